This is an optimization exercise on Yosys and OpenROAD, whose aim is small area, a short achievable clock period and few clock cycles per item, not a production implementation.
RTL that was checked went through simulation tests only; none was proved equivalent to the original.
Order is by start time. A run may have started before the one above it ended, and the first run may already hold edits.
Not every run is shown, and edits may drop behaviour that the tests do not exercise.
Function not checked in runs 7, 8, 10, 16 to 23, 28 and 29: the RTL went through the layout flow alone.
Power is estimated from default activity; no workload was simulated.

--- flow/run.sh ---
#!/bin/bash
# synth_recipe.tcl (not shown) runs the flow's synth.tcl, then flattens the netlist and writes it again
# the make line also repeats each setting of config.mk as NAME=value (left out here)
make -C /OpenROAD-flow-scripts/flow DESIGN_CONFIG=/design/flow/config.mk WORK_HOME=/design/flow/orfs CLKGATE_MAP_FILE= SYNTH_SCRIPT=/design/flow/synth_recipe.tcl finish
--- flow/config.mk ---
export PLATFORM = sky130hd
export DESIGN_NAME = mult32x32
export DESIGN_NICKNAME = mult32x32
export VERILOG_FILES = /design/flow/design.v
export SDC_FILE = /design/flow/constraint.sdc
export NUM_CORES = 4
export LEC_CHECK = 0
export CAP_MARGIN = 20
export CORE_MARGIN = 2
export CORE_UTILIZATION = 40
export SLEW_MARGIN = 20
--- flow/constraint.sdc ---
create_clock -name core_clock -period 12.0 [get_ports {clk}]
set_input_delay 2.4000 -clock core_clock [delete_from_list [all_inputs] [get_ports {clk}]]
set_output_delay 2.4000 -clock core_clock [all_outputs]
set_load 0.01 [all_outputs]
--- flow/design.v ---
module mult32x32_arith (
    input logic clk,              
    input logic reset,            
    input logic [31:0] a,         
    input logic [31:0] b,         
    input logic upd_prod,         
    output logic [63:0] product   
);
always_ff @(posedge clk, posedge reset) begin
	if (reset == 1'b1)
		product <= 64'b0;
	else if (upd_prod == 1'b1)
		product <= a * b;
end
endmodule
module mult32x32_fsm (
    input logic start,      
    output logic busy,      
    output logic upd_prod   
);
assign busy = 1'b0;
assign upd_prod = start;
endmodule
module mult32x32 (
    input logic clk,             
    input logic reset,           
    input logic start,           
    input logic [31:0] a,        
    input logic [31:0] b,        
    output logic busy,           
    output logic [63:0] product  
);
logic upd_prod;
mult32x32_arith arith(.clk(clk),
                      .reset(reset),
                      .a(a),
                      .b(b),
                      .upd_prod(upd_prod),
                      .product(product));
mult32x32_fsm fsm(.start(start),
                  .busy(busy),
                  .upd_prod(upd_prod));
endmodule
==> impl_results.md, run 1 <==
* Vias in the first global route at 28100
* Count of cell types in the netlist at 69
* Number of flip-flops in the largest register at 64
* Dpl ws at about 1.0 ns
* Hold_sp: arith.product[6]$_DFFE_PP0P_
* Most common cell after layout, fill and taps aside: fa_1
* Tcrit/Tclk final at around nine tenths
* Biggest regs: arith.product (64)
* Final hold violations at 0
* CP delay by family, top: adder cells
* Least-Margin Pin Slew at 1.02 ns
* Root Driver: clkbuf_16
* Mapped cell area at ~36000 sq um
* Post-route ant nets at 0
* Post-CTS Setup Bufs at 0
* DRC Markers at 0
* GRT overflow at 0
* Minimum clock period at 10.65 ns
* Pins Over Slew Limit at 0
* Top reg by flops: arith.product
* R2R cell count at 2
* Initial core utilization at 40.5%
* 1st-iter DRT viols at approximately 1600
* Synth top area share at between 40% and 50%
* WP buf/inv at 7
* Site Rows at ~110
* I/O pin total at between 100 and 150
* Worst setup EP type: flip-flop
* First-pass GRT wire length at between 150000 and 200000 um
* Register area share after synthesis at between 4 and 5%
* Layout Utilization at 43.6%
* Number of antenna violations at the first check in global routing at 3
* HPWL Detailed at between 80000 and 90000 um
* Largest cells by area after synthesis: fa_1 (50%), and2_1 (10%), ha_1 (9.2%), inv_1 (9.1%), nand2_1 (5.2%)
* Total global-route track usage at about 23%
* Most frequent CP cell: fa_1
* WP data required at between 10 and 15 ns
* H-tree depth at 3
* Pin count of the biggest net entering global routing at 65
* Final worst slack at ~1.4 ns
* CP Max Fanout at 19
* Area delta synth->final at 7.63%
* Post-synth ARST share at 100%
* Die Footprint at between 90000 and 100000 sq um
* Crit path DAT at roughly 11 ns
* Commonest cells after routing, fill and taps aside: fa_1 (896), inv_1 (870), and2_1 (603)
* NumNets Final at approximately 5100
* Hold path endpoint: arith.product[6]$_DFFE_PP0P_
* Crit-path cells: clkdlybuf4s50_1 -> buf_4 -> nand2_1 -> fa_1 -> inv_1 -> fa_1 -> inv_1 -> fa_1 -> inv_1 -> fa_1 -> fa_1 -> fa_1 -> fa_1 -> inv_1 -> fa_1 -> inv_1 -> ha_1 -> and3_1 -> nand4_1 -> a311oi_1 -> o311ai_4 -> a211oi_2 -> nor2_1 -> o311ai_1
* Startpoint Class: input port
* WL/cell at around 20 um
* Achievable frequency at between 0.09 and 0.1 GHz
* Rel. slew slack at a little under a third
* Seq cells post-synth at between 60 and 70
* Hold WS at a little under 0.5 ns
* CTS tree: built
* Layout cell share with drive strength beyond 1 at between 3 and 4%
* Hold Path Class: flip-flop to flip-flop
* Synth area leader: fa_1
* Worst setup path class: input port to flip-flop
* Drt pass-1 iters at 5
* CTS Buf Count at 9
* Top_reg_cell synth: dfrtp_1
* Setup violators final at 0
* DRT Wirelength at 99200 um
* N_diodes at 0
* YS warnings at 1
* Clock skew at 0 ns
* MaxCap Viol Count at 0
* Flop2flop setup slack at 11.14 ns
* Clock Sinks at 64
* Hold path depth at 1
* Maximum root-to-sink buffer count at 2
* Reg clk slew, reported paths at around 0.060 ns
* DR vias/cell at about 5.1
* Reg2reg end: arith.product[60]$_DFFE_PP0P_
* Post-synth EDFFs at 0
* Worst-Skew Late Latency at ~0.34 ns
* Routed vias at ~26000
* Crit path max-delay cell type: clkdlybuf4s50_1
* Die width at between 300 and 400 um
* Port Buf Inserts at 130
* Run status: finished clean
* CP max stage delay at around 1.1 ns
* Worst R2R Start: arith.product[60]$_DFFE_PP0P_
* RSZ-0062 raised after global routing: no
* RD Place Congestion at approximately 0.87
* Core box area at roughly 89000 sq um
* Resize count post-CTS at 0
* CTS Hold Bufs at 0
* Die Y at roughly 300 um
* Synth Area per Inst at between 9 and 10 sq um
* Post-synthesis instance total at slightly below 4000
* Final-layout fill cell count at ~8700
* Setup tns final at 0 ns
==> how the worst max path moves through the flow <==
stage | from | end | slack [ns] | cells past startpoint
5_1_grt | b[9] | arith.product[54]$_DFFE_PP0P_ | 0.99 | 24
4_1_cts | b[9] | arith.product[62]$_DFFE_PP0P_ | 1.38 | 24
2_1_floorplan | a[25] | arith.product[62]$_DFFE_PP0P_ | 2.84 | 25
6_report | b[9] | arith.product[62]$_DFFE_PP0P_ | 1.35 | 24
3_3_place_gp | b[8] | arith.product[61]$_DFFE_PP0P_ | 1.15 | 25
3_5_place_dp | b[9] | arith.product[62]$_DFFE_PP0P_ | 1.05 | 24
==> stage by stage <==
| stage | cells | instance area, sq um |
|---|---|---|
| 5_1_grt | 5063 | 38700 |
| 3_3_place_gp | 5047 | 38400 |
| 2_1_floorplan | 3906 | 35900 |
| 6_report | 5063 | 38700 |
| 4_1_cts | 5063 | 38700 |
| 3_5_place_dp | 5047 | 38400 |
==> synth_stat cells (3+ instances only) <==
library cell	count
a21o_1	19
nand2_1	500
nor3_1	22
nand2b_1	4
inv_1	871
clkbuf_2	3
buf_2	10
or2_2	4
and3_1	12
o31ai_1	16
a31oi_1	7
nand4_1	17
fa_1	896
xnor2_1	26
or3_1	4
clkbuf_1	209
xor2_1	18
o21ai_1	3
a41oi_1	3
nand3_1	18
a311oi_1	3
and2_1	603
a21oi_1	76
mux2_2	39
nor2_1	36
dfrtp_1	64
a211oi_1	11
o31a_1	4
o21ai_0	49
o21a_1	24
o21bai_1	16
o211ai_1	5
ha_1	263
==> routing by layer <==
| metal | GRT usage [%] | vias to the layer above | routed length [um] |
|---|---|---|---|
| li1 | - | 11400 | - |
| met1 | 34.4 | 13600 | 47300 |
| met2 | 34.7 | 770 | 44100 |
| met3 | 3.23 | 73 | 6400 |
| met4 | 3.32 | 4 | 1350 |
| met5 | 0 | - | 26 |
==> cells by family (layout without fill, tap and decap cells) <==
logic type | count (synthesis) | count (layout) | share of synthesized area, %
AND/OR/NAND/NOR | 1232 | 1232 | 17.6
adder cells (fa/ha/maj) | 1159 | 1159 | 59.1
buffers and inverters | 1097 | 1089 | 11.5
AO/OA/AOI/OAI | 268 | 268 | 4.97
flip-flops | 64 | 64 | 4.46
XOR/XNOR | 44 | 44 | 1.07
multiplexers | 41 | 41 | 1.28
other | 1 | 1 | 0.0104
==> layout make-up <==
cell class / instances / area (sq um) / area share [%]
Multi-Input combinational cell: 2745 / 30200 / 78.1
Inverter: 871 / 3270 / 8.45
Timing Repair Buffer: 202 / 1830 / 4.72
Sequential cell: 64 / 1600 / 4.14
Tap cell: 1165 / 1460 / 3.77
Clock buffer: 11 / 253 / 0.653
Clock inverter: 5 / 78.8 / 0.204
Testbench counts, summed over its fixed seeds: cycles 3,200, items 3,200.
Power of run 1 is not shown: default switching activity piles up to over one toggle a cycle in this logic, so the estimate is an artifact.
## Run 2: large edit since run 1, in outline
flow/design.v: 43 -> 1903 lines; modules unchanged: 2
  mult32x32_arith: edited, 15 -> 1861 lines, shown in part
  mult32x32_fa: new, 7 lines
  mult32x32_ha: new, 7 lines
==> module mult32x32_arith, changes in run 2, first 92 of 1859 lines <==
@@ -6,10 +6,1856 @@
     input logic upd_prod,         
     output logic [63:0] product   
 );
+logic one0, two0, neg0;
+logic [32:0] x0;
+logic [32:0] pp0;
+logic one1, two1, neg1;
+logic [32:0] x1;
+logic [32:0] pp1;
+logic one2, two2, neg2;
+logic [32:0] x2;
+logic [32:0] pp2;
+logic one3, two3, neg3;
+logic [32:0] x3;
+logic [32:0] pp3;
+logic one4, two4, neg4;
+logic [32:0] x4;
+logic [32:0] pp4;
+logic one5, two5, neg5;
+logic [32:0] x5;
+logic [32:0] pp5;
+logic one6, two6, neg6;
+logic [32:0] x6;
+logic [32:0] pp6;
+logic one7, two7, neg7;
+logic [32:0] x7;
+logic [32:0] pp7;
+logic one8, two8, neg8;
+logic [32:0] x8;
+logic [32:0] pp8;
+logic one9, two9, neg9;
+logic [32:0] x9;
+logic [32:0] pp9;
+logic one10, two10, neg10;
+logic [32:0] x10;
+logic [32:0] pp10;
+logic one11, two11, neg11;
+logic [32:0] x11;
+logic [32:0] pp11;
+logic one12, two12, neg12;
+logic [32:0] x12;
+logic [32:0] pp12;
+logic one13, two13, neg13;
+logic [32:0] x13;
+logic [32:0] pp13;
+logic one14, two14, neg14;
+logic [32:0] x14;
+logic [32:0] pp14;
+logic one15, two15, neg15;
+logic [32:0] x15;
+logic [32:0] pp15;
+logic s1, c2;
+logic s3, c4;
+logic s5, c6;
+logic s7, c8;
+logic s9, c10;
+logic s11, c12;
+logic s13, c14;
+logic s15, c16;
+logic s17, c18;
+logic s19, c20;
+logic s21, c22;
+logic s23, c24;
+logic s25, c26;
+logic s27, c28;
+logic s29, c30;
+logic s31, c32;
+logic s33, c34;
+logic s35, c36;
+logic s37, c38;
+logic s39, c40;
+logic s41, c42;
+logic s43, c44;
+logic s45, c46;
+logic s47, c48;
+logic s49, c50;
+logic s51, c52;
+logic s53, c54;
+logic s55, c56;
+logic s57, c58;
+logic s59, c60;
+logic s61, c62;
+logic s63, c64;
+logic s65, c66;
+logic s67, c68;
+logic s69, c70;
+logic s71, c72;
+logic s73, c74;
+logic s75, c76;
+logic s77, c78;
+logic s79, c80;
==> module mult32x32_fa as of run 2 <==
module mult32x32_fa (
    input logic x, y, z,
    output logic s, c
);
assign s = x ^ y ^ z;
assign c = (x & y) | (x & z) | (y & z);
endmodule
==> module mult32x32_ha as of run 2 <==
module mult32x32_ha (
    input logic x, y,
    output logic s, c
);
assign s = x ^ y;
assign c = x & y;
endmodule
--- a/flow/config.mk
+++ b/flow/config.mk
@@ -9,3 +9,5 @@
 export CORE_MARGIN = 2
 export CORE_UTILIZATION = 40
 export SLEW_MARGIN = 20
+export SYNTH_HIERARCHICAL = 1
+export SYNTH_MINIMUM_KEEP_SIZE = 0
==> run 2 against run 1 <==
  * Sequential cell count is 64 higher
  * Setup slack better by 3.2 ns
  * Sequential share of layout area increased by 8.4 points
  * Core utilization increased by 0.90 points
==> impl_results.md, run 2 <==
* Layout cell share with drive strength beyond 1 at 6.70%
* Reg clk slew, reported paths at 0.07 ns
* Synth Area per Inst at around 10 sq um
* Uppermost routed layer: met5
* Crit path max-delay cell type: inv_2
* DR vias/cell at about 6.3
* CTS Hold Bufs at 0
* Synth area leader: fa_1
* Minimum clock period at about 7.5 ns
* Vias in the first global route at about 24000
* Synth top area share at between 30% and 40%
* Tcrit/Tclk final at roughly 62%
* Seq cells post-synth at 128
* Port Buf Inserts at 130
* CTS Buf Count at 17
* N_diodes at 0
* Crit-path cells: clkdlybuf4s50_1 -> ha_1 -> nand2b_1 -> inv_2 -> xnor2_1 -> o22ai_1 -> fa_1 -> fa_1 -> fa_1 -> fa_1 -> fa_1 -> fa_1
* Pin count of the biggest net entering global routing at between 70 and 80
* Rel. slew slack at between 20% and 30%
* Biggest regs: arith.sum_q (64), arith.carry_q (63), arith.valid (1)
* Design area at between 30000 and 40000 sq um
* Final hold violations at 0
* Post-synth EDFFs at between 100 and 150
* Routed vias at 23300
* Site Rows at 96
* Critical Path Source: b[15]
* Mapped cell area at roughly 28000 sq um
* Worst setup EP type: flip-flop
* Clock skew at 0 ns
* CTS tree: built
* Count of cell types in the netlist at 75
* Resize count post-CTS at 0
* Most common cell after layout, fill and taps aside: xnor2_1
* WP data required at between 10 and 15 ns
* HPWL Detailed at 74900 um
* Met2 WL post-DR at roughly 45000 um
* CP Max Fanout at 34
* Setup violators final at 0
* H-tree depth at 4
* I/O pin total at approximately 130
* Drt pass-1 iters at 8
* Achievable frequency at 0.134 GHz
* Hold_sp: arith.valid$_DFFE_PP0P_
* Top reg by flops: arith.sum_q
* Post-route ant nets at 0
* Crit path DAT at between 7 and 8 ns
* Post-synth ARST share at 0.781%
* Count leader, synth: xnor2_1
* Final-layout fill cell count at approximately 6400
* Pins Over Slew Limit at 0
* Die Y at between 200 and 300 um
* Worst setup path class: input port to flip-flop
* Run status: finished clean
* RSZ-0062 raised after global routing: no
* Met3 wire len at between 10000 and 15000 um
* WL/cell at ~27 um
* Clock Sinks at 128
* Total global-route track usage at 28.3%
* DRT Wirelength at 101000 um
* Initial core utilization at 40.6%
* Post-synthesis instance total at 2772
* Register area share after synthesis at 13.7%
* Post-CTS Setup Bufs at 0
* Least-Margin Pin Slew at ~1.1 ns
* Worst R2R Start: arith.valid$_DFFE_PP0P_
* Setup tns final at 0 ns
* Die width at 268 um
* Hold WS at 1.30 ns
* GRT overflow at 0
* Commonest cells after routing, fill and taps aside: xnor2_1 (503), o22ai_1 (481), fa_1 (469)
* 1st-iter DRT viols at about 2700
* DRC Markers at 0
* Maximum root-to-sink buffer count at 2
* Root Driver: clkbuf_16
* Hold Path Class: flip-flop to flip-flop
* CP max stage delay at a little over 0.8 ns
* Number of antenna violations at the first check in global routing at 3
* Synth cell count leaders: xnor2_1 (503), o22ai_1 (481), fa_1 (469)
* Number of flip-flops in the largest register at 64
* Worst-Skew Late Latency at 0.44 ns
* MaxCap Viol Count at 0
* YS warnings at 7
* Die Footprint at 71900 sq um
* RD Place Congestion at between 1 and 1.5
* Core box area at between 60000 and 70000 sq um
* Most frequent CP cell: fa_1
* CP delay by family, top: adder cells
* Top_reg_cell synth: edfxtp_1
* NumNets Final at approximately 3400
* Met1 WL at 39700 um
* Startpoint Class: input port
* Area after DPL at 30000 sq um
* First-pass GRT wire length at roughly 150000 um
* WP buf/inv at 2
* Area delta synth->final at 9.63%
* Largest cells by area after synthesis: fa_1 (34%), xnor2_1 (16%), edfxtp_1 (14%), o22ai_1 (11%), ha_1 (5.8%)
## run 2: changes by cell type in the layout (fill, tap and decap cells not counted), sizes merged, moves of 60 or more
cell,change
inv,-795
and2,-575
o22ai,+479
xnor2,+477
fa,-427
nand2,-378
ha,-133
edfxtp,+127
dfrtp,-63
nor2,+60
## run 2: cell families (layout without fill, tap and decap cells)
logic type | count (synthesis) | in the layout | synth area share [%]
compound gates | 792 | 792 | 18.2
fa+ha+maj | 599 | 599 | 39.4
xor+xnor | 529 | 529 | 16.6
simple gates | 379 | 379 | 6.66
buf+inv | 315 | 303 | 4.31
flops | 128 | 128 | 13.7
mux | 29 | 29 | 1.04
other cells | 1 | 1 | 0.0134
## run 2: stage by stage
| stage | std cells | utilization [%] | worst slack [ns] |
|---|---|---|---|
| CTS | 3691 | 44.5 | 4.55 |
| global route | 3691 | 44.5 | 4.34 |
| floorplan | 2772 | - | 5.18 |
| detailed placement | 3659 | 43.6 | 4.08 |
| global placement | 3659 | 43.6 | 4.09 |
| finish | 3691 | 44.5 | 4.53 |
## run 2: worst paths after layout
| check | end | slack (ns) | cells after the start |
|---|---|---|---|
| min in group asynchronous | arith.valid$_DFFE_PP0P_ | 2.08 | 2 |
| setup reg to reg | arith.valid$_DFFE_PP0P_ | 10.63 | 1 |
| hold / removal | arith.valid$_DFFE_PP0P_ | 1.30 | 1 |
| setup / recovery | arith.carry_q[36]$_DFFE_PP_ | 4.53 | 12 |
| hold reg to reg | arith.valid$_DFFE_PP0P_ | 1.30 | 1 |
| max in group asynchronous | arith.valid$_DFFE_PP0P_ | 9.83 | 2 |
## run 2: Yosys stat by module, one instance, submodules excluded, a selection
module / flops+latches / times used / area (sq um) / cells
mult32x32_ha: 0 / 41 / 12.5 / 1
mult32x32_fa: 0 / 469 / 20.0 / 1
mult32x32_arith: 128 / 1 / 18000 / 2259
mult32x32_fsm: 0 / 1 / 18.8 / 3
## run 2: metal layers
| layer | vias to the layer above | track usage, % |
|---|---|---|
| met5 | - | 0.270 |
| met1 | 11600 | 37.6 |
| met3 | 278 | 8.18 |
| li1 | 9854 | - |
| met2 | 1559 | 43.7 |
| met4 | 6 | 11.3 |
## run 2: final cells by class
| class | instances | area [sq um] | area share [%] |
|---|---|---|---|
| multi-input cells | 2329 | 22900 | 74.9 |
| clock buffers | 17 | 425 | 1.39 |
| clock inverters | 15 | 196 | 0.642 |
| well taps | 931 | 1160 | 3.81 |
| flip-flops and latches | 128 | 3840 | 12.5 |
| inverters | 69 | 259 | 0.846 |
| repair buffers | 202 | 1790 | 5.84 |
Testbench counts for the RTL of run 2, summed over its fixed seeds: cycles 3,200, items 3,200.
Power of run 2 is not shown: the default activity estimate is doubtful for this run.
==> run 3, diff against run 2 <==
--- a/flow/config.mk
+++ b/flow/config.mk
@@ -8,6 +8,7 @@
 export CAP_MARGIN = 20
 export CORE_MARGIN = 2
 export CORE_UTILIZATION = 40
+export SETUP_SLACK_MARGIN = 5
 export SLEW_MARGIN = 20
 export SYNTH_HIERARCHICAL = 1
 export SYNTH_MINIMUM_KEEP_SIZE = 0
==> run 3 against run 2 <==
  * Still clean
  * Clock skew unchanged
  * Setup slack improved by 0.54 ns
  * Die area stayed put
  * Largest cell class unchanged
  * Highest routed layer unchanged
==> impl_results.md, run 3 <==
* Synth Area per Inst at around 10 sq um
* Worst-Skew Late Latency at ~0.44 ns
* Minimum clock period at 6.93 ns
* Tcrit/Tclk final at between 50% and 60%
* Number of antenna violations at the first check in global routing at 2
* DRC Markers at 0
* RD Place Congestion at just over 1
* Port Buf Inserts at 130
* HPWL Detailed at about 75000 um
* Achievable frequency at 0.144 GHz
* NumNets Final at between 3000 and 4000
* Vias in the first global route at approximately 24000
* Core box area at 68800 sq um
* Count of cell types in the netlist at 75
* Least-Margin Pin Slew at 1.02 ns
* CP max stage delay at 0.56 ns
* Number of flip-flops in the largest register at 64
* Biggest regs: arith.sum_q (64), arith.carry_q (63), arith.valid (1)
* Largest cells by area after synthesis: fa_1 (34%), xnor2_1 (16%), edfxtp_1 (14%), o22ai_1 (11%), ha_1 (5.8%)
* Maximum root-to-sink buffer count at 2
* Clock skew at 0 ns
* Dpl ws at around 4.1 ns
* Clock Sinks at 128
* Register area share after synthesis at between 10 and 15%
* N_diodes at 0
* Post-synthesis instance total at roughly 2800
* Register area at around 3800 sq um
* Crit path max-delay cell type: fa_1
* Total global-route track usage at between 20% and 30%
* Pins Over Slew Limit at 0
* Seq cells post-synth at 128
* Area delta synth->final at 11.6%
* H-tree depth at 4
* Multi-input gate area at 23000 sq um
* CP delay by family, top: adder cells
* WP buf/inv at 4
* Setup violators final at 0
* WL/cell at about 28 um
* Commonest cells after routing, fill and taps aside: xnor2_1 (501), o22ai_1 (478), fa_1 (469)
* Count leader, synth: xnor2_1
* Final worst slack at slightly above 5 ns
* Top reg by flops: arith.sum_q
* Root Driver: clkbuf_16
* Die Y at between 200 and 300 um
* MaxCap Viol Count at 0
* Final-layout fill cell count at ~6300
* I/O pin total at 132
* CP Max Fanout at 35
* Post-route ant nets at 0
* Synth top area share at between 30 and 40%
* Most common cell after layout, fill and taps aside: xnor2_1
* Rel. slew slack at a little under a third
* DR vias/cell at 6.37
* First-pass GRT wire length at 154000 um
* Setup tns final at 0 ns
* Reg clk slew, reported paths at 0.06 ns
* Run status: finished clean
* CTS Buf Count at 17
* CTS tree: built
* Final hold violations at 0
* Worst setup path class: input port to flip-flop
* Top_reg_cell synth: edfxtp_1
* Crit-path cells: clkdlybuf4s50_1 -> buf_6 -> nand2b_1 -> inv_2 -> clkbuf_8 -> xnor2_1 -> o22ai_1 -> fa_1 -> fa_1 -> fa_1 -> fa_1 -> fa_1
* Pin count of the biggest net entering global routing at between 70 and 80
* 1st-iter DRT viols at roughly 2700
* Die Footprint at between 70000 and 80000 sq um
* Initial core utilization at between 40% and 50%
* Most frequent CP cell: fa_1
* Drt pass-1 iters at 8
* Worst setup EP type: flip-flop
* RSZ-0062 raised after global routing: no
* Crit path DAT at a little over 7 ns
* Post-synth ARST share at less than 1%
* Startpoint Class: input port
* Synth area leader: fa_1
* Mapped cell area at 27900 sq um
* GRT overflow at 0
* Die width at roughly 270 um
* Synth cell count leaders: xnor2_1 (503), o22ai_1 (481), fa_1 (469)
* Site Rows at 96
* Routed vias at 23600
* Layout cell share with drive strength beyond 1 at under 10%
* Post-synth EDFFs at 127
* WP data required at about 12 ns
* DRT Wirelength at about 100000 um
* YS warnings at 7
* Hold Path Class: flip-flop to flip-flop
* CTS Hold Bufs at 0
==> run 3: cell counts after synthesis <==
Identical to the previous run, type by type.
==> run 3: per-module statistics from Yosys (local to each module, per instance), a selection <==
module	flops+latches	times used	cell area (sq um)	cells inside
mult32x32_fsm	0	1	18.8	3
mult32x32_ha	0	41	12.5	1
mult32x32_arith	128	1	18000	2259
mult32x32_fa	0	469	20.0	1
==> run 3: per-stage QoR <==
step | cells | hold slack, ns | utilization (%) | area [sq um]
after floorplan | 2772 | 0.800 | - | 27900
after global placement | 3659 | 1.30 | 43.6 | 30000
after detailed placement | 3659 | 1.29 | 43.6 | 30000
after CTS | 3697 | 1.31 | 45.0 | 31000
after global routing | 3702 | 1.35 | 45.3 | 31200
final | 3702 | 1.29 | 45.3 | 31200
==> run 3: cell type report <==
type | instances | share of cell area, %
clock inverter | 15 | 0.630
sequential | 128 | 12.3
multi-input combinational | 2329 | 73.9
clock buffer | 17 | 1.36
tap | 931 | 3.74
timing repair inverter | 4 | 0.112
timing repair buffer | 209 | 6.65
inverter | 69 | 1.34
==> run 3: final timing paths <==
kind / end / slack (ns) / startpoint / cells after the start
setup / recovery: arith.sum_q[44]$_DFFE_PP_ / 5.07 / b[31] / 12
hold / removal: arith.valid$_DFFE_PP0P_ / 1.29 / arith.valid$_DFFE_PP0P_ / 1
setup reg to reg: arith.valid$_DFFE_PP0P_ / 10.64 / arith.valid$_DFFE_PP0P_ / 1
hold reg to reg: arith.valid$_DFFE_PP0P_ / 1.29 / arith.valid$_DFFE_PP0P_ / 1
max in group asynchronous: arith.valid$_DFFE_PP0P_ / 9.82 / reset / 2
min in group asynchronous: arith.valid$_DFFE_PP0P_ / 2.09 / reset / 2
==> run 3: logic make-up (layout without fill, tap and decap cells) <==
family	count (synthesis)	count (layout)	synth area share, %
AOI/OAI and AO/OA	792	792	18.2
adders and majority gates	599	599	39.4
xor gates and xnor gates	529	529	16.6
and+or+nand+nor	379	379	6.66
buffers and inverters	315	314	4.31
DFF	128	128	13.7
muxes	29	29	1.04
other	1	1	0.0134
==> run 3: what timing repair did <==
item	4_1_cts	5_1_grt
buffers inserted	0	2
endpoints found under the setup margin	63	38
gates cloned	6	3
hold endpoints to repair	0	0
gates resized for setup	56	34
==> run 3: metal layers <==
| layer | routed length [um] | global-route usage (%) | vias to the layer above |
|---|---|---|---|
| met4 | 4780 | 11.9 | 4 |
| met1 | 40000 | 37.4 | 11800 |
| met5 | 32 | 0.338 | - |
| li1 | - | - | 9889 |
| met3 | 13000 | 9.15 | 301 |
| met2 | 45400 | 43.9 | 1583 |
Power of run 3 is not shown: the default activity estimate is doubtful for this run.
==> run 4, diff against run 3 <==
--- a/flow/config.mk
+++ b/flow/config.mk
@@ -5,6 +5,7 @@
 export SDC_FILE = /design/flow/constraint.sdc
 export NUM_CORES = 4
 export LEC_CHECK = 0
+export ABC_AREA = 1
 export CAP_MARGIN = 20
 export CORE_MARGIN = 2
 export CORE_UTILIZATION = 40
==> run 4 against run 3 <==
  * Maximum frequency rose by 0.41%
  * Routed wire length rose by 5.8%
  * Die area up 7.9%
  * Setup slack better by 0.029 ns
  * Hold slack worse by 0.63 ns
  * Clock-buffer cell count increased by 1
  * First-iteration DRC count is 0.29% higher
  * Critical path type unchanged
==> impl_results.md, run 4 <==
* Startpoint Class: input port
* Tcrit/Tclk final at a little under three fifths
* NumNets Final at 4157
* Mapped cell area at between 30000 and 40000 sq um
* Port Buf Inserts at 130
* Routed vias at 25500
* Largest cells by area after synthesis: fa_1 (31%), xnor2_1 (14%), edfxtp_1 (13%), o22ai_1 (11%), nand2_1 (7.4%)
* Site Rows at 100
* RD Place Congestion at between 0.9 and 1
* Rel. slew slack at approximately a third
* Most common cell after layout, fill and taps aside: nand2_1
* WP buf/inv at 3
* DR vias/cell at 5.69
* Register area share after synthesis at roughly 13%
* Crit path max-delay cell type: fa_1
* Synth top area share at 31.1%
* Layout cell share with drive strength beyond 1 at 7.25%
* Post-synth ARST share at 0.781%
* R2R cell count at 1
* Reg clk slew, reported paths at around 0.070 ns
* Hold Path Class: flip-flop to flip-flop
* Count leader, synth: nand2_1
* CTS Buf Count at 17
* Count of cell types in the netlist at 40
* 1st-iter DRT viols at about 2700
* Setup tns final at 0 ns
* CP delay by family, top: adder cells
* Flop2flop setup slack at between 10 and 15 ns
* Setup violators final at 0
* Pin count of the biggest net entering global routing at 74
* H-tree depth at 4
* Synth cell count leaders: nand2_1 (591), o22ai_1 (516), xnor2_1 (483)
* Synth area leader: fa_1
* Post-route ant nets at 0
* WL/cell at 24.4 um
* Top reg by flops: arith.sum_q
* Crit path depth at 11
* DRT Wirelength at 109000 um
* Clock skew at 0 ns
* Number of flip-flops in the largest register at between 60 and 70
* Worst setup EP type: flip-flop
* Reg2reg end: arith.valid$_DFFE_PP0P_
* I/O pin total at 132
* Die Footprint at around 78000 sq um
* Die Y at approximately 280 um
* WP data required at between 10 and 15 ns
* First-pass GRT wire length at approximately 160000 um
* Clock Sinks at around 130
* Post-synthesis instance total at about 3500
* Post-synth EDFFs at between 100 and 150
* HPWL Detailed at between 80000 and 90000 um
* Total global-route track usage at ~28%
* RSZ-0062 raised after global routing: yes
* Achievable frequency at approximately 0.14 GHz
* Top_reg_cell synth: edfxtp_1
* CTS tree: built
* Minimum clock period at ~7 ns
* Worst-Skew Late Latency at ~0.46 ns
* Maximum root-to-sink buffer count at 2
* Least-Margin Pin Slew at around 1 ns
* CP max stage delay at roughly 0.57 ns
* Crit path DAT at around 7.1 ns
* Number of antenna violations at the first check in global routing at 4
* Crit-path cells: clkdlybuf4s50_1 -> ha_1 -> inv_1 -> buf_6 -> o22ai_1 -> fa_1 -> fa_1 -> fa_1 -> fa_1 -> fa_1 -> fa_1
* Pins Over Slew Limit at 0
* Most frequent CP cell: fa_1
* Run status: finished clean
* Worst setup path class: input port to flip-flop
* Vias in the first global route at between 20000 and 30000
* Biggest regs: arith.sum_q (64), arith.carry_q (63), arith.valid (1)
* Commonest cells after routing, fill and taps aside: nand2_1 (591), o22ai_1 (516), xnor2_1 (483)
* Initial core utilization at 40.4%
* Die width at 279 um
* CTS Hold Bufs at 0
* DRC Markers at 0
* Critical Path Source: b[15]
* YS warnings at 7
* Worst R2R Start: arith.valid$_DFFE_PP0P_
* MaxCap Viol Count at 0
* Core box area at approximately 75000 sq um
* Drt pass-1 iters at 8
* Seq cells post-synth at between 100 and 150
* Critical Path End: arith.carry_q[36]$_DFFE_PP_
* CP Max Fanout at 25
* Synth Area per Inst at about 8.7 sq um
* GRT overflow at 0
* Root Driver: clkbuf_16
* Area delta synth->final at 8.87%
* Final hold violations at 0
-- run 4: cell types whose count changed after synthesis, moves of 33 or more --
cell / delta
buf_4: +38
buf_1: -35
inv_1: +366
a21o_1: -33
buf_2: +69
nor2_1: +38
o21ai_0: -42
nand2_2: +47
nand3_1: +36
o22ai_1: +35
nand2_1: +471
clkbuf_1: -102
-- run 4: per-module statistics from Yosys, one instance, submodules excluded, a selection --
module	copies in the design	area, sq um
mult32x32_arith	1	20200
mult32x32_fa	469	20.0
mult32x32_fsm	1	18.8
mult32x32_ha	41	12.5
-- run 4: metrics by stage --
step	hold WS (ns)	util, %	area, sq um	setup WS, ns	instances
6_report	0.654	44.0	32800	5.10	4475
3_5_place_dp	0.630	43.1	32100	4.20	4433
3_3_place_gp	0.642	43.1	32100	4.22	4433
2_1_floorplan	0.640	-	30200	5.53	3475
5_1_grt	0.691	44.0	32800	4.99	4473
4_1_cts	0.646	43.9	32700	5.04	4467
-- run 4: worst min-delay path by stage --
stage	to	depth (start not counted)	start
global placement	arith.valid$_DFFE_PP0P_	1	arith.valid$_DFFE_PP0P_
finish	arith.valid$_DFFE_PP0P_	1	arith.valid$_DFFE_PP0P_
global route	arith.valid$_DFFE_PP0P_	1	arith.valid$_DFFE_PP0P_
detailed placement	arith.valid$_DFFE_PP0P_	1	arith.valid$_DFFE_PP0P_
CTS	arith.valid$_DFFE_PP0P_	1	arith.valid$_DFFE_PP0P_
floorplan	arith.valid$_DFFE_PP0P_	2	arith.valid$_DFFE_PP0P_
-- run 4: cell type report --
class	instances	area (sq um)
well taps	969	1210
repair buffers	214	1960
fillers	7365	41700
diodes	2	5.00
clock buffers	18	429
flip-flops and latches	128	3840
multi-input cells	2698	23600
clock inverters	14	134
inverters	432	1630
-- run 4: cells by family after synthesis --
logic type	count (synthesis)	share of synthesized area, %
buffers and inverters	649	8.94
adder cells (fa/ha/maj)	599	36.5
AO/OA/AOI/OAI	640	12.8
XOR/XNOR	525	15.2
flip-flops	128	12.7
other	1	0.0124
AND/OR/NAND/NOR	933	13.7
-- run 4: repair_timing --
item	CTS	global route
resized for setup	6	14
setup buffers	2	6
setup endpoints to repair	31	32
pin swaps	0	1
-- run 4: routing by layer --
metal  routed length, um  track usage (%)  vias up
met5                  35                0        -
met4                4980             11.5        4
met3               13600             9.39      242
met2               46300             42.6     1517
met1               44200             37.7    12200
li1                    -                -    11500
Power of run 4 is not shown: the default activity estimate is doubtful for this run.
==> run 5, diff against run 4 <==
==> flow/flow/run.sh (new file) <==
#!/bin/bash
# Standard ORFS layout, with a plain buffer on each port and a tighter
# setup target for repair_timing.
set -euo pipefail
export BUFFER_PORTS_ARGS="-buffer_cell sky130_fd_sc_hd__buf_2"
export SETUP_SLACK_MARGIN=5
bash standard.sh > standard.log 2>&1
==> flow/standard.sh (new file) <==
#!/bin/bash
# synth_recipe.tcl (not shown) runs the flow's synth.tcl, then flattens the netlist and writes it again
# the make line also repeats each setting of config.mk as NAME=value (left out here)
make -C /OpenROAD-flow-scripts/flow DESIGN_CONFIG=/design/flow/config.mk WORK_HOME=/design/flow/orfs CLKGATE_MAP_FILE= SYNTH_SCRIPT=/design/flow/synth_recipe.tcl "${@:-finish}"
--- a/flow/config.mk
+++ b/flow/config.mk
@@ -5,11 +5,9 @@
 export SDC_FILE = /design/flow/constraint.sdc
 export NUM_CORES = 4
 export LEC_CHECK = 0
-export ABC_AREA = 1
 export CAP_MARGIN = 20
 export CORE_MARGIN = 2
 export CORE_UTILIZATION = 40
-export SETUP_SLACK_MARGIN = 5
 export SLEW_MARGIN = 20
 export SYNTH_HIERARCHICAL = 1
 export SYNTH_MINIMUM_KEEP_SIZE = 0
removed: flow/run.sh
==> run 5 against run 4 <==
  * Core utilization decreased by 0.56 points
  * Final cell count decreased by 18%
  * Hold slack improved by 0.16 ns
  * Clock-buffer cell count increased by 4
  * Sequential cell count unchanged
  * Critical path depth increased by 2
  * Synthesized area decreased by 7.4%
  * Global-route usage decreased by 0.29 points
  * Highest routed layer is now met4
  * Via count decreased by 9.0%
  * Routed wire length decreased by 7.3%
  * Non-clock buffer count decreased by 27
  * Die area decreased by 7.3%
==> impl_results.md, run 5 <==
* Run status: finished clean
* Setup tns final at 0 ns
* DR vias/cell at about 6.3
* Achievable frequency at around 0.15 GHz
* H-tree depth at 4
* CTS Hold Bufs at 0
* Layout cell share with drive strength beyond 1 at 10.5%
* Most common cell after layout, fill and taps aside: xnor2_1
* Setup violators final at 0
* Minimum clock period at between 6 and 7 ns
* Rel. slew slack at 33.9%
* Synth top area share at roughly a third
* Largest cells by area after synthesis: fa_1 (34%), xnor2_1 (16%), edfxtp_1 (14%), o22ai_1 (11%), ha_1 (5.8%)
* Mapped cell area at about 28000 sq um
* Synth area leader: fa_1
* Post-synthesis instance total at about 2800
* Initial core utilization at 40.6%
* Worst-Skew Late Latency at between 0.4 and 0.5 ns
* 1st-iter DRT viols at about 2900
* Top_reg_cell synth: edfxtp_1
* Area after DPL at about 30000 sq um
* RD Place Congestion at a little over 1
* Core box area at 68800 sq um
* I/O pin total at ~130
* RSZ-0062 raised after global routing: no
* Post-synth ARST share at less than 1%
* Pin count of the biggest net entering global routing at between 70 and 80
* Vias in the first global route at 23200
* Crit path DAT at 7.08 ns
* DRT Wirelength at about 100000 um
* Post-route ant nets at 0
* Final hold violations at 0
* Hold path depth at 2
* CTS tree: built
* Pins Over Slew Limit at 0
* Die Footprint at between 70000 and 80000 sq um
* Top reg by flops: arith.sum_q
* Number of flip-flops in the largest register at 64
* DRC Markers at 0
* MaxCap Viol Count at 0
* Count leader, synth: xnor2_1
* YS warnings at 7
* Final worst slack at between 5 and 6 ns
* Worst setup EP type: flip-flop
* Startpoint Class: input port
* Multi-input gate area at roughly 23000 sq um
* Post-synth EDFFs at around 130
* Synth Area per Inst at 10.1 sq um
* Clock Sinks at roughly 130
* Design area at 29900 sq um
* Register area share after synthesis at between 10% and 20%
* Final-layout fill cell count at roughly 6500
* Port Buf Inserts at 130
* Area delta synth->final at 7.15%
* Maximum root-to-sink buffer count at 2
* CP Max Fanout at 34
* GRT overflow at 0
* Clock skew at 0 ns
* Reg clk slew, reported paths at about 0.060 ns
* First-pass GRT wire length at 149000 um
* Number of antenna violations at the first check in global routing at 3
* HPWL Detailed at 76900 um
* WP data required at about 12 ns
* Seq cells post-synth at about 130
* R2R cell count at 2
* NumNets Final at roughly 3400
* WL/cell at ~27 um
* Least-Margin Pin Slew at 0.991 ns
* Layout Cells excl Fill at between 3000 and 4000
* CTS Buf Count at 17
* Placed insts at approximately 3600
* Dpl ws at roughly 4.3 ns
* Register area at ~3800 sq um
* Tcrit/Tclk final at between 50 and 60%
* Die width at ~270 um
* Hold Path Class: flip-flop to flip-flop
* Worst setup path class: input port to flip-flop
* Count of cell types in the netlist at 75
* Site Rows at 96
* Total global-route track usage at 28.1%
* Commonest cells after routing, fill and taps aside: xnor2_1 (503), o22ai_1 (481), fa_1 (469)
* Synth cell count leaders: xnor2_1 (503), o22ai_1 (481), fa_1 (469)
* Root Driver: clkbuf_16
* Biggest regs: arith.sum_q (64), arith.carry_q (63), arith.valid (1)
* Routed vias at between 20000 and 25000
* Die Y at approximately 270 um
* Drt pass-1 iters at 9
[run 5: kinds of logic (layout without fill, tap and decap cells)]
kind of cell | count (synthesis) | in the layout | share of synthesized area (%)
buf+inv | 315 | 288 | 4.31
simple gates | 379 | 379 | 6.66
compound gates | 792 | 792 | 18.2
fa+ha+maj | 599 | 599 | 39.4
flops | 128 | 128 | 13.7
other cells | 1 | 2 | 0.0134
xor+xnor | 529 | 529 | 16.6
mux | 29 | 29 | 1.04
[run 5: final cells by class]
type                            count  area share (%)
Sequential cell                   128            12.8
Antenna cell                        1         0.00836
Inverter                           69           0.912
Clock inverter                     10           0.335
Multi-Input combinational cell   2329            76.7
Tap cell                          931            3.89
Clock buffer                       22            1.62
Timing Repair Buffer              187            3.73
[run 5: path summary, 6_finish.rpt]
| kind | start | endpoint | slack, ns |
|---|---|---|---|
| setup / recovery | b[3] | arith.carry_q[36]$_DFFE_PP_ | 5.11 |
| max in group asynchronous | reset | arith.valid$_DFFE_PP0P_ | 10.14 |
| hold / removal | arith.valid$_DFFE_PP0P_ | arith.valid$_DFFE_PP0P_ | 0.82 |
| setup reg to reg | arith.valid$_DFFE_PP0P_ | arith.valid$_DFFE_PP0P_ | 10.98 |
| min in group asynchronous | reset | arith.valid$_DFFE_PP0P_ | 1.78 |
| hold reg to reg | arith.valid$_DFFE_PP0P_ | arith.valid$_DFFE_PP0P_ | 0.82 |
[run 5: per-module statistics from Yosys (local to each module, per instance), excerpt]
module / area, sq um / copies in the design
mult32x32_arith: 18000 / 1
mult32x32_fa: 20.0 / 469
mult32x32_fsm: 18.8 / 1
mult32x32_ha: 12.5 / 41
[run 5: stage by stage]
step | utilization, % | hold slack [ns]
2_1_floorplan | - | 0.800
4_1_cts | 43.4 | 0.834
6_report | 43.5 | 0.819
5_1_grt | 43.5 | 0.874
3_3_place_gp | 42.5 | 0.816
3_5_place_dp | 42.5 | 0.821
[run 5: worst max-delay path, cell delays in order]
cell and delay, ns:
buf_2 0.17, ha_1 0.21, nand2b_1 0.40, inv_2 0.13
clkbuf_8 0.38, xnor2_1 0.21, o22ai_1 0.16, fa_1 0.51
fa_1 0.48, fa_1 0.45, fa_1 0.54, fa_1 0.59
fa_1 0.42
[run 5: what timing repair did]
action / 4_1_cts / 5_1_grt
cloned: 0 / 0
pin swaps: 0 / 0
gates resized for setup: 3 / 15
endpoints found under the setup margin: 21 / 27
setup buffers: 0 / 0
[run 5: routing by layer]
metal	share of wire [%]	GRT usage, %	up-vias
li1	-	-	9814
met1	41	38.9	11600
met2	43	42.9	1519
met3	11	6.68	255
met4	4.2	9.98	0
met5	0	0	-
Power of run 5 is not shown: the default activity estimate is doubtful for this run.
==> run 6, diff against run 5 <==
==> flow/flow/run.sh (replaced) <==
#!/bin/bash
# Standard ORFS layout, with a plain buffer on each port and a tighter
# setup target for repair_timing.
set -euo pipefail
export BUFFER_PORTS_ARGS="-buffer_cell sky130_fd_sc_hd__buf_2"
export SETUP_SLACK_MARGIN=6.5
bash standard.sh > standard.log 2>&1
==> run 6 against run 5 <==
  * Cell area increased by 26%
  * Die area unchanged
  * Synthesized cell count is the same
  * Clock skew unchanged
  * Non-clock buffer count grew 209
  * Sequential cell count stayed put
  * Register-to-register slack is essentially flat
  * Synthesized area unchanged
  * Global-route usage up 3.9 points
  * Via count is 9.2% higher
  * First-iteration DRC count rose by 2.8%
  * Critical path depth shrank 4
  * Critical path type unchanged
==> impl_results.md, run 6 <==
* GRT overflow at 0
* CTS tree: built
* Achievable frequency at 0.163 GHz
* Post-route ant nets at 0
* Top_reg_cell synth: edfxtp_1
* Worst setup EP type: flip-flop
* CP max stage delay at about 0.56 ns
* Multi-input gate area at about 27000 sq um
* Core box area at between 60000 and 70000 sq um
* 1st-iter DRT viols at ~3000
* First-pass GRT wire length at roughly 170000 um
* Least-Margin Pin Slew at ~0.94 ns
* HPWL Detailed at 76200 um
* Flop2flop setup slack at between 10 and 15 ns
* Final hold violations at 0
* Most common cell after layout, fill and taps aside: o22ai_1
* Worst-Skew Late Latency at 0.44 ns
* CP delay by family, top: adder cells
* Port Buf Inserts at 130
* Post-synthesis instance total at 2772
* Number of antenna violations at the first check in global routing at 2
* Synth cell count leaders: xnor2_1 (503), o22ai_1 (481), fa_1 (469)
* Die width at about 270 um
* Setup tns final at 0 ns
* CTS Buf Count at 17
* Pins Over Slew Limit at 0
* Minimum clock period at just over 6 ns
* Run status: finished clean
* Startpoint Class: input port
* Commonest cells after routing, fill and taps aside: o22ai_1 (372), xnor2_1 (349), fa_1 (278)
* Maximum root-to-sink buffer count at 2
* Die Y at roughly 270 um
* DRT Wirelength at between 100000 and 150000 um
* Drt pass-1 iters at 5
* Count of cell types in the netlist at between 70 and 80
* Hold Path Class: flip-flop to flip-flop
* Largest cells by area after synthesis: fa_1 (34%), xnor2_1 (16%), edfxtp_1 (14%), o22ai_1 (11%), ha_1 (5.8%)
* Mapped cell area at about 28000 sq um
* Top reg by flops: arith.sum_q
* Layout cell share with drive strength beyond 1 at approximately 39%
* Most frequent CP cell: fa_2
* Synth top area share at approximately 34%
* Seq cells post-synth at about 130
* I/O pin total at approximately 130
* CTS Hold Bufs at 0
* Hold_sp: arith.valid$_DFFE_PP0P_
* Worst R2R Start: arith.valid$_DFFE_PP0P_
* Area delta synth->final at 35.5%
* YS warnings at 7
* Final-layout fill cell count at ~5700
* RSZ-0062 raised after global routing: yes
* Setup violators final at 0
* Hold path endpoint: arith.valid$_DFFE_PP0P_
* NumNets Final at about 3600
* Crit path DAT at roughly 6.3 ns
* R2R cell count at 2
* Clock skew at 0 ns
* WP data required at between 10 and 15 ns
* Rel. slew slack at between 30 and 40%
* Worst setup path class: input port to flip-flop
* Pin count of the biggest net entering global routing at 73
* Biggest regs: arith.sum_q (64), arith.carry_q (63), arith.valid (1)
* Site Rows at 96
* Register area share after synthesis at ~14%
* Crit-path cells: buf_4 -> xnor2_1 -> o22ai_1 -> fa_1 -> fa_1 -> fa_2 -> fa_2 -> fa_2 -> fa_2
* Reg clk slew, reported paths at approximately 0.06 ns
* Synth Area per Inst at 10.1 sq um
* Register area at about 3800 sq um
* Post-synth EDFFs at 127
* MaxCap Viol Count at 0
* Root Driver: clkbuf_16
* Tcrit/Tclk final at roughly half
* DR vias/cell at approximately 6.5
* Hold path depth at 2
* CP Max Fanout at 19
* WP buf/inv at 1
* H-tree depth at 4
* DRC Markers at 0
* Vias in the first global route at around 26000
* Crit path max-delay cell type: fa_2
* Die Footprint at between 70000 and 80000 sq um
* Count leader, synth: xnor2_1
* Routed vias at roughly 25000
* Clock Sinks at around 130
* Reg2reg end: arith.valid$_DFFE_PP0P_
* Synth area leader: fa_1
* Post-synth ARST share at less than 1%
* Initial core utilization at 40.6%
* N_diodes at 0
* WL/cell at 29.7 um
* Total global-route track usage at between 30% and 40%
* Number of flip-flops in the largest register at 64
* RD Place Congestion at between 0.9 and 1
-- run 6: cell types whose count changed in the layout (fill, tap and decap cells not counted), moves of 51 or more --
cell,change
xnor2_2,+103
fa_2,+191
xnor2_1,-154
ha_1,-53
buf_12,+51
buf_4,+132
o22ai_2,+103
o22ai_1,-109
xnor2_4,+51
fa_1,-191
-- run 6: per-module statistics from Yosys (local to each module, per instance), a selection --
module           copies in the design  cell area (sq um)  cells inside
mult32x32_fa                      469               20.0             1
mult32x32_arith                     1              18000          2259
mult32x32_ha                       41               12.5             1
mult32x32_fsm                       1               18.8             3
-- run 6: cells by family (layout without fill, tap and decap cells) --
group / after synthesis / in the layout / synth area share [%]
xor gates and xnor gates: 529 / 529 / 16.6
buffers and inverters: 315 / 524 / 4.31
adders and majority gates: 599 / 599 / 39.4
muxes: 29 / 29 / 1.04
and+or+nand+nor: 379 / 379 / 6.66
DFF: 128 / 128 / 13.7
other: 1 / 1 / 0.0134
AOI/OAI and AO/OA: 792 / 792 / 18.2
-- run 6: timing repair --
action	4_1_cts	5_1_grt
endpoints found under the setup margin	124	118
resized for setup	671	208
gates cloned	35	2
pin swaps	227	110
buffers inserted	148	69
-- run 6: final cells by class --
class / instances / share of cell area [%]
Sequential cell: 128 / 10.1
Multi-Input combinational cell: 2329 / 72.3
Clock buffer: 18 / 1.13
Clock inverter: 14 / 0.480
Inverter: 69 / 1.35
Timing Repair Buffer: 396 / 10.4
Tap cell: 931 / 3.08
Timing Repair inverter: 27 / 1.10
-- run 6: tightest hold or removal path, stage by stage (launching register included) --
cell and delay [ns]:
dfrtp_1 0.32, buf_4 0.30, or2_2 0.17
-- run 6: stage by stage --
stage	cell area, sq um	cells	hold WS [ns]	worst slack [ns]	util (%)
2_1_floorplan	29900	2772	0.800	5.84	-
3_3_place_gp	30400	3626	0.812	4.63	44.2
3_5_place_dp	30400	3626	0.827	4.44	44.2
4_1_cts	36200	3841	0.844	5.90	52.6
5_1_grt	37800	3912	0.878	5.82	55.0
6_report	37800	3912	0.825	5.85	55.0
-- run 6: per-layer routing --
metal | track usage (%) | vias to the layer above | part of all wire (%)
met3 | 7.47 | 421 | 11
met1 | 42.7 | 12700 | 39
met5 | 0 | - | 0.0086
met2 | 49.8 | 1878 | 45
li1 | - | 10300 | -
met4 | 14.2 | 2 | 5.6
-- run 6: worst max-delay path by stage --
stage          slack [ns]   from  depth (start not counted)                           to
2_1_floorplan        5.84   b[1]                         12  arith.carry_q[30]$_DFFE_PP_
5_1_grt              5.82   b[7]                         13  arith.carry_q[32]$_DFFE_PP_
3_3_place_gp         4.63   b[0]                         12  arith.carry_q[32]$_DFFE_PP_
6_report             5.85  a[28]                          9  arith.carry_q[35]$_DFFE_PP_
3_5_place_dp         4.44   b[0]                         12  arith.carry_q[32]$_DFFE_PP_
4_1_cts              5.90   b[1]                         13  arith.carry_q[31]$_DFFE_PP_
Power of run 6 is not shown: the default activity estimate is doubtful for this run.
==> run 7, diff against run 6 <==
--- a/flow/design.v
+++ b/flow/design.v
@@ -582,6 +582,7 @@
 logic s1051, c1052;
 logic [63:0] sum_d, carry_d;
 logic [63:0] sum_q, carry_q;
+logic [63:0] third_d, third_q;
 logic valid;
 assign one0 = b[0] ^ 1'b0;
 assign two0 = (b[1] & ~b[0] & ~1'b0) | (~b[1] & b[0] & 1'b0);
@@ -1679,26 +1680,26 @@
 mult32x32_fa s971_i (.x(s665), .y(c848), .z(s849), .s(s971), .c(c972));
 mult32x32_fa s973_i (.x(s669), .y(c850), .z(s851), .s(s973), .c(c974));
 mult32x32_fa s975_i (.x(s673), .y(c852), .z(s853), .s(s975), .c(c976));
-mult32x32_fa s977_i (.x(s677), .y(c854), .z(s855), .s(s977), .c(c978));
-mult32x32_fa s979_i (.x(s681), .y(c856), .z(s857), .s(s979), .c(c980));
-mult32x32_fa s981_i (.x(s685), .y(c858), .z(s859), .s(s981), .c(c982));
-mult32x32_fa s983_i (.x(s689), .y(c860), .z(s861), .s(s983), .c(c984));
-mult32x32_fa s985_i (.x(s693), .y(c862), .z(s863), .s(s985), .c(c986));
-mult32x32_fa s987_i (.x(s697), .y(c864), .z(s865), .s(s987), .c(c988));
-mult32x32_fa s989_i (.x(s701), .y(c866), .z(s867), .s(s989), .c(c990));
-mult32x32_fa s991_i (.x(s705), .y(c868), .z(s869), .s(s991), .c(c992));
-mult32x32_fa s993_i (.x(s709), .y(c870), .z(s871), .s(s993), .c(c994));
-mult32x32_fa s995_i (.x(s713), .y(c872), .z(s873), .s(s995), .c(c996));
-mult32x32_fa s997_i (.x(s717), .y(c874), .z(s875), .s(s997), .c(c998));
-mult32x32_fa s999_i (.x(s721), .y(c876), .z(s877), .s(s999), .c(c1000));
-mult32x32_fa s1001_i (.x(s725), .y(c878), .z(s879), .s(s1001), .c(c1002));
-mult32x32_fa s1003_i (.x(s729), .y(c880), .z(s881), .s(s1003), .c(c1004));
-mult32x32_fa s1005_i (.x(s733), .y(c882), .z(s883), .s(s1005), .c(c1006));
-mult32x32_fa s1007_i (.x(s737), .y(c884), .z(s885), .s(s1007), .c(c1008));
-mult32x32_fa s1009_i (.x(s741), .y(c886), .z(s887), .s(s1009), .c(c1010));
-mult32x32_fa s1011_i (.x(c742), .y(s889), .z(c888), .s(s1011), .c(c1012));
-mult32x32_fa s1013_i (.x(c746), .y(s891), .z(c890), .s(s1013), .c(c1014));
-mult32x32_fa s1015_i (.x(s753), .y(c892), .z(s893), .s(s1015), .c(c1016));
+mult32x32_ha s977_i (.x(s677), .y(c854), .s(s977), .c(c978));
+mult32x32_ha s979_i (.x(s681), .y(c856), .s(s979), .c(c980));
+mult32x32_ha s981_i (.x(s685), .y(c858), .s(s981), .c(c982));
+mult32x32_ha s983_i (.x(s689), .y(c860), .s(s983), .c(c984));
+mult32x32_ha s985_i (.x(s693), .y(c862), .s(s985), .c(c986));
+mult32x32_ha s987_i (.x(s697), .y(c864), .s(s987), .c(c988));
+mult32x32_ha s989_i (.x(s701), .y(c866), .s(s989), .c(c990));
+mult32x32_ha s991_i (.x(s705), .y(c868), .s(s991), .c(c992));
+mult32x32_ha s993_i (.x(s709), .y(c870), .s(s993), .c(c994));
+mult32x32_ha s995_i (.x(s713), .y(c872), .s(s995), .c(c996));
+mult32x32_ha s997_i (.x(s717), .y(c874), .s(s997), .c(c998));
+mult32x32_ha s999_i (.x(s721), .y(c876), .s(s999), .c(c1000));
+mult32x32_ha s1001_i (.x(s725), .y(c878), .s(s1001), .c(c1002));
+mult32x32_ha s1003_i (.x(s729), .y(c880), .s(s1003), .c(c1004));
+mult32x32_ha s1005_i (.x(s733), .y(c882), .s(s1005), .c(c1006));
+mult32x32_ha s1007_i (.x(s737), .y(c884), .s(s1007), .c(c1008));
+mult32x32_ha s1009_i (.x(s741), .y(c886), .s(s1009), .c(c1010));
+mult32x32_ha s1011_i (.x(c742), .y(s889), .s(s1011), .c(c1012));
+mult32x32_ha s1013_i (.x(c746), .y(s891), .s(s1013), .c(c1014));
+mult32x32_ha s1015_i (.x(s753), .y(c892), .s(s1015), .c(c1016));
 mult32x32_fa s1017_i (.x(s757), .y(c894), .z(s895), .s(s1017), .c(c1018));
 mult32x32_fa s1019_i (.x(s761), .y(c896), .z(s897), .s(s1019), .c(c1020));
 mult32x32_fa s1021_i (.x(s765), .y(c898), .z(s899), .s(s1021), .c(c1022));
@@ -1719,136 +1720,201 @@
 mult32x32_fa s1051_i (.x(~neg15), .y(c928), .z((a[31] & b[31])), .s(s1051), .c(c1052));
 assign sum_d[0] = neg0;
 assign carry_d[0] = pp0[0];
+assign third_d[0] = 1'b0;
 assign sum_d[1] = pp0[1];
 assign carry_d[1] = 1'b0;
+assign third_d[1] = 1'b0;
 assign sum_d[2] = s929;
 assign carry_d[2] = pp1[0];
+assign third_d[2] = 1'b0;
 assign sum_d[3] = c930;
 assign carry_d[3] = s931;
+assign third_d[3] = 1'b0;
 assign sum_d[4] = c932;
 assign carry_d[4] = s933;
+assign third_d[4] = 1'b0;
 assign sum_d[5] = c934;
 assign carry_d[5] = s935;
+assign third_d[5] = 1'b0;
 assign sum_d[6] = c936;
 assign carry_d[6] = s937;
+assign third_d[6] = 1'b0;
 assign sum_d[7] = c938;
 assign carry_d[7] = s939;
+assign third_d[7] = 1'b0;
 assign sum_d[8] = c940;
 assign carry_d[8] = s941;
+assign third_d[8] = 1'b0;
 assign sum_d[9] = c942;
 assign carry_d[9] = s943;
+assign third_d[9] = 1'b0;
 assign sum_d[10] = c944;
 assign carry_d[10] = s945;
+assign third_d[10] = 1'b0;
 assign sum_d[11] = c946;
 assign carry_d[11] = s947;
+assign third_d[11] = 1'b0;
 assign sum_d[12] = c948;
 assign carry_d[12] = s949;
+assign third_d[12] = 1'b0;
 assign sum_d[13] = c950;
 assign carry_d[13] = s951;
+assign third_d[13] = 1'b0;
 assign sum_d[14] = c952;
 assign carry_d[14] = s953;
+assign third_d[14] = 1'b0;
 assign sum_d[15] = c954;
 assign carry_d[15] = s955;
+assign third_d[15] = 1'b0;
 assign sum_d[16] = c956;
 assign carry_d[16] = s957;
+assign third_d[16] = 1'b0;
 assign sum_d[17] = c958;
 assign carry_d[17] = s959;
+assign third_d[17] = 1'b0;
 assign sum_d[18] = c960;
 assign carry_d[18] = s961;
+assign third_d[18] = 1'b0;
 assign sum_d[19] = c962;
 assign carry_d[19] = s963;
+assign third_d[19] = 1'b0;
 assign sum_d[20] = c964;
 assign carry_d[20] = s965;
+assign third_d[20] = 1'b0;
 assign sum_d[21] = c966;
 assign carry_d[21] = s967;
+assign third_d[21] = 1'b0;
 assign sum_d[22] = c968;
 assign carry_d[22] = s969;
+assign third_d[22] = 1'b0;
 assign sum_d[23] = c970;
 assign carry_d[23] = s971;
+assign third_d[23] = 1'b0;
 assign sum_d[24] = c972;
 assign carry_d[24] = s973;
+assign third_d[24] = 1'b0;
 assign sum_d[25] = c974;
 assign carry_d[25] = s975;
+assign third_d[25] = 1'b0;
 assign sum_d[26] = c976;
 assign carry_d[26] = s977;
+assign third_d[26] = s855;
 assign sum_d[27] = c978;
 assign carry_d[27] = s979;
+assign third_d[27] = s857;
 assign sum_d[28] = c980;
 assign carry_d[28] = s981;
+assign third_d[28] = s859;
 assign sum_d[29] = c982;
 assign carry_d[29] = s983;
+assign third_d[29] = s861;
 assign sum_d[30] = c984;
 assign carry_d[30] = s985;
+assign third_d[30] = s863;
 assign sum_d[31] = c986;
 assign carry_d[31] = s987;
+assign third_d[31] = s865;
 assign sum_d[32] = c988;
 assign carry_d[32] = s989;
+assign third_d[32] = s867;
 assign sum_d[33] = c990;
 assign carry_d[33] = s991;
+assign third_d[33] = s869;
 assign sum_d[34] = c992;
 assign carry_d[34] = s993;
+assign third_d[34] = s871;
 assign sum_d[35] = c994;
 assign carry_d[35] = s995;
+assign third_d[35] = s873;
 assign sum_d[36] = c996;
 assign carry_d[36] = s997;
+assign third_d[36] = s875;
 assign sum_d[37] = c998;
 assign carry_d[37] = s999;
+assign third_d[37] = s877;
 assign sum_d[38] = c1000;
 assign carry_d[38] = s1001;
+assign third_d[38] = s879;
 assign sum_d[39] = c1002;
 assign carry_d[39] = s1003;
+assign third_d[39] = s881;
 assign sum_d[40] = c1004;
 assign carry_d[40] = s1005;
+assign third_d[40] = s883;
 assign sum_d[41] = c1006;
 assign carry_d[41] = s1007;
+assign third_d[41] = s885;
 assign sum_d[42] = c1008;
 assign carry_d[42] = s1009;
+assign third_d[42] = s887;
 assign sum_d[43] = c1010;
 assign carry_d[43] = s1011;
+assign third_d[43] = c888;
 assign sum_d[44] = c1012;
 assign carry_d[44] = s1013;
+assign third_d[44] = c890;
 assign sum_d[45] = c1014;
 assign carry_d[45] = s1015;
+assign third_d[45] = s893;
 assign sum_d[46] = c1016;
 assign carry_d[46] = s1017;
+assign third_d[46] = 1'b0;
 assign sum_d[47] = c1018;
 assign carry_d[47] = s1019;
+assign third_d[47] = 1'b0;
 assign sum_d[48] = c1020;
 assign carry_d[48] = s1021;
+assign third_d[48] = 1'b0;
 assign sum_d[49] = c1022;
 assign carry_d[49] = s1023;
+assign third_d[49] = 1'b0;
 assign sum_d[50] = c1024;
 assign carry_d[50] = s1025;
+assign third_d[50] = 1'b0;
 assign sum_d[51] = c1026;
 assign carry_d[51] = s1027;
+assign third_d[51] = 1'b0;
 assign sum_d[52] = c1028;
 assign carry_d[52] = s1029;
+assign third_d[52] = 1'b0;
 assign sum_d[53] = c1030;
 assign carry_d[53] = s1031;
+assign third_d[53] = 1'b0;
 assign sum_d[54] = c1032;
 assign carry_d[54] = s1033;
+assign third_d[54] = 1'b0;
 assign sum_d[55] = c1034;
 assign carry_d[55] = s1035;
+assign third_d[55] = 1'b0;
 assign sum_d[56] = c1036;
 assign carry_d[56] = s1037;
+assign third_d[56] = 1'b0;
 assign sum_d[57] = c1038;
 assign carry_d[57] = s1039;
+assign third_d[57] = 1'b0;
 assign sum_d[58] = c1040;
 assign carry_d[58] = s1041;
+assign third_d[58] = 1'b0;
 assign sum_d[59] = c1042;
 assign carry_d[59] = s1043;
+assign third_d[59] = 1'b0;
 assign sum_d[60] = c1044;
 assign carry_d[60] = s1045;
+assign third_d[60] = 1'b0;
 assign sum_d[61] = c1046;
 assign carry_d[61] = s1047;
+assign third_d[61] = 1'b0;
 assign sum_d[62] = c1048;
 assign carry_d[62] = s1049;
+assign third_d[62] = 1'b0;
 assign sum_d[63] = c1050;
 assign carry_d[63] = s1051;
+assign third_d[63] = 1'b0;
 always_ff @(posedge clk) begin
 	if (upd_prod == 1'b1) begin
 		sum_q <= sum_d;
 		carry_q <= carry_d;
+		third_q <= third_d;
 	end
 end
 always_ff @(posedge clk, posedge reset) begin
@@ -1857,7 +1923,7 @@
 	else if (upd_prod == 1'b1)
 		valid <= 1'b1;
 end
-assign product = valid ? (sum_q + carry_q) : 64'b0;
+assign product = valid ? (sum_q + carry_q + third_q) : 64'b0;
 endmodule
 module mult32x32_fa (
     input logic x, y, z,
==> flow/flow/run.sh (replaced) <==
#!/bin/bash
# Standard ORFS layout, with a plain buffer on each port and a tighter
# setup target for repair_timing.
set -euo pipefail
export BUFFER_PORTS_ARGS="-buffer_cell sky130_fd_sc_hd__buf_2"
export SETUP_SLACK_MARGIN=5
bash standard.sh > standard.log 2>&1
==> run 7 against run 6 <==
  * Sequential cell count is 20 higher
  * Register-to-register slack worse by 0.04 ns
  * Synthesized area is 5.1% higher
  * Critical endpoint is now arith.carry_q[17]$_DFFE_PP_
  * Maximum frequency is 11% lower
  * Clock skew stayed put
  * Setup slack worse by 0.78 ns
  * Largest cell class unchanged
  * Sequential share of layout area is 4.1 points higher
  * Core utilization is 12 points lower
  * Critical path type unchanged
  * Synthesized cell count is 4.2% higher
==> impl_results.md, run 7 <==
* Setup tns final at 0 ns
* 1st-iter DRT viols at roughly 2800
* Largest cells by area after synthesis: fa_1 (32%), xnor2_1 (15%), edfxtp_1 (15%), o22ai_1 (10%), ha_1 (8.1%)
* Tcrit/Tclk final at ~58%
* I/O pin total at about 130
* Least-Margin Pin Slew at between 1 and 1.5 ns
* RSZ-0062 raised after global routing: no
* Synth Area per Inst at between 10 and 15 sq um
* Layout Utilization at between 40% and 50%
* YS warnings at 7
* NumNets Final at 3568
* Hold Path Class: flip-flop to flip-flop
* Port Buf Inserts at 130
* Number of flip-flops in the largest register at 64
* Run status: finished clean
* Biggest regs: arith.sum_q (64), arith.carry_q (63), arith.third_q (20)
* RD Place Congestion at 0.942
* Crit path DAT at approximately 7.1 ns
* DRT Wirelength at about 110000 um
* Top_reg_cell synth: edfxtp_1
* Post-synthesis instance total at approximately 2900
* CTS tree: built
* Area delta synth->final at 6.51%
* Die Footprint at roughly 76000 sq um
* Crit path max-delay cell type: inv_2
* Root Driver: clkbuf_16
* Register area share after synthesis at between 10% and 20%
* DR vias/cell at approximately 6.3
* HPWL Detailed at between 80000 and 90000 um
* WP data required at between 10 and 15 ns
* DRC Markers at 0
* MaxCap Viol Count at 0
* Core box area at roughly 73000 sq um
* Post-synth ARST share at 0.676%
* Worst setup path class: input port to flip-flop
* GRT overflow at 0
* Layout cell share with drive strength beyond 1 at under 10%
* Synth area leader: fa_1
* Count leader, synth: xnor2_1
* Top reg by flops: arith.sum_q
* Setup violators final at 0
* Post-synth EDFFs at ~150
* Area after DPL at a little over 30000 sq um
* Commonest cells after routing, fill and taps aside: xnor2_1 (507), o22ai_1 (480), fa_1 (469)
* Final hold violations at 0
* Count of cell types in the netlist at 75
* WL/cell at about 28 um
* Design area at 31300 sq um
* CP max stage delay at 0.77 ns
* Number of antenna violations at the first check in global routing at 5
* H-tree depth at 4
* Achievable frequency at between 0.1 and 0.15 GHz
* CTS Buf Count at 17
* Vias in the first global route at around 24000
* Mapped cell area at between 20000 and 30000 sq um
* Clock skew at 0 ns
* Reg clk slew, reported paths at roughly 0.07 ns
* Synth cell count leaders: xnor2_1 (507), o22ai_1 (480), fa_1 (469)
* Post-route ant nets at 0
* Minimum clock period at 6.92 ns
* Synth top area share at 32.0%
* Worst-Skew Late Latency at about 0.46 ns
* Site Rows at 99
* Total global-route track usage at 28.0%
* Seq cells post-synth at between 100 and 150
* Maximum root-to-sink buffer count at 2
* Startpoint Class: input port
* Pin count of the biggest net entering global routing at 76
* Post-CTS Setup Bufs at 0
* CP Max Fanout at 34
* First-pass GRT wire length at ~160000 um
* Clock Sinks at around 150
* Crit-path cells: buf_2 -> ha_1 -> nand2b_1 -> inv_2 -> xnor2_1 -> o22ai_1 -> fa_1 -> fa_1 -> fa_1 -> fa_1
* Drt pass-1 iters at 6
* Worst setup EP type: flip-flop
* Routed vias at approximately 24000
* Most common cell after layout, fill and taps aside: xnor2_1
* Pins Over Slew Limit at 0
* Most frequent CP cell: fa_1
* Rel. slew slack at roughly 31%
* Initial core utilization at 40.3%
* Die Y at 275 um
* Die width at 275 um
## run 7: timing repair
item                                    CTS  global route
hold endpoints to repair                  0             0
hold buffers                              0             0
pin swaps                                 0             0
endpoints found under the setup margin   18            10
gates resized for setup                   2             6
## run 7: final cells by class
cell class	instances	area, sq um
Multi-Input combinational cell	2406	23700
Tap cell	959	1200
Sequential cell	148	4440
Timing Repair Buffer	182	1050
Clock inverter	14	143
Antenna cell	1	2.50
Clock buffer	18	429
Inverter	86	330
Fill cell	7023	41600
## run 7: metal layers
metal / GRT usage (%) / wire, um / vias to the layer above
li1: - / - / 10200
met1: 38.9 / 43400 / 12100
met2: 42.1 / 45900 / 1507
met3: 6.91 / 11900 / 281
met4: 11.2 / 4820 / 4
met5: 0 / 22 / -
## run 7: modules after synthesis (local to each module, per instance), excerpt
| module | cell area (sq um) | cells | flip-flops and latches |
|---|---|---|---|
| mult32x32_ha | 12.5 | 1 | 0 |
| mult32x32_arith | 19600 | 2376 | 148 |
| mult32x32_fsm | 18.8 | 3 | 0 |
| mult32x32_fa | 20.0 | 1 | 0 |
## run 7: cells by family after synthesis
group / synth area share [%]
fa+ha+maj: 40.1
other cells: 0.0128
flops: 15.1
buf+inv: 4.46
xor+xnor: 15.6
compound gates: 17.1
mux: 1.09
simple gates: 6.48
## run 7: worst paths after layout
path	cells after the start	slack, ns	startpoint	to
setup / recovery	10	5.08	b[15]	arith.carry_q[17]$_DFFE_PP_
hold / removal	2	0.88	arith.valid$_DFFE_PP0P_	arith.valid$_DFFE_PP0P_
setup reg to reg	2	10.94	arith.valid$_DFFE_PP0P_	arith.valid$_DFFE_PP0P_
hold reg to reg	2	0.88	arith.valid$_DFFE_PP0P_	arith.valid$_DFFE_PP0P_
max in group asynchronous	2	10.16	reset	arith.valid$_DFFE_PP0P_
min in group asynchronous	2	1.75	reset	arith.valid$_DFFE_PP0P_
## run 7: critical path, delay by kind of cell
family	cells	cell delay (ns)
adders and majority gates	5	2.28
and+or+nand+nor	1	0.26
AOI/OAI and AO/OA	1	0.77
xor gates and xnor gates	1	0.43
buffers and inverters	2	0.91
## run 7: through the flow
stage | instances | worst slack (ns) | hold WS [ns]
after floorplan | 2889 | 5.45 | 0.891
after global placement | 3781 | 4.45 | 0.851
after detailed placement | 3781 | 4.37 | 0.859
after CTS | 3813 | 5.13 | 0.874
after global routing | 3813 | 5.00 | 0.907
final | 3814 | 5.08 | 0.884
Power of run 7 is not shown: the default activity estimate is doubtful for this run.
==> run 8, diff against run 7 <==
--- a/flow/design.v
+++ b/flow/design.v
@@ -518,68 +518,6 @@
 logic s923, c924;
 logic s925, c926;
 logic s927, c928;
-logic s929, c930;
-logic s931, c932;
-logic s933, c934;
-logic s935, c936;
-logic s937, c938;
-logic s939, c940;
-logic s941, c942;
-logic s943, c944;
-logic s945, c946;
-logic s947, c948;
-logic s949, c950;
-logic s951, c952;
-logic s953, c954;
-logic s955, c956;
-logic s957, c958;
-logic s959, c960;
-logic s961, c962;
-logic s963, c964;
-logic s965, c966;
-logic s967, c968;
-logic s969, c970;
-logic s971, c972;
-logic s973, c974;
-logic s975, c976;
-logic s977, c978;
-logic s979, c980;
-logic s981, c982;
-logic s983, c984;
-logic s985, c986;
-logic s987, c988;
-logic s989, c990;
-logic s991, c992;
-logic s993, c994;
-logic s995, c996;
-logic s997, c998;
-logic s999, c1000;
-logic s1001, c1002;
-logic s1003, c1004;
-logic s1005, c1006;
-logic s1007, c1008;
-logic s1009, c1010;
-logic s1011, c1012;
-logic s1013, c1014;
-logic s1015, c1016;
-logic s1017, c1018;
-logic s1019, c1020;
-logic s1021, c1022;
-logic s1023, c1024;
-logic s1025, c1026;
-logic s1027, c1028;
-logic s1029, c1030;
-logic s1031, c1032;
-logic s1033, c1034;
-logic s1035, c1036;
-logic s1037, c1038;
-logic s1039, c1040;
-logic s1041, c1042;
-logic s1043, c1044;
-logic s1045, c1046;
-logic s1047, c1048;
-logic s1049, c1050;
-logic s1051, c1052;
 logic [63:0] sum_d, carry_d;
 logic [63:0] sum_q, carry_q;
 logic [63:0] third_d, third_q;
@@ -1656,260 +1594,198 @@
 mult32x32_fa s925_i (.x(~neg14), .y(c810), .z((a[29] & b[31])), .s(s925), .c(c926));
 assign s927 = ~(a[30] & b[31]);
 assign c928 = (a[30] & b[31]);
-mult32x32_ha s929_i (.x(neg1), .y(pp0[2]), .s(s929), .c(c930));
-mult32x32_ha s931_i (.x(pp0[3]), .y(pp1[1]), .s(s931), .c(c932));
-mult32x32_fa s933_i (.x(pp1[2]), .y(pp2[0]), .z(s811), .s(s933), .c(c934));
-mult32x32_fa s935_i (.x(pp2[1]), .y(c812), .z(s813), .s(s935), .c(c936));
-mult32x32_fa s937_i (.x(c814), .y(s599), .z(s815), .s(s937), .c(c938));
-mult32x32_fa s939_i (.x(s601), .y(c816), .z(s817), .s(s939), .c(c940));
-mult32x32_fa s941_i (.x(s603), .y(c818), .z(s819), .s(s941), .c(c942));
-mult32x32_fa s943_i (.x(s607), .y(c820), .z(s821), .s(s943), .c(c944));
-mult32x32_fa s945_i (.x(s613), .y(c822), .z(s823), .s(s945), .c(c946));
-mult32x32_fa s947_i (.x(s617), .y(c824), .z(s825), .s(s947), .c(c948));
-mult32x32_fa s949_i (.x(s621), .y(c826), .z(s827), .s(s949), .c(c950));
-mult32x32_fa s951_i (.x(s625), .y(c828), .z(s829), .s(s951), .c(c952));
-mult32x32_fa s953_i (.x(s629), .y(c830), .z(s831), .s(s953), .c(c954));
-mult32x32_fa s955_i (.x(s633), .y(c832), .z(s833), .s(s955), .c(c956));
-mult32x32_fa s957_i (.x(s637), .y(c834), .z(s835), .s(s957), .c(c958));
-mult32x32_fa s959_i (.x(s641), .y(c836), .z(s837), .s(s959), .c(c960));
-mult32x32_fa s961_i (.x(s645), .y(c838), .z(s839), .s(s961), .c(c962));
-mult32x32_fa s963_i (.x(s649), .y(c840), .z(s841), .s(s963), .c(c964));
-mult32x32_fa s965_i (.x(s653), .y(c842), .z(s843), .s(s965), .c(c966));
-mult32x32_fa s967_i (.x(s657), .y(c844), .z(s845), .s(s967), .c(c968));
-mult32x32_fa s969_i (.x(s661), .y(c846), .z(s847), .s(s969), .c(c970));
-mult32x32_fa s971_i (.x(s665), .y(c848), .z(s849), .s(s971), .c(c972));
-mult32x32_fa s973_i (.x(s669), .y(c850), .z(s851), .s(s973), .c(c974));
-mult32x32_fa s975_i (.x(s673), .y(c852), .z(s853), .s(s975), .c(c976));
-mult32x32_ha s977_i (.x(s677), .y(c854), .s(s977), .c(c978));
-mult32x32_ha s979_i (.x(s681), .y(c856), .s(s979), .c(c980));
-mult32x32_ha s981_i (.x(s685), .y(c858), .s(s981), .c(c982));
-mult32x32_ha s983_i (.x(s689), .y(c860), .s(s983), .c(c984));
-mult32x32_ha s985_i (.x(s693), .y(c862), .s(s985), .c(c986));
-mult32x32_ha s987_i (.x(s697), .y(c864), .s(s987), .c(c988));
-mult32x32_ha s989_i (.x(s701), .y(c866), .s(s989), .c(c990));
-mult32x32_ha s991_i (.x(s705), .y(c868), .s(s991), .c(c992));
-mult32x32_ha s993_i (.x(s709), .y(c870), .s(s993), .c(c994));
-mult32x32_ha s995_i (.x(s713), .y(c872), .s(s995), .c(c996));
-mult32x32_ha s997_i (.x(s717), .y(c874), .s(s997), .c(c998));
-mult32x32_ha s999_i (.x(s721), .y(c876), .s(s999), .c(c1000));
-mult32x32_ha s1001_i (.x(s725), .y(c878), .s(s1001), .c(c1002));
-mult32x32_ha s1003_i (.x(s729), .y(c880), .s(s1003), .c(c1004));
-mult32x32_ha s1005_i (.x(s733), .y(c882), .s(s1005), .c(c1006));
-mult32x32_ha s1007_i (.x(s737), .y(c884), .s(s1007), .c(c1008));
-mult32x32_ha s1009_i (.x(s741), .y(c886), .s(s1009), .c(c1010));
-mult32x32_ha s1011_i (.x(c742), .y(s889), .s(s1011), .c(c1012));
-mult32x32_ha s1013_i (.x(c746), .y(s891), .s(s1013), .c(c1014));
-mult32x32_ha s1015_i (.x(s753), .y(c892), .s(s1015), .c(c1016));
-mult32x32_fa s1017_i (.x(s757), .y(c894), .z(s895), .s(s1017), .c(c1018));
-mult32x32_fa s1019_i (.x(s761), .y(c896), .z(s897), .s(s1019), .c(c1020));
-mult32x32_fa s1021_i (.x(s765), .y(c898), .z(s899), .s(s1021), .c(c1022));
-mult32x32_fa s1023_i (.x(s769), .y(c900), .z(s901), .s(s1023), .c(c1024));
-mult32x32_fa s1025_i (.x(s773), .y(c902), .z(s903), .s(s1025), .c(c1026));
-mult32x32_fa s1027_i (.x(s777), .y(c904), .z(s905), .s(s1027), .c(c1028));
-mult32x32_fa s1029_i (.x(c778), .y(s907), .z(c906), .s(s1029), .c(c1030));
-mult32x32_fa s1031_i (.x(s785), .y(c908), .z(s909), .s(s1031), .c(c1032));
-mult32x32_fa s1033_i (.x(s789), .y(c910), .z(s911), .s(s1033), .c(c1034));
-mult32x32_fa s1035_i (.x(s793), .y(c912), .z(s913), .s(s1035), .c(c1036));
-mult32x32_fa s1037_i (.x(s797), .y(c914), .z(s915), .s(s1037), .c(c1038));
-mult32x32_fa s1039_i (.x(c798), .y(s917), .z(c916), .s(s1039), .c(c1040));
-mult32x32_fa s1041_i (.x(c802), .y(s919), .z(c918), .s(s1041), .c(c1042));
-mult32x32_fa s1043_i (.x(s807), .y(c920), .z(s921), .s(s1043), .c(c1044));
-mult32x32_fa s1045_i (.x(c808), .y(s923), .z(c922), .s(s1045), .c(c1046));
-mult32x32_fa s1047_i (.x(s925), .y(pp15[31]), .z(c924), .s(s1047), .c(c1048));
-mult32x32_fa s1049_i (.x(s927), .y(c926), .z(pp15[32]), .s(s1049), .c(c1050));
-mult32x32_fa s1051_i (.x(~neg15), .y(c928), .z((a[31] & b[31])), .s(s1051), .c(c1052));
 assign sum_d[0] = neg0;
 assign carry_d[0] = pp0[0];
 assign third_d[0] = 1'b0;
 assign sum_d[1] = pp0[1];
 assign carry_d[1] = 1'b0;
 assign third_d[1] = 1'b0;
-assign sum_d[2] = s929;
-assign carry_d[2] = pp1[0];
-assign third_d[2] = 1'b0;
-assign sum_d[3] = c930;
-assign carry_d[3] = s931;
+assign sum_d[2] = neg1;
+assign carry_d[2] = pp0[2];
+assign third_d[2] = pp1[0];
+assign sum_d[3] = pp0[3];
+assign carry_d[3] = pp1[1];
 assign third_d[3] = 1'b0;
-assign sum_d[4] = c932;
-assign carry_d[4] = s933;
-assign third_d[4] = 1'b0;
-assign sum_d[5] = c934;
-assign carry_d[5] = s935;
-assign third_d[5] = 1'b0;
-assign sum_d[6] = c936;
-assign carry_d[6] = s937;
-assign third_d[6] = 1'b0;
-assign sum_d[7] = c938;
-assign carry_d[7] = s939;
-assign third_d[7] = 1'b0;
-assign sum_d[8] = c940;
-assign carry_d[8] = s941;
-assign third_d[8] = 1'b0;
-assign sum_d[9] = c942;
-assign carry_d[9] = s943;
-assign third_d[9] = 1'b0;
-assign sum_d[10] = c944;
-assign carry_d[10] = s945;
-assign third_d[10] = 1'b0;
-assign sum_d[11] = c946;
-assign carry_d[11] = s947;
-assign third_d[11] = 1'b0;
-assign sum_d[12] = c948;
-assign carry_d[12] = s949;
-assign third_d[12] = 1'b0;
-assign sum_d[13] = c950;
-assign carry_d[13] = s951;
-assign third_d[13] = 1'b0;
-assign sum_d[14] = c952;
-assign carry_d[14] = s953;
-assign third_d[14] = 1'b0;
-assign sum_d[15] = c954;
-assign carry_d[15] = s955;
-assign third_d[15] = 1'b0;
-assign sum_d[16] = c956;
-assign carry_d[16] = s957;
-assign third_d[16] = 1'b0;
-assign sum_d[17] = c958;
-assign carry_d[17] = s959;
-assign third_d[17] = 1'b0;
-assign sum_d[18] = c960;
-assign carry_d[18] = s961;
-assign third_d[18] = 1'b0;
-assign sum_d[19] = c962;
-assign carry_d[19] = s963;
-assign third_d[19] = 1'b0;
-assign sum_d[20] = c964;
-assign carry_d[20] = s965;
-assign third_d[20] = 1'b0;
-assign sum_d[21] = c966;
-assign carry_d[21] = s967;
-assign third_d[21] = 1'b0;
-assign sum_d[22] = c968;
-assign carry_d[22] = s969;
-assign third_d[22] = 1'b0;
-assign sum_d[23] = c970;
-assign carry_d[23] = s971;
-assign third_d[23] = 1'b0;
-assign sum_d[24] = c972;
-assign carry_d[24] = s973;
-assign third_d[24] = 1'b0;
-assign sum_d[25] = c974;
-assign carry_d[25] = s975;
-assign third_d[25] = 1'b0;
-assign sum_d[26] = c976;
-assign carry_d[26] = s977;
+assign sum_d[4] = pp1[2];
+assign carry_d[4] = pp2[0];
+assign third_d[4] = s811;
+assign sum_d[5] = pp2[1];
+assign carry_d[5] = c812;
+assign third_d[5] = s813;
+assign sum_d[6] = c814;
+assign carry_d[6] = s599;
+assign third_d[6] = s815;
+assign sum_d[7] = s601;
+assign carry_d[7] = c816;
+assign third_d[7] = s817;
+assign sum_d[8] = s603;
+assign carry_d[8] = c818;
+assign third_d[8] = s819;
+assign sum_d[9] = s607;
+assign carry_d[9] = c820;
+assign third_d[9] = s821;
+assign sum_d[10] = s613;
+assign carry_d[10] = c822;
+assign third_d[10] = s823;
+assign sum_d[11] = s617;
+assign carry_d[11] = c824;
+assign third_d[11] = s825;
+assign sum_d[12] = s621;
+assign carry_d[12] = c826;
+assign third_d[12] = s827;
+assign sum_d[13] = s625;
+assign carry_d[13] = c828;
+assign third_d[13] = s829;
+assign sum_d[14] = s629;
+assign carry_d[14] = c830;
+assign third_d[14] = s831;
+assign sum_d[15] = s633;
+assign carry_d[15] = c832;
+assign third_d[15] = s833;
+assign sum_d[16] = s637;
+assign carry_d[16] = c834;
+assign third_d[16] = s835;
+assign sum_d[17] = s641;
+assign carry_d[17] = c836;
+assign third_d[17] = s837;
+assign sum_d[18] = s645;
+assign carry_d[18] = c838;
+assign third_d[18] = s839;
+assign sum_d[19] = s649;
+assign carry_d[19] = c840;
+assign third_d[19] = s841;
+assign sum_d[20] = s653;
+assign carry_d[20] = c842;
+assign third_d[20] = s843;
+assign sum_d[21] = s657;
+assign carry_d[21] = c844;
+assign third_d[21] = s845;
+assign sum_d[22] = s661;
+assign carry_d[22] = c846;
+assign third_d[22] = s847;
+assign sum_d[23] = s665;
+assign carry_d[23] = c848;
+assign third_d[23] = s849;
+assign sum_d[24] = s669;
+assign carry_d[24] = c850;
+assign third_d[24] = s851;
+assign sum_d[25] = s673;
+assign carry_d[25] = c852;
+assign third_d[25] = s853;
+assign sum_d[26] = s677;
+assign carry_d[26] = c854;
 assign third_d[26] = s855;
-assign sum_d[27] = c978;
-assign carry_d[27] = s979;
+assign sum_d[27] = s681;
+assign carry_d[27] = c856;
 assign third_d[27] = s857;
-assign sum_d[28] = c980;
-assign carry_d[28] = s981;
+assign sum_d[28] = s685;
+assign carry_d[28] = c858;
 assign third_d[28] = s859;
-assign sum_d[29] = c982;
-assign carry_d[29] = s983;
+assign sum_d[29] = s689;
+assign carry_d[29] = c860;
 assign third_d[29] = s861;
-assign sum_d[30] = c984;
-assign carry_d[30] = s985;
+assign sum_d[30] = s693;
+assign carry_d[30] = c862;
 assign third_d[30] = s863;
-assign sum_d[31] = c986;
-assign carry_d[31] = s987;
+assign sum_d[31] = s697;
+assign carry_d[31] = c864;
 assign third_d[31] = s865;
-assign sum_d[32] = c988;
-assign carry_d[32] = s989;
+assign sum_d[32] = s701;
+assign carry_d[32] = c866;
 assign third_d[32] = s867;
-assign sum_d[33] = c990;
-assign carry_d[33] = s991;
+assign sum_d[33] = s705;
+assign carry_d[33] = c868;
 assign third_d[33] = s869;
-assign sum_d[34] = c992;
-assign carry_d[34] = s993;
+assign sum_d[34] = s709;
+assign carry_d[34] = c870;
 assign third_d[34] = s871;
-assign sum_d[35] = c994;
-assign carry_d[35] = s995;
+assign sum_d[35] = s713;
+assign carry_d[35] = c872;
 assign third_d[35] = s873;
-assign sum_d[36] = c996;
-assign carry_d[36] = s997;
+assign sum_d[36] = s717;
+assign carry_d[36] = c874;
 assign third_d[36] = s875;
-assign sum_d[37] = c998;
-assign carry_d[37] = s999;
+assign sum_d[37] = s721;
+assign carry_d[37] = c876;
 assign third_d[37] = s877;
-assign sum_d[38] = c1000;
-assign carry_d[38] = s1001;
+assign sum_d[38] = s725;
+assign carry_d[38] = c878;
 assign third_d[38] = s879;
-assign sum_d[39] = c1002;
-assign carry_d[39] = s1003;
+assign sum_d[39] = s729;
+assign carry_d[39] = c880;
 assign third_d[39] = s881;
-assign sum_d[40] = c1004;
-assign carry_d[40] = s1005;
+assign sum_d[40] = s733;
+assign carry_d[40] = c882;
 assign third_d[40] = s883;
-assign sum_d[41] = c1006;
-assign carry_d[41] = s1007;
+assign sum_d[41] = s737;
+assign carry_d[41] = c884;
 assign third_d[41] = s885;
-assign sum_d[42] = c1008;
-assign carry_d[42] = s1009;
+assign sum_d[42] = s741;
+assign carry_d[42] = c886;
 assign third_d[42] = s887;
-assign sum_d[43] = c1010;
-assign carry_d[43] = s1011;
+assign sum_d[43] = c742;
+assign carry_d[43] = s889;
 assign third_d[43] = c888;
-assign sum_d[44] = c1012;
-assign carry_d[44] = s1013;
+assign sum_d[44] = c746;
+assign carry_d[44] = s891;
 assign third_d[44] = c890;
-assign sum_d[45] = c1014;
-assign carry_d[45] = s1015;
+assign sum_d[45] = s753;
+assign carry_d[45] = c892;
 assign third_d[45] = s893;
-assign sum_d[46] = c1016;
-assign carry_d[46] = s1017;
-assign third_d[46] = 1'b0;
-assign sum_d[47] = c1018;
-assign carry_d[47] = s1019;
-assign third_d[47] = 1'b0;
-assign sum_d[48] = c1020;
-assign carry_d[48] = s1021;
-assign third_d[48] = 1'b0;
-assign sum_d[49] = c1022;
-assign carry_d[49] = s1023;
-assign third_d[49] = 1'b0;
-assign sum_d[50] = c1024;
-assign carry_d[50] = s1025;
-assign third_d[50] = 1'b0;
-assign sum_d[51] = c1026;
-assign carry_d[51] = s1027;
-assign third_d[51] = 1'b0;
-assign sum_d[52] = c1028;
-assign carry_d[52] = s1029;
-assign third_d[52] = 1'b0;
-assign sum_d[53] = c1030;
-assign carry_d[53] = s1031;
-assign third_d[53] = 1'b0;
-assign sum_d[54] = c1032;
-assign carry_d[54] = s1033;
-assign third_d[54] = 1'b0;
-assign sum_d[55] = c1034;
-assign carry_d[55] = s1035;
-assign third_d[55] = 1'b0;
-assign sum_d[56] = c1036;
-assign carry_d[56] = s1037;
-assign third_d[56] = 1'b0;
-assign sum_d[57] = c1038;
-assign carry_d[57] = s1039;
-assign third_d[57] = 1'b0;
-assign sum_d[58] = c1040;
-assign carry_d[58] = s1041;
-assign third_d[58] = 1'b0;
-assign sum_d[59] = c1042;
-assign carry_d[59] = s1043;
-assign third_d[59] = 1'b0;
-assign sum_d[60] = c1044;
-assign carry_d[60] = s1045;
-assign third_d[60] = 1'b0;
-assign sum_d[61] = c1046;
-assign carry_d[61] = s1047;
-assign third_d[61] = 1'b0;
-assign sum_d[62] = c1048;
-assign carry_d[62] = s1049;
-assign third_d[62] = 1'b0;
-assign sum_d[63] = c1050;
-assign carry_d[63] = s1051;
-assign third_d[63] = 1'b0;
+assign sum_d[46] = s757;
+assign carry_d[46] = c894;
+assign third_d[46] = s895;
+assign sum_d[47] = s761;
+assign carry_d[47] = c896;
+assign third_d[47] = s897;
+assign sum_d[48] = s765;
+assign carry_d[48] = c898;
+assign third_d[48] = s899;
+assign sum_d[49] = s769;
+assign carry_d[49] = c900;
+assign third_d[49] = s901;
+assign sum_d[50] = s773;
+assign carry_d[50] = c902;
+assign third_d[50] = s903;
+assign sum_d[51] = s777;
+assign carry_d[51] = c904;
+assign third_d[51] = s905;
+assign sum_d[52] = c778;
+assign carry_d[52] = s907;
+assign third_d[52] = c906;
+assign sum_d[53] = s785;
+assign carry_d[53] = c908;
+assign third_d[53] = s909;
+assign sum_d[54] = s789;
+assign carry_d[54] = c910;
+assign third_d[54] = s911;
+assign sum_d[55] = s793;
+assign carry_d[55] = c912;
+assign third_d[55] = s913;
+assign sum_d[56] = s797;
+assign carry_d[56] = c914;
+assign third_d[56] = s915;
+assign sum_d[57] = c798;
+assign carry_d[57] = s917;
+assign third_d[57] = c916;
+assign sum_d[58] = c802;
+assign carry_d[58] = s919;
+assign third_d[58] = c918;
+assign sum_d[59] = s807;
+assign carry_d[59] = c920;
+assign third_d[59] = s921;
+assign sum_d[60] = c808;
+assign carry_d[60] = s923;
+assign third_d[60] = c922;
+assign sum_d[61] = s925;
+assign carry_d[61] = pp15[31];
+assign third_d[61] = c924;
+assign sum_d[62] = s927;
+assign carry_d[62] = c926;
+assign third_d[62] = pp15[32];
+assign sum_d[63] = ~neg15;
+assign carry_d[63] = c928;
+assign third_d[63] = (a[31] & b[31]);
 always_ff @(posedge clk) begin
 	if (upd_prod == 1'b1) begin
 		sum_q <= sum_d;
==> run 8 against run 7 <==
  * Cell area is 2.0% higher
  * Clock skew stayed put
  * Die area is 1.6% higher
  * Routed wire length is 1.2% lower
  * Highest routed layer is now met4
==> impl_results.md, run 8 <==
* Initial core utilization at 40.2%
* Most common cell after layout, fill and taps aside: xnor2_1
* I/O pin total at between 100 and 150
* Clock skew at 0 ns
* Hold Path Class: flip-flop to flip-flop
* Largest cells by area after synthesis: fa_1 (31%), edfxtp_1 (19%), xnor2_1 (15%), o22ai_1 (10%), ha_1 (5.4%)
* Register area share after synthesis at 19.0%
* NumNets Final at 3470
* Worst-Skew Late Latency at roughly 0.47 ns
* Number of antenna violations at the first check in global routing at 1
* Run status: finished clean
* Hold_sp: arith.valid$_DFFE_PP0P_
* Post-route ant nets at 0
* Port Buf Inserts at 130
* CP max stage delay at roughly 0.77 ns
* Post-synth EDFFs at roughly 190
* Commonest cells after routing, fill and taps aside: xnor2_1 (521), o22ai_1 (481), fa_1 (469)
* Rel. slew slack at around 28%
* Top reg by flops: arith.sum_q
* DRT Wirelength at around 100000 um
* Post-synthesis instance total at approximately 2900
* Least-Margin Pin Slew at between 1 and 1.5 ns
* DR vias/cell at 6.28
* Setup tns final at 0 ns
* Total global-route track usage at between 20% and 30%
* RD Place Congestion at ~0.94
* Site Rows at 100
* Crit-path cells: fa_1 -> ha_1 -> and4_1 -> and2_1 -> a22o_1 -> nor2b_1 -> a2111o_1 -> and2_1 -> a31oi_1 -> xnor2_1 -> and2_1 -> buf_2
* Area delta synth->final at 6.86%
* 1st-iter DRT viols at roughly 2600
* Synth area leader: fa_1
* Final-layout fill cell count at ~7000
* YS warnings at 7
* Crit path DAT at approximately 4.4 ns
* Synth top area share at around a third
* RSZ-0062 raised after global routing: yes
* Crit path max-delay cell type: fa_1
* Die Y at ~280 um
* Root Driver: clkbuf_16
* Clock Sinks at roughly 190
* GRT overflow at 0
* Vias in the first global route at roughly 24000
* CTS Buf Count at 17
* CTS tree: built
* Die Footprint at between 70000 and 80000 sq um
* Minimum clock period at around 7 ns
* Tcrit/Tclk final at 57.0%
* Core box area at around 74000 sq um
* Seq cells post-synth at 189
* Worst setup EP type: output port
* Register area at 5670 sq um
* Pin count of the biggest net entering global routing at roughly 70
* Pins Over Slew Limit at 0
* Maximum root-to-sink buffer count at 2
* Most frequent CP cell: and2_1
* Reg clk slew, reported paths at 0.08 ns
* Multi-input gate area at 23000 sq um
* WP data required at 9.60 ns
* Biggest regs: arith.sum_q (64), arith.carry_q (63), arith.third_q (61)
* H-tree depth at 4
* Setup violators final at 0
* Count leader, synth: xnor2_1
* CP Max Fanout at 9
* MaxCap Viol Count at 0
* Count of cell types in the netlist at roughly 70
* Critical Path Source: arith.sum_q[17]$_DFFE_PP_
* HPWL Detailed at 79700 um
* Achievable frequency at around 0.15 GHz
* Startpoint Class: flip-flop
* Drt pass-1 iters at 6
* First-pass GRT wire length at 155000 um
* Post-synth ARST share at 0.529%
* Layout cell share with drive strength beyond 1 at 9.37%
* Top_reg_cell synth: edfxtp_1
* DRC Markers at 0
* Synth Area per Inst at 10.4 sq um
* N_diodes at 0
* Worst setup path class: flip-flop to output port
* Synth cell count leaders: xnor2_1 (521), o22ai_1 (481), fa_1 (469)
* WL/cell at 27.7 um
* Mapped cell area at approximately 30000 sq um
* Number of flip-flops in the largest register at 64
* Final hold violations at 0
* Die width at around 280 um
* Worst R2R Start: arith.valid$_DFFE_PP0P_
* Routed vias at 23800
==> run 8: changes by cell type after synthesis, sizes merged, moves of 9 or more <==
| cell | before | now |
|---|---|---|
| ha | 191 | 129 |
| and2 | 27 | 81 |
| edfxtp | 147 | 188 |
| nor2 | 92 | 51 |
| a21oi | 120 | 104 |
| clkbuf | 155 | 170 |
| xnor2 | 507 | 521 |
| mux2i | 32 | 23 |
| o21ai | 80 | 71 |
==> run 8: timing repair <==
| action | CTS | global route |
|---|---|---|
| hold buffers | 0 | 0 |
| setup buffers | 0 | 3 |
| gates resized for setup | 3 | 6 |
| endpoints found under the setup margin | 4 | 11 |
| endpoints found under the hold margin | 0 | 0 |
| gates cloned | 0 | 0 |
| pin swaps | 0 | 2 |
==> run 8: logic make-up (layout without fill, tap and decap cells) <==
| family | Yosys count | in the layout | synth area share, % |
|---|---|---|---|
| fa+ha+maj | 598 | 598 | 36.9 |
| other cells | 1 | 1 | 0.0126 |
| xor+xnor | 539 | 539 | 15.8 |
| simple gates | 392 | 392 | 6.83 |
| flops | 189 | 189 | 19.0 |
| compound gates | 780 | 780 | 16.4 |
| buf+inv | 335 | 295 | 4.27 |
| mux | 23 | 23 | 0.772 |
==> run 8: layout make-up <==
cell class | count | area share [%]
Clock buffer | 19 | 1.36
Clock inverter | 12 | 0.659
Inverter | 79 | 0.930
Multi-Input combinational cell | 2333 | 72.1
Sequential cell | 189 | 17.8
Tap cell | 969 | 3.80
Timing Repair Buffer | 185 | 3.36
==> run 8: critical path, delay by kind of cell, from the launching register on <==
kind / cells / cell delay [ns]
compound gates: 3 / 1.08
buf+inv: 1 / 0.13
simple gates: 5 / 0.98
fa+ha+maj: 2 / 1.17
flops: 1 / 0.40
xor+xnor: 1 / 0.20
==> run 8: worst paths after layout <==
path | endpoint | slack (ns) | depth (start not counted)
hold reg to reg | arith.valid$_DFFE_PP0P_ | 1.16 | 1
hold / removal | arith.valid$_DFFE_PP0P_ | 1.16 | 1
setup / recovery | product[51] | 5.16 | 12
max in group asynchronous | arith.valid$_DFFE_PP0P_ | 10.15 | 2
setup reg to reg | arith.valid$_DFFE_PP0P_ | 10.76 | 1
min in group asynchronous | arith.valid$_DFFE_PP0P_ | 1.75 | 2
==> run 8: routing by layer <==
metal | up-vias | global-route usage [%] | share of wire [%]
met5 | - | 0 | 0
met4 | 0 | 10.1 | 3.8
met3 | 216 | 8.94 | 13
met2 | 1512 | 39.8 | 43
met1 | 11900 | 36.9 | 41
li1 | 10100 | - | -
==> run 8: stage by stage <==
step	hold WS (ns)	cell area (sq um)	utilization (%)	setup slack, ns	cells
3_3_place_gp	1.15	31200	42.0	4.83	3752
5_1_grt	1.28	31900	43.0	4.99	3786
4_1_cts	1.20	31800	42.9	5.01	3783
3_5_place_dp	1.19	31200	42.0	4.71	3752
6_report	1.16	31900	43.0	5.16	3786
2_1_floorplan	0.730	29800	-	5.68	2857
==> run 8: Yosys stat by module (local to each module, per instance), excerpt <==
module	cells inside	flops+latches
mult32x32_arith	2406	189
mult32x32_ha	1	0
mult32x32_fa	1	0
mult32x32_fsm	3	0
Power of run 8 is not shown: the default activity estimate is doubtful for this run.
==> run 9, diff against run 8 <==
==> flow/design.v: back to that of run 2 <==
--- a/flow/config.mk
+++ b/flow/config.mk
@@ -7,7 +7,7 @@
 export LEC_CHECK = 0
 export CAP_MARGIN = 20
 export CORE_MARGIN = 2
-export CORE_UTILIZATION = 40
+export CORE_UTILIZATION = 60
 export SLEW_MARGIN = 20
 export SYNTH_HIERARCHICAL = 1
 export SYNTH_MINIMUM_KEEP_SIZE = 0
==> run 9 against run 8 <==
  * Die area is 37% lower
  * First-iteration DRC count is 17% higher
  * Still clean on timing, DRC and antenna
  * Largest cell class unchanged
  * Critical path type is now input port to flip-flop
  * Cell area down 7.5%
  * Maximum frequency shrank 2.2%
  * Core utilization up 21 points
  * Final cell count shrank 12%
  * Critical endpoint is now arith.carry_q[34]$_DFFE_PP_
==> impl_results.md, run 9 <==
* WL/cell at 28.8 um
* First-pass GRT wire length at around 140000 um
* Worst R2R Start: arith.valid$_DFFE_PP0P_
* Hold path depth at 1
* DR vias/cell at between 6 and 7
* Biggest regs: arith.sum_q (64), arith.carry_q (63), arith.valid (1)
* Commonest cells after routing, fill and taps aside: xnor2_1 (503), o22ai_1 (481), fa_1 (469)
* Layout cell share with drive strength beyond 1 at ~10%
* Pins Over Slew Limit at 0
* Register area share after synthesis at a little over an eighth
* Top reg by flops: arith.sum_q
* Seq cells post-synth at around 130
* RD Place Congestion at between 1 and 1.5
* Total global-route track usage at around two fifths
* YS warnings at 7
* Crit path DAT at about 7.2 ns
* Area after DPL at ~29000 sq um
* Placed insts at roughly 3300
* Setup violators final at 0
* Port Buf Inserts at 130
* Die Footprint at between 40000 and 50000 sq um
* Layout Utilization at 63.7%
* DRT Wirelength at around 96000 um
* Minimum clock period at roughly 7.0 ns
* HPWL Detailed at 72700 um
* Initial core utilization at between 60% and 70%
* Rel. slew slack at between 30% and 40%
* NumNets Final at 3388
* Site Rows at 79
* Synth area leader: fa_1
* Hold path endpoint: arith.valid$_DFFE_PP0P_
* Top_reg_cell synth: edfxtp_1
* Design area at between 20000 and 30000 sq um
* Post-route ant nets at 0
* Hold_sp: arith.valid$_DFFE_PP0P_
* CP Max Fanout at between 40 and 50
* Final-layout fill cell count at between 3000 and 4000
* Number of antenna violations at the first check in global routing at 5
* Startpoint Class: input port
* Number of flip-flops in the largest register at 64
* Reg clk slew, reported paths at around 0.060 ns
* Worst setup path class: input port to flip-flop
* Achievable frequency at between 0.1 and 0.15 GHz
* Largest cells by area after synthesis: fa_1 (34%), xnor2_1 (16%), edfxtp_1 (14%), o22ai_1 (11%), ha_1 (5.8%)
* Flop2flop setup slack at 10.81 ns
* CTS Hold Bufs at 0
* Least-Margin Pin Slew at roughly 0.94 ns
* Count of cell types in the netlist at 75
* Clock skew at 0 ns
* Root Driver: clkbuf_16
* Setup tns final at 0 ns
* WP data required at 12.16 ns
* DRC Markers at 0
* Core box area at 46300 sq um
* H-tree depth at 4
* Post-synth EDFFs at between 100 and 150
* Pin count of the biggest net entering global routing at 78
* Most common cell after layout, fill and taps aside: xnor2_1
* Reg2reg end: arith.valid$_DFFE_PP0P_
* Worst setup EP type: flip-flop
* N_diodes at 0
* Drt pass-1 iters at 5
* Synth Area per Inst at about 10 sq um
* Post-synthesis instance total at 2772
* Post-synth ARST share at 0.781%
* I/O pin total at 132
* Die width at about 220 um
* Final hold violations at 0
* Routed vias at 23200
* CTS Buf Count at 17
* GRT overflow at 0
* Tcrit/Tclk final at about 58%
* RSZ-0062 raised after global routing: no
* Area delta synth->final at 5.59%
* Die Y at ~220 um
* CTS tree: built
* Count leader, synth: xnor2_1
* Vias in the first global route at approximately 23000
* R2R cell count at 1
* MaxCap Viol Count at 0
* Layout Cells excl Fill at between 3000 and 4000
* Clock Sinks at approximately 130
* Synth cell count leaders: xnor2_1 (503), o22ai_1 (481), fa_1 (469)
* Run status: finished clean
* Maximum root-to-sink buffer count at 2
* Mapped cell area at 27900 sq um
* 1st-iter DRT viols at slightly above 3000
* Synth top area share at 33.6%
* Worst-Skew Late Latency at 0.43 ns
* Hold Path Class: flip-flop to flip-flop
==> run 9: cell types whose count changed after synthesis, sizes merged, moves of 10 or more <==
cell    previous run  this run
and2              81        28
inv               79        68
nor2              51        96
edfxtp           188       127
xnor2            521       503
nand4             21        11
o21ai             71        82
clkbuf           170       156
==> run 9: worst max path at each step <==
stage | to | slack [ns] | startpoint
finish | arith.carry_q[34]$_DFFE_PP_ | 5.00 | b[1]
global route | arith.carry_q[34]$_DFFE_PP_ | 5.01 | b[1]
CTS | arith.carry_q[34]$_DFFE_PP_ | 5.00 | b[1]
detailed placement | arith.carry_q[31]$_DFFE_PP_ | 4.21 | b[0]
global placement | arith.carry_q[32]$_DFFE_PP_ | 4.28 | b[0]
floorplan | arith.carry_q[33]$_DFFE_PP_ | 5.18 | b[5]
==> run 9: metrics by stage <==
stage	hold slack (ns)	setup WS [ns]
6_report	1.08	5.00
5_1_grt	1.13	5.01
4_1_cts	1.10	5.00
3_5_place_dp	1.08	4.21
3_3_place_gp	1.08	4.28
2_1_floorplan	0.800	5.18
==> run 9: repair_timing <==
| item | CTS | global route |
|---|---|---|
| resized for setup | 10 | 20 |
| buffers inserted | 0 | 3 |
| endpoints found under the setup margin | 35 | 38 |
==> run 9: cell families after synthesis <==
kind of cell	Yosys count	synth area share (%)
AND/OR/NAND/NOR	379	6.66
adder cells (fa/ha/maj)	599	39.4
buffers and inverters	315	4.31
flip-flops	128	13.7
multiplexers	29	1.04
AO/OA/AOI/OAI	792	18.2
other	1	0.0134
XOR/XNOR	529	16.6
==> run 9: area by class of cell <==
cell class / instances / area, sq um / share of cell area [%]
Clock buffer: 18 / 429 / 1.46
Sequential cell: 128 / 3840 / 13.0
Timing Repair Buffer: 177 / 1040 / 3.53
Inverter: 69 / 295 / 1.00
Clock inverter: 14 / 179 / 0.607
Multi-Input combinational cell: 2329 / 22900 / 77.8
Tap cell: 607 / 759 / 2.58
==> run 9: critical path: stages <==
cell      delay [ns]
buf_2           0.12
buf_12          0.18
ha_1            0.22
nand2b_1        0.28
inv_2           0.25
buf_12          0.26
xnor2_1         0.12
o22ai_1         0.34
fa_1            0.51
fa_1            0.58
fa_1            0.45
fa_1            0.43
fa_1            0.55
fa_1            0.43
==> run 9: modules after synthesis (local to each module, per instance), a selection <==
module / copies in the design / flip-flops and latches / cells
mult32x32_ha: 41 / 0 / 1
mult32x32_fa: 469 / 0 / 1
mult32x32_arith: 1 / 128 / 2259
mult32x32_fsm: 1 / 0 / 3
==> run 9: layer usage <==
metal	vias up	part of all wire (%)	track usage (%)
met2	1698	41	57.6
met3	245	14	14.1
met4	0	4.3	15.6
met1	11400	40	57.7
li1	9826	-	-
met5	-	0	0
Testbench counts for the RTL of run 9, summed over its fixed seeds: cycles 3,200, items 3,200.
Power of run 9 is not shown: the default activity estimate is doubtful for this run.
==> run 10, diff against run 9 <==
--- a/flow/design.v
+++ b/flow/design.v
@@ -583,10 +583,40 @@
 logic [63:0] sum_d, carry_d;
 logic [63:0] sum_q, carry_q;
 logic valid;
-assign one0 = b[0] ^ 1'b0;
-assign two0 = (b[1] & ~b[0] & ~1'b0) | (~b[1] & b[0] & 1'b0);
-assign neg0 = b[1] & ~(b[0] & 1'b0);
-assign x0 = {1'b0, a} ^ {33{neg0}};
+mult32x32_benc e0 (.b2(b[1]), .b1(b[0]), .b0(1'b0), .one(one0), .two(two0), .neg(neg0));
+assign x0[0] = a[0] ^ neg0;
+assign x0[1] = a[1] ^ neg0;
+assign x0[2] = a[2] ^ neg0;
+assign x0[3] = a[3] ^ neg0;
+assign x0[4] = a[4] ^ neg0;
+assign x0[5] = a[5] ^ neg0;
+assign x0[6] = a[6] ^ neg0;
+assign x0[7] = a[7] ^ neg0;
+assign x0[8] = a[8] ^ neg0;
+assign x0[9] = a[9] ^ neg0;
+assign x0[10] = a[10] ^ neg0;
+assign x0[11] = a[11] ^ neg0;
+assign x0[12] = a[12] ^ neg0;
+assign x0[13] = a[13] ^ neg0;
+assign x0[14] = a[14] ^ neg0;
+assign x0[15] = a[15] ^ neg0;
+assign x0[16] = a[16] ^ neg0;
+assign x0[17] = a[17] ^ neg0;
+assign x0[18] = a[18] ^ neg0;
+assign x0[19] = a[19] ^ neg0;
+assign x0[20] = a[20] ^ neg0;
+assign x0[21] = a[21] ^ neg0;
+assign x0[22] = a[22] ^ neg0;
+assign x0[23] = a[23] ^ neg0;
+assign x0[24] = a[24] ^ neg0;
+assign x0[25] = a[25] ^ neg0;
+assign x0[26] = a[26] ^ neg0;
+assign x0[27] = a[27] ^ neg0;
+assign x0[28] = a[28] ^ neg0;
+assign x0[29] = a[29] ^ neg0;
+assign x0[30] = a[30] ^ neg0;
+assign x0[31] = a[31] ^ neg0;
+assign x0[32] = 1'b0 ^ neg0;
 assign pp0[0] = (one0 & x0[0]) | (two0 & neg0);
 assign pp0[1] = (one0 & x0[1]) | (two0 & x0[0]);
 assign pp0[2] = (one0 & x0[2]) | (two0 & x0[1]);
@@ -620,10 +650,40 @@
 assign pp0[30] = (one0 & x0[30]) | (two0 & x0[29]);
 assign pp0[31] = (one0 & x0[31]) | (two0 & x0[30]);
 assign pp0[32] = (one0 & x0[32]) | (two0 & x0[31]);
-assign one1 = b[2] ^ b[1];
-assign two1 = (b[3] & ~b[2] & ~b[1]) | (~b[3] & b[2] & b[1]);
-assign neg1 = b[3] & ~(b[2] & b[1]);
-assign x1 = {1'b0, a} ^ {33{neg1}};
+mult32x32_benc e1 (.b2(b[3]), .b1(b[2]), .b0(b[1]), .one(one1), .two(two1), .neg(neg1));
+assign x1[0] = a[0] ^ neg1;
+assign x1[1] = a[1] ^ neg1;
+assign x1[2] = a[2] ^ neg1;
+assign x1[3] = a[3] ^ neg1;
+assign x1[4] = a[4] ^ neg1;
+assign x1[5] = a[5] ^ neg1;
+assign x1[6] = a[6] ^ neg1;
+assign x1[7] = a[7] ^ neg1;
+assign x1[8] = a[8] ^ neg1;
+assign x1[9] = a[9] ^ neg1;
+assign x1[10] = a[10] ^ neg1;
+assign x1[11] = a[11] ^ neg1;
+assign x1[12] = a[12] ^ neg1;
+assign x1[13] = a[13] ^ neg1;
+assign x1[14] = a[14] ^ neg1;
+assign x1[15] = a[15] ^ neg1;
+assign x1[16] = a[16] ^ neg1;
+assign x1[17] = a[17] ^ neg1;
+assign x1[18] = a[18] ^ neg1;
+assign x1[19] = a[19] ^ neg1;
+assign x1[20] = a[20] ^ neg1;
+assign x1[21] = a[21] ^ neg1;
+assign x1[22] = a[22] ^ neg1;
+assign x1[23] = a[23] ^ neg1;
+assign x1[24] = a[24] ^ neg1;
+assign x1[25] = a[25] ^ neg1;
+assign x1[26] = a[26] ^ neg1;
+assign x1[27] = a[27] ^ neg1;
+assign x1[28] = a[28] ^ neg1;
+assign x1[29] = a[29] ^ neg1;
+assign x1[30] = a[30] ^ neg1;
+assign x1[31] = a[31] ^ neg1;
+assign x1[32] = 1'b0 ^ neg1;
 assign pp1[0] = (one1 & x1[0]) | (two1 & neg1);
 assign pp1[1] = (one1 & x1[1]) | (two1 & x1[0]);
 assign pp1[2] = (one1 & x1[2]) | (two1 & x1[1]);
@@ -657,10 +717,40 @@
 assign pp1[30] = (one1 & x1[30]) | (two1 & x1[29]);
 assign pp1[31] = (one1 & x1[31]) | (two1 & x1[30]);
 assign pp1[32] = (one1 & x1[32]) | (two1 & x1[31]);
-assign one2 = b[4] ^ b[3];
-assign two2 = (b[5] & ~b[4] & ~b[3]) | (~b[5] & b[4] & b[3]);
-assign neg2 = b[5] & ~(b[4] & b[3]);
-assign x2 = {1'b0, a} ^ {33{neg2}};
+mult32x32_benc e2 (.b2(b[5]), .b1(b[4]), .b0(b[3]), .one(one2), .two(two2), .neg(neg2));
+assign x2[0] = a[0] ^ neg2;
+assign x2[1] = a[1] ^ neg2;
+assign x2[2] = a[2] ^ neg2;
+assign x2[3] = a[3] ^ neg2;
+assign x2[4] = a[4] ^ neg2;
+assign x2[5] = a[5] ^ neg2;
+assign x2[6] = a[6] ^ neg2;
+assign x2[7] = a[7] ^ neg2;
+assign x2[8] = a[8] ^ neg2;
+assign x2[9] = a[9] ^ neg2;
+assign x2[10] = a[10] ^ neg2;
+assign x2[11] = a[11] ^ neg2;
+assign x2[12] = a[12] ^ neg2;
+assign x2[13] = a[13] ^ neg2;
+assign x2[14] = a[14] ^ neg2;
+assign x2[15] = a[15] ^ neg2;
+assign x2[16] = a[16] ^ neg2;
+assign x2[17] = a[17] ^ neg2;
+assign x2[18] = a[18] ^ neg2;
+assign x2[19] = a[19] ^ neg2;
+assign x2[20] = a[20] ^ neg2;
+assign x2[21] = a[21] ^ neg2;
+assign x2[22] = a[22] ^ neg2;
+assign x2[23] = a[23] ^ neg2;
+assign x2[24] = a[24] ^ neg2;
+assign x2[25] = a[25] ^ neg2;
+assign x2[26] = a[26] ^ neg2;
+assign x2[27] = a[27] ^ neg2;
+assign x2[28] = a[28] ^ neg2;
+assign x2[29] = a[29] ^ neg2;
+assign x2[30] = a[30] ^ neg2;
+assign x2[31] = a[31] ^ neg2;
+assign x2[32] = 1'b0 ^ neg2;
 assign pp2[0] = (one2 & x2[0]) | (two2 & neg2);
 assign pp2[1] = (one2 & x2[1]) | (two2 & x2[0]);
 assign pp2[2] = (one2 & x2[2]) | (two2 & x2[1]);
@@ -694,10 +784,40 @@
 assign pp2[30] = (one2 & x2[30]) | (two2 & x2[29]);
 assign pp2[31] = (one2 & x2[31]) | (two2 & x2[30]);
 assign pp2[32] = (one2 & x2[32]) | (two2 & x2[31]);
-assign one3 = b[6] ^ b[5];
-assign two3 = (b[7] & ~b[6] & ~b[5]) | (~b[7] & b[6] & b[5]);
-assign neg3 = b[7] & ~(b[6] & b[5]);
-assign x3 = {1'b0, a} ^ {33{neg3}};
+mult32x32_benc e3 (.b2(b[7]), .b1(b[6]), .b0(b[5]), .one(one3), .two(two3), .neg(neg3));
+assign x3[0] = a[0] ^ neg3;
+assign x3[1] = a[1] ^ neg3;
+assign x3[2] = a[2] ^ neg3;
+assign x3[3] = a[3] ^ neg3;
+assign x3[4] = a[4] ^ neg3;
+assign x3[5] = a[5] ^ neg3;
+assign x3[6] = a[6] ^ neg3;
+assign x3[7] = a[7] ^ neg3;
+assign x3[8] = a[8] ^ neg3;
+assign x3[9] = a[9] ^ neg3;
+assign x3[10] = a[10] ^ neg3;
+assign x3[11] = a[11] ^ neg3;
+assign x3[12] = a[12] ^ neg3;
+assign x3[13] = a[13] ^ neg3;
+assign x3[14] = a[14] ^ neg3;
+assign x3[15] = a[15] ^ neg3;
+assign x3[16] = a[16] ^ neg3;
+assign x3[17] = a[17] ^ neg3;
+assign x3[18] = a[18] ^ neg3;
+assign x3[19] = a[19] ^ neg3;
+assign x3[20] = a[20] ^ neg3;
+assign x3[21] = a[21] ^ neg3;
+assign x3[22] = a[22] ^ neg3;
+assign x3[23] = a[23] ^ neg3;
+assign x3[24] = a[24] ^ neg3;
+assign x3[25] = a[25] ^ neg3;
+assign x3[26] = a[26] ^ neg3;
+assign x3[27] = a[27] ^ neg3;
+assign x3[28] = a[28] ^ neg3;
+assign x3[29] = a[29] ^ neg3;
+assign x3[30] = a[30] ^ neg3;
+assign x3[31] = a[31] ^ neg3;
+assign x3[32] = 1'b0 ^ neg3;
 assign pp3[0] = (one3 & x3[0]) | (two3 & neg3);
 assign pp3[1] = (one3 & x3[1]) | (two3 & x3[0]);
 assign pp3[2] = (one3 & x3[2]) | (two3 & x3[1]);
@@ -731,10 +851,40 @@
 assign pp3[30] = (one3 & x3[30]) | (two3 & x3[29]);
 assign pp3[31] = (one3 & x3[31]) | (two3 & x3[30]);
 assign pp3[32] = (one3 & x3[32]) | (two3 & x3[31]);
-assign one4 = b[8] ^ b[7];
-assign two4 = (b[9] & ~b[8] & ~b[7]) | (~b[9] & b[8] & b[7]);
-assign neg4 = b[9] & ~(b[8] & b[7]);
-assign x4 = {1'b0, a} ^ {33{neg4}};
+mult32x32_benc e4 (.b2(b[9]), .b1(b[8]), .b0(b[7]), .one(one4), .two(two4), .neg(neg4));
+assign x4[0] = a[0] ^ neg4;
+assign x4[1] = a[1] ^ neg4;
+assign x4[2] = a[2] ^ neg4;
+assign x4[3] = a[3] ^ neg4;
+assign x4[4] = a[4] ^ neg4;
+assign x4[5] = a[5] ^ neg4;
+assign x4[6] = a[6] ^ neg4;
+assign x4[7] = a[7] ^ neg4;
+assign x4[8] = a[8] ^ neg4;
+assign x4[9] = a[9] ^ neg4;
+assign x4[10] = a[10] ^ neg4;
+assign x4[11] = a[11] ^ neg4;
+assign x4[12] = a[12] ^ neg4;
+assign x4[13] = a[13] ^ neg4;
+assign x4[14] = a[14] ^ neg4;
+assign x4[15] = a[15] ^ neg4;
+assign x4[16] = a[16] ^ neg4;
+assign x4[17] = a[17] ^ neg4;
+assign x4[18] = a[18] ^ neg4;
+assign x4[19] = a[19] ^ neg4;
+assign x4[20] = a[20] ^ neg4;
+assign x4[21] = a[21] ^ neg4;
+assign x4[22] = a[22] ^ neg4;
+assign x4[23] = a[23] ^ neg4;
+assign x4[24] = a[24] ^ neg4;
+assign x4[25] = a[25] ^ neg4;
+assign x4[26] = a[26] ^ neg4;
+assign x4[27] = a[27] ^ neg4;
+assign x4[28] = a[28] ^ neg4;
+assign x4[29] = a[29] ^ neg4;
+assign x4[30] = a[30] ^ neg4;
+assign x4[31] = a[31] ^ neg4;
+assign x4[32] = 1'b0 ^ neg4;
 assign pp4[0] = (one4 & x4[0]) | (two4 & neg4);
 assign pp4[1] = (one4 & x4[1]) | (two4 & x4[0]);
 assign pp4[2] = (one4 & x4[2]) | (two4 & x4[1]);
@@ -768,10 +918,40 @@
 assign pp4[30] = (one4 & x4[30]) | (two4 & x4[29]);
 assign pp4[31] = (one4 & x4[31]) | (two4 & x4[30]);
 assign pp4[32] = (one4 & x4[32]) | (two4 & x4[31]);
-assign one5 = b[10] ^ b[9];
-assign two5 = (b[11] & ~b[10] & ~b[9]) | (~b[11] & b[10] & b[9]);
-assign neg5 = b[11] & ~(b[10] & b[9]);
-assign x5 = {1'b0, a} ^ {33{neg5}};
+mult32x32_benc e5 (.b2(b[11]), .b1(b[10]), .b0(b[9]), .one(one5), .two(two5), .neg(neg5));
+assign x5[0] = a[0] ^ neg5;
+assign x5[1] = a[1] ^ neg5;
+assign x5[2] = a[2] ^ neg5;
+assign x5[3] = a[3] ^ neg5;
+assign x5[4] = a[4] ^ neg5;
+assign x5[5] = a[5] ^ neg5;
+assign x5[6] = a[6] ^ neg5;
+assign x5[7] = a[7] ^ neg5;
+assign x5[8] = a[8] ^ neg5;
+assign x5[9] = a[9] ^ neg5;
+assign x5[10] = a[10] ^ neg5;
+assign x5[11] = a[11] ^ neg5;
+assign x5[12] = a[12] ^ neg5;
+assign x5[13] = a[13] ^ neg5;
+assign x5[14] = a[14] ^ neg5;
+assign x5[15] = a[15] ^ neg5;
+assign x5[16] = a[16] ^ neg5;
+assign x5[17] = a[17] ^ neg5;
+assign x5[18] = a[18] ^ neg5;
+assign x5[19] = a[19] ^ neg5;
+assign x5[20] = a[20] ^ neg5;
+assign x5[21] = a[21] ^ neg5;
+assign x5[22] = a[22] ^ neg5;
+assign x5[23] = a[23] ^ neg5;
+assign x5[24] = a[24] ^ neg5;
+assign x5[25] = a[25] ^ neg5;
+assign x5[26] = a[26] ^ neg5;
+assign x5[27] = a[27] ^ neg5;
+assign x5[28] = a[28] ^ neg5;
+assign x5[29] = a[29] ^ neg5;
+assign x5[30] = a[30] ^ neg5;
+assign x5[31] = a[31] ^ neg5;
+assign x5[32] = 1'b0 ^ neg5;
 assign pp5[0] = (one5 & x5[0]) | (two5 & neg5);
 assign pp5[1] = (one5 & x5[1]) | (two5 & x5[0]);
 assign pp5[2] = (one5 & x5[2]) | (two5 & x5[1]);
@@ -805,10 +985,40 @@
 assign pp5[30] = (one5 & x5[30]) | (two5 & x5[29]);
 assign pp5[31] = (one5 & x5[31]) | (two5 & x5[30]);
 assign pp5[32] = (one5 & x5[32]) | (two5 & x5[31]);
-assign one6 = b[12] ^ b[11];
-assign two6 = (b[13] & ~b[12] & ~b[11]) | (~b[13] & b[12] & b[11]);
-assign neg6 = b[13] & ~(b[12] & b[11]);
-assign x6 = {1'b0, a} ^ {33{neg6}};
+mult32x32_benc e6 (.b2(b[13]), .b1(b[12]), .b0(b[11]), .one(one6), .two(two6), .neg(neg6));
+assign x6[0] = a[0] ^ neg6;
+assign x6[1] = a[1] ^ neg6;
+assign x6[2] = a[2] ^ neg6;
+assign x6[3] = a[3] ^ neg6;
+assign x6[4] = a[4] ^ neg6;
+assign x6[5] = a[5] ^ neg6;
+assign x6[6] = a[6] ^ neg6;
+assign x6[7] = a[7] ^ neg6;
+assign x6[8] = a[8] ^ neg6;
+assign x6[9] = a[9] ^ neg6;
+assign x6[10] = a[10] ^ neg6;
+assign x6[11] = a[11] ^ neg6;
+assign x6[12] = a[12] ^ neg6;
+assign x6[13] = a[13] ^ neg6;
+assign x6[14] = a[14] ^ neg6;
+assign x6[15] = a[15] ^ neg6;
+assign x6[16] = a[16] ^ neg6;
+assign x6[17] = a[17] ^ neg6;
+assign x6[18] = a[18] ^ neg6;
+assign x6[19] = a[19] ^ neg6;
+assign x6[20] = a[20] ^ neg6;
+assign x6[21] = a[21] ^ neg6;
+assign x6[22] = a[22] ^ neg6;
+assign x6[23] = a[23] ^ neg6;
+assign x6[24] = a[24] ^ neg6;
+assign x6[25] = a[25] ^ neg6;
+assign x6[26] = a[26] ^ neg6;
+assign x6[27] = a[27] ^ neg6;
+assign x6[28] = a[28] ^ neg6;
+assign x6[29] = a[29] ^ neg6;
+assign x6[30] = a[30] ^ neg6;
+assign x6[31] = a[31] ^ neg6;
+assign x6[32] = 1'b0 ^ neg6;
 assign pp6[0] = (one6 & x6[0]) | (two6 & neg6);
 assign pp6[1] = (one6 & x6[1]) | (two6 & x6[0]);
 assign pp6[2] = (one6 & x6[2]) | (two6 & x6[1]);
@@ -842,10 +1052,40 @@
 assign pp6[30] = (one6 & x6[30]) | (two6 & x6[29]);
 assign pp6[31] = (one6 & x6[31]) | (two6 & x6[30]);
 assign pp6[32] = (one6 & x6[32]) | (two6 & x6[31]);
-assign one7 = b[14] ^ b[13];
-assign two7 = (b[15] & ~b[14] & ~b[13]) | (~b[15] & b[14] & b[13]);
-assign neg7 = b[15] & ~(b[14] & b[13]);
-assign x7 = {1'b0, a} ^ {33{neg7}};
+mult32x32_benc e7 (.b2(b[15]), .b1(b[14]), .b0(b[13]), .one(one7), .two(two7), .neg(neg7));
+assign x7[0] = a[0] ^ neg7;
+assign x7[1] = a[1] ^ neg7;
+assign x7[2] = a[2] ^ neg7;
+assign x7[3] = a[3] ^ neg7;
+assign x7[4] = a[4] ^ neg7;
+assign x7[5] = a[5] ^ neg7;
+assign x7[6] = a[6] ^ neg7;
+assign x7[7] = a[7] ^ neg7;
+assign x7[8] = a[8] ^ neg7;
+assign x7[9] = a[9] ^ neg7;
+assign x7[10] = a[10] ^ neg7;
+assign x7[11] = a[11] ^ neg7;
+assign x7[12] = a[12] ^ neg7;
+assign x7[13] = a[13] ^ neg7;
+assign x7[14] = a[14] ^ neg7;
+assign x7[15] = a[15] ^ neg7;
+assign x7[16] = a[16] ^ neg7;
+assign x7[17] = a[17] ^ neg7;
+assign x7[18] = a[18] ^ neg7;
+assign x7[19] = a[19] ^ neg7;
+assign x7[20] = a[20] ^ neg7;
+assign x7[21] = a[21] ^ neg7;
+assign x7[22] = a[22] ^ neg7;
+assign x7[23] = a[23] ^ neg7;
+assign x7[24] = a[24] ^ neg7;
+assign x7[25] = a[25] ^ neg7;
+assign x7[26] = a[26] ^ neg7;
+assign x7[27] = a[27] ^ neg7;
+assign x7[28] = a[28] ^ neg7;
+assign x7[29] = a[29] ^ neg7;
+assign x7[30] = a[30] ^ neg7;
+assign x7[31] = a[31] ^ neg7;
+assign x7[32] = 1'b0 ^ neg7;
 assign pp7[0] = (one7 & x7[0]) | (two7 & neg7);
 assign pp7[1] = (one7 & x7[1]) | (two7 & x7[0]);
 assign pp7[2] = (one7 & x7[2]) | (two7 & x7[1]);
@@ -879,10 +1119,40 @@
 assign pp7[30] = (one7 & x7[30]) | (two7 & x7[29]);
 assign pp7[31] = (one7 & x7[31]) | (two7 & x7[30]);
 assign pp7[32] = (one7 & x7[32]) | (two7 & x7[31]);
-assign one8 = b[16] ^ b[15];
-assign two8 = (b[17] & ~b[16] & ~b[15]) | (~b[17] & b[16] & b[15]);
-assign neg8 = b[17] & ~(b[16] & b[15]);
-assign x8 = {1'b0, a} ^ {33{neg8}};
+mult32x32_benc e8 (.b2(b[17]), .b1(b[16]), .b0(b[15]), .one(one8), .two(two8), .neg(neg8));
+assign x8[0] = a[0] ^ neg8;
+assign x8[1] = a[1] ^ neg8;
+assign x8[2] = a[2] ^ neg8;
+assign x8[3] = a[3] ^ neg8;
+assign x8[4] = a[4] ^ neg8;
+assign x8[5] = a[5] ^ neg8;
+assign x8[6] = a[6] ^ neg8;
+assign x8[7] = a[7] ^ neg8;
+assign x8[8] = a[8] ^ neg8;
+assign x8[9] = a[9] ^ neg8;
+assign x8[10] = a[10] ^ neg8;
+assign x8[11] = a[11] ^ neg8;
+assign x8[12] = a[12] ^ neg8;
+assign x8[13] = a[13] ^ neg8;
+assign x8[14] = a[14] ^ neg8;
+assign x8[15] = a[15] ^ neg8;
+assign x8[16] = a[16] ^ neg8;
+assign x8[17] = a[17] ^ neg8;
+assign x8[18] = a[18] ^ neg8;
+assign x8[19] = a[19] ^ neg8;
+assign x8[20] = a[20] ^ neg8;
+assign x8[21] = a[21] ^ neg8;
+assign x8[22] = a[22] ^ neg8;
+assign x8[23] = a[23] ^ neg8;
+assign x8[24] = a[24] ^ neg8;
+assign x8[25] = a[25] ^ neg8;
+assign x8[26] = a[26] ^ neg8;
+assign x8[27] = a[27] ^ neg8;
+assign x8[28] = a[28] ^ neg8;
+assign x8[29] = a[29] ^ neg8;
+assign x8[30] = a[30] ^ neg8;
+assign x8[31] = a[31] ^ neg8;
+assign x8[32] = 1'b0 ^ neg8;
 assign pp8[0] = (one8 & x8[0]) | (two8 & neg8);
 assign pp8[1] = (one8 & x8[1]) | (two8 & x8[0]);
 assign pp8[2] = (one8 & x8[2]) | (two8 & x8[1]);
@@ -916,10 +1186,40 @@
 assign pp8[30] = (one8 & x8[30]) | (two8 & x8[29]);
 assign pp8[31] = (one8 & x8[31]) | (two8 & x8[30]);
 assign pp8[32] = (one8 & x8[32]) | (two8 & x8[31]);
-assign one9 = b[18] ^ b[17];
-assign two9 = (b[19] & ~b[18] & ~b[17]) | (~b[19] & b[18] & b[17]);
-assign neg9 = b[19] & ~(b[18] & b[17]);
-assign x9 = {1'b0, a} ^ {33{neg9}};
+mult32x32_benc e9 (.b2(b[19]), .b1(b[18]), .b0(b[17]), .one(one9), .two(two9), .neg(neg9));
+assign x9[0] = a[0] ^ neg9;
+assign x9[1] = a[1] ^ neg9;
+assign x9[2] = a[2] ^ neg9;
+assign x9[3] = a[3] ^ neg9;
+assign x9[4] = a[4] ^ neg9;
+assign x9[5] = a[5] ^ neg9;
+assign x9[6] = a[6] ^ neg9;
+assign x9[7] = a[7] ^ neg9;
+assign x9[8] = a[8] ^ neg9;
+assign x9[9] = a[9] ^ neg9;
+assign x9[10] = a[10] ^ neg9;
+assign x9[11] = a[11] ^ neg9;
+assign x9[12] = a[12] ^ neg9;
+assign x9[13] = a[13] ^ neg9;
+assign x9[14] = a[14] ^ neg9;
+assign x9[15] = a[15] ^ neg9;
+assign x9[16] = a[16] ^ neg9;
+assign x9[17] = a[17] ^ neg9;
+assign x9[18] = a[18] ^ neg9;
+assign x9[19] = a[19] ^ neg9;
+assign x9[20] = a[20] ^ neg9;
+assign x9[21] = a[21] ^ neg9;
+assign x9[22] = a[22] ^ neg9;
+assign x9[23] = a[23] ^ neg9;
+assign x9[24] = a[24] ^ neg9;
+assign x9[25] = a[25] ^ neg9;
+assign x9[26] = a[26] ^ neg9;
+assign x9[27] = a[27] ^ neg9;
+assign x9[28] = a[28] ^ neg9;
+assign x9[29] = a[29] ^ neg9;
+assign x9[30] = a[30] ^ neg9;
+assign x9[31] = a[31] ^ neg9;
+assign x9[32] = 1'b0 ^ neg9;
 assign pp9[0] = (one9 & x9[0]) | (two9 & neg9);
 assign pp9[1] = (one9 & x9[1]) | (two9 & x9[0]);
 assign pp9[2] = (one9 & x9[2]) | (two9 & x9[1]);
@@ -953,10 +1253,40 @@
 assign pp9[30] = (one9 & x9[30]) | (two9 & x9[29]);
 assign pp9[31] = (one9 & x9[31]) | (two9 & x9[30]);
 assign pp9[32] = (one9 & x9[32]) | (two9 & x9[31]);
-assign one10 = b[20] ^ b[19];
-assign two10 = (b[21] & ~b[20] & ~b[19]) | (~b[21] & b[20] & b[19]);
-assign neg10 = b[21] & ~(b[20] & b[19]);
-assign x10 = {1'b0, a} ^ {33{neg10}};
+mult32x32_benc e10 (.b2(b[21]), .b1(b[20]), .b0(b[19]), .one(one10), .two(two10), .neg(neg10));
+assign x10[0] = a[0] ^ neg10;
+assign x10[1] = a[1] ^ neg10;
+assign x10[2] = a[2] ^ neg10;
+assign x10[3] = a[3] ^ neg10;
+assign x10[4] = a[4] ^ neg10;
+assign x10[5] = a[5] ^ neg10;
+assign x10[6] = a[6] ^ neg10;
+assign x10[7] = a[7] ^ neg10;
+assign x10[8] = a[8] ^ neg10;
+assign x10[9] = a[9] ^ neg10;
+assign x10[10] = a[10] ^ neg10;
+assign x10[11] = a[11] ^ neg10;
+assign x10[12] = a[12] ^ neg10;
+assign x10[13] = a[13] ^ neg10;
+assign x10[14] = a[14] ^ neg10;
+assign x10[15] = a[15] ^ neg10;
+assign x10[16] = a[16] ^ neg10;
+assign x10[17] = a[17] ^ neg10;
+assign x10[18] = a[18] ^ neg10;
+assign x10[19] = a[19] ^ neg10;
+assign x10[20] = a[20] ^ neg10;
+assign x10[21] = a[21] ^ neg10;
+assign x10[22] = a[22] ^ neg10;
+assign x10[23] = a[23] ^ neg10;
+assign x10[24] = a[24] ^ neg10;
+assign x10[25] = a[25] ^ neg10;
+assign x10[26] = a[26] ^ neg10;
+assign x10[27] = a[27] ^ neg10;
+assign x10[28] = a[28] ^ neg10;
+assign x10[29] = a[29] ^ neg10;
+assign x10[30] = a[30] ^ neg10;
+assign x10[31] = a[31] ^ neg10;
+assign x10[32] = 1'b0 ^ neg10;
 assign pp10[0] = (one10 & x10[0]) | (two10 & neg10);
 assign pp10[1] = (one10 & x10[1]) | (two10 & x10[0]);
 assign pp10[2] = (one10 & x10[2]) | (two10 & x10[1]);
@@ -990,10 +1320,40 @@
 assign pp10[30] = (one10 & x10[30]) | (two10 & x10[29]);
 assign pp10[31] = (one10 & x10[31]) | (two10 & x10[30]);
 assign pp10[32] = (one10 & x10[32]) | (two10 & x10[31]);
-assign one11 = b[22] ^ b[21];
-assign two11 = (b[23] & ~b[22] & ~b[21]) | (~b[23] & b[22] & b[21]);
-assign neg11 = b[23] & ~(b[22] & b[21]);
-assign x11 = {1'b0, a} ^ {33{neg11}};
+mult32x32_benc e11 (.b2(b[23]), .b1(b[22]), .b0(b[21]), .one(one11), .two(two11), .neg(neg11));
+assign x11[0] = a[0] ^ neg11;
+assign x11[1] = a[1] ^ neg11;
+assign x11[2] = a[2] ^ neg11;
+assign x11[3] = a[3] ^ neg11;
+assign x11[4] = a[4] ^ neg11;
+assign x11[5] = a[5] ^ neg11;
+assign x11[6] = a[6] ^ neg11;
+assign x11[7] = a[7] ^ neg11;
+assign x11[8] = a[8] ^ neg11;
+assign x11[9] = a[9] ^ neg11;
+assign x11[10] = a[10] ^ neg11;
+assign x11[11] = a[11] ^ neg11;
+assign x11[12] = a[12] ^ neg11;
+assign x11[13] = a[13] ^ neg11;
+assign x11[14] = a[14] ^ neg11;
+assign x11[15] = a[15] ^ neg11;
+assign x11[16] = a[16] ^ neg11;
+assign x11[17] = a[17] ^ neg11;
+assign x11[18] = a[18] ^ neg11;
+assign x11[19] = a[19] ^ neg11;
+assign x11[20] = a[20] ^ neg11;
+assign x11[21] = a[21] ^ neg11;
+assign x11[22] = a[22] ^ neg11;
+assign x11[23] = a[23] ^ neg11;
+assign x11[24] = a[24] ^ neg11;
+assign x11[25] = a[25] ^ neg11;
+assign x11[26] = a[26] ^ neg11;
+assign x11[27] = a[27] ^ neg11;
+assign x11[28] = a[28] ^ neg11;
+assign x11[29] = a[29] ^ neg11;
+assign x11[30] = a[30] ^ neg11;
+assign x11[31] = a[31] ^ neg11;
+assign x11[32] = 1'b0 ^ neg11;
 assign pp11[0] = (one11 & x11[0]) | (two11 & neg11);
 assign pp11[1] = (one11 & x11[1]) | (two11 & x11[0]);
 assign pp11[2] = (one11 & x11[2]) | (two11 & x11[1]);
@@ -1027,10 +1387,40 @@
 assign pp11[30] = (one11 & x11[30]) | (two11 & x11[29]);
 assign pp11[31] = (one11 & x11[31]) | (two11 & x11[30]);
 assign pp11[32] = (one11 & x11[32]) | (two11 & x11[31]);
-assign one12 = b[24] ^ b[23];
-assign two12 = (b[25] & ~b[24] & ~b[23]) | (~b[25] & b[24] & b[23]);
-assign neg12 = b[25] & ~(b[24] & b[23]);
-assign x12 = {1'b0, a} ^ {33{neg12}};
+mult32x32_benc e12 (.b2(b[25]), .b1(b[24]), .b0(b[23]), .one(one12), .two(two12), .neg(neg12));
+assign x12[0] = a[0] ^ neg12;
+assign x12[1] = a[1] ^ neg12;
+assign x12[2] = a[2] ^ neg12;
+assign x12[3] = a[3] ^ neg12;
+assign x12[4] = a[4] ^ neg12;
+assign x12[5] = a[5] ^ neg12;
+assign x12[6] = a[6] ^ neg12;
+assign x12[7] = a[7] ^ neg12;
+assign x12[8] = a[8] ^ neg12;
+assign x12[9] = a[9] ^ neg12;
+assign x12[10] = a[10] ^ neg12;
+assign x12[11] = a[11] ^ neg12;
+assign x12[12] = a[12] ^ neg12;
+assign x12[13] = a[13] ^ neg12;
+assign x12[14] = a[14] ^ neg12;
+assign x12[15] = a[15] ^ neg12;
+assign x12[16] = a[16] ^ neg12;
+assign x12[17] = a[17] ^ neg12;
+assign x12[18] = a[18] ^ neg12;
+assign x12[19] = a[19] ^ neg12;
+assign x12[20] = a[20] ^ neg12;
+assign x12[21] = a[21] ^ neg12;
+assign x12[22] = a[22] ^ neg12;
+assign x12[23] = a[23] ^ neg12;
+assign x12[24] = a[24] ^ neg12;
+assign x12[25] = a[25] ^ neg12;
+assign x12[26] = a[26] ^ neg12;
+assign x12[27] = a[27] ^ neg12;
+assign x12[28] = a[28] ^ neg12;
+assign x12[29] = a[29] ^ neg12;
+assign x12[30] = a[30] ^ neg12;
+assign x12[31] = a[31] ^ neg12;
+assign x12[32] = 1'b0 ^ neg12;
 assign pp12[0] = (one12 & x12[0]) | (two12 & neg12);
 assign pp12[1] = (one12 & x12[1]) | (two12 & x12[0]);
 assign pp12[2] = (one12 & x12[2]) | (two12 & x12[1]);
@@ -1064,10 +1454,40 @@
 assign pp12[30] = (one12 & x12[30]) | (two12 & x12[29]);
 assign pp12[31] = (one12 & x12[31]) | (two12 & x12[30]);
 assign pp12[32] = (one12 & x12[32]) | (two12 & x12[31]);
-assign one13 = b[26] ^ b[25];
-assign two13 = (b[27] & ~b[26] & ~b[25]) | (~b[27] & b[26] & b[25]);
-assign neg13 = b[27] & ~(b[26] & b[25]);
-assign x13 = {1'b0, a} ^ {33{neg13}};
+mult32x32_benc e13 (.b2(b[27]), .b1(b[26]), .b0(b[25]), .one(one13), .two(two13), .neg(neg13));
+assign x13[0] = a[0] ^ neg13;
+assign x13[1] = a[1] ^ neg13;
+assign x13[2] = a[2] ^ neg13;
+assign x13[3] = a[3] ^ neg13;
+assign x13[4] = a[4] ^ neg13;
+assign x13[5] = a[5] ^ neg13;
+assign x13[6] = a[6] ^ neg13;
+assign x13[7] = a[7] ^ neg13;
+assign x13[8] = a[8] ^ neg13;
+assign x13[9] = a[9] ^ neg13;
+assign x13[10] = a[10] ^ neg13;
+assign x13[11] = a[11] ^ neg13;
+assign x13[12] = a[12] ^ neg13;
+assign x13[13] = a[13] ^ neg13;
+assign x13[14] = a[14] ^ neg13;
+assign x13[15] = a[15] ^ neg13;
+assign x13[16] = a[16] ^ neg13;
+assign x13[17] = a[17] ^ neg13;
+assign x13[18] = a[18] ^ neg13;
+assign x13[19] = a[19] ^ neg13;
+assign x13[20] = a[20] ^ neg13;
+assign x13[21] = a[21] ^ neg13;
+assign x13[22] = a[22] ^ neg13;
+assign x13[23] = a[23] ^ neg13;
+assign x13[24] = a[24] ^ neg13;
+assign x13[25] = a[25] ^ neg13;
+assign x13[26] = a[26] ^ neg13;
+assign x13[27] = a[27] ^ neg13;
+assign x13[28] = a[28] ^ neg13;
+assign x13[29] = a[29] ^ neg13;
+assign x13[30] = a[30] ^ neg13;
+assign x13[31] = a[31] ^ neg13;
+assign x13[32] = 1'b0 ^ neg13;
 assign pp13[0] = (one13 & x13[0]) | (two13 & neg13);
 assign pp13[1] = (one13 & x13[1]) | (two13 & x13[0]);
 assign pp13[2] = (one13 & x13[2]) | (two13 & x13[1]);
@@ -1101,10 +1521,40 @@
 assign pp13[30] = (one13 & x13[30]) | (two13 & x13[29]);
 assign pp13[31] = (one13 & x13[31]) | (two13 & x13[30]);
 assign pp13[32] = (one13 & x13[32]) | (two13 & x13[31]);
-assign one14 = b[28] ^ b[27];
-assign two14 = (b[29] & ~b[28] & ~b[27]) | (~b[29] & b[28] & b[27]);
-assign neg14 = b[29] & ~(b[28] & b[27]);
-assign x14 = {1'b0, a} ^ {33{neg14}};
+mult32x32_benc e14 (.b2(b[29]), .b1(b[28]), .b0(b[27]), .one(one14), .two(two14), .neg(neg14));
+assign x14[0] = a[0] ^ neg14;
+assign x14[1] = a[1] ^ neg14;
+assign x14[2] = a[2] ^ neg14;
+assign x14[3] = a[3] ^ neg14;
+assign x14[4] = a[4] ^ neg14;
+assign x14[5] = a[5] ^ neg14;
+assign x14[6] = a[6] ^ neg14;
+assign x14[7] = a[7] ^ neg14;
+assign x14[8] = a[8] ^ neg14;
+assign x14[9] = a[9] ^ neg14;
+assign x14[10] = a[10] ^ neg14;
+assign x14[11] = a[11] ^ neg14;
+assign x14[12] = a[12] ^ neg14;
+assign x14[13] = a[13] ^ neg14;
+assign x14[14] = a[14] ^ neg14;
+assign x14[15] = a[15] ^ neg14;
+assign x14[16] = a[16] ^ neg14;
+assign x14[17] = a[17] ^ neg14;
+assign x14[18] = a[18] ^ neg14;
+assign x14[19] = a[19] ^ neg14;
+assign x14[20] = a[20] ^ neg14;
+assign x14[21] = a[21] ^ neg14;
+assign x14[22] = a[22] ^ neg14;
+assign x14[23] = a[23] ^ neg14;
+assign x14[24] = a[24] ^ neg14;
+assign x14[25] = a[25] ^ neg14;
+assign x14[26] = a[26] ^ neg14;
+assign x14[27] = a[27] ^ neg14;
+assign x14[28] = a[28] ^ neg14;
+assign x14[29] = a[29] ^ neg14;
+assign x14[30] = a[30] ^ neg14;
+assign x14[31] = a[31] ^ neg14;
+assign x14[32] = 1'b0 ^ neg14;
 assign pp14[0] = (one14 & x14[0]) | (two14 & neg14);
 assign pp14[1] = (one14 & x14[1]) | (two14 & x14[0]);
 assign pp14[2] = (one14 & x14[2]) | (two14 & x14[1]);
@@ -1138,10 +1588,40 @@
 assign pp14[30] = (one14 & x14[30]) | (two14 & x14[29]);
 assign pp14[31] = (one14 & x14[31]) | (two14 & x14[30]);
 assign pp14[32] = (one14 & x14[32]) | (two14 & x14[31]);
-assign one15 = b[30] ^ b[29];
-assign two15 = (b[31] & ~b[30] & ~b[29]) | (~b[31] & b[30] & b[29]);
-assign neg15 = b[31] & ~(b[30] & b[29]);
-assign x15 = {1'b0, a} ^ {33{neg15}};
+mult32x32_benc e15 (.b2(b[31]), .b1(b[30]), .b0(b[29]), .one(one15), .two(two15), .neg(neg15));
+assign x15[0] = a[0] ^ neg15;
+assign x15[1] = a[1] ^ neg15;
+assign x15[2] = a[2] ^ neg15;
+assign x15[3] = a[3] ^ neg15;
+assign x15[4] = a[4] ^ neg15;
+assign x15[5] = a[5] ^ neg15;
+assign x15[6] = a[6] ^ neg15;
+assign x15[7] = a[7] ^ neg15;
+assign x15[8] = a[8] ^ neg15;
+assign x15[9] = a[9] ^ neg15;
+assign x15[10] = a[10] ^ neg15;
+assign x15[11] = a[11] ^ neg15;
+assign x15[12] = a[12] ^ neg15;
+assign x15[13] = a[13] ^ neg15;
+assign x15[14] = a[14] ^ neg15;
+assign x15[15] = a[15] ^ neg15;
+assign x15[16] = a[16] ^ neg15;
+assign x15[17] = a[17] ^ neg15;
+assign x15[18] = a[18] ^ neg15;
+assign x15[19] = a[19] ^ neg15;
+assign x15[20] = a[20] ^ neg15;
+assign x15[21] = a[21] ^ neg15;
+assign x15[22] = a[22] ^ neg15;
+assign x15[23] = a[23] ^ neg15;
+assign x15[24] = a[24] ^ neg15;
+assign x15[25] = a[25] ^ neg15;
+assign x15[26] = a[26] ^ neg15;
+assign x15[27] = a[27] ^ neg15;
+assign x15[28] = a[28] ^ neg15;
+assign x15[29] = a[29] ^ neg15;
+assign x15[30] = a[30] ^ neg15;
+assign x15[31] = a[31] ^ neg15;
+assign x15[32] = 1'b0 ^ neg15;
 assign pp15[0] = (one15 & x15[0]) | (two15 & neg15);
 assign pp15[1] = (one15 & x15[1]) | (two15 & x15[0]);
 assign pp15[2] = (one15 & x15[2]) | (two15 & x15[1]);
@@ -1859,6 +2339,14 @@
 end
 assign product = valid ? (sum_q + carry_q) : 64'b0;
 endmodule
+module mult32x32_benc (
+    input logic b2, b1, b0,
+    output logic one, two, neg
+);
+assign one = b1 ^ b0;
+assign two = (b2 & ~b1 & ~b0) | (~b2 & b1 & b0);
+assign neg = b2 & ~(b1 & b0);
+endmodule
 module mult32x32_fa (
     input logic x, y, z,
     output logic s, c
--- a/flow/config.mk
+++ b/flow/config.mk
@@ -7,7 +7,7 @@
 export LEC_CHECK = 0
 export CAP_MARGIN = 20
 export CORE_MARGIN = 2
-export CORE_UTILIZATION = 60
+export CORE_UTILIZATION = 40
 export SLEW_MARGIN = 20
 export SYNTH_HIERARCHICAL = 1
 export SYNTH_MINIMUM_KEEP_SIZE = 0
==> run 10 against run 9 <==
  * Still clean
  * Via count up 40%
  * Non-clock buffer count rose by 90
  * Die area increased by 72%
  * Cell area grew 16%
  * Clock skew unchanged
  * Setup slack gained 0.042 ns
  * Synthesized cell count grew 31%
  * Clock-buffer cell count down 1
  * Synthesized area is 16% higher
  * Routed wire length up 45%
  * Critical path type unchanged
==> impl_results.md, run 10 <==
* Port Buf Inserts at 130
* Crit path max-delay cell type: fa_1
* Post-route ant nets at 0
* Internal power at about 0.005 W
* Startpoint Class: input port
* Pin count of the biggest net entering global routing at 74
* Tcrit/Tclk final at 57.9%
* DR vias/cell at around 7.4
* Clock skew at 0 ns
* Multi-input gate area at roughly 26000 sq um
* Least-Margin Pin Slew at ~0.99 ns
* Synth Area per Inst at approximately 8.9 sq um
* WP buf/inv at 3
* H-tree depth at 4
* Register area share after synthesis at 11.9%
* Commonest cells after routing, fill and taps aside: a21oi_1 (597), a221oi_1 (499), a22oi_1 (497)
* Total global-route track usage at 32.6%
* Comb power frac at 83.4%
* Post-synth ARST share at less than 1%
* Vias in the first global route at 30400
* Minimum clock period at a little under 7 ns
* GRT overflow at 0
* WP data required at 12.14 ns
* Register area at between 3000 and 4000 sq um
* Layout cell share with drive strength beyond 1 at 12.0%
* Seq pwr share at about 12%
* Pins Over Slew Limit at 0
* 1st-iter DRT viols at around 5200
* CTS Hold Bufs at 0
* Maximum root-to-sink buffer count at 2
* CTS Buf Count at 17
* Count leader, synth: a21oi_1
* Die Footprint at between 80000 and 90000 sq um
* NumNets Final at 3987
* Most frequent CP cell: fa_1
* Achievable frequency at 0.144 GHz
* Setup violators final at 0
* Synth area leader: fa_1
* Reg clk slew, reported paths at ~0.06 ns
* Rel. slew slack at about 34%
* Post-synth EDFFs at 127
* RSZ-0062 raised after global routing: yes
* Routed vias at about 32000
* CP delay by family, top: adder cells
* Worst IR Drop VDD at between 0.0002 and 0.00025 V
* CTS tree: built
* Setup tns final at 0 ns
* Clk pwr share at 5.1%
* Top_reg_cell synth: edfxtp_1
* Number of antenna violations at the first check in global routing at 9
* Sw Ratio at 53.4%
* Seq cells post-synth at approximately 130
* Die Y at ~290 um
* Pwr per Cell Area at 313 nW/um^2
* Design area at about 34000 sq um
* Crit-path cells: buf_2 -> ha_2 -> nor2b_4 -> buf_4 -> inv_1 -> o21ai_0 -> fa_1 -> fa_1 -> fa_1 -> fa_1 -> fa_1
* Area after DPL at 33300 sq um
* Layout Utilization at a little over two fifths
* Count of cell types in the netlist at between 70 and 80
* YS warnings at 7
* CP max stage delay at 0.61 ns
* Top reg by flops: arith.sum_q
* I/O pin total at 132
* Final-layout fill cell count at 7677
* Drt pass-1 iters at 7
* Final hold violations at 0
* DRT Wirelength at about 140000 um
* Core box area at around 80000 sq um
* RD Place Congestion at about 0.95
* CP Max Fanout at 38
* Most common cell after layout, fill and taps aside: a21oi_1
* MaxCap Viol Count at 0
* Worst setup EP type: flip-flop
* Synth cell count leaders: a21oi_1 (597), clkbuf_1 (500), a221oi_1 (499)
* Number of flip-flops in the largest register at 64
* NetSw at 0.00572 W
* Clock Sinks at roughly 130
* Worst-Skew Late Latency at about 0.42 ns
* HPWL Detailed at slightly below 90000 um
* Worst setup path class: input port to flip-flop
* Post-synthesis instance total at between 3000 and 4000
* Die width at ~290 um
* First-pass GRT wire length at slightly above 200000 um
* Biggest regs: arith.sum_q (64), arith.carry_q (63), arith.valid (1)
* Crit path DAT at between 7 and 8 ns
* Area delta synth->final at 5.73%
* Synth top area share at ~29%
* DRC Markers at 0
* Hold Path Class: flip-flop to flip-flop
* Site Rows at roughly 100
* WL/cell at approximately 32 um
* Largest cells by area after synthesis: fa_1 (29%), a221oi_1 (14%), edfxtp_1 (12%), a22oi_1 (12%), a21oi_1 (9.2%)
* Root Driver: clkbuf_16
* Static leakage at between 10 and 15 nW
* Run status: finished clean
* Initial core utilization at between 40% and 50%
* Mapped cell area at ~32000 sq um
[run 10: changes by cell type after synthesis, moves of 38 or more]
cell,previous run,this run
a21oi_1,100,597
a221oi_1,1,499
a22oi_1,0,497
clkbuf_1,155,500
inv_1,53,91
o22ai_1,481,3
xnor2_1,503,23
[run 10: cells by family after synthesis]
logic type	after synthesis	synth area share, %
AO/OA/AOI/OAI	1788	38.9
buffers and inverters	686	8.04
adder cells (fa/ha/maj)	600	34.1
AND/OR/NAND/NOR	355	5.35
flip-flops	128	11.9
XOR/XNOR	44	1.19
multiplexers	17	0.564
other	2	0.0232
[run 10: area by class of cell]
cell class | instances | area share [%]
multi-input combinational | 2815 | 76.9
sequential | 128 | 11.2
timing repair buffer | 267 | 5.12
tap | 1060 | 3.87
clock buffer | 17 | 1.24
inverter | 91 | 1.04
clock inverter | 15 | 0.578
antenna | 4 | 0.0292
[run 10: power groups by stage]
stage,registers [W],logic (W),clock network (W)
floorplan,0.00121,0.00524,0
global placement,0.00124,0.00850,0
detailed placement,0.00124,0.00869,0
CTS,0.00124,0.00871,0.000556
global route,0.00125,0.00979,0.000572
finish,0.00123,0.00895,0.000546
[run 10: per-layer routing]
| layer | part of all wire, % | global-route usage [%] |
|---|---|---|
| met1 | 37 | 43.0 |
| met2 | 42 | 47.6 |
| met3 | 16 | 13.4 |
| met4 | 4.6 | 12.7 |
| met5 | 0.039 | 0 |
[run 10: final timing paths]
check	depth (start not counted)	slack, ns	end	start
max in group asynchronous	2	10.11	arith.valid$_DFFE_PP0P_	reset
hold / removal	2	0.88	arith.valid$_DFFE_PP0P_	arith.valid$_DFFE_PP0P_
hold reg to reg	2	0.88	arith.valid$_DFFE_PP0P_	arith.valid$_DFFE_PP0P_
setup / recovery	11	5.05	arith.carry_q[27]$_DFFE_PP_	b[25]
min in group asynchronous	2	1.80	arith.valid$_DFFE_PP0P_	reset
setup reg to reg	2	10.95	arith.valid$_DFFE_PP0P_	arith.valid$_DFFE_PP0P_
[run 10: per-stage QoR]
| stage | total power [W] | hold WS [ns] | std cells | setup slack (ns) |
|---|---|---|---|---|
| global route | 0.0116 | 0.933 | 4396 | 4.95 |
| floorplan | 0.00646 | 1.11 | 3622 | 5.35 |
| detailed placement | 0.00994 | 0.893 | 4336 | 4.35 |
| global placement | 0.00974 | 0.891 | 4336 | 4.41 |
| finish | 0.0107 | 0.883 | 4397 | 5.05 |
| CTS | 0.0105 | 0.914 | 4373 | 5.01 |
[run 10: worst register-to-register path: stages, from the launching register on]
cell	delay, ns
dfrtp_1	0.35
buf_4	0.25
or2_2	0.34
[run 10: per-module statistics from Yosys (local to each module, per instance), a selection]
| module | cells inside | flops+latches |
|---|---|---|
| mult32x32_ha | 1 | 0 |
| mult32x32_fsm | 3 | 0 |
| mult32x32_arith | 3027 | 128 |
| mult32x32_benc | 5 | 0 |
| mult32x32_fa | 1 | 0 |
[run 10: timing repair]
item                                    4_1_cts  5_1_grt
cloned                                        4        3
setup buffers                                 1       17
pin swaps                                     1        1
gates resized for setup                       2       24
endpoints found under the setup margin       15       41
==> run 11, diff against run 10 <==
==> flow/design.v: back to that of run 2 <==
==> flow/flow/run.sh (replaced) <==
#!/bin/bash
# Standard ORFS layout, with a plain buffer on each port and a tighter
# setup target for repair_timing.
set -euo pipefail
export BUFFER_PORTS_ARGS="-buffer_cell sky130_fd_sc_hd__buf_2"
export SETUP_SLACK_MARGIN=5.5
bash standard.sh > standard.log 2>&1
==> run 11 against run 10 <==
  * Critical path type unchanged
  * Clock skew is the same
  * Maximum frequency grew 7.5%
  * Hold slack worse by 0.045 ns
  * Sequential cell count unchanged
  * Sequential share of layout area grew 1.2 points
  * Critical path depth up 2
  * Routed wire length shrank 25%
  * Global-route usage decreased by 3.8 points
  * First-iteration DRC count is 51% lower
  * Final cell count is 15% lower
  * Non-clock buffer count down 43
  * Cell area is 9.7% lower
==> impl_results.md, run 11 <==
* Synth Area per Inst at ~10 sq um
* Biggest regs: arith.sum_q (64), arith.carry_q (63), arith.valid (1)
* YS warnings at 7
* H-tree depth at 4
* Area delta synth->final at 10.7%
* GR met3 Demand/Resource at about 7.8%
* Most common cell after layout, fill and taps aside: xnor2_1
* Site Rows at 96
* Setup tns final at 0 ns
* Layout Utilization at about 45%
* Post-synth ARST share at less than 1%
* HPWL Detailed at around 76000 um
* MaxCap Viol Count at 0
* Register area share after synthesis at between 10% and 20%
* Minimum clock period at 6.47 ns
* Pins Over Slew Limit at 0
* Drt pass-1 iters at 6
* Tcrit/Tclk final at a little over half
* Post-synth EDFFs at around 130
* Gr busiest metal: met2
* CP max stage delay at 0.58 ns
* Least-Margin Pin Slew at slightly below 1 ns
* Crit path DAT at between 6 and 7 ns
* Setup violators final at 0
* Count leader, synth: xnor2_1
* Die width at 268 um
* Vias in the first global route at 23800
* GR Layer Usage met2 at 43.6%
* Count of cell types in the netlist at between 70 and 80
* Maximum root-to-sink buffer count at 2
* Run status: finished clean
* Synth area leader: fa_1
* Pin count of the biggest net entering global routing at 75
* Synth top area share at ~34%
* Die Y at approximately 270 um
* WP buf/inv at 3
* Clock skew at 0 ns
* WL/cell at approximately 28 um
* First-pass GRT wire length at around 150000 um
* Hold_sp: arith.valid$_DFFE_PP0P_
* Hold Path Class: flip-flop to flip-flop
* Root Driver: clkbuf_16
* NumNets Final at 3438
* CTS Buf Count at 17
* Initial core utilization at roughly two fifths
* Commonest cells after routing, fill and taps aside: xnor2_1 (493), o22ai_1 (468), fa_1 (466)
* Top_reg_cell synth: edfxtp_1
* Worst-Skew Late Latency at roughly 0.44 ns
* Worst setup path class: input port to flip-flop
* Top reg by flops: arith.sum_q
* Largest cells by area after synthesis: fa_1 (34%), xnor2_1 (16%), edfxtp_1 (14%), o22ai_1 (11%), ha_1 (5.8%)
* CTS tree: built
* Die Footprint at approximately 72000 sq um
* RD Place Congestion at just under 1
* RSZ-0062 raised after global routing: yes
* Crit-path cells: buf_2 -> ha_1 -> nand2b_4 -> inv_4 -> buf_12 -> xnor2_1 -> o22ai_2 -> fa_1 -> fa_1 -> fa_1 -> fa_1 -> fa_1 -> fa_1
* Achievable frequency at 0.155 GHz
* Routed vias at around 24000
* Final hold violations at 0
* Critical Path Source: b[3]
* Clock Sinks at around 130
* Post-route ant nets at 0
* Synth cell count leaders: xnor2_1 (503), o22ai_1 (481), fa_1 (469)
* WP data required at 12.18 ns
* Layout cell share with drive strength beyond 1 at 13.4%
* 1st-iter DRT viols at around 2500
* Post-synthesis instance total at approximately 2800
* Startpoint Class: input port
* DR vias/cell at approximately 6.4
* Number of flip-flops in the largest register at between 60 and 70
* I/O pin total at ~130
* Final-layout fill cell count at roughly 6500
* Seq cells post-synth at 128
* DRC Markers at 0
* DRT Wirelength at 105000 um
* Reg clk slew, reported paths at around 0.070 ns
* Total global-route track usage at a little under 30%
* CP Max Fanout at 8
* Most frequent CP cell: fa_1
* GR met1 Demand/Resource at approximately two fifths
* Crit path max-delay cell type: fa_1
* Worst R2R Start: arith.valid$_DFFE_PP0P_
* Core box area at slightly below 70000 sq um
* Rel. slew slack at a little over a third
* GRT overflow at 0
* Worst setup EP type: flip-flop
* CP delay by family, top: adder cells
* Mapped cell area at 27900 sq um
* Port Buf Inserts at 130
* Number of antenna violations at the first check in global routing at 7
run 11: path summary, 6_finish.rpt:
kind | end | slack, ns | depth (start not counted)
min in group asynchronous | arith.valid$_DFFE_PP0P_ | 1.78 | 2
worst min-delay path | arith.valid$_DFFE_PP0P_ | 0.84 | 2
max in group asynchronous | arith.valid$_DFFE_PP0P_ | 10.13 | 2
worst min register to register | arith.valid$_DFFE_PP0P_ | 0.84 | 2
worst max-delay path | arith.carry_q[32]$_DFFE_PP_ | 5.53 | 13
worst max register to register | arith.valid$_DFFE_PP0P_ | 10.97 | 2
run 11: layout make-up:
cell class	instances	area (sq um)	share of cell area (%)
clock inverters	14	148	0.478
clock buffers	18	439	1.42
inverters	69	338	1.09
multi-input cells	2329	23200	75.1
flip-flops and latches	128	3840	12.4
diodes	3	7.51	0.0243
well taps	931	1160	3.77
repair inverters	3	22.5	0.0729
repair buffers	224	1750	5.65
run 11: cell families (layout without fill, tap and decap cells):
group | Yosys count | in the layout | share of synthesized area (%)
AO/OA/AOI/OAI | 792 | 792 | 18.2
XOR/XNOR | 529 | 529 | 16.6
adder cells (fa/ha/maj) | 599 | 599 | 39.4
buffers and inverters | 315 | 328 | 4.31
flip-flops | 128 | 128 | 13.7
multiplexers | 29 | 29 | 1.04
other | 1 | 4 | 0.0134
AND/OR/NAND/NOR | 379 | 379 | 6.66
run 11: Yosys stat by module (local to each module, per instance), excerpt:
module           area (sq um)  flops+latches
mult32x32_arith         18000            128
mult32x32_fa             20.0              0
mult32x32_fsm            18.8              0
mult32x32_ha             12.5              0
run 11: layer usage:
layer	vias to the layer above	wire length, um	share of wire [%]
met1	11900	42000	40
li1	9918	-	-
met3	295	12100	12
met5	-	84	0.080
met4	10	5450	5.2
met2	1555	45300	43
run 11: stage by stage:
step | instance area, sq um | std cells | setup slack [ns] | hold WS [ns]
3_3_place_gp | 29300 | 3641 | 4.39 | 0.826
5_1_grt | 30900 | 3716 | 5.44 | 0.869
3_5_place_dp | 29300 | 3641 | 4.29 | 0.826
4_1_cts | 30300 | 3692 | 5.47 | 0.841
2_1_floorplan | 28000 | 2772 | 5.47 | 0.800
6_report | 30900 | 3719 | 5.53 | 0.837
run 11: repair_timing:
| item | in CTS | in global routing |
|---|---|---|
| setup endpoints to repair | 64 | 35 |
| hold buffers | 0 | 0 |
| pin swaps | 0 | 8 |
| buffers inserted | 12 | 19 |
| cloned | 7 | 5 |
| resized for setup | 64 | 61 |
run 11: worst min-delay path, delay by kind of cell (launching register included):
| kind | cells | cell delay [ns] |
|---|---|---|
| buf+inv | 1 | 0.31 |
| flops | 1 | 0.32 |
| simple gates | 1 | 0.17 |
Testbench counts for the RTL of run 11, summed over its fixed seeds: cycles 3,200, items 3,200.
Power of run 11 is not shown: the default activity estimate is doubtful for this run.
==> run 12, diff against run 11 <==
==> flow/flow/run.sh (replaced) <==
#!/bin/bash
# Standard ORFS layout, with a plain buffer on each port and a tighter
# setup target for repair_timing.
set -euo pipefail
export BUFFER_PORTS_ARGS="-buffer_cell sky130_fd_sc_hd__buf_2"
export SETUP_SLACK_MARGIN=6.0
bash standard.sh > standard.log 2>&1
==> run 12 against run 11 <==
  * Still clean
  * Register-to-register slack about the same
  * Sequential share of layout area down 1.1 points
  * Setup slack better by 0.37 ns
  * Clock-buffer cell count down 1
  * Global-route usage up 1.2 points
==> impl_results.md, run 12 <==
* Run status: finished clean
* Layout Cells excl Fill at approximately 3800
* Hold path depth at 2
* Synth cell count leaders: xnor2_1 (503), o22ai_1 (481), fa_1 (469)
* Hold WS at a little over 0.8 ns
* Pin count of the biggest net entering global routing at a little over 70
* Synth top area share at 33.6%
* WL/cell at between 20 and 30 um
* Number of flip-flops in the largest register at 64
* Post-synthesis simple-gate area fraction at 6.66%
* Pwr per Cell Area at ~300 nW/um^2
* H-tree depth at 4
* Seq cells post-synth at 128
* CTS Buf Count at 17
* Worst setup path class: input port to flip-flop
* Worst setup EP type: flip-flop
* Worst R2R Start: arith.valid$_DFFE_PP0P_
* Main combinational cell family by area after synthesis: adder cells
* Static leakage at 12.7 nW
* NumNets Final at ~3500
* MaxCap Viol Count at 0
* Synth area leader: fa_1
* First-pass GRT wire length at 160000 um
* Post-Synth XOR/XNOR Area at 16.6%
* Placed insts at between 3000 and 4000
* Clock Sinks at 128
* DR vias/cell at roughly 6.4
* DRC Markers at 0
* Clock skew at 0 ns
* Rel. slew slack at 33.9%
* Hold Path Class: flip-flop to flip-flop
* RD Place Congestion at approximately 0.93
* Count leader, synth: xnor2_1
* Largest cells by area after synthesis: fa_1 (34%), xnor2_1 (16%), edfxtp_1 (14%), o22ai_1 (11%), ha_1 (5.8%)
* Setup tns final at 0 ns
* Critical Path Source: b[7]
* Least-Margin Pin Slew at between 0.9 and 1 ns
* Final hold violations at 0
* Biggest regs: arith.sum_q (64), arith.carry_q (63), arith.valid (1)
* Post-synth EDFFs at approximately 130
* Reg clk slew, reported paths at around 0.06 ns
* Mapped cell area at roughly 28000 sq um
* DRT Wirelength at around 110000 um
* Post-synthesis adder-cell area fraction at between 30 and 40%
* GRT overflow at 0
* Most common cell after layout, fill and taps aside: o22ai_1
* Compound-Gate Fraction of Synth Area at a little under a fifth
* Startpoint Class: input port
* Worst-Skew Late Latency at about 0.46 ns
* Number of antenna violations at the first check in global routing at 3
* I/O pin total at 132
* WP data required at 12.20 ns
* Die width at 268 um
* Worst IR Drop VDD at between 0.00015 and 0.0002 V
* Register area share after synthesis at 13.7%
* Top_reg_cell synth: edfxtp_1
* Area delta synth->final at 22.0%
* Drt pass-1 iters at 6
* Post-route ant nets at 0
* Root Driver: clkbuf_16
* Vias in the first global route at 24600
* Reg2reg end: arith.valid$_DFFE_PP0P_
* Total global-route track usage at a little under a third
* Minimum clock period at approximately 6.1 ns
* R2R cell count at 2
* Tcrit/Tclk final at 50.9%
* Dpl ws at approximately 4.2 ns
* Port Buf Inserts at 130
* Commonest cells after routing, fill and taps aside: o22ai_1 (410), xnor2_1 (392), fa_1 (385)
* Site Rows at 96
* HPWL Detailed at between 70000 and 80000 um
* YS warnings at 7
* Synth Area per Inst at between 10 and 15 sq um
* Post-synth ARST share at less than 1%
* Crit path DAT at roughly 6.3 ns
* 1st-iter DRT viols at 2842
* Die Y at between 200 and 300 um
* Flop2flop setup slack at approximately 11 ns
* Final-layout fill cell count at 6047
* Post-synthesis instance total at ~2800
* Final worst slack at ~5.9 ns
* Initial core utilization at between 40% and 50%
* Critical Path End: arith.carry_q[36]$_DFFE_PP_
* Count of cell types in the netlist at 75
* CTS Hold Bufs at 0
* Multiplexer share of the synthesized area at 1.04%
* Die Footprint at ~72000 sq um
* Pins Over Slew Limit at 0
* Layout cell share with drive strength beyond 1 at approximately a quarter
* Achievable frequency at 0.164 GHz
* CP Max Fanout at 8
* Core box area at roughly 69000 sq um
* Setup violators final at 0
* Maximum root-to-sink buffer count at 2
* CTS tree: built
* RSZ-0062 raised after global routing: yes
* Top reg by flops: arith.sum_q
* Routed vias at 24300
## run 12: per-module statistics from Yosys, one instance, submodules excluded, excerpt
module | cells | area (sq um) | flip-flops and latches | times used
mult32x32_arith | 2259 | 18000 | 128 | 1
mult32x32_fa | 1 | 20.0 | 0 | 469
mult32x32_ha | 1 | 12.5 | 0 | 41
mult32x32_fsm | 3 | 18.8 | 0 | 1
## run 12: cell families after synthesis
kind of cell | Yosys count
other cells | 1
buf+inv | 315
flops | 128
mux | 29
fa+ha+maj | 599
compound gates | 792
simple gates | 379
xor+xnor | 529
## run 12: repair_timing
action / in CTS / in global routing
gates cloned: 18 / 2
setup buffers: 51 / 49
gates resized for setup: 177 / 246
pin swaps: 33 / 66
setup endpoints to repair: 83 / 71
## run 12: through the flow
step / area [sq um] / power, W / util (%)
floorplan: 29400 / 0.00654 / -
global placement: 30100 / 0.00894 / 43.7
detailed placement: 30100 / 0.00915 / 43.7
CTS: 32100 / 0.00987 / 46.7
global route: 34100 / 0.0111 / 49.5
finish: 34100 / 0.0102 / 49.5
## run 12: critical path: stages
cell	delay, ns
buf_8	0.10
ha_4	0.13
nand2b_4	0.19
inv_16	0.07
buf_4	0.14
buf_4	0.13
xnor2_2	0.14
o22ai_1	0.24
fa_1	0.47
fa_1	0.52
fa_2	0.47
fa_2	0.35
fa_1	0.52
fa_2	0.43
## run 12: how the worst min path moves through the flow
stage | start | end
3_3_place_gp | arith.valid$_DFFE_PP0P_ | arith.valid$_DFFE_PP0P_
2_1_floorplan | arith.valid$_DFFE_PP0P_ | arith.valid$_DFFE_PP0P_
5_1_grt | arith.valid$_DFFE_PP0P_ | arith.valid$_DFFE_PP0P_
3_5_place_dp | arith.valid$_DFFE_PP0P_ | arith.valid$_DFFE_PP0P_
6_report | arith.valid$_DFFE_PP0P_ | arith.valid$_DFFE_PP0P_
4_1_cts | arith.valid$_DFFE_PP0P_ | arith.valid$_DFFE_PP0P_
## run 12: metal layers
| layer | wire length (um) | GRT usage [%] | vias up |
|---|---|---|---|
| met5 | 13 | 0 | - |
| met4 | 5290 | 12.5 | 2 |
| met3 | 13700 | 8.91 | 352 |
| met2 | 47500 | 45.2 | 1796 |
| met1 | 42900 | 40.3 | 12100 |
| li1 | - | - | 10100 |
## run 12: layout make-up
cell class	instances	area [sq um]	share of cell area, %
diodes	2	5.00	0.0147
flip-flops and latches	128	3840	11.3
clock buffers	17	425	1.25
repair buffers	275	2500	7.33
inverters	69	519	1.52
clock inverters	15	175	0.514
repair inverters	16	204	0.599
well taps	931	1160	3.42
multi-input cells	2329	25200	74.1
## run 12: power by group
group	leakage, nW	internal [W]	switching, W
Combinational	11.2	0.00356	0.00474
Sequential	1.25	0.00118	0.000165
Clock	0.285	0.000312	0.000233
Total	12.7	0.00505	0.00514
==> run 13, diff against run 12 <==
==> flow/flow/run.sh (replaced) <==
#!/bin/bash
# Standard ORFS layout, with a plain buffer on each port and a tighter
# setup target for repair_timing.
set -euo pipefail
export BUFFER_PORTS_ARGS="-buffer_cell sky130_fd_sc_hd__buf_2"
export SETUP_SLACK_MARGIN=5.5
bash standard.sh > standard.log 2>&1
--- a/flow/config.mk
+++ b/flow/config.mk
@@ -8,6 +8,8 @@
 export CAP_MARGIN = 20
 export CORE_MARGIN = 2
 export CORE_UTILIZATION = 40
+export CTS_CLUSTER_DIAMETER = 100
+export CTS_CLUSTER_SIZE = 40
 export SLEW_MARGIN = 20
 export SYNTH_HIERARCHICAL = 1
 export SYNTH_MINIMUM_KEEP_SIZE = 0
==> run 13 against run 12 <==
  * Via count fell by 2.8%
  * Global-route usage fell by 1.2 points
  * Clock skew did not move
  * Maximum frequency fell by 5.7%
  * Highest routed layer unchanged
==> impl_results.md, run 13 <==
* Run status: finished clean
* Gr busiest metal: met2
* Most common cell after layout, fill and taps aside: xnor2_1
* Synth Area per Inst at about 10 sq um
* Top_reg_cell synth: edfxtp_1
* Tcrit/Tclk final at ~54%
* Reg2reg end: arith.valid$_DFFE_PP0P_
* RD Place Congestion at around 0.97
* Drt pass-1 iters at 6
* Count leader, synth: xnor2_1
* Post-synth EDFFs at between 100 and 150
* Top reg by flops: arith.sum_q
* Pins Over Slew Limit at 0
* Layout cell share with drive strength beyond 1 at between 10 and 15%
* WL/cell at ~28 um
* Hold_sp: arith.valid$_DFFE_PP0P_
* Crit path max-delay cell type: fa_1
* Count of cell types in the netlist at 75
* Final-layout fill cell count at ~6500
* GR Layer Usage met2 at ~44%
* Hold path endpoint: arith.valid$_DFFE_PP0P_
* Worst R2R Start: arith.valid$_DFFE_PP0P_
* CP Max Fanout at 8
* Setup tns final at 0 ns
* Initial core utilization at 40.6%
* CTS tree: built
* Synth area leader: fa_1
* Least-Margin Pin Slew at just under 1 ns
* Root Driver: clkbuf_16
* Hold Path Class: flip-flop to flip-flop
* Biggest regs: arith.sum_q (64), arith.carry_q (63), arith.valid (1)
* Hold path depth at 2
* Largest cells by area after synthesis: fa_1 (34%), xnor2_1 (16%), edfxtp_1 (14%), o22ai_1 (11%), ha_1 (5.8%)
* DRC Markers at 0
* Site Rows at between 90 and 100
* First-pass GRT wire length at ~150000 um
* Clock Sinks at 128
* GRT overflow at 0
* Worst setup path class: input port to flip-flop
* Maximum root-to-sink buffer count at 2
* Crit-path cells: buf_2 -> ha_1 -> nand2b_4 -> inv_4 -> buf_12 -> xnor2_1 -> o22ai_2 -> fa_1 -> fa_1 -> fa_1 -> fa_1 -> fa_1 -> fa_1
* Worst setup EP type: flip-flop
* Achievable frequency at roughly 0.15 GHz
* NumNets Final at about 3400
* WP buf/inv at 3
* Total global-route track usage at roughly 29%
* CTS Hold Bufs at 0
* Post-route ant nets at 0
* H-tree depth at 4
* Register area share after synthesis at between 10% and 20%
* GR met1 Demand/Resource at about two fifths
* Pin count of the biggest net entering global routing at 75
* Routed vias at roughly 24000
* YS warnings at 7
* Startpoint Class: input port
* Most frequent CP cell: fa_1
* Number of antenna violations at the first check in global routing at 7
* WP data required at roughly 12 ns
* Rel. slew slack at 34.9%
* CP delay by family, top: adder cells
* Post-synthesis instance total at approximately 2800
* Core box area at between 60000 and 70000 sq um
* Clock skew at 0 ns
* Vias in the first global route at between 20000 and 25000
* Commonest cells after routing, fill and taps aside: xnor2_1 (493), o22ai_1 (468), fa_1 (466)
* Setup violators final at 0
* CP max stage delay at between 0.5 and 0.6 ns
* Flop2flop setup slack at between 10 and 15 ns
* I/O pin total at 132
* Die Y at 268 um
* Synth top area share at 33.6%
* Die width at approximately 270 um
* CTS Buf Count at 17
* RSZ-0062 raised after global routing: yes
* HPWL Detailed at ~76000 um
* Final hold violations at 0
* Area delta synth->final at 10.7%
* Synth cell count leaders: xnor2_1 (503), o22ai_1 (481), fa_1 (469)
* Crit path DAT at around 6.7 ns
* GR met3 Demand/Resource at roughly 7.8%
* Die Footprint at roughly 72000 sq um
* Number of flip-flops in the largest register at 64
* DRT Wirelength at 105000 um
* MaxCap Viol Count at 0
* Seq cells post-synth at 128
* Post-synth ARST share at less than 1%
* Mapped cell area at approximately 28000 sq um
* Port Buf Inserts at 130
* 1st-iter DRT viols at around 2500
* Worst-Skew Late Latency at approximately 0.44 ns
* Minimum clock period at roughly 6.5 ns
* Reg clk slew, reported paths at ~0.07 ns
* R2R cell count at 2
* DR vias/cell at roughly 6.4
[run 13: cell counts after synthesis]
No cell type changed its count.
[run 13: repair_timing]
item	4_1_cts	5_1_grt
buffers inserted	12	19
cloned	7	5
endpoints found under the setup margin	64	35
pin swaps	0	8
gates resized for setup	64	61
[run 13: metrics by stage]
step | hold WS [ns] | utilization [%] | worst slack, ns | cell area (sq um) | cells
5_1_grt | 0.869 | 44.9 | 5.44 | 30900 | 3716
4_1_cts | 0.841 | 44.1 | 5.47 | 30300 | 3692
3_3_place_gp | 0.826 | 42.5 | 4.39 | 29300 | 3641
2_1_floorplan | 0.800 | - | 5.47 | 28000 | 2772
6_report | 0.837 | 44.9 | 5.53 | 30900 | 3719
3_5_place_dp | 0.826 | 42.5 | 4.29 | 29300 | 3641
[run 13: routing by layer]
metal,vias up,share of wire (%)
met5,-,0.080
met4,10,5.2
met3,295,12
met2,1555,43
met1,11900,40
li1,9918,-
[run 13: tightest hold or removal path: cells and delay by family (launching register included)]
family,cells,cell delay (ns)
flops,1,0.32
buf+inv,1,0.31
simple gates,1,0.17
[run 13: kinds of logic after synthesis]
logic type / after synthesis / share of synthesized area (%)
AND/OR/NAND/NOR: 379 / 6.66
adder cells (fa/ha/maj): 599 / 39.4
flip-flops: 128 / 13.7
AO/OA/AOI/OAI: 792 / 18.2
multiplexers: 29 / 1.04
other: 1 / 0.0134
buffers and inverters: 315 / 4.31
XOR/XNOR: 529 / 16.6
[run 13: worst max-delay path by stage]
| stage | startpoint | end | slack, ns | depth (start not counted) |
|---|---|---|---|---|
| after floorplan | b[5] | arith.carry_q[38]$_DFFE_PP_ | 5.47 | 12 |
| after global placement | b[1] | arith.carry_q[35]$_DFFE_PP_ | 4.39 | 13 |
| after detailed placement | b[1] | arith.carry_q[36]$_DFFE_PP_ | 4.29 | 13 |
| after CTS | b[9] | arith.carry_q[36]$_DFFE_PP_ | 5.47 | 13 |
| after global routing | b[15] | arith.carry_q[36]$_DFFE_PP_ | 5.44 | 12 |
| final | b[3] | arith.carry_q[32]$_DFFE_PP_ | 5.53 | 13 |
[run 13: per-module statistics from Yosys, one instance, submodules excluded, excerpt]
module / cells / times used
mult32x32_fsm: 3 / 1
mult32x32_fa: 1 / 469
mult32x32_arith: 2259 / 1
mult32x32_ha: 1 / 41
[run 13: cell type report]
type / count / area [sq um] / share of cell area, %
multi-input combinational: 2329 / 23200 / 75.1
sequential: 128 / 3840 / 12.4
inverter: 69 / 338 / 1.09
tap: 931 / 1160 / 3.77
timing repair inverter: 3 / 22.5 / 0.0729
timing repair buffer: 224 / 1750 / 5.65
clock inverter: 14 / 148 / 0.478
clock buffer: 18 / 439 / 1.42
antenna: 3 / 7.51 / 0.0243
Power of run 13 is not shown: the default activity estimate is doubtful for this run.
==> run 14, diff against run 13 <==
--- a/flow/config.mk
+++ b/flow/config.mk
@@ -5,11 +5,10 @@
 export SDC_FILE = /design/flow/constraint.sdc
 export NUM_CORES = 4
 export LEC_CHECK = 0
+export ABC_CLOCK_PERIOD_IN_PS = 2000
 export CAP_MARGIN = 20
 export CORE_MARGIN = 2
 export CORE_UTILIZATION = 40
-export CTS_CLUSTER_DIAMETER = 100
-export CTS_CLUSTER_SIZE = 40
 export SLEW_MARGIN = 20
 export SYNTH_HIERARCHICAL = 1
 export SYNTH_MINIMUM_KEEP_SIZE = 0
==> run 14 against run 13 <==
  * Final cell count is the same
  * Synthesized area did not move
  * Setup slack stayed put
  * Register-to-register slack barely moved
  * Routed wire length unchanged
  * Critical path type unchanged
==> impl_results.md, run 14 <==
* Run status: finished clean
* Maximum root-to-sink buffer count at 2
* DRC Markers at 0
* Initial core utilization at just over 40%
* Synth area leader: fa_1
* Worst R2R Start: arith.valid$_DFFE_PP0P_
* Site Rows at 96
* Startpoint Class: input port
* Setup tns final at 0 ns
* DRT Wirelength at around 100000 um
* Hold Path Class: flip-flop to flip-flop
* YS warnings at 7
* Die Y at ~270 um
* First-pass GRT wire length at 153000 um
* Root Driver: clkbuf_16
* HPWL Detailed at 76300 um
* Core box area at between 60000 and 70000 sq um
* Count of cell types in the netlist at 75
* Clock skew at 0 ns
* Number of antenna violations at the first check in global routing at 7
* Final hold violations at 0
* Port Buf Inserts at 130
* Total global-route track usage at between 20% and 30%
* I/O pin total at about 130
* Critical Path Source: b[3]
* Number of flip-flops in the largest register at between 60 and 70
* Flop2flop setup slack at 10.97 ns
* Achievable frequency at around 0.15 GHz
* Largest cells by area after synthesis: fa_1 (34%), xnor2_1 (16%), edfxtp_1 (14%), o22ai_1 (11%), ha_1 (5.8%)
* RD Place Congestion at slightly below 1
* Synth top area share at 33.6%
* Crit path DAT at ~6.7 ns
* Die Footprint at between 70000 and 80000 sq um
* Least-Margin Pin Slew at just under 1 ns
* Most common cell after layout, fill and taps aside: xnor2_1
* 1st-iter DRT viols at between 2000 and 3000
* Minimum clock period at between 6 and 7 ns
* MaxCap Viol Count at 0
* Top reg by flops: arith.sum_q
* CTS Buf Count at 17
* CP Max Fanout at 8
* Synth cell count leaders: xnor2_1 (503), o22ai_1 (481), fa_1 (469)
* Layout cell share with drive strength beyond 1 at 13.4%
* Post-route ant nets at 0
* Worst setup path class: input port to flip-flop
* WL/cell at between 20 and 30 um
* Drt pass-1 iters at 6
* R2R cell count at 2
* Clock Sinks at roughly 130
* Rel. slew slack at 34.9%
* Post-synth EDFFs at roughly 130
* Top_reg_cell synth: edfxtp_1
* Die width at 268 um
* Mapped cell area at ~28000 sq um
* Worst-Skew Late Latency at 0.44 ns
* Tcrit/Tclk final at between 50% and 60%
* Register area share after synthesis at between 10% and 20%
* WP data required at 12.18 ns
* Routed vias at ~24000
* Seq cells post-synth at around 130
* Pins Over Slew Limit at 0
* Count leader, synth: xnor2_1
* Pin count of the biggest net entering global routing at 75
* Biggest regs: arith.sum_q (64), arith.carry_q (63), arith.valid (1)
* NumNets Final at approximately 3400
* Reg clk slew, reported paths at around 0.070 ns
* Commonest cells after routing, fill and taps aside: xnor2_1 (493), o22ai_1 (468), fa_1 (466)
* Placed insts at between 3000 and 4000
* Critical Path End: arith.carry_q[32]$_DFFE_PP_
* Vias in the first global route at ~24000
* CTS Hold Bufs at 0
* Setup violators final at 0
* RSZ-0062 raised after global routing: yes
* Worst setup EP type: flip-flop
* Synth Area per Inst at between 10 and 15 sq um
* GRT overflow at 0
* Layout Cells excl Fill at approximately 3700
* Post-synth ARST share at less than 1%
* Reg2reg end: arith.valid$_DFFE_PP0P_
* DR vias/cell at around 6.4
* Post-synthesis instance total at between 2000 and 3000
* H-tree depth at 4
* CTS tree: built
* Area delta synth->final at 10.7%
[run 14: cell counts after synthesis]
Identical to the previous run, type by type.
[run 14: logic make-up after synthesis]
family | after synthesis | synth area share, %
AOI/OAI and AO/OA | 792 | 18.2
xor gates and xnor gates | 529 | 16.6
adders and majority gates | 599 | 39.4
buffers and inverters | 315 | 4.31
DFF | 128 | 13.7
muxes | 29 | 1.04
other | 1 | 0.0134
and+or+nand+nor | 379 | 6.66
[run 14: layout make-up]
| class | count | area (sq um) |
|---|---|---|
| Fill cell | 6450 | 37900 |
| Multi-Input combinational cell | 2329 | 23200 |
| Sequential cell | 128 | 3840 |
| Timing Repair Buffer | 224 | 1750 |
| Tap cell | 931 | 1160 |
| Clock buffer | 18 | 439 |
| Inverter | 69 | 338 |
| Clock inverter | 14 | 148 |
| Timing Repair inverter | 3 | 22.5 |
| Antenna cell | 3 | 7.51 |
[run 14: metrics by stage]
stage	hold slack, ns	util, %	cell area, sq um	worst slack, ns
2_1_floorplan	0.800	-	28000	5.47
4_1_cts	0.841	44.1	30300	5.47
3_5_place_dp	0.826	42.5	29300	4.29
5_1_grt	0.869	44.9	30900	5.44
6_report	0.837	44.9	30900	5.53
3_3_place_gp	0.826	42.5	29300	4.39
[run 14: Yosys stat by module, one instance, submodules excluded, a selection]
module,flip-flops and latches,times used
mult32x32_fsm,0,1
mult32x32_arith,128,1
mult32x32_ha,0,41
mult32x32_fa,0,469
[run 14: layer usage]
layer	routed length (um)	GRT usage, %	vias to the layer above
met2	45300	43.6	1555
met3	12100	7.79	295
li1	-	-	9918
met5	84	0	-
met4	5450	12.6	10
met1	42000	38.8	11900
[run 14: timing repair]
action	in CTS	in global routing
cloned	7	5
endpoints found under the setup margin	64	35
pin swaps	0	8
setup buffers	12	19
resized for setup	64	61
[run 14: worst min-delay path by stage]
stage | start | to | slack [ns] | cells past startpoint
2_1_floorplan | arith.valid$_DFFE_PP0P_ | arith.valid$_DFFE_PP0P_ | 0.80 | 2
4_1_cts | arith.valid$_DFFE_PP0P_ | arith.valid$_DFFE_PP0P_ | 0.84 | 2
5_1_grt | arith.valid$_DFFE_PP0P_ | arith.valid$_DFFE_PP0P_ | 0.87 | 2
3_5_place_dp | arith.valid$_DFFE_PP0P_ | arith.valid$_DFFE_PP0P_ | 0.83 | 2
6_report | arith.valid$_DFFE_PP0P_ | arith.valid$_DFFE_PP0P_ | 0.84 | 2
3_3_place_gp | arith.valid$_DFFE_PP0P_ | arith.valid$_DFFE_PP0P_ | 0.83 | 2
[run 14: worst max-delay path: stages]
cell,delay (ns)
buf_2,0.22
ha_1,0.18
nand2b_4,0.22
inv_4,0.09
buf_12,0.16
xnor2_1,0.28
o22ai_2,0.13
fa_1,0.52
fa_1,0.58
fa_1,0.45
fa_1,0.44
fa_1,0.55
fa_1,0.42
Power of run 14 is not shown: the default activity estimate is doubtful for this run.
==> run 15, diff against run 14 <==
--- a/flow/config.mk
+++ b/flow/config.mk
@@ -5,10 +5,9 @@
 export SDC_FILE = /design/flow/constraint.sdc
 export NUM_CORES = 4
 export LEC_CHECK = 0
-export ABC_CLOCK_PERIOD_IN_PS = 2000
 export CAP_MARGIN = 20
 export CORE_MARGIN = 2
-export CORE_UTILIZATION = 40
+export CORE_UTILIZATION = 50
 export SLEW_MARGIN = 20
 export SYNTH_HIERARCHICAL = 1
 export SYNTH_MINIMUM_KEEP_SIZE = 0
==> run 15 against run 14 <==
  * Core utilization is 11 points higher
  * Synthesized area unchanged
  * First-iteration DRC count is 6.6% higher
  * Via count is 0.74% lower
  * Die area down 20%
  * Global-route usage is 7.1 points higher
  * Sequential share of layout area about the same
  * Routed wire length is 1.7% lower
  * Cell area shrank 0.15%
  * Largest cell class unchanged
==> impl_results.md, run 15 <==
* DRT Wirelength at 103000 um
* Post-synthesis instance total at about 2800
* Design area at slightly above 30000 sq um
* Hold Path Class: flip-flop to flip-flop
* Most frequent CP cell: fa_1
* Least-Margin Pin Slew at between 1 and 1.5 ns
* CTS tree: built
* Reg clk slew, reported paths at approximately 0.060 ns
* Clock skew at 0 ns
* Clock Sinks at roughly 130
* Routed vias at 23500
* Die width at roughly 240 um
* Pin count of the biggest net entering global routing at 79
* CP max stage delay at around 0.60 ns
* Crit path max-delay cell type: fa_1
* I/O pin total at approximately 130
* Post-synth ARST share at less than 1%
* Final worst slack at approximately 5.5 ns
* CP delay by family, top: adder cells
* DR vias/cell at around 6.7
* 1st-iter DRT viols at 2700
* Mapped cell area at about 28000 sq um
* Worst-Skew Late Latency at approximately 0.45 ns
* Initial core utilization at 50.6%
* Area after DPL at ~29000 sq um
* MaxCap Viol Count at 0
* Final hold violations at 0
* Most common cell after layout, fill and taps aside: xnor2_1
* WL/cell at 29.3 um
* Synth area leader: fa_1
* Worst setup path class: input port to flip-flop
* Tcrit/Tclk final at 53.8%
* CTS Hold Bufs at 0
* Die Footprint at around 58000 sq um
* HPWL Detailed at 75300 um
* Crit path DAT at ~6.6 ns
* Synth Area per Inst at approximately 10 sq um
* Vias in the first global route at approximately 24000
* Worst setup EP type: flip-flop
* NumNets Final at roughly 3400
* Root Driver: clkbuf_16
* Achievable frequency at roughly 0.15 GHz
* Layout cell share with drive strength beyond 1 at roughly 14%
* Startpoint Class: input port
* Largest cells by area after synthesis: fa_1 (34%), xnor2_1 (16%), edfxtp_1 (14%), o22ai_1 (11%), ha_1 (5.8%)
* Run status: finished clean
* Hold WS at ~0.76 ns
* H-tree depth at 4
* CP Max Fanout at 20
* Total global-route track usage at between 30% and 40%
* Rel. slew slack at 31.6%
* DRC Markers at 0
* Top_reg_cell synth: edfxtp_1
* First-pass GRT wire length at about 150000 um
* Pins Over Slew Limit at 0
* CTS Buf Count at 17
* Register area share after synthesis at 13.7%
* Area delta synth->final at 10.5%
* Site Rows at between 80 and 90
* Post-synth EDFFs at roughly 130
* Number of antenna violations at the first check in global routing at 4
* Seq cells post-synth at 128
* Setup violators final at 0
* RD Place Congestion at just under 1
* Synth cell count leaders: xnor2_1 (503), o22ai_1 (481), fa_1 (469)
* Setup tns final at 0 ns
* Minimum clock period at between 6 and 7 ns
* Synth top area share at 33.6%
* Commonest cells after routing, fill and taps aside: xnor2_1 (478), o22ai_1 (457), fa_1 (457)
* Number of flip-flops in the largest register at 64
* Count of cell types in the netlist at 75
* Count leader, synth: xnor2_1
* GRT overflow at 0
* WP buf/inv at 3
* RSZ-0062 raised after global routing: yes
* Core box area at approximately 55000 sq um
* Drt pass-1 iters at 5
* Hold_sp: arith.valid$_DFFE_PP0P_
* Post-route ant nets at 0
* Worst R2R Start: arith.valid$_DFFE_PP0P_
* Top reg by flops: arith.sum_q
* Biggest regs: arith.sum_q (64), arith.carry_q (63), arith.valid (1)
* YS warnings at 7
* Port Buf Inserts at 130
* Dpl ws at approximately 4.3 ns
* Maximum root-to-sink buffer count at 2
* Critical Path Source: b[23]
* Die Y at around 240 um
* WP data required at 12.16 ns
* Final-layout fill cell count at 4870
* Crit-path cells: buf_2 -> ha_1 -> nand2b_2 -> inv_16 -> buf_8 -> xnor2_1 -> o22ai_1 -> fa_1 -> fa_1 -> fa_1 -> fa_1 -> fa_2
-- run 15: cell counts after synthesis --
Identical to the previous run, type by type.
-- run 15: per-stage QoR --
step	instances	utilization [%]
2_1_floorplan	2772	-
3_3_place_gp	3456	52.6
3_5_place_dp	3456	52.6
4_1_cts	3502	54.9
5_1_grt	3519	55.9
6_report	3520	55.9
-- run 15: final cells by class --
type	count	area [sq um]	area share [%]
Timing Repair inverter	5	43.8	0.142
Sequential cell	128	3840	12.4
Multi-Input combinational cell	2329	23400	75.8
Antenna cell	1	2.50	0.00811
Inverter	69	429	1.39
Tap cell	748	936	3.03
Clock inverter	14	189	0.612
Clock buffer	17	425	1.38
Timing Repair Buffer	209	1600	5.18
-- run 15: worst paths after layout --
check                                               to  cells after the start  slack [ns]
max                        arith.carry_q[43]$_DFFE_PP_                     12        5.54
min                            arith.valid$_DFFE_PP0P_                      2        0.76
max reg2reg                    arith.valid$_DFFE_PP0P_                      2       11.01
min reg2reg                    arith.valid$_DFFE_PP0P_                      2        0.76
max in group asynchronous      arith.valid$_DFFE_PP0P_                      2       10.14
min in group asynchronous      arith.valid$_DFFE_PP0P_                      2        1.77
-- run 15: modules after synthesis (local to each module, per instance), excerpt --
module	cell area, sq um	cells
mult32x32_fa	20.0	1
mult32x32_fsm	18.8	3
mult32x32_arith	18000	2259
mult32x32_ha	12.5	1
-- run 15: logic make-up (layout without fill, tap and decap cells) --
family,count (synthesis),in the layout,share of synthesized area (%)
AOI/OAI and AO/OA,792,792,18.2
buffers and inverters,315,314,4.31
other,1,2,0.0134
muxes,29,29,1.04
DFF,128,128,13.7
xor gates and xnor gates,529,529,16.6
and+or+nand+nor,379,379,6.66
adders and majority gates,599,599,39.4
-- run 15: per-layer routing --
metal  part of all wire, %  global-route usage [%]  vias up
met3                    13                    11.0      269
met1                    41                    50.7    11700
met4                   4.6                    15.6        2
met2                    42                    50.7     1623
li1                      -                       -     9886
met5                0.0078                       0        -
-- run 15: repair_timing --
| action | CTS | global route |
|---|---|---|
| buffers inserted | 8 | 12 |
| gates cloned | 7 | 5 |
| endpoints found under the setup margin | 65 | 42 |
| pin swaps | 0 | 19 |
| gates resized for setup | 102 | 76 |
-- run 15: worst reg2reg max path: stages, from the launching register on --
cell,delay [ns]
dfrtp_1,0.35
buf_4,0.21
or2_2,0.31
Power of run 15 is not shown: the default activity estimate is doubtful for this run.
==> run 16, diff against run 15 <==
--- a/flow/design.v
+++ b/flow/design.v
@@ -586,8 +586,40 @@
 assign one0 = b[0] ^ 1'b0;
 assign two0 = (b[1] & ~b[0] & ~1'b0) | (~b[1] & b[0] & 1'b0);
 assign neg0 = b[1] & ~(b[0] & 1'b0);
-assign x0 = {1'b0, a} ^ {33{neg0}};
-assign pp0[0] = (one0 & x0[0]) | (two0 & neg0);
+assign x0[0] = a[0] ^ b[1];
+assign x0[1] = a[1] ^ b[1];
+assign x0[2] = a[2] ^ b[1];
+assign x0[3] = a[3] ^ b[1];
+assign x0[4] = a[4] ^ b[1];
+assign x0[5] = a[5] ^ b[1];
+assign x0[6] = a[6] ^ b[1];
+assign x0[7] = a[7] ^ b[1];
+assign x0[8] = a[8] ^ b[1];
+assign x0[9] = a[9] ^ b[1];
+assign x0[10] = a[10] ^ b[1];
+assign x0[11] = a[11] ^ b[1];
+assign x0[12] = a[12] ^ b[1];
+assign x0[13] = a[13] ^ b[1];
+assign x0[14] = a[14] ^ b[1];
+assign x0[15] = a[15] ^ b[1];
+assign x0[16] = a[16] ^ b[1];
+assign x0[17] = a[17] ^ b[1];
+assign x0[18] = a[18] ^ b[1];
+assign x0[19] = a[19] ^ b[1];
+assign x0[20] = a[20] ^ b[1];
+assign x0[21] = a[21] ^ b[1];
+assign x0[22] = a[22] ^ b[1];
+assign x0[23] = a[23] ^ b[1];
+assign x0[24] = a[24] ^ b[1];
+assign x0[25] = a[25] ^ b[1];
+assign x0[26] = a[26] ^ b[1];
+assign x0[27] = a[27] ^ b[1];
+assign x0[28] = a[28] ^ b[1];
+assign x0[29] = a[29] ^ b[1];
+assign x0[30] = a[30] ^ b[1];
+assign x0[31] = a[31] ^ b[1];
+assign x0[32] = 1'b0 ^ b[1];
+assign pp0[0] = (one0 & x0[0]) | (two0 & b[1]);
 assign pp0[1] = (one0 & x0[1]) | (two0 & x0[0]);
 assign pp0[2] = (one0 & x0[2]) | (two0 & x0[1]);
 assign pp0[3] = (one0 & x0[3]) | (two0 & x0[2]);
@@ -623,8 +655,40 @@
 assign one1 = b[2] ^ b[1];
 assign two1 = (b[3] & ~b[2] & ~b[1]) | (~b[3] & b[2] & b[1]);
 assign neg1 = b[3] & ~(b[2] & b[1]);
-assign x1 = {1'b0, a} ^ {33{neg1}};
-assign pp1[0] = (one1 & x1[0]) | (two1 & neg1);
+assign x1[0] = a[0] ^ b[3];
+assign x1[1] = a[1] ^ b[3];
+assign x1[2] = a[2] ^ b[3];
+assign x1[3] = a[3] ^ b[3];
+assign x1[4] = a[4] ^ b[3];
+assign x1[5] = a[5] ^ b[3];
+assign x1[6] = a[6] ^ b[3];
+assign x1[7] = a[7] ^ b[3];
+assign x1[8] = a[8] ^ b[3];
+assign x1[9] = a[9] ^ b[3];
+assign x1[10] = a[10] ^ b[3];
+assign x1[11] = a[11] ^ b[3];
+assign x1[12] = a[12] ^ b[3];
+assign x1[13] = a[13] ^ b[3];
+assign x1[14] = a[14] ^ b[3];
+assign x1[15] = a[15] ^ b[3];
+assign x1[16] = a[16] ^ b[3];
+assign x1[17] = a[17] ^ b[3];
+assign x1[18] = a[18] ^ b[3];
+assign x1[19] = a[19] ^ b[3];
+assign x1[20] = a[20] ^ b[3];
+assign x1[21] = a[21] ^ b[3];
+assign x1[22] = a[22] ^ b[3];
+assign x1[23] = a[23] ^ b[3];
+assign x1[24] = a[24] ^ b[3];
+assign x1[25] = a[25] ^ b[3];
+assign x1[26] = a[26] ^ b[3];
+assign x1[27] = a[27] ^ b[3];
+assign x1[28] = a[28] ^ b[3];
+assign x1[29] = a[29] ^ b[3];
+assign x1[30] = a[30] ^ b[3];
+assign x1[31] = a[31] ^ b[3];
+assign x1[32] = 1'b0 ^ b[3];
+assign pp1[0] = (one1 & x1[0]) | (two1 & b[3]);
 assign pp1[1] = (one1 & x1[1]) | (two1 & x1[0]);
 assign pp1[2] = (one1 & x1[2]) | (two1 & x1[1]);
 assign pp1[3] = (one1 & x1[3]) | (two1 & x1[2]);
@@ -660,8 +724,40 @@
 assign one2 = b[4] ^ b[3];
 assign two2 = (b[5] & ~b[4] & ~b[3]) | (~b[5] & b[4] & b[3]);
 assign neg2 = b[5] & ~(b[4] & b[3]);
-assign x2 = {1'b0, a} ^ {33{neg2}};
-assign pp2[0] = (one2 & x2[0]) | (two2 & neg2);
+assign x2[0] = a[0] ^ b[5];
+assign x2[1] = a[1] ^ b[5];
+assign x2[2] = a[2] ^ b[5];
+assign x2[3] = a[3] ^ b[5];
+assign x2[4] = a[4] ^ b[5];
+assign x2[5] = a[5] ^ b[5];
+assign x2[6] = a[6] ^ b[5];
+assign x2[7] = a[7] ^ b[5];
+assign x2[8] = a[8] ^ b[5];
+assign x2[9] = a[9] ^ b[5];
+assign x2[10] = a[10] ^ b[5];
+assign x2[11] = a[11] ^ b[5];
+assign x2[12] = a[12] ^ b[5];
+assign x2[13] = a[13] ^ b[5];
+assign x2[14] = a[14] ^ b[5];
+assign x2[15] = a[15] ^ b[5];
+assign x2[16] = a[16] ^ b[5];
+assign x2[17] = a[17] ^ b[5];
+assign x2[18] = a[18] ^ b[5];
+assign x2[19] = a[19] ^ b[5];
+assign x2[20] = a[20] ^ b[5];
+assign x2[21] = a[21] ^ b[5];
+assign x2[22] = a[22] ^ b[5];
+assign x2[23] = a[23] ^ b[5];
+assign x2[24] = a[24] ^ b[5];
+assign x2[25] = a[25] ^ b[5];
+assign x2[26] = a[26] ^ b[5];
+assign x2[27] = a[27] ^ b[5];
+assign x2[28] = a[28] ^ b[5];
+assign x2[29] = a[29] ^ b[5];
+assign x2[30] = a[30] ^ b[5];
+assign x2[31] = a[31] ^ b[5];
+assign x2[32] = 1'b0 ^ b[5];
+assign pp2[0] = (one2 & x2[0]) | (two2 & b[5]);
 assign pp2[1] = (one2 & x2[1]) | (two2 & x2[0]);
 assign pp2[2] = (one2 & x2[2]) | (two2 & x2[1]);
 assign pp2[3] = (one2 & x2[3]) | (two2 & x2[2]);
@@ -697,8 +793,40 @@
 assign one3 = b[6] ^ b[5];
 assign two3 = (b[7] & ~b[6] & ~b[5]) | (~b[7] & b[6] & b[5]);
 assign neg3 = b[7] & ~(b[6] & b[5]);
-assign x3 = {1'b0, a} ^ {33{neg3}};
-assign pp3[0] = (one3 & x3[0]) | (two3 & neg3);
+assign x3[0] = a[0] ^ b[7];
+assign x3[1] = a[1] ^ b[7];
+assign x3[2] = a[2] ^ b[7];
+assign x3[3] = a[3] ^ b[7];
+assign x3[4] = a[4] ^ b[7];
+assign x3[5] = a[5] ^ b[7];
+assign x3[6] = a[6] ^ b[7];
+assign x3[7] = a[7] ^ b[7];
+assign x3[8] = a[8] ^ b[7];
+assign x3[9] = a[9] ^ b[7];
+assign x3[10] = a[10] ^ b[7];
+assign x3[11] = a[11] ^ b[7];
+assign x3[12] = a[12] ^ b[7];
+assign x3[13] = a[13] ^ b[7];
+assign x3[14] = a[14] ^ b[7];
+assign x3[15] = a[15] ^ b[7];
+assign x3[16] = a[16] ^ b[7];
+assign x3[17] = a[17] ^ b[7];
+assign x3[18] = a[18] ^ b[7];
+assign x3[19] = a[19] ^ b[7];
+assign x3[20] = a[20] ^ b[7];
+assign x3[21] = a[21] ^ b[7];
+assign x3[22] = a[22] ^ b[7];
+assign x3[23] = a[23] ^ b[7];
+assign x3[24] = a[24] ^ b[7];
+assign x3[25] = a[25] ^ b[7];
+assign x3[26] = a[26] ^ b[7];
+assign x3[27] = a[27] ^ b[7];
+assign x3[28] = a[28] ^ b[7];
+assign x3[29] = a[29] ^ b[7];
+assign x3[30] = a[30] ^ b[7];
+assign x3[31] = a[31] ^ b[7];
+assign x3[32] = 1'b0 ^ b[7];
+assign pp3[0] = (one3 & x3[0]) | (two3 & b[7]);
 assign pp3[1] = (one3 & x3[1]) | (two3 & x3[0]);
 assign pp3[2] = (one3 & x3[2]) | (two3 & x3[1]);
 assign pp3[3] = (one3 & x3[3]) | (two3 & x3[2]);
@@ -734,8 +862,40 @@
 assign one4 = b[8] ^ b[7];
 assign two4 = (b[9] & ~b[8] & ~b[7]) | (~b[9] & b[8] & b[7]);
 assign neg4 = b[9] & ~(b[8] & b[7]);
-assign x4 = {1'b0, a} ^ {33{neg4}};
-assign pp4[0] = (one4 & x4[0]) | (two4 & neg4);
+assign x4[0] = a[0] ^ b[9];
+assign x4[1] = a[1] ^ b[9];
+assign x4[2] = a[2] ^ b[9];
+assign x4[3] = a[3] ^ b[9];
+assign x4[4] = a[4] ^ b[9];
+assign x4[5] = a[5] ^ b[9];
+assign x4[6] = a[6] ^ b[9];
+assign x4[7] = a[7] ^ b[9];
+assign x4[8] = a[8] ^ b[9];
+assign x4[9] = a[9] ^ b[9];
+assign x4[10] = a[10] ^ b[9];
+assign x4[11] = a[11] ^ b[9];
+assign x4[12] = a[12] ^ b[9];
+assign x4[13] = a[13] ^ b[9];
+assign x4[14] = a[14] ^ b[9];
+assign x4[15] = a[15] ^ b[9];
+assign x4[16] = a[16] ^ b[9];
+assign x4[17] = a[17] ^ b[9];
+assign x4[18] = a[18] ^ b[9];
+assign x4[19] = a[19] ^ b[9];
+assign x4[20] = a[20] ^ b[9];
+assign x4[21] = a[21] ^ b[9];
+assign x4[22] = a[22] ^ b[9];
+assign x4[23] = a[23] ^ b[9];
+assign x4[24] = a[24] ^ b[9];
+assign x4[25] = a[25] ^ b[9];
+assign x4[26] = a[26] ^ b[9];
+assign x4[27] = a[27] ^ b[9];
+assign x4[28] = a[28] ^ b[9];
+assign x4[29] = a[29] ^ b[9];
+assign x4[30] = a[30] ^ b[9];
+assign x4[31] = a[31] ^ b[9];
+assign x4[32] = 1'b0 ^ b[9];
+assign pp4[0] = (one4 & x4[0]) | (two4 & b[9]);
 assign pp4[1] = (one4 & x4[1]) | (two4 & x4[0]);
 assign pp4[2] = (one4 & x4[2]) | (two4 & x4[1]);
 assign pp4[3] = (one4 & x4[3]) | (two4 & x4[2]);
@@ -771,8 +931,40 @@
 assign one5 = b[10] ^ b[9];
 assign two5 = (b[11] & ~b[10] & ~b[9]) | (~b[11] & b[10] & b[9]);
 assign neg5 = b[11] & ~(b[10] & b[9]);
-assign x5 = {1'b0, a} ^ {33{neg5}};
-assign pp5[0] = (one5 & x5[0]) | (two5 & neg5);
+assign x5[0] = a[0] ^ b[11];
+assign x5[1] = a[1] ^ b[11];
+assign x5[2] = a[2] ^ b[11];
+assign x5[3] = a[3] ^ b[11];
+assign x5[4] = a[4] ^ b[11];
+assign x5[5] = a[5] ^ b[11];
+assign x5[6] = a[6] ^ b[11];
+assign x5[7] = a[7] ^ b[11];
+assign x5[8] = a[8] ^ b[11];
+assign x5[9] = a[9] ^ b[11];
+assign x5[10] = a[10] ^ b[11];
+assign x5[11] = a[11] ^ b[11];
+assign x5[12] = a[12] ^ b[11];
+assign x5[13] = a[13] ^ b[11];
+assign x5[14] = a[14] ^ b[11];
+assign x5[15] = a[15] ^ b[11];
+assign x5[16] = a[16] ^ b[11];
+assign x5[17] = a[17] ^ b[11];
+assign x5[18] = a[18] ^ b[11];
+assign x5[19] = a[19] ^ b[11];
+assign x5[20] = a[20] ^ b[11];
+assign x5[21] = a[21] ^ b[11];
+assign x5[22] = a[22] ^ b[11];
+assign x5[23] = a[23] ^ b[11];
+assign x5[24] = a[24] ^ b[11];
+assign x5[25] = a[25] ^ b[11];
+assign x5[26] = a[26] ^ b[11];
+assign x5[27] = a[27] ^ b[11];
+assign x5[28] = a[28] ^ b[11];
+assign x5[29] = a[29] ^ b[11];
+assign x5[30] = a[30] ^ b[11];
+assign x5[31] = a[31] ^ b[11];
+assign x5[32] = 1'b0 ^ b[11];
+assign pp5[0] = (one5 & x5[0]) | (two5 & b[11]);
 assign pp5[1] = (one5 & x5[1]) | (two5 & x5[0]);
 assign pp5[2] = (one5 & x5[2]) | (two5 & x5[1]);
 assign pp5[3] = (one5 & x5[3]) | (two5 & x5[2]);
@@ -808,8 +1000,40 @@
 assign one6 = b[12] ^ b[11];
 assign two6 = (b[13] & ~b[12] & ~b[11]) | (~b[13] & b[12] & b[11]);
 assign neg6 = b[13] & ~(b[12] & b[11]);
-assign x6 = {1'b0, a} ^ {33{neg6}};
-assign pp6[0] = (one6 & x6[0]) | (two6 & neg6);
+assign x6[0] = a[0] ^ b[13];
+assign x6[1] = a[1] ^ b[13];
+assign x6[2] = a[2] ^ b[13];
+assign x6[3] = a[3] ^ b[13];
+assign x6[4] = a[4] ^ b[13];
+assign x6[5] = a[5] ^ b[13];
+assign x6[6] = a[6] ^ b[13];
+assign x6[7] = a[7] ^ b[13];
+assign x6[8] = a[8] ^ b[13];
+assign x6[9] = a[9] ^ b[13];
+assign x6[10] = a[10] ^ b[13];
+assign x6[11] = a[11] ^ b[13];
+assign x6[12] = a[12] ^ b[13];
+assign x6[13] = a[13] ^ b[13];
+assign x6[14] = a[14] ^ b[13];
+assign x6[15] = a[15] ^ b[13];
+assign x6[16] = a[16] ^ b[13];
+assign x6[17] = a[17] ^ b[13];
+assign x6[18] = a[18] ^ b[13];
+assign x6[19] = a[19] ^ b[13];
+assign x6[20] = a[20] ^ b[13];
+assign x6[21] = a[21] ^ b[13];
+assign x6[22] = a[22] ^ b[13];
+assign x6[23] = a[23] ^ b[13];
+assign x6[24] = a[24] ^ b[13];
+assign x6[25] = a[25] ^ b[13];
+assign x6[26] = a[26] ^ b[13];
+assign x6[27] = a[27] ^ b[13];
+assign x6[28] = a[28] ^ b[13];
+assign x6[29] = a[29] ^ b[13];
+assign x6[30] = a[30] ^ b[13];
+assign x6[31] = a[31] ^ b[13];
+assign x6[32] = 1'b0 ^ b[13];
+assign pp6[0] = (one6 & x6[0]) | (two6 & b[13]);
 assign pp6[1] = (one6 & x6[1]) | (two6 & x6[0]);
 assign pp6[2] = (one6 & x6[2]) | (two6 & x6[1]);
 assign pp6[3] = (one6 & x6[3]) | (two6 & x6[2]);
@@ -845,8 +1069,40 @@
 assign one7 = b[14] ^ b[13];
 assign two7 = (b[15] & ~b[14] & ~b[13]) | (~b[15] & b[14] & b[13]);
 assign neg7 = b[15] & ~(b[14] & b[13]);
-assign x7 = {1'b0, a} ^ {33{neg7}};
-assign pp7[0] = (one7 & x7[0]) | (two7 & neg7);
+assign x7[0] = a[0] ^ b[15];
+assign x7[1] = a[1] ^ b[15];
+assign x7[2] = a[2] ^ b[15];
+assign x7[3] = a[3] ^ b[15];
+assign x7[4] = a[4] ^ b[15];
+assign x7[5] = a[5] ^ b[15];
+assign x7[6] = a[6] ^ b[15];
+assign x7[7] = a[7] ^ b[15];
+assign x7[8] = a[8] ^ b[15];
+assign x7[9] = a[9] ^ b[15];
+assign x7[10] = a[10] ^ b[15];
+assign x7[11] = a[11] ^ b[15];
+assign x7[12] = a[12] ^ b[15];
+assign x7[13] = a[13] ^ b[15];
+assign x7[14] = a[14] ^ b[15];
+assign x7[15] = a[15] ^ b[15];
+assign x7[16] = a[16] ^ b[15];
+assign x7[17] = a[17] ^ b[15];
+assign x7[18] = a[18] ^ b[15];
+assign x7[19] = a[19] ^ b[15];
+assign x7[20] = a[20] ^ b[15];
+assign x7[21] = a[21] ^ b[15];
+assign x7[22] = a[22] ^ b[15];
+assign x7[23] = a[23] ^ b[15];
+assign x7[24] = a[24] ^ b[15];
+assign x7[25] = a[25] ^ b[15];
+assign x7[26] = a[26] ^ b[15];
+assign x7[27] = a[27] ^ b[15];
+assign x7[28] = a[28] ^ b[15];
+assign x7[29] = a[29] ^ b[15];
+assign x7[30] = a[30] ^ b[15];
+assign x7[31] = a[31] ^ b[15];
+assign x7[32] = 1'b0 ^ b[15];
+assign pp7[0] = (one7 & x7[0]) | (two7 & b[15]);
 assign pp7[1] = (one7 & x7[1]) | (two7 & x7[0]);
 assign pp7[2] = (one7 & x7[2]) | (two7 & x7[1]);
 assign pp7[3] = (one7 & x7[3]) | (two7 & x7[2]);
@@ -882,8 +1138,40 @@
 assign one8 = b[16] ^ b[15];
 assign two8 = (b[17] & ~b[16] & ~b[15]) | (~b[17] & b[16] & b[15]);
 assign neg8 = b[17] & ~(b[16] & b[15]);
-assign x8 = {1'b0, a} ^ {33{neg8}};
-assign pp8[0] = (one8 & x8[0]) | (two8 & neg8);
+assign x8[0] = a[0] ^ b[17];
+assign x8[1] = a[1] ^ b[17];
+assign x8[2] = a[2] ^ b[17];
+assign x8[3] = a[3] ^ b[17];
+assign x8[4] = a[4] ^ b[17];
+assign x8[5] = a[5] ^ b[17];
+assign x8[6] = a[6] ^ b[17];
+assign x8[7] = a[7] ^ b[17];
+assign x8[8] = a[8] ^ b[17];
+assign x8[9] = a[9] ^ b[17];
+assign x8[10] = a[10] ^ b[17];
+assign x8[11] = a[11] ^ b[17];
+assign x8[12] = a[12] ^ b[17];
+assign x8[13] = a[13] ^ b[17];
+assign x8[14] = a[14] ^ b[17];
+assign x8[15] = a[15] ^ b[17];
+assign x8[16] = a[16] ^ b[17];
+assign x8[17] = a[17] ^ b[17];
+assign x8[18] = a[18] ^ b[17];
+assign x8[19] = a[19] ^ b[17];
+assign x8[20] = a[20] ^ b[17];
+assign x8[21] = a[21] ^ b[17];
+assign x8[22] = a[22] ^ b[17];
+assign x8[23] = a[23] ^ b[17];
+assign x8[24] = a[24] ^ b[17];
+assign x8[25] = a[25] ^ b[17];
+assign x8[26] = a[26] ^ b[17];
+assign x8[27] = a[27] ^ b[17];
+assign x8[28] = a[28] ^ b[17];
+assign x8[29] = a[29] ^ b[17];
+assign x8[30] = a[30] ^ b[17];
+assign x8[31] = a[31] ^ b[17];
+assign x8[32] = 1'b0 ^ b[17];
+assign pp8[0] = (one8 & x8[0]) | (two8 & b[17]);
 assign pp8[1] = (one8 & x8[1]) | (two8 & x8[0]);
 assign pp8[2] = (one8 & x8[2]) | (two8 & x8[1]);
 assign pp8[3] = (one8 & x8[3]) | (two8 & x8[2]);
@@ -919,8 +1207,40 @@
 assign one9 = b[18] ^ b[17];
 assign two9 = (b[19] & ~b[18] & ~b[17]) | (~b[19] & b[18] & b[17]);
 assign neg9 = b[19] & ~(b[18] & b[17]);
-assign x9 = {1'b0, a} ^ {33{neg9}};
-assign pp9[0] = (one9 & x9[0]) | (two9 & neg9);
+assign x9[0] = a[0] ^ b[19];
+assign x9[1] = a[1] ^ b[19];
+assign x9[2] = a[2] ^ b[19];
+assign x9[3] = a[3] ^ b[19];
+assign x9[4] = a[4] ^ b[19];
+assign x9[5] = a[5] ^ b[19];
+assign x9[6] = a[6] ^ b[19];
+assign x9[7] = a[7] ^ b[19];
+assign x9[8] = a[8] ^ b[19];
+assign x9[9] = a[9] ^ b[19];
+assign x9[10] = a[10] ^ b[19];
+assign x9[11] = a[11] ^ b[19];
+assign x9[12] = a[12] ^ b[19];
+assign x9[13] = a[13] ^ b[19];
+assign x9[14] = a[14] ^ b[19];
+assign x9[15] = a[15] ^ b[19];
+assign x9[16] = a[16] ^ b[19];
+assign x9[17] = a[17] ^ b[19];
+assign x9[18] = a[18] ^ b[19];
+assign x9[19] = a[19] ^ b[19];
+assign x9[20] = a[20] ^ b[19];
+assign x9[21] = a[21] ^ b[19];
+assign x9[22] = a[22] ^ b[19];
+assign x9[23] = a[23] ^ b[19];
+assign x9[24] = a[24] ^ b[19];
+assign x9[25] = a[25] ^ b[19];
+assign x9[26] = a[26] ^ b[19];
+assign x9[27] = a[27] ^ b[19];
+assign x9[28] = a[28] ^ b[19];
+assign x9[29] = a[29] ^ b[19];
+assign x9[30] = a[30] ^ b[19];
+assign x9[31] = a[31] ^ b[19];
+assign x9[32] = 1'b0 ^ b[19];
+assign pp9[0] = (one9 & x9[0]) | (two9 & b[19]);
 assign pp9[1] = (one9 & x9[1]) | (two9 & x9[0]);
 assign pp9[2] = (one9 & x9[2]) | (two9 & x9[1]);
 assign pp9[3] = (one9 & x9[3]) | (two9 & x9[2]);
@@ -956,8 +1276,40 @@
 assign one10 = b[20] ^ b[19];
 assign two10 = (b[21] & ~b[20] & ~b[19]) | (~b[21] & b[20] & b[19]);
 assign neg10 = b[21] & ~(b[20] & b[19]);
-assign x10 = {1'b0, a} ^ {33{neg10}};
-assign pp10[0] = (one10 & x10[0]) | (two10 & neg10);
+assign x10[0] = a[0] ^ b[21];
+assign x10[1] = a[1] ^ b[21];
+assign x10[2] = a[2] ^ b[21];
+assign x10[3] = a[3] ^ b[21];
+assign x10[4] = a[4] ^ b[21];
+assign x10[5] = a[5] ^ b[21];
+assign x10[6] = a[6] ^ b[21];
+assign x10[7] = a[7] ^ b[21];
+assign x10[8] = a[8] ^ b[21];
+assign x10[9] = a[9] ^ b[21];
+assign x10[10] = a[10] ^ b[21];
+assign x10[11] = a[11] ^ b[21];
+assign x10[12] = a[12] ^ b[21];
+assign x10[13] = a[13] ^ b[21];
+assign x10[14] = a[14] ^ b[21];
+assign x10[15] = a[15] ^ b[21];
+assign x10[16] = a[16] ^ b[21];
+assign x10[17] = a[17] ^ b[21];
+assign x10[18] = a[18] ^ b[21];
+assign x10[19] = a[19] ^ b[21];
+assign x10[20] = a[20] ^ b[21];
+assign x10[21] = a[21] ^ b[21];
+assign x10[22] = a[22] ^ b[21];
+assign x10[23] = a[23] ^ b[21];
+assign x10[24] = a[24] ^ b[21];
+assign x10[25] = a[25] ^ b[21];
+assign x10[26] = a[26] ^ b[21];
+assign x10[27] = a[27] ^ b[21];
+assign x10[28] = a[28] ^ b[21];
+assign x10[29] = a[29] ^ b[21];
+assign x10[30] = a[30] ^ b[21];
+assign x10[31] = a[31] ^ b[21];
+assign x10[32] = 1'b0 ^ b[21];
+assign pp10[0] = (one10 & x10[0]) | (two10 & b[21]);
 assign pp10[1] = (one10 & x10[1]) | (two10 & x10[0]);
 assign pp10[2] = (one10 & x10[2]) | (two10 & x10[1]);
 assign pp10[3] = (one10 & x10[3]) | (two10 & x10[2]);
@@ -993,8 +1345,40 @@
 assign one11 = b[22] ^ b[21];
 assign two11 = (b[23] & ~b[22] & ~b[21]) | (~b[23] & b[22] & b[21]);
 assign neg11 = b[23] & ~(b[22] & b[21]);
-assign x11 = {1'b0, a} ^ {33{neg11}};
-assign pp11[0] = (one11 & x11[0]) | (two11 & neg11);
+assign x11[0] = a[0] ^ b[23];
+assign x11[1] = a[1] ^ b[23];
+assign x11[2] = a[2] ^ b[23];
+assign x11[3] = a[3] ^ b[23];
+assign x11[4] = a[4] ^ b[23];
+assign x11[5] = a[5] ^ b[23];
+assign x11[6] = a[6] ^ b[23];
+assign x11[7] = a[7] ^ b[23];
+assign x11[8] = a[8] ^ b[23];
+assign x11[9] = a[9] ^ b[23];
+assign x11[10] = a[10] ^ b[23];
+assign x11[11] = a[11] ^ b[23];
+assign x11[12] = a[12] ^ b[23];
+assign x11[13] = a[13] ^ b[23];
+assign x11[14] = a[14] ^ b[23];
+assign x11[15] = a[15] ^ b[23];
+assign x11[16] = a[16] ^ b[23];
+assign x11[17] = a[17] ^ b[23];
+assign x11[18] = a[18] ^ b[23];
+assign x11[19] = a[19] ^ b[23];
+assign x11[20] = a[20] ^ b[23];
+assign x11[21] = a[21] ^ b[23];
+assign x11[22] = a[22] ^ b[23];
+assign x11[23] = a[23] ^ b[23];
+assign x11[24] = a[24] ^ b[23];
+assign x11[25] = a[25] ^ b[23];
+assign x11[26] = a[26] ^ b[23];
+assign x11[27] = a[27] ^ b[23];
+assign x11[28] = a[28] ^ b[23];
+assign x11[29] = a[29] ^ b[23];
+assign x11[30] = a[30] ^ b[23];
+assign x11[31] = a[31] ^ b[23];
+assign x11[32] = 1'b0 ^ b[23];
+assign pp11[0] = (one11 & x11[0]) | (two11 & b[23]);
 assign pp11[1] = (one11 & x11[1]) | (two11 & x11[0]);
 assign pp11[2] = (one11 & x11[2]) | (two11 & x11[1]);
 assign pp11[3] = (one11 & x11[3]) | (two11 & x11[2]);
@@ -1030,8 +1414,40 @@
 assign one12 = b[24] ^ b[23];
 assign two12 = (b[25] & ~b[24] & ~b[23]) | (~b[25] & b[24] & b[23]);
 assign neg12 = b[25] & ~(b[24] & b[23]);
-assign x12 = {1'b0, a} ^ {33{neg12}};
-assign pp12[0] = (one12 & x12[0]) | (two12 & neg12);
+assign x12[0] = a[0] ^ b[25];
+assign x12[1] = a[1] ^ b[25];
+assign x12[2] = a[2] ^ b[25];
+assign x12[3] = a[3] ^ b[25];
+assign x12[4] = a[4] ^ b[25];
+assign x12[5] = a[5] ^ b[25];
+assign x12[6] = a[6] ^ b[25];
+assign x12[7] = a[7] ^ b[25];
+assign x12[8] = a[8] ^ b[25];
+assign x12[9] = a[9] ^ b[25];
+assign x12[10] = a[10] ^ b[25];
+assign x12[11] = a[11] ^ b[25];
+assign x12[12] = a[12] ^ b[25];
+assign x12[13] = a[13] ^ b[25];
+assign x12[14] = a[14] ^ b[25];
+assign x12[15] = a[15] ^ b[25];
+assign x12[16] = a[16] ^ b[25];
+assign x12[17] = a[17] ^ b[25];
+assign x12[18] = a[18] ^ b[25];
+assign x12[19] = a[19] ^ b[25];
+assign x12[20] = a[20] ^ b[25];
+assign x12[21] = a[21] ^ b[25];
+assign x12[22] = a[22] ^ b[25];
+assign x12[23] = a[23] ^ b[25];
+assign x12[24] = a[24] ^ b[25];
+assign x12[25] = a[25] ^ b[25];
+assign x12[26] = a[26] ^ b[25];
+assign x12[27] = a[27] ^ b[25];
+assign x12[28] = a[28] ^ b[25];
+assign x12[29] = a[29] ^ b[25];
+assign x12[30] = a[30] ^ b[25];
+assign x12[31] = a[31] ^ b[25];
+assign x12[32] = 1'b0 ^ b[25];
+assign pp12[0] = (one12 & x12[0]) | (two12 & b[25]);
 assign pp12[1] = (one12 & x12[1]) | (two12 & x12[0]);
 assign pp12[2] = (one12 & x12[2]) | (two12 & x12[1]);
 assign pp12[3] = (one12 & x12[3]) | (two12 & x12[2]);
@@ -1067,8 +1483,40 @@
 assign one13 = b[26] ^ b[25];
 assign two13 = (b[27] & ~b[26] & ~b[25]) | (~b[27] & b[26] & b[25]);
 assign neg13 = b[27] & ~(b[26] & b[25]);
-assign x13 = {1'b0, a} ^ {33{neg13}};
-assign pp13[0] = (one13 & x13[0]) | (two13 & neg13);
+assign x13[0] = a[0] ^ b[27];
+assign x13[1] = a[1] ^ b[27];
+assign x13[2] = a[2] ^ b[27];
+assign x13[3] = a[3] ^ b[27];
+assign x13[4] = a[4] ^ b[27];
+assign x13[5] = a[5] ^ b[27];
+assign x13[6] = a[6] ^ b[27];
+assign x13[7] = a[7] ^ b[27];
+assign x13[8] = a[8] ^ b[27];
+assign x13[9] = a[9] ^ b[27];
+assign x13[10] = a[10] ^ b[27];
+assign x13[11] = a[11] ^ b[27];
+assign x13[12] = a[12] ^ b[27];
+assign x13[13] = a[13] ^ b[27];
+assign x13[14] = a[14] ^ b[27];
+assign x13[15] = a[15] ^ b[27];
+assign x13[16] = a[16] ^ b[27];
+assign x13[17] = a[17] ^ b[27];
+assign x13[18] = a[18] ^ b[27];
+assign x13[19] = a[19] ^ b[27];
+assign x13[20] = a[20] ^ b[27];
+assign x13[21] = a[21] ^ b[27];
+assign x13[22] = a[22] ^ b[27];
+assign x13[23] = a[23] ^ b[27];
+assign x13[24] = a[24] ^ b[27];
+assign x13[25] = a[25] ^ b[27];
+assign x13[26] = a[26] ^ b[27];
+assign x13[27] = a[27] ^ b[27];
+assign x13[28] = a[28] ^ b[27];
+assign x13[29] = a[29] ^ b[27];
+assign x13[30] = a[30] ^ b[27];
+assign x13[31] = a[31] ^ b[27];
+assign x13[32] = 1'b0 ^ b[27];
+assign pp13[0] = (one13 & x13[0]) | (two13 & b[27]);
 assign pp13[1] = (one13 & x13[1]) | (two13 & x13[0]);
 assign pp13[2] = (one13 & x13[2]) | (two13 & x13[1]);
 assign pp13[3] = (one13 & x13[3]) | (two13 & x13[2]);
@@ -1104,8 +1552,40 @@
 assign one14 = b[28] ^ b[27];
 assign two14 = (b[29] & ~b[28] & ~b[27]) | (~b[29] & b[28] & b[27]);
 assign neg14 = b[29] & ~(b[28] & b[27]);
-assign x14 = {1'b0, a} ^ {33{neg14}};
-assign pp14[0] = (one14 & x14[0]) | (two14 & neg14);
+assign x14[0] = a[0] ^ b[29];
+assign x14[1] = a[1] ^ b[29];
+assign x14[2] = a[2] ^ b[29];
+assign x14[3] = a[3] ^ b[29];
+assign x14[4] = a[4] ^ b[29];
+assign x14[5] = a[5] ^ b[29];
+assign x14[6] = a[6] ^ b[29];
+assign x14[7] = a[7] ^ b[29];
+assign x14[8] = a[8] ^ b[29];
+assign x14[9] = a[9] ^ b[29];
+assign x14[10] = a[10] ^ b[29];
+assign x14[11] = a[11] ^ b[29];
+assign x14[12] = a[12] ^ b[29];
+assign x14[13] = a[13] ^ b[29];
+assign x14[14] = a[14] ^ b[29];
+assign x14[15] = a[15] ^ b[29];
+assign x14[16] = a[16] ^ b[29];
+assign x14[17] = a[17] ^ b[29];
+assign x14[18] = a[18] ^ b[29];
+assign x14[19] = a[19] ^ b[29];
+assign x14[20] = a[20] ^ b[29];
+assign x14[21] = a[21] ^ b[29];
+assign x14[22] = a[22] ^ b[29];
+assign x14[23] = a[23] ^ b[29];
+assign x14[24] = a[24] ^ b[29];
+assign x14[25] = a[25] ^ b[29];
+assign x14[26] = a[26] ^ b[29];
+assign x14[27] = a[27] ^ b[29];
+assign x14[28] = a[28] ^ b[29];
+assign x14[29] = a[29] ^ b[29];
+assign x14[30] = a[30] ^ b[29];
+assign x14[31] = a[31] ^ b[29];
+assign x14[32] = 1'b0 ^ b[29];
+assign pp14[0] = (one14 & x14[0]) | (two14 & b[29]);
 assign pp14[1] = (one14 & x14[1]) | (two14 & x14[0]);
 assign pp14[2] = (one14 & x14[2]) | (two14 & x14[1]);
 assign pp14[3] = (one14 & x14[3]) | (two14 & x14[2]);
@@ -1141,8 +1621,40 @@
 assign one15 = b[30] ^ b[29];
 assign two15 = (b[31] & ~b[30] & ~b[29]) | (~b[31] & b[30] & b[29]);
 assign neg15 = b[31] & ~(b[30] & b[29]);
-assign x15 = {1'b0, a} ^ {33{neg15}};
-assign pp15[0] = (one15 & x15[0]) | (two15 & neg15);
+assign x15[0] = a[0] ^ b[31];
+assign x15[1] = a[1] ^ b[31];
+assign x15[2] = a[2] ^ b[31];
+assign x15[3] = a[3] ^ b[31];
+assign x15[4] = a[4] ^ b[31];
+assign x15[5] = a[5] ^ b[31];
+assign x15[6] = a[6] ^ b[31];
+assign x15[7] = a[7] ^ b[31];
+assign x15[8] = a[8] ^ b[31];
+assign x15[9] = a[9] ^ b[31];
+assign x15[10] = a[10] ^ b[31];
+assign x15[11] = a[11] ^ b[31];
+assign x15[12] = a[12] ^ b[31];
+assign x15[13] = a[13] ^ b[31];
+assign x15[14] = a[14] ^ b[31];
+assign x15[15] = a[15] ^ b[31];
+assign x15[16] = a[16] ^ b[31];
+assign x15[17] = a[17] ^ b[31];
+assign x15[18] = a[18] ^ b[31];
+assign x15[19] = a[19] ^ b[31];
+assign x15[20] = a[20] ^ b[31];
+assign x15[21] = a[21] ^ b[31];
+assign x15[22] = a[22] ^ b[31];
+assign x15[23] = a[23] ^ b[31];
+assign x15[24] = a[24] ^ b[31];
+assign x15[25] = a[25] ^ b[31];
+assign x15[26] = a[26] ^ b[31];
+assign x15[27] = a[27] ^ b[31];
+assign x15[28] = a[28] ^ b[31];
+assign x15[29] = a[29] ^ b[31];
+assign x15[30] = a[30] ^ b[31];
+assign x15[31] = a[31] ^ b[31];
+assign x15[32] = 1'b0 ^ b[31];
+assign pp15[0] = (one15 & x15[0]) | (two15 & b[31]);
 assign pp15[1] = (one15 & x15[1]) | (two15 & x15[0]);
 assign pp15[2] = (one15 & x15[2]) | (two15 & x15[1]);
 assign pp15[3] = (one15 & x15[3]) | (two15 & x15[2]);
--- a/flow/config.mk
+++ b/flow/config.mk
@@ -7,7 +7,7 @@
 export LEC_CHECK = 0
 export CAP_MARGIN = 20
 export CORE_MARGIN = 2
-export CORE_UTILIZATION = 50
+export CORE_UTILIZATION = 40
 export SLEW_MARGIN = 20
 export SYNTH_HIERARCHICAL = 1
 export SYNTH_MINIMUM_KEEP_SIZE = 0
==> run 16 against run 15 <==
  * Sequential share of layout area fell by 1.3 points
  * Synthesized area rose by 12%
  * Non-clock buffer count is 45 higher
  * Critical path depth decreased by 1
  * Clock skew did not move
  * Hold slack improved by 0.030 ns
  * Clock-buffer cell count did not move
  * Cell area grew 11%
  * Largest cell class unchanged
  * Highest routed layer unchanged
==> impl_results.md, run 16 <==
* Run status: finished clean
* Die Y at ~280 um
* Crit path depth at 11
* WP buf/inv at 3
* Startpoint Class: input port
* Setup tns final at 0 ns
* Clock skew at 0 ns
* Post-synth EDFFs at 127
* Pin count of the biggest net entering global routing at 80
* Pins Over Slew Limit at 0
* Setup violators final at 0
* CP delay by family, top: adder cells
* Hold WS at 0.790 ns
* Static leakage at 13.5 nW
* Number of antenna violations at the first check in global routing at 19
* DR vias/cell at a little under 7
* Achievable frequency at between 0.15 and 0.2 GHz
* Vias in the first global route at approximately 27000
* Worst-Skew Late Latency at 0.42 ns
* Crit path DAT at 6.67 ns
* WL/cell at between 30 and 40 um
* Crit path max-delay cell type: fa_1
* Largest cells by area after synthesis: fa_1 (30%), edfxtp_1 (12%), a221oi_1 (7.9%), a21oi_1 (6.6%), ha_1 (6.5%)
* Number of flip-flops in the largest register at between 60 and 70
* Register area share after synthesis at 12.3%
* Seq cells post-synth at about 130
* H-tree depth at 4
* Routed vias at roughly 29000
* Post-synth ARST share at less than 1%
* Reg clk slew, reported paths at 0.06 ns
* Post-synthesis instance total at around 3400
* Minimum clock period at between 6 and 7 ns
* Worst IR Drop VDD at 0.000164 V
* Die width at around 280 um
* DRT Wirelength at ~130000 um
* Top_reg_cell synth: edfxtp_1
* Most common cell after layout, fill and taps aside: fa_1
* CP Max Fanout at 27
* Total power at between 0.009 and 0.01 W
* RD Place Congestion at roughly 0.98
* Synth Area per Inst at approximately 9.3 sq um
* Most frequent CP cell: fa_1
* RSZ-0062 raised after global routing: yes
* Biggest regs: arith.sum_q (64), arith.carry_q (63), arith.valid (1)
* Count of cell types in the netlist at 69
* CTS Buf Count at 17
* Clock Sinks at ~130
* CTS tree: built
* Synth cell count leaders: fa_1 (469), a21oi_1 (408), clkbuf_1 (399)
* GRT overflow at 0
* Crit-path cells: buf_2 -> buf_4 -> clkinv_4 -> a22oi_1 -> a21oi_2 -> fa_1 -> fa_1 -> fa_1 -> fa_1 -> fa_1 -> fa_1
* Initial core utilization at 40.3%
* Final hold violations at 0
* Root Driver: clkbuf_16
* Port Buf Inserts at 130
* Rel. slew slack at between 30% and 40%
* First-pass GRT wire length at ~190000 um
* Final-layout fill cell count at 7323
* NumNets Final at 3890
* Count leader, synth: fa_1
* Top reg by flops: arith.sum_q
* CP max stage delay at 0.59 ns
* Area delta synth->final at 10.4%
* Pwr per Cell Area at 286 nW/um^2
* Worst setup EP type: flip-flop
* 1st-iter DRT viols at approximately 4300
* Post-route ant nets at 0
* Commonest cells after routing, fill and taps aside: fa_1 (459), a21oi_1 (406), a221oi_1 (276)
* YS warnings at 7
* MaxCap Viol Count at 0
* Core box area at 77200 sq um
* HPWL Detailed at between 80000 and 90000 um
* Least-Margin Pin Slew at around 1 ns
* WP data required at around 12 ns
* CTS Hold Bufs at 0
* DRC Markers at 0
* Worst setup path class: input port to flip-flop
* Die Footprint at 80100 sq um
* Maximum root-to-sink buffer count at 2
* Hold Path Class: flip-flop to flip-flop
* Layout cell share with drive strength beyond 1 at 12.0%
* R2R cell count at 2
* Tcrit/Tclk final at 54.1%
* Hold path depth at 2
* Synth area leader: fa_1
* Mapped cell area at around 31000 sq um
* Site Rows at just over 100
* Drt pass-1 iters at 6
* I/O pin total at ~130
* Total global-route track usage at a little under a third
* Synth top area share at slightly above 30%
-- run 16: cell count changes in the layout (fill, tap and decap cells not counted), moves of 154 or more --
| cell | previous run | this run |
|---|---|---|
| a21oi_1 | 84 | 406 |
| o22ai_1 | 457 | 8 |
| xnor2_1 | 478 | 27 |
| xor2_1 | 26 | 180 |
| a22oi_1 | 0 | 240 |
| a221oi_1 | 1 | 276 |
| a22o_1 | 22 | 188 |
-- run 16: worst reg2reg max path, cell delays in order (launching register included) --
cell     delay, ns
dfrtp_1       0.35
buf_4         0.22
or2_2         0.32
-- run 16: metrics by stage --
step	cell area (sq um)	setup slack, ns	instances	util (%)
2_1_floorplan	31300	5.50	3353	-
3_3_place_gp	32100	3.84	4163	41.6
3_5_place_dp	32100	4.17	4163	41.6
4_1_cts	33600	5.48	4211	43.5
5_1_grt	34400	5.46	4247	44.5
6_report	34400	5.50	4248	44.5
-- run 16: final timing paths --
| kind | to | from | slack (ns) |
|---|---|---|---|
| worst min register to register | arith.valid$_DFFE_PP0P_ | arith.valid$_DFFE_PP0P_ | 0.79 |
| worst max register to register | arith.valid$_DFFE_PP0P_ | arith.valid$_DFFE_PP0P_ | 11.00 |
| min in group asynchronous | arith.valid$_DFFE_PP0P_ | reset | 1.80 |
| worst max-delay path | arith.carry_q[33]$_DFFE_PP_ | a[18] | 5.50 |
| worst min-delay path | arith.valid$_DFFE_PP0P_ | arith.valid$_DFFE_PP0P_ | 0.79 |
| max in group asynchronous | arith.valid$_DFFE_PP0P_ | reset | 10.10 |
-- run 16: final cells by class --
cell class              count  area, sq um  area share (%)
diodes                      3         7.51          0.0218
clock buffers              17          425            1.24
clock inverters            15          191           0.557
inverters                 119          543            1.58
multi-input cells        2672        25600            74.4
flip-flops and latches    128         3840            11.2
well taps                1040         1300            3.79
repair buffers            254         2490            7.25
-- run 16: cells by family (layout without fill, tap and decap cells) --
logic type,after synthesis,in the layout,share of synthesized area (%)
compound gates,1407,1407,31.8
xor+xnor,207,207,5.82
fa+ha+maj,631,631,36.7
buf+inv,555,405,6.79
flops,128,128,12.3
mux,7,7,0.241
other cells,1,4,0.0120
simple gates,417,419,6.34
-- run 16: timing repair --
action                                  CTS  global route
pin swaps                                 2             9
endpoints found under the setup margin   80            54
buffers inserted                          6            23
cloned                                   10            11
resized for setup                       138            85
-- run 16: where the power goes --
part / total, W / switching (W) / internal [W]
clock network: 0.000545 / 0.000213 / 0.000333
logic: 0.00810 / 0.00481 / 0.00329
registers: 0.00120 / 0.0000751 / 0.00113
-- run 16: modules after synthesis (local to each module, per instance), a selection --
module / cells / area [sq um]
mult32x32_fsm: 3 / 18.8
mult32x32_ha: 1 / 12.5
mult32x32_arith: 2840 / 21200
mult32x32_fa: 1 / 20.0
-- run 16: layer usage --
metal | vias to the layer above | routed length, um | global-route usage (%)
li1 | 12200 | - | -
met1 | 14300 | 51200 | 42.1
met2 | 2118 | 53700 | 44.3
met3 | 403 | 16300 | 8.90
met4 | 22 | 7640 | 13.3
met5 | - | 132 | 0
## Run 17: large edit since run 16, in outline
flow/design.v: 2415 -> 2507 lines; modules unchanged: 4
  mult32x32_arith: edited, 2373 -> 2453 lines, shown in part
  mult32x32_xn: new, 6 lines
  mult32x32_bsel: new, 6 lines
==> module mult32x32_arith, changes in run 17, first 84 of 2314 lines <==
@@ -7,53 +7,85 @@
     output logic [63:0] product   
 );
 logic one0, two0, neg0;
-logic [32:0] x0;
+logic [32:0] xn0;
+logic onen0, twon0, sgn0;
 logic [32:0] pp0;
+logic [32:0] x0;
 logic one1, two1, neg1;
-logic [32:0] x1;
+logic [32:0] xn1;
+logic onen1, twon1, sgn1;
 logic [32:0] pp1;
+logic [32:0] x1;
 logic one2, two2, neg2;
-logic [32:0] x2;
+logic [32:0] xn2;
+logic onen2, twon2, sgn2;
 logic [32:0] pp2;
+logic [32:0] x2;
 logic one3, two3, neg3;
-logic [32:0] x3;
+logic [32:0] xn3;
+logic onen3, twon3, sgn3;
 logic [32:0] pp3;
+logic [32:0] x3;
 logic one4, two4, neg4;
-logic [32:0] x4;
+logic [32:0] xn4;
+logic onen4, twon4, sgn4;
 logic [32:0] pp4;
+logic [32:0] x4;
 logic one5, two5, neg5;
-logic [32:0] x5;
+logic [32:0] xn5;
+logic onen5, twon5, sgn5;
 logic [32:0] pp5;
+logic [32:0] x5;
 logic one6, two6, neg6;
-logic [32:0] x6;
+logic [32:0] xn6;
+logic onen6, twon6, sgn6;
 logic [32:0] pp6;
+logic [32:0] x6;
 logic one7, two7, neg7;
-logic [32:0] x7;
+logic [32:0] xn7;
+logic onen7, twon7, sgn7;
 logic [32:0] pp7;
+logic [32:0] x7;
 logic one8, two8, neg8;
-logic [32:0] x8;
+logic [32:0] xn8;
+logic onen8, twon8, sgn8;
 logic [32:0] pp8;
+logic [32:0] x8;
 logic one9, two9, neg9;
-logic [32:0] x9;
+logic [32:0] xn9;
+logic onen9, twon9, sgn9;
 logic [32:0] pp9;
+logic [32:0] x9;
 logic one10, two10, neg10;
-logic [32:0] x10;
+logic [32:0] xn10;
+logic onen10, twon10, sgn10;
 logic [32:0] pp10;
+logic [32:0] x10;
 logic one11, two11, neg11;
-logic [32:0] x11;
+logic [32:0] xn11;
+logic onen11, twon11, sgn11;
 logic [32:0] pp11;
+logic [32:0] x11;
 logic one12, two12, neg12;
-logic [32:0] x12;
+logic [32:0] xn12;
+logic onen12, twon12, sgn12;
 logic [32:0] pp12;
+logic [32:0] x12;
 logic one13, two13, neg13;
-logic [32:0] x13;
+logic [32:0] xn13;
==> module mult32x32_xn as of run 17 <==
module mult32x32_xn (
    input logic a, s,
    output logic y
);
assign y = ~(a ^ s);
endmodule
==> module mult32x32_bsel as of run 17 <==
module mult32x32_bsel (
    input logic onen, twon, xn0, xn1,
    output logic pp
);
assign pp = ~((onen | xn0) & (twon | xn1));
endmodule
==> run 17 against run 16 <==
  * Still clean on timing, DRC and antenna
  * Synthesized cell count shrank 24%
  * Maximum frequency increased by 0.20%
  * Synthesized area fell by 14%
  * Final cell count shrank 15%
  * Sequential share of layout area grew 1.4 points
  * Via count is 20% lower
  * Sequential power grew 8%
  * Critical path type unchanged
  * Largest cell class unchanged
  * Largest power group unchanged
==> impl_results.md, run 17 <==
* Run status: finished clean
* Flop2flop setup slack at around 11 ns
* Synth top area share at 34.9%
* WL/cell at between 20 and 30 um
* GR met3 Demand/Resource at under 10%
* Synth area leader: fa_1
* HPWL Detailed at approximately 77000 um
* Pins Over Slew Limit at 0
* I/O pin total at about 130
* Mapped cell area at 26900 sq um
* Vias in the first global route at 23600
* Multiplexer share of the synthesized area at less than 1%
* Seq pwr share at approximately 14%
* RD Place Congestion at just over 1
* Root Driver: clkbuf_16
* Count leader, synth: xnor2_1
* Hold Path Class: flip-flop to flip-flop
* CTS tree: built
* GRT overflow at 0
* Gr busiest metal: met2
* Biggest regs: arith.sum_q (64), arith.carry_q (63), arith.valid (1)
* Initial core utilization at ~40%
* Worst setup path class: input port to flip-flop
* CP Max Fanout at 38
* Top_reg_cell synth: edfxtp_1
* Seq cells post-synth at around 130
* Worst setup EP type: flip-flop
* Pin count of the biggest net entering global routing at around 70
* Area delta synth->final at 13.7%
* Hold path depth at 2
* Crit path DAT at ~6.7 ns
* RSZ-0062 raised after global routing: yes
* Synth Area per Inst at ~11 sq um
* Most frequent CP cell: fa_1
* Reg2reg end: arith.valid$_DFFE_PP0P_
* Worst-Skew Late Latency at between 0.4 and 0.5 ns
* Critical Path End: arith.carry_q[45]$_DFFE_PP_
* DRC Markers at 0
* Post-synth EDFFs at 127
* Total power at ~0.0094 W
* Post-Synth XOR/XNOR Area at 18.4%
* Total global-route track usage at 29.3%
* YS warnings at 7
* Routed vias at 23200
* Layout Cells excl Fill at ~3600
* NetSw at about 0.0048 W
* Maximum root-to-sink buffer count at 2
* Port Buf Inserts at 130
* GR met1 Demand/Resource at 39.1%
* R2R cell count at 2
* Hold WS at ~0.78 ns
* Synth cell count leaders: xnor2_1 (541), o22ai_1 (529), fa_1 (469)
* Sw Ratio at approximately half
* Top reg by flops: arith.sum_q
* NumNets Final at 3408
* Count of cell types in the netlist at 62
* Tcrit/Tclk final at a little over half
* 1st-iter DRT viols at between 2000 and 3000
* Clock Sinks at between 100 and 150
* Register area share after synthesis at between 10% and 20%
* Least-Margin Pin Slew at 1.02 ns
* Critical Path Source: b[19]
* Crit path max-delay cell type: a21oi_2
* CTS Buf Count at 17
* Final hold violations at 0
* Post-synthesis instance total at 2534
* Clk pwr share at about 5.3%
* Comb power frac at approximately four fifths
* Die width at 263 um
* CTS Hold Bufs at 0
* DRT Wirelength at between 100000 and 150000 um
* Area after DPL at just under 30000 sq um
* Post-synthesis adder-cell area fraction at about two fifths
* Design area at between 30000 and 40000 sq um
* GR Layer Usage met2 at roughly 43%
* Post-synthesis simple-gate area fraction at just under 6%
* Pwr per Cell Area at about 310 nW/um^2
* DR vias/cell at approximately 6.4
* N_diodes at 0
* Die Footprint at roughly 69000 sq um
* Rel. slew slack at about a third
* Compound-Gate Fraction of Synth Area at between 15 and 20%
* Commonest cells after routing, fill and taps aside: xnor2_1 (541), o22ai_1 (515), fa_1 (469)
* H-tree depth at 4
* Setup violators final at 0
* Clock skew at 0 ns
* Number of flip-flops in the largest register at 64
* WP data required at ~12 ns
* Placed insts at roughly 3500
* Drt pass-1 iters at 6
* Post-route ant nets at 0
* Crit-path cells: buf_2 -> buf_12 -> inv_1 -> nor3_4 -> a21oi_2 -> o22ai_1 -> fa_1 -> fa_1 -> fa_1 -> fa_1 -> fa_1
* Minimum clock period at roughly 6.5 ns
* CP max stage delay at 0.75 ns
* Number of antenna violations at the first check in global routing at 6
* MaxCap Viol Count at 0
* Layout cell share with drive strength beyond 1 at around an eighth
* Worst R2R Start: arith.valid$_DFFE_PP0P_
* Setup tns final at 0 ns
* Post-synth ARST share at less than 1%
* Static leakage at approximately 11 nW
* Startpoint Class: input port
* Reg clk slew, reported paths at 0.06 ns
* Achievable frequency at about 0.15 GHz
* Site Rows at between 90 and 100
* Main combinational cell family by area after synthesis: adder cells
* Largest cells by area after synthesis: fa_1 (35%), xnor2_1 (18%), edfxtp_1 (14%), o22ai_1 (12%), ha_1 (6.0%)
* Most common cell after layout, fill and taps aside: xnor2_1
* Die Y at between 200 and 300 um
* Worst IR Drop VDD at about 0.00016 V
* Core box area at roughly 67000 sq um
* Internal power at ~0.0047 W
* First-pass GRT wire length at around 150000 um
-- run 17: cell types whose count changed in the layout (fill, tap and decap cells not counted), moves of 18 or more --
cell	delta
a22o_1	-188
a221oi_1	-275
nor2_1	-34
xor2_1	-155
a21oi_1	-333
buf_4	-18
o211ai_1	-30
o21ai_0	-62
nand2_1	-48
o22ai_1	+507
xnor2_1	+514
ha_1	-20
a22oi_1	-240
-- run 17: area by class of cell --
type | count | area [sq um]
repair inverters | 6 | 37.5
flip-flops and latches | 128 | 3840
well taps | 873 | 1090
multi-input cells | 2267 | 22900
inverters | 106 | 435
repair buffers | 216 | 1690
clock inverters | 15 | 136
fillers | 6260 | 36200
clock buffers | 17 | 425
-- run 17: worst min-delay path by stage --
stage | start | to | slack (ns)
after floorplan | arith.valid$_DFFE_PP0P_ | arith.valid$_DFFE_PP0P_ | 0.85
after global placement | arith.valid$_DFFE_PP0P_ | arith.valid$_DFFE_PP0P_ | 0.78
after detailed placement | arith.valid$_DFFE_PP0P_ | arith.valid$_DFFE_PP0P_ | 0.79
after CTS | arith.valid$_DFFE_PP0P_ | arith.valid$_DFFE_PP0P_ | 0.80
after global routing | arith.valid$_DFFE_PP0P_ | arith.valid$_DFFE_PP0P_ | 0.81
final | arith.valid$_DFFE_PP0P_ | arith.valid$_DFFE_PP0P_ | 0.78
-- run 17: per-stage QoR --
| stage | util, % | setup WS, ns |
|---|---|---|
| 4_1_cts | 44.9 | 5.49 |
| 3_5_place_dp | 43.4 | 4.30 |
| 5_1_grt | 45.8 | 5.42 |
| 2_1_floorplan | - | 5.48 |
| 3_3_place_gp | 43.4 | 4.38 |
| 6_report | 45.8 | 5.52 |
-- run 17: timing repair --
action | CTS | global route
pin swaps | 5 | 4
cloned | 8 | 8
endpoints found under the setup margin | 75 | 63
gates resized for setup | 54 | 53
buffers inserted | 13 | 22
-- run 17: per-layer routing --
layer	vias to the layer above	wire length [um]
li1	9760	-
met1	11600	40000
met3	318	13200
met4	8	6070
met5	-	56
met2	1583	44100
-- run 17: per-module statistics from Yosys (local to each module, per instance), a selection --
| module | flops+latches | copies in the design | cell area (sq um) |
|---|---|---|---|
| mult32x32_arith | 128 | 1 | 9180 |
| mult32x32_bsel | 0 | 528 | 6.26 |
| mult32x32_fa | 0 | 469 | 20.0 |
| mult32x32_fsm | 0 | 1 | 18.8 |
| mult32x32_ha | 0 | 41 | 12.5 |
| mult32x32_xn | 0 | 512 | 8.76 |
-- run 17: power groups by stage --
stage	combinational (W)	clock (W)	sequential, W
after floorplan	0.00495	0	0.00120
after global placement	0.00728	0	0.00130
after detailed placement	0.00747	0	0.00130
after CTS	0.00753	0.000511	0.00129
after global routing	0.00851	0.000528	0.00132
final	0.00763	0.000502	0.00130
-- run 17: logic make-up (layout without fill, tap and decap cells) --
group,after synthesis,after routing
other,1,1
adder cells (fa/ha/maj),599,599
buffers and inverters,142,360
AND/OR/NAND/NOR,321,321
XOR/XNOR,566,566
flip-flops,128,128
AO/OA/AOI/OAI,771,774
multiplexers,6,6
-- run 17: worst max-delay path, delay by kind of cell --
family / cells / cell delay [ns]
fa+ha+maj: 5 / 2.57
compound gates: 2 / 0.95
buf+inv: 3 / 0.57
simple gates: 1 / 0.13
==> run 18: too many edits to list; what changed since run 17 <==
flow/design.v: 2507 -> 2507 lines; modules unchanged: 6
  mult32x32_arith: edited, 2453 -> 2453 lines, shown in part
==> module mult32x32_arith, changes in run 18, first 35 of 1168 lines <==
@@ -620,39 +620,39 @@
 assign neg0 = b[1] & ~(b[0] & 1'b0);
 assign onen0 = ~one0;
 assign twon0 = ~two0;
-assign sgn0 = ~b[1];
-mult32x32_xn x0_0 (.a(a[0]), .s(b[1]), .y(xn0[0]));
-mult32x32_xn x0_1 (.a(a[1]), .s(b[1]), .y(xn0[1]));
-mult32x32_xn x0_2 (.a(a[2]), .s(b[1]), .y(xn0[2]));
-mult32x32_xn x0_3 (.a(a[3]), .s(b[1]), .y(xn0[3]));
-mult32x32_xn x0_4 (.a(a[4]), .s(b[1]), .y(xn0[4]));
-mult32x32_xn x0_5 (.a(a[5]), .s(b[1]), .y(xn0[5]));
-mult32x32_xn x0_6 (.a(a[6]), .s(b[1]), .y(xn0[6]));
-mult32x32_xn x0_7 (.a(a[7]), .s(b[1]), .y(xn0[7]));
-mult32x32_xn x0_8 (.a(a[8]), .s(b[1]), .y(xn0[8]));
-mult32x32_xn x0_9 (.a(a[9]), .s(b[1]), .y(xn0[9]));
-mult32x32_xn x0_10 (.a(a[10]), .s(b[1]), .y(xn0[10]));
-mult32x32_xn x0_11 (.a(a[11]), .s(b[1]), .y(xn0[11]));
-mult32x32_xn x0_12 (.a(a[12]), .s(b[1]), .y(xn0[12]));
-mult32x32_xn x0_13 (.a(a[13]), .s(b[1]), .y(xn0[13]));
-mult32x32_xn x0_14 (.a(a[14]), .s(b[1]), .y(xn0[14]));
-mult32x32_xn x0_15 (.a(a[15]), .s(b[1]), .y(xn0[15]));
-mult32x32_xn x0_16 (.a(a[16]), .s(b[1]), .y(xn0[16]));
-mult32x32_xn x0_17 (.a(a[17]), .s(b[1]), .y(xn0[17]));
-mult32x32_xn x0_18 (.a(a[18]), .s(b[1]), .y(xn0[18]));
-mult32x32_xn x0_19 (.a(a[19]), .s(b[1]), .y(xn0[19]));
-mult32x32_xn x0_20 (.a(a[20]), .s(b[1]), .y(xn0[20]));
-mult32x32_xn x0_21 (.a(a[21]), .s(b[1]), .y(xn0[21]));
-mult32x32_xn x0_22 (.a(a[22]), .s(b[1]), .y(xn0[22]));
-mult32x32_xn x0_23 (.a(a[23]), .s(b[1]), .y(xn0[23]));
-mult32x32_xn x0_24 (.a(a[24]), .s(b[1]), .y(xn0[24]));
-mult32x32_xn x0_25 (.a(a[25]), .s(b[1]), .y(xn0[25]));
-mult32x32_xn x0_26 (.a(a[26]), .s(b[1]), .y(xn0[26]));
-mult32x32_xn x0_27 (.a(a[27]), .s(b[1]), .y(xn0[27]));
-mult32x32_xn x0_28 (.a(a[28]), .s(b[1]), .y(xn0[28]));
-mult32x32_xn x0_29 (.a(a[29]), .s(b[1]), .y(xn0[29]));
==> run 18 against run 17 <==
  * Still clean on timing, DRC and antenna
  * Hold slack gained 0.10 ns
  * Routed wire length down 3.0%
  * Via count fell by 0.46%
  * Cell area up 3.5%
  * Register-to-register slack lost 0.05 ns
  * Non-clock buffer count is 16 higher
  * Global-route usage is 0.67 points lower
  * Core utilization rose by 1.6 points
  * Synthesized area barely moved
  * Die area about the same
  * Clock skew did not move
  * First-iteration DRC count decreased by 0.80%
  * Critical endpoint is now arith.carry_q[36]$_DFFE_PP_
  * Largest cell class unchanged
==> impl_results.md, run 18 <==
* Pin count of the biggest net entering global routing at 70
* Rel. slew slack at between 30% and 40%
* HPWL Detailed at ~75000 um
* Initial core utilization at between 40% and 50%
* Number of antenna violations at the first check in global routing at 3
* Pins Over Slew Limit at 0
* Final hold violations at 0
* CP Max Fanout at 17
* Crit path DAT at ~6.7 ns
* WL/cell at ~28 um
* Routed vias at 23100
* First-pass GRT wire length at ~150000 um
* Most frequent CP cell: fa_1
* RD Place Congestion at between 0.9 and 1
* CTS Hold Bufs at 0
* DR vias/cell at 6.38
* Tcrit/Tclk final at 54.3%
* Number of flip-flops in the largest register at between 60 and 70
* Site Rows at 95
* GRT overflow at 0
* MaxCap Viol Count at 0
* CTS Buf Count at 17
* Area delta synth->final at 17.7%
* YS warnings at 7
* Die Y at around 260 um
* Setup violators final at 0
* Commonest cells after routing, fill and taps aside: o22ai_1 (510), xnor2_1 (438), fa_1 (428)
* Layout cell share with drive strength beyond 1 at ~18%
* Seq cells post-synth at between 100 and 150
* Worst setup path class: input port to flip-flop
* DRC Markers at 0
* Flop2flop setup slack at 10.95 ns
* Port Buf Inserts at 130
* CP max stage delay at around 0.58 ns
* Hold path depth at 1
* Synth area leader: fa_1
* N_diodes at 0
* Least-Margin Pin Slew at about 1.0 ns
* Largest cells by area after synthesis: fa_1 (35%), xnor2_1 (18%), edfxtp_1 (14%), o22ai_1 (12%), ha_1 (6.1%)
* CTS tree: built
* Post-synth ARST share at 0.781%
* DRT Wirelength at around 100000 um
* H-tree depth at 4
* Post-route ant nets at 0
* Vias in the first global route at 23600
* Hold path endpoint: arith.valid$_DFFE_PP0P_
* Clock skew at 0 ns
* Register area share after synthesis at between 10 and 15%
* Worst setup EP type: flip-flop
* Worst-Skew Late Latency at roughly 0.43 ns
* WP data required at between 10 and 15 ns
* I/O pin total at between 100 and 150
* Hold Path Class: flip-flop to flip-flop
* Final-layout fill cell count at 6049
* NumNets Final at about 3400
* Reg clk slew, reported paths at 0.06 ns
* Minimum clock period at about 6.5 ns
* Biggest regs: arith.sum_q (64), arith.carry_q (63), arith.valid (1)
* Die width at 263 um
* Core box area at approximately 67000 sq um
* Startpoint Class: input port
* Clock Sinks at 128
* Synth Area per Inst at 10.7 sq um
* Crit path max-delay cell type: fa_1
* Hold_sp: arith.valid$_DFFE_PP0P_
* Die Footprint at just under 70000 sq um
* RSZ-0062 raised after global routing: yes
* Count leader, synth: xnor2_1
* Setup tns final at 0 ns
* Post-synthesis instance total at 2520
* Drt pass-1 iters at 6
* Total global-route track usage at 28.6%
* Synth top area share at 34.9%
* Synth cell count leaders: xnor2_1 (541), o22ai_1 (529), fa_1 (469)
* Worst R2R Start: arith.valid$_DFFE_PP0P_
* Achievable frequency at around 0.15 GHz
* Count of cell types in the netlist at 62
* Top reg by flops: arith.sum_q
* Crit-path cells: buf_2 -> ha_1 -> nand2b_4 -> clkinvlp_4 -> buf_12 -> xnor2_1 -> o22ai_1 -> fa_1 -> fa_1 -> fa_1 -> fa_1 -> fa_1 -> fa_1
* Reg2reg end: arith.valid$_DFFE_PP0P_
* Run status: finished clean
* R2R cell count at 1
* Maximum root-to-sink buffer count at 2
* Post-synth EDFFs at 127
* 1st-iter DRT viols at ~2800
* Most common cell after layout, fill and taps aside: o22ai_1
* Root Driver: clkbuf_16
* Top_reg_cell synth: edfxtp_1
* Mapped cell area at approximately 27000 sq um
-- run 18: logic make-up after synthesis --
logic type | count (synthesis) | synth area share (%)
and+or+nand+nor | 322 | 5.90
DFF | 128 | 14.3
other | 1 | 0.0140
adders and majority gates | 599 | 41.0
AOI/OAI and AO/OA | 771 | 18.3
buffers and inverters | 127 | 1.83
xor gates and xnor gates | 566 | 18.4
muxes | 6 | 0.224
-- run 18: how the worst max path moves through the flow --
stage,startpoint,to,slack [ns],cells past startpoint
2_1_floorplan,b[5],arith.carry_q[35]$_DFFE_PP_,4.96,11
6_report,b[5],arith.carry_q[36]$_DFFE_PP_,5.48,13
5_1_grt,b[5],arith.carry_q[36]$_DFFE_PP_,5.40,13
4_1_cts,b[9],arith.carry_q[34]$_DFFE_PP_,5.50,13
3_3_place_gp,b[1],arith.carry_q[34]$_DFFE_PP_,3.74,13
3_5_place_dp,b[27],arith.carry_q[43]$_DFFE_PP_,4.40,11
-- run 18: worst max-delay path, delay by kind of cell --
family,cells,cell delay (ns)
and+or+nand+nor,1,0.13
adders and majority gates,7,3.16
xor gates and xnor gates,1,0.34
buffers and inverters,3,0.43
AOI/OAI and AO/OA,1,0.18
-- run 18: per-module statistics from Yosys, one instance, submodules excluded, a selection --
module	area, sq um	flops+latches
mult32x32_ha	12.5	0
mult32x32_xn	8.76	0
mult32x32_fa	20.0	0
mult32x32_bsel	6.26	0
mult32x32_fsm	18.8	0
mult32x32_arith	9160	128
-- run 18: final cells by class --
type / count / area (sq um) / area share (%)
Multi-Input combinational cell: 2265 / 23900 / 75.5
Sequential cell: 128 / 3840 / 12.1
Clock buffer: 18 / 429 / 1.36
Inverter: 91 / 398 / 1.26
Timing Repair inverter: 2 / 15.0 / 0.0475
Tap cell: 873 / 1090 / 3.45
Clock inverter: 14 / 145 / 0.459
Timing Repair Buffer: 232 / 1850 / 5.84
-- run 18: repair_timing --
action,in CTS,in global routing
setup buffers,18,25
endpoints found under the setup margin,80,29
resized for setup,69,59
gates cloned,7,3
pin swaps,5,11
-- run 18: through the flow --
stage / utilization [%] / setup WS, ns / hold WS [ns] / instance area (sq um) / cells
finish: 47.3 / 5.48 / 0.881 / 31600 / 3623
global route: 47.3 / 5.40 / 0.916 / 31600 / 3623
CTS: 46.4 / 5.50 / 0.902 / 31000 / 3595
detailed placement: 44.5 / 4.40 / 0.886 / 29700 / 3538
global placement: 44.4 / 3.74 / 0.882 / 29700 / 3536
floorplan: - / 4.96 / 0.846 / 27700 / 2520
-- run 18: layer usage --
metal	wire, um	vias up	track usage, %	part of all wire, %
li1	-	9758	-	-
met3	11300	258	6.83	11
met4	4370	4	12.1	4.4
met5	24	-	0	0.024
met1	40000	11600	39.0	40
met2	44500	1529	43.6	44
Power of run 18 is not shown: the default activity estimate is doubtful for this run.
==> run 19, diff against run 18 <==
==> flow/design.v: back to that of run 17 <==
==> flow/flow/run.sh (replaced) <==
#!/bin/bash
# Standard ORFS layout, with a plain buffer on each port and a tighter
# setup target for repair_timing.
set -euo pipefail
export BUFFER_PORTS_ARGS="-buffer_cell sky130_fd_sc_hd__buf_2"
export SETUP_SLACK_MARGIN=6.0
bash standard.sh > standard.log 2>&1
==> run 19 against run 18 <==
  * Routed wire length up 17%
  * Still clean on timing, DRC and antenna
  * Die area is essentially flat
  * Core utilization is 5.3 points higher
  * Highest routed layer unchanged
  * Synthesized cell count rose by 0.56%
  * Setup slack gained 0.27 ns
  * Global-route usage rose by 4.2 points
  * Largest cell class unchanged
  * Register-to-register slack better by 0.05 ns
==> impl_results.md, run 19 <==
* CTS Hold Bufs at 0
* Number of antenna violations at the first check in global routing at 2
* Minimum clock period at between 6 and 7 ns
* HPWL Detailed at ~78000 um
* Drt pass-1 iters at 6
* Most common cell after layout, fill and taps aside: xnor2_1
* Clock skew at 0 ns
* CP max stage delay at 0.57 ns
* Run status: finished clean
* Most frequent CP cell: buf_12
* Register area share after synthesis at 14.3%
* Rel. slew slack at roughly two fifths
* Post-synth EDFFs at 127
* Setup tns final at 0 ns
* Post-route ant nets at 0
* Crit path max-delay cell type: fa_1
* Count of cell types in the netlist at slightly above 60
* YS warnings at 7
* Pin count of the biggest net entering global routing at 69
* Commonest cells after routing, fill and taps aside: xnor2_1 (518), o22ai_1 (412), fa_1 (403)
* CP delay by family, top: adder cells
* Post-synth ARST share at less than 1%
* Clk pwr share at roughly 5.5%
* WP data required at between 10 and 15 ns
* Crit path DAT at ~6.5 ns
* WP buf/inv at 4
* Seq pwr share at approximately an eighth
* MaxCap Viol Count at 0
* Internal power at about 0.005 W
* Least-Margin Pin Slew at ~0.90 ns
* N_diodes at 0
* Static leakage at between 10 and 15 nW
* Worst R2R Start: arith.valid$_DFFE_PP0P_
* 1st-iter DRT viols at between 3000 and 4000
* Die width at about 260 um
* Tcrit/Tclk final at 52.1%
* Pins Over Slew Limit at 0
* Worst-Skew Late Latency at ~0.47 ns
* Post-synthesis instance total at approximately 2500
* RD Place Congestion at 0.957
* Worst IR Drop VDD at 0.000178 V
* First-pass GRT wire length at ~170000 um
* Reg clk slew, reported paths at 0.06 ns
* Startpoint Class: input port
* CTS tree: built
* Sw Ratio at between 40% and 50%
* Final worst slack at ~5.8 ns
* H-tree depth at 4
* Crit path depth at 13
* WL/cell at between 30 and 40 um
* Die Footprint at between 60000 and 70000 sq um
* Core box area at between 60000 and 70000 sq um
* CTS Buf Count at 17
* Vias in the first global route at between 20000 and 30000
* Dpl ws at 4.33 ns
* Biggest regs: arith.sum_q (64), arith.carry_q (63), arith.valid (1)
* Pwr per Cell Area at 290 nW/um^2
* Achievable frequency at 0.160 GHz
* Area delta synth->final at 30.7%
* RSZ-0062 raised after global routing: yes
* I/O pin total at 132
* Worst setup EP type: flip-flop
* Total global-route track usage at 32.8%
* Comb power frac at 81.5%
* CP Max Fanout at 7
* Port Buf Inserts at 130
* Largest cells by area after synthesis: fa_1 (35%), xnor2_1 (18%), edfxtp_1 (14%), o22ai_1 (12%), ha_1 (6.0%)
* Flop2flop setup slack at 11.00 ns
* GRT overflow at 0
* Reg2reg end: arith.valid$_DFFE_PP0P_
* R2R cell count at 2
* Setup violators final at 0
* Final-layout fill cell count at between 5000 and 6000
* Number of flip-flops in the largest register at 64
* Synth top area share at 34.9%
* DRC Markers at 0
* Root Driver: clkbuf_16
* Seq cells post-synth at 128
* Clock Sinks at ~130
* Maximum root-to-sink buffer count at 2
* Layout cell share with drive strength beyond 1 at between 20 and 30%
* Final hold violations at 0
* Synth cell count leaders: xnor2_1 (541), o22ai_1 (529), fa_1 (469)
* Top reg by flops: arith.sum_q
* Die Y at around 260 um
* Critical Path Source: b[17]
* Site Rows at between 90 and 100
* Synth area leader: fa_1
* DR vias/cell at between 6 and 7
* Routed vias at ~25000
* Worst setup path class: input port to flip-flop
* DRT Wirelength at between 100000 and 150000 um
* Count leader, synth: xnor2_1
* Top_reg_cell synth: edfxtp_1
* Hold Path Class: flip-flop to flip-flop
* Crit-path cells: buf_12 -> buf_12 -> buf_12 -> nor2b_4 -> a21oi_4 -> buf_12 -> o22ai_4 -> fa_1 -> fa_1 -> fa_2 -> fa_2 -> fa_2 -> fa_1
* Synth Area per Inst at 10.6 sq um
* Initial core utilization at around two fifths
* Mapped cell area at 26900 sq um
* NumNets Final at 3616
* NetSw at 0.00505 W
* Critical Path End: arith.carry_q[36]$_DFFE_PP_
-- run 19: cell count changes in the layout (fill, tap and decap cells not counted), sizes merged, moves of 2 or more --
cell	previous run	this run
bufbuf	5	21
inv	84	88
buf	222	383
bufinv	1	3
clkinv	2	5
nor3b	17	3
a21oi	88	95
clkbuf	23	25
clkinvlp	20	39
nor3	16	30
-- run 19: worst min path at each step --
stage	startpoint	endpoint	cells past startpoint	slack, ns
2_1_floorplan	arith.valid$_DFFE_PP0P_	arith.valid$_DFFE_PP0P_	2	0.85
3_3_place_gp	arith.valid$_DFFE_PP0P_	arith.valid$_DFFE_PP0P_	2	0.79
3_5_place_dp	arith.valid$_DFFE_PP0P_	arith.valid$_DFFE_PP0P_	2	0.80
4_1_cts	arith.valid$_DFFE_PP0P_	arith.valid$_DFFE_PP0P_	2	0.81
5_1_grt	arith.valid$_DFFE_PP0P_	arith.valid$_DFFE_PP0P_	2	0.85
6_report	arith.valid$_DFFE_PP0P_	arith.valid$_DFFE_PP0P_	2	0.79
-- run 19: cell type report --
cell class              instances  area [sq um]  area share [%]
repair inverters               14           100           0.285
well taps                     873          1090            3.11
clock buffers                  17           425            1.21
multi-input cells            2271         24800            70.7
repair buffers                412          4180            11.9
flip-flops and latches        128          3840            10.9
clock inverters                15           181           0.516
inverters                     106           484            1.38
-- run 19: power by group through the flow --
stage / Combinational [W] / Sequential, W / Clock [W]
6_report: 0.00831 / 0.00133 / 0.000558
5_1_grt: 0.00913 / 0.00134 / 0.000579
4_1_cts: 0.00789 / 0.00131 / 0.000565
3_5_place_dp: 0.00754 / 0.00131 / 0
3_3_place_gp: 0.00731 / 0.00131 / 0
2_1_floorplan: 0.00502 / 0.00120 / 0
-- run 19: logic make-up (layout without fill, tap and decap cells) --
logic type	after synthesis	count (layout)	share of synthesized area, %
DFF	128	128	14.3
and+or+nand+nor	321	321	5.76
adders and majority gates	599	599	41.0
xor gates and xnor gates	566	566	18.4
buffers and inverters	142	564	2.03
AOI/OAI and AO/OA	771	778	18.3
other	1	1	0.0139
muxes	6	6	0.223
-- run 19: repair_timing --
action                                  in CTS  in global routing
pin swaps                                   62                110
resized for setup                          252                203
gates cloned                                42                  3
buffers inserted                           134                 86
endpoints found under the setup margin     118                 84
-- run 19: per-layer routing --
metal  vias to the layer above  global-route usage [%]  part of all wire [%]
met4                         4                    17.1                   6.8
met3                       465                    9.23                    13
li1                      10200                       -                     -
met1                     12400                    43.5                    38
met2                      2047                    48.7                    42
met5                         -                       0                 0.020
-- run 19: per-module statistics from Yosys (local to each module, per instance), a selection --
module	cells	flip-flops and latches	area (sq um)
mult32x32_fa	1	0	20.0
mult32x32_fsm	3	0	18.8
mult32x32_arith	981	128	9180
mult32x32_ha	1	0	12.5
mult32x32_bsel	1	0	6.26
mult32x32_xn	1	0	8.76
-- run 19: metrics by stage --
step                      hold WS (ns)  area (sq um)  instances  utilization (%)  power [W]
after floorplan                  0.846         27500       2534                -    0.00622
after global placement           0.787         29400       3539             44.0    0.00862
after detailed placement         0.800         29400       3539             44.0    0.00886
after CTS                        0.815         33300       3747             49.9    0.00977
after global routing             0.851         35100       3836             52.6     0.0111
final                            0.787         35100       3836             52.6     0.0102
-- run 19: tightest hold or removal path, stage by stage, from the launching register on --
cell	delay [ns]
dfrtp_1	0.32
buf_4	0.27
or2_2	0.16
==> run 20, diff against run 19 <==
==> flow/flow/run.sh (replaced) <==
#!/bin/bash
# Standard ORFS layout, with a plain buffer on each port and a tighter
# setup target for repair_timing.
set -euo pipefail
export BUFFER_PORTS_ARGS="-buffer_cell sky130_fd_sc_hd__buf_2"
export SETUP_SLACK_MARGIN=5.75
bash standard.sh > standard.log 2>&1
==> run 20 against run 19 <==
  * Setup slack worse by 0.065 ns
  * Register-to-register slack worse by 0.02 ns
  * Core utilization down 3.7 points
  * Final cell count down 2.5%
  * Total power down 2.9%
  * Combinational power down 3.0%
  * Non-clock buffer count down 99
  * Cell area down 7.1%
  * Global-route usage down 2.1 points
  * Critical endpoint is now arith.carry_q[23]$_DFFE_PP_
  * Hold slack better by 0.024 ns
  * Clock-buffer cell count unchanged
==> impl_results.md, run 20 <==
* Run status: finished clean
* Least-Margin Pin Slew at 0.879 ns
* DR vias/cell at between 6 and 7
* CTS tree: built
* Top_reg_cell synth: edfxtp_1
* Minimum clock period at roughly 6.3 ns
* Synth top area share at approximately a third
* Design area at around 33000 sq um
* Synth Area per Inst at between 10 and 15 sq um
* Crit path DAT at around 6.5 ns
* Number of antenna violations at the first check in global routing at 5
* WP data required at ~12 ns
* First-pass GRT wire length at between 150000 and 200000 um
* Most common cell after layout, fill and taps aside: xnor2_1
* 1st-iter DRT viols at between 3000 and 4000
* CP max stage delay at slightly below 0.6 ns
* MaxCap Viol Count at 0
* RSZ-0062 raised after global routing: yes
* Clock skew at 0 ns
* RD Place Congestion at between 0.9 and 1
* Top reg by flops: arith.sum_q
* Post-synth EDFFs at 127
* Die Footprint at ~70000 sq um
* Crit path max-delay cell type: fa_1
* Commonest cells after routing, fill and taps aside: xnor2_1 (540), o22ai_1 (473), fa_1 (441)
* Number of flip-flops in the largest register at 64
* Count of cell types in the netlist at 62
* Post-synthesis instance total at around 2500
* Crit-path cells: clkbuf_4 -> buf_12 -> ha_2 -> clkinvlp_4 -> buf_4 -> o22ai_1 -> ha_1 -> fa_1 -> fa_1 -> fa_1 -> fa_1
* Vias in the first global route at about 24000
* Most frequent CP cell: fa_1
* Total global-route track usage at a little under a third
* HPWL Detailed at ~80000 um
* Total power at between 0.009 and 0.01 W
* Dpl ws at ~4.4 ns
* DRC Markers at 0
* Flop2flop setup slack at between 10 and 15 ns
* Worst IR Drop VDD at 0.000174 V
* Routed vias at roughly 24000
* Hold Path Class: flip-flop to flip-flop
* Port Buf Inserts at 130
* Pwr per Cell Area at roughly 300 nW/um^2
* Reg clk slew, reported paths at 0.06 ns
* Maximum root-to-sink buffer count at 2
* Pin count of the biggest net entering global routing at 62
* Mapped cell area at between 20000 and 30000 sq um
* Largest cells by area after synthesis: fa_1 (35%), xnor2_1 (18%), edfxtp_1 (14%), o22ai_1 (12%), ha_1 (6.0%)
* Synth cell count leaders: xnor2_1 (541), o22ai_1 (529), fa_1 (469)
* Seq cells post-synth at between 100 and 150
* Clock Sinks at ~130
* I/O pin total at around 130
* Pins Over Slew Limit at 0
* Layout cell share with drive strength beyond 1 at about 19%
* Post-synth ARST share at less than 1%
* Core box area at around 67000 sq um
* Initial core utilization at a little over 40%
* YS warnings at 7
* Worst-Skew Late Latency at about 0.46 ns
* Final hold violations at 0
* Area after DPL at roughly 29000 sq um
* Biggest regs: arith.sum_q (64), arith.carry_q (63), arith.valid (1)
* Setup tns final at 0 ns
* Worst setup path class: input port to flip-flop
* Die Y at 263 um
* Register area share after synthesis at between 10% and 20%
* CTS Buf Count at 17
* CP Max Fanout at 12
* Setup violators final at 0
* WL/cell at about 30 um
* GRT overflow at 0
* Synth area leader: fa_1
* Tcrit/Tclk final at a little over half
* Drt pass-1 iters at 6
* Rel. slew slack at 41.4%
* Static leakage at 12.1 nW
* Final-layout fill cell count at a little over 6000
* WP buf/inv at 4
* Post-route ant nets at 0
* CTS Hold Bufs at 0
* DRT Wirelength at 111000 um
* CP delay by family, top: adder cells
* Achievable frequency at 0.158 GHz
* Area delta synth->final at 21.4%
* Root Driver: clkbuf_16
* Worst setup EP type: flip-flop
* NumNets Final at around 3500
* Final worst slack at roughly 5.7 ns
* Startpoint Class: input port
* Die width at roughly 260 um
* Count leader, synth: xnor2_1
* Site Rows at 95
* H-tree depth at 4
## run 20: cell counts after synthesis
Identical to the previous run, type by type.
## run 20: per-stage QoR
step | hold WS [ns] | util, % | instances
global route | 0.846 | 48.8 | 3740
floorplan | 0.846 | - | 2534
CTS | 0.812 | 46.8 | 3653
finish | 0.811 | 48.9 | 3742
detailed placement | 0.800 | 43.8 | 3535
global placement | 0.776 | 43.8 | 3535
## run 20: cells by family after synthesis
family	after synthesis	share of synthesized area [%]
mux	6	0.223
other cells	1	0.0139
xor+xnor	566	18.4
buf+inv	142	2.03
fa+ha+maj	599	41.0
compound gates	771	18.3
flops	128	14.3
simple gates	321	5.76
## run 20: final cells by class
type | instances | area, sq um | share of cell area [%]
Multi-Input combinational cell | 2273 | 23600 | 72.4
Sequential cell | 128 | 3840 | 11.8
Clock inverter | 15 | 160 | 0.491
Tap cell | 873 | 1090 | 3.35
Antenna cell | 2 | 5.00 | 0.0153
Timing Repair Buffer | 313 | 2880 | 8.83
Timing Repair inverter | 15 | 110 | 0.337
Clock buffer | 17 | 425 | 1.30
Inverter | 106 | 480 | 1.47
## run 20: repair_timing
| action | in CTS | in global routing |
|---|---|---|
| pin swaps | 11 | 27 |
| resized for setup | 119 | 94 |
| endpoints found under the setup margin | 88 | 74 |
| gates cloned | 25 | 16 |
| buffers inserted | 61 | 71 |
## run 20: power breakdown
part | switching [W] | total (W) | leakage, nW | internal, W
clock network | 0.000224 | 0.000531 | 0.273 | 0.000307
registers | 0.000156 | 0.00131 | 1.25 | 0.00115
logic | 0.00462 | 0.00806 | 10.6 | 0.00344
total | 0.00500 | 0.00990 | 12.1 | 0.00490
## run 20: worst register-to-register path: stages, from the launching register on
cell,delay (ns)
dfrtp_1,0.37
buf_4,0.22
or2_2,0.32
## run 20: Yosys stat by module, one instance, submodules excluded, excerpt
module           copies in the design  cells  area [sq um]
mult32x32_arith                     1    981          9180
mult32x32_fsm                       1      3          18.8
mult32x32_fa                      469      1          20.0
mult32x32_xn                      512      1          8.76
mult32x32_bsel                    528      1          6.26
mult32x32_ha                       41      1          12.5
## run 20: worst paths after layout
check | from | end | depth (start not counted)
max in group asynchronous | reset | arith.valid$_DFFE_PP0P_ | 2
worst max-delay path | b[15] | arith.carry_q[23]$_DFFE_PP_ | 11
worst max register to register | arith.valid$_DFFE_PP0P_ | arith.valid$_DFFE_PP0P_ | 2
worst min register to register | arith.valid$_DFFE_PP0P_ | arith.valid$_DFFE_PP0P_ | 2
worst min-delay path | arith.valid$_DFFE_PP0P_ | arith.valid$_DFFE_PP0P_ | 2
min in group asynchronous | reset | arith.valid$_DFFE_PP0P_ | 2
## run 20: metal layers
| metal | wire length [um] | vias up | track usage (%) |
|---|---|---|---|
| met5 | 27 | - | 0 |
| met4 | 6930 | 4 | 14.9 |
| met2 | 47900 | 1794 | 46.4 |
| met3 | 13500 | 415 | 8.73 |
| met1 | 42100 | 12000 | 40.3 |
| li1 | - | 9989 | - |
==> run 21: too many edits to list; what changed since run 20 <==
flow/design.v: 2507 -> 2611 lines; modules unchanged: 6
  mult32x32_arith: edited, 2453 -> 2549 lines, shown in part
  mult32x32_benc: new, 8 lines
==> module mult32x32_arith, changes in run 21, first 80 of 1564 lines <==
@@ -6,84 +6,148 @@
     input logic upd_prod,         
     output logic [63:0] product   
 );
-logic one0, two0, neg0;
+logic one0_0, two0_0, neg0_0;
+logic one0_1, two0_1, neg0_1;
+logic neg0;
 logic [32:0] xn0;
-logic onen0, twon0, sgn0;
+logic sgn0;
+logic onen0_0, twon0_0;
+logic onen0_1, twon0_1;
 logic [32:0] pp0;
 logic [32:0] x0;
-logic one1, two1, neg1;
+logic one1_0, two1_0, neg1_0;
+logic one1_1, two1_1, neg1_1;
+logic neg1;
 logic [32:0] xn1;
-logic onen1, twon1, sgn1;
+logic sgn1;
+logic onen1_0, twon1_0;
+logic onen1_1, twon1_1;
 logic [32:0] pp1;
 logic [32:0] x1;
-logic one2, two2, neg2;
+logic one2_0, two2_0, neg2_0;
+logic one2_1, two2_1, neg2_1;
+logic neg2;
 logic [32:0] xn2;
-logic onen2, twon2, sgn2;
+logic sgn2;
+logic onen2_0, twon2_0;
+logic onen2_1, twon2_1;
 logic [32:0] pp2;
 logic [32:0] x2;
-logic one3, two3, neg3;
+logic one3_0, two3_0, neg3_0;
+logic one3_1, two3_1, neg3_1;
+logic neg3;
 logic [32:0] xn3;
-logic onen3, twon3, sgn3;
+logic sgn3;
+logic onen3_0, twon3_0;
+logic onen3_1, twon3_1;
 logic [32:0] pp3;
 logic [32:0] x3;
-logic one4, two4, neg4;
+logic one4_0, two4_0, neg4_0;
+logic one4_1, two4_1, neg4_1;
+logic neg4;
 logic [32:0] xn4;
-logic onen4, twon4, sgn4;
+logic sgn4;
+logic onen4_0, twon4_0;
+logic onen4_1, twon4_1;
 logic [32:0] pp4;
 logic [32:0] x4;
-logic one5, two5, neg5;
+logic one5_0, two5_0, neg5_0;
+logic one5_1, two5_1, neg5_1;
+logic neg5;
 logic [32:0] xn5;
-logic onen5, twon5, sgn5;
+logic sgn5;
+logic onen5_0, twon5_0;
+logic onen5_1, twon5_1;
 logic [32:0] pp5;
 logic [32:0] x5;
-logic one6, two6, neg6;
+logic one6_0, two6_0, neg6_0;
+logic one6_1, two6_1, neg6_1;
+logic neg6;
 logic [32:0] xn6;
-logic onen6, twon6, sgn6;
+logic sgn6;
+logic onen6_0, twon6_0;
+logic onen6_1, twon6_1;
 logic [32:0] pp6;
==> module mult32x32_benc as of run 21 <==
module mult32x32_benc (
    input logic b2, b1, b0,
    output logic one, two, neg
);
assign one = b1 ^ b0;
assign two = (b2 & ~b1 & ~b0) | (~b2 & b1 & b0);
assign neg = b2 & ~(b1 & b0);
endmodule
==> flow/flow/run.sh (replaced) <==
#!/bin/bash
# Standard ORFS layout, with a plain buffer on each port and a tighter
# setup target for repair_timing.
set -euo pipefail
export BUFFER_PORTS_ARGS="-buffer_cell sky130_fd_sc_hd__buf_2"
export SETUP_SLACK_MARGIN=5.5
bash standard.sh > standard.log 2>&1
==> run 21 against run 20 <==
  * Setup slack got worse by 0.15 ns
  * First-iteration DRC count fell by 8.6%
  * Non-clock buffer count fell by 76
  * Final cell count rose by 2.3%
  * Synthesized area rose by 3.1%
  * Clock skew did not move
  * Core utilization fell by 2.7 points
  * Maximum frequency fell by 2.2%
  * Hold slack got worse by 0.033 ns
  * Routed wire length fell by 7.3%
  * Sequential share of layout area rose by 0.37 points
==> impl_results.md, run 21 <==
* CTS Hold Bufs at 0
* CTS tree: built
* Number of antenna violations at the first check in global routing at 2
* GRT overflow at 0
* Most frequent CP cell: fa_1
* RSZ-0062 raised after global routing: yes
* Hold Path Class: flip-flop to flip-flop
* Clock Sinks at between 100 and 150
* Worst-Skew Late Latency at between 0.4 and 0.5 ns
* WP buf/inv at 4
* YS warnings at 7
* Maximum root-to-sink buffer count at 2
* Achievable frequency at approximately 0.15 GHz
* Initial core utilization at ~40%
* Post-route ant nets at 0
* 1st-iter DRT viols at between 2000 and 3000
* Final hold violations at 0
* H-tree depth at 4
* MaxCap Viol Count at 0
* CP delay by family, top: adder cells
* Mapped cell area at roughly 28000 sq um
* Crit path max-delay cell type: fa_2
* Synth Area per Inst at between 10 and 15 sq um
* N_diodes at 0
* WL/cell at around 27 um
* Rel. slew slack at about two fifths
* DR vias/cell at 6.21
* Clock skew at 0 ns
* Worst setup EP type: flip-flop
* Layout cell share with drive strength beyond 1 at 13.4%
* Top reg by flops: arith.sum_q
* Final-layout fill cell count at 6376
* DRT Wirelength at just over 100000 um
* DRC Markers at 0
* Run status: finished clean
* Die Footprint at just over 70000 sq um
* Reg clk slew, reported paths at 0.06 ns
* RD Place Congestion at about 0.96
* Root Driver: clkbuf_16
* CP max stage delay at between 0.5 and 0.6 ns
* Setup violators final at 0
* Port Buf Inserts at 130
* Most common cell after layout, fill and taps aside: xnor2_1
* Pins Over Slew Limit at 0
* Dpl ws at 4.63 ns
* CP Max Fanout at 44
* First-pass GRT wire length at 148000 um
* Final worst slack at about 5.5 ns
* Worst setup path class: input port to flip-flop
* WP data required at 12.14 ns
* Total global-route track usage at between 20 and 30%
* Biggest regs: arith.sum_q (64), arith.carry_q (63), arith.valid (1)
* Vias in the first global route at 23500
* Routed vias at about 24000
* Crit-path cells: buf_2 -> buf_12 -> nand2b_1 -> o22ai_2 -> clkinvlp_4 -> buf_4 -> o22ai_1 -> fa_1 -> fa_1 -> fa_1 -> fa_1 -> fa_2
* Crit path DAT at between 6 and 7 ns
* Number of flip-flops in the largest register at 64
* Area delta synth->final at 14.1%
* Core box area at approximately 69000 sq um
* Startpoint Class: input port
* CTS Buf Count at 17
* NumNets Final at ~3600
* Die width at 267 um
* Minimum clock period at around 6.5 ns
* Tcrit/Tclk final at between 50 and 60%
* HPWL Detailed at 77900 um
* Site Rows at 96
* Setup tns final at 0 ns
* I/O pin total at about 130
* Die Y at about 270 um
* Commonest cells after routing, fill and taps aside: xnor2_1 (539), o22ai_1 (508), fa_1 (468)
* Drt pass-1 iters at 7
* Post-synthesis instance total at ~2700
* Least-Margin Pin Slew at 0.923 ns
* Pin count of the biggest net entering global routing at 67
run 21: path summary, 6_finish.rpt:
path | startpoint | to | slack [ns] | depth (start not counted)
max reg2reg | arith.valid$_DFFE_PP0P_ | arith.valid$_DFFE_PP0P_ | 11.00 | 2
min reg2reg | arith.valid$_DFFE_PP0P_ | arith.valid$_DFFE_PP0P_ | 0.78 | 2
max in group asynchronous | reset | arith.valid$_DFFE_PP0P_ | 10.13 | 2
max | b[13] | arith.carry_q[44]$_DFFE_PP_ | 5.54 | 12
min | arith.valid$_DFFE_PP0P_ | arith.valid$_DFFE_PP0P_ | 0.78 | 2
min in group asynchronous | reset | arith.valid$_DFFE_PP0P_ | 1.78 | 2
run 21: layer usage:
metal	track usage [%]	part of all wire [%]	up-vias
met1	38.5	41	11900
met5	0	0	-
li1	-	-	10100
met2	41.0	43	1491
met4	11.0	4.6	0
met3	7.93	12	258
run 21: layout make-up:
type	instances	area, sq um	share of cell area (%)
timing repair buffer	237	1840	5.80
timing repair inverter	5	32.5	0.103
inverter	154	709	2.24
sequential	128	3840	12.1
clock inverter	14	180	0.570
clock buffer	18	429	1.36
multi-input combinational	2340	23400	74.1
tap	931	1160	3.68
run 21: timing repair:
action	CTS	global route
gates cloned	0	14
setup endpoints to repair	61	46
endpoints found under the hold margin	0	0
pin swaps	1	5
setup buffers	20	56
resized for setup	58	73
run 21: tightest hold or removal path: stages, from the launching register on:
cell and delay [ns]:
dfrtp_1 0.32, buf_4 0.27, or2_2 0.16
run 21: per-stage QoR:
stage	util [%]	hold slack, ns	area (sq um)	cells
after global placement	43.1	0.778	29600	3705
after detailed placement	43.1	0.782	29600	3705
after floorplan	-	0.846	27800	2658
final	46.1	0.778	31600	3827
after global routing	46.1	0.818	31600	3827
after CTS	44.6	0.797	30600	3757
Power of run 21 is not shown: the default activity estimate is doubtful for this run.
--- run 22: outline of the changes from run 21 ---
flow/design.v: 2611 -> 2691 lines; modules unchanged: 7
  mult32x32_arith: edited, 2549 -> 2629 lines, shown in part
==> module mult32x32_arith, changes in run 22, first 79 of 1096 lines <==
@@ -8,146 +8,178 @@
 );
 logic one0_0, two0_0, neg0_0;
 logic one0_1, two0_1, neg0_1;
+logic one0_2, two0_2, neg0_2;
 logic neg0;
 logic [32:0] xn0;
 logic sgn0;
 logic onen0_0, twon0_0;
 logic onen0_1, twon0_1;
+logic onen0_2, twon0_2;
 logic [32:0] pp0;
 logic [32:0] x0;
 logic one1_0, two1_0, neg1_0;
 logic one1_1, two1_1, neg1_1;
+logic one1_2, two1_2, neg1_2;
 logic neg1;
 logic [32:0] xn1;
 logic sgn1;
 logic onen1_0, twon1_0;
 logic onen1_1, twon1_1;
+logic onen1_2, twon1_2;
 logic [32:0] pp1;
 logic [32:0] x1;
 logic one2_0, two2_0, neg2_0;
 logic one2_1, two2_1, neg2_1;
+logic one2_2, two2_2, neg2_2;
 logic neg2;
 logic [32:0] xn2;
 logic sgn2;
 logic onen2_0, twon2_0;
 logic onen2_1, twon2_1;
+logic onen2_2, twon2_2;
 logic [32:0] pp2;
 logic [32:0] x2;
 logic one3_0, two3_0, neg3_0;
 logic one3_1, two3_1, neg3_1;
+logic one3_2, two3_2, neg3_2;
 logic neg3;
 logic [32:0] xn3;
 logic sgn3;
 logic onen3_0, twon3_0;
 logic onen3_1, twon3_1;
+logic onen3_2, twon3_2;
 logic [32:0] pp3;
 logic [32:0] x3;
 logic one4_0, two4_0, neg4_0;
 logic one4_1, two4_1, neg4_1;
+logic one4_2, two4_2, neg4_2;
 logic neg4;
 logic [32:0] xn4;
 logic sgn4;
 logic onen4_0, twon4_0;
 logic onen4_1, twon4_1;
+logic onen4_2, twon4_2;
 logic [32:0] pp4;
 logic [32:0] x4;
 logic one5_0, two5_0, neg5_0;
 logic one5_1, two5_1, neg5_1;
+logic one5_2, two5_2, neg5_2;
 logic neg5;
 logic [32:0] xn5;
 logic sgn5;
 logic onen5_0, twon5_0;
 logic onen5_1, twon5_1;
+logic onen5_2, twon5_2;
 logic [32:0] pp5;
 logic [32:0] x5;
 logic one6_0, two6_0, neg6_0;
 logic one6_1, two6_1, neg6_1;
+logic one6_2, two6_2, neg6_2;
 logic neg6;
 logic [32:0] xn6;
 logic sgn6;
 logic onen6_0, twon6_0;
 logic onen6_1, twon6_1;
+logic onen6_2, twon6_2;
 logic [32:0] pp6;
 logic [32:0] x6;
==> run 22 against run 21 <==
  * Still clean
  * Clock skew stayed put
  * Sequential share of layout area increased by 0.16 points
  * Register-to-register slack barely moved
  * Routed wire length is 0.99% lower
  * Clock-buffer cell count stayed put
  * Non-clock buffer count shrank 83
  * Global-route usage down 0.31 points
  * Critical endpoint is now arith.carry_q[32]$_DFFE_PP_
  * Largest cell class unchanged
==> impl_results.md, run 22 <==
* Run status: finished clean
* Post-synthesis instance total at roughly 2700
* CTS Buf Count at 17
* I/O pin total at 132
* R2R cell count at 2
* Reg2reg end: arith.valid$_DFFE_PP0P_
* HPWL Detailed at between 80000 and 90000 um
* Worst R2R Start: arith.valid$_DFFE_PP0P_
* Tcrit/Tclk final at approximately 54%
* Critical Path End: arith.carry_q[32]$_DFFE_PP_
* Core box area at about 70000 sq um
* WP data required at 12.17 ns
* RSZ-0062 raised after global routing: yes
* Most common cell after layout, fill and taps aside: xnor2_1
* Minimum clock period at between 6 and 7 ns
* CP Max Fanout at just under 50
* Port Buf Inserts at 130
* Area delta synth->final at 9.89%
* YS warnings at 7
* Top reg by flops: arith.sum_q
* Worst setup path class: input port to flip-flop
* First-pass GRT wire length at approximately 150000 um
* Clock skew at 0 ns
* Final hold violations at 0
* Drt pass-1 iters at 6
* Pin count of the biggest net entering global routing at 86
* Hold WS at ~0.80 ns
* Root Driver: clkbuf_16
* Clock Sinks at between 100 and 150
* DRT Wirelength at 101000 um
* H-tree depth at 4
* Layout cell share with drive strength beyond 1 at slightly above 9%
* Critical Path Source: b[7]
* 1st-iter DRT viols at about 2500
* Achievable frequency at between 0.15 and 0.2 GHz
* Final-layout fill cell count at 6763
* Setup violators final at 0
* CTS tree: built
* Startpoint Class: input port
* Synth Area per Inst at about 10 sq um
* Die width at 271 um
* Area after DPL at between 30000 and 40000 sq um
* Routed vias at 23600
* Design area at around 31000 sq um
* Mapped cell area at about 28000 sq um
* MaxCap Viol Count at 0
* N_diodes at 0
* CTS Hold Bufs at 0
* Hold Path Class: flip-flop to flip-flop
* Biggest regs: arith.sum_q (64), arith.carry_q (63), arith.valid (1)
* Worst setup EP type: flip-flop
* Rel. slew slack at between 20% and 30%
* Site Rows at slightly below 100
* Number of flip-flops in the largest register at 64
* Die Footprint at 73200 sq um
* Hold_sp: arith.valid$_DFFE_PP0P_
* Maximum root-to-sink buffer count at 2
* Post-route ant nets at 0
* DR vias/cell at a little over 6
* Number of antenna violations at the first check in global routing at 4
* WL/cell at approximately 26 um
* Commonest cells after routing, fill and taps aside: xnor2_1 (539), o22ai_1 (523), fa_1 (468)
* RD Place Congestion at 0.956
* Vias in the first global route at roughly 24000
* Total global-route track usage at around 28%
* Pins Over Slew Limit at 0
* Reg clk slew, reported paths at about 0.060 ns
* DRC Markers at 0
* Flop2flop setup slack at approximately 11 ns
* Layout Utilization at 44.5%
* Worst-Skew Late Latency at around 0.43 ns
* Die Y at 271 um
* GRT overflow at 0
* Least-Margin Pin Slew at between 1 and 1.5 ns
* Crit path DAT at between 6 and 7 ns
* Hold path depth at 2
* Setup tns final at 0 ns
* NumNets Final at 3593
* Initial core utilization at 40.5%
run 22: timing repair:
| item | 4_1_cts | 5_1_grt |
|---|---|---|
| buffers inserted | 2 | 3 |
| gates resized for setup | 27 | 53 |
| pin swaps | 3 | 3 |
| cloned | 0 | 0 |
| setup endpoints to repair | 47 | 38 |
run 22: critical path: stages:
cell        delay [ns]
buf_2             0.12
buf_12            0.20
ha_1              0.36
clkinvlp_4        0.22
o22ai_1           0.36
fa_1              0.48
fa_1              0.51
fa_1              0.51
fa_1              0.43
fa_1              0.55
fa_1              0.44
run 22: cell type report:
| type | count | area [sq um] | share of cell area [%] |
|---|---|---|---|
| tap | 940 | 1180 | 3.77 |
| multi-input combinational | 2407 | 23900 | 76.6 |
| inverter | 186 | 721 | 2.31 |
| sequential | 128 | 3840 | 12.3 |
| clock inverter | 14 | 158 | 0.505 |
| clock buffer | 18 | 429 | 1.37 |
| timing repair buffer | 154 | 998 | 3.20 |
run 22: metal layers:
layer	wire (um)	share of wire, %	vias to the layer above	GRT usage [%]
met4	4320	4.3	0	10.2
met5	0	0	-	0
met2	43600	43	1223	41.2
met1	43700	43	11900	39.4
met3	9780	9.6	188	5.49
li1	-	-	10200	-
run 22: worst min-delay path by stage:
stage,end,slack (ns)
final,arith.valid$_DFFE_PP0P_,0.80
after global routing,arith.valid$_DFFE_PP0P_,0.86
after CTS,arith.valid$_DFFE_PP0P_,0.81
after detailed placement,arith.valid$_DFFE_PP0P_,0.80
after global placement,arith.valid$_DFFE_PP0P_,0.79
after floorplan,arith.valid$_DFFE_PP0P_,0.85
run 22: metrics by stage:
step,std cells,setup slack (ns)
after global routing,3847,5.50
after floorplan,2757,5.86
after detailed placement,3810,4.78
after CTS,3844,5.45
after global placement,3810,4.87
final,3847,5.57
Power of run 22 is not shown: the default activity estimate is doubtful for this run.
--- run 23: outline of the changes from run 22 ---
flow/design.v: 2691 -> 2545 lines; modules unchanged: 6
  mult32x32_arith: edited, 2629 -> 2485 lines, shown in part
  mult32x32_twon: new, 6 lines
  removed: mult32x32_benc
==> module mult32x32_arith, changes in run 23, first 78 of 1180 lines <==
@@ -6,180 +6,116 @@
     input logic upd_prod,         
     output logic [63:0] product   
 );
-logic one0_0, two0_0, neg0_0;
-logic one0_1, two0_1, neg0_1;
-logic one0_2, two0_2, neg0_2;
 logic neg0;
 logic [32:0] xn0;
 logic sgn0;
 logic onen0_0, twon0_0;
 logic onen0_1, twon0_1;
-logic onen0_2, twon0_2;
 logic [32:0] pp0;
 logic [32:0] x0;
-logic one1_0, two1_0, neg1_0;
-logic one1_1, two1_1, neg1_1;
-logic one1_2, two1_2, neg1_2;
 logic neg1;
 logic [32:0] xn1;
 logic sgn1;
 logic onen1_0, twon1_0;
 logic onen1_1, twon1_1;
-logic onen1_2, twon1_2;
 logic [32:0] pp1;
 logic [32:0] x1;
-logic one2_0, two2_0, neg2_0;
-logic one2_1, two2_1, neg2_1;
-logic one2_2, two2_2, neg2_2;
 logic neg2;
 logic [32:0] xn2;
 logic sgn2;
 logic onen2_0, twon2_0;
 logic onen2_1, twon2_1;
-logic onen2_2, twon2_2;
 logic [32:0] pp2;
 logic [32:0] x2;
-logic one3_0, two3_0, neg3_0;
-logic one3_1, two3_1, neg3_1;
-logic one3_2, two3_2, neg3_2;
 logic neg3;
 logic [32:0] xn3;
 logic sgn3;
 logic onen3_0, twon3_0;
 logic onen3_1, twon3_1;
-logic onen3_2, twon3_2;
 logic [32:0] pp3;
 logic [32:0] x3;
-logic one4_0, two4_0, neg4_0;
-logic one4_1, two4_1, neg4_1;
-logic one4_2, two4_2, neg4_2;
 logic neg4;
 logic [32:0] xn4;
 logic sgn4;
 logic onen4_0, twon4_0;
 logic onen4_1, twon4_1;
-logic onen4_2, twon4_2;
 logic [32:0] pp4;
 logic [32:0] x4;
-logic one5_0, two5_0, neg5_0;
-logic one5_1, two5_1, neg5_1;
-logic one5_2, two5_2, neg5_2;
 logic neg5;
 logic [32:0] xn5;
 logic sgn5;
 logic onen5_0, twon5_0;
 logic onen5_1, twon5_1;
-logic onen5_2, twon5_2;
 logic [32:0] pp5;
 logic [32:0] x5;
-logic one6_0, two6_0, neg6_0;
-logic one6_1, two6_1, neg6_1;
-logic one6_2, two6_2, neg6_2;
 logic neg6;
 logic [32:0] xn6;
 logic sgn6;
 logic onen6_0, twon6_0;
 logic onen6_1, twon6_1;
==> module mult32x32_twon as of run 23 <==
module mult32x32_twon (
    input logic b2, b1, b0,
    output logic y
);
assign y = ~((b2 & ~b1 & ~b0) | (~b2 & b1 & b0));
endmodule
==> run 23 against run 22 <==
  * First-iteration DRC count rose by 2.4%
  * Clock-buffer cell count fell by 1
  * Die area fell by 4.3%
  * Clock skew did not move
  * Non-clock buffer count rose by 69
  * Setup slack got worse by 0.0054 ns
  * Synthesized area fell by 4.3%
  * Still clean on timing, DRC and antenna
==> impl_results.md, run 23 <==
* Drt pass-1 iters at 6
* Synth Area per Inst at between 10 and 15 sq um
* Seq cells post-synth at ~130
* Setup violators final at 0
* Final hold violations at 0
* Worst setup path class: input port to flip-flop
* Pwr per Cell Area at between 300 and 400 nW/um^2
* WP data required at 12.20 ns
* DRC Markers at 0
* YS warnings at 7
* RD Place Congestion at approximately 0.95
* Core box area at approximately 67000 sq um
* CTS tree: built
* Design area at between 30000 and 40000 sq um
* Startpoint Class: input port
* Most common cell after layout, fill and taps aside: xnor2_1
* Root Driver: clkbuf_16
* Count leader, synth: xnor2_1
* Comb power frac at about four fifths
* Commonest cells after routing, fill and taps aside: xnor2_1 (565), o22ai_1 (528), fa_1 (469)
* Clock skew at 0 ns
* Post-synth EDFFs at 127
* Clock Sinks at about 130
* Vias in the first global route at between 20000 and 25000
* Initial core utilization at between 40% and 50%
* Pin count of the biggest net entering global routing at between 70 and 80
* Least-Margin Pin Slew at around 0.99 ns
* Reg clk slew, reported paths at 0.06 ns
* Worst IR Drop VDD at 0.000175 V
* Setup tns final at 0 ns
* Mapped cell area at around 27000 sq um
* 1st-iter DRT viols at 2602
* Die Y at approximately 260 um
* DRT Wirelength at roughly 99000 um
* Crit path max-delay cell type: fa_1
* Achievable frequency at 0.155 GHz
* Biggest regs: arith.sum_q (64), arith.carry_q (63), arith.valid (1)
* HPWL Detailed at around 77000 um
* Number of antenna violations at the first check in global routing at 6
* Largest cells by area after synthesis: fa_1 (35%), xnor2_1 (18%), edfxtp_1 (14%), o22ai_1 (12%), ha_1 (5.3%)
* Rel. slew slack at 33.4%
* Static leakage at ~11 nW
* GRT overflow at 0
* Placed insts at 3590
* Worst-Skew Late Latency at about 0.45 ns
* Layout cell share with drive strength beyond 1 at around 11%
* Port Buf Inserts at between 100 and 150
* MaxCap Viol Count at 0
* Maximum root-to-sink buffer count at 2
* DR vias/cell at 6.28
* Clk pwr share at between 5 and 6%
* WL/cell at 27.1 um
* Layout Cells excl Fill at between 3000 and 4000
* Synth cell count leaders: xnor2_1 (572), o22ai_1 (529), fa_1 (469)
* Crit-path cells: buf_2 -> clkbuf_8 -> nor3b_1 -> a21oi_1 -> buf_4 -> o22ai_1 -> fa_1 -> fa_1 -> fa_1 -> fa_1 -> fa_1 -> fa_1
* H-tree depth at 4
* Synth top area share at 34.5%
* Area delta synth->final at 12.6%
* WP buf/inv at 3
* Internal power at approximately 0.0049 W
* CTS Hold Bufs at 0
* Post-synthesis instance total at about 2500
* Die width at 265 um
* Number of flip-flops in the largest register at 64
* Minimum clock period at 6.43 ns
* Site Rows at 95
* Top_reg_cell synth: edfxtp_1
* Hold Path Class: flip-flop to flip-flop
* Register area share after synthesis at between 10% and 20%
* CTS Buf Count at 17
* NumNets Final at around 3400
* CP Max Fanout at 45
* Tcrit/Tclk final at a little over half
* Run status: finished clean
* I/O pin total at 132
* Post-synth ARST share at less than 1%
* Die Footprint at 70100 sq um
* Routed vias at 22900
* Crit path DAT at about 6.6 ns
* Total global-route track usage at around 28%
* Seq pwr share at between 10 and 15%
* Sw Ratio at between 40% and 50%
* Post-route ant nets at 0
* Synth area leader: fa_1
* Count of cell types in the netlist at 67
* Top reg by flops: arith.sum_q
* Pins Over Slew Limit at 0
* NetSw at around 0.0048 W
* Area after DPL at 29400 sq um
* CP max stage delay at roughly 0.55 ns
* Most frequent CP cell: fa_1
* First-pass GRT wire length at approximately 150000 um
* CP delay by family, top: adder cells
* Worst setup EP type: flip-flop
* RSZ-0062 raised after global routing: yes
run 23: cell families (layout without fill, tap and decap cells):
kind of cell / count (synthesis) / count (layout) / share of synthesized area [%]
xor+xnor: 599 / 599 / 19.3
mux: 5 / 5 / 0.184
fa+ha+maj: 584 / 584 / 39.8
flops: 128 / 128 / 14.1
simple gates: 348 / 348 / 6.85
other cells: 2 / 8 / 0.0276
compound gates: 770 / 773 / 18.1
buf+inv: 111 / 334 / 1.56
run 23: path summary, 6_finish.rpt:
check,startpoint,end,slack (ns),cells after the start
max in group asynchronous,reset,arith.valid$_DFFE_PP0P_,10.10,2
worst min register to register,arith.valid$_DFFE_PP0P_,arith.valid$_DFFE_PP0P_,1.26,1
worst max register to register,arith.valid$_DFFE_PP0P_,arith.valid$_DFFE_PP0P_,10.66,1
min in group asynchronous,reset,arith.valid$_DFFE_PP0P_,1.78,2
worst min-delay path,arith.valid$_DFFE_PP0P_,arith.valid$_DFFE_PP0P_,1.26,1
worst max-delay path,b[11],arith.carry_q[32]$_DFFE_PP_,5.57,12
run 23: metal layers:
metal	vias to the layer above	wire, um	track usage [%]	share of wire, %
li1	9825	-	-	-
met1	11500	40500	39.0	41
met2	1342	42500	42.2	43
met3	211	11500	7.01	12
met4	4	4390	10.7	4.4
met5	-	20	0	0.020
run 23: repair_timing:
| action | CTS | global route |
|---|---|---|
| setup buffers | 11 | 14 |
| gates cloned | 0 | 4 |
| setup endpoints to repair | 53 | 55 |
| gates resized for setup | 26 | 43 |
| pin swaps | 4 | 10 |
run 23: layout make-up:
type	instances	area [sq um]
antenna	1	2.50
tap	873	1090
clock inverter	15	181
clock buffer	17	425
sequential	128	3840
multi-input combinational	2316	23300
timing repair buffer	223	1500
inverter	79	297
fill	6318	36700
run 23: per-stage QoR:
stage	power (W)	utilization, %	worst slack [ns]	hold WS [ns]
5_1_grt	0.0106	45.5	5.47	1.35
6_report	0.00964	45.5	5.57	1.26
3_3_place_gp	0.00877	43.7	4.43	1.24
4_1_cts	0.00957	44.9	5.51	1.27
2_1_floorplan	0.00621	-	5.50	0.829
3_5_place_dp	0.00897	43.7	4.42	1.26
run 23: power groups by stage:
stage	clock network (W)	logic (W)	registers (W)
after floorplan	0	0.00500	0.00121
after global placement	0	0.00747	0.00130
after detailed placement	0	0.00767	0.00130
after CTS	0.000552	0.00773	0.00129
after global routing	0.000564	0.00868	0.00131
final	0.000545	0.00780	0.00130
run 23: per-module statistics from Yosys (local to each module, per instance), excerpt:
| module | cell area, sq um | flip-flops and latches | copies in the design |
|---|---|---|---|
| mult32x32_bsel | 6.26 | 0 | 528 |
| mult32x32_xn | 8.76 | 0 | 544 |
| mult32x32_fsm | 18.8 | 0 | 1 |
| mult32x32_fa | 20.0 | 0 | 469 |
| mult32x32_twon | 18.8 | 0 | 32 |
| mult32x32_arith | 8600 | 128 | 1 |
| mult32x32_ha | 12.5 | 0 | 41 |
--- run 24: outline of the changes from run 23 ---
flow/design.v: 2545 -> 2497 lines; modules unchanged: 7
  mult32x32_arith: edited, 2485 -> 2437 lines, shown in part
==> module mult32x32_arith, changes in run 24, first 93 of 1431 lines <==
@@ -9,113 +9,97 @@
 logic neg0;
 logic [32:0] xn0;
 logic sgn0;
-logic onen0_0, twon0_0;
-logic onen0_1, twon0_1;
+logic onen0, twon0;
 logic [32:0] pp0;
 logic [32:0] x0;
 logic neg1;
 logic [32:0] xn1;
 logic sgn1;
-logic onen1_0, twon1_0;
-logic onen1_1, twon1_1;
+logic onen1, twon1;
 logic [32:0] pp1;
 logic [32:0] x1;
 logic neg2;
 logic [32:0] xn2;
 logic sgn2;
-logic onen2_0, twon2_0;
-logic onen2_1, twon2_1;
+logic onen2, twon2;
 logic [32:0] pp2;
 logic [32:0] x2;
 logic neg3;
 logic [32:0] xn3;
 logic sgn3;
-logic onen3_0, twon3_0;
-logic onen3_1, twon3_1;
+logic onen3, twon3;
 logic [32:0] pp3;
 logic [32:0] x3;
 logic neg4;
 logic [32:0] xn4;
 logic sgn4;
-logic onen4_0, twon4_0;
-logic onen4_1, twon4_1;
+logic onen4, twon4;
 logic [32:0] pp4;
 logic [32:0] x4;
 logic neg5;
 logic [32:0] xn5;
 logic sgn5;
-logic onen5_0, twon5_0;
-logic onen5_1, twon5_1;
+logic onen5, twon5;
 logic [32:0] pp5;
 logic [32:0] x5;
 logic neg6;
 logic [32:0] xn6;
 logic sgn6;
-logic onen6_0, twon6_0;
-logic onen6_1, twon6_1;
+logic onen6, twon6;
 logic [32:0] pp6;
 logic [32:0] x6;
 logic neg7;
 logic [32:0] xn7;
 logic sgn7;
-logic onen7_0, twon7_0;
-logic onen7_1, twon7_1;
+logic onen7, twon7;
 logic [32:0] pp7;
 logic [32:0] x7;
 logic neg8;
 logic [32:0] xn8;
 logic sgn8;
-logic onen8_0, twon8_0;
-logic onen8_1, twon8_1;
+logic onen8, twon8;
 logic [32:0] pp8;
 logic [32:0] x8;
 logic neg9;
 logic [32:0] xn9;
 logic sgn9;
-logic onen9_0, twon9_0;
-logic onen9_1, twon9_1;
+logic onen9, twon9;
 logic [32:0] pp9;
 logic [32:0] x9;
 logic neg10;
 logic [32:0] xn10;
 logic sgn10;
-logic onen10_0, twon10_0;
-logic onen10_1, twon10_1;
+logic onen10, twon10;
 logic [32:0] pp10;
 logic [32:0] x10;
 logic neg11;
 logic [32:0] xn11;
 logic sgn11;
-logic onen11_0, twon11_0;
==> flow/flow/run.sh (replaced) <==
#!/bin/bash
# Standard ORFS layout, with a plain buffer on each port and a tighter
# setup target for repair_timing.
set -euo pipefail
export BUFFER_PORTS_ARGS="-buffer_cell sky130_fd_sc_hd__buf_2"
export SETUP_SLACK_MARGIN=5.25
bash standard.sh > standard.log 2>&1
==> run 24 against run 23 <==
  * Still clean
  * Final cell count shrank 3.2%
  * Sequential power about the same
  * Clock-buffer cell count rose by 2
  * Total power decreased by 0.87%
  * Critical path type unchanged
  * Largest power group unchanged
==> impl_results.md, run 24 <==
* Die width at about 260 um
* Main combinational cell family by area after synthesis: adder cells
* Commonest cells after routing, fill and taps aside: xnor2_1 (540), o22ai_1 (529), fa_1 (469)
* RD Place Congestion at approximately 0.93
* Area delta synth->final at 10.8%
* H-tree depth at 4
* Top reg by flops: arith.sum_q
* NumNets Final at 3308
* RSZ-0062 raised after global routing: no
* Post-route ant nets at 0
* WP data required at 12.21 ns
* Register area share after synthesis at 14.4%
* Count of cell types in the netlist at 67
* Minimum clock period at 6.61 ns
* CTS Buf Count at 17
* Layout cell share with drive strength beyond 1 at between 10 and 15%
* Maximum root-to-sink buffer count at 2
* GRT overflow at 0
* Most common cell after layout, fill and taps aside: xnor2_1
* Synth top area share at 35.1%
* CTS tree: built
* Rel. slew slack at around a third
* Site Rows at 94
* Mapped cell area at 26700 sq um
* Worst setup path class: input port to flip-flop
* Biggest regs: arith.sum_q (64), arith.carry_q (63), arith.valid (1)
* 1st-iter DRT viols at between 2000 and 3000
* Tcrit/Tclk final at 55.1%
* Seq pwr share at approximately 13%
* DRT Wirelength at slightly above 100000 um
* Design area at ~30000 sq um
* Drt pass-1 iters at 6
* I/O pin total at between 100 and 150
* Area after DPL at about 29000 sq um
* Routed vias at around 23000
* Worst IR Drop VDD at roughly 0.00016 V
* Number of flip-flops in the largest register at 64
* Worst setup EP type: flip-flop
* Post-synthesis instance total at 2483
* Comb power frac at about four fifths
* First-pass GRT wire length at between 150000 and 200000 um
* HPWL Detailed at just under 80000 um
* Port Buf Inserts at 130
* WP buf/inv at 3
* Pwr per Cell Area at 323 nW/um^2
* Pins Over Slew Limit at 0
* Achievable frequency at ~0.15 GHz
* Count leader, synth: xnor2_1
* Die Footprint at 68900 sq um
* Static leakage at around 11 nW
* Sw Ratio at 49.7%
* Root Driver: clkbuf_16
* Crit path max-delay cell type: fa_1
* Most frequent CP cell: fa_1
* Least-Margin Pin Slew at approximately 0.99 ns
* WL/cell at a little under 30 um
* YS warnings at 7
* CP max stage delay at just under 0.6 ns
* Startpoint Class: input port
* Worst-Skew Late Latency at roughly 0.47 ns
* Dpl ws at around 4.5 ns
* Post-synth EDFFs at 127
* NetSw at 0.00475 W
* Core box area at between 60000 and 70000 sq um
* Multiplexer share of the synthesized area at less than 1%
* Setup tns final at 0 ns
* Post-synthesis simple-gate area fraction at 6.14%
* Reg clk slew, reported paths at 0.06 ns
* DRC Markers at 0
* CP Max Fanout at 40
* Crit path DAT at 6.81 ns
* Clk pwr share at between 5 and 6%
* Synth cell count leaders: xnor2_1 (556), o22ai_1 (529), fa_1 (469)
* Final hold violations at 0
* Compound-Gate Fraction of Synth Area at between 10% and 20%
* Hold WS at about 1.2 ns
* Post-synth ARST share at less than 1%
* Total global-route track usage at between 20% and 30%
* Initial core utilization at approximately 40%
* Synth area leader: fa_1
* Synth Area per Inst at 10.8 sq um
* Run status: finished clean
* Post-synthesis adder-cell area fraction at a little over 40%
* Pin count of the biggest net entering global routing at 72
* Post-Synth XOR/XNOR Area at 19.1%
* Total power at 0.00956 W
* Die Y at between 200 and 300 um
* Final worst slack at 5.39 ns
* Top_reg_cell synth: edfxtp_1
* DR vias/cell at around 6.4
* Clock Sinks at approximately 130
* Internal power at 0.00481 W
* Vias in the first global route at 23300
* Setup violators final at 0
* Clock skew at 0 ns
* Hold Path Class: flip-flop to flip-flop
* CP delay by family, top: adder cells
* Largest cells by area after synthesis: fa_1 (35%), xnor2_1 (18%), edfxtp_1 (14%), o22ai_1 (12%), ha_1 (5.4%)
* Seq cells post-synth at roughly 130
* MaxCap Viol Count at 0
* Crit-path cells: buf_2 -> buf_6 -> nor3b_1 -> a21oi_2 -> buf_4 -> o22ai_1 -> fa_1 -> fa_1 -> fa_1 -> fa_1 -> fa_1 -> fa_1
* Number of antenna violations at the first check in global routing at 2
[run 24: cells by family (layout without fill, tap and decap cells)]
logic type / Yosys count / after routing
other: 2 / 5
AND/OR/NAND/NOR: 316 / 316
flip-flops: 128 / 128
XOR/XNOR: 583 / 583
multiplexers: 5 / 5
AO/OA/AOI/OAI: 754 / 754
buffers and inverters: 111 / 296
adder cells (fa/ha/maj): 584 / 584
[run 24: what timing repair did]
action,CTS,global route
endpoints found under the setup margin,25,30
hold buffers,0,0
resized for setup,5,11
cloned,0,0
buffers inserted,0,8
pin swaps,0,1
[run 24: path summary, 6_finish.rpt]
kind / from / endpoint / slack [ns] / depth (start not counted)
min: arith.valid$_DFFE_PP0P_ / arith.valid$_DFFE_PP0P_ / 1.25 / 1
max reg2reg: arith.valid$_DFFE_PP0P_ / arith.valid$_DFFE_PP0P_ / 10.68 / 1
max: b[3] / arith.carry_q[34]$_DFFE_PP_ / 5.39 / 12
min in group asynchronous: reset / arith.valid$_DFFE_PP0P_ / 1.75 / 2
max in group asynchronous: reset / arith.valid$_DFFE_PP0P_ / 10.15 / 2
min reg2reg: arith.valid$_DFFE_PP0P_ / arith.valid$_DFFE_PP0P_ / 1.25 / 1
[run 24: final cells by class]
| type | instances | area (sq um) |
|---|---|---|
| antenna | 1 | 2.50 |
| fill | 6195 | 36300 |
| sequential | 128 | 3840 |
| clock buffer | 19 | 433 |
| inverter | 79 | 297 |
| timing repair buffer | 185 | 1140 |
| tap | 864 | 1080 |
| multi-input combinational | 2246 | 22700 |
| clock inverter | 13 | 163 |
[run 24: routing by layer]
layer / vias to the layer above / share of wire, % / GRT usage [%] / wire, um
met5: - / 0.095 / 0.970 / 99
met4: 4 / 4.4 / 12.4 / 4530
met3: 225 / 11 / 7.59 / 11700
met2: 1554 / 43 / 44.2 / 44900
met1: 11400 / 41 / 41.5 / 42400
li1: 9515 / - / - / -
[run 24: stage by stage]
stage	std cells	utilization [%]
2_1_floorplan	2485	-
3_3_place_gp	3494	43.8
3_5_place_dp	3494	43.8
4_1_cts	3526	44.7
5_1_grt	3535	44.9
6_report	3535	44.9
[run 24: power by group through the flow]
stage          clock (W)  sequential, W  combinational [W]
4_1_cts         0.000556        0.00127            0.00766
2_1_floorplan          0        0.00121            0.00500
3_5_place_dp           0        0.00128            0.00764
3_3_place_gp           0        0.00128            0.00741
5_1_grt         0.000573        0.00129            0.00862
6_report        0.000553        0.00128            0.00773
[run 24: Yosys stat by module, one instance, submodules excluded, excerpt]
module / cells inside / flip-flops and latches / area [sq um] / copies in the design
mult32x32_fa: 1 / 0 / 20.0 / 469
mult32x32_bsel: 1 / 0 / 6.26 / 528
mult32x32_fsm: 3 / 0 / 18.8 / 1
mult32x32_xn: 1 / 0 / 8.76 / 528
mult32x32_ha: 1 / 0 / 12.5 / 41
mult32x32_arith: 866 / 128 / 8600 / 1
mult32x32_twon: 3 / 0 / 18.8 / 16
Testbench counts for the RTL of run 24, summed over its fixed seeds: cycles 3,200, items 3,200.
==> run 25, diff against run 24 <==
==> flow/flow/run.sh (replaced) <==
#!/bin/bash
# Standard ORFS layout, with a plain buffer on each port and a tighter
# setup target for repair_timing.
set -euo pipefail
export BUFFER_PORTS_ARGS="-buffer_cell sky130_fd_sc_hd__buf_2"
export SETUP_SLACK_MARGIN=5.75
bash standard.sh > standard.log 2>&1
==> run 25 against run 24 <==
  * Synthesized cell count stayed put
  * Sequential cell count stayed put
  * Via count is 3.5% higher
  * Hold slack worse by 0.032 ns
  * Sequential share of layout area is 0.91 points lower
  * Clock power is 5.4% lower
  * First-iteration DRC count is 11% higher
  * Critical path depth is 3 lower
  * Clock-buffer cell count stayed put
  * Total power is 5.5% higher
  * Global-route usage is 0.34 points lower
==> impl_results.md, run 25 <==
* Number of antenna violations at the first check in global routing at 8
* Crit path max-delay cell type: fa_2
* NumNets Final at approximately 3400
* Die Footprint at 68900 sq um
* WL/cell at 29.3 um
* Root Driver: clkbuf_16
* DRC Markers at 0
* Site Rows at 94
* CTS tree: built
* Biggest regs: arith.sum_q (64), arith.carry_q (63), arith.valid (1)
* Startpoint Class: input port
* Synth cell count leaders: xnor2_1 (556), o22ai_1 (529), fa_1 (469)
* CTS Hold Bufs at 0
* Count of cell types in the netlist at 67
* Total global-route track usage at between 20% and 30%
* Run status: finished clean
* Clock Sinks at 128
* Synth Area per Inst at between 10 and 15 sq um
* Post-route ant nets at 0
* Worst setup EP type: flip-flop
* Worst setup path class: input port to flip-flop
* Maximum root-to-sink buffer count at 2
* Synth area leader: fa_1
* Clock skew at 0 ns
* Crit-path cells: buf_2 -> xnor2_1 -> o22ai_1 -> ha_1 -> fa_1 -> fa_1 -> fa_1 -> fa_2 -> fa_1
* Mapped cell area at about 27000 sq um
* Placed insts at ~3500
* Largest cells by area after synthesis: fa_1 (35%), xnor2_1 (18%), edfxtp_1 (14%), o22ai_1 (12%), ha_1 (5.4%)
* Number of flip-flops in the largest register at between 60 and 70
* Pwr per Cell Area at ~320 nW/um^2
* I/O pin total at 132
* DR vias/cell at between 6 and 7
* Most frequent CP cell: fa_1
* Layout Cells excl Fill at 3603
* Worst IR Drop VDD at slightly above 0.0002 V
* Rel. slew slack at roughly 28%
* Pins Over Slew Limit at 0
* Tcrit/Tclk final at 51.9%
* Commonest cells after routing, fill and taps aside: xnor2_1 (540), o22ai_1 (488), fa_1 (433)
* Post-synthesis instance total at ~2500
* YS warnings at 7
* CTS Buf Count at 17
* Final hold violations at 0
* Layout cell share with drive strength beyond 1 at between 15 and 20%
* 1st-iter DRT viols at 3138
* Count leader, synth: xnor2_1
* Static leakage at 11.7 nW
* WP data required at ~12 ns
* Port Buf Inserts at 130
* Setup violators final at 0
* CP max stage delay at 0.61 ns
* Drt pass-1 iters at 6
* Initial core utilization at 40.5%
* Seq cells post-synth at ~130
* Top_reg_cell synth: edfxtp_1
* Achievable frequency at approximately 0.16 GHz
* Die Y at 263 um
* Synth top area share at a little over a third
* Routed vias at approximately 23000
* Setup tns final at 0 ns
* Most common cell after layout, fill and taps aside: xnor2_1
* Reg clk slew, reported paths at 0.06 ns
* GRT overflow at 0
* Area delta synth->final at 19.2%
* RD Place Congestion at between 0.9 and 1
* Least-Margin Pin Slew at roughly 1.1 ns
* CP Max Fanout at 17
* Worst-Skew Late Latency at approximately 0.45 ns
* Core box area at 66000 sq um
* Die width at roughly 260 um
* Top reg by flops: arith.sum_q
* First-pass GRT wire length at around 150000 um
* Post-synth EDFFs at 127
* H-tree depth at 4
* Minimum clock period at ~6.2 ns
* Register area share after synthesis at between 10% and 20%
* Pin count of the biggest net entering global routing at ~80
* Crit path DAT at roughly 6.4 ns
* MaxCap Viol Count at 0
* Post-synth ARST share at less than 1%
* RSZ-0062 raised after global routing: yes
* Hold Path Class: flip-flop to flip-flop
* DRT Wirelength at 106000 um
* Vias in the first global route at ~24000
* HPWL Detailed at about 74000 um
run 25: changes by cell type in the layout (fill, tap and decap cells not counted), sizes merged:
cell      delta
bufbuf       +4
clkinvlp     +1
clkinv       +1
xnor2        +2
clkbuf      +27
a21oi        +4
inv          -1
buf         +31
bufinv       -1
run 25: where the power goes:
part | switching (W) | internal (W) | total (W)
Combinational | 0.00470 | 0.00357 | 0.00828
Sequential | 0.000129 | 0.00116 | 0.00129
Clock | 0.000217 | 0.000306 | 0.000523
run 25: worst paths after layout:
path                                         start                          end  slack (ns)  cells past startpoint
min                        arith.valid$_DFFE_PP0P_      arith.valid$_DFFE_PP0P_        1.21                      1
max reg2reg                arith.valid$_DFFE_PP0P_      arith.valid$_DFFE_PP0P_       10.71                      1
max in group asynchronous                    reset      arith.valid$_DFFE_PP0P_       10.13                      2
min in group asynchronous                    reset      arith.valid$_DFFE_PP0P_        1.77                      2
max                                          a[21]  arith.carry_q[27]$_DFFE_PP_        5.78                      9
min reg2reg                arith.valid$_DFFE_PP0P_      arith.valid$_DFFE_PP0P_        1.21                      1
run 25: per-stage QoR:
step / setup slack [ns] / total power (W) / util [%] / area (sq um) / hold WS [ns]
4_1_cts: 5.75 / 0.00983 / 46.6 / 30800 / 1.26
3_3_place_gp: 4.61 / 0.00901 / 44.6 / 29400 / 1.24
5_1_grt: 5.71 / 0.0110 / 48.3 / 31900 / 1.32
6_report: 5.78 / 0.0101 / 48.3 / 31900 / 1.21
3_5_place_dp: 4.56 / 0.00922 / 44.6 / 29400 / 1.26
2_1_floorplan: 5.72 / 0.00625 / - / 27400 / 0.829
run 25: kinds of logic (layout without fill, tap and decap cells):
family          Yosys count  in the layout  share of synthesized area [%]
compound gates          754            758                           18.1
fa+ha+maj               584            584                           40.5
xor+xnor                583            585                           19.1
simple gates            316            316                           6.14
flops                   128            128                           14.4
buf+inv                 111            358                           1.59
mux                       5              5                          0.187
other cells               2              5                         0.0281
run 25: worst max-delay path: cells and delay by family:
kind	cells	cell delay [ns]
adders and majority gates	6	2.93
buffers and inverters	1	0.59
xor gates and xnor gates	1	0.28
AOI/OAI and AO/OA	1	0.15
run 25: routing by layer:
metal / global-route usage [%] / part of all wire [%]
met4: 14.8 / 5.9
met1: 39.9 / 39
met3: 8.58 / 13
met5: 0 / 0.026
met2: 43.1 / 42
run 25: layout make-up:
type | instances | area [sq um]
clock inverter | 13 | 141
inverter | 79 | 297
fill | 5909 | 34100
sequential | 128 | 3840
tap | 864 | 1080
clock buffer | 19 | 433
multi-input combinational | 2252 | 23700
antenna | 1 | 2.50
timing repair buffer | 247 | 2400
run 25: timing repair:
item	CTS	global route
pin swaps	15	26
cloned	10	14
resized for setup	86	91
setup endpoints to repair	79	63
setup buffers	20	32
run 25: per-module statistics from Yosys (local to each module, per instance), excerpt:
module | flip-flops and latches | cells inside
mult32x32_fa | 0 | 1
mult32x32_bsel | 0 | 1
mult32x32_twon | 0 | 3
mult32x32_xn | 0 | 1
mult32x32_arith | 128 | 866
mult32x32_fsm | 0 | 3
mult32x32_ha | 0 | 1
==> run 26, diff against run 25 <==
==> flow/flow/run.sh (replaced) <==
#!/bin/bash
# Standard ORFS layout, with a plain buffer on each port and a tighter
# setup target for repair_timing.
set -euo pipefail
export BUFFER_PORTS_ARGS="-buffer_cell sky130_fd_sc_hd__buf_2"
export SETUP_SLACK_MARGIN=5.5
bash standard.sh > standard.log 2>&1
==> run 26 against run 25 <==
  * Non-clock buffer count shrank 56
  * Routed wire length shrank 6.7%
  * Die area is the same
  * Critical path type unchanged
  * Critical endpoint is now arith.carry_q[33]$_DFFE_PP_
==> impl_results.md, run 26 <==
* Worst setup path class: input port to flip-flop
* 1st-iter DRT viols at 2739
* Final hold violations at 0
* Count leader, synth: xnor2_1
* Routed vias at roughly 23000
* Die width at roughly 260 um
* GR met1 Demand/Resource at 39.1%
* Largest cells by area after synthesis: fa_1 (35%), xnor2_1 (18%), edfxtp_1 (14%), o22ai_1 (12%), ha_1 (5.4%)
* Least-Margin Pin Slew at 1.06 ns
* Post-synthesis instance total at between 2000 and 2500
* Reg clk slew, reported paths at 0.06 ns
* YS warnings at 7
* Top_reg_cell synth: edfxtp_1
* Synth Area per Inst at approximately 11 sq um
* Setup violators final at 0
* Compound-Gate Fraction of Synth Area at between 10% and 20%
* Post-synth EDFFs at 127
* Total global-route track usage at between 20% and 30%
* WL/cell at ~28 um
* Startpoint Class: input port
* GR Layer Usage met2 at a little over two fifths
* RD Place Congestion at about 0.94
* Commonest cells after routing, fill and taps aside: xnor2_1 (540), o22ai_1 (528), fa_1 (469)
* DRT Wirelength at 98400 um
* Post-route ant nets at 0
* Worst setup EP type: flip-flop
* Hold Path Class: flip-flop to flip-flop
* GRT overflow at 0
* Gr busiest metal: met2
* Register area share after synthesis at around 14%
* Pin count of the biggest net entering global routing at 72
* Worst-Skew Late Latency at about 0.44 ns
* Number of flip-flops in the largest register at 64
* Setup tns final at 0 ns
* Main combinational cell family by area after synthesis: adder cells
* Post-synthesis adder-cell area fraction at between 40% and 50%
* Area after DPL at roughly 29000 sq um
* CTS tree: built
* Multiplexer share of the synthesized area at less than 1%
* NumNets Final at 3319
* Synth top area share at 35.1%
* Post-synthesis simple-gate area fraction at approximately 6.1%
* DRC Markers at 0
* Most common cell after layout, fill and taps aside: xnor2_1
* Design area at around 30000 sq um
* Run status: finished clean
* Synth area leader: fa_1
* MaxCap Viol Count at 0
* Achievable frequency at roughly 0.16 GHz
* CTS Buf Count at 17
* Vias in the first global route at roughly 23000
* Clock Sinks at between 100 and 150
* Layout cell share with drive strength beyond 1 at between 10% and 20%
* Port Buf Inserts at between 100 and 150
* CP Max Fanout at 36
* GR met3 Demand/Resource at between 7 and 8%
* I/O pin total at about 130
* First-pass GRT wire length at about 150000 um
* Post-Synth XOR/XNOR Area at a little under a fifth
* Site Rows at 94
* Core box area at 66000 sq um
* Top reg by flops: arith.sum_q
* Mapped cell area at 26700 sq um
* Post-synth ARST share at 0.781%
* Rel. slew slack at slightly below 30%
* Drt pass-1 iters at 6
* Maximum root-to-sink buffer count at 2
* H-tree depth at 4
* WP data required at 12.18 ns
* Seq cells post-synth at ~130
* Count of cell types in the netlist at 67
* Crit path DAT at 6.60 ns
* HPWL Detailed at 73900 um
* Area delta synth->final at 12.8%
* Number of antenna violations at the first check in global routing at 6
* Root Driver: clkbuf_16
* Die Footprint at approximately 69000 sq um
* Initial core utilization at between 40% and 50%
* Synth cell count leaders: xnor2_1 (556), o22ai_1 (529), fa_1 (469)
* DR vias/cell at about 6.4
* Clock skew at 0 ns
* Minimum clock period at between 6 and 7 ns
* Tcrit/Tclk final at between 50% and 60%
* Pins Over Slew Limit at 0
* RSZ-0062 raised after global routing: no
* Biggest regs: arith.sum_q (64), arith.carry_q (63), arith.valid (1)
* Die Y at around 260 um
## run 26: cell counts after synthesis
Identical to the previous run, type by type.
## run 26: cell type report
type | count | area, sq um
inverter | 79 | 297
clock inverter | 15 | 128
antenna | 2 | 5.00
sequential | 128 | 3840
timing repair buffer | 191 | 1330
multi-input combinational | 2251 | 23100
fill | 6144 | 35800
clock buffer | 17 | 425
tap | 864 | 1080
## run 26: timing repair
item / 4_1_cts / 5_1_grt
setup buffers: 11 / 5
cloned: 5 / 0
setup endpoints to repair: 62 / 53
pin swaps: 5 / 5
hold buffers: 0 / 0
resized for setup: 35 / 39
## run 26: worst max-delay path, cell delays in order
cell and delay, ns:
buf_2 0.25, buf_6 0.45, inv_1 0.22, o22ai_1 0.33, fa_1 0.49, fa_1 0.53, fa_1 0.45, fa_1 0.44
fa_1 0.55, fa_1 0.42
## run 26: cell families (layout without fill, tap and decap cells)
family | count (synthesis) | after routing
adders and majority gates | 584 | 584
buffers and inverters | 111 | 302
muxes | 5 | 5
other | 2 | 6
xor gates and xnor gates | 583 | 584
AOI/OAI and AO/OA | 754 | 758
DFF | 128 | 128
and+or+nand+nor | 316 | 316
## run 26: path summary, 6_finish.rpt
path                                              start                           to  slack (ns)  cells after the start
worst max-delay path                               b[1]  arith.carry_q[33]$_DFFE_PP_        5.58                     10
worst min-delay path            arith.valid$_DFFE_PP0P_      arith.valid$_DFFE_PP0P_        1.21                      1
worst max register to register  arith.valid$_DFFE_PP0P_      arith.valid$_DFFE_PP0P_       10.72                      1
worst min register to register  arith.valid$_DFFE_PP0P_      arith.valid$_DFFE_PP0P_        1.21                      1
max in group asynchronous                         reset      arith.valid$_DFFE_PP0P_       10.13                      2
min in group asynchronous                         reset      arith.valid$_DFFE_PP0P_        1.77                      2
## run 26: stage by stage
step                std cells  setup WS (ns)  hold WS (ns)  utilization [%]
floorplan                2485           5.50         0.829                -
detailed placement       3492           4.58          1.24             44.1
global route             3545           5.47          1.32             45.7
global placement         3492           4.64          1.22             44.1
finish                   3547           5.58          1.21             45.7
CTS                      3540           5.47          1.26             45.4
## run 26: per-module statistics from Yosys (local to each module, per instance), a selection
module / cell area [sq um] / copies in the design / cells
mult32x32_ha: 12.5 / 41 / 1
mult32x32_xn: 8.76 / 528 / 1
mult32x32_arith: 8600 / 1 / 866
mult32x32_bsel: 6.26 / 528 / 1
mult32x32_fa: 20.0 / 469 / 1
mult32x32_fsm: 18.8 / 1 / 3
mult32x32_twon: 18.8 / 16 / 3
## run 26: layer usage
layer	share of wire (%)	vias to the layer above
li1	-	9552
met1	41	11400
met2	43	1396
met3	11	238
met4	4.4	6
met5	0.038	-
Power of run 26 is not shown: the default activity estimate is doubtful for this run.
==> run 27, diff against run 26 <==
==> flow/flow/run.sh (replaced) <==
#!/bin/bash
# Standard ORFS layout, with a plain buffer on each port and a tighter
# setup target for repair_timing.
set -euo pipefail
export BUFFER_PORTS_ARGS="-buffer_cell sky130_fd_sc_hd__buf_4"
export SETUP_SLACK_MARGIN=5.5
bash standard.sh > standard.log 2>&1
==> run 27 against run 26 <==
  * Clock-buffer cell count rose by 1
  * Global-route usage rose by 1.2 points
  * Cell area rose by 1.0%
  * Setup slack got worse by 0.039 ns
  * Synthesized area did not move
  * Maximum frequency fell by 0.60%
  * Synthesized cell count did not move
  * Hold slack improved by 0.053 ns
  * Critical path depth rose by 1
  * Critical endpoint is now arith.carry_q[29]$_DFFE_PP_
==> impl_results.md, run 27 <==
* R2R cell count at 1
* Least-Margin Pin Slew at 1.05 ns
* YS warnings at 7
* Final hold violations at 0
* Run status: finished clean
* Post-synthesis simple-gate area fraction at ~6.1%
* Setup tns final at 0 ns
* Post-route ant nets at 0
* Number of flip-flops in the largest register at between 60 and 70
* Largest cells by area after synthesis: fa_1 (35%), xnor2_1 (18%), edfxtp_1 (14%), o22ai_1 (12%), ha_1 (5.4%)
* Routed vias at 22700
* Compound-Gate Fraction of Synth Area at a little under a fifth
* Count of cell types in the netlist at between 60 and 70
* Crit path max-delay cell type: fa_1
* Post-synthesis instance total at 2483
* Tcrit/Tclk final at between 50% and 60%
* Layout cell share with drive strength beyond 1 at approximately 11%
* Hold Path Class: flip-flop to flip-flop
* CTS Buf Count at 17
* Total global-route track usage at 29.6%
* Clock Sinks at around 130
* CTS tree: built
* Seq cells post-synth at around 130
* First-pass GRT wire length at about 150000 um
* Reg clk slew, reported paths at around 0.060 ns
* Crit path DAT at about 6.7 ns
* RSZ-0062 raised after global routing: yes
* Post-Synth XOR/XNOR Area at roughly a fifth
* Vias in the first global route at 23300
* Post-synth EDFFs at 127
* Most common cell after layout, fill and taps aside: xnor2_1
* Commonest cells after routing, fill and taps aside: xnor2_1 (540), o22ai_1 (528), fa_1 (469)
* Achievable frequency at between 0.15 and 0.2 GHz
* Pin count of the biggest net entering global routing at 72
* WL/cell at a little under 30 um
* DRC Markers at 0
* Drt pass-1 iters at 7
* Port Buf Inserts at between 100 and 150
* Number of antenna violations at the first check in global routing at 6
* Top reg by flops: arith.sum_q
* WP data required at 12.19 ns
* Post-synth ARST share at less than 1%
* Rel. slew slack at 29.4%
* Die width at around 260 um
* Most frequent CP cell: fa_1
* DR vias/cell at 6.40
* 1st-iter DRT viols at between 2000 and 3000
* Pins Over Slew Limit at 0
* Core box area at around 66000 sq um
* Hold path depth at 1
* N_diodes at 0
* Maximum root-to-sink buffer count at 2
* Worst setup path class: input port to flip-flop
* I/O pin total at 132
* Multiplexer share of the synthesized area at less than 1%
* Synth cell count leaders: xnor2_1 (556), o22ai_1 (529), fa_1 (469)
* Minimum clock period at around 6.5 ns
* Crit-path cells: clkbuf_8 -> nor3b_4 -> a21oi_4 -> buf_4 -> o22ai_1 -> ha_1 -> fa_1 -> fa_1 -> fa_1 -> fa_1 -> fa_1
* Clock skew at 0 ns
* Mapped cell area at approximately 27000 sq um
* MaxCap Viol Count at 0
* Biggest regs: arith.sum_q (64), arith.carry_q (63), arith.valid (1)
* Initial core utilization at 40.5%
* Site Rows at 94
* CP Max Fanout at between 40 and 50
* H-tree depth at 4
* Main combinational cell family by area after synthesis: adder cells
* Final-layout fill cell count at 6100
* Synth top area share at about a third
* Post-synthesis adder-cell area fraction at 40.5%
* Root Driver: clkbuf_16
* Synth area leader: fa_1
* NumNets Final at roughly 3300
* Startpoint Class: input port
* Area delta synth->final at 13.9%
* CTS Hold Bufs at 0
* Die Footprint at slightly below 70000 sq um
* Count leader, synth: xnor2_1
* Register area share after synthesis at between 10% and 20%
* Worst setup EP type: flip-flop
* Die Y at 263 um
* RD Place Congestion at approximately 0.95
* CP max stage delay at ~0.54 ns
* DRT Wirelength at about 100000 um
* Worst-Skew Late Latency at 0.44 ns
* HPWL Detailed at about 78000 um
* Top_reg_cell synth: edfxtp_1
* Setup violators final at 0
* Synth Area per Inst at 10.8 sq um
* GRT overflow at 0
## run 27: cell types whose count changed in the layout (fill, tap and decap cells not counted), sizes merged
cell,previous run,this run
clkinv,5,3
bufinv,0,3
diode,2,0
clkbuf,19,20
inv,85,86
clkinvlp,4,1
buf,189,176
a21oi,83,88
xnor2,557,560
## run 27: kinds of logic after synthesis
kind of cell / after synthesis
buf+inv: 111
flops: 128
fa+ha+maj: 584
mux: 5
xor+xnor: 583
simple gates: 316
compound gates: 754
other cells: 2
## run 27: final timing paths
kind | slack, ns | startpoint | to
max | 5.54 | b[13] | arith.carry_q[29]$_DFFE_PP_
min | 1.26 | arith.valid$_DFFE_PP0P_ | arith.valid$_DFFE_PP0P_
max reg2reg | 10.66 | arith.valid$_DFFE_PP0P_ | arith.valid$_DFFE_PP0P_
min reg2reg | 1.26 | arith.valid$_DFFE_PP0P_ | arith.valid$_DFFE_PP0P_
max in group asynchronous | 10.11 | reset | arith.valid$_DFFE_PP0P_
min in group asynchronous | 1.79 | reset | arith.valid$_DFFE_PP0P_
## run 27: routing by layer
metal | track usage [%] | share of wire, % | vias to the layer above
met5 | 0 | 0.026 | -
met4 | 14.2 | 5.6 | 4
met3 | 8.90 | 12 | 288
met2 | 43.8 | 42 | 1495
met1 | 39.8 | 40 | 11300
li1 | - | - | 9548
## run 27: final cells by class
class	instances	area [sq um]	area share [%]
sequential	128	3840	12.6
clock inverter	14	178	0.583
timing repair buffer	178	1470	4.83
inverter	79	297	0.973
multi-input combinational	2259	23200	76.1
tap	864	1080	3.55
clock buffer	18	429	1.41
## run 27: worst max-delay path: cells and delay by family
family                     cells  cell delay, ns
and+or+nand+nor                1            0.47
buffers and inverters          2            0.58
adders and majority gates      6            2.67
AOI/OAI and AO/OA              2            0.44
## run 27: repair_timing
action	CTS	global route
pin swaps	6	10
buffers inserted	13	11
gates resized for setup	25	30
cloned	8	5
endpoints found under the hold margin	0	0
endpoints found under the setup margin	56	52
## run 27: through the flow
stage,utilization (%),hold slack (ns),instances,instance area (sq um),setup slack (ns)
6_report,46.2,1.26,3540,30500,5.54
5_1_grt,46.2,1.35,3540,30500,5.45
4_1_cts,45.7,1.27,3524,30200,5.50
3_5_place_dp,44.3,1.27,3471,29200,4.62
3_3_place_gp,44.3,1.22,3471,29200,4.67
2_1_floorplan,-,0.829,2485,27100,5.50
## run 27: per-module statistics from Yosys, one instance, submodules excluded, excerpt
module | cell area (sq um) | copies in the design
mult32x32_arith | 8600 | 1
mult32x32_fa | 20.0 | 469
mult32x32_fsm | 18.8 | 1
mult32x32_twon | 18.8 | 16
mult32x32_ha | 12.5 | 41
mult32x32_xn | 8.76 | 528
mult32x32_bsel | 6.26 | 528
Power of run 27 is not shown: the default activity estimate is doubtful for this run.
==> run 28, diff against run 27 <==
--- a/flow/design.v
+++ b/flow/design.v
@@ -510,124 +510,240 @@
 logic s811, c812;
 logic s813, c814;
 logic s815, c816;
-logic s817, c818;
-logic s819, c820;
+logic t817;
+logic s818, c819;
+logic t820;
 logic s821, c822;
-logic s823, c824;
-logic s825, c826;
+logic t823;
+logic s824, c825;
+logic t826;
 logic s827, c828;
-logic s829, c830;
-logic s831, c832;
+logic t829;
+logic s830, c831;
+logic t832;
 logic s833, c834;
-logic s835, c836;
-logic s837, c838;
+logic t835;
+logic s836, c837;
+logic t838;
 logic s839, c840;
-logic s841, c842;
-logic s843, c844;
+logic t841;
+logic s842, c843;
+logic t844;
 logic s845, c846;
-logic s847, c848;
-logic s849, c850;
+logic t847;
+logic s848, c849;
+logic t850;
 logic s851, c852;
-logic s853, c854;
-logic s855, c856;
+logic t853;
+logic s854, c855;
+logic t856;
 logic s857, c858;
-logic s859, c860;
-logic s861, c862;
+logic t859;
+logic s860, c861;
+logic t862;
 logic s863, c864;
-logic s865, c866;
-logic s867, c868;
+logic t865;
+logic s866, c867;
+logic t868;
 logic s869, c870;
-logic s871, c872;
-logic s873, c874;
+logic t871;
+logic s872, c873;
+logic t874;
 logic s875, c876;
-logic s877, c878;
-logic s879, c880;
+logic t877;
+logic s878, c879;
+logic t880;
 logic s881, c882;
-logic s883, c884;
-logic s885, c886;
+logic t883;
+logic s884, c885;
+logic t886;
 logic s887, c888;
-logic s889, c890;
-logic s891, c892;
+logic t889;
+logic s890, c891;
+logic t892;
 logic s893, c894;
-logic s895, c896;
-logic s897, c898;
+logic t895;
+logic s896, c897;
+logic t898;
 logic s899, c900;
-logic s901, c902;
-logic s903, c904;
+logic t901;
+logic s902, c903;
+logic t904;
 logic s905, c906;
-logic s907, c908;
-logic s909, c910;
+logic t907;
+logic s908, c909;
+logic t910;
 logic s911, c912;
-logic s913, c914;
-logic s915, c916;
+logic t913;
+logic s914, c915;
+logic t916;
 logic s917, c918;
-logic s919, c920;
-logic s921, c922;
+logic t919;
+logic s920, c921;
+logic t922;
 logic s923, c924;
-logic s925, c926;
-logic s927, c928;
+logic t925;
+logic s926, c927;
+logic t928;
 logic s929, c930;
-logic s931, c932;
-logic s933, c934;
+logic t931;
+logic s932, c933;
+logic t934;
 logic s935, c936;
-logic s937, c938;
-logic s939, c940;
+logic t937;
+logic s938, c939;
+logic t940;
 logic s941, c942;
-logic s943, c944;
-logic s945, c946;
+logic t943;
+logic s944, c945;
+logic t946;
 logic s947, c948;
-logic s949, c950;
-logic s951, c952;
+logic t949;
+logic s950, c951;
+logic t952;
 logic s953, c954;
-logic s955, c956;
-logic s957, c958;
+logic t955;
+logic s956, c957;
+logic t958;
 logic s959, c960;
-logic s961, c962;
-logic s963, c964;
+logic t961;
+logic s962, c963;
+logic t964;
 logic s965, c966;
-logic s967, c968;
-logic s969, c970;
+logic t967;
+logic s968, c969;
+logic t970;
 logic s971, c972;
-logic s973, c974;
-logic s975, c976;
+logic t973;
+logic s974, c975;
+logic t976;
 logic s977, c978;
-logic s979, c980;
-logic s981, c982;
+logic t979;
+logic s980, c981;
+logic t982;
 logic s983, c984;
 logic s985, c986;
 logic s987, c988;
 logic s989, c990;
-logic s991, c992;
-logic s993, c994;
+logic t991;
+logic s992, c993;
+logic t994;
 logic s995, c996;
-logic s997, c998;
-logic s999, c1000;
+logic t997;
+logic s998, c999;
+logic t1000;
 logic s1001, c1002;
-logic s1003, c1004;
-logic s1005, c1006;
+logic t1003;
+logic s1004, c1005;
+logic t1006;
 logic s1007, c1008;
-logic s1009, c1010;
-logic s1011, c1012;
+logic t1009;
+logic s1010, c1011;
+logic t1012;
 logic s1013, c1014;
-logic s1015, c1016;
-logic s1017, c1018;
+logic t1015;
+logic s1016, c1017;
+logic t1018;
 logic s1019, c1020;
-logic s1021, c1022;
-logic s1023, c1024;
+logic t1021;
+logic s1022, c1023;
+logic t1024;
 logic s1025, c1026;
-logic s1027, c1028;
-logic s1029, c1030;
+logic t1027;
+logic s1028, c1029;
+logic t1030;
 logic s1031, c1032;
-logic s1033, c1034;
-logic s1035, c1036;
+logic t1033;
+logic s1034, c1035;
+logic t1036;
 logic s1037, c1038;
-logic s1039, c1040;
-logic s1041, c1042;
+logic t1039;
+logic s1040, c1041;
+logic t1042;
 logic s1043, c1044;
-logic s1045, c1046;
-logic s1047, c1048;
+logic t1045;
+logic s1046, c1047;
+logic t1048;
 logic s1049, c1050;
-logic s1051, c1052;
+logic t1051;
+logic s1052, c1053;
+logic t1054;
+logic s1055, c1056;
+logic t1057;
+logic s1058, c1059;
+logic t1060;
+logic s1061, c1062;
+logic t1063;
+logic s1064, c1065;
+logic t1066;
+logic s1067, c1068;
+logic t1069;
+logic s1070, c1071;
+logic t1072;
+logic s1073, c1074;
+logic t1075;
+logic s1076, c1077;
+logic t1078;
+logic s1079, c1080;
+logic t1081;
+logic s1082, c1083;
+logic t1084;
+logic s1085, c1086;
+logic t1087;
+logic s1088, c1089;
+logic t1090;
+logic s1091, c1092;
+logic t1093;
+logic s1094, c1095;
+logic t1096;
+logic s1097, c1098;
+logic t1099;
+logic s1100, c1101;
+logic t1102;
+logic s1103, c1104;
+logic t1105;
+logic s1106, c1107;
+logic t1108;
+logic s1109, c1110;
+logic t1111;
+logic s1112, c1113;
+logic t1114;
+logic s1115, c1116;
+logic t1117;
+logic s1118, c1119;
+logic t1120;
+logic s1121, c1122;
+logic t1123;
+logic s1124, c1125;
+logic t1126;
+logic s1127, c1128;
+logic t1129;
+logic s1130, c1131;
+logic t1132;
+logic s1133, c1134;
+logic t1135;
+logic s1136, c1137;
+logic t1138;
+logic s1139, c1140;
+logic t1141;
+logic s1142, c1143;
+logic t1144;
+logic s1145, c1146;
+logic t1147;
+logic s1148, c1149;
+logic t1150;
+logic s1151, c1152;
+logic t1153;
+logic s1154, c1155;
+logic t1156;
+logic s1157, c1158;
+logic t1159;
+logic s1160, c1161;
+logic t1162;
+logic s1163, c1164;
+logic t1165;
+logic s1166, c1167;
+logic t1168;
 logic [63:0] sum_d, carry_d;
 logic [63:0] sum_q, carry_q;
 logic valid;
@@ -2173,254 +2289,486 @@
 assign c810 = (a[28] & b[31]);
 mult32x32_ha s811_i (.x(neg2), .y(pp0[4]), .s(s811), .c(c812));
 mult32x32_ha s813_i (.x(pp0[5]), .y(pp1[3]), .s(s813), .c(c814));
-mult32x32_fa s815_i (.x(pp1[4]), .y(pp2[2]), .z(pp3[0]), .s(s815), .c(c816));
-mult32x32_fa s817_i (.x(pp2[3]), .y(pp3[1]), .z(c600), .s(s817), .c(c818));
-mult32x32_fa s819_i (.x(pp4[0]), .y(c602), .z(s605), .s(s819), .c(c820));
-mult32x32_fa s821_i (.x(c606), .y(s609), .z(c604), .s(s821), .c(c822));
-mult32x32_fa s823_i (.x(c610), .y(c608), .z(s611), .s(s823), .c(c824));
-mult32x32_fa s825_i (.x(c612), .y(s615), .z(c614), .s(s825), .c(c826));
-mult32x32_fa s827_i (.x(c616), .y(s619), .z(c618), .s(s827), .c(c828));
-mult32x32_fa s829_i (.x(c620), .y(s623), .z(c622), .s(s829), .c(c830));
-mult32x32_fa s831_i (.x(c624), .y(s627), .z(c626), .s(s831), .c(c832));
-mult32x32_fa s833_i (.x(c628), .y(c630), .z(s631), .s(s833), .c(c834));
-mult32x32_fa s835_i (.x(c632), .y(c634), .z(s635), .s(s835), .c(c836));
-mult32x32_fa s837_i (.x(c636), .y(s639), .z(c638), .s(s837), .c(c838));
-mult32x32_fa s839_i (.x(c640), .y(s643), .z(c642), .s(s839), .c(c840));
-mult32x32_fa s841_i (.x(c644), .y(s647), .z(c646), .s(s841), .c(c842));
-mult32x32_fa s843_i (.x(c648), .y(s651), .z(c650), .s(s843), .c(c844));
-mult32x32_fa s845_i (.x(c652), .y(s655), .z(c654), .s(s845), .c(c846));
-mult32x32_fa s847_i (.x(c656), .y(s659), .z(c658), .s(s847), .c(c848));
-mult32x32_fa s849_i (.x(c660), .y(s663), .z(c662), .s(s849), .c(c850));
-mult32x32_fa s851_i (.x(c664), .y(c666), .z(s667), .s(s851), .c(c852));
-mult32x32_fa s853_i (.x(c668), .y(c670), .z(s671), .s(s853), .c(c854));
-mult32x32_fa s855_i (.x(c672), .y(s675), .z(c674), .s(s855), .c(c856));
-mult32x32_fa s857_i (.x(c676), .y(s679), .z(c678), .s(s857), .c(c858));
-mult32x32_fa s859_i (.x(c680), .y(s683), .z(c682), .s(s859), .c(c860));
-mult32x32_fa s861_i (.x(c684), .y(s687), .z(c686), .s(s861), .c(c862));
-mult32x32_fa s863_i (.x(c688), .y(s691), .z(c690), .s(s863), .c(c864));
-mult32x32_fa s865_i (.x(c692), .y(s695), .z(c694), .s(s865), .c(c866));
-mult32x32_fa s867_i (.x(c696), .y(s699), .z(c698), .s(s867), .c(c868));
-mult32x32_fa s869_i (.x(c700), .y(s703), .z(c702), .s(s869), .c(c870));
-mult32x32_fa s871_i (.x(c704), .y(s707), .z(c706), .s(s871), .c(c872));
-mult32x32_fa s873_i (.x(c708), .y(s711), .z(c710), .s(s873), .c(c874));
-mult32x32_fa s875_i (.x(c712), .y(s715), .z(c714), .s(s875), .c(c876));
-mult32x32_fa s877_i (.x(c716), .y(s719), .z(c718), .s(s877), .c(c878));
-mult32x32_fa s879_i (.x(c720), .y(s723), .z(c722), .s(s879), .c(c880));
-mult32x32_fa s881_i (.x(c724), .y(s727), .z(c726), .s(s881), .c(c882));
-mult32x32_fa s883_i (.x(s731), .y(c728), .z(c730), .s(s883), .c(c884));
-mult32x32_fa s885_i (.x(c732), .y(s735), .z(c734), .s(s885), .c(c886));
-mult32x32_fa s887_i (.x(c736), .y(s739), .z(c738), .s(s887), .c(c888));
-mult32x32_fa s889_i (.x(c740), .y(s743), .z(s745), .s(s889), .c(c890));
-mult32x32_fa s891_i (.x(c744), .y(s747), .z(s749), .s(s891), .c(c892));
-mult32x32_fa s893_i (.x(c748), .y(s751), .z(c750), .s(s893), .c(c894));
-mult32x32_fa s895_i (.x(c752), .y(s755), .z(c754), .s(s895), .c(c896));
-mult32x32_fa s897_i (.x(s759), .y(c756), .z(c758), .s(s897), .c(c898));
-mult32x32_fa s899_i (.x(s763), .y(c760), .z(c762), .s(s899), .c(c900));
-mult32x32_fa s901_i (.x(s767), .y(c764), .z(c766), .s(s901), .c(c902));
-mult32x32_fa s903_i (.x(c768), .y(s771), .z(c770), .s(s903), .c(c904));
-mult32x32_fa s905_i (.x(c772), .y(s775), .z(c774), .s(s905), .c(c906));
-mult32x32_fa s907_i (.x(s779), .y(c776), .z(s781), .s(s907), .c(c908));
-mult32x32_fa s909_i (.x(c780), .y(s783), .z(c782), .s(s909), .c(c910));
-mult32x32_fa s911_i (.x(c784), .y(s787), .z(c786), .s(s911), .c(c912));
-mult32x32_fa s913_i (.x(s791), .y(c788), .z(c790), .s(s913), .c(c914));
-mult32x32_fa s915_i (.x(c792), .y(s795), .z(c794), .s(s915), .c(c916));
-mult32x32_fa s917_i (.x(s799), .y(c796), .z(s801), .s(s917), .c(c918));
-mult32x32_fa s919_i (.x(c800), .y(s803), .z(s805), .s(s919), .c(c920));
-mult32x32_fa s921_i (.x(pp15[29]), .y(c804), .z(c806), .s(s921), .c(c922));
-mult32x32_fa s923_i (.x(s809), .y(pp14[32]), .z(pp15[30]), .s(s923), .c(c924));
-mult32x32_fa s925_i (.x(~neg14), .y(c810), .z((a[29] & b[31])), .s(s925), .c(c926));
-assign s927 = ~(a[30] & b[31]);
-assign c928 = (a[30] & b[31]);
-mult32x32_ha s929_i (.x(neg1), .y(pp0[2]), .s(s929), .c(c930));
-mult32x32_ha s931_i (.x(pp0[3]), .y(pp1[1]), .s(s931), .c(c932));
-mult32x32_fa s933_i (.x(pp1[2]), .y(pp2[0]), .z(s811), .s(s933), .c(c934));
-mult32x32_fa s935_i (.x(pp2[1]), .y(c812), .z(s813), .s(s935), .c(c936));
-mult32x32_fa s937_i (.x(c814), .y(s599), .z(s815), .s(s937), .c(c938));
-mult32x32_fa s939_i (.x(s601), .y(c816), .z(s817), .s(s939), .c(c940));
-mult32x32_fa s941_i (.x(s603), .y(c818), .z(s819), .s(s941), .c(c942));
-mult32x32_fa s943_i (.x(s607), .y(c820), .z(s821), .s(s943), .c(c944));
-mult32x32_fa s945_i (.x(s613), .y(c822), .z(s823), .s(s945), .c(c946));
-mult32x32_fa s947_i (.x(s617), .y(c824), .z(s825), .s(s947), .c(c948));
-mult32x32_fa s949_i (.x(s621), .y(c826), .z(s827), .s(s949), .c(c950));
-mult32x32_fa s951_i (.x(s625), .y(c828), .z(s829), .s(s951), .c(c952));
-mult32x32_fa s953_i (.x(s629), .y(c830), .z(s831), .s(s953), .c(c954));
-mult32x32_fa s955_i (.x(s633), .y(c832), .z(s833), .s(s955), .c(c956));
-mult32x32_fa s957_i (.x(s637), .y(c834), .z(s835), .s(s957), .c(c958));
-mult32x32_fa s959_i (.x(s641), .y(c836), .z(s837), .s(s959), .c(c960));
-mult32x32_fa s961_i (.x(s645), .y(c838), .z(s839), .s(s961), .c(c962));
-mult32x32_fa s963_i (.x(s649), .y(c840), .z(s841), .s(s963), .c(c964));
-mult32x32_fa s965_i (.x(s653), .y(c842), .z(s843), .s(s965), .c(c966));
-mult32x32_fa s967_i (.x(s657), .y(c844), .z(s845), .s(s967), .c(c968));
-mult32x32_fa s969_i (.x(s661), .y(c846), .z(s847), .s(s969), .c(c970));
-mult32x32_fa s971_i (.x(s665), .y(c848), .z(s849), .s(s971), .c(c972));
-mult32x32_fa s973_i (.x(s669), .y(c850), .z(s851), .s(s973), .c(c974));
-mult32x32_fa s975_i (.x(s673), .y(c852), .z(s853), .s(s975), .c(c976));
-mult32x32_fa s977_i (.x(s677), .y(c854), .z(s855), .s(s977), .c(c978));
-mult32x32_fa s979_i (.x(s681), .y(c856), .z(s857), .s(s979), .c(c980));
-mult32x32_fa s981_i (.x(s685), .y(c858), .z(s859), .s(s981), .c(c982));
-mult32x32_fa s983_i (.x(s689), .y(c860), .z(s861), .s(s983), .c(c984));
-mult32x32_fa s985_i (.x(s693), .y(c862), .z(s863), .s(s985), .c(c986));
-mult32x32_fa s987_i (.x(s697), .y(c864), .z(s865), .s(s987), .c(c988));
-mult32x32_fa s989_i (.x(s701), .y(c866), .z(s867), .s(s989), .c(c990));
-mult32x32_fa s991_i (.x(s705), .y(c868), .z(s869), .s(s991), .c(c992));
-mult32x32_fa s993_i (.x(s709), .y(c870), .z(s871), .s(s993), .c(c994));
-mult32x32_fa s995_i (.x(s713), .y(c872), .z(s873), .s(s995), .c(c996));
-mult32x32_fa s997_i (.x(s717), .y(c874), .z(s875), .s(s997), .c(c998));
-mult32x32_fa s999_i (.x(s721), .y(c876), .z(s877), .s(s999), .c(c1000));
-mult32x32_fa s1001_i (.x(s725), .y(c878), .z(s879), .s(s1001), .c(c1002));
-mult32x32_fa s1003_i (.x(s729), .y(c880), .z(s881), .s(s1003), .c(c1004));
-mult32x32_fa s1005_i (.x(s733), .y(c882), .z(s883), .s(s1005), .c(c1006));
-mult32x32_fa s1007_i (.x(s737), .y(c884), .z(s885), .s(s1007), .c(c1008));
-mult32x32_fa s1009_i (.x(s741), .y(c886), .z(s887), .s(s1009), .c(c1010));
-mult32x32_fa s1011_i (.x(c742), .y(s889), .z(c888), .s(s1011), .c(c1012));
-mult32x32_fa s1013_i (.x(c746), .y(s891), .z(c890), .s(s1013), .c(c1014));
-mult32x32_fa s1015_i (.x(s753), .y(c892), .z(s893), .s(s1015), .c(c1016));
-mult32x32_fa s1017_i (.x(s757), .y(c894), .z(s895), .s(s1017), .c(c1018));
-mult32x32_fa s1019_i (.x(s761), .y(c896), .z(s897), .s(s1019), .c(c1020));
-mult32x32_fa s1021_i (.x(s765), .y(c898), .z(s899), .s(s1021), .c(c1022));
-mult32x32_fa s1023_i (.x(s769), .y(c900), .z(s901), .s(s1023), .c(c1024));
-mult32x32_fa s1025_i (.x(s773), .y(c902), .z(s903), .s(s1025), .c(c1026));
-mult32x32_fa s1027_i (.x(s777), .y(c904), .z(s905), .s(s1027), .c(c1028));
-mult32x32_fa s1029_i (.x(c778), .y(s907), .z(c906), .s(s1029), .c(c1030));
-mult32x32_fa s1031_i (.x(s785), .y(c908), .z(s909), .s(s1031), .c(c1032));
-mult32x32_fa s1033_i (.x(s789), .y(c910), .z(s911), .s(s1033), .c(c1034));
-mult32x32_fa s1035_i (.x(s793), .y(c912), .z(s913), .s(s1035), .c(c1036));
-mult32x32_fa s1037_i (.x(s797), .y(c914), .z(s915), .s(s1037), .c(c1038));
-mult32x32_fa s1039_i (.x(c798), .y(s917), .z(c916), .s(s1039), .c(c1040));
-mult32x32_fa s1041_i (.x(c802), .y(s919), .z(c918), .s(s1041), .c(c1042));
-mult32x32_fa s1043_i (.x(s807), .y(c920), .z(s921), .s(s1043), .c(c1044));
-mult32x32_fa s1045_i (.x(c808), .y(s923), .z(c922), .s(s1045), .c(c1046));
-mult32x32_fa s1047_i (.x(s925), .y(pp15[31]), .z(c924), .s(s1047), .c(c1048));
-mult32x32_fa s1049_i (.x(s927), .y(c926), .z(pp15[32]), .s(s1049), .c(c1050));
-mult32x32_fa s1051_i (.x(~neg15), .y(c928), .z((a[31] & b[31])), .s(s1051), .c(c1052));
+mult32x32_x2 t817_i (.x(pp1[4]), .y(pp2[2]), .s(t817));
+mult32x32_x2 s815_i (.x(t817), .y(pp3[0]), .s(s815));
+mult32x32_mj c816_i (.x(pp1[4]), .y(pp2[2]), .z(pp3[0]), .c(c816));
+mult32x32_x2 t820_i (.x(pp2[3]), .y(pp3[1]), .s(t820));
+mult32x32_x2 s818_i (.x(t820), .y(c600), .s(s818));
+mult32x32_mj c819_i (.x(pp2[3]), .y(pp3[1]), .z(c600), .c(c819));
+mult32x32_x2 t823_i (.x(pp4[0]), .y(c602), .s(t823));
+mult32x32_x2 s821_i (.x(t823), .y(s605), .s(s821));
+mult32x32_mj c822_i (.x(pp4[0]), .y(c602), .z(s605), .c(c822));
+mult32x32_x2 t826_i (.x(c606), .y(s609), .s(t826));
+mult32x32_x2 s824_i (.x(t826), .y(c604), .s(s824));
+mult32x32_mj c825_i (.x(c606), .y(s609), .z(c604), .c(c825));
+mult32x32_x2 t829_i (.x(c610), .y(c608), .s(t829));
+mult32x32_x2 s827_i (.x(t829), .y(s611), .s(s827));
+mult32x32_mj c828_i (.x(c610), .y(c608), .z(s611), .c(c828));
+mult32x32_x2 t832_i (.x(c612), .y(s615), .s(t832));
+mult32x32_x2 s830_i (.x(t832), .y(c614), .s(s830));
+mult32x32_mj c831_i (.x(c612), .y(s615), .z(c614), .c(c831));
+mult32x32_x2 t835_i (.x(c616), .y(s619), .s(t835));
+mult32x32_x2 s833_i (.x(t835), .y(c618), .s(s833));
+mult32x32_mj c834_i (.x(c616), .y(s619), .z(c618), .c(c834));
+mult32x32_x2 t838_i (.x(c620), .y(s623), .s(t838));
+mult32x32_x2 s836_i (.x(t838), .y(c622), .s(s836));
+mult32x32_mj c837_i (.x(c620), .y(s623), .z(c622), .c(c837));
+mult32x32_x2 t841_i (.x(c624), .y(s627), .s(t841));
+mult32x32_x2 s839_i (.x(t841), .y(c626), .s(s839));
+mult32x32_mj c840_i (.x(c624), .y(s627), .z(c626), .c(c840));
+mult32x32_x2 t844_i (.x(c628), .y(c630), .s(t844));
+mult32x32_x2 s842_i (.x(t844), .y(s631), .s(s842));
+mult32x32_mj c843_i (.x(c628), .y(c630), .z(s631), .c(c843));
+mult32x32_x2 t847_i (.x(c632), .y(c634), .s(t847));
+mult32x32_x2 s845_i (.x(t847), .y(s635), .s(s845));
+mult32x32_mj c846_i (.x(c632), .y(c634), .z(s635), .c(c846));
+mult32x32_x2 t850_i (.x(c636), .y(s639), .s(t850));
+mult32x32_x2 s848_i (.x(t850), .y(c638), .s(s848));
+mult32x32_mj c849_i (.x(c636), .y(s639), .z(c638), .c(c849));
+mult32x32_x2 t853_i (.x(c640), .y(s643), .s(t853));
+mult32x32_x2 s851_i (.x(t853), .y(c642), .s(s851));
+mult32x32_mj c852_i (.x(c640), .y(s643), .z(c642), .c(c852));
+mult32x32_x2 t856_i (.x(c644), .y(s647), .s(t856));
+mult32x32_x2 s854_i (.x(t856), .y(c646), .s(s854));
+mult32x32_mj c855_i (.x(c644), .y(s647), .z(c646), .c(c855));
+mult32x32_x2 t859_i (.x(c648), .y(s651), .s(t859));
+mult32x32_x2 s857_i (.x(t859), .y(c650), .s(s857));
+mult32x32_mj c858_i (.x(c648), .y(s651), .z(c650), .c(c858));
+mult32x32_x2 t862_i (.x(c652), .y(s655), .s(t862));
+mult32x32_x2 s860_i (.x(t862), .y(c654), .s(s860));
+mult32x32_mj c861_i (.x(c652), .y(s655), .z(c654), .c(c861));
+mult32x32_x2 t865_i (.x(c656), .y(s659), .s(t865));
+mult32x32_x2 s863_i (.x(t865), .y(c658), .s(s863));
+mult32x32_mj c864_i (.x(c656), .y(s659), .z(c658), .c(c864));
+mult32x32_x2 t868_i (.x(c660), .y(s663), .s(t868));
+mult32x32_x2 s866_i (.x(t868), .y(c662), .s(s866));
+mult32x32_mj c867_i (.x(c660), .y(s663), .z(c662), .c(c867));
+mult32x32_x2 t871_i (.x(c664), .y(c666), .s(t871));
+mult32x32_x2 s869_i (.x(t871), .y(s667), .s(s869));
+mult32x32_mj c870_i (.x(c664), .y(c666), .z(s667), .c(c870));
+mult32x32_x2 t874_i (.x(c668), .y(c670), .s(t874));
+mult32x32_x2 s872_i (.x(t874), .y(s671), .s(s872));
+mult32x32_mj c873_i (.x(c668), .y(c670), .z(s671), .c(c873));
+mult32x32_x2 t877_i (.x(c672), .y(s675), .s(t877));
+mult32x32_x2 s875_i (.x(t877), .y(c674), .s(s875));
+mult32x32_mj c876_i (.x(c672), .y(s675), .z(c674), .c(c876));
+mult32x32_x2 t880_i (.x(c676), .y(s679), .s(t880));
+mult32x32_x2 s878_i (.x(t880), .y(c678), .s(s878));
+mult32x32_mj c879_i (.x(c676), .y(s679), .z(c678), .c(c879));
+mult32x32_x2 t883_i (.x(c680), .y(s683), .s(t883));
+mult32x32_x2 s881_i (.x(t883), .y(c682), .s(s881));
+mult32x32_mj c882_i (.x(c680), .y(s683), .z(c682), .c(c882));
+mult32x32_x2 t886_i (.x(c684), .y(s687), .s(t886));
+mult32x32_x2 s884_i (.x(t886), .y(c686), .s(s884));
+mult32x32_mj c885_i (.x(c684), .y(s687), .z(c686), .c(c885));
+mult32x32_x2 t889_i (.x(c688), .y(s691), .s(t889));
+mult32x32_x2 s887_i (.x(t889), .y(c690), .s(s887));
+mult32x32_mj c888_i (.x(c688), .y(s691), .z(c690), .c(c888));
+mult32x32_x2 t892_i (.x(c692), .y(s695), .s(t892));
+mult32x32_x2 s890_i (.x(t892), .y(c694), .s(s890));
+mult32x32_mj c891_i (.x(c692), .y(s695), .z(c694), .c(c891));
+mult32x32_x2 t895_i (.x(c696), .y(s699), .s(t895));
+mult32x32_x2 s893_i (.x(t895), .y(c698), .s(s893));
+mult32x32_mj c894_i (.x(c696), .y(s699), .z(c698), .c(c894));
+mult32x32_x2 t898_i (.x(c700), .y(s703), .s(t898));
+mult32x32_x2 s896_i (.x(t898), .y(c702), .s(s896));
+mult32x32_mj c897_i (.x(c700), .y(s703), .z(c702), .c(c897));
+mult32x32_x2 t901_i (.x(c704), .y(s707), .s(t901));
+mult32x32_x2 s899_i (.x(t901), .y(c706), .s(s899));
+mult32x32_mj c900_i (.x(c704), .y(s707), .z(c706), .c(c900));
+mult32x32_x2 t904_i (.x(c708), .y(s711), .s(t904));
+mult32x32_x2 s902_i (.x(t904), .y(c710), .s(s902));
+mult32x32_mj c903_i (.x(c708), .y(s711), .z(c710), .c(c903));
+mult32x32_x2 t907_i (.x(c712), .y(s715), .s(t907));
+mult32x32_x2 s905_i (.x(t907), .y(c714), .s(s905));
+mult32x32_mj c906_i (.x(c712), .y(s715), .z(c714), .c(c906));
+mult32x32_x2 t910_i (.x(c716), .y(s719), .s(t910));
+mult32x32_x2 s908_i (.x(t910), .y(c718), .s(s908));
+mult32x32_mj c909_i (.x(c716), .y(s719), .z(c718), .c(c909));
+mult32x32_x2 t913_i (.x(c720), .y(s723), .s(t913));
+mult32x32_x2 s911_i (.x(t913), .y(c722), .s(s911));
+mult32x32_mj c912_i (.x(c720), .y(s723), .z(c722), .c(c912));
+mult32x32_x2 t916_i (.x(c724), .y(s727), .s(t916));
+mult32x32_x2 s914_i (.x(t916), .y(c726), .s(s914));
+mult32x32_mj c915_i (.x(c724), .y(s727), .z(c726), .c(c915));
+mult32x32_x2 t919_i (.x(s731), .y(c728), .s(t919));
+mult32x32_x2 s917_i (.x(t919), .y(c730), .s(s917));
+mult32x32_mj c918_i (.x(s731), .y(c728), .z(c730), .c(c918));
+mult32x32_x2 t922_i (.x(c732), .y(s735), .s(t922));
+mult32x32_x2 s920_i (.x(t922), .y(c734), .s(s920));
+mult32x32_mj c921_i (.x(c732), .y(s735), .z(c734), .c(c921));
+mult32x32_x2 t925_i (.x(c736), .y(s739), .s(t925));
+mult32x32_x2 s923_i (.x(t925), .y(c738), .s(s923));
+mult32x32_mj c924_i (.x(c736), .y(s739), .z(c738), .c(c924));
+mult32x32_x2 t928_i (.x(c740), .y(s743), .s(t928));
+mult32x32_x2 s926_i (.x(t928), .y(s745), .s(s926));
+mult32x32_mj c927_i (.x(c740), .y(s743), .z(s745), .c(c927));
+mult32x32_x2 t931_i (.x(c744), .y(s747), .s(t931));
+mult32x32_x2 s929_i (.x(t931), .y(s749), .s(s929));
+mult32x32_mj c930_i (.x(c744), .y(s747), .z(s749), .c(c930));
+mult32x32_x2 t934_i (.x(c748), .y(s751), .s(t934));
+mult32x32_x2 s932_i (.x(t934), .y(c750), .s(s932));
+mult32x32_mj c933_i (.x(c748), .y(s751), .z(c750), .c(c933));
+mult32x32_x2 t937_i (.x(c752), .y(s755), .s(t937));
+mult32x32_x2 s935_i (.x(t937), .y(c754), .s(s935));
+mult32x32_mj c936_i (.x(c752), .y(s755), .z(c754), .c(c936));
+mult32x32_x2 t940_i (.x(s759), .y(c756), .s(t940));
+mult32x32_x2 s938_i (.x(t940), .y(c758), .s(s938));
+mult32x32_mj c939_i (.x(s759), .y(c756), .z(c758), .c(c939));
+mult32x32_x2 t943_i (.x(s763), .y(c760), .s(t943));
+mult32x32_x2 s941_i (.x(t943), .y(c762), .s(s941));
+mult32x32_mj c942_i (.x(s763), .y(c760), .z(c762), .c(c942));
+mult32x32_x2 t946_i (.x(s767), .y(c764), .s(t946));
+mult32x32_x2 s944_i (.x(t946), .y(c766), .s(s944));
+mult32x32_mj c945_i (.x(s767), .y(c764), .z(c766), .c(c945));
+mult32x32_x2 t949_i (.x(c768), .y(s771), .s(t949));
+mult32x32_x2 s947_i (.x(t949), .y(c770), .s(s947));
+mult32x32_mj c948_i (.x(c768), .y(s771), .z(c770), .c(c948));
+mult32x32_x2 t952_i (.x(c772), .y(s775), .s(t952));
+mult32x32_x2 s950_i (.x(t952), .y(c774), .s(s950));
+mult32x32_mj c951_i (.x(c772), .y(s775), .z(c774), .c(c951));
+mult32x32_x2 t955_i (.x(s779), .y(c776), .s(t955));
+mult32x32_x2 s953_i (.x(t955), .y(s781), .s(s953));
+mult32x32_mj c954_i (.x(s779), .y(c776), .z(s781), .c(c954));
+mult32x32_x2 t958_i (.x(c780), .y(s783), .s(t958));
+mult32x32_x2 s956_i (.x(t958), .y(c782), .s(s956));
+mult32x32_mj c957_i (.x(c780), .y(s783), .z(c782), .c(c957));
+mult32x32_x2 t961_i (.x(c784), .y(s787), .s(t961));
+mult32x32_x2 s959_i (.x(t961), .y(c786), .s(s959));
+mult32x32_mj c960_i (.x(c784), .y(s787), .z(c786), .c(c960));
+mult32x32_x2 t964_i (.x(s791), .y(c788), .s(t964));
+mult32x32_x2 s962_i (.x(t964), .y(c790), .s(s962));
+mult32x32_mj c963_i (.x(s791), .y(c788), .z(c790), .c(c963));
+mult32x32_x2 t967_i (.x(c792), .y(s795), .s(t967));
+mult32x32_x2 s965_i (.x(t967), .y(c794), .s(s965));
+mult32x32_mj c966_i (.x(c792), .y(s795), .z(c794), .c(c966));
+mult32x32_x2 t970_i (.x(s799), .y(c796), .s(t970));
+mult32x32_x2 s968_i (.x(t970), .y(s801), .s(s968));
+mult32x32_mj c969_i (.x(s799), .y(c796), .z(s801), .c(c969));
+mult32x32_x2 t973_i (.x(c800), .y(s803), .s(t973));
+mult32x32_x2 s971_i (.x(t973), .y(s805), .s(s971));
+mult32x32_mj c972_i (.x(c800), .y(s803), .z(s805), .c(c972));
+mult32x32_x2 t976_i (.x(pp15[29]), .y(c804), .s(t976));
+mult32x32_x2 s974_i (.x(t976), .y(c806), .s(s974));
+mult32x32_mj c975_i (.x(pp15[29]), .y(c804), .z(c806), .c(c975));
+mult32x32_x2 t979_i (.x(s809), .y(pp14[32]), .s(t979));
+mult32x32_x2 s977_i (.x(t979), .y(pp15[30]), .s(s977));
+mult32x32_mj c978_i (.x(s809), .y(pp14[32]), .z(pp15[30]), .c(c978));
+mult32x32_x2 t982_i (.x(~neg14), .y(c810), .s(t982));
+mult32x32_x2 s980_i (.x(t982), .y((a[29] & b[31])), .s(s980));
+mult32x32_mj c981_i (.x(~neg14), .y(c810), .z((a[29] & b[31])), .c(c981));
+assign s983 = ~(a[30] & b[31]);
+assign c984 = (a[30] & b[31]);
+mult32x32_ha s985_i (.x(neg1), .y(pp0[2]), .s(s985), .c(c986));
+mult32x32_ha s987_i (.x(pp0[3]), .y(pp1[1]), .s(s987), .c(c988));
+mult32x32_x2 t991_i (.x(pp1[2]), .y(pp2[0]), .s(t991));
+mult32x32_x2 s989_i (.x(t991), .y(s811), .s(s989));
+mult32x32_mj c990_i (.x(pp1[2]), .y(pp2[0]), .z(s811), .c(c990));
+mult32x32_x2 t994_i (.x(pp2[1]), .y(c812), .s(t994));
+mult32x32_x2 s992_i (.x(t994), .y(s813), .s(s992));
+mult32x32_mj c993_i (.x(pp2[1]), .y(c812), .z(s813), .c(c993));
+mult32x32_x2 t997_i (.x(c814), .y(s599), .s(t997));
+mult32x32_x2 s995_i (.x(t997), .y(s815), .s(s995));
+mult32x32_mj c996_i (.x(c814), .y(s599), .z(s815), .c(c996));
+mult32x32_x2 t1000_i (.x(s601), .y(c816), .s(t1000));
+mult32x32_x2 s998_i (.x(t1000), .y(s818), .s(s998));
+mult32x32_mj c999_i (.x(s601), .y(c816), .z(s818), .c(c999));
+mult32x32_x2 t1003_i (.x(s603), .y(c819), .s(t1003));
+mult32x32_x2 s1001_i (.x(t1003), .y(s821), .s(s1001));
+mult32x32_mj c1002_i (.x(s603), .y(c819), .z(s821), .c(c1002));
+mult32x32_x2 t1006_i (.x(s607), .y(c822), .s(t1006));
+mult32x32_x2 s1004_i (.x(t1006), .y(s824), .s(s1004));
+mult32x32_mj c1005_i (.x(s607), .y(c822), .z(s824), .c(c1005));
+mult32x32_x2 t1009_i (.x(s613), .y(c825), .s(t1009));
+mult32x32_x2 s1007_i (.x(t1009), .y(s827), .s(s1007));
+mult32x32_mj c1008_i (.x(s613), .y(c825), .z(s827), .c(c1008));
+mult32x32_x2 t1012_i (.x(s617), .y(c828), .s(t1012));
+mult32x32_x2 s1010_i (.x(t1012), .y(s830), .s(s1010));
+mult32x32_mj c1011_i (.x(s617), .y(c828), .z(s830), .c(c1011));
+mult32x32_x2 t1015_i (.x(s621), .y(c831), .s(t1015));
+mult32x32_x2 s1013_i (.x(t1015), .y(s833), .s(s1013));
+mult32x32_mj c1014_i (.x(s621), .y(c831), .z(s833), .c(c1014));
+mult32x32_x2 t1018_i (.x(s625), .y(c834), .s(t1018));
+mult32x32_x2 s1016_i (.x(t1018), .y(s836), .s(s1016));
+mult32x32_mj c1017_i (.x(s625), .y(c834), .z(s836), .c(c1017));
+mult32x32_x2 t1021_i (.x(s629), .y(c837), .s(t1021));
+mult32x32_x2 s1019_i (.x(t1021), .y(s839), .s(s1019));
+mult32x32_mj c1020_i (.x(s629), .y(c837), .z(s839), .c(c1020));
+mult32x32_x2 t1024_i (.x(s633), .y(c840), .s(t1024));
+mult32x32_x2 s1022_i (.x(t1024), .y(s842), .s(s1022));
+mult32x32_mj c1023_i (.x(s633), .y(c840), .z(s842), .c(c1023));
+mult32x32_x2 t1027_i (.x(s637), .y(c843), .s(t1027));
+mult32x32_x2 s1025_i (.x(t1027), .y(s845), .s(s1025));
+mult32x32_mj c1026_i (.x(s637), .y(c843), .z(s845), .c(c1026));
+mult32x32_x2 t1030_i (.x(s641), .y(c846), .s(t1030));
+mult32x32_x2 s1028_i (.x(t1030), .y(s848), .s(s1028));
+mult32x32_mj c1029_i (.x(s641), .y(c846), .z(s848), .c(c1029));
+mult32x32_x2 t1033_i (.x(s645), .y(c849), .s(t1033));
+mult32x32_x2 s1031_i (.x(t1033), .y(s851), .s(s1031));
+mult32x32_mj c1032_i (.x(s645), .y(c849), .z(s851), .c(c1032));
+mult32x32_x2 t1036_i (.x(s649), .y(c852), .s(t1036));
+mult32x32_x2 s1034_i (.x(t1036), .y(s854), .s(s1034));
+mult32x32_mj c1035_i (.x(s649), .y(c852), .z(s854), .c(c1035));
+mult32x32_x2 t1039_i (.x(s653), .y(c855), .s(t1039));
+mult32x32_x2 s1037_i (.x(t1039), .y(s857), .s(s1037));
+mult32x32_mj c1038_i (.x(s653), .y(c855), .z(s857), .c(c1038));
+mult32x32_x2 t1042_i (.x(s657), .y(c858), .s(t1042));
+mult32x32_x2 s1040_i (.x(t1042), .y(s860), .s(s1040));
+mult32x32_mj c1041_i (.x(s657), .y(c858), .z(s860), .c(c1041));
+mult32x32_x2 t1045_i (.x(s661), .y(c861), .s(t1045));
+mult32x32_x2 s1043_i (.x(t1045), .y(s863), .s(s1043));
+mult32x32_mj c1044_i (.x(s661), .y(c861), .z(s863), .c(c1044));
+mult32x32_x2 t1048_i (.x(s665), .y(c864), .s(t1048));
+mult32x32_x2 s1046_i (.x(t1048), .y(s866), .s(s1046));
+mult32x32_mj c1047_i (.x(s665), .y(c864), .z(s866), .c(c1047));
+mult32x32_x2 t1051_i (.x(s669), .y(c867), .s(t1051));
+mult32x32_x2 s1049_i (.x(t1051), .y(s869), .s(s1049));
+mult32x32_mj c1050_i (.x(s669), .y(c867), .z(s869), .c(c1050));
+mult32x32_x2 t1054_i (.x(s673), .y(c870), .s(t1054));
+mult32x32_x2 s1052_i (.x(t1054), .y(s872), .s(s1052));
+mult32x32_mj c1053_i (.x(s673), .y(c870), .z(s872), .c(c1053));
+mult32x32_x2 t1057_i (.x(s677), .y(c873), .s(t1057));
+mult32x32_x2 s1055_i (.x(t1057), .y(s875), .s(s1055));
+mult32x32_mj c1056_i (.x(s677), .y(c873), .z(s875), .c(c1056));
+mult32x32_x2 t1060_i (.x(s681), .y(c876), .s(t1060));
+mult32x32_x2 s1058_i (.x(t1060), .y(s878), .s(s1058));
+mult32x32_mj c1059_i (.x(s681), .y(c876), .z(s878), .c(c1059));
+mult32x32_x2 t1063_i (.x(s685), .y(c879), .s(t1063));
+mult32x32_x2 s1061_i (.x(t1063), .y(s881), .s(s1061));
+mult32x32_mj c1062_i (.x(s685), .y(c879), .z(s881), .c(c1062));
+mult32x32_x2 t1066_i (.x(s689), .y(c882), .s(t1066));
+mult32x32_x2 s1064_i (.x(t1066), .y(s884), .s(s1064));
+mult32x32_mj c1065_i (.x(s689), .y(c882), .z(s884), .c(c1065));
+mult32x32_x2 t1069_i (.x(s693), .y(c885), .s(t1069));
+mult32x32_x2 s1067_i (.x(t1069), .y(s887), .s(s1067));
+mult32x32_mj c1068_i (.x(s693), .y(c885), .z(s887), .c(c1068));
+mult32x32_x2 t1072_i (.x(s697), .y(c888), .s(t1072));
+mult32x32_x2 s1070_i (.x(t1072), .y(s890), .s(s1070));
+mult32x32_mj c1071_i (.x(s697), .y(c888), .z(s890), .c(c1071));
+mult32x32_x2 t1075_i (.x(s701), .y(c891), .s(t1075));
+mult32x32_x2 s1073_i (.x(t1075), .y(s893), .s(s1073));
+mult32x32_mj c1074_i (.x(s701), .y(c891), .z(s893), .c(c1074));
+mult32x32_x2 t1078_i (.x(s705), .y(c894), .s(t1078));
+mult32x32_x2 s1076_i (.x(t1078), .y(s896), .s(s1076));
+mult32x32_mj c1077_i (.x(s705), .y(c894), .z(s896), .c(c1077));
+mult32x32_x2 t1081_i (.x(s709), .y(c897), .s(t1081));
+mult32x32_x2 s1079_i (.x(t1081), .y(s899), .s(s1079));
+mult32x32_mj c1080_i (.x(s709), .y(c897), .z(s899), .c(c1080));
+mult32x32_x2 t1084_i (.x(s713), .y(c900), .s(t1084));
+mult32x32_x2 s1082_i (.x(t1084), .y(s902), .s(s1082));
+mult32x32_mj c1083_i (.x(s713), .y(c900), .z(s902), .c(c1083));
+mult32x32_x2 t1087_i (.x(s717), .y(c903), .s(t1087));
+mult32x32_x2 s1085_i (.x(t1087), .y(s905), .s(s1085));
+mult32x32_mj c1086_i (.x(s717), .y(c903), .z(s905), .c(c1086));
+mult32x32_x2 t1090_i (.x(s721), .y(c906), .s(t1090));
+mult32x32_x2 s1088_i (.x(t1090), .y(s908), .s(s1088));
+mult32x32_mj c1089_i (.x(s721), .y(c906), .z(s908), .c(c1089));
+mult32x32_x2 t1093_i (.x(s725), .y(c909), .s(t1093));
+mult32x32_x2 s1091_i (.x(t1093), .y(s911), .s(s1091));
+mult32x32_mj c1092_i (.x(s725), .y(c909), .z(s911), .c(c1092));
+mult32x32_x2 t1096_i (.x(s729), .y(c912), .s(t1096));
+mult32x32_x2 s1094_i (.x(t1096), .y(s914), .s(s1094));
+mult32x32_mj c1095_i (.x(s729), .y(c912), .z(s914), .c(c1095));
+mult32x32_x2 t1099_i (.x(s733), .y(c915), .s(t1099));
+mult32x32_x2 s1097_i (.x(t1099), .y(s917), .s(s1097));
+mult32x32_mj c1098_i (.x(s733), .y(c915), .z(s917), .c(c1098));
+mult32x32_x2 t1102_i (.x(s737), .y(c918), .s(t1102));
+mult32x32_x2 s1100_i (.x(t1102), .y(s920), .s(s1100));
+mult32x32_mj c1101_i (.x(s737), .y(c918), .z(s920), .c(c1101));
+mult32x32_x2 t1105_i (.x(s741), .y(c921), .s(t1105));
+mult32x32_x2 s1103_i (.x(t1105), .y(s923), .s(s1103));
+mult32x32_mj c1104_i (.x(s741), .y(c921), .z(s923), .c(c1104));
+mult32x32_x2 t1108_i (.x(c742), .y(s926), .s(t1108));
+mult32x32_x2 s1106_i (.x(t1108), .y(c924), .s(s1106));
+mult32x32_mj c1107_i (.x(c742), .y(s926), .z(c924), .c(c1107));
+mult32x32_x2 t1111_i (.x(c746), .y(s929), .s(t1111));
+mult32x32_x2 s1109_i (.x(t1111), .y(c927), .s(s1109));
+mult32x32_mj c1110_i (.x(c746), .y(s929), .z(c927), .c(c1110));
+mult32x32_x2 t1114_i (.x(s753), .y(c930), .s(t1114));
+mult32x32_x2 s1112_i (.x(t1114), .y(s932), .s(s1112));
+mult32x32_mj c1113_i (.x(s753), .y(c930), .z(s932), .c(c1113));
+mult32x32_x2 t1117_i (.x(s757), .y(c933), .s(t1117));
+mult32x32_x2 s1115_i (.x(t1117), .y(s935), .s(s1115));
+mult32x32_mj c1116_i (.x(s757), .y(c933), .z(s935), .c(c1116));
+mult32x32_x2 t1120_i (.x(s761), .y(c936), .s(t1120));
+mult32x32_x2 s1118_i (.x(t1120), .y(s938), .s(s1118));
+mult32x32_mj c1119_i (.x(s761), .y(c936), .z(s938), .c(c1119));
+mult32x32_x2 t1123_i (.x(s765), .y(c939), .s(t1123));
+mult32x32_x2 s1121_i (.x(t1123), .y(s941), .s(s1121));
+mult32x32_mj c1122_i (.x(s765), .y(c939), .z(s941), .c(c1122));
+mult32x32_x2 t1126_i (.x(s769), .y(c942), .s(t1126));
+mult32x32_x2 s1124_i (.x(t1126), .y(s944), .s(s1124));
+mult32x32_mj c1125_i (.x(s769), .y(c942), .z(s944), .c(c1125));
+mult32x32_x2 t1129_i (.x(s773), .y(c945), .s(t1129));
+mult32x32_x2 s1127_i (.x(t1129), .y(s947), .s(s1127));
+mult32x32_mj c1128_i (.x(s773), .y(c945), .z(s947), .c(c1128));
+mult32x32_x2 t1132_i (.x(s777), .y(c948), .s(t1132));
+mult32x32_x2 s1130_i (.x(t1132), .y(s950), .s(s1130));
+mult32x32_mj c1131_i (.x(s777), .y(c948), .z(s950), .c(c1131));
+mult32x32_x2 t1135_i (.x(c778), .y(s953), .s(t1135));
+mult32x32_x2 s1133_i (.x(t1135), .y(c951), .s(s1133));
+mult32x32_mj c1134_i (.x(c778), .y(s953), .z(c951), .c(c1134));
+mult32x32_x2 t1138_i (.x(s785), .y(c954), .s(t1138));
+mult32x32_x2 s1136_i (.x(t1138), .y(s956), .s(s1136));
+mult32x32_mj c1137_i (.x(s785), .y(c954), .z(s956), .c(c1137));
+mult32x32_x2 t1141_i (.x(s789), .y(c957), .s(t1141));
+mult32x32_x2 s1139_i (.x(t1141), .y(s959), .s(s1139));
+mult32x32_mj c1140_i (.x(s789), .y(c957), .z(s959), .c(c1140));
+mult32x32_x2 t1144_i (.x(s793), .y(c960), .s(t1144));
+mult32x32_x2 s1142_i (.x(t1144), .y(s962), .s(s1142));
+mult32x32_mj c1143_i (.x(s793), .y(c960), .z(s962), .c(c1143));
+mult32x32_x2 t1147_i (.x(s797), .y(c963), .s(t1147));
+mult32x32_x2 s1145_i (.x(t1147), .y(s965), .s(s1145));
+mult32x32_mj c1146_i (.x(s797), .y(c963), .z(s965), .c(c1146));
+mult32x32_x2 t1150_i (.x(c798), .y(s968), .s(t1150));
+mult32x32_x2 s1148_i (.x(t1150), .y(c966), .s(s1148));
+mult32x32_mj c1149_i (.x(c798), .y(s968), .z(c966), .c(c1149));
+mult32x32_x2 t1153_i (.x(c802), .y(s971), .s(t1153));
+mult32x32_x2 s1151_i (.x(t1153), .y(c969), .s(s1151));
+mult32x32_mj c1152_i (.x(c802), .y(s971), .z(c969), .c(c1152));
+mult32x32_x2 t1156_i (.x(s807), .y(c972), .s(t1156));
+mult32x32_x2 s1154_i (.x(t1156), .y(s974), .s(s1154));
+mult32x32_mj c1155_i (.x(s807), .y(c972), .z(s974), .c(c1155));
+mult32x32_x2 t1159_i (.x(c808), .y(s977), .s(t1159));
+mult32x32_x2 s1157_i (.x(t1159), .y(c975), .s(s1157));
+mult32x32_mj c1158_i (.x(c808), .y(s977), .z(c975), .c(c1158));
+mult32x32_x2 t1162_i (.x(s980), .y(pp15[31]), .s(t1162));
+mult32x32_x2 s1160_i (.x(t1162), .y(c978), .s(s1160));
+mult32x32_mj c1161_i (.x(s980), .y(pp15[31]), .z(c978), .c(c1161));
+mult32x32_x2 t1165_i (.x(s983), .y(c981), .s(t1165));
+mult32x32_x2 s1163_i (.x(t1165), .y(pp15[32]), .s(s1163));
+mult32x32_mj c1164_i (.x(s983), .y(c981), .z(pp15[32]), .c(c1164));
+mult32x32_x2 t1168_i (.x(~neg15), .y(c984), .s(t1168));
+mult32x32_x2 s1166_i (.x(t1168), .y((a[31] & b[31])), .s(s1166));
+mult32x32_mj c1167_i (.x(~neg15), .y(c984), .z((a[31] & b[31])), .c(c1167));
 assign sum_d[0] = neg0;
 assign carry_d[0] = pp0[0];
 assign sum_d[1] = pp0[1];
 assign carry_d[1] = 1'b0;
-assign sum_d[2] = s929;
+assign sum_d[2] = s985;
 assign carry_d[2] = pp1[0];
-assign sum_d[3] = c930;
-assign carry_d[3] = s931;
-assign sum_d[4] = c932;
-assign carry_d[4] = s933;
-assign sum_d[5] = c934;
-assign carry_d[5] = s935;
-assign sum_d[6] = c936;
-assign carry_d[6] = s937;
-assign sum_d[7] = c938;
-assign carry_d[7] = s939;
-assign sum_d[8] = c940;
-assign carry_d[8] = s941;
-assign sum_d[9] = c942;
-assign carry_d[9] = s943;
-assign sum_d[10] = c944;
-assign carry_d[10] = s945;
-assign sum_d[11] = c946;
-assign carry_d[11] = s947;
-assign sum_d[12] = c948;
-assign carry_d[12] = s949;
-assign sum_d[13] = c950;
-assign carry_d[13] = s951;
-assign sum_d[14] = c952;
-assign carry_d[14] = s953;
-assign sum_d[15] = c954;
-assign carry_d[15] = s955;
-assign sum_d[16] = c956;
-assign carry_d[16] = s957;
-assign sum_d[17] = c958;
-assign carry_d[17] = s959;
-assign sum_d[18] = c960;
-assign carry_d[18] = s961;
-assign sum_d[19] = c962;
-assign carry_d[19] = s963;
-assign sum_d[20] = c964;
-assign carry_d[20] = s965;
-assign sum_d[21] = c966;
-assign carry_d[21] = s967;
-assign sum_d[22] = c968;
-assign carry_d[22] = s969;
-assign sum_d[23] = c970;
-assign carry_d[23] = s971;
-assign sum_d[24] = c972;
-assign carry_d[24] = s973;
-assign sum_d[25] = c974;
-assign carry_d[25] = s975;
-assign sum_d[26] = c976;
-assign carry_d[26] = s977;
-assign sum_d[27] = c978;
-assign carry_d[27] = s979;
-assign sum_d[28] = c980;
-assign carry_d[28] = s981;
-assign sum_d[29] = c982;
-assign carry_d[29] = s983;
-assign sum_d[30] = c984;
-assign carry_d[30] = s985;
-assign sum_d[31] = c986;
-assign carry_d[31] = s987;
-assign sum_d[32] = c988;
-assign carry_d[32] = s989;
-assign sum_d[33] = c990;
-assign carry_d[33] = s991;
-assign sum_d[34] = c992;
-assign carry_d[34] = s993;
-assign sum_d[35] = c994;
-assign carry_d[35] = s995;
-assign sum_d[36] = c996;
-assign carry_d[36] = s997;
-assign sum_d[37] = c998;
-assign carry_d[37] = s999;
-assign sum_d[38] = c1000;
-assign carry_d[38] = s1001;
-assign sum_d[39] = c1002;
-assign carry_d[39] = s1003;
-assign sum_d[40] = c1004;
-assign carry_d[40] = s1005;
-assign sum_d[41] = c1006;
-assign carry_d[41] = s1007;
-assign sum_d[42] = c1008;
-assign carry_d[42] = s1009;
-assign sum_d[43] = c1010;
-assign carry_d[43] = s1011;
-assign sum_d[44] = c1012;
-assign carry_d[44] = s1013;
-assign sum_d[45] = c1014;
-assign carry_d[45] = s1015;
-assign sum_d[46] = c1016;
-assign carry_d[46] = s1017;
-assign sum_d[47] = c1018;
-assign carry_d[47] = s1019;
-assign sum_d[48] = c1020;
-assign carry_d[48] = s1021;
-assign sum_d[49] = c1022;
-assign carry_d[49] = s1023;
-assign sum_d[50] = c1024;
-assign carry_d[50] = s1025;
-assign sum_d[51] = c1026;
-assign carry_d[51] = s1027;
-assign sum_d[52] = c1028;
-assign carry_d[52] = s1029;
-assign sum_d[53] = c1030;
-assign carry_d[53] = s1031;
-assign sum_d[54] = c1032;
-assign carry_d[54] = s1033;
-assign sum_d[55] = c1034;
-assign carry_d[55] = s1035;
-assign sum_d[56] = c1036;
-assign carry_d[56] = s1037;
-assign sum_d[57] = c1038;
-assign carry_d[57] = s1039;
-assign sum_d[58] = c1040;
-assign carry_d[58] = s1041;
-assign sum_d[59] = c1042;
-assign carry_d[59] = s1043;
-assign sum_d[60] = c1044;
-assign carry_d[60] = s1045;
-assign sum_d[61] = c1046;
-assign carry_d[61] = s1047;
-assign sum_d[62] = c1048;
-assign carry_d[62] = s1049;
-assign sum_d[63] = c1050;
-assign carry_d[63] = s1051;
+assign sum_d[3] = c986;
+assign carry_d[3] = s987;
+assign sum_d[4] = c988;
+assign carry_d[4] = s989;
+assign sum_d[5] = c990;
+assign carry_d[5] = s992;
+assign sum_d[6] = c993;
+assign carry_d[6] = s995;
+assign sum_d[7] = c996;
+assign carry_d[7] = s998;
+assign sum_d[8] = c999;
+assign carry_d[8] = s1001;
+assign sum_d[9] = c1002;
+assign carry_d[9] = s1004;
+assign sum_d[10] = c1005;
+assign carry_d[10] = s1007;
+assign sum_d[11] = c1008;
+assign carry_d[11] = s1010;
+assign sum_d[12] = c1011;
+assign carry_d[12] = s1013;
+assign sum_d[13] = c1014;
+assign carry_d[13] = s1016;
+assign sum_d[14] = c1017;
+assign carry_d[14] = s1019;
+assign sum_d[15] = c1020;
+assign carry_d[15] = s1022;
+assign sum_d[16] = c1023;
+assign carry_d[16] = s1025;
+assign sum_d[17] = c1026;
+assign carry_d[17] = s1028;
+assign sum_d[18] = c1029;
+assign carry_d[18] = s1031;
+assign sum_d[19] = c1032;
+assign carry_d[19] = s1034;
+assign sum_d[20] = c1035;
+assign carry_d[20] = s1037;
+assign sum_d[21] = c1038;
+assign carry_d[21] = s1040;
+assign sum_d[22] = c1041;
+assign carry_d[22] = s1043;
+assign sum_d[23] = c1044;
+assign carry_d[23] = s1046;
+assign sum_d[24] = c1047;
+assign carry_d[24] = s1049;
+assign sum_d[25] = c1050;
+assign carry_d[25] = s1052;
+assign sum_d[26] = c1053;
+assign carry_d[26] = s1055;
+assign sum_d[27] = c1056;
+assign carry_d[27] = s1058;
+assign sum_d[28] = c1059;
+assign carry_d[28] = s1061;
+assign sum_d[29] = c1062;
+assign carry_d[29] = s1064;
+assign sum_d[30] = c1065;
+assign carry_d[30] = s1067;
+assign sum_d[31] = c1068;
+assign carry_d[31] = s1070;
+assign sum_d[32] = c1071;
+assign carry_d[32] = s1073;
+assign sum_d[33] = c1074;
+assign carry_d[33] = s1076;
+assign sum_d[34] = c1077;
+assign carry_d[34] = s1079;
+assign sum_d[35] = c1080;
+assign carry_d[35] = s1082;
+assign sum_d[36] = c1083;
+assign carry_d[36] = s1085;
+assign sum_d[37] = c1086;
+assign carry_d[37] = s1088;
+assign sum_d[38] = c1089;
+assign carry_d[38] = s1091;
+assign sum_d[39] = c1092;
+assign carry_d[39] = s1094;
+assign sum_d[40] = c1095;
+assign carry_d[40] = s1097;
+assign sum_d[41] = c1098;
+assign carry_d[41] = s1100;
+assign sum_d[42] = c1101;
+assign carry_d[42] = s1103;
+assign sum_d[43] = c1104;
+assign carry_d[43] = s1106;
+assign sum_d[44] = c1107;
+assign carry_d[44] = s1109;
+assign sum_d[45] = c1110;
+assign carry_d[45] = s1112;
+assign sum_d[46] = c1113;
+assign carry_d[46] = s1115;
+assign sum_d[47] = c1116;
+assign carry_d[47] = s1118;
+assign sum_d[48] = c1119;
+assign carry_d[48] = s1121;
+assign sum_d[49] = c1122;
+assign carry_d[49] = s1124;
+assign sum_d[50] = c1125;
+assign carry_d[50] = s1127;
+assign sum_d[51] = c1128;
+assign carry_d[51] = s1130;
+assign sum_d[52] = c1131;
+assign carry_d[52] = s1133;
+assign sum_d[53] = c1134;
+assign carry_d[53] = s1136;
+assign sum_d[54] = c1137;
+assign carry_d[54] = s1139;
+assign sum_d[55] = c1140;
+assign carry_d[55] = s1142;
+assign sum_d[56] = c1143;
+assign carry_d[56] = s1145;
+assign sum_d[57] = c1146;
+assign carry_d[57] = s1148;
+assign sum_d[58] = c1149;
+assign carry_d[58] = s1151;
+assign sum_d[59] = c1152;
+assign carry_d[59] = s1154;
+assign sum_d[60] = c1155;
+assign carry_d[60] = s1157;
+assign sum_d[61] = c1158;
+assign carry_d[61] = s1160;
+assign sum_d[62] = c1161;
+assign carry_d[62] = s1163;
+assign sum_d[63] = c1164;
+assign carry_d[63] = s1166;
 always_ff @(posedge clk) begin
 	if (upd_prod == 1'b1) begin
 		sum_q <= sum_d;
@@ -2447,6 +2795,18 @@
 );
 assign pp = ~((onen | xn0) & (twon | xn1));
 endmodule
+module mult32x32_x2 (
+    input logic x, y,
+    output logic s
+);
+assign s = x ^ y;
+endmodule
+module mult32x32_mj (
+    input logic x, y, z,
+    output logic c
+);
+assign c = (x & y) | (x & z) | (y & z);
+endmodule
 module mult32x32_twon (
     input logic b2, b1, b0,
     output logic y
==> flow/flow/run.sh (replaced) <==
#!/bin/bash
# Standard ORFS layout, with a plain buffer on each port and a tighter
# setup target for repair_timing.
set -euo pipefail
export BUFFER_PORTS_ARGS="-buffer_cell sky130_fd_sc_hd__buf_2"
export SETUP_SLACK_MARGIN=5.5
bash standard.sh > standard.log 2>&1
==> run 28 against run 27 <==
  * Die area grew 3.7%
  * Hold slack worse by 0.0098 ns
  * Via count rose by 5.3%
  * Highest routed layer is now met4
  * Non-clock buffer count is 5 higher
  * Cell area increased by 1.1%
  * Synthesized area increased by 3.8%
  * Sequential share of layout area shrank 0.13 points
  * Still clean
  * Critical path type unchanged
  * Routed wire length about the same
  * Clock-buffer cell count shrank 1
  * Largest cell class unchanged
  * Global-route usage shrank 0.77 points
  * Maximum frequency is 0.72% higher
  * Register-to-register slack barely moved
==> impl_results.md, run 28 <==
* CP Max Fanout at 40
* Routed vias at between 20000 and 25000
* Pin count of the biggest net entering global routing at between 70 and 80
* I/O pin total at 132
* Port Buf Inserts at 130
* GRT overflow at 0
* Crit path DAT at about 6.6 ns
* Post-synthesis simple-gate area fraction at 5.92%
* Seq cells post-synth at approximately 130
* Setup violators final at 0
* Compound-Gate Fraction of Synth Area at around 17%
* Root Driver: clkbuf_16
* Layout Utilization at ~45%
* Synth cell count leaders: xnor2_1 (556), o22ai_1 (529), fa_1 (353)
* Number of flip-flops in the largest register at 64
* Worst-Skew Late Latency at 0.45 ns
* Least-Margin Pin Slew at approximately 1.0 ns
* Startpoint Class: input port
* Maximum root-to-sink buffer count at 2
* Achievable frequency at between 0.15 and 0.2 GHz
* Count leader, synth: xnor2_1
* Biggest regs: arith.sum_q (64), arith.carry_q (63), arith.valid (1)
* Crit-path cells: buf_2 -> buf_4 -> nor3b_1 -> a21oi_2 -> buf_4 -> o22ai_1 -> ha_1 -> fa_1 -> fa_1 -> fa_1 -> maj3_2 -> xor2_1 -> xor2_1
* Top_reg_cell synth: edfxtp_1
* Post-synth EDFFs at between 100 and 150
* NumNets Final at 3421
* Register area share after synthesis at between 10% and 20%
* Site Rows at between 90 and 100
* Main combinational cell family by area after synthesis: adder cells
* Die width at approximately 270 um
* Hold Path Class: flip-flop to flip-flop
* CP max stage delay at about 0.54 ns
* Post-synthesis adder-cell area fraction at roughly a third
* Worst setup EP type: flip-flop
* Die Y at around 270 um
* Top reg by flops: arith.sum_q
* Dpl ws at about 4.7 ns
* Clock skew at 0 ns
* MaxCap Viol Count at 0
* Mapped cell area at approximately 28000 sq um
* Run status: finished clean
* Drt pass-1 iters at 6
* Commonest cells after routing, fill and taps aside: xnor2_1 (540), o22ai_1 (527), fa_1 (353)
* Count of cell types in the netlist at 68
* Largest cells by area after synthesis: fa_1 (25%), xnor2_1 (18%), edfxtp_1 (14%), o22ai_1 (12%), xor2_1 (8.2%)
* Initial core utilization at 40.5%
* Total global-route track usage at 28.9%
* CTS Buf Count at 17
* Most common cell after layout, fill and taps aside: xnor2_1
* Clock Sinks at 128
* Vias in the first global route at ~24000
* Synth Area per Inst at between 10 and 15 sq um
* DRC Markers at 0
* Core box area at between 60000 and 70000 sq um
* Synth area leader: fa_1
* Worst setup path class: input port to flip-flop
* CTS tree: built
* RSZ-0062 raised after global routing: yes
* Setup tns final at 0 ns
* YS warnings at 7
* Reg clk slew, reported paths at around 0.060 ns
* Final worst slack at ~5.6 ns
* First-pass GRT wire length at 154000 um
* HPWL Detailed at 79700 um
* Crit path max-delay cell type: o22ai_1
* Multiplexer share of the synthesized area at 0.180%
* Post-synthesis instance total at 2714
* Post-synth ARST share at less than 1%
* Synth top area share at roughly 25%
* WL/cell at between 20 and 30 um
* RD Place Congestion at around 0.96
* Final hold violations at 0
* Number of antenna violations at the first check in global routing at 1
* Minimum clock period at approximately 6.4 ns
* Post-Synth XOR/XNOR Area at 25.7%
* WP data required at approximately 12 ns
* Rel. slew slack at about a third
* Layout cell share with drive strength beyond 1 at between 10% and 20%
* Post-route ant nets at 0
* Area delta synth->final at 11.0%
* Pins Over Slew Limit at 0
* Most frequent CP cell: fa_1
* Final-layout fill cell count at between 6000 and 7000
* Tcrit/Tclk final at between 50% and 60%
* 1st-iter DRT viols at 2831
* Die Footprint at ~71000 sq um
* DRT Wirelength at about 100000 um
* DR vias/cell at around 6.2
* H-tree depth at 4
[run 28: cell types whose count changed in the layout (fill, tap and decap cells not counted), moves of 11 or more]
cell	previous run	this run
xor2_1	27	259
nor3b_1	5	16
maj3_2	0	115
buf_2	0	126
fa_1	469	353
buf_4	159	48
a21oi_4	17	3
[run 28: modules after synthesis (local to each module, per instance), excerpt]
module           area (sq um)  flops+latches  copies in the design  cells inside
mult32x32_x2             8.76              0                   232             1
mult32x32_fsm            18.8              0                     1             3
mult32x32_mj             11.3              0                   115             1
mult32x32_bsel           6.26              0                   528             1
mult32x32_xn             8.76              0                   528             1
mult32x32_arith          8600            128                     1           866
mult32x32_ha             12.5              0                    41             1
mult32x32_twon           18.8              0                    16             3
mult32x32_fa             20.0              0                   353             1
[run 28: cell families (layout without fill, tap and decap cells)]
kind of cell             Yosys count  after routing
multiplexers                       5              5
flip-flops                       128            128
adder cells (fa/ha/maj)          583            583
AND/OR/NAND/NOR                  316            316
AO/OA/AOI/OAI                    754            754
other                              2              5
XOR/XNOR                         815            815
buffers and inverters            111            293
[run 28: layer usage]
layer | vias up | track usage (%) | wire [um]
met4 | 0 | 9.87 | 3720
met1 | 11900 | 41.3 | 44200
met5 | - | 0 | 0
met3 | 209 | 6.45 | 11200
li1 | 10300 | - | -
met2 | 1458 | 42.8 | 43900
[run 28: stage by stage]
stage | cell area [sq um] | hold WS (ns) | std cells
floorplan | 27900 | 0.829 | 2716
global placement | 30000 | 1.25 | 3792
detailed placement | 30000 | 1.28 | 3792
CTS | 30700 | 1.29 | 3826
global route | 30800 | 1.36 | 3830
finish | 30800 | 1.25 | 3830
[run 28: repair_timing]
item	4_1_cts	5_1_grt
pin swaps	1	7
setup buffers	3	3
setup endpoints to repair	36	31
hold buffers	0	0
resized for setup	12	21
[run 28: path summary, 6_finish.rpt]
check | startpoint | to | slack, ns | cells past startpoint
setup / recovery | b[19] | arith.carry_q[33]$_DFFE_PP_ | 5.58 | 13
hold / removal | arith.valid$_DFFE_PP0P_ | arith.valid$_DFFE_PP0P_ | 1.25 | 1
setup reg to reg | arith.valid$_DFFE_PP0P_ | arith.valid$_DFFE_PP0P_ | 10.67 | 1
hold reg to reg | arith.valid$_DFFE_PP0P_ | arith.valid$_DFFE_PP0P_ | 1.25 | 1
max in group asynchronous | reset | arith.valid$_DFFE_PP0P_ | 10.13 | 2
min in group asynchronous | reset | arith.valid$_DFFE_PP0P_ | 1.77 | 2
[run 28: layout make-up]
type	instances	area (sq um)	area share, %
antenna	1	2.50	0.00813
clock buffer	17	425	1.38
clock inverter	14	158	0.512
inverter	79	297	0.963
multi-input combinational	2477	23800	77.3
sequential	128	3840	12.5
tap	931	1160	3.78
timing repair buffer	183	1110	3.62
[run 28: critical path: cells and delay by family]
family	cells	cell delay, ns
fa+ha+maj	5	2.16
xor+xnor	2	0.31
buf+inv	3	0.81
simple gates	1	0.29
compound gates	2	0.59
Power of run 28 is not shown: the default activity estimate is doubtful for this run.
--- run 29: outline of the changes from run 28 ---
flow/design.v: 2857 -> 3154 lines; modules unchanged: 9
  mult32x32_arith: edited, 2785 -> 3082 lines, shown in part
==> module mult32x32_arith, changes in run 29, first 104 of 1801 lines <==
@@ -404,177 +404,210 @@
 logic s599, c600;
 logic s601, c602;
 logic s603, c604;
-logic s605, c606;
-logic s607, c608;
-logic s609, c610;
+logic t605;
+logic s606, c607;
+logic s608, c609;
+logic t610;
 logic s611, c612;
 logic s613, c614;
-logic s615, c616;
-logic s617, c618;
+logic t615;
+logic s616, c617;
+logic t618;
 logic s619, c620;
-logic s621, c622;
-logic s623, c624;
+logic t621;
+logic s622, c623;
+logic t624;
 logic s625, c626;
-logic s627, c628;
-logic s629, c630;
+logic t627;
+logic s628, c629;
+logic t630;
 logic s631, c632;
-logic s633, c634;
-logic s635, c636;
+logic t633;
+logic s634, c635;
+logic t636;
 logic s637, c638;
-logic s639, c640;
-logic s641, c642;
+logic t639;
+logic s640, c641;
+logic t642;
 logic s643, c644;
-logic s645, c646;
-logic s647, c648;
+logic t645;
+logic s646, c647;
+logic t648;
 logic s649, c650;
-logic s651, c652;
-logic s653, c654;
+logic t651;
+logic s652, c653;
+logic t654;
 logic s655, c656;
-logic s657, c658;
-logic s659, c660;
+logic t657;
+logic s658, c659;
+logic t660;
 logic s661, c662;
-logic s663, c664;
-logic s665, c666;
+logic t663;
+logic s664, c665;
+logic t666;
 logic s667, c668;
-logic s669, c670;
-logic s671, c672;
+logic t669;
+logic s670, c671;
+logic t672;
 logic s673, c674;
-logic s675, c676;
-logic s677, c678;
+logic t675;
+logic s676, c677;
+logic t678;
 logic s679, c680;
-logic s681, c682;
-logic s683, c684;
+logic t681;
+logic s682, c683;
+logic t684;
 logic s685, c686;
-logic s687, c688;
-logic s689, c690;
+logic t687;
+logic s688, c689;
+logic t690;
 logic s691, c692;
-logic s693, c694;
-logic s695, c696;
+logic t693;
+logic s694, c695;
+logic t696;
 logic s697, c698;
-logic s699, c700;
-logic s701, c702;
+logic t699;
+logic s700, c701;
+logic t702;
 logic s703, c704;
-logic s705, c706;
==> run 29 against run 28 <==
  * Still clean
  * Core utilization fell by 0.50 points
  * Clock-buffer cell count unchanged
  * Critical path depth did not move
  * First-iteration DRC count fell by 10%
  * Via count up 1.0%
  * Clock skew unchanged
  * Die area grew 3.1%
  * Synthesized area increased by 3.1%
  * Synthesized cell count grew 7.3%
  * Maximum frequency rose by 0.98%
  * Routed wire length decreased by 8.0%
==> impl_results.md, run 29 <==
* Run status: finished clean
* Post-synth ARST share at 0.781%
* WP buf/inv at 3
* Setup tns final at 0 ns
* Crit path max-delay cell type: fa_1
* Register area share after synthesis at 13.4%
* 1st-iter DRT viols at 2538
* DRC Markers at 0
* Top reg by flops: arith.sum_q
* Reg2reg end: arith.valid$_DFFE_PP0P_
* Seq cells post-synth at between 100 and 150
* Initial core utilization at ~40%
* Critical Path Source: b[23]
* Pin count of the biggest net entering global routing at 72
* Post-route ant nets at 0
* Largest cells by area after synthesis: fa_1 (18%), xnor2_1 (17%), xor2_1 (14%), edfxtp_1 (13%), o22ai_1 (12%)
* Layout cell share with drive strength beyond 1 at between 10% and 20%
* Drt pass-1 iters at 6
* Clock skew at 0 ns
* Worst-Skew Late Latency at 0.44 ns
* Top_reg_cell synth: edfxtp_1
* DRT Wirelength at 94800 um
* Post-synth EDFFs at 127
* Worst setup path class: input port to flip-flop
* Hold path depth at 1
* Final-layout fill cell count at just under 7000
* CP max stage delay at between 0.5 and 0.6 ns
* Tcrit/Tclk final at ~53%
* Routed vias at between 20000 and 25000
* HPWL Detailed at approximately 74000 um
* Post-synthesis instance total at 2912
* Commonest cells after routing, fill and taps aside: xnor2_1 (540), o22ai_1 (529), xor2_1 (457)
* DR vias/cell at 5.95
* Die Footprint at around 74000 sq um
* CTS Buf Count at 17
* RD Place Congestion at a little over 0.9
* Most frequent CP cell: fa_1
* Vias in the first global route at roughly 23000
* Hold Path Class: flip-flop to flip-flop
* Flop2flop setup slack at around 11 ns
* Startpoint Class: input port
* GRT overflow at 0
* Core box area at around 71000 sq um
* WP data required at around 12 ns
* CTS Hold Bufs at 0
* Port Buf Inserts at 130
* Area delta synth->final at 10.3%
* Pins Over Slew Limit at 0
* Crit-path cells: buf_2 -> buf_4 -> nor2b_1 -> a21oi_2 -> buf_4 -> o22ai_1 -> fa_1 -> fa_1 -> fa_1 -> maj3_2 -> maj3_2 -> xor2_1 -> xor2_1
* Most common cell after layout, fill and taps aside: xnor2_1
* Maximum root-to-sink buffer count at 2
* CP Max Fanout at 40
* WL/cell at between 20 and 25 um
* RSZ-0062 raised after global routing: yes
* Reg clk slew, reported paths at about 0.060 ns
* H-tree depth at 4
* Crit path DAT at between 6 and 7 ns
* Least-Margin Pin Slew at roughly 0.95 ns
* MaxCap Viol Count at 0
* First-pass GRT wire length at 144000 um
* Clock Sinks at about 130
* Mapped cell area at between 20000 and 30000 sq um
* I/O pin total at 132
* CTS tree: built
* Synth cell count leaders: xnor2_1 (556), o22ai_1 (529), xor2_1 (457)
* Biggest regs: arith.sum_q (64), arith.carry_q (63), arith.valid (1)
* Synth Area per Inst at roughly 9.8 sq um
* Hold_sp: arith.valid$_DFFE_PP0P_
* Final hold violations at 0
* Die width at around 270 um
* YS warnings at 7
* Achievable frequency at 0.157 GHz
* Synth top area share at approximately 18%
* Die Y at ~270 um
* Count of cell types in the netlist at 68
* Worst R2R Start: arith.valid$_DFFE_PP0P_
* Minimum clock period at about 6.4 ns
* Rel. slew slack at a little over a third
* Count leader, synth: xnor2_1
* NumNets Final at approximately 3500
* Number of antenna violations at the first check in global routing at 3
* Root Driver: clkbuf_16
* Total global-route track usage at about a quarter
* Setup violators final at 0
* CP delay by family, top: adder cells
* Synth area leader: fa_1
* Site Rows at between 90 and 100
* Hold path endpoint: arith.valid$_DFFE_PP0P_
* Number of flip-flops in the largest register at between 60 and 70
* Worst setup EP type: flip-flop
* R2R cell count at 1
## run 29: cell type report
type | instances | area (sq um) | area share [%]
diodes | 2 | 5.00 | 0.0158
clock buffers | 17 | 425 | 1.35
clock inverters | 14 | 144 | 0.456
inverters | 79 | 297 | 0.939
multi-input cells | 2675 | 24600 | 77.8
flip-flops and latches | 128 | 3840 | 12.2
well taps | 950 | 1190 | 3.76
repair buffers | 189 | 1120 | 3.55
## run 29: what timing repair did
| item | CTS | global route |
|---|---|---|
| endpoints found under the setup margin | 26 | 32 |
| pin swaps | 1 | 4 |
| buffers inserted | 1 | 10 |
| hold endpoints to repair | 0 | 0 |
| gates resized for setup | 2 | 7 |
## run 29: modules after synthesis (local to each module, per instance), a selection
module | copies in the design | cell area, sq um | cells inside | flip-flops and latches
mult32x32_ha | 41 | 12.5 | 1 | 0
mult32x32_fsm | 1 | 18.8 | 3 | 0
mult32x32_twon | 16 | 18.8 | 3 | 0
mult32x32_xn | 528 | 8.76 | 1 | 0
mult32x32_arith | 1 | 8600 | 866 | 128
mult32x32_fa | 254 | 20.0 | 1 | 0
mult32x32_bsel | 528 | 6.26 | 1 | 0
mult32x32_x2 | 430 | 8.76 | 1 | 0
mult32x32_mj | 214 | 11.3 | 1 | 0
## run 29: layer usage
| metal | routed length, um | track usage [%] |
|---|---|---|
| met1 | 41500 | 35.8 |
| met2 | 41100 | 38.2 |
| met3 | 8570 | 4.94 |
| met4 | 3660 | 9.63 |
| met5 | 0 | 0 |
## run 29: worst max path at each step
| stage | to | cells after the start |
|---|---|---|
| floorplan | arith.carry_q[36]$_DFFE_PP_ | 10 |
| global placement | arith.carry_q[36]$_DFFE_PP_ | 13 |
| detailed placement | arith.carry_q[34]$_DFFE_PP_ | 13 |
| CTS | arith.carry_q[34]$_DFFE_PP_ | 13 |
| global route | arith.carry_q[43]$_DFFE_PP_ | 14 |
| finish | arith.carry_q[38]$_DFFE_PP_ | 13 |
## run 29: logic make-up (layout without fill, tap and decap cells)
kind of cell	after synthesis	in the layout	synth area share, %
buffers and inverters	111	299	1.48
AND/OR/NAND/NOR	316	316	5.74
flip-flops	128	128	13.4
other	2	6	0.0262
XOR/XNOR	1013	1013	31.0
adder cells (fa/ha/maj)	583	583	31.2
multiplexers	5	5	0.175
AO/OA/AOI/OAI	754	754	16.9
## run 29: stage by stage
step           setup WS, ns  hold slack (ns)  utilization (%)  cell area (sq um)  std cells
3_3_place_gp           4.92             1.24             43.4              30900       4010
2_1_floorplan          5.52            0.829                -              28800       2914
5_1_grt                5.48             1.33             44.4              31600       4052
6_report               5.64             1.22             44.4              31600       4054
3_5_place_dp           4.87             1.27             43.4              30900       4010
4_1_cts                5.51             1.27             44.3              31500       4042
Power of run 29 is not shown: the default activity estimate is doubtful for this run.
==> run 30, diff against run 29 <==
==> flow/design.v: back to that of run 24 <==
--- a/flow/config.mk
+++ b/flow/config.mk
@@ -8,6 +8,7 @@
 export CAP_MARGIN = 20
 export CORE_MARGIN = 2
 export CORE_UTILIZATION = 40
+export GPL_ROUTABILITY_DRIVEN = 0
 export SLEW_MARGIN = 20
 export SYNTH_HIERARCHICAL = 1
 export SYNTH_MINIMUM_KEEP_SIZE = 0
==> run 30 against run 29 <==
  * Final cell count decreased by 12%
  * Die area decreased by 6.4%
  * Largest cell class unchanged
  * Clock-buffer cell count unchanged
  * Clock skew unchanged
  * Sequential share of layout area increased by 0.55 points
  * Cell area decreased by 4.3%
  * Routed wire length increased by 3.5%
  * Maximum frequency decreased by 1.1%
  * Critical path depth decreased by 2
  * Global-route usage increased by 3.0 points
  * Sequential cell count unchanged
  * Register-to-register slack improved by 0.03 ns
==> impl_results.md, run 30 <==
* Area after DPL at 29100 sq um
* Root Driver: clkbuf_16
* WP data required at between 10 and 15 ns
* Startpoint Class: input port
* Synth Area per Inst at around 11 sq um
* Initial core utilization at around two fifths
* Top_reg_cell synth: edfxtp_1
* Gr busiest metal: met2
* Crit-path cells: buf_2 -> clkbuf_8 -> nor3b_4 -> buf_4 -> a21oi_4 -> o22ai_1 -> fa_1 -> fa_1 -> fa_1 -> fa_1 -> fa_1
* N_diodes at 0
* Worst-Skew Late Latency at approximately 0.45 ns
* First-pass GRT wire length at approximately 150000 um
* Die Footprint at around 69000 sq um
* Most frequent CP cell: fa_1
* Reg clk slew, reported paths at about 0.060 ns
* Crit path DAT at 6.59 ns
* Run status: finished clean
* Design area at ~30000 sq um
* Biggest regs: arith.sum_q (64), arith.carry_q (63), arith.valid (1)
* Maximum root-to-sink buffer count at 2
* Count of cell types in the netlist at 67
* Mapped cell area at approximately 27000 sq um
* 1st-iter DRT viols at 2417
* GR met1 Demand/Resource at a little under two fifths
* Post-synth ARST share at 0.781%
* Die width at about 260 um
* Pins Over Slew Limit at 0
* I/O pin total at 132
* Synth cell count leaders: xnor2_1 (556), o22ai_1 (529), fa_1 (469)
* Clock skew at 0 ns
* Core box area at roughly 66000 sq um
* Post-route ant nets at 0
* Worst setup path class: input port to flip-flop
* Rel. slew slack at 23.3%
* Count leader, synth: xnor2_1
* RSZ-0062 raised after global routing: yes
* Drt pass-1 iters at 7
* Final hold violations at 0
* Hold Path Class: flip-flop to flip-flop
* GR met3 Demand/Resource at roughly 8.6%
* CTS Buf Count at 17
* Synth top area share at about a third
* Top reg by flops: arith.sum_q
* Least-Margin Pin Slew at 1.14 ns
* CP max stage delay at a little under 0.6 ns
* Port Buf Inserts at 130
* Register area share after synthesis at between 10% and 20%
* Total global-route track usage at between 20 and 30%
* CP delay by family, top: adder cells
* Crit path max-delay cell type: fa_1
* WL/cell at ~28 um
* Setup tns final at 0 ns
* GRT overflow at 0
* Routed vias at between 20000 and 25000
* Number of antenna violations at the first check in global routing at 1
* DR vias/cell at 6.38
* Most common cell after layout, fill and taps aside: xnor2_1
* Area delta synth->final at 12.9%
* Die Y at between 200 and 300 um
* Site Rows at 94
* CTS tree: built
* Vias in the first global route at approximately 23000
* CP Max Fanout at 40
* Number of flip-flops in the largest register at 64
* Post-synthesis instance total at about 2500
* DRC Markers at 0
* Synth area leader: fa_1
* Pin count of the biggest net entering global routing at a little over 70
* Worst setup EP type: flip-flop
* Clock Sinks at approximately 130
* NumNets Final at ~3300
* Tcrit/Tclk final at 53.5%
* Seq cells post-synth at ~130
* MaxCap Viol Count at 0
* Layout cell share with drive strength beyond 1 at between 10% and 20%
* Minimum clock period at about 6.4 ns
* DRT Wirelength at between 90000 and 100000 um
* GR Layer Usage met2 at 42.7%
* Post-synth EDFFs at between 100 and 150
* HPWL Detailed at 73000 um
* Achievable frequency at ~0.16 GHz
* H-tree depth at 4
* WP buf/inv at 3
* Setup violators final at 0
* Largest cells by area after synthesis: fa_1 (35%), xnor2_1 (18%), edfxtp_1 (14%), o22ai_1 (12%), ha_1 (5.4%)
* YS warnings at 7
* Commonest cells after routing, fill and taps aside: xnor2_1 (540), o22ai_1 (528), fa_1 (469)
[run 30: worst paths after layout]
kind	to	startpoint	slack, ns	depth (start not counted)
setup / recovery	arith.carry_q[42]$_DFFE_PP_	b[21]	5.58	11
hold / removal	arith.valid$_DFFE_PP0P_	arith.valid$_DFFE_PP0P_	1.20	1
setup reg to reg	arith.valid$_DFFE_PP0P_	arith.valid$_DFFE_PP0P_	10.73	1
hold reg to reg	arith.valid$_DFFE_PP0P_	arith.valid$_DFFE_PP0P_	1.20	1
max in group asynchronous	arith.valid$_DFFE_PP0P_	reset	10.14	2
min in group asynchronous	arith.valid$_DFFE_PP0P_	reset	1.76	2
[run 30: cell families after synthesis]
family                     count (synthesis)  share of synthesized area (%)
muxes                                      5                          0.187
adders and majority gates                584                           40.5
other                                      2                         0.0281
and+or+nand+nor                          316                           6.14
buffers and inverters                    111                           1.59
AOI/OAI and AO/OA                        754                           18.1
DFF                                      128                           14.4
xor gates and xnor gates                 583                           19.1
[run 30: per-module statistics from Yosys (local to each module, per instance), excerpt]
module | copies in the design | flops+latches | cell area [sq um] | cells inside
mult32x32_arith | 1 | 128 | 8600 | 866
mult32x32_fa | 469 | 0 | 20.0 | 1
mult32x32_fsm | 1 | 0 | 18.8 | 3
mult32x32_twon | 16 | 0 | 18.8 | 3
mult32x32_ha | 41 | 0 | 12.5 | 1
mult32x32_xn | 528 | 0 | 8.76 | 1
mult32x32_bsel | 528 | 0 | 6.26 | 1
[run 30: per-layer routing]
metal	wire length, um	share of wire, %	vias to the layer above
met5	0	0	-
met4	4900	5.0	0
met3	12300	12	249
met2	42300	43	1472
met1	38700	39	11400
li1	-	-	9554
[run 30: per-stage QoR]
stage / hold WS [ns] / setup slack, ns / instances / util, %
after floorplan: 0.829 / 5.50 / 2485 / -
after global placement: 1.20 / 4.42 / 3491 / 44.0
after detailed placement: 1.23 / 4.37 / 3491 / 44.0
after CTS: 1.24 / 5.50 / 3537 / 45.4
after global routing: 1.31 / 5.48 / 3548 / 45.8
final: 1.20 / 5.58 / 3548 / 45.8
[run 30: repair_timing]
action                     in CTS  in global routing
setup buffers                   9                 10
hold buffers                    0                  0
gates cloned                    5                  1
pin swaps                       6                  5
gates resized for setup        42                 33
setup endpoints to repair      68                 41
[run 30: final cells by class]
cell class | instances | area [sq um]
clock inverters | 15 | 170
multi-input cells | 2252 | 23100
clock buffers | 17 | 425
fillers | 6110 | 35800
repair buffers | 193 | 1310
inverters | 79 | 297
well taps | 864 | 1080
flip-flops and latches | 128 | 3840
Testbench counts for the RTL of run 30, summed over its fixed seeds: cycles 3,200, items 3,200.
Power of run 30 is not shown: the default activity estimate is doubtful for this run.
==> run 31, diff against run 30 <==
==> flow/flow/run.sh (replaced) <==
#!/bin/bash
# Standard ORFS layout, with a plain buffer on each port and a tighter
# setup target for repair_timing.
set -euo pipefail
export BUFFER_PORTS_ARGS="-buffer_cell sky130_fd_sc_hd__buf_1"
export SETUP_SLACK_MARGIN=5.5
bash standard.sh > standard.log 2>&1
--- a/flow/config.mk
+++ b/flow/config.mk
@@ -8,7 +8,6 @@
 export CAP_MARGIN = 20
 export CORE_MARGIN = 2
 export CORE_UTILIZATION = 40
-export GPL_ROUTABILITY_DRIVEN = 0
 export SLEW_MARGIN = 20
 export SYNTH_HIERARCHICAL = 1
 export SYNTH_MINIMUM_KEEP_SIZE = 0
==> run 31 against run 30 <==
  * Core utilization rose by 0.74 points
  * Sequential share of layout area fell by 0.20 points
  * Largest cell class unchanged
  * Register-to-register slack got worse by 0.05 ns
  * Hold slack improved by 0.042 ns
  * Still clean
  * Critical endpoint is now arith.carry_q[33]$_DFFE_PP_
  * Synthesized area did not move
  * Maximum frequency fell by 0.76%
  * Setup slack got worse by 0.050 ns
  * Die area did not move
  * Clock skew did not move
  * Routed wire length rose by 5.0%
  * Clock-buffer cell count did not move
==> impl_results.md, run 31 <==
* Placed insts at between 3000 and 4000
* WL/cell at ~29 um
* Count of cell types in the netlist at 67
* Root Driver: clkbuf_16
* Synth top area share at 35.1%
* Clock Sinks at 128
* Number of antenna violations at the first check in global routing at 7
* YS warnings at 7
* Minimum clock period at approximately 6.5 ns
* Least-Margin Pin Slew at slightly below 1 ns
* CTS Buf Count at 17
* DRT Wirelength at roughly 100000 um
* Routed vias at ~23000
* Register area at 3840 sq um
* Number of flip-flops in the largest register at 64
* Register area share after synthesis at 14.4%
* Die Y at 263 um
* Initial core utilization at roughly two fifths
* GRT overflow at 0
* Final-layout fill cell count at just over 6000
* Crit path DAT at ~6.6 ns
* RSZ-0062 raised after global routing: yes
* Setup tns final at 0 ns
* Drt pass-1 iters at 6
* Post-synth EDFFs at 127
* DR vias/cell at approximately 6.3
* Post-synthesis simple-gate area fraction at 6.14%
* Seq cells post-synth at approximately 130
* Count leader, synth: xnor2_1
* Most common cell after layout, fill and taps aside: xnor2_1
* Total global-route track usage at between 20% and 30%
* Achievable frequency at 0.155 GHz
* Post-synth ARST share at 0.781%
* Multiplexer share of the synthesized area at less than 1%
* WP data required at approximately 12 ns
* Multi-input gate area at 23400 sq um
* Top reg by flops: arith.sum_q
* Final hold violations at 0
* Post-synthesis adder-cell area fraction at 40.5%
* Compound-Gate Fraction of Synth Area at between 15 and 20%
* Reg clk slew, reported paths at 0.06 ns
* Die width at about 260 um
* Worst-Skew Late Latency at 0.44 ns
* Core box area at around 66000 sq um
* Clock skew at 0 ns
* Synth cell count leaders: xnor2_1 (556), o22ai_1 (529), fa_1 (469)
* Run status: finished clean
* Startpoint Class: input port
* RD Place Congestion at about 0.96
* NumNets Final at roughly 3400
* 1st-iter DRT viols at 2439
* Vias in the first global route at 23500
* Commonest cells after routing, fill and taps aside: xnor2_1 (540), o22ai_1 (519), fa_1 (468)
* CTS Hold Bufs at 0
* Top_reg_cell synth: edfxtp_1
* Pins Over Slew Limit at 0
* Pin count of the biggest net entering global routing at between 70 and 80
* Biggest regs: arith.sum_q (64), arith.carry_q (63), arith.valid (1)
* Maximum root-to-sink buffer count at 2
* DRC Markers at 0
* CTS tree: built
* Die Footprint at 68900 sq um
* Layout cell share with drive strength beyond 1 at approximately a tenth
* First-pass GRT wire length at between 150000 and 200000 um
* Layout Cells excl Fill at roughly 3600
* Synth area leader: fa_1
* HPWL Detailed at approximately 77000 um
* Post-synthesis instance total at about 2500
* CP Max Fanout at 41
* Final worst slack at 5.53 ns
* Dpl ws at ~4.5 ns
* Setup violators final at 0
* Synth Area per Inst at between 10 and 15 sq um
* MaxCap Viol Count at 0
* Largest cells by area after synthesis: fa_1 (35%), xnor2_1 (18%), edfxtp_1 (14%), o22ai_1 (12%), ha_1 (5.4%)
* Site Rows at 94
* H-tree depth at 4
* Port Buf Inserts at 130
* Area delta synth->final at 14.8%
* Post-Synth XOR/XNOR Area at 19.1%
* Worst setup EP type: flip-flop
* I/O pin total at roughly 130
* N_diodes at 0
* Mapped cell area at roughly 27000 sq um
* Tcrit/Tclk final at 53.9%
* Hold Path Class: flip-flop to flip-flop
* Post-route ant nets at 0
* Worst setup path class: input port to flip-flop
* Main combinational cell family by area after synthesis: adder cells
* Rel. slew slack at 33.9%
## run 31: cell counts after synthesis
No cell type changed its count.
## run 31: area by class of cell
cell class                      instances  share of cell area, %
Multi-Input combinational cell       2266                   76.3
Inverter                               79                  0.966
Sequential cell                       128                   12.5
Clock inverter                         15                  0.546
Clock buffer                           17                   1.39
Timing Repair Buffer                  228                   4.79
Tap cell                              864                   3.52
## run 31: final timing paths
kind	start	endpoint	slack (ns)	cells after the start
max in group asynchronous	reset	arith.valid$_DFFE_PP0P_	10.14	2
worst min-delay path	arith.valid$_DFFE_PP0P_	arith.valid$_DFFE_PP0P_	1.24	1
worst min register to register	arith.valid$_DFFE_PP0P_	arith.valid$_DFFE_PP0P_	1.24	1
worst max register to register	arith.valid$_DFFE_PP0P_	arith.valid$_DFFE_PP0P_	10.68	1
min in group asynchronous	reset	arith.valid$_DFFE_PP0P_	1.76	2
worst max-delay path	b[13]	arith.carry_q[33]$_DFFE_PP_	5.53	11
## run 31: worst max-delay path, cell delays in order
cell	delay [ns]
clkbuf_2	0.10
buf_12	0.19
nor2b_2	0.23
a21oi_4	0.39
o22ai_1	0.21
fa_1	0.66
fa_1	0.47
fa_1	0.51
fa_1	0.43
fa_1	0.56
fa_1	0.45
## run 31: what timing repair did
item / in CTS / in global routing
hold endpoints to repair: 0 / 0
pin swaps: 18 / 5
resized for setup: 53 / 60
gates cloned: 18 / 2
setup buffers: 26 / 7
endpoints found under the setup margin: 69 / 56
## run 31: logic make-up after synthesis
kind of cell / Yosys count
fa+ha+maj: 584
xor+xnor: 583
mux: 5
compound gates: 754
buf+inv: 111
simple gates: 316
flops: 128
other cells: 2
## run 31: routing by layer
layer | share of wire, % | GRT usage [%]
met4 | 4.3 | 11.0
met1 | 41 | 40.3
met2 | 42 | 43.5
met5 | 0.053 | 0
met3 | 12 | 9.72
## run 31: per-stage QoR
stage | hold slack, ns | util, % | area (sq um)
3_5_place_dp | 1.25 | 44.1 | 29100
3_3_place_gp | 1.21 | 44.1 | 29100
6_report | 1.24 | 46.5 | 30700
4_1_cts | 1.26 | 46.0 | 30400
2_1_floorplan | 0.829 | - | 27100
5_1_grt | 1.34 | 46.5 | 30700
## run 31: per-module statistics from Yosys, one instance, submodules excluded, a selection
module / copies in the design / flip-flops and latches / cell area (sq um)
mult32x32_arith: 1 / 128 / 8600
mult32x32_bsel: 528 / 0 / 6.26
mult32x32_fa: 469 / 0 / 20.0
mult32x32_fsm: 1 / 0 / 18.8
mult32x32_ha: 41 / 0 / 12.5
mult32x32_twon: 16 / 0 / 18.8
mult32x32_xn: 528 / 0 / 8.76
Power of run 31 is not shown: the default activity estimate is doubtful for this run.
==> run 32, diff against run 31 <==
==> flow/flow/run.sh (replaced) <==
#!/bin/bash
# Standard ORFS layout, with a plain buffer on each port and a tighter
# setup target for repair_timing.
set -euo pipefail
export BUFFER_PORTS_ARGS="-buffer_cell sky130_fd_sc_hd__buf_2"
export SETUP_SLACK_MARGIN=5.5
bash standard.sh > standard.log 2>&1
--- a/flow/config.mk
+++ b/flow/config.mk
@@ -11,3 +11,4 @@
 export SLEW_MARGIN = 20
 export SYNTH_HIERARCHICAL = 1
 export SYNTH_MINIMUM_KEEP_SIZE = 0
+export TNS_END_PERCENT = 30
==> run 32 against run 31 <==
  * First-iteration DRC count grew 11%
  * Sequential cell count stayed put
  * Critical endpoint is now arith.carry_q[48]$_DFFE_PP_
  * Routed wire length is 4.4% lower
  * Hold slack got worse by 0.036 ns
  * Register-to-register slack improved by 0.04 ns
  * Sequential share of layout area increased by 0.24 points
  * Via count fell by 1.0%
  * Largest cell class unchanged
  * Clock skew unchanged
==> impl_results.md, run 32 <==
* Commonest cells after routing, fill and taps aside: xnor2_1 (540), o22ai_1 (528), fa_1 (469)
* MaxCap Viol Count at 0
* Site Rows at between 90 and 100
* Maximum root-to-sink buffer count at 2
* Die width at around 260 um
* GRT overflow at 0
* Total global-route track usage at between 20 and 30%
* Layout Cells excl Fill at 3544
* CTS tree: built
* Post-synthesis simple-gate area fraction at between 6 and 7%
* Final hold violations at 0
* Run status: finished clean
* WL/cell at 27.8 um
* Flop2flop setup slack at roughly 11 ns
* DR vias/cell at 6.36
* Count of cell types in the netlist at 67
* Main combinational cell family by area after synthesis: adder cells
* Setup tns final at 0 ns
* Count leader, synth: xnor2_1
* Minimum clock period at 6.44 ns
* Top_reg_cell synth: edfxtp_1
* Worst setup EP type: flip-flop
* DRC Markers at 0
* Vias in the first global route at around 23000
* Worst setup path class: input port to flip-flop
* Synth Area per Inst at 10.8 sq um
* HPWL Detailed at 73900 um
* DRT Wirelength at between 90000 and 100000 um
* Setup violators final at 0
* Mapped cell area at roughly 27000 sq um
* Register area share after synthesis at between 10% and 20%
* Synth cell count leaders: xnor2_1 (556), o22ai_1 (529), fa_1 (469)
* Pins Over Slew Limit at 0
* Clock skew at 0 ns
* Startpoint Class: input port
* Tcrit/Tclk final at a little over half
* Post-synth ARST share at 0.781%
* Drt pass-1 iters at 7
* Top reg by flops: arith.sum_q
* Worst-Skew Late Latency at between 0.4 and 0.5 ns
* Clock Sinks at roughly 130
* Compound-Gate Fraction of Synth Area at 18.1%
* First-pass GRT wire length at approximately 150000 um
* Initial core utilization at 40.5%
* Placed insts at approximately 3500
* Largest cells by area after synthesis: fa_1 (35%), xnor2_1 (18%), edfxtp_1 (14%), o22ai_1 (12%), ha_1 (5.4%)
* H-tree depth at 4
* Layout Utilization at 45.7%
* Crit path DAT at ~6.6 ns
* Most common cell after layout, fill and taps aside: xnor2_1
* Root Driver: clkbuf_16
* Post-synthesis adder-cell area fraction at 40.5%
* Achievable frequency at about 0.16 GHz
* Post-route ant nets at 0
* GR met3 Demand/Resource at 7.74%
* RSZ-0062 raised after global routing: yes
* CP Max Fanout at 41
* Post-Synth XOR/XNOR Area at a little under a fifth
* YS warnings at 7
* Synth top area share at between 30% and 40%
* Least-Margin Pin Slew at about 1.1 ns
* Post-synthesis instance total at between 2000 and 2500
* Seq cells post-synth at about 130
* Die Y at around 260 um
* Gr busiest metal: met2
* Number of flip-flops in the largest register at between 60 and 70
* Reg clk slew, reported paths at 0.07 ns
* Post-synth EDFFs at ~130
* Biggest regs: arith.sum_q (64), arith.carry_q (63), arith.valid (1)
* Core box area at roughly 66000 sq um
* Synth area leader: fa_1
* Final worst slack at approximately 5.6 ns
* Number of antenna violations at the first check in global routing at 6
* RD Place Congestion at between 0.9 and 1
* GR met1 Demand/Resource at roughly two fifths
* Layout cell share with drive strength beyond 1 at a little under an eighth
* Hold Path Class: flip-flop to flip-flop
* Area delta synth->final at 12.6%
* I/O pin total at 132
* Routed vias at 22500
* Die Footprint at between 60000 and 70000 sq um
* GR Layer Usage met2 at ~42%
* Dpl ws at approximately 4.6 ns
* NumNets Final at roughly 3300
* 1st-iter DRT viols at ~2700
* Pin count of the biggest net entering global routing at just over 70
* Multiplexer share of the synthesized area at 0.187%
* CTS Buf Count at 17
* WP data required at between 10 and 15 ns
* Rel. slew slack at 29.2%
* Port Buf Inserts at between 100 and 150
[run 32: per-module statistics from Yosys (local to each module, per instance), a selection]
module	flip-flops and latches	area (sq um)	cells	times used
mult32x32_fsm	0	18.8	3	1
mult32x32_ha	0	12.5	1	41
mult32x32_bsel	0	6.26	1	528
mult32x32_xn	0	8.76	1	528
mult32x32_fa	0	20.0	1	469
mult32x32_twon	0	18.8	3	16
mult32x32_arith	128	8600	866	1
[run 32: worst max-delay path: stages]
cell	delay, ns
buf_2	0.10
buf_8	0.35
nor3b_4	0.41
a21oi_4	0.15
buf_12	0.18
o22ai_1	0.38
fa_1	0.57
fa_1	0.51
fa_1	0.47
fa_1	0.52
fa_1	0.54
[run 32: final timing paths]
check	to	depth (start not counted)	startpoint
setup / recovery	arith.carry_q[48]$_DFFE_PP_	11	b[19]
hold / removal	arith.valid$_DFFE_PP0P_	1	arith.valid$_DFFE_PP0P_
setup reg to reg	arith.valid$_DFFE_PP0P_	1	arith.valid$_DFFE_PP0P_
hold reg to reg	arith.valid$_DFFE_PP0P_	1	arith.valid$_DFFE_PP0P_
max in group asynchronous	arith.valid$_DFFE_PP0P_	2	reset
min in group asynchronous	arith.valid$_DFFE_PP0P_	2	reset
[run 32: kinds of logic after synthesis]
| kind of cell | Yosys count |
|---|---|
| XOR/XNOR | 583 |
| adder cells (fa/ha/maj) | 584 |
| AO/OA/AOI/OAI | 754 |
| multiplexers | 5 |
| buffers and inverters | 111 |
| other | 2 |
| AND/OR/NAND/NOR | 316 |
| flip-flops | 128 |
[run 32: area by class of cell]
cell class	count	area, sq um
inverter	79	297
timing repair buffer	189	1310
sequential	128	3840
antenna	1	2.50
clock buffer	17	425
tap	864	1080
fill	6147	35900
multi-input combinational	2251	23000
clock inverter	15	128
[run 32: stage by stage]
step,hold slack (ns),area (sq um)
finish,1.20,30100
global route,1.32,30100
detailed placement,1.24,29100
CTS,1.26,30000
floorplan,0.829,27100
global placement,1.22,29100
[run 32: routing by layer]
layer | vias to the layer above | share of wire, %
met3 | 223 | 11
met1 | 11400 | 41
met2 | 1373 | 43
li1 | 9543 | -
met4 | 6 | 4.2
met5 | - | 0.038
[run 32: what timing repair did]
| action | CTS | global route |
|---|---|---|
| endpoints found under the hold margin | 0 | 0 |
| gates cloned | 5 | 0 |
| pin swaps | 5 | 1 |
| endpoints found under the setup margin | 62 | 53 |
| hold buffers | 0 | 0 |
| buffers inserted | 11 | 3 |
| resized for setup | 35 | 34 |
Power of run 32 is not shown: the default activity estimate is doubtful for this run.
==> run 33, diff against run 32 <==
--- a/flow/config.mk
+++ b/flow/config.mk
@@ -8,7 +8,7 @@
 export CAP_MARGIN = 20
 export CORE_MARGIN = 2
 export CORE_UTILIZATION = 40
+export CTS_BUF_LIST = sky130_fd_sc_hd__clkbuf_4 sky130_fd_sc_hd__clkbuf_8
 export SLEW_MARGIN = 20
 export SYNTH_HIERARCHICAL = 1
 export SYNTH_MINIMUM_KEEP_SIZE = 0
-export TNS_END_PERCENT = 30
==> run 33 against run 32 <==
  * Still clean
  * Clock skew stayed put
  * Final cell count is 0.14% higher
  * Cell area is 0.53% lower
  * Synthesized cell count stayed put
  * Setup slack better by 0.0056 ns
  * Synthesized area stayed put
  * Critical path depth stayed put
  * Clock-buffer cell count stayed put
  * Routed wire length hardly changed
  * Maximum frequency hardly changed
  * Non-clock buffer count is 4 higher
  * Register-to-register slack hardly changed
  * Critical path type unchanged
  * Critical endpoint is now arith.sum_q[44]$_DFFE_PP_
==> impl_results.md, run 33 <==
* Run status: finished clean
* Final-layout fill cell count at between 6000 and 7000
* Root Driver: clkbuf_8
* WP data required at 12.19 ns
* Clock Sinks at between 100 and 150
* Port Buf Inserts at 130
* CP Max Fanout at 40
* Top_reg_cell synth: edfxtp_1
* I/O pin total at ~130
* Setup violators final at 0
* Pins Over Slew Limit at 0
* Critical Path Source: b[21]
* Site Rows at 94
* Die Footprint at between 60000 and 70000 sq um
* Synth Area per Inst at about 11 sq um
* Number of flip-flops in the largest register at 64
* Routed vias at approximately 23000
* Setup tns final at 0 ns
* Reg clk slew, reported paths at 0.09 ns
* DR vias/cell at between 6 and 7
* RD Place Congestion at between 0.9 and 1
* Rel. slew slack at between 30% and 40%
* Crit path DAT at around 6.6 ns
* Tcrit/Tclk final at 53.6%
* Die Y at about 260 um
* RSZ-0062 raised after global routing: yes
* Hold Path Class: flip-flop to flip-flop
* Count leader, synth: xnor2_1
* Multi-input gate area at roughly 23000 sq um
* Synth area leader: fa_1
* DRC Markers at 0
* First-pass GRT wire length at 148000 um
* 1st-iter DRT viols at 2747
* CTS tree: built
* Total global-route track usage at 28.4%
* Top reg by flops: arith.sum_q
* DRT Wirelength at around 100000 um
* YS warnings at 7
* Worst setup path class: input port to flip-flop
* Worst-Skew Late Latency at slightly below 0.5 ns
* Maximum root-to-sink buffer count at 2
* GRT overflow at 0
* Minimum clock period at roughly 6.4 ns
* Initial core utilization at around two fifths
* Achievable frequency at around 0.16 GHz
* Synth cell count leaders: xnor2_1 (556), o22ai_1 (529), fa_1 (469)
* Hold_sp: arith.valid$_DFFE_PP0P_
* Core box area at 66000 sq um
* Largest cells by area after synthesis: fa_1 (35%), xnor2_1 (18%), edfxtp_1 (14%), o22ai_1 (12%), ha_1 (5.4%)
* Register area at around 3800 sq um
* Post-synth ARST share at 0.781%
* Number of antenna violations at the first check in global routing at 5
* Clock skew at 0 ns
* CTS Buf Count at 17
* Area delta synth->final at 12.0%
* Commonest cells after routing, fill and taps aside: xnor2_1 (540), o22ai_1 (529), fa_1 (469)
* Final hold violations at 0
* Mapped cell area at 26700 sq um
* Least-Margin Pin Slew at 1.00 ns
* Count of cell types in the netlist at 67
* Drt pass-1 iters at 6
* HPWL Detailed at 73900 um
* Post-route ant nets at 0
* Vias in the first global route at around 23000
* WL/cell at roughly 28 um
* Register area share after synthesis at between 10% and 20%
* Post-synthesis instance total at 2483
* Die width at between 200 and 300 um
* Startpoint Class: input port
* Layout cell share with drive strength beyond 1 at between 10% and 20%
* Synth top area share at 35.1%
* Worst R2R Start: arith.valid$_DFFE_PP0P_
* MaxCap Viol Count at 0
* Seq cells post-synth at about 130
* NumNets Final at ~3300
* H-tree depth at 4
* Most common cell after layout, fill and taps aside: xnor2_1
* Biggest regs: arith.sum_q (64), arith.carry_q (63), arith.valid (1)
* Pin count of the biggest net entering global routing at 72
* Worst setup EP type: flip-flop
* Post-synth EDFFs at between 100 and 150
## run 33: cell counts after synthesis
No cell type changed its count.
## run 33: final timing paths
check | slack (ns) | depth (start not counted) | to
setup / recovery | 5.56 | 11 | arith.sum_q[44]$_DFFE_PP_
hold / removal | 1.21 | 1 | arith.valid$_DFFE_PP0P_
setup reg to reg | 10.71 | 1 | arith.valid$_DFFE_PP0P_
hold reg to reg | 1.21 | 1 | arith.valid$_DFFE_PP0P_
max in group asynchronous | 10.19 | 2 | arith.valid$_DFFE_PP0P_
min in group asynchronous | 1.72 | 2 | arith.valid$_DFFE_PP0P_
## run 33: critical path: stages
cell      delay, ns
buf_2          0.11
clkbuf_8       0.39
nor3b_4        0.48
a21oi_4        0.14
buf_12         0.19
o22ai_1        0.22
fa_1           0.48
fa_1           0.53
fa_1           0.58
fa_1           0.45
fa_1           0.60
## run 33: metal layers
metal | global-route usage [%] | vias to the layer above | share of wire, % | routed length, um
met5 | 0 | - | 0.024 | 24
met4 | 10.1 | 4 | 3.8 | 3710
met3 | 7.26 | 207 | 12 | 11300
met2 | 42.8 | 1452 | 44 | 43000
met1 | 39.4 | 11300 | 41 | 40500
li1 | - | 9544 | - | -
## run 33: repair_timing
action                     4_1_cts  5_1_grt
pin swaps                        5        7
setup endpoints to repair       59       50
hold buffers                     0        0
cloned                           4        1
resized for setup               25       41
buffers inserted                11        7
## run 33: through the flow
step	instance area [sq um]	setup slack [ns]	instances	hold slack (ns)	util (%)
4_1_cts	29700	5.50	3539	1.26	45.0
2_1_floorplan	27100	5.50	2485	0.829	-
3_5_place_dp	29100	4.58	3492	1.24	44.1
3_3_place_gp	29100	4.64	3492	1.22	44.1
6_report	30000	5.56	3549	1.21	45.4
5_1_grt	30000	5.49	3548	1.32	45.4
## run 33: area by class of cell
class                      instances  share of cell area [%]
multi-input combinational       2251                    76.9
clock buffer                      17                   0.781
clock inverter                    15                   0.426
timing repair buffer             193                    4.43
inverter                          79                   0.990
tap                              864                    3.61
sequential                       128                    12.8
antenna                            2                  0.0167
## run 33: per-module statistics from Yosys (local to each module, per instance), a selection
module | times used | cells inside | flip-flops and latches | area (sq um)
mult32x32_arith | 1 | 866 | 128 | 8600
mult32x32_fa | 469 | 1 | 0 | 20.0
mult32x32_fsm | 1 | 3 | 0 | 18.8
mult32x32_twon | 16 | 3 | 0 | 18.8
mult32x32_ha | 41 | 1 | 0 | 12.5
mult32x32_xn | 528 | 1 | 0 | 8.76
mult32x32_bsel | 528 | 1 | 0 | 6.26
## run 33: cell families after synthesis
| kind of cell | count (synthesis) | share of synthesized area [%] |
|---|---|---|
| buffers and inverters | 111 | 1.59 |
| AO/OA/AOI/OAI | 754 | 18.1 |
| multiplexers | 5 | 0.187 |
| other | 2 | 0.0281 |
| XOR/XNOR | 583 | 19.1 |
| AND/OR/NAND/NOR | 316 | 6.14 |
| flip-flops | 128 | 14.4 |
| adder cells (fa/ha/maj) | 584 | 40.5 |
Power of run 33 is not shown: the default activity estimate is doubtful for this run.
==> run 34, diff against run 33 <==
--- a/flow/config.mk
+++ b/flow/config.mk
@@ -9,6 +9,7 @@
 export CORE_MARGIN = 2
 export CORE_UTILIZATION = 40
 export CTS_BUF_LIST = sky130_fd_sc_hd__clkbuf_4 sky130_fd_sc_hd__clkbuf_8
+export PLACE_DENSITY = 0.8
 export SLEW_MARGIN = 20
 export SYNTH_HIERARCHICAL = 1
 export SYNTH_MINIMUM_KEEP_SIZE = 0
==> run 34 against run 33 <==
  * Sequential cell count did not move
  * Highest routed layer unchanged
  * Die area did not move
  * Setup slack got worse by 0.027 ns
  * Core utilization rose by 0.29 points
  * Still clean on timing, DRC and antenna
==> impl_results.md, run 34 <==
* Routed vias at 23100
* Most common cell after layout, fill and taps aside: xnor2_1
* Worst setup EP type: flip-flop
* Worst IR Drop VDD at roughly 0.00018 V
* Mapped cell area at between 20000 and 30000 sq um
* Static leakage at around 11 nW
* Post-synth EDFFs at approximately 130
* GRT overflow at 0
* R2R cell count at 1
* Layout Cells excl Fill at approximately 3600
* Synth Area per Inst at 10.8 sq um
* Setup tns final at 0 ns
* Site Rows at 94
* Number of antenna violations at the first check in global routing at 5
* Achievable frequency at between 0.15 and 0.2 GHz
* Layout cell share with drive strength beyond 1 at between 10% and 20%
* Initial core utilization at 40.5%
* Pin count of the biggest net entering global routing at roughly 70
* Most frequent CP cell: fa_1
* Final worst slack at 5.54 ns
* Crit-path cells: buf_2 -> clkbuf_8 -> nor3b_4 -> a21oi_4 -> buf_4 -> o22ai_1 -> ha_1 -> fa_1 -> fa_1 -> fa_1 -> fa_1 -> fa_1
* Count leader, synth: xnor2_1
* RSZ-0062 raised after global routing: yes
* Least-Margin Pin Slew at approximately 0.93 ns
* Hold path depth at 1
* Synth top area share at between 30% and 40%
* Pwr per Cell Area at between 300 and 400 nW/um^2
* Commonest cells after routing, fill and taps aside: xnor2_1 (540), o22ai_1 (526), fa_1 (469)
* Setup violators final at 0
* Count of cell types in the netlist at 67
* HPWL Detailed at between 70000 and 80000 um
* Root Driver: clkbuf_8
* First-pass GRT wire length at ~140000 um
* I/O pin total at about 130
* Clock Sinks at approximately 130
* DRC Markers at 0
* Synth area leader: fa_1
* 1st-iter DRT viols at 3382
* Port Buf Inserts at 130
* Worst setup path class: input port to flip-flop
* Dpl ws at around 4.4 ns
* Core box area at roughly 66000 sq um
* Register area share after synthesis at between 10% and 20%
* Synth cell count leaders: xnor2_1 (556), o22ai_1 (529), fa_1 (469)
* Crit path DAT at between 6 and 7 ns
* RD Place Congestion at ~1.0
* Post-synth ARST share at 0.781%
* H-tree depth at 4
* WP data required at roughly 12 ns
* Die Footprint at 68900 sq um
* Layout Utilization at 45.7%
* MaxCap Viol Count at 0
* Tcrit/Tclk final at between 50% and 60%
* Clock skew at 0 ns
* Post-route ant nets at 0
* Rel. slew slack at around 38%
* CTS Hold Bufs at 0
* Hold WS at approximately 1.2 ns
* WL/cell at approximately 27 um
* Final hold violations at 0
* NumNets Final at 3333
* Die Y at around 260 um
* CP max stage delay at a little under 0.6 ns
* Worst-Skew Late Latency at 0.51 ns
* Pins Over Slew Limit at 0
* Total global-route track usage at between 20% and 30%
* Hold Path Class: flip-flop to flip-flop
* CP Max Fanout at 40
* Largest cells by area after synthesis: fa_1 (35%), xnor2_1 (18%), edfxtp_1 (14%), o22ai_1 (12%), ha_1 (5.4%)
* Run status: finished clean
* Startpoint Class: input port
* Top_reg_cell synth: edfxtp_1
* CTS Buf Count at 17
* Vias in the first global route at approximately 23000
* Post-synthesis instance total at around 2500
* Maximum root-to-sink buffer count at 2
* CTS tree: built
* Area delta synth->final at 12.7%
* Biggest regs: arith.sum_q (64), arith.carry_q (63), arith.valid (1)
* Die width at ~260 um
* Placed insts at 3483
* Reg clk slew, reported paths at 0.08 ns
* Seq cells post-synth at approximately 130
* DR vias/cell at between 6 and 7
* Drt pass-1 iters at 8
* Number of flip-flops in the largest register at 64
* Crit path max-delay cell type: fa_1
* Top reg by flops: arith.sum_q
* YS warnings at 7
* DRT Wirelength at 96000 um
* Minimum clock period at between 6 and 7 ns
run 34: cell count changes in the layout (fill, tap and decap cells not counted), moves of 4 or more:
cell	delta
nor2b_1	-4
buf_6	-7
nor2b_2	+5
a21oi_2	+8
buf_4	+11
nor3b_4	+4
run 34: path summary, 6_finish.rpt:
kind | endpoint | from | slack, ns
min in group asynchronous | arith.valid$_DFFE_PP0P_ | reset | 1.70
setup reg to reg | arith.valid$_DFFE_PP0P_ | arith.valid$_DFFE_PP0P_ | 10.72
hold / removal | arith.valid$_DFFE_PP0P_ | arith.valid$_DFFE_PP0P_ | 1.20
setup / recovery | arith.carry_q[32]$_DFFE_PP_ | b[17] | 5.54
max in group asynchronous | arith.valid$_DFFE_PP0P_ | reset | 10.20
hold reg to reg | arith.valid$_DFFE_PP0P_ | arith.valid$_DFFE_PP0P_ | 1.20
run 34: where the power goes:
part / internal [W] / leakage (nW) / total (W) / switching [W]
Clock: 0.000191 / 0.205 / 0.000407 / 0.000216
Sequential: 0.00116 / 1.25 / 0.00126 / 0.000104
Combinational: 0.00332 / 9.62 / 0.00769 / 0.00436
run 34: area by class of cell:
| cell class | instances | area (sq um) |
|---|---|---|
| Fill cell | 5935 | 35800 |
| Multi-Input combinational cell | 2260 | 23200 |
| Sequential cell | 128 | 3840 |
| Timing Repair Buffer | 196 | 1330 |
| Tap cell | 864 | 1080 |
| Inverter | 79 | 297 |
| Clock buffer | 17 | 234 |
| Clock inverter | 15 | 175 |
| Antenna cell | 1 | 2.50 |
run 34: logic make-up after synthesis:
group | Yosys count | share of synthesized area [%]
simple gates | 316 | 6.14
mux | 5 | 0.187
compound gates | 754 | 18.1
other cells | 2 | 0.0281
fa+ha+maj | 584 | 40.5
flops | 128 | 14.4
buf+inv | 111 | 1.59
xor+xnor | 583 | 19.1
run 34: metrics by stage:
| stage | power (W) | cell area [sq um] |
|---|---|---|
| 2_1_floorplan | 0.00621 | 27100 |
| 6_report | 0.00936 | 30200 |
| 3_3_place_gp | 0.00842 | 29000 |
| 3_5_place_dp | 0.00875 | 29000 |
| 5_1_grt | 0.0102 | 30200 |
| 4_1_cts | 0.00920 | 29800 |
run 34: worst max-delay path: cells and delay by family:
family | cells | cell delay (ns)
buf+inv | 3 | 0.62
compound gates | 2 | 0.46
simple gates | 1 | 0.42
fa+ha+maj | 6 | 2.78
run 34: per-layer routing:
layer  global-route usage, %  up-vias  share of wire, %
li1                        -     9595                 -
met3                    9.47      446                14
met5                       0        -             0.030
met4                    15.8        4               7.2
met2                    40.9     1924                43
met1                    34.6    11200                36
run 34: timing repair:
| item | CTS | global route |
|---|---|---|
| gates resized for setup | 27 | 47 |
| gates cloned | 11 | 3 |
| pin swaps | 14 | 10 |
| buffers inserted | 20 | 9 |
| setup endpoints to repair | 57 | 40 |
run 34: Yosys stat by module, one instance, submodules excluded, a selection:
module           flops+latches  copies in the design
mult32x32_twon               0                    16
mult32x32_bsel               0                   528
mult32x32_fa                 0                   469
mult32x32_arith            128                     1
mult32x32_fsm                0                     1
mult32x32_xn                 0                   528
==> run 35, diff against run 34 <==
==> flow/flow/run.sh (replaced) <==
#!/bin/bash
# Standard ORFS layout, with a plain buffer on each port and a tighter
# setup target for repair_timing.
set -euo pipefail
export BUFFER_PORTS_ARGS="-buffer_cell sky130_fd_sc_hd__buf_2"
export SETUP_SLACK_MARGIN=5.4
bash standard.sh > standard.log 2>&1
--- a/flow/config.mk
+++ b/flow/config.mk
@@ -9,7 +9,6 @@
 export CORE_MARGIN = 2
 export CORE_UTILIZATION = 40
 export CTS_BUF_LIST = sky130_fd_sc_hd__clkbuf_4 sky130_fd_sc_hd__clkbuf_8
-export PLACE_DENSITY = 0.8
 export SLEW_MARGIN = 20
 export SYNTH_HIERARCHICAL = 1
 export SYNTH_MINIMUM_KEEP_SIZE = 0
==> run 35 against run 34 <==
  * Via count decreased by 1.9%
  * Sequential share of layout area up 0.19 points
  * Final cell count shrank 0.51%
  * Critical path depth is 2 higher
  * Still clean on timing, DRC and antenna
  * Critical path type is now flip-flop to output port
==> impl_results.md, run 35 <==
* Run status: finished clean
* Seq cells post-synth at 128
* Worst R2R Start: arith.valid$_DFFE_PP0P_
* Synth cell count leaders: xnor2_1 (556), o22ai_1 (529), fa_1 (469)
* Critical Path Source: arith.sum_q[0]$_DFFE_PP_
* Mapped cell area at 26700 sq um
* I/O pin total at approximately 130
* Root Driver: clkbuf_8
* Layout Utilization at a little under half
* Synth Area per Inst at roughly 11 sq um
* Most common cell after layout, fill and taps aside: xnor2_1
* Startpoint Class: flip-flop
* Biggest regs: arith.sum_q (64), arith.carry_q (63), arith.valid (1)
* Post-synth EDFFs at around 130
* Worst setup path class: flip-flop to output port
* Rel. slew slack at approximately 36%
* Clock Sinks at 128
* Worst-Skew Late Latency at ~0.50 ns
* Register area share after synthesis at between 10 and 15%
* YS warnings at 7
* WL/cell at 28.3 um
* Area delta synth->final at 11.1%
* Crit path DAT at 4.15 ns
* GR Layer Usage met2 at 43.2%
* Post-synth ARST share at less than 1%
* H-tree depth at 4
* Core box area at 66000 sq um
* Achievable frequency at roughly 0.15 GHz
* Number of flip-flops in the largest register at between 60 and 70
* Setup violators final at 0
* 1st-iter DRT viols at 2815
* MaxCap Viol Count at 0
* RD Place Congestion at ~0.96
* NumNets Final at approximately 3300
* HPWL Detailed at ~75000 um
* GR met1 Demand/Resource at between 30% and 40%
* CTS Hold Bufs at 0
* Commonest cells after routing, fill and taps aside: xnor2_1 (540), o22ai_1 (528), fa_1 (469)
* Die Y at 263 um
* Gr busiest metal: met2
* Minimum clock period at 6.55 ns
* Synth area leader: fa_1
* Hold Path Class: flip-flop to flip-flop
* CP Max Fanout at 4
* Hold path depth at 1
* GR met3 Demand/Resource at between 7 and 8%
* Maximum root-to-sink buffer count at 2
* DR vias/cell at between 6 and 7
* Total global-route track usage at between 20% and 30%
* Pins Over Slew Limit at 0
* Vias in the first global route at approximately 23000
* Pin count of the biggest net entering global routing at 72
* Die Footprint at ~69000 sq um
* R2R cell count at 1
* Post-synthesis instance total at around 2500
* Initial core utilization at just over 40%
* Least-Margin Pin Slew at between 0.9 and 1 ns
* Count of cell types in the netlist at 67
* WP data required at roughly 9.6 ns
* Largest cells by area after synthesis: fa_1 (35%), xnor2_1 (18%), edfxtp_1 (14%), o22ai_1 (12%), ha_1 (5.4%)
* Worst setup EP type: output port
* Routed vias at 22700
* Number of antenna violations at the first check in global routing at 5
* DRC Markers at 0
* CTS tree: built
* Final hold violations at 0
* Site Rows at 94
* Clock skew at 0 ns
* RSZ-0062 raised after global routing: no
* Top_reg_cell synth: edfxtp_1
* Count leader, synth: xnor2_1
* DRT Wirelength at 100000 um
* Tcrit/Tclk final at between 50 and 60%
* Synth top area share at a little over a third
* Drt pass-1 iters at 5
* Port Buf Inserts at 130
* Setup tns final at 0 ns
* Top reg by flops: arith.sum_q
* First-pass GRT wire length at ~150000 um
* Post-route ant nets at 0
* Die width at approximately 260 um
* Layout cell share with drive strength beyond 1 at between 10% and 20%
* Hold_sp: arith.valid$_DFFE_PP0P_
* GRT overflow at 0
* CTS Buf Count at 17
* Reg clk slew, reported paths at approximately 0.090 ns
run 35: cell counts after synthesis:
Identical to the previous run, type by type.
run 35: kinds of logic after synthesis:
logic type	Yosys count	share of synthesized area, %
flip-flops	128	14.4
multiplexers	5	0.187
buffers and inverters	111	1.59
AO/OA/AOI/OAI	754	18.1
XOR/XNOR	583	19.1
AND/OR/NAND/NOR	316	6.14
other	2	0.0281
adder cells (fa/ha/maj)	584	40.5
run 35: worst max-delay path: stages (launching register included):
cell       delay, ns
edfxtp_1        0.38
ha_1            0.26
ha_2            0.23
a2111oi_4       0.37
o31ai_2         0.16
a311oi_2        0.29
buf_4           0.18
nor4_2          0.05
nor3_2          0.40
nand2_2         0.17
a31oi_4         0.33
o21ai_2         0.13
a211oi_2        0.25
mux2i_1         0.25
buf_2           0.17
run 35: modules after synthesis, one instance, submodules excluded, a selection:
| module | copies in the design | flip-flops and latches | area [sq um] |
|---|---|---|---|
| mult32x32_fa | 469 | 0 | 20.0 |
| mult32x32_xn | 528 | 0 | 8.76 |
| mult32x32_bsel | 528 | 0 | 6.26 |
| mult32x32_twon | 16 | 0 | 18.8 |
| mult32x32_arith | 1 | 128 | 8600 |
| mult32x32_ha | 41 | 0 | 12.5 |
| mult32x32_fsm | 1 | 0 | 18.8 |
run 35: path summary, 6_finish.rpt:
| path | end | slack [ns] |
|---|---|---|
| setup / recovery | product[60] | 5.45 |
| hold / removal | arith.valid$_DFFE_PP0P_ | 1.23 |
| setup reg to reg | arith.valid$_DFFE_PP0P_ | 10.69 |
| hold reg to reg | arith.valid$_DFFE_PP0P_ | 1.23 |
| max in group asynchronous | arith.valid$_DFFE_PP0P_ | 10.20 |
| min in group asynchronous | arith.valid$_DFFE_PP0P_ | 1.71 |
run 35: repair_timing:
action | 4_1_cts | 5_1_grt
endpoints found under the setup margin | 48 | 43
setup buffers | 6 | 3
resized for setup | 18 | 26
pin swaps | 5 | 6
gates cloned | 2 | 0
run 35: cell type report:
type	instances	area, sq um
fill	6164	36300
multi-input combinational	2248	22900
sequential	128	3840
timing repair buffer	190	1210
tap	864	1080
inverter	79	297
clock buffer	17	234
clock inverter	15	190
antenna	1	2.50
run 35: stage by stage:
step / worst slack, ns / instances / hold WS [ns] / cell area (sq um)
2_1_floorplan: 5.43 / 2485 / 0.829 / 27000
3_3_place_gp: 4.47 / 3498 / 1.22 / 29000
3_5_place_dp: 4.43 / 3498 / 1.26 / 29000
4_1_cts: 5.41 / 3538 / 1.28 / 29600
5_1_grt: 5.38 / 3542 / 1.34 / 29700
6_report: 5.45 / 3542 / 1.23 / 29700
run 35: routing by layer:
layer  vias up  wire length (um)  part of all wire (%)
met5         -                43                 0.043
met4         6              4840                   4.8
met3       260             11600                    12
li1       9530                 -                     -
met2      1445             43300                    43
met1     11500             40400                    40
Power of run 35 is not shown: the default activity estimate is doubtful for this run.
==> run 36, diff against run 35 <==
==> flow/flow/run.sh (replaced) <==
#!/bin/bash
# Standard ORFS layout, with a plain buffer on each port and a tighter
# setup target for repair_timing.
set -euo pipefail
export BUFFER_PORTS_ARGS="-buffer_cell sky130_fd_sc_hd__buf_2"
export SETUP_SLACK_MARGIN=5.6
bash standard.sh > standard.log 2>&1
==> run 36 against run 35 <==
  * Hold slack worse by 0.020 ns
  * First-iteration DRC count down 9.2%
  * Cell area up 1.3%
  * Die area unchanged
  * Clock-buffer cell count up 1
  * Routed wire length down 0.35%
  * Core utilization up 0.60 points
  * Synthesized cell count unchanged
  * Register-to-register slack better by 0.02 ns
  * Final cell count up 0.17%
  * Setup slack better by 0.20 ns
  * Via count down 0.80%
  * Critical path type is now input port to flip-flop
==> impl_results.md, run 36 <==
* Run status: finished clean
* Worst setup path class: input port to flip-flop
* Final-layout fill cell count at just over 6000
* Clock skew at 0 ns
* Maximum root-to-sink buffer count at 2
* I/O pin total at roughly 130
* Count of cell types in the netlist at 67
* Port Buf Inserts at 130
* First-pass GRT wire length at 149000 um
* WL/cell at 28.1 um
* Crit path max-delay cell type: fa_1
* CTS Buf Count at 17
* CTS tree: built
* Layout Utilization at 45.6%
* GRT overflow at 0
* Area delta synth->final at 12.6%
* DRC Markers at 0
* Largest cells by area after synthesis: fa_1 (35%), xnor2_1 (18%), edfxtp_1 (14%), o22ai_1 (12%), ha_1 (5.4%)
* Multi-input gate area at between 20000 and 25000 sq um
* Post-synth ARST share at less than 1%
* Layout cell share with drive strength beyond 1 at about an eighth
* Pin count of the biggest net entering global routing at about 70
* Initial core utilization at approximately 41%
* Post-synthesis instance total at about 2500
* Routed vias at ~23000
* Register area share after synthesis at between 10 and 15%
* Hold Path Class: flip-flop to flip-flop
* Most common cell after layout, fill and taps aside: xnor2_1
* Synth cell count leaders: xnor2_1 (556), o22ai_1 (529), fa_1 (469)
* WP data required at around 12 ns
* Post-route ant nets at 0
* Tcrit/Tclk final at between 50% and 60%
* YS warnings at 7
* Seq cells post-synth at about 130
* Crit path DAT at roughly 6.6 ns
* Number of flip-flops in the largest register at 64
* Vias in the first global route at between 20000 and 25000
* Achievable frequency at between 0.15 and 0.2 GHz
* Total global-route track usage at between 20 and 30%
* HPWL Detailed at between 70000 and 80000 um
* MaxCap Viol Count at 0
* Synth top area share at a little over a third
* Rel. slew slack at between 30% and 40%
* DR vias/cell at 6.35
* Pins Over Slew Limit at 0
* Reg clk slew, reported paths at around 0.08 ns
* Top reg by flops: arith.sum_q
* Root Driver: clkbuf_8
* Crit-path cells: buf_2 -> buf_12 -> nor3b_2 -> a21oi_4 -> buf_6 -> o22ai_1 -> fa_1 -> fa_1 -> fa_1 -> fa_1 -> fa_1 -> fa_1
* Mapped cell area at 26700 sq um
* CP Max Fanout at 33
* Final hold violations at 0
* Top_reg_cell synth: edfxtp_1
* Setup tns final at 0 ns
* Synth area leader: fa_1
* CP delay by family, top: adder cells
* Drt pass-1 iters at 5
* NumNets Final at between 3000 and 4000
* Worst-Skew Late Latency at about 0.48 ns
* Register area at approximately 3800 sq um
* 1st-iter DRT viols at about 2600
* Core box area at around 66000 sq um
* H-tree depth at 4
* WP buf/inv at 3
* Minimum clock period at ~6.4 ns
* Setup violators final at 0
* Die width at 263 um
* Site Rows at 94
* Most frequent CP cell: fa_1
* Synth Area per Inst at approximately 11 sq um
* Clock Sinks at roughly 130
* CP max stage delay at roughly 0.55 ns
* Worst setup EP type: flip-flop
* Die Footprint at 68900 sq um
* RSZ-0062 raised after global routing: yes
* Startpoint Class: input port
* Flop2flop setup slack at 10.71 ns
* Count leader, synth: xnor2_1
* DRT Wirelength at about 100000 um
* Die Y at 263 um
* Least-Margin Pin Slew at about 0.94 ns
* Biggest regs: arith.sum_q (64), arith.carry_q (63), arith.valid (1)
* Number of antenna violations at the first check in global routing at 3
* Commonest cells after routing, fill and taps aside: xnor2_1 (540), o22ai_1 (520), fa_1 (468)
* RD Place Congestion at around 0.96
* Post-synth EDFFs at about 130
==> run 36: per-module statistics from Yosys, one instance, submodules excluded, a selection <==
module	cells inside	flip-flops and latches	copies in the design	area, sq um
mult32x32_xn	1	0	528	8.76
mult32x32_bsel	1	0	528	6.26
mult32x32_twon	3	0	16	18.8
mult32x32_fsm	3	0	1	18.8
mult32x32_fa	1	0	469	20.0
mult32x32_arith	866	128	1	8600
mult32x32_ha	1	0	41	12.5
==> run 36: logic make-up after synthesis <==
logic type	synth area share [%]
AO/OA/AOI/OAI	18.1
adder cells (fa/ha/maj)	40.5
XOR/XNOR	19.1
AND/OR/NAND/NOR	6.14
flip-flops	14.4
buffers and inverters	1.59
multiplexers	0.187
other	0.0281
==> run 36: timing repair <==
action	4_1_cts	5_1_grt
gates resized for setup	42	49
buffers inserted	8	4
endpoints found under the setup margin	61	45
pin swaps	6	4
hold buffers	0	0
cloned	1	4
==> run 36: worst paths after layout <==
path                                          from                          end  depth (start not counted)
max reg2reg                arith.valid$_DFFE_PP0P_      arith.valid$_DFFE_PP0P_                          1
max in group asynchronous                    reset      arith.valid$_DFFE_PP0P_                          2
min in group asynchronous                    reset      arith.valid$_DFFE_PP0P_                          2
min                        arith.valid$_DFFE_PP0P_      arith.valid$_DFFE_PP0P_                          1
max                                          b[13]  arith.carry_q[33]$_DFFE_PP_                         12
min reg2reg                arith.valid$_DFFE_PP0P_      arith.valid$_DFFE_PP0P_                          1
==> run 36: metrics by stage <==
step	setup WS, ns	hold slack (ns)	std cells	cell area [sq um]
floorplan	5.63	0.829	2485	27200
global route	5.58	1.33	3547	30100
global placement	4.59	1.20	3497	29100
CTS	5.60	1.25	3538	29800
finish	5.65	1.21	3548	30100
detailed placement	4.55	1.24	3497	29100
==> run 36: cell type report <==
class	count	area share (%)
multi-input cells	2247	76.6
flip-flops and latches	128	12.8
repair buffers	196	4.85
well taps	864	3.59
inverters	79	0.985
clock buffers	18	0.802
clock inverters	14	0.370
diodes	2	0.0166
==> run 36: layer usage <==
metal  GRT usage [%]  vias up  wire [um]
li1                -     9511          -
met1            39.0    11400      41000
met2            42.6     1361      43400
met3            8.22      224      11200
met4            11.7        2       4180
met5               0        -         16
Power of run 36 is not shown: the default activity estimate is doubtful for this run.

[what the ideal ports hide]
How much do the figures lean on ideal ports? The routed layouts below were timed once more, with nothing changed but the port constraints.
Step 1, drivers: a clkbuf_16 drives clk and a buf_2 each remaining input, both assumed.
Step 2 moves the port delays by t, midway between the first and last clock arrival at a register: inputs arrive t later, outputs are due t later. That takes back most of the time a late clock gives input paths.
a / b / c = ideal ports / drivers / drivers and shift; a / b = the first two.
run | t (ns) | setup WS [ns] | hold WS [ns]
run 1 | 0.391 | 1.354 / 1.332 / 0.942 | 0.494 / 0.494 / 0.494
run 2 | 0.498 | 4.534 / 4.560 / 4.061 | 1.300 / 1.300 / 1.300
run 3 | 0.496 | 5.073 / 5.095 / 4.599 | 1.285 / 1.285 / 1.285
run 4 | 0.521 | 5.102 / 5.147 / 4.626 | 0.654 / 0.654 / 0.654
run 5 | 0.504 | 5.106 / 5.142 / 4.638 | 0.819 / 0.819 / 0.819
run 6 | 0.494 | 5.854 / 5.873 / 5.378 | 0.825 / 0.825 / 0.825
run 7 | 0.514 | 5.079 / 5.115 / 4.602 | 0.884 / 0.884 / 0.884
run 8 | 0.527 | 5.158 / 5.097 / 4.702 | 1.162 / 1.162 / 1.162
run 9 | 0.490 | 5.004 / 5.045 / 4.555 | 1.083 / 1.083 / 1.083
run 10 | 0.470 | 5.046 / 5.069 / 4.599 | 0.883 / 0.883 / 0.883
run 11 | 0.497 | 5.529 / 5.555 / 5.058 | 0.837 / 0.837 / 0.837
run 12 | 0.514 | 5.897 / 5.896 / 5.383 | 0.831 / 0.831 / 0.831
run 13 | 0.497 | 5.529 / 5.555 / 5.058 | 0.837 / 0.837 / 0.837
run 14 | 0.497 | 5.529 / 5.555 / 5.058 | 0.837 / 0.837 / 0.837
run 15 | 0.501 | 5.544 / 5.582 / 5.081 | 0.760 / 0.760 / 0.760
run 16 | 0.474 | 5.503 / 5.523 / 5.049 | 0.790 / 0.790 / 0.790
run 17 | 0.514 | 5.516 / 5.560 / 5.046 | 0.778 / 0.778 / 0.778
run 18 | 0.488 | 5.482 / 5.512 / 5.024 | 0.881 / 0.881 / 0.881
run 19 | 0.532 | 5.750 / 5.763 / 5.231 | 0.787 / 0.787 / 0.787
run 20 | 0.516 | 5.685 / 5.701 / 5.185 | 0.811 / 0.811 / 0.811
run 21 | 0.489 | 5.540 / 5.518 / 5.069 | 0.778 / 0.778 / 0.778
run 22 | 0.487 | 5.572 / 5.538 / 5.118 | 0.803 / 0.803 / 0.803
run 23 | 0.510 | 5.567 / 5.594 / 5.089 | 1.265 / 1.265 / 1.265
run 24 | 0.528 | 5.394 / 5.382 / 4.868 | 1.247 / 1.247 / 1.247
run 25 | 0.502 | 5.777 / 5.775 / 5.303 | 1.215 / 1.215 / 1.215
run 26 | 0.497 | 5.576 / 5.553 / 5.105 | 1.209 / 1.209 / 1.209
run 27 | 0.503 | 5.537 / 5.556 / 5.053 | 1.263 / 1.263 / 1.263
run 28 | 0.508 | 5.583 / 5.556 / 5.109 | 1.253 / 1.253 / 1.253
run 29 | 0.489 | 5.645 / 5.656 / 5.167 | 1.224 / 1.224 / 1.224
run 30 | 0.504 | 5.577 / 5.614 / 5.110 | 1.199 / 1.199 / 1.199
run 31 | 0.491 | 5.528 / 5.562 / 5.070 | 1.241 / 1.241 / 1.241
run 32 | 0.503 | 5.557 / 5.572 / 5.081 | 1.205 / 1.205 / 1.205
run 33 | 0.545 | 5.563 / 5.592 / 5.047 | 1.215 / 1.215 / 1.215
run 34 | 0.559 | 5.536 / 5.543 / 4.984 | 1.201 / 1.201 / 1.201
run 35 | 0.557 | 5.451 / 5.400 / 4.962 | 1.233 / 1.233 / 1.233
run 36 | 0.536 | 5.650 / 5.680 / 5.144 | 1.212 / 1.212 / 1.212
After both steps every run listed still meets setup and hold. The setup slack of run 34, which loses most, moves by +0.007 ns with the drivers and by -0.552 ns with both steps.
